This is an optimization exercise on Yosys and OpenROAD, whose aim is small area, a short achievable clock period and few clock cycles, not a production implementation.
Where RTL was checked, it was by simulation tests only, not by an equivalence proof against the original.
The runs stand in the order in which they began. Some may have run side by side, so a run need not build on the results above it, and the first need not be the original design.
The series may have gaps, and a smaller design here may also do less where the tests do not look.
No functional check of the RTL was part of runs 2 to 15 and 17.

**config.mk**
```make
export PLATFORM = sky130hd
export DESIGN_NAME = copyEngine
export DESIGN_NICKNAME = copyEngine
export VERILOG_FILES = /design/flow/design.v
export SDC_FILE = /design/flow/constraint.sdc
export NUM_CORES = 4
export LEC_CHECK = 0
export CAP_MARGIN = 20
export CORE_MARGIN = 2
export CORE_UTILIZATION = 40
export SLEW_MARGIN = 20
```
**constraint.sdc**
```tcl
create_clock -name core_clock -period 10.0 [get_ports {clk}]
set_input_delay 2.0000 -clock core_clock [delete_from_list [all_inputs] [get_ports {clk}]]
set_output_delay 2.0000 -clock core_clock [all_outputs]
set_load 0.01 [all_outputs]
```
**design.v**
```verilog
module copyEngine  #(
    parameter DATA_WIDTH       = 64,
    parameter ADDR_WIDTH       = 32,
    parameter LEN              = 16,
    parameter FULL_WORD_SIZE   = DATA_WIDTH / 8
) (
    input                             rstn,
    input                             clk,
    input                             src_dw_sel_i, 
    input                             dst_dw_sel_i, 
    input                             copy_i,
    input                             set_i,
    input        [7:0]                setVal_i,
    input                             flush_i,
    input        [LEN-1:0]            len_i,
    input        [ADDR_WIDTH-1:0]     src_i,
    input        [ADDR_WIDTH-1:0]     dst_i,
    output logic                      done_o,
    output logic                      mem_re_r,
    output logic [ADDR_WIDTH-1:0]     mem_rad_r,
    input                             mem_rreq_rdy,
    input        [DATA_WIDTH-1:0]     mem_rdat,
    input                             mem_rdat_rdy,
    output logic [FULL_WORD_SIZE-1:0] mem_bwe_r,
    output logic [ADDR_WIDTH-1:0]     mem_wad_r,
    output logic [DATA_WIDTH-1:0]     mem_wdat_r,
    input                             mem_wreq_rdy,
    output logic                      flush_r,
    output logic [ADDR_WIDTH-1:0]     cmd_adr_r,
    input                             cmd_rdy
);
    localparam int WORD_SIZE = FULL_WORD_SIZE / 2;
    localparam int RD_FIFO_DW = 32;
    localparam int RD_FIFO_AW = 4;
    localparam int BYTE_SHIFT = $clog2(FULL_WORD_SIZE);
    localparam int LOG_BYTE_SHIFT = $clog2(BYTE_SHIFT);
    localparam int ALIGN_BUF_SIZE = 2*RD_FIFO_DW;
    localparam int ALIGN_BUF_SIZE_BYTES = ALIGN_BUF_SIZE / 8;
    localparam int LOG_ALIGN_BUF_SIZE = $clog2(ALIGN_BUF_SIZE);
    localparam int LOG_ALIGN_BUF_SIZE_BYTES = $clog2(ALIGN_BUF_SIZE_BYTES);
    localparam int FULL_WRITE_MASK = {FULL_WORD_SIZE {1'b1}};
    localparam int WRITE_MASK = {WORD_SIZE {1'b1}};
    localparam int WRITE_FIRST=0;
    localparam int WRITE_MIDDLE=1;
    localparam int WRITE_LAST=2;
    localparam int WRITE_SKIP=3;  
    logic [BYTE_SHIFT-1:0]              srcShift, srcShift_r;
    logic [BYTE_SHIFT-1:0]              dstShift, dstShift_r;
    logic [BYTE_SHIFT:0]                readNum;
    logic [BYTE_SHIFT:0]                writeNum;
    logic [LOG_ALIGN_BUF_SIZE_BYTES:0]  readNum_s1;
    logic                               cmdBusy, cmdBusy_r;
    logic                               flush;
    logic [ADDR_WIDTH-1:0]              cmd_adr;
    logic                               rdBusy, rdBusy_r, wrBusy, wrBusy_r;
    logic [LEN-1:0]                     rdCnt, rdCnt_r, wrCnt, wrCnt_r;
    logic [ADDR_WIDTH-1:0]              srcPtr, srcPtr_r, dstPtr, dstPtr_r;
    logic [ALIGN_BUF_SIZE-1:0]          alignBuf_r, alignBuf;
    logic                               memset_run, memset_run_r;
    logic [7:0]                         memset_val, memset_val_r;
    logic                               rstall, wstall;
    logic                               firstRead_req, firstRead_req_r, firstRead_vld, firstRead_vld_r;
    logic                               firstWrite, firstWrite_r;
    logic [1:0]                         writeCase;
    logic [LOG_ALIGN_BUF_SIZE_BYTES:0]  bufNum, bufNum_r;
    logic [FULL_WORD_SIZE-1:0]          mem_bwe, bwe;
    logic [ADDR_WIDTH-1:0]              mem_wad;
    logic [DATA_WIDTH-1:0]              mem_wdat;
    logic                               mem_re;
    logic [ADDR_WIDTH-1:0]              mem_rad;
    logic                               rdfifo_reserve;
    logic                               rdfifo_we;
    logic                               rdfifo_re;
    logic [RD_FIFO_DW-1:0]              rdfifo_wdat;
    logic [RD_FIFO_DW-1:0]              rdfifo_rdat;
    logic                               rdfifo_rrdy;
    logic                               rdfifo_wrdy;
    logic                               almost_full;
    logic                               src_dw_sel, src_dw_sel_r; 
    logic                               dst_dw_sel, dst_dw_sel_r; 
    logic [LOG_BYTE_SHIFT:0]            src_word_size, src_word_size_r;
    logic [LOG_BYTE_SHIFT:0]            dst_word_size, dst_word_size_r;
    assign rdfifo_wdat =  src_dw_sel_r ? {mem_rdat[55:48], mem_rdat[39:32], mem_rdat[23:16], mem_rdat[7:0]} : mem_rdat[31:0];
    reserve_fifo #(
        .DW     (RD_FIFO_DW),
        .AW     (RD_FIFO_AW)
    ) rdfifo (
        .rstn            (rstn),
        .clk             (clk),
        .rd_en           (rdfifo_re),
        .reserve_en      (rdfifo_reserve),
        .dout            (rdfifo_rdat),
        .wr_en           (rdfifo_we),
        .din             (rdfifo_wdat),
        .wrdy            (rdfifo_wrdy),
        .rrdy            (rdfifo_rrdy)
    );
    always @(posedge clk or negedge rstn) begin
        if (~rstn) begin
            alignBuf_r <= 0;
            mem_re_r <= 0;
            mem_rad_r <= 0;
            mem_bwe_r <= 0;
            mem_wad_r <= 0;
            mem_wdat_r <= 0;
            {memset_run_r, memset_val_r, rdCnt_r, wrCnt_r, rdBusy_r, wrBusy_r, alignBuf_r, bufNum_r, srcShift_r, dstShift_r,
            firstWrite_r, firstRead_req_r, firstRead_vld_r, srcPtr_r, dstPtr_r, src_dw_sel_r,
            dst_dw_sel_r} <= 0;
            flush_r <= 0;
            cmd_adr_r <= 0;
            cmdBusy_r <= 0;
        end
        else begin
            alignBuf_r <= alignBuf;
            mem_re_r <= mem_re;
            mem_rad_r <= mem_rad;
            mem_bwe_r <= mem_bwe;
            mem_wad_r <= mem_wad;
            mem_wdat_r <= mem_wdat;
            {memset_run_r, memset_val_r, rdCnt_r, wrCnt_r, rdBusy_r, wrBusy_r, alignBuf_r, bufNum_r, srcShift_r, dstShift_r,  firstWrite_r, firstRead_req_r, firstRead_vld_r, srcPtr_r, dstPtr_r, src_dw_sel_r, dst_dw_sel_r} <=
                {memset_run, memset_val, rdCnt, wrCnt, rdBusy, wrBusy, alignBuf, bufNum, srcShift, dstShift, firstWrite, firstRead_req, firstRead_vld, srcPtr, dstPtr, src_dw_sel, dst_dw_sel};
            flush_r <= flush;
            cmd_adr_r <= cmd_adr;
            cmdBusy_r <= cmdBusy;
        end
    end
    always @(*) begin
        {memset_run, memset_val, rdCnt, wrCnt, rdBusy, wrBusy, alignBuf, bufNum, srcShift, dstShift, firstWrite, firstRead_req, firstRead_vld, srcPtr, dstPtr, src_dw_sel, dst_dw_sel}=
            {memset_run_r, memset_val_r, rdCnt_r, wrCnt_r, rdBusy_r, wrBusy_r, alignBuf_r, bufNum_r, srcShift_r, dstShift_r, firstWrite_r, firstRead_req_r, firstRead_vld_r, srcPtr_r, dstPtr_r, src_dw_sel_r, dst_dw_sel_r} ;
        {writeNum, rdfifo_re, bwe} = 0;
        writeCase = WRITE_SKIP;  
        cmdBusy = cmdBusy_r;
        cmd_adr = cmd_adr_r;
        flush = flush_r;
        if (~rdBusy_r && ~wrBusy_r && ~cmdBusy_r && (mem_bwe_r==0) && (copy_i || set_i || flush_i)) begin  
            srcShift = src_dw_sel_i ? (src_i & 7) : (src_i & 3);
            dstShift = dst_dw_sel_i ? (dst_i & 7) : (dst_i & 3);
            srcPtr = src_i;
            dstPtr = dst_i;
            rdCnt = len_i;
            wrCnt = len_i;
            firstRead_req = 1;
            firstRead_vld = 1;
            firstWrite = 1;
            rdBusy = copy_i;
            wrBusy = (copy_i || set_i);
            memset_run = set_i & ~copy_i;
            memset_val = setVal_i;
            src_dw_sel = src_dw_sel_i;
            dst_dw_sel = dst_dw_sel_i;
            cmdBusy = flush_i;
            cmd_adr = dst_i;
            flush = flush_i;
        end
        if (flush_r && cmd_rdy) begin
            cmdBusy = 0;
            cmd_adr = 0;
            flush = 0;
        end
            if(firstWrite_r==1) begin  
                if (dst_dw_sel_r) begin 
                    writeNum = (((FULL_WORD_SIZE-dstShift_r) / 2) > wrCnt_r) ? (wrCnt_r*2) : (FULL_WORD_SIZE-dstShift_r); 
                    writeCase = ((wrCnt_r <= WORD_SIZE) && ((writeNum/2)==wrCnt_r)) ? WRITE_LAST : WRITE_FIRST;
                end
                else begin
                    writeNum = ((WORD_SIZE-dstShift_r) > wrCnt_r) ? wrCnt_r : (WORD_SIZE-dstShift_r); 
                    writeCase = ((wrCnt_r <= WORD_SIZE) && (writeNum==wrCnt_r)) ? WRITE_LAST : WRITE_FIRST;
                end
                for (int b=0; b<FULL_WORD_SIZE; b++) begin
                    if (b < writeNum) bwe[dstShift_r + b] = 1;
                end
            end
            else if((wrCnt_r<=WORD_SIZE) && wrBusy_r) begin  
                bwe = shift_right_mask(WORD_SIZE-wrCnt_r, dst_dw_sel_r);          
                writeNum = dst_dw_sel_r ? (wrCnt_r*2) : wrCnt_r;
                writeCase = WRITE_LAST;
            end
            else begin
                bwe = dst_dw_sel_r ? {FULL_WORD_SIZE {1'b1}} : {WORD_SIZE {1'b1}};
                writeNum = dst_dw_sel_r ? FULL_WORD_SIZE : WORD_SIZE;
                writeCase = WRITE_MIDDLE;
            end
        rstall = (mem_rreq_rdy && rdBusy_r && rdfifo_wrdy) ? 0 : 1;
        wstall = (mem_wreq_rdy && wrBusy_r && (((bufNum_r>=writeNum && ~dst_dw_sel_r)) || (bufNum_r>=(writeNum/2) && dst_dw_sel_r))) ? 0 : 1;
        readNum = (firstRead_req_r && src_dw_sel_r) ? (FULL_WORD_SIZE - srcShift_r)/2 :
                  (firstRead_req_r && ~src_dw_sel_r) ? (WORD_SIZE - srcShift_r) :
                                                        WORD_SIZE;          
        mem_re = mem_re_r;
        mem_rad = mem_rad_r;
        if (~rstall) begin
            firstRead_req = 0;
            rdCnt = (rdCnt_r >= readNum) ? (rdCnt_r - readNum) : 0;
            rdBusy = (rdCnt==0) ? 0 : 1;
            srcPtr = srcPtr_r + (src_dw_sel_r ? readNum*2 : readNum);
            mem_re = 1;
            mem_rad = src_dw_sel_r ? (srcPtr_r >> BYTE_SHIFT) : (srcPtr_r >> (BYTE_SHIFT-1));
        end
        else if (mem_rreq_rdy) begin
            mem_re = 0;
        end
        rdfifo_reserve = mem_rreq_rdy & mem_re_r;
        rdfifo_we = mem_rdat_rdy; 
            if(~wstall) begin
                if (writeCase==WRITE_LAST) begin
                    bufNum = 0;
                    alignBuf = 0;
                end
                else if (dst_dw_sel) begin
                    bufNum -= (writeNum / 2);                  
                    alignBuf >>= (writeNum*4);          
                end
                else begin
                    bufNum -= writeNum;                  
                    alignBuf >>= (writeNum*8);          
                end
            end
            else begin
                bwe=0; writeCase=WRITE_SKIP; writeNum=0;  
            end
        readNum_s1 = (firstRead_vld_r && src_dw_sel_r) ? (FULL_WORD_SIZE - srcShift_r)/2 :
                    (firstRead_vld_r && ~src_dw_sel_r) ? (WORD_SIZE - srcShift_r) :
                                                         WORD_SIZE;          
        if(rdfifo_rrdy && ((bufNum+readNum_s1)<ALIGN_BUF_SIZE_BYTES) && ~memset_run_r) begin
            rdfifo_re = 1;
            firstRead_vld = 0;
            if(firstRead_vld_r && src_dw_sel_r) begin
                alignBuf |= (rdfifo_rdat >> (srcShift_r*4));
            end
            else if (firstRead_vld_r) begin
                alignBuf |= (rdfifo_rdat >> (srcShift_r*8));
            end
            else begin  
                alignBuf |= (rdfifo_rdat << (bufNum*8));      
            end
            bufNum += readNum_s1;  
        end
        else if ((bufNum<ALIGN_BUF_SIZE_BYTES) && memset_run_r && (writeCase!=WRITE_LAST)) begin
            alignBuf = {ALIGN_BUF_SIZE_BYTES {memset_val_r}};
            bufNum += (((ALIGN_BUF_SIZE_BYTES - bufNum) > wrCnt_r) ? wrCnt_r : (ALIGN_BUF_SIZE_BYTES - bufNum));
        end
        mem_bwe = mem_bwe_r;
        mem_wad = mem_wad_r;
        mem_wdat = mem_wdat_r;
        if (~wstall) begin
            firstWrite = 0;
            if (dst_dw_sel_r) begin
                dstPtr = dstPtr_r + writeNum;
                dstShift = (dstPtr & 7);
                mem_bwe = bwe;
                mem_wad = dstPtr_r >> BYTE_SHIFT;
                wrCnt = wrCnt_r - writeNum/2;
                if (firstWrite_r) begin
                    mem_wdat = shift_left(alignBuf_r[31:0], dstShift_r, dst_dw_sel_r); 
                end
                else begin
                    mem_wdat = {8'b0, alignBuf_r[31:24], 8'b0, alignBuf_r[23:16], 8'b0, alignBuf_r[15:8], 8'b0, alignBuf_r[7:0]};
                end
            end
            else begin
                dstPtr = dstPtr_r + writeNum;
                dstShift = (dstPtr & 3);
                mem_bwe = bwe;
                mem_wad = dstPtr_r >> (BYTE_SHIFT - 1);
                wrCnt = wrCnt_r - writeNum;
                if (firstWrite_r) begin
                    mem_wdat = shift_left(alignBuf_r[31:0], dstShift_r, dst_dw_sel_r); 
                end
                else begin
                    mem_wdat = alignBuf_r[31:0];
                end
            end
            if(writeCase==WRITE_LAST) begin
                wrBusy = 0;
                memset_run = 0;
            end
        end
        else if (mem_wreq_rdy) begin
            mem_bwe = 0;
        end
        done_o = ~rdBusy_r && ~wrBusy_r && (mem_bwe_r==0) && ~cmdBusy_r;
    end
function [DATA_WIDTH-1:0] shift_left;
    input [31:0]           dat;
    input [BYTE_SHIFT-1:0] shift;
    input                  dw_sel;
    if (dw_sel) begin
        shift_left = 0;
        for (int i=0; i<FULL_WORD_SIZE; i++) begin
            if ((i&1)==0) begin
                shift_left[(i + shift)*8 +: 8] = dat[i*8/2 +: 8];
            end
        end
    end
    else begin
        shift_left = (dat << (8*shift)) & ({{32{1'b0}}, {32{1'b1}}});
    end
endfunction
function [FULL_WORD_SIZE-1:0] shift_right_mask;
    input [BYTE_SHIFT-1:0] shift;
    input                  dw_sel;
    shift_right_mask = dw_sel ? (FULL_WRITE_MASK>>(shift*2)) : (WRITE_MASK>>shift);
endfunction
endmodule
module reserve_fifo#(
    parameter DW = 32,
    parameter AW = 1
)(
    input                   rstn,
    input                   clk,
    input                   reserve_en,
    input                   wr_en,
    input        [DW-1:0]   din,
    input                   rd_en,
    output logic [DW-1:0]   dout,
    output logic            wrdy,
    output logic            rrdy
);
    localparam DEPTH = (1 << AW);
    reg [DW-1:0]   mem[DEPTH];
    logic [AW-1:0] wptr, wptr_r;
    logic [AW-1:0] rptr, rptr_r;
    logic [AW:0]   num, num_r, reserveNum, reserveNum_r;
    logic          we;
    logic vrdy;
    always @(posedge clk or negedge rstn) begin
        if (~rstn) begin
            wptr_r <= 0;
            rptr_r <= 0;
            num_r <= 0;
            reserveNum_r<=0;
        end
        else begin
            wptr_r <= wptr;
            rptr_r <= rptr;
            num_r <= num;
            reserveNum_r<=reserveNum;
        end
    end
    always @(*) begin
        wrdy = (reserveNum_r < (DEPTH-1));
        rrdy = (num_r!=0);
        wptr = wptr_r;
        rptr = rptr_r;
        reserveNum = (reserveNum_r + reserve_en - rd_en);
        num        = num_r        + wr_en      - rd_en;
        we = 0;
        if (wr_en) begin
            wptr = wptr_r + 1;
            we = 1;
        end
        if (rd_en) begin
            rptr = rptr_r + 1;
        end
    end
    always @(posedge clk) begin
        if (we) begin
            mem[wptr_r] <= din;
        end
    end
    assign dout = mem[rptr_r];
endmodule
```
**run.sh**
```bash
#!/bin/bash
# synth_recipe.tcl (not shown) runs the flow's synth.tcl, then flattens the netlist and writes it again
# the make line also repeats each setting of config.mk as NAME=value (left out here)
make -C /OpenROAD-flow-scripts/flow DESIGN_CONFIG=/design/flow/config.mk WORK_HOME=/design/flow/orfs CLKGATE_MAP_FILE= SYNTH_SCRIPT=/design/flow/synth_recipe.tcl finish
```
==> metrics.md, run 1 <==
| Metric | Value |
|---|---|
| Run status | `finished clean` |
| Critical path startpoint category | `register` |
| Critical path endpoint category | `register` |
| Worst hold path class | `reg -> reg` |
| WL per Instance | `about 25 um` |
| Crit-path max FO | `38` |
| Placement Rows | `125` |
| Total cell area at the placement stage | `0.05130 mm2` |
| Fin crit period | `a little over 9 ns` |
| Fin cells | `~6,000` |
| Endpoint of the worst hold path | `mem_rad_r[29]` |
| Final routed DRC violation total | `0` |
| Critical Path AT | `9.82 ns` |
| Insertion delay to the later sink of the worst-skew pair | `a little over 0.7 ns` |
| Share of final-layout standard cells stronger than drive strength 1 | `0.09641` |
| Number of ports placed on the die boundary | `about 330` |
| Cell depth of the worst hold path | `2` |
| Buffer cell driving the clock tree root | `clkbuf_16` |
| Chip Height | `346.4 um` |
| CP most frequent cell | `ha_1` |
| Core region area | `0.1162 mm2` |
| Final HPWL from detailed placement | `97.96 mm` |
| Number of global-route vias before repair | `between 30,000 and 40,000` |
| Number of hold buffers added after CTS | `0` |
| Initial core utilization | `0.4035` |
| H-tree depth | `3` |
| Antenna-violating nets left | `0` |
| Area Overhead vs Synth | `16.16%` |
| Most used flip-flop cell after synthesis | `edfxtp_1` |
| Setup repair after global routing missed its margin | `false` |
| Unique cell type count in the Yosys netlist | `about 110` |
| #FFs+latches synth | `between 800 and 900` |
| Post-Syn Area per Cell | `10.96 um2` |
| Required time worst endpoint | `around 11 ns` |
| Ratio of final minimum period to clock period | `0.9267` |
| Setup skew after layout | `between 0.07 and 0.08 ns` |
| Worst R2R Start | `dstPtr_r[1]` |
| CTS tree | `built` |
| Routed vias/inst | `~6` |
| Detailed-router iteration count before antenna repair | `8` |
| Slowest CP cell | `or4b_2` |
| Total length of routed wires | `roughly 150 mm` |
| Fraction of the yosys area taken by sequential cells | `0.5243` |
| R2r endpoint | `bufNum_r[2]` |
| # nets final | `roughly 4,700` |
| Worst-case reg-to-reg path depth | `38` |
| Source of the worst hold timing path | `mem_rad_r[29]` |
| Number of pins exceeding their max-slew limit in the final report | `0` |
| Quantity of I/O buffers inserted on ports | `~310` |
| Fmax achieved | `roughly 0.11 GHz` |
| Die Span X | `around 350 um` |
| Largest net degree at the start of global routing | `approximately 140` |
| First-pass GRT wire length | `approximately 220 mm` |
| Proportion of synthesized flip-flops having asynchronous set or reset | `0.4182` |
| Number of cells produced by synthesis | `about 4,300` |
| Final Hold Fails | `0` |
| Remaining Overflow, GRT | `0` |
| Register-to-register path setup slack | `between 0.7 and 0.8 ns` |
| Register clock-pin slew on the reported worst setup and hold paths | `around 0.06 ns` |
| Cell Area, Synth | `0.04689 mm2` |
| Placer's final routability congestion estimate | `0.9508` |
| CTS Buf Count | `97` |
| Setup Crit Path Kind | `reg -> reg` |
| Via count | `36,340` |
| Worst-margin pin slew | `1.126 ns` |
| Post-Layout Inst Area | `approximately 0.054 mm2` |
| Global Route Usage Sum | `0.2417` |
| Die area | `about 0.12 mm2` |
| Post-synth EDFFs | `between 500 and 600` |
| 1st-iter DRT viols | `between 3,000 and 4,000` |
| Maximum buffer depth of the clock tree | `3` |
| DP Cell Count | `5,859` |
| Total setup violations reported at the end of the flow | `0` |
| Number of sinks driven by the clock tree | `880` |
| Total negative setup slack | `0 ns` |
| Highest cell delay on the worst timing path | `slightly below 0.7 ns` |
| Max-slew headroom at the worst pin | `0.2464` |
| Max Cap Violations | `0` |
| Number of antenna violations at the first check in global routing | `1` |
| Ys Warns | `2` |
cells by family (layout without fill, tap and decap cells):
group | count (synthesis) | count (layout) | share of synthesized area
compound gates | 1210 | 1210 | 0.1752
simple gates | 1187 | 1187 | 0.1126
flops | 880 | 880 | 0.5243
mux | 446 | 446 | 0.1173
buf+inv | 424 | 653 | 0.03722
fa+ha+maj | 92 | 92 | 0.02599
xor+xnor | 39 | 39 | 0.007285
other cells | 1 | 7 | 0.00007998
metrics by stage:
step | utilization | hold WS [ns] | worst slack [ns]
floorplan | - | 0.4464 | 1.083
global placement | 0.4413 | 0.4523 | 0.5861
detailed placement | 0.4415 | 0.4581 | 0.5176
CTS | 0.4685 | 0.4702 | 0.4394
global route | 0.4687 | 0.4964 | 0.03463
finish | 0.4687 | 0.4644 | 0.7330
flip-flops by register name (all words and copies together), names as in the netlist, 3 cells and up:
register,cells
wrCnt_r,16
rdfifo.wptr_r,4
rdCnt_r,16
bufNum_r,4
cmd_adr_r,32
rdfifo.mem,512
mem_bwe_r,8
srcShift_r,3
rdfifo.rptr_r,4
mem_wad_r,30
alignBuf_r,64
mem_rad_r,30
srcPtr_r,32
dstPtr_r,32
mem_wdat_r,64
rdfifo.reserveNum_r,5
memset_val_r,8
rdfifo.num_r,5
timing repair:
action / 4_1_cts / 5_1_grt
endpoints found under the setup margin: 0 / 3
gates resized for setup: 0 / 3
setup buffers: 0 / 0
placed cells by master, fill, tap and decap left out, types with 29 or more instances in the layout:
cell               n
edfxtp_1         512
nand2_1          505
dfrtp_1          364
nor2_1           312
clkdlybuf4s50_1  312
mux2i_1          311
o21ai_0          304
a21oi_1          236
nand3_1          125
a221oi_1         108
clkbuf_16         97
inv_1             81
ha_1              79
mux4_2            77
a22oi_1           75
buf_4             70
mux2_2            58
a222oi_1          44
a211oi_1          44
nor3_1            43
a31oi_1           40
o22ai_1           40
o211ai_1          36
a21o_1            31
xnor2_1           29
synth_stat cells (58+ instances only):
master,count,area share
edfxtp_1,512,0.33
nand2_1,505,0.040
dfrtp_1,368,0.20
nor2_1,313,0.025
mux2i_1,311,0.066
o21ai_0,305,0.033
clkbuf_1,239,0.019
a21oi_1,238,0.025
nand3_1,125,0.013
a221oi_1,108,0.020
inv_1,81,0.0065
ha_1,79,0.021
mux4_2,77,0.037
a22oi_1,75,0.012
mux2_2,58,0.014
critical path, delay by kind of cell (launching register included):
family / cells / cell delay, ns
AO/OA/AOI/OAI: 15 / 3.01
adder cells (fa/ha/maj): 9 / 2.79
AND/OR/NAND/NOR: 9 / 2.09
buffers and inverters: 4 / 0.69
flip-flops: 1 / 0.38
XOR/XNOR: 1 / 0.16
cell type report:
type                            count  area (um2)
Timing Repair Buffer              388        3740
Fill cell                       10650       61740
Clock inverter                     41       452.9
Inverter                           88       342.8
Multi-Input combinational cell   2979       20720
Clock buffer                      136        2694
Sequential cell                   880       24600
Antenna cell                        2       5.005
Tap cell                         1524        1907
worst max path at each step:
stage / startpoint / endpoint / cells after the start / slack [ns]
finish: dstPtr_r[1] / bufNum_r[2] / 38 / 0.73
global route: dstPtr_r[1] / bufNum_r[2] / 39 / 0.03
CTS: dstPtr_r[1] / bufNum_r[2] / 38 / 0.44
detailed placement: dstPtr_r[1] / bufNum_r[2] / 38 / 0.52
global placement: dstPtr_r[1] / bufNum_r[2] / 38 / 0.59
floorplan: dstPtr_r[0] / bufNum_r[2] / 42 / 1.08
metal layers:
metal	vias to the layer above	GRT usage	part of all wire
met3	266	0.03416	0.062
met5	-	0	0
met2	1428	0.3924	0.47
met1	18040	0.3357	0.44
li1	16610	-	-
met4	0	0.07272	0.030
Testbench counts, summed over its fixed seeds: cycles 26,377.
Power of run 1 is not shown: the default activity estimate is doubtful for this run.
==> run 2: changes to the inputs <==
==> design.v (replaced) <==
module copyEngine  #(
    parameter DATA_WIDTH       = 64,
    parameter ADDR_WIDTH       = 32,
    parameter LEN              = 16,
    parameter FULL_WORD_SIZE   = DATA_WIDTH / 8
) (
    input                             rstn,
    input                             clk,
    input                             src_dw_sel_i, 
    input                             dst_dw_sel_i, 
    input                             copy_i,
    input                             set_i,
    input        [7:0]                setVal_i,
    input                             flush_i,
    input        [LEN-1:0]            len_i,
    input        [ADDR_WIDTH-1:0]     src_i,
    input        [ADDR_WIDTH-1:0]     dst_i,
    output logic                      done_o,
    output logic                      mem_re_r,
    output logic [ADDR_WIDTH-1:0]     mem_rad_r,
    input                             mem_rreq_rdy,
    input        [DATA_WIDTH-1:0]     mem_rdat,
    input                             mem_rdat_rdy,
    output logic [FULL_WORD_SIZE-1:0] mem_bwe_r,
    output logic [ADDR_WIDTH-1:0]     mem_wad_r,
    output logic [DATA_WIDTH-1:0]     mem_wdat_r,
    input                             mem_wreq_rdy,
    output logic                      flush_r,
    output logic [ADDR_WIDTH-1:0]     cmd_adr_r,
    input                             cmd_rdy
);
    localparam int K  = 4;                
    localparam int PW = $clog2(K);
    logic              idle_r;            
    logic              copy_r;            
    logic              ddw_r;             
    logic              sdw_r;             
    logic [1:0]        os_r, od_r;        
    logic              rfirst_r, wfirst_r, prime_r;
    logic              rrem_r;            
    logic              wbusy_r;           
    logic [LEN-1:0]    rcnt_r, wcnt_r;    
    logic [29:0]       sadr_r;            
    logic [31:0]       dadr_r;            
    logic [3:0]        wm_r;              
    logic [31:0]       wd_r;              
    logic [23:0]       prev_r;            
    logic [PW:0]       resv_r;            
    logic [PW:0]       cnt_r;             
    logic [PW-1:0]     wp_r, rp_r;
    logic [31:0]       fifo_r [K];
    wire acc      = idle_r & (copy_i | set_i | flush_i);
    wire acc_copy = idle_r & copy_i;
    wire acc_wr   = idle_r & (copy_i | set_i);
    wire acc_fl   = idle_r & flush_i & ~copy_i & ~set_i;
    wire       raccept = mem_re_r & mem_rreq_rdy;
    wire [2:0] rk      = rfirst_r ? (3'd4 - {1'b0, os_r}) : 3'd4;
    wire       rmore   = rcnt_r > {{(LEN-3){1'b0}}, rk};
    wire       wv      = |wm_r;
    wire       waccept = wv & mem_wreq_rdy;
    wire       ofree   = ~wv | mem_wreq_rdy;
    wire       fne     = (cnt_r != 0);
    wire       rdone   = ~rrem_r & (resv_r == 0);
    wire       pneed   = copy_r & prime_r & (os_r > od_r);
    wire       hv      = fne | mem_rdat_rdy;
    wire       dok     = ~copy_r | hv | rdone;
    wire       produce = wbusy_r & ~pneed & dok & ofree;
    wire       ppop    = pneed & hv;
    wire       pop     = ppop | (produce & copy_r & hv);
    wire       byp     = pop & ~fne;
    wire [1:0] lo   = wfirst_r ? od_r : 2'd0;
    wire [2:0] wk   = 3'd4 - {1'b0, lo};
    wire       last = wcnt_r <= {{(LEN-3){1'b0}}, wk};
    wire [1:0] hi   = last ? (lo + wcnt_r[1:0] - 2'd1) : 2'd3;
    logic [3:0] mask;
    always_comb
        for (int i = 0; i < 4; i++) mask[i] = (i >= lo) && (i <= hi);
    wire [31:0] rdin = sdw_r ? {mem_rdat[55:48], mem_rdat[39:32], mem_rdat[23:16], mem_rdat[7:0]}
                             : mem_rdat[31:0];
    wire [31:0] head = fne ? fifo_r[rp_r] : rdin;
    wire [1:0]  t    = os_r - od_r - 2'd1;
    wire [55:0] comb7 = {head, prev_r};
    wire [31:0] aligned = comb7[8*t +: 32];
    wire [PW:0] resv_n = resv_r + raccept - pop;
    always_ff @(posedge clk or negedge rstn) begin
        if (~rstn) begin
            idle_r   <= 1'b1;
            copy_r   <= 1'b0;
            mem_re_r <= 1'b0;
            flush_r  <= 1'b0;
            rrem_r   <= 1'b0;
            wbusy_r  <= 1'b0;
            wm_r     <= 4'd0;
            resv_r   <= '0;
            cnt_r    <= '0;
            wp_r     <= '0;
            rp_r     <= '0;
        end
        else begin
            if (acc) begin
                idle_r   <= 1'b0;
                copy_r   <= copy_i;
                mem_re_r <= copy_i;
                rrem_r   <= copy_i;
                wbusy_r  <= copy_i | set_i;
                flush_r  <= flush_i & ~copy_i & ~set_i;
            end
            else begin
                if (flush_r & cmd_rdy) begin
                    flush_r <= 1'b0;
                    idle_r  <= 1'b1;
                end
                if (waccept & ~wbusy_r)
                    idle_r <= 1'b1;
                if (raccept)
                    rrem_r <= rmore;
                mem_re_r <= (raccept ? rmore : rrem_r) & (resv_n < K);
                if (produce & last)
                    wbusy_r <= 1'b0;
            end
            if (produce)
                wm_r <= mask;
            else if (mem_wreq_rdy)
                wm_r <= 4'd0;
            resv_r <= resv_n;
            cnt_r  <= cnt_r + (mem_rdat_rdy & ~byp) - (pop & fne);
            if (mem_rdat_rdy & ~byp) wp_r <= (wp_r == K-1) ? '0 : wp_r + 1'b1;
            if (pop & fne)    rp_r <= (rp_r == K-1) ? '0 : rp_r + 1'b1;
        end
    end
    always_ff @(posedge clk) begin
        if (acc) begin
            sdw_r    <= src_dw_sel_i;
            ddw_r    <= dst_dw_sel_i;
            os_r     <= src_dw_sel_i ? src_i[2:1] : src_i[1:0];
            od_r     <= dst_dw_sel_i ? dst_i[2:1] : dst_i[1:0];
            rfirst_r <= 1'b1;
            wfirst_r <= 1'b1;
            prime_r  <= 1'b1;
            rcnt_r   <= len_i;
            wcnt_r   <= len_i;
            sadr_r   <= src_dw_sel_i ? {1'b0, src_i[31:3]} : src_i[31:2];
            dadr_r   <= acc_fl ? dst_i : dst_dw_sel_i ? {3'b0, dst_i[31:3]} : {2'b0, dst_i[31:2]};
        end
        else begin
            if (raccept) begin
                rfirst_r <= 1'b0;
                rcnt_r   <= rcnt_r - rk;
                sadr_r   <= sadr_r + 1'b1;
            end
            if (ppop)
                prime_r <= 1'b0;
            if (produce) begin
                wfirst_r <= 1'b0;
                prime_r  <= 1'b0;
                wcnt_r   <= wcnt_r - wk;
            end
            if (waccept)
                dadr_r <= dadr_r + 1'b1;
        end
        if (acc & set_i & ~copy_i)
            wd_r <= {4{setVal_i}};
        else if (produce & copy_r)
            wd_r <= aligned;
        if (pop)
            prev_r <= head[31:8];
        if (mem_rdat_rdy & ~byp)
            fifo_r[wp_r] <= rdin;
    end
    assign done_o    = idle_r;
    assign mem_rad_r = {2'b0, sadr_r};
    assign mem_wad_r = dadr_r;
    assign cmd_adr_r = dadr_r;
    assign mem_bwe_r = ddw_r ? {wm_r[3], wm_r[3], wm_r[2], wm_r[2], wm_r[1], wm_r[1], wm_r[0], wm_r[0]}
                             : {4'b0, wm_r};
    assign mem_wdat_r = ddw_r ? {8'b0, wd_r[31:24], 8'b0, wd_r[23:16], 8'b0, wd_r[15:8], 8'b0, wd_r[7:0]}
                              : {32'b0, wd_r};
endmodule
==> run 2 against run 1 <==
Effect of this change: still clean; area after synthesis decreased by 64%; critical path type is now in -> reg; cell count decreased by 64%; largest cell class unchanged; register-to-register slack improved by 5.4 ns; flip-flop and latch count decreased by 573; worst hold slack improved by 0.0039 ns; critical path depth decreased by 26; clock-buffer cell count decreased by 92; via count decreased by 68%; non-clock buffer count decreased by 70.
==> metrics.md, run 2 <==
| Metric | Value |
|---|---|
| Run status | `finished clean` |
| Worst-margin pin slew | `around 1.1 ns` |
| Quantity of I/O buffers inserted on ports | `roughly 300` |
| Leading cell type in the layout, fill and taps excluded | `clkdlybuf4s50_1` |
| Largest net degree at the start of global routing | `100` |
| Chip Height | `roughly 210 um` |
| Insertion delay to the later sink of the worst-skew pair | `approximately 0.56 ns` |
| Setup repair after global routing missed its margin | `false` |
| Max-slew headroom at the worst pin | `0.2774` |
| Most used standard cells in the synthesized netlist | `edfxtp_1 (284), nand2_1 (128), a21oi_1 (88)` |
| WL per Instance | `20.02 um` |
| Fraction of the yosys area taken by sequential cells | `0.5351` |
| Initial core utilization | `0.4050` |
| CTS Buf Count | `37` |
| Setup bufs post-CTS | `0` |
| Cell chain of the critical path | `clkdlybuf4s50_1 > o21ai_0 > o21bai_1 > o21a_2 > ha_1 > inv_1 > ha_1 > inv_1 > fa_1 > xnor2_1 > xnor2_1 > o21ai_0` |
| Required time worst endpoint | `~10 ns` |
| Placement Rows | `75` |
| Via count | `11,670` |
| Number of antenna violations at the first check in global routing | `4` |
| Final HPWL from detailed placement | `a little over 30 mm` |
| Critical path startpoint category | `input pin` |
| Proportion of synthesized flip-flops having asynchronous set or reset | `0.06515` |
| Fin crit period | `about 4.6 ns` |
| Setup skew after layout | `roughly 0.021 ns` |
| Antenna-violating nets left | `0` |
| Slowest CP cell | `o21a_2` |
| Die area | `around 0.044 mm2` |
| H-tree depth | `2` |
| Cell with the most instances after synthesis | `edfxtp_1` |
| Remaining Overflow, GRT | `0` |
| Unique cell type count in the Yosys netlist | `66` |
| Source of the worst hold timing path | `prime_r` |
| Core region area | `around 0.042 mm2` |
| Placer's final routability congestion estimate | `around 0.8` |
| PostCTS Resize Cnt | `0` |
| Share of final-layout standard cells stronger than drive strength 1 | `0.1266` |
| Top cell type by total area after synthesis | `edfxtp_1` |
| Final Hold Fails | `0` |
| Area Overhead vs Synth | `25.07%` |
| Fmax achieved | `around 0.22 GHz` |
| 1st-iter DRT viols | `735` |
| Total length of routed wires | `~44 mm` |
| Total negative setup slack | `0 ns` |
| Crit-path max FO | `25` |
| # nets final | `~1,800` |
| Crit path buffers/inverters | `3` |
| Max Cap Violations | `0` |
| Highest-count cells in the layout ignoring fill and taps | `clkdlybuf4s50_1 (297), edfxtp_1 (284), nand2_1 (127)` |
| Maximum buffer depth of the clock tree | `3` |
| Die Span X | `~210 um` |
| Register clock-pin slew on the reported worst setup and hold paths | `about 0.060 ns` |
| Dominant cells by area after synthesis | `edfxtp_1 (50%), mux2_2 (4.2%), mux2i_1 (4.0%)` |
| Final routed DRC violation total | `0` |
| Critical Path AT | `roughly 5 ns` |
| Number of cells produced by synthesis | `1,386` |
| Number of hold buffers added after CTS | `0` |
| Post-synth EDFFs | `about 280` |
| First-pass GRT wire length | `roughly 68 mm` |
| Post-Syn Area per Cell | `about 12 um2` |
| Most used flip-flop cell after synthesis | `edfxtp_1` |
| Detailed-router iteration count before antenna repair | `5` |
| Buffer cell driving the clock tree root | `clkbuf_16` |
| Number of global-route vias before repair | `11,540` |
| Routed vias/inst | `about 5.3` |
| Highest cell delay on the worst timing path | `approximately 0.61 ns` |
| Number of ports placed on the die boundary | `334` |
| Ys Warns | `1` |
| Worst hold path class | `reg -> reg` |
| CTS tree | `built` |
| Number of sinks driven by the clock tree | `307` |
| Critical Path Start | `mem_wreq_rdy` |
| Max reg flops | `128` |
| Global Route Usage Sum | `0.1976` |
| Delay-heaviest family, CP | `compound AO/OA/AOI/OAI gates` |
| Cell Area, Synth | `about 0.017 mm2` |
| Critical path endpoint category | `register` |
| Number of pins exceeding their max-slew limit in the final report | `0` |
| #FFs+latches synth | `about 310` |
| Ratio of final minimum period to clock period | `0.4641` |
| Setup Crit Path Kind | `in -> reg` |
| Total setup violations reported at the end of the flow | `0` |
| Worst R2R Start | `os_r[0]` |
| Fraction of post-synthesis cell area in the top cell type by area | `0.5021` |
run 2: metal layers:
| metal | global-route usage | vias up | wire [um] |
|---|---|---|---|
| met2 | 0.3238 | 325 | 21160 |
| met3 | 0.02920 | 58 | 2150 |
| met4 | 0.06725 | 0 | 1018 |
| li1 | - | 5575 | - |
| met1 | 0.2695 | 5713 | 19590 |
| met5 | 0 | - | 0 |
run 2: final cells by class:
type / instances / area (um2)
Fill cell: 3736 / 20700
Sequential cell: 307 / 9091
Multi-Input combinational cell: 928 / 7061
Timing Repair Buffer: 318 / 3126
Clock buffer: 44 / 982.2
Tap cell: 539 / 674.4
Clock inverter: 22 / 181.4
Inverter: 32 / 120.1
Antenna cell: 4 / 10.01
run 2: worst paths after layout:
path / endpoint / slack, ns / cells past startpoint
min in group asynchronous: wp_r[0] / 1.39 / 1
min reg2reg: prime_r / 0.47 / 2
max in group asynchronous: idle_r / 8.25 / 1
max reg2reg: mem_re_r / 6.17 / 15
min: prime_r / 0.47 / 2
max: mem_re_r / 5.36 / 12
run 2: per-stage QoR:
stage	hold WS [ns]	instance area [um2]	instances	utilization	setup WS (ns)
CTS	0.4671	21240	2190	0.5063	5.039
finish	0.4683	21250	2194	0.5065	5.359
global placement	0.4444	20070	2124	0.4785	4.454
floorplan	0.4346	17050	1403	-	5.326
global route	0.4982	21250	2194	0.5065	5.085
detailed placement	0.4605	20080	2124	0.4786	4.463
run 2: worst reg2reg max path, cell delays in order, from the launching register on:
cell and delay, ns:
edfxtp_1 0.44, inv_1 0.12, ha_2 0.27, buf_4 0.31, nand2_1 0.15, o2111a_1 0.24
o21bai_1 0.20, o21a_2 0.61, ha_1 0.35, inv_1 0.05, ha_1 0.12, inv_1 0.05
fa_1 0.37, xnor2_1 0.18, xnor2_1 0.16, o21ai_0 0.11
run 2: kinds of logic (layout without fill, tap and decap cells):
group | count (synthesis) | after routing | share of synthesized area
and+or+nand+nor | 380 | 380 | 0.1148
DFF | 307 | 307 | 0.5351
AOI/OAI and AO/OA | 230 | 230 | 0.08390
muxes | 181 | 181 | 0.1411
buffers and inverters | 168 | 416 | 0.05561
xor gates and xnor gates | 91 | 91 | 0.04692
adders and majority gates | 28 | 28 | 0.02239
other | 1 | 22 | 0.0002208
Power of run 2 is not shown: the default activity estimate is doubtful for this run.
==> run 3: changes to the inputs <==
==> design.v (replaced) <==
module copyEngine  #(
    parameter DATA_WIDTH       = 64,
    parameter ADDR_WIDTH       = 32,
    parameter LEN              = 16,
    parameter FULL_WORD_SIZE   = DATA_WIDTH / 8
) (
    input                             rstn,
    input                             clk,
    input                             src_dw_sel_i, 
    input                             dst_dw_sel_i, 
    input                             copy_i,
    input                             set_i,
    input        [7:0]                setVal_i,
    input                             flush_i,
    input        [LEN-1:0]            len_i,
    input        [ADDR_WIDTH-1:0]     src_i,
    input        [ADDR_WIDTH-1:0]     dst_i,
    output logic                      done_o,
    output logic                      mem_re_r,
    output logic [ADDR_WIDTH-1:0]     mem_rad_r,
    input                             mem_rreq_rdy,
    input        [DATA_WIDTH-1:0]     mem_rdat,
    input                             mem_rdat_rdy,
    output logic [FULL_WORD_SIZE-1:0] mem_bwe_r,
    output logic [ADDR_WIDTH-1:0]     mem_wad_r,
    output logic [DATA_WIDTH-1:0]     mem_wdat_r,
    input                             mem_wreq_rdy,
    output logic                      flush_r,
    output logic [ADDR_WIDTH-1:0]     cmd_adr_r,
    input                             cmd_rdy
);
    localparam int K  = 4;                
    localparam int PW = $clog2(K);
    logic              idle_r;            
    logic              copy_r;            
    logic              sdw_r, ddw_r;      
    logic [2:0]        sl_r, dl_r;        
    logic              rfirst_r, wfirst_r, prime_r;
    logic              rrem_r;            
    logic              wbusy_r;           
    logic [LEN-1:0]    rcnt_r, wcnt_r;    
    logic [29:0]       sadr_r;            
    logic [29:0]       dadr_r;            
    logic [7:0]        bwe_r;
    logic              wv;                
    logic [7:0]        wd_r [6];          
    logic [23:0]       prev_r;            
    logic [PW:0]       resv_r;            
    logic [PW:0]       cnt_r;             
    logic [PW-1:0]     wp_r, rp_r;
    logic [31:0]       fifo_r [K];
    wire [1:0] os = sdw_r ? sl_r[2:1] : sl_r[1:0];
    wire [1:0] od = ddw_r ? dl_r[2:1] : dl_r[1:0];
    wire       raccept = mem_re_r & mem_rreq_rdy;
    wire [2:0] rk      = rfirst_r ? (3'd4 - {1'b0, os}) : 3'd4;
    wire       rmore   = rcnt_r > {{(LEN-3){1'b0}}, rk};
    wire       fne     = (cnt_r != 0);
    wire       rdone   = ~rrem_r & (resv_r == 0);
    wire       pneed   = copy_r & prime_r & (os > od);
    wire       pr_base = wbusy_r & ~pneed;
    wire       dok_reg = ~copy_r | fne | rdone;
    wire       produce = pr_base & (~wv | mem_wreq_rdy) & (dok_reg | mem_rdat_rdy);
    wire       ppop    = pneed & (fne | mem_rdat_rdy);
    wire       hpop    = copy_r & (fne | mem_rdat_rdy);
    wire       pop     = ppop | (produce & hpop);
    wire       byp     = ~fne;            
    wire [1:0] lo   = wfirst_r ? od : 2'd0;
    wire [2:0] wk   = 3'd4 - {1'b0, lo};
    wire       last = wcnt_r <= {{(LEN-3){1'b0}}, wk};
    wire [1:0] hi   = last ? (lo + wcnt_r[1:0] - 2'd1) : 2'd3;
    logic [3:0] mask;
    always_comb
        for (int i = 0; i < 4; i++) mask[i] = (i >= lo) && (i <= hi);
    wire [7:0] bwe_n = ddw_r ? {mask[3], mask[3], mask[2], mask[2], mask[1], mask[1], mask[0], mask[0]}
                             : {4'b0, mask};
    wire [31:0] rdin = sdw_r ? {mem_rdat[55:48], mem_rdat[39:32], mem_rdat[23:16], mem_rdat[7:0]}
                             : mem_rdat[31:0];
    wire [31:0] head = byp ? rdin : fifo_r[rp_r];
    wire [1:0]  t    = os - od - 2'd1;
    wire [55:0] comb7 = {head, prev_r};
    wire [31:0] al = comb7[8*t +: 32];
    always_ff @(posedge clk or negedge rstn) begin
        if (~rstn) begin
            idle_r   <= 1'b1;
            copy_r   <= 1'b0;
            mem_re_r <= 1'b0;
            flush_r  <= 1'b0;
            rrem_r   <= 1'b0;
            wbusy_r  <= 1'b0;
            bwe_r    <= 8'd0;
            wv       <= 1'b0;
            resv_r   <= '0;
            cnt_r    <= '0;
            wp_r     <= '0;
            rp_r     <= '0;
        end
        else begin
            if (idle_r) begin
                idle_r   <= ~(copy_i | set_i | flush_i);
                copy_r   <= copy_i;
                mem_re_r <= copy_i;
                rrem_r   <= copy_i;
                wbusy_r  <= copy_i | set_i;
                flush_r  <= flush_i;
            end
            else begin
                if (flush_r & cmd_rdy) begin
                    flush_r <= 1'b0;
                    idle_r  <= 1'b1;
                end
                if (wv & mem_wreq_rdy & ~wbusy_r)
                    idle_r <= 1'b1;
                if (raccept)
                    rrem_r <= rmore;
                if (raccept)
                    mem_re_r <= rmore & (resv_r + 1 - pop < K);
                else
                    mem_re_r <= rrem_r & (resv_r - pop < K);
                if (produce & last)
                    wbusy_r <= 1'b0;
            end
            if (produce) begin
                bwe_r <= bwe_n;
                wv    <= 1'b1;
            end
            else if (mem_wreq_rdy) begin
                bwe_r <= 8'd0;
                wv    <= 1'b0;
            end
            resv_r <= resv_r + raccept - pop;
            cnt_r  <= cnt_r + (mem_rdat_rdy & ~(pop & byp)) - (pop & ~byp);
            if (mem_rdat_rdy & ~(pop & byp)) wp_r <= wp_r + 1'b1;
            if (pop & ~byp)                  rp_r <= rp_r + 1'b1;
        end
    end
    always_ff @(posedge clk) begin
        if (idle_r) begin
            sdw_r    <= src_dw_sel_i;
            ddw_r    <= dst_dw_sel_i;
            sl_r     <= src_i[2:0];
            dl_r     <= dst_i[2:0];
            rfirst_r <= 1'b1;
            wfirst_r <= 1'b1;
            prime_r  <= 1'b1;
            rcnt_r   <= len_i;
            wcnt_r   <= len_i;
            sadr_r   <= src_dw_sel_i ? {1'b0, src_i[31:3]} : src_i[31:2];
            dadr_r   <= (dst_dw_sel_i & ~flush_i) ? {1'b0, dst_i[31:3]} : dst_i[31:2];
            wd_r[0]  <= setVal_i;
            wd_r[1]  <= dst_dw_sel_i ? 8'd0 : setVal_i;
            wd_r[2]  <= setVal_i;
            wd_r[3]  <= dst_dw_sel_i ? 8'd0 : setVal_i;
            wd_r[4]  <= setVal_i;
            wd_r[5]  <= setVal_i;
        end
        else begin
            if (raccept) begin
                rfirst_r <= 1'b0;
                rcnt_r   <= rcnt_r - rk;
                sadr_r   <= sadr_r + 1'b1;
            end
            if (ppop)
                prime_r <= 1'b0;
            if (produce) begin
                wfirst_r <= 1'b0;
                prime_r  <= 1'b0;
                wcnt_r   <= wcnt_r - wk;
            end
            if (wv & mem_wreq_rdy)
                dadr_r <= dadr_r + 1'b1;
            if (produce & copy_r) begin
                wd_r[0] <= al[7:0];
                wd_r[1] <= ddw_r ? 8'd0 : al[15:8];
                wd_r[2] <= ddw_r ? al[15:8] : al[23:16];
                wd_r[3] <= ddw_r ? 8'd0 : al[31:24];
                wd_r[4] <= al[23:16];
                wd_r[5] <= al[31:24];
            end
        end
        if (pop)
            prev_r <= head[31:8];
        if (mem_rdat_rdy & ~(pop & byp))
            fifo_r[wp_r] <= rdin;
    end
    assign done_o     = idle_r;
    assign mem_rad_r  = {2'b0, sadr_r};
    assign mem_wad_r  = {2'b0, dadr_r};
    assign cmd_adr_r  = {dadr_r, dl_r[1:0]};
    assign mem_bwe_r  = bwe_r;
    assign mem_wdat_r = {8'd0, wd_r[5], 8'd0, wd_r[4], wd_r[3], wd_r[2], wd_r[1], wd_r[0]};
endmodule
==> flow/run.sh (new file) <==
#!/bin/bash
bash standard.sh SETUP_SLACK_MARGIN=7 finish > standard.log 2>&1
==> standard.sh (new file) <==
#!/bin/bash
# synth_recipe.tcl (not shown) runs the flow's synth.tcl, then flattens the netlist and writes it again
# the make line also repeats each setting of config.mk as NAME=value (left out here)
make -C /OpenROAD-flow-scripts/flow DESIGN_CONFIG=/design/flow/config.mk WORK_HOME=/design/flow/orfs CLKGATE_MAP_FILE= SYNTH_SCRIPT=/design/flow/synth_recipe.tcl "${@:-finish}"
removed: run.sh
==> run 3 against run 2 <==
Effect of this change: fmax rose by 38%; critical endpoint is now cnt_r[2]; die area rose by 5.5%; final area rose by 16%; clock-buffer cell count rose by 3; cell count rose by 17%; wire length rose by 29%; register-to-register slack improved by 0.57 ns; area after synthesis rose by 5.6%; sequential share of layout area fell by 3.6 points; critical path type unchanged; critical path depth rose by 1; highest routed layer is now met5; setup slack improved by 1.3 ns; still clean on timing, DRC and antenna.
==> metrics.md, run 3 <==
| Metric | Value |
|---|---|
| Multi-input combinational cell area | `0.008252 mm2` |
| Chip Height | `between 200 and 250 um` |
| Antenna-violating nets left | `0` |
| Placer's final routability congestion estimate | `0.9010` |
| Total length of routed wires | `~57 mm` |
| Storage cell area | `0.009652 mm2` |
| Largest net degree at the start of global routing | `60` |
| Register-to-register path setup slack | `just under 7 ns` |
| Dominant cells by area after synthesis | `edfxtp_1 (50%), mux2i_1 (6.1%), mux4_2 (4.3%)` |
| # nets final | `~2,100` |
| Highest-count cells in the layout ignoring fill and taps | `edfxtp_1 (300), buf_4 (158), nand2_1 (126)` |
| Ratio of final minimum period to clock period | `0.3372` |
| Unique cell type count in the Yosys netlist | `around 70` |
| Most used flip-flop cell after synthesis | `edfxtp_1` |
| Critical Path Start | `mem_wreq_rdy` |
| Cell Area, Synth | `0.01794 mm2` |
| Global Route Usage Sum | `0.2353` |
| H-tree depth | `2` |
| CTS tree | `built` |
| Number of ports placed on the die boundary | `roughly 330` |
| Final HPWL from detailed placement | `around 35 mm` |
| Setup repair after global routing missed its margin | `true` |
| Top cell type by total area after synthesis | `edfxtp_1` |
| Area Overhead vs Synth | `37.16%` |
| 1st-iter DRT viols | `1,236` |
| Capturing element of the worst setup path | `cnt_r[2]` |
| Share of final-layout standard cells stronger than drive strength 1 | `0.3288` |
| R2r endpoint | `cnt_r[2]` |
| Post-place setup slack | `5.467 ns` |
| #FFs+latches synth | `326` |
| Maximum buffer depth of the clock tree | `3` |
| Required time worst endpoint | `10.43 ns` |
| Critical path startpoint category | `input pin` |
| Highest cell delay on the worst timing path | `about 0.34 ns` |
| Placement Rows | `slightly below 80` |
| Post-Syn Area per Cell | `approximately 12 um2` |
| Worst hold path class | `reg -> reg` |
| Final routed DRC violation total | `0` |
| Fmax achieved | `about 0.30 GHz` |
| Number of antenna violations at the first check in global routing | `2` |
| Cell with the most instances after synthesis | `edfxtp_1` |
| Slowest CP cell | `fa_2` |
| Tightest hold margin | `approximately 0.48 ns` |
| Core region area | `roughly 0.044 mm2` |
| Max reg flops | `roughly 130` |
| Run status | `finished clean` |
| Worst-margin pin slew | `about 1.0 ns` |
| Buffer cell driving the clock tree root | `clkbuf_16` |
| CP most frequent cell | `inv_2` |
| Final Hold Fails | `0` |
| Proportion of synthesized flip-flops having asynchronous set or reset | `0.07055` |
| Stages on worst setup path | `13` |
| PnR worst setup slack | `6.628 ns` |
| Die Span X | `~220 um` |
| Routed vias/inst | `5.452` |
| Most used standard cells in the synthesized netlist | `edfxtp_1 (300), nand2_1 (132), mux2i_1 (110)` |
| WL per Instance | `about 22 um` |
| Total setup violations reported at the end of the flow | `0` |
| Max-slew headroom at the worst pin | `0.2966` |
| Fin crit period | `3.372 ns` |
| Post-Layout Inst Area | `around 0.025 mm2` |
| Total cell area at the placement stage | `0.02140 mm2` |
| Leading cell type in the layout, fill and taps excluded | `edfxtp_1` |
| Number of pins exceeding their max-slew limit in the final report | `0` |
| CTS Buf Count | `37` |
| Remaining Overflow, GRT | `0` |
| Worst-case reg-to-reg path depth | `16` |
| Post-synth EDFFs | `300` |
| Critical Path AT | `between 3 and 4 ns` |
| Setup Crit Path Kind | `in -> reg` |
| Critical path endpoint category | `register` |
| Register clock-pin slew on the reported worst setup and hold paths | `0.06 ns` |
| Worst R2R Start | `sdw_r` |
| Number of sinks driven by the clock tree | `between 300 and 400` |
| Fraction of post-synthesis cell area in the top cell type by area | `0.5021` |
| Initial core utilization | `0.4057` |
| First-pass GRT wire length | `around 84 mm` |
| Quantity of I/O buffers inserted on ports | `between 200 and 300` |
| Ys Warns | `2` |
| Number of global-route vias before repair | `between 10,000 and 15,000` |
| Fraction of the yosys area taken by sequential cells | `0.5376` |
| Via count | `approximately 14,000` |
| Insertion delay to the later sink of the worst-skew pair | `between 0.5 and 0.6 ns` |
| Delay-heaviest family, CP | `adder cells` |
| Setup skew after layout | `approximately 0.032 ns` |
| Max Cap Violations | `0` |
| Number of cells produced by synthesis | `about 1,500` |
| Crit-path max FO | `2` |
| Cell chain of the critical path | `buf_8 > nand2b_4 > and3_4 > o21ai_4 > and2_4 > inv_2 > ha_4 > inv_2 > ha_4 > inv_2 > fa_2 > xnor2_2 > xnor2_1` |
| Crit path buffers/inverters | `4` |
| Total negative setup slack | `0 ns` |
| Number of inserted filler cells in the final layout | `3,698` |
| Die area | `around 0.047 mm2` |
| Detailed-router iteration count before antenna repair | `5` |
==> run 3: cell count changes in the layout (fill, tap and decap cells not counted), moves of 19 or more <==
cell / before / now
a211oi_1: 44 / 22
and2_1: 45 / 22
buf_2: 2 / 99
buf_4: 19 / 158
buf_6: 0 / 90
clkdlybuf4s50_1: 297 / 95
dlygate4sd2_1: 0 / 19
mux2_2: 64 / 33
mux2i_1: 68 / 88
nand3_1: 24 / 59
nor2b_1: 27 / 8
==> run 3: layer usage <==
metal / vias up / track usage / wire length, um
met4: 2 / 0.09333 / 2255
li1: 6473 / - / -
met2: 571 / 0.3771 / 26230
met1: 6904 / 0.3067 / 23340
met5: - / 0 / 13
met3: 95 / 0.05877 / 4844
==> run 3: worst min-delay path by stage <==
stage	slack, ns	start	cells past startpoint	endpoint
2_1_floorplan	0.44	rfirst_r	2	rfirst_r
3_3_place_gp	0.46	rfirst_r	2	rfirst_r
3_5_place_dp	0.47	rfirst_r	2	rfirst_r
4_1_cts	0.48	rfirst_r	2	rfirst_r
5_1_grt	0.53	rfirst_r	2	rfirst_r
6_report	0.48	rfirst_r	2	rfirst_r
==> run 3: worst min-delay path, cell delays in order (launching register included) <==
cell and delay, ns:
dfxtp_1 0.33, nand2_1 0.06, nand2_1 0.04
==> run 3: layout make-up <==
cell class | count | area share
clock inverters | 21 | 0.006915
repair inverters | 5 | 0.001576
flip-flops and latches | 326 | 0.3922
repair buffers | 506 | 0.1839
multi-input cells | 1018 | 0.3353
inverters | 60 | 0.01073
diodes | 1 | 0.0001017
well taps | 592 | 0.03010
clock buffers | 47 | 0.03915
==> run 3: cells by family (layout without fill, tap and decap cells) <==
logic type | count (synthesis) | in the layout | share of synthesized area
xor gates and xnor gates | 86 | 86 | 0.04240
buffers and inverters | 191 | 639 | 0.05377
DFF | 326 | 326 | 0.5376
and+or+nand+nor | 427 | 427 | 0.1177
other | 1 | 21 | 0.0002090
AOI/OAI and AO/OA | 263 | 263 | 0.09136
adders and majority gates | 29 | 29 | 0.02190
muxes | 193 | 193 | 0.1350
==> run 3: through the flow <==
step,instances,utilization
2_1_floorplan,1535,-
6_report,2576,0.5565
3_3_place_gp,2306,0.4839
5_1_grt,2576,0.5565
3_5_place_dp,2306,0.4839
4_1_cts,2540,0.5406
==> run 3: repair_timing <==
| action | 4_1_cts | 5_1_grt |
|---|---|---|
| setup buffers | 158 | 31 |
| endpoints found under the hold margin | 0 | 0 |
| cloned | 8 | 4 |
| endpoints found under the setup margin | 592 | 458 |
| hold buffers | 0 | 0 |
| pin swaps | 39 | 43 |
| resized for setup | 855 | 123 |
Power of run 3 is not shown: the default activity estimate is doubtful for this run.
==> run 4: changes to the inputs <==
--- a/design.v
+++ b/design.v
@@ -37,2 +37,4 @@
     logic [2:0]        sl_r, dl_r;        
+    logic              pgt_r;             
+    logic [1:0]        t_r;               
     logic              rfirst_r, wfirst_r, prime_r;
@@ -43,9 +45,8 @@
     logic [29:0]       dadr_r;            
+    logic              wv_r;              
     logic [7:0]        bwe_r;
-    logic              wv;                
     logic [7:0]        wd_r [6];          
     logic [23:0]       prev_r;            
-    logic [PW:0]       resv_r;            
-    logic [PW:0]       cnt_r;             
-    logic [PW-1:0]     wp_r, rp_r;
+    logic [K-1:0]      resv_r;            
+    logic [PW:0]       wp_r, rp_r;        
     logic [31:0]       fifo_r [K];
@@ -56,12 +57,13 @@
     wire       rmore   = rcnt_r > {{(LEN-3){1'b0}}, rk};
-    wire       fne     = (cnt_r != 0);
-    wire       rdone   = ~rrem_r & (resv_r == 0);
-    wire       pneed   = copy_r & prime_r & (os > od);
+    wire       fne     = (wp_r != rp_r);
+    wire       rdone   = ~rrem_r & ~resv_r[0];
+    wire       pneed   = copy_r & prime_r & pgt_r;
     wire       pr_base = wbusy_r & ~pneed;
     wire       dok_reg = ~copy_r | fne | rdone;
-    wire       produce = pr_base & (~wv | mem_wreq_rdy) & (dok_reg | mem_rdat_rdy);
-    wire       ppop    = pneed & (fne | mem_rdat_rdy);
-    wire       hpop    = copy_r & (fne | mem_rdat_rdy);
-    wire       pop     = ppop | (produce & hpop);
-    wire       byp     = ~fne;            
+    wire       hv      = fne | mem_rdat_rdy;
+    wire       produce = pr_base & (~wv_r | mem_wreq_rdy) & (dok_reg | mem_rdat_rdy);
+    wire       ppop    = pneed & hv;
+    wire       pop     = ppop | (produce & copy_r & hv);
+    wire       fpush   = mem_rdat_rdy & (fne | ~pop);
+    wire       fpop    = pop & fne;
     wire [1:0] lo   = wfirst_r ? od : 2'd0;
@@ -77,6 +79,8 @@
                              : mem_rdat[31:0];
-    wire [31:0] head = byp ? rdin : fifo_r[rp_r];
-    wire [1:0]  t    = os - od - 2'd1;
-    wire [55:0] comb7 = {head, prev_r};
-    wire [31:0] al = comb7[8*t +: 32];
+    wire [55:0] cf = {fifo_r[rp_r[PW-1:0]], prev_r};
+    wire [55:0] cr = {rdin, prev_r};
+    wire [31:0] alf = cf[8*t_r +: 32];
+    wire [31:0] alr = cr[8*t_r +: 32];
+    wire [31:0] al  = fne ? alf : alr;
+    wire [31:0] head = fne ? fifo_r[rp_r[PW-1:0]] : rdin;
     always_ff @(posedge clk or negedge rstn) begin
@@ -89,6 +93,5 @@
             wbusy_r  <= 1'b0;
+            wv_r     <= 1'b0;
             bwe_r    <= 8'd0;
-            wv       <= 1'b0;
             resv_r   <= '0;
-            cnt_r    <= '0;
             wp_r     <= '0;
@@ -110,3 +113,3 @@
                 end
-                if (wv & mem_wreq_rdy & ~wbusy_r)
+                if (wv_r & mem_wreq_rdy & ~wbusy_r)
                     idle_r <= 1'b1;
@@ -115,5 +118,5 @@
                 if (raccept)
-                    mem_re_r <= rmore & (resv_r + 1 - pop < K);
+                    mem_re_r <= rmore & (pop ? ~resv_r[K-1] : ~resv_r[K-2]);
                 else
-                    mem_re_r <= rrem_r & (resv_r - pop < K);
+                    mem_re_r <= rrem_r & (pop | ~resv_r[K-1]);
                 if (produce & last)
@@ -123,3 +126,3 @@
                 bwe_r <= bwe_n;
-                wv    <= 1'b1;
+                wv_r  <= 1'b1;
             end
@@ -127,8 +130,10 @@
                 bwe_r <= 8'd0;
-                wv    <= 1'b0;
+                wv_r  <= 1'b0;
             end
-            resv_r <= resv_r + raccept - pop;
-            cnt_r  <= cnt_r + (mem_rdat_rdy & ~(pop & byp)) - (pop & ~byp);
-            if (mem_rdat_rdy & ~(pop & byp)) wp_r <= wp_r + 1'b1;
-            if (pop & ~byp)                  rp_r <= rp_r + 1'b1;
+            if (raccept & ~pop)
+                resv_r <= {resv_r[K-2:0], 1'b1};
+            else if (~raccept & pop)
+                resv_r <= {1'b0, resv_r[K-1:1]};
+            if (fpush) wp_r <= wp_r + 1'b1;
+            if (fpop)  rp_r <= rp_r + 1'b1;
         end
@@ -136,2 +141,4 @@
     always_ff @(posedge clk) begin
+        pgt_r <= os > od;
+        t_r   <= os - od - 2'd1;
         if (idle_r) begin
@@ -168,3 +175,3 @@
             end
-            if (wv & mem_wreq_rdy)
+            if (wv_r & mem_wreq_rdy)
                 dadr_r <= dadr_r + 1'b1;
@@ -181,4 +188,4 @@
             prev_r <= head[31:8];
-        if (mem_rdat_rdy & ~(pop & byp))
-            fifo_r[wp_r] <= rdin;
+        if (fpush)
+            fifo_r[wp_r[PW-1:0]] <= rdin;
     end
==> run.sh (new file) <==
#!/bin/bash
# synth_recipe.tcl (not shown) runs the flow's synth.tcl, then flattens the netlist and writes it again
# the make line also repeats each setting of config.mk as NAME=value (left out here)
make -C /OpenROAD-flow-scripts/flow DESIGN_CONFIG=/design/flow/config.mk WORK_HOME=/design/flow/orfs CLKGATE_MAP_FILE= SYNTH_SCRIPT=/design/flow/synth_recipe.tcl finish
removed: flow/run.sh
removed: standard.sh
==> run 4 against run 3 <==
Effect of this change: via count shrank 10%; register-to-register slack lost 0.31 ns; cell count shrank 10%; clock-buffer cell count grew 2; setup slack lost 0.77 ns; die area shrank 1.6%; worst hold slack lost 0.015 ns; sequential share of layout area grew 4.7 points; critical endpoint is now done_o.
==> metrics.md, run 4 <==
| Metric | Value |
|---|---|
| Most used standard cells in the synthesized netlist | `edfxtp_1 (300), nand2_1 (128), mux2i_1 (69)` |
| PostCTS Resize Cnt | `0` |
| Top cell type by total area after synthesis | `edfxtp_1` |
| Remaining Overflow, GRT | `0` |
| Multi-input combinational cell area | `0.007098 mm2` |
| Final HPWL from detailed placement | `35.00 mm` |
| Quantity of I/O buffers inserted on ports | `about 300` |
| Buffer cell driving the clock tree root | `clkbuf_16` |
| Length of routed wiring on met1 | `roughly 21 mm` |
| Cell with the most instances after synthesis | `edfxtp_1` |
| Max-slew headroom at the worst pin | `0.3353` |
| Initial core utilization | `0.4072` |
| Critical Path AT | `roughly 2.1 ns` |
| H-tree depth | `2` |
| Fraction of the yosys area taken by sequential cells | `0.5497` |
| Highest cell delay on the worst timing path | `0.94 ns` |
| Critical path startpoint category | `register` |
| Die area | `about 0.046 mm2` |
| Antenna-violating nets left | `0` |
| Tightest hold margin | `between 0.4 and 0.5 ns` |
| Setup bufs post-CTS | `0` |
| Fin crit period | `approximately 4.1 ns` |
| Via count | `roughly 13,000` |
| Unique cell type count in the Yosys netlist | `between 60 and 70` |
| Share of final-layout standard cells stronger than drive strength 1 | `0.1127` |
| Cell Area, Synth | `between 0.015 and 0.02 mm2` |
| Leading cell type in the layout, fill and taps excluded | `edfxtp_1` |
| Required time worst endpoint | `about 8 ns` |
| Setup repair after global routing missed its margin | `false` |
| Number of global-route vias before repair | `roughly 12,000` |
| Core region area | `0.04336 mm2` |
| Post-synth EDFFs | `300` |
| Chip Height | `between 200 and 250 um` |
| Crit-path max FO | `48` |
| Critical path endpoint category | `output port` |
| Number of hold buffers added after CTS | `0` |
| Largest net degree at the start of global routing | `78` |
| Proportion of synthesized flip-flops having asynchronous set or reset | `0.06991` |
| Total length of routed wires | `approximately 48 mm` |
| Run status | `finished clean` |
| Detail Route met2 WL | `approximately 23 mm` |
| Number of ports placed on the die boundary | `between 300 and 400` |
| Ratio of final minimum period to clock period | `0.4143` |
| Placer's final routability congestion estimate | `0.8755` |
| Highest-count cells in the layout ignoring fill and taps | `edfxtp_1 (300), clkdlybuf4s50_1 (296), nand2_1 (127)` |
| Ys Warns | `2` |
| # nets final | `approximately 1,900` |
| 1st-iter DRT viols | `854` |
| First-pass GRT wire length | `around 74 mm` |
| Total setup violations reported at the end of the flow | `0` |
| Max Cap Violations | `0` |
| Final Hold Fails | `0` |
| Amount of wire on met3 after detailed routing | `~3.4 mm` |
| Slowest CP cell | `dfstp_4` |
| Setup skew after layout | `around 0.018 ns` |
| Setup Crit Path Kind | `reg -> out` |
| Share of the core filled with cells | `0.5098` |
| Global Route Usage Sum | `0.2076` |
| Max reg flops | `between 100 and 150` |
| Routed vias/inst | `5.450` |
| Worst-margin pin slew | `around 1.0 ns` |
| Post-Syn Area per Cell | `12.22 um2` |
| Register clock-pin slew on the reported worst setup and hold paths | `0.05 ns` |
| Area Overhead vs Synth | `25.19%` |
| Final routed DRC violation total | `0` |
| Number of sinks driven by the clock tree | `roughly 330` |
| Insertion delay to the later sink of the worst-skew pair | `around 0.54 ns` |
| Fmax achieved | `0.2414 GHz` |
| Number of inserted filler cells in the final layout | `~3,800` |
| Worst hold path class | `reg -> reg` |
| WL per Instance | `approximately 21 um` |
| Top Layer Used | `met5` |
| Most used flip-flop cell after synthesis | `edfxtp_1` |
| CTS tree | `built` |
| Cell chain of the critical path | `clkdlybuf4s50_1` |
| Number of pins exceeding their max-slew limit in the final report | `0` |
| Dominant cells by area after synthesis | `edfxtp_1 (51%), mux4_2 (4.7%), mux2i_1 (3.9%)` |
| Storage cell area | `0.009713 mm2` |
| Number of antenna violations at the first check in global routing | `1` |
| Detailed-router iteration count before antenna repair | `5` |
| Number of cells produced by synthesis | `1,445` |
| Fraction of post-synthesis cell area in the top cell type by area | `0.5102` |
| Placement Rows | `between 70 and 80` |
| CTS Buf Count | `39` |
| Total negative setup slack | `0 ns` |
| Die Span X | `about 210 um` |
| #FFs+latches synth | `329` |
| PnR worst setup slack | `slightly below 6 ns` |
| Delay-heaviest family, CP | `flip-flops` |
| Maximum buffer depth of the clock tree | `3` |
| Crit path buffers/inverters | `1` |
| Post-place setup slack | `between 5 and 6 ns` |
[run 4: layout make-up]
type | instances | share of cell area
Sequential cell | 329 | 0.4394
Inverter | 52 | 0.008887
Clock inverter | 21 | 0.006566
Clock buffer | 49 | 0.04868
Antenna cell | 1 | 0.0001132
Timing Repair Buffer | 320 | 0.1421
Tap cell | 585 | 0.03311
Multi-Input combinational cell | 951 | 0.3211
[run 4: kinds of logic after synthesis]
group / after synthesis / synth area share
XOR/XNOR: 81 / 0.04273
other: 1 / 0.0002124
multiplexers: 161 / 0.1265
flip-flops: 329 / 0.5497
AND/OR/NAND/NOR: 377 / 0.1040
adder cells (fa/ha/maj): 23 / 0.01715
AO/OA/AOI/OAI: 289 / 0.1065
buffers and inverters: 184 / 0.05322
[run 4: stage by stage]
step	instance area [um2]	std cells
CTS	22100	2307
global route	22100	2307
floorplan	17730	1464
detailed placement	20880	2237
global placement	20890	2237
finish	22100	2308
[run 4: worst paths after layout]
| path | to | cells after the start | slack [ns] | from |
|---|---|---|---|---|
| min reg2reg | rfirst_r | 2 | 0.47 | rfirst_r |
| max in group asynchronous | rp_r[0] | 1 | 8.11 | rstn |
| max reg2reg | wcnt_r[13] | 11 | 6.43 | ddw_r |
| max | done_o | 1 | 5.86 | idle_r |
| min in group asynchronous | rp_r[2] | 1 | 1.46 | rstn |
| min | rfirst_r | 2 | 0.47 | rfirst_r |
[run 4: per-layer routing]
metal,track usage,vias up
met1,0.2828,6110
met3,0.04525,52
li1,-,5944
met5,0,-
met2,0.3382,471
met4,0.05208,2
Power of run 4 is not shown: the default activity estimate is doubtful for this run.
==> run 5: changes to the inputs <==
==> flow/run.sh (new file) <==
#!/bin/bash
bash standard.sh "BUFFER_PORTS_ARGS=-buffer_cell sky130_fd_sc_hd__buf_2" SETUP_SLACK_MARGIN=7 finish > standard.log 2>&1
==> standard.sh (new file) <==
#!/bin/bash
# synth_recipe.tcl (not shown) runs the flow's synth.tcl, then flattens the netlist and writes it again
# the make line also repeats each setting of config.mk as NAME=value (left out here)
make -C /OpenROAD-flow-scripts/flow DESIGN_CONFIG=/design/flow/config.mk WORK_HOME=/design/flow/orfs CLKGATE_MAP_FILE= SYNTH_SCRIPT=/design/flow/synth_recipe.tcl "${@:-finish}"
removed: run.sh
==> run 5 against run 4 <==
Effect of this change: clock-buffer cell count stayed put; first-iteration DRC count is 28% higher; cell count is 5.2% higher; global-route usage up 0.54 points; area after synthesis unchanged; fmax up 25%; wire length rose by 5.0%; worst hold slack got worse by 0.0012 ns; synthesized cell count unchanged; still clean on timing, DRC and antenna; final area grew 0.71%.
==> metrics.md, run 5 <==
| Metric | Value |
|---|---|
| Required time worst endpoint | `about 8.0 ns` |
| Maximum buffer depth of the clock tree | `3` |
| CTS Buf Count | `40` |
| Fmax achieved | `roughly 0.30 GHz` |
| Critical path startpoint category | `register` |
| Max reg flops | `around 130` |
| Buffer cell driving the clock tree root | `clkbuf_16` |
| Fin crit period | `3.310 ns` |
| Most used flip-flop cell after synthesis | `edfxtp_1` |
| Dominant cells by area after synthesis | `edfxtp_1 (51%), mux4_2 (4.7%), mux2i_1 (3.9%)` |
| Crit path buffers/inverters | `1` |
| Global Route Usage Sum | `0.2130` |
| Max Cap Violations | `0` |
| Total length of routed wires | `just over 50 mm` |
| Most used standard cells in the synthesized netlist | `edfxtp_1 (300), nand2_1 (128), mux2i_1 (69)` |
| Highest-count cells in the layout ignoring fill and taps | `edfxtp_1 (300), buf_2 (272), nand2_1 (124)` |
| Post-synth EDFFs | `300` |
| Delay-heaviest family, CP | `flip-flops` |
| Number of sinks driven by the clock tree | `329` |
| Number of hold buffers added after CTS | `0` |
| Slowest CP cell | `dfstp_4` |
| Number of antenna violations at the first check in global routing | `7` |
| Fraction of post-synthesis cell area in the top cell type by area | `0.5102` |
| Worst hold path class | `reg -> reg` |
| Highest cell delay on the worst timing path | `0.65 ns` |
| #FFs+latches synth | `around 330` |
| H-tree depth | `2` |
| Cell chain of the critical path | `buf_6` |
| Cell Area, Synth | `about 0.018 mm2` |
| CTS tree | `built` |
| Die Span X | `~210 um` |
| Insertion delay to the later sink of the worst-skew pair | `0.57 ns` |
| Share of final-layout standard cells stronger than drive strength 1 | `0.3522` |
| Number of cells produced by synthesis | `about 1,400` |
| Number of global-route vias before repair | `12,590` |
| Fraction of the yosys area taken by sequential cells | `0.5497` |
| Chip Height | `approximately 210 um` |
| Ratio of final minimum period to clock period | `0.3310` |
| Via count | `between 10,000 and 15,000` |
| Final Hold Fails | `0` |
| Critical path endpoint category | `output port` |
| Register clock-pin slew on the reported worst setup and hold paths | `about 0.060 ns` |
| Largest net degree at the start of global routing | `74` |
| Detailed-router iteration count before antenna repair | `5` |
| Crit-path max FO | `2` |
| Quantity of I/O buffers inserted on ports | `about 300` |
| Core region area | `roughly 0.043 mm2` |
| Number of pins exceeding their max-slew limit in the final report | `0` |
| Setup Crit Path Kind | `reg -> out` |
| Run status | `finished clean` |
| Initial core utilization | `0.4072` |
| Proportion of synthesized flip-flops having asynchronous set or reset | `0.06991` |
| Worst-margin pin slew | `0.9752 ns` |
| Remaining Overflow, GRT | `0` |
| Number of ports placed on the die boundary | `between 300 and 400` |
| Max-slew headroom at the worst pin | `0.3499` |
| Total setup violations reported at the end of the flow | `0` |
| Placer's final routability congestion estimate | `approximately 0.88` |
| Routed vias/inst | `approximately 5.5` |
| Final HPWL from detailed placement | `approximately 34 mm` |
| Antenna-violating nets left | `0` |
| Top cell type by total area after synthesis | `edfxtp_1` |
| First-pass GRT wire length | `75.29 mm` |
| Die area | `between 0.04 and 0.05 mm2` |
| Unique cell type count in the Yosys netlist | `64` |
| Area Overhead vs Synth | `26.09%` |
| # nets final | `1,995` |
| Leading cell type in the layout, fill and taps excluded | `edfxtp_1` |
| Setup repair after global routing missed its margin | `true` |
| Ys Warns | `2` |
| Placement Rows | `76` |
| Total negative setup slack | `0 ns` |
| 1st-iter DRT viols | `roughly 1,100` |
| Post-Syn Area per Cell | `12.22 um2` |
| Final routed DRC violation total | `0` |
| Cell with the most instances after synthesis | `edfxtp_1` |
| WL per Instance | `between 20 and 25 um` |
| Setup skew after layout | `0.02153 ns` |
| Critical Path AT | `roughly 1.3 ns` |
[run 5: cell types whose count changed in the layout (fill, tap and decap cells not counted), sizes merged]
cell / change
buf: +401
clkdlybuf4s50: -296
and2: +6
bufinv: +3
diode: +3
clkinv: +2
clkinvlp: -2
bufbuf: +1
inv: +1
nand2b: +1
nand3: +1
[run 5: metrics by stage]
stage | setup WS (ns) | std cells | util | hold WS [ns] | area [um2]
2_1_floorplan | 6.229 | 1464 | - | 0.4395 | 18020
3_3_place_gp | 6.054 | 2230 | 0.4507 | 0.4559 | 19550
3_5_place_dp | 6.040 | 2230 | 0.4507 | 0.4584 | 19550
4_1_cts | 6.664 | 2393 | 0.5038 | 0.4679 | 21840
5_1_grt | 6.664 | 2428 | 0.5133 | 0.5099 | 22260
6_report | 6.690 | 2429 | 0.5134 | 0.4680 | 22260
[run 5: path summary, 6_finish.rpt]
path	from	endpoint	slack, ns	cells after the start
min in group asynchronous	rstn	rp_r[1]	1.42	1
min reg2reg	rfirst_r	rfirst_r	0.47	2
min	rfirst_r	rfirst_r	0.47	2
max	idle_r	done_o	6.69	1
max reg2reg	sdw_r	rcnt_r[13]	7.09	11
max in group asynchronous	rstn	rp_r[0]	8.18	1
[run 5: final cells by class]
cell class	count	area [um2]
diodes	4	10.01
clock buffers	49	1035
clock inverters	24	254.0
fillers	3785	21100
inverters	52	200.2
multi-input cells	959	7551
flip-flops and latches	329	9713
well taps	585	732.0
repair buffers	426	2759
repair inverters	1	7.507
[run 5: cell families after synthesis]
kind of cell	count (synthesis)	synth area share
simple gates	377	0.1040
flops	329	0.5497
compound gates	289	0.1065
buf+inv	184	0.05322
mux	161	0.1265
xor+xnor	81	0.04273
fa+ha+maj	23	0.01715
other cells	1	0.0002124
[run 5: timing repair]
action,in CTS,in global routing
setup buffers,82,30
setup endpoints to repair,498,341
pin swaps,11,9
hold endpoints to repair,0,0
resized for setup,62,43
cloned,8,2
[run 5: routing by layer]
metal / vias up / share of wire / track usage
li1: 6183 / - / -
met5: - / 0.00045 / 0
met3: 91 / 0.069 / 0.04099
met2: 543 / 0.47 / 0.3465
met1: 6509 / 0.42 / 0.2817
met4: 4 / 0.033 / 0.08449
Power of run 5 is not shown: the default activity estimate is doubtful for this run.
==> run 6: changes to the inputs <==
==> flow/run.sh (replaced) <==
#!/bin/bash
bash standard.sh "BUFFER_PORTS_ARGS=-buffer_cell sky130_fd_sc_hd__buf_1" SETUP_SLACK_MARGIN=7 TNS_END_PERCENT=10 finish > standard.log 2>&1
==> run 6 against run 5 <==
Effect of this change: cell count decreased by 3.7%; die area stayed put; area after synthesis unchanged; utilization shrank 3.4 points; worst hold slack got worse by 0.0031 ns; final area decreased by 6.6%; sequential share of layout area is 3.1 points higher; critical endpoint unchanged; clock skew down 0.0022 ns; non-clock buffer count shrank 86; via count fell by 2.9%; synthesized cell count did not move.
==> metrics.md, run 6 <==
| Metric | Value |
|---|---|
| Run status | `finished clean` |
| Cell Area, Synth | `between 0.015 and 0.02 mm2` |
| Number of hold buffers added after CTS | `0` |
| Antenna-violating nets left | `0` |
| Total setup violations reported at the end of the flow | `0` |
| Proportion of synthesized flip-flops having asynchronous set or reset | `0.06991` |
| WL per Instance | `21.36 um` |
| Max reg flops | `approximately 130` |
| R2r endpoint | `mem_re_r` |
| Number of global-route vias before repair | `~12,000` |
| Largest family of logic cells by synthesized area | `multiplexers` |
| Number of sinks driven by the clock tree | `329` |
| Top Layer Used | `met5` |
| Delay-heaviest family, CP | `flip-flops` |
| Die area | `about 0.046 mm2` |
| Detail Route met2 WL | `between 20 and 25 mm` |
| Max-slew headroom at the worst pin | `0.4414` |
| Top cell type by total area after synthesis | `edfxtp_1` |
| Worst-case reg-to-reg path depth | `8` |
| Quantity of I/O buffers inserted on ports | `slightly below 300` |
| Fin crit period | `approximately 3.3 ns` |
| Placement Rows | `76` |
| Amount of wire on met3 after detailed routing | `3.719 mm` |
| CTS Buf Count | `39` |
| Worst-margin pin slew | `about 0.84 ns` |
| Source of the worst hold timing path | `rfirst_r` |
| Final HPWL from detailed placement | `~33 mm` |
| Critical Path AT | `about 1.3 ns` |
| Chip Height | `about 210 um` |
| Slowest CP cell | `dfstp_4` |
| Cell depth of the worst hold path | `2` |
| Dominant cells by area after synthesis | `edfxtp_1 (51%), mux4_2 (4.7%), mux2i_1 (3.9%)` |
| Endpoint of the worst hold path | `rfirst_r` |
| Fraction of post-synthesis cell area in the top cell type by area | `0.5102` |
| Crit path buffers/inverters | `1` |
| Final routed DRC violation total | `0` |
| #FFs+latches synth | `around 330` |
| Max Cap Violations | `0` |
| Cell chain of the critical path | `buf_6` |
| XOR/XNOR share of the synthesized area | `0.04273` |
| Critical path startpoint category | `register` |
| Area Overhead vs Synth | `17.82%` |
| H-tree depth | `2` |
| Number of pins exceeding their max-slew limit in the final report | `0` |
| Stages on worst setup path | `1` |
| Highest-count cells in the layout ignoring fill and taps | `edfxtp_1 (300), buf_1 (296), nand2_1 (125)` |
| Worst R2R Start | `idle_r` |
| Setup skew after layout | `approximately 0.019 ns` |
| # nets final | `about 1,900` |
| Via count | `12,940` |
| Post-synth EDFFs | `300` |
| Routed vias/inst | `5.529` |
| Fmax achieved | `around 0.3 GHz` |
| Simple-gate portion of the synthesized area | `0.1040` |
| Detailed-router iteration count before antenna repair | `5` |
| Unique cell type count in the Yosys netlist | `between 60 and 70` |
| Final Hold Fails | `0` |
| Number of cells produced by synthesis | `between 1,000 and 1,500` |
| Post-Syn Area per Cell | `approximately 12 um2` |
| Fraction of the yosys area taken by sequential cells | `0.5497` |
| Initial core utilization | `0.4072` |
| Core region area | `between 0.04 and 0.05 mm2` |
| Setup repair after global routing missed its margin | `true` |
| Crit-path max FO | `2` |
| Most used standard cells in the synthesized netlist | `edfxtp_1 (300), nand2_1 (128), mux2i_1 (69)` |
| Leading cell type in the layout, fill and taps excluded | `edfxtp_1` |
| Maximum buffer depth of the clock tree | `3` |
| CTS tree | `built` |
| Number of ports placed on the die boundary | `~330` |
| Share of final-layout standard cells stronger than drive strength 1 | `0.1421` |
| Placer's final routability congestion estimate | `roughly 0.86` |
| Highest cell delay on the worst timing path | `roughly 0.65 ns` |
| Die Span X | `about 210 um` |
| Remaining Overflow, GRT | `0` |
| Fraction of synthesized area in multiplexers | `0.1265` |
| Number of inserted filler cells in the final layout | `just under 4,000` |
| Total length of routed wires | `around 50 mm` |
| Ys Warns | `2` |
| Fraction of the mapped netlist area in compound gates | `0.1065` |
| Register-to-register path setup slack | `6.91 ns` |
| Register clock-pin slew on the reported worst setup and hold paths | `~0.06 ns` |
| Global Route Usage Sum | `0.2078` |
| Number of antenna violations at the first check in global routing | `5` |
| Required time worst endpoint | `roughly 8 ns` |
| Most used flip-flop cell after synthesis | `edfxtp_1` |
| Cell with the most instances after synthesis | `edfxtp_1` |
| Synth Area in Adders | `0.01715` |
| Setup Crit Path Kind | `reg -> out` |
| Insertion delay to the later sink of the worst-skew pair | `between 0.5 and 0.6 ns` |
| Ratio of final minimum period to clock period | `0.3329` |
| Buffer cell driving the clock tree root | `clkbuf_16` |
| Worst hold path class | `reg -> reg` |
| Largest net degree at the start of global routing | `slightly below 80` |
| Critical path endpoint category | `output port` |
| First-pass GRT wire length | `about 74 mm` |
| Total negative setup slack | `0 ns` |
| Length of routed wiring on met1 | `21.36 mm` |
| 1st-iter DRT viols | `about 1,100` |
==> run 6: logic make-up (layout without fill, tap and decap cells) <==
| kind of cell | Yosys count | in the layout |
|---|---|---|
| XOR/XNOR | 81 | 81 |
| adder cells (fa/ha/maj) | 23 | 23 |
| AND/OR/NAND/NOR | 377 | 384 |
| AO/OA/AOI/OAI | 289 | 289 |
| flip-flops | 329 | 329 |
| buffers and inverters | 184 | 465 |
| other | 1 | 23 |
| multiplexers | 161 | 161 |
==> run 6: through the flow <==
stage	utilization	hold WS [ns]	instances	setup slack, ns	area, um2
final	0.4797	0.4649	2340	6.671	20800
after global routing	0.4797	0.5164	2340	6.637	20800
after CTS	0.4715	0.4701	2313	6.634	20440
after detailed placement	0.4387	0.4618	2234	5.779	19020
after global placement	0.4387	0.4504	2234	5.802	19020
after floorplan	-	0.4395	1464	6.229	17760
==> run 6: final cells by class <==
class / count / area, um2 / area share
Sequential cell: 329 / 9713 / 0.4669
Multi-Input combinational cell: 958 / 7328 / 0.3523
Timing Repair Buffer: 340 / 1555 / 0.07477
Clock buffer: 46 / 1012 / 0.04866
Tap cell: 585 / 732.0 / 0.03519
Clock inverter: 26 / 245.2 / 0.01179
Inverter: 52 / 200.2 / 0.009624
Timing Repair inverter: 1 / 7.507 / 0.0003609
Antenna cell: 3 / 7.507 / 0.0003609
==> run 6: what timing repair did <==
item	4_1_cts	5_1_grt
resized for setup	22	35
buffers inserted	7	15
endpoints found under the setup margin	554	534
cloned	0	9
pin swaps	1	15
==> run 6: layer usage <==
layer,vias to the layer above,track usage
met5,-,0
met4,4,0.05579
met3,69,0.04468
met2,521,0.3387
met1,6347,0.2820
li1,5997,-
==> run 6: how the worst max path moves through the flow <==
stage / end / from / slack (ns)
2_1_floorplan: wd_r[0][0] / mem_wreq_rdy / 6.23
5_1_grt: done_o / idle_r / 6.64
3_3_place_gp: fifo_r[0][10] / mem_wreq_rdy / 5.80
6_report: done_o / idle_r / 6.67
4_1_cts: done_o / idle_r / 6.63
3_5_place_dp: fifo_r[1][10] / mem_wreq_rdy / 5.78
Power of run 6 is not shown: the default activity estimate is doubtful for this run.
==> run 7: changes to the inputs <==
--- a/design.v
+++ b/design.v
@@ -34,8 +34,11 @@
     logic              idle_r;            
+    logic              busy_r;            
     logic              copy_r;            
     logic              sdw_r, ddw_r;      
-    logic [2:0]        sl_r, dl_r;        
+    logic [1:0]        os_r, od_r;        
+    logic [1:0]        ro_r, wo_r;        
+    logic [1:0]        dl_r;              
     logic              pgt_r;             
     logic [1:0]        t_r;               
-    logic              rfirst_r, wfirst_r, prime_r;
+    logic              prime_r;
     logic              rrem_r;            
@@ -52,7 +55,6 @@
     logic [31:0]       fifo_r [K];
-    wire [1:0] os = sdw_r ? sl_r[2:1] : sl_r[1:0];
-    wire [1:0] od = ddw_r ? dl_r[2:1] : dl_r[1:0];
     wire       raccept = mem_re_r & mem_rreq_rdy;
-    wire [2:0] rk      = rfirst_r ? (3'd4 - {1'b0, os}) : 3'd4;
-    wire       rmore   = rcnt_r > {{(LEN-3){1'b0}}, rk};
+    wire [2:0] rsum    = {1'b0, rcnt_r[1:0]} + {1'b0, ro_r};
+    wire       rmore   = (rcnt_r[LEN-1:3] != 0) | ({1'b0, rcnt_r[2:0]} + {2'b0, ro_r} > 4'd4);
+    wire [LEN-1:0] rcnt_n = {rsum[2] ? rcnt_r[LEN-1:2] : rcnt_r[LEN-1:2] - 1'b1, rsum[1:0]};
     wire       fne     = (wp_r != rp_r);
@@ -68,6 +70,7 @@
     wire       fpop    = pop & fne;
-    wire [1:0] lo   = wfirst_r ? od : 2'd0;
-    wire [2:0] wk   = 3'd4 - {1'b0, lo};
-    wire       last = wcnt_r <= {{(LEN-3){1'b0}}, wk};
-    wire [1:0] hi   = last ? (lo + wcnt_r[1:0] - 2'd1) : 2'd3;
+    wire [1:0] lo   = wo_r;
+    wire [2:0] wsum = {1'b0, wcnt_r[1:0]} + {1'b0, lo};
+    wire       last = (wcnt_r[LEN-1:3] == 0) & ({1'b0, wcnt_r[2:0]} + {2'b0, lo} <= 4'd4);
+    wire [1:0] hi   = last ? (wsum[1:0] - 2'd1) : 2'd3;
+    wire [LEN-1:0] wcnt_n = {wsum[2] ? wcnt_r[LEN-1:2] : wcnt_r[LEN-1:2] - 1'b1, wsum[1:0]};
     logic [3:0] mask;
@@ -88,2 +91,3 @@
             idle_r   <= 1'b1;
+            busy_r   <= 1'b0;
             copy_r   <= 1'b0;
@@ -102,2 +106,3 @@
                 idle_r   <= ~(copy_i | set_i | flush_i);
+                busy_r   <= copy_i | set_i | flush_i;
                 copy_r   <= copy_i;
@@ -112,5 +117,8 @@
                     idle_r  <= 1'b1;
+                    busy_r  <= 1'b0;
                 end
-                if (wv_r & mem_wreq_rdy & ~wbusy_r)
+                if (wv_r & mem_wreq_rdy & ~wbusy_r) begin
                     idle_r <= 1'b1;
+                    busy_r <= 1'b0;
+                end
                 if (raccept)
@@ -141,4 +149,4 @@
     always_ff @(posedge clk) begin
-        pgt_r <= os > od;
-        t_r   <= os - od - 2'd1;
+        pgt_r <= os_r > od_r;
+        t_r   <= os_r - od_r - 2'd1;
         if (idle_r) begin
@@ -146,6 +154,7 @@
             ddw_r    <= dst_dw_sel_i;
-            sl_r     <= src_i[2:0];
-            dl_r     <= dst_i[2:0];
-            rfirst_r <= 1'b1;
-            wfirst_r <= 1'b1;
+            os_r     <= src_dw_sel_i ? src_i[2:1] : src_i[1:0];
+            od_r     <= dst_dw_sel_i ? dst_i[2:1] : dst_i[1:0];
+            ro_r     <= src_dw_sel_i ? src_i[2:1] : src_i[1:0];
+            wo_r     <= dst_dw_sel_i ? dst_i[2:1] : dst_i[1:0];
+            dl_r     <= dst_i[1:0];
             prime_r  <= 1'b1;
@@ -164,4 +173,4 @@
             if (raccept) begin
-                rfirst_r <= 1'b0;
-                rcnt_r   <= rcnt_r - rk;
+                ro_r     <= 2'd0;
+                rcnt_r   <= rcnt_n;
                 sadr_r   <= sadr_r + 1'b1;
@@ -171,5 +180,5 @@
             if (produce) begin
-                wfirst_r <= 1'b0;
+                wo_r     <= 2'd0;
                 prime_r  <= 1'b0;
-                wcnt_r   <= wcnt_r - wk;
+                wcnt_r   <= wcnt_n;
             end
@@ -191,3 +200,3 @@
     end
-    assign done_o     = idle_r;
+    assign done_o     = ~busy_r;
     assign mem_rad_r  = {2'b0, sadr_r};
==> flow/run.sh (replaced) <==
#!/bin/bash
bash standard.sh "BUFFER_PORTS_ARGS=-buffer_cell sky130_fd_sc_hd__buf_1" SETUP_SLACK_MARGIN=7 TNS_END_PERCENT=10 "CTS_ARGS=-sink_clustering_enable -repair_clock_nets -dont_use_dummy_load" finish > standard.log 2>&1
--- a/config.mk
+++ b/config.mk
@@ -9,3 +9,3 @@
 export CORE_MARGIN = 2
-export CORE_UTILIZATION = 40
+export CORE_UTILIZATION = 65
 export SLEW_MARGIN = 20
==> run 7 against run 6 <==
Effect of this change: clock skew rose by 0.016 ns; fmax rose by 5.1%; still clean on timing, DRC and antenna; critical path depth unchanged; via count up 0.18%; flip-flop and latch count rose by 3; utilization rose by 29 points; cell count fell by 13%; first-iteration DRC count up 46%.
==> metrics.md, run 7 <==
| Metric | Value |
|---|---|
| Run status | `finished clean` |
| Final routed DRC violation total | `0` |
| Quantity of I/O buffers inserted on ports | `between 200 and 300` |
| H-tree depth | `2` |
| Area Overhead vs Synth | `16.87%` |
| Number of cells produced by synthesis | `~1,400` |
| Required time worst endpoint | `approximately 8.0 ns` |
| Post-Syn Area per Cell | `approximately 13 um2` |
| Fraction of the yosys area taken by sequential cells | `0.5587` |
| Number of ports placed on the die boundary | `334` |
| Worst hold path class | `reg -> reg` |
| Max reg flops | `around 130` |
| CTS Buf Count | `36` |
| Global Route Usage Sum | `0.3125` |
| Number of inserted filler cells in the final layout | `1,763` |
| WL per Instance | `~23 um` |
| Top cell type by total area after synthesis | `edfxtp_1` |
| Crit path buffers/inverters | `1` |
| Die Span X | `around 170 um` |
| Number of antenna violations at the first check in global routing | `5` |
| Post-synth EDFFs | `between 300 and 400` |
| CTS tree | `built` |
| Total setup violations reported at the end of the flow | `0` |
| Largest net degree at the start of global routing | `70` |
| Number of global-route vias before repair | `11,890` |
| First-pass GRT wire length | `67.70 mm` |
| Proportion of synthesized flip-flops having asynchronous set or reset | `0.07229` |
| Number of sinks driven by the clock tree | `332` |
| Total length of routed wires | `45.94 mm` |
| Antenna-violating nets left | `0` |
| #FFs+latches synth | `~330` |
| Buffer cell driving the clock tree root | `clkbuf_16` |
| Core region area | `about 0.027 mm2` |
| Delay-heaviest family, CP | `flip-flops` |
| Setup Crit Path Kind | `reg -> out` |
| Fin crit period | `roughly 3.2 ns` |
| Initial core utilization | `0.6570` |
| # nets final | `about 1,900` |
| Worst-margin pin slew | `about 1.1 ns` |
| Cell chain of the critical path | `buf_1` |
| Leading cell type in the layout, fill and taps excluded | `edfxtp_1` |
| Unique cell type count in the Yosys netlist | `73` |
| Routed vias/inst | `6.372` |
| Fraction of post-synthesis cell area in the top cell type by area | `0.5199` |
| Cell Area, Synth | `between 0.015 and 0.02 mm2` |
| Cell with the most instances after synthesis | `edfxtp_1` |
| 1st-iter DRT viols | `around 1,600` |
| Critical path endpoint category | `output port` |
| Storage cell area | `0.009819 mm2` |
| Insertion delay to the later sink of the worst-skew pair | `~0.52 ns` |
| Critical Path AT | `between 1 and 1.5 ns` |
| Register clock-pin slew on the reported worst setup and hold paths | `roughly 0.060 ns` |
| Dominant cells by area after synthesis | `edfxtp_1 (52%), mux2i_1 (4.4%), mux4_2 (4.1%)` |
| Maximum buffer depth of the clock tree | `3` |
| Placement Rows | `60` |
| Placer's final routability congestion estimate | `approximately 0.9` |
| Final HPWL from detailed placement | `approximately 30 mm` |
| Most used standard cells in the synthesized netlist | `edfxtp_1 (304), nand2_1 (91), nor2_1 (85)` |
| Detailed-router iteration count before antenna repair | `7` |
| Max Cap Violations | `0` |
| Remaining Overflow, GRT | `0` |
| Number of pins exceeding their max-slew limit in the final report | `0` |
| Most used flip-flop cell after synthesis | `edfxtp_1` |
| Max-slew headroom at the worst pin | `0.2868` |
| Setup repair after global routing missed its margin | `true` |
| Ratio of final minimum period to clock period | `0.3168` |
| Multi-input combinational cell area | `between 0.007 and 0.008 mm2` |
| Highest cell delay on the worst timing path | `between 0.4 and 0.5 ns` |
| Via count | `about 13,000` |
| Share of final-layout standard cells stronger than drive strength 1 | `0.1737` |
| Crit-path max FO | `5` |
| Die area | `0.02835 mm2` |
| Final Hold Fails | `0` |
| Chip Height | `168.4 um` |
| Slowest CP cell | `edfxtp_1` |
| Ys Warns | `2` |
| Critical path startpoint category | `register` |
| Highest-count cells in the layout ignoring fill and taps | `edfxtp_1 (304), buf_1 (284), nand2_1 (90)` |
| Total negative setup slack | `0 ns` |
| Setup skew after layout | `0.03509 ns` |
| Fmax achieved | `~0.32 GHz` |
| Number of hold buffers added after CTS | `0` |
==> run 7: final timing paths <==
path,start,end,slack (ns),depth (start not counted)
max,sadr_r[4],mem_rad_r[4],6.83,1
min,resv_r[1],resv_r[1],0.51,2
max reg2reg,wp_r[1],wd_r[5][7],7.09,5
min reg2reg,resv_r[1],resv_r[1],0.51,2
max in group asynchronous,rstn,idle_r,8.23,2
min in group asynchronous,rstn,bwe_r[3],1.46,2
==> run 7: worst register-to-register path: cells and delay by family, from the launching register on <==
| family | cells | cell delay, ns |
|---|---|---|
| mux | 3 | 0.96 |
| simple gates | 1 | 0.44 |
| xor+xnor | 1 | 0.63 |
| flops | 1 | 0.58 |
==> run 7: logic make-up after synthesis <==
| group | count (synthesis) | synth area share |
|---|---|---|
| xor+xnor | 82 | 0.04453 |
| mux | 171 | 0.1315 |
| buf+inv | 178 | 0.05301 |
| fa+ha+maj | 20 | 0.01511 |
| compound gates | 270 | 0.09976 |
| simple gates | 341 | 0.09712 |
| other cells | 1 | 0.0002136 |
| flops | 332 | 0.5587 |
==> run 7: routing by layer <==
metal  routed length, um  vias up  share of wire  GRT usage
met2               21820      760           0.48     0.4906
met5                   0        -              0          0
li1                    -     5831              -          -
met4                1855        0          0.040     0.1387
met1               17880     6237           0.39     0.4268
met3                4380      133          0.095    0.06535
==> run 7: layout make-up <==
class	instances	area share
Antenna cell	6	0.0007317
Clock buffer	36	0.04390
Inverter	46	0.008963
Multi-Input combinational cell	911	0.3602
Sequential cell	332	0.4785
Tap cell	341	0.02079
Timing Repair Buffer	361	0.08658
Timing Repair inverter	1	0.0003658
==> run 7: per-stage QoR <==
stage	cells	setup WS, ns	util	instance area [um2]	hold slack, ns
floorplan	1414	6.260	-	17680	0.4637
global placement	1937	5.848	0.6961	18600	0.4760
detailed placement	1937	5.812	0.6961	18600	0.5020
CTS	1995	6.806	0.7438	19880	0.5137
global route	2033	6.813	0.7677	20520	0.5524
finish	2034	6.832	0.7678	20520	0.5090
==> run 7: repair_timing <==
item / CTS / global route
pin swaps: 8 / 30
gates resized for setup: 32 / 94
endpoints found under the setup margin: 488 / 431
setup buffers: 15 / 32
cloned: 7 / 1
Power of run 7 is not shown: the default activity estimate is doubtful for this run.
==> run 8: changes to the inputs <==
==> flow/run.sh (replaced) <==
#!/bin/bash
bash standard.sh "BUFFER_PORTS_ARGS=-buffer_cell sky130_fd_sc_hd__buf_1" SETUP_SLACK_MARGIN=7 TNS_END_PERCENT=10 finish > standard.log 2>&1
--- a/config.mk
+++ b/config.mk
@@ -9,3 +9,3 @@
 export CORE_MARGIN = 2
-export CORE_UTILIZATION = 65
+export CORE_UTILIZATION = 40
 export SLEW_MARGIN = 20
==> run 8 against run 7 <==
Effect of this change: flip-flop and latch count is the same; register-to-register slack about the same; area after synthesis unchanged; setup slack lost 0.085 ns; cell count rose by 14%; largest cell class unchanged; worst hold slack improved by 0.0042 ns; still clean on timing, DRC and antenna; critical path depth unchanged; synthesized cell count is the same; clock skew down 0.011 ns; clock-buffer cell count grew 15; sequential share of layout area down 1.1 points; critical path type unchanged; highest routed layer is now met5; non-clock buffer count increased by 5; critical endpoint is now cmd_adr_r[8].
==> metrics.md, run 8 <==
| Metric | Value |
|---|---|
| Initial core utilization | `0.4067` |
| Buffer cell driving the clock tree root | `clkbuf_16` |
| 1st-iter DRT viols | `between 1,000 and 1,500` |
| Delay-heaviest family, CP | `flip-flops` |
| Fin crit period | `approximately 3.3 ns` |
| Post-synth EDFFs | `304` |
| Tightest hold margin | `~0.51 ns` |
| Most used flip-flop cell after synthesis | `edfxtp_1` |
| Number of ports placed on the die boundary | `roughly 330` |
| CTS tree | `built` |
| Number of sinks driven by the clock tree | `332` |
| Leading cell type in the layout, fill and taps excluded | `edfxtp_1` |
| Fraction of post-synthesis cell area in the top cell type by area | `0.5199` |
| Area Overhead vs Synth | `19.57%` |
| Final HPWL from detailed placement | `between 30 and 40 mm` |
| Highest cell delay on the worst timing path | `around 0.48 ns` |
| Post-Layout Inst Area | `around 0.021 mm2` |
| Maximum buffer depth of the clock tree | `3` |
| Cell Area, Synth | `between 0.015 and 0.02 mm2` |
| Top cell type by total area after synthesis | `edfxtp_1` |
| Worst R2R Start | `wp_r[2]` |
| Critical path endpoint category | `output port` |
| Quantity of I/O buffers inserted on ports | `between 200 and 300` |
| Routed vias/inst | `approximately 5.6` |
| Core region area | `around 0.043 mm2` |
| Fraction of the yosys area taken by sequential cells | `0.5587` |
| Die Span X | `213.5 um` |
| Detailed-router iteration count before antenna repair | `5` |
| Number of global-route vias before repair | `11,810` |
| Setup skew after layout | `approximately 0.024 ns` |
| Max Cap Violations | `0` |
| Total negative setup slack | `0 ns` |
| Final Hold Fails | `0` |
| Placer's final routability congestion estimate | `roughly 0.82` |
| Dominant cells by area after synthesis | `edfxtp_1 (52%), mux2i_1 (4.4%), mux4_2 (4.1%)` |
| Share of final-layout standard cells stronger than drive strength 1 | `0.1760` |
| First-pass GRT wire length | `slightly above 70 mm` |
| Die area | `~0.046 mm2` |
| Worst hold path class | `reg -> reg` |
| Number of antenna violations at the first check in global routing | `7` |
| Total setup violations reported at the end of the flow | `0` |
| Chip Height | `213.5 um` |
| Placement Rows | `76` |
| WL per Instance | `~22 um` |
| Fmax achieved | `just over 0.3 GHz` |
| Ratio of final minimum period to clock period | `0.3253` |
| Number of hold buffers added after CTS | `0` |
| Total cell area at the placement stage | `between 0.015 and 0.02 mm2` |
| Via count | `roughly 13,000` |
| Critical Path Start | `dadr_r[6]` |
| #FFs+latches synth | `332` |
| Post-place setup slack | `~5.8 ns` |
| Cell chain of the critical path | `clkbuf_2` |
| Unique cell type count in the Yosys netlist | `73` |
| Max-slew headroom at the worst pin | `0.4158` |
| Crit-path max FO | `5` |
| Run status | `finished clean` |
| Highest-count cells in the layout ignoring fill and taps | `edfxtp_1 (304), buf_1 (283), nand2_1 (90)` |
| Total length of routed wires | `~50 mm` |
| Source of the worst hold timing path | `busy_r` |
| Worst-margin pin slew | `0.8753 ns` |
| Setup repair after global routing missed its margin | `true` |
| Final routed DRC violation total | `0` |
| Antenna-violating nets left | `0` |
| Insertion delay to the later sink of the worst-skew pair | `between 0.5 and 0.6 ns` |
| Critical path startpoint category | `register` |
| Post-Syn Area per Cell | `roughly 13 um2` |
| CTS Buf Count | `37` |
| Remaining Overflow, GRT | `0` |
| Number of cells produced by synthesis | `about 1,400` |
| Critical Path AT | `approximately 1.3 ns` |
| PnR worst setup slack | `slightly below 7 ns` |
| Required time worst endpoint | `8.00 ns` |
| Ys Warns | `2` |
| Crit path buffers/inverters | `1` |
| H-tree depth | `2` |
| Most used standard cells in the synthesized netlist | `edfxtp_1 (304), nand2_1 (91), nor2_1 (85)` |
| Max reg flops | `approximately 130` |
| Register clock-pin slew on the reported worst setup and hold paths | `about 0.060 ns` |
| Slowest CP cell | `edfxtp_1` |
| Setup Crit Path Kind | `reg -> out` |
| Number of pins exceeding their max-slew limit in the final report | `0` |
| Largest net degree at the start of global routing | `73` |
| Global Route Usage Sum | `0.2089` |
| Proportion of synthesized flip-flops having asynchronous set or reset | `0.07229` |
| Cell with the most instances after synthesis | `edfxtp_1` |
| # nets final | `1,881` |
==> run 8: cell counts after synthesis <==
Identical to the previous run, type by type.
==> run 8: metal layers <==
layer / GRT usage / share of wire / vias to the layer above
li1: - / - / 5905
met1: 0.2887 / 0.42 / 6324
met2: 0.3401 / 0.48 / 576
met3: 0.03720 / 0.079 / 72
met4: 0.05723 / 0.023 / 4
met5: 0 / 0.00067 / -
==> run 8: worst register-to-register path, cell delays in order (launching register included) <==
cell and delay [ns]:
dfrtp_1 0.53, xnor2_4 0.60, nand3_4 0.49, mux4_2 0.62, mux2i_1 0.24, o21ai_1 0.14
==> run 8: cell type report <==
class,count,area [um2]
Timing Repair Buffer,366,1752
Clock buffer,51,998.5
Inverter,46,182.7
Timing Repair inverter,1,7.507
Clock inverter,17,215.2
Multi-Input combinational cell,914,7283
Tap cell,585,732.0
Sequential cell,332,9817
Fill cell,3852,22180
Antenna cell,3,7.507
==> run 8: per-stage QoR <==
| step | cells | utilization |
|---|---|---|
| 6_report | 2315 | 0.4863 |
| 5_1_grt | 2315 | 0.4863 |
| 4_1_cts | 2256 | 0.4693 |
| 3_5_place_dp | 2179 | 0.4379 |
| 3_3_place_gp | 2179 | 0.4379 |
| 2_1_floorplan | 1414 | - |
==> run 8: kinds of logic (layout without fill, tap and decap cells) <==
logic type,Yosys count,after routing,share of synthesized area
XOR/XNOR,82,85,0.04453
adder cells (fa/ha/maj),20,20,0.01511
buffers and inverters,178,481,0.05301
AND/OR/NAND/NOR,341,347,0.09712
multiplexers,171,171,0.1315
flip-flops,332,332,0.5587
AO/OA/AOI/OAI,270,271,0.09976
other,1,23,0.0002136
==> run 8: repair_timing <==
item | 4_1_cts | 5_1_grt
setup buffers | 4 | 50
setup endpoints to repair | 470 | 443
gates resized for setup | 14 | 66
cloned | 5 | 6
pin swaps | 5 | 13
==> run 8: final timing paths <==
| kind | end | slack (ns) | depth (start not counted) |
|---|---|---|---|
| max | cmd_adr_r[8] | 6.75 | 1 |
| min | busy_r | 0.51 | 1 |
| max reg2reg | wd_r[3][4] | 7.09 | 5 |
| min reg2reg | busy_r | 0.51 | 1 |
| max in group asynchronous | idle_r | 8.26 | 2 |
| min in group asynchronous | busy_r | 1.45 | 2 |
Power of run 8 is not shown: the default activity estimate is doubtful for this run.
==> run 9: changes to the inputs <==
--- a/design.v
+++ b/design.v
@@ -38,3 +38,3 @@
     logic [1:0]        os_r, od_r;        
-    logic [1:0]        ro_r, wo_r;        
+    logic [1:0]        wo_r;              
     logic [1:0]        dl_r;              
@@ -43,5 +43,5 @@
     logic              prime_r;
-    logic              rrem_r;            
+    logic              dneg_r;            
     logic              wbusy_r;           
-    logic [LEN-1:0]    rcnt_r, wcnt_r;    
+    logic [LEN-1:0]    wcnt_r;            
     logic [29:0]       sadr_r;            
@@ -56,7 +56,10 @@
     wire       raccept = mem_re_r & mem_rreq_rdy;
-    wire [2:0] rsum    = {1'b0, rcnt_r[1:0]} + {1'b0, ro_r};
-    wire       rmore   = (rcnt_r[LEN-1:3] != 0) | ({1'b0, rcnt_r[2:0]} + {2'b0, ro_r} > 4'd4);
-    wire [LEN-1:0] rcnt_n = {rsum[2] ? rcnt_r[LEN-1:2] : rcnt_r[LEN-1:2] - 1'b1, rsum[1:0]};
+    wire       wbig    = wcnt_r[LEN-1:5] != 0;                         
+    wire [3:0] wn      = ({1'b0, wcnt_r[4:0]} + {4'b0, wo_r} + 6'd3) >> 2;
+    wire [3:0] pw      = wn + {3'b0, prime_r & pgt_r} - {3'b0, dneg_r};
+    wire [2:0] nresv   = {2'b0, resv_r[0]} + {2'b0, resv_r[1]} + {2'b0, resv_r[2]} + {2'b0, resv_r[3]};
+    wire       rrem    = copy_r & wbusy_r & (wbig | (pw > {1'b0, nresv}));
+    wire       rmore   = copy_r & wbusy_r & (wbig | (pw > {1'b0, nresv} + 4'd1));
     wire       fne     = (wp_r != rp_r);
-    wire       rdone   = ~rrem_r & ~resv_r[0];
+    wire       rdone   = ~rrem & ~resv_r[0];
     wire       pneed   = copy_r & prime_r & pgt_r;
@@ -88,2 +91,8 @@
     wire [31:0] head = fne ? fifo_r[rp_r[PW-1:0]] : rdin;
+    wire [1:0] os_i = src_dw_sel_i ? src_i[2:1] : src_i[1:0];
+    wire [1:0] od_i = dst_dw_sel_i ? dst_i[2:1] : dst_i[1:0];
+    wire [2:0] ls_i = {1'b0, os_i} + {1'b0, len_i[1:0]};
+    wire [2:0] ld_i = {1'b0, od_i} + {1'b0, len_i[1:0]};
+    wire [1:0] cs_i = (ls_i == 0) ? 2'd0 : (ls_i <= 4) ? 2'd1 : 2'd2;
+    wire [1:0] cd_i = (ld_i == 0) ? 2'd0 : (ld_i <= 4) ? 2'd1 : 2'd2;
     always_ff @(posedge clk or negedge rstn) begin
@@ -95,3 +104,2 @@
             flush_r  <= 1'b0;
-            rrem_r   <= 1'b0;
             wbusy_r  <= 1'b0;
@@ -109,3 +117,2 @@
                 mem_re_r <= copy_i;
-                rrem_r   <= copy_i;
                 wbusy_r  <= copy_i | set_i;
@@ -124,7 +131,5 @@
                 if (raccept)
-                    rrem_r <= rmore;
-                if (raccept)
                     mem_re_r <= rmore & (pop ? ~resv_r[K-1] : ~resv_r[K-2]);
                 else
-                    mem_re_r <= rrem_r & (pop | ~resv_r[K-1]);
+                    mem_re_r <= rrem & (pop | ~resv_r[K-1]);
                 if (produce & last)
@@ -149,3 +154,2 @@
     always_ff @(posedge clk) begin
-        pgt_r <= os_r > od_r;
         t_r   <= os_r - od_r - 2'd1;
@@ -154,9 +158,9 @@
             ddw_r    <= dst_dw_sel_i;
-            os_r     <= src_dw_sel_i ? src_i[2:1] : src_i[1:0];
-            od_r     <= dst_dw_sel_i ? dst_i[2:1] : dst_i[1:0];
-            ro_r     <= src_dw_sel_i ? src_i[2:1] : src_i[1:0];
-            wo_r     <= dst_dw_sel_i ? dst_i[2:1] : dst_i[1:0];
+            os_r     <= os_i;
+            od_r     <= od_i;
+            pgt_r    <= os_i > od_i;
+            dneg_r   <= ({1'b0, cs_i} - {1'b0, os_i > od_i} - {1'b0, cd_i}) == 3'b111;
+            wo_r     <= od_i;
             dl_r     <= dst_i[1:0];
             prime_r  <= 1'b1;
-            rcnt_r   <= len_i;
             wcnt_r   <= len_i;
@@ -173,4 +177,2 @@
             if (raccept) begin
-                ro_r     <= 2'd0;
-                rcnt_r   <= rcnt_n;
                 sadr_r   <= sadr_r + 1'b1;
==> run 9 against run 8 <==
Effect of this change: final area fell by 6.0%; area after synthesis fell by 6.4%; critical path depth rose by 9; sequential share of layout area rose by 0.32 points; critical path type is now in -> reg; register-to-register slack got worse by 1.1 ns; cell count fell by 4.1%; first-iteration DRC count fell by 22%; flip-flop and latch count fell by 18; clock-buffer cell count fell by 4; worst hold slack got worse by 0.039 ns; die area fell by 6.3%.
==> metrics.md, run 9 <==
| Metric | Value |
|---|---|
| Placer's final routability congestion estimate | `between 0.8 and 0.9` |
| Critical path startpoint category | `input pin` |
| Total length of routed wires | `between 40 and 50 mm` |
| Antenna-violating nets left | `0` |
| Number of ports placed on the die boundary | `334` |
| First-pass GRT wire length | `approximately 67 mm` |
| Maximum buffer depth of the clock tree | `3` |
| Number of global-route vias before repair | `around 12,000` |
| Dominant cells by area after synthesis | `edfxtp_1 (53%), mux4_2 (4.4%), nand2_1 (3.4%)` |
| Final HPWL from detailed placement | `around 31 mm` |
| Number of cells produced by synthesis | `~1,400` |
| Number of antenna violations at the first check in global routing | `1` |
| Insertion delay to the later sink of the worst-skew pair | `0.55 ns` |
| Most used standard cells in the synthesized netlist | `edfxtp_1 (288), nand2_1 (147), nor2_1 (99)` |
| Core region area | `0.04065 mm2` |
| CTS tree | `built` |
| Detailed-router iteration count before antenna repair | `5` |
| Number of sinks driven by the clock tree | `around 310` |
| Die area | `around 0.043 mm2` |
| Initial core utilization | `0.4043` |
| Proportion of synthesized flip-flops having asynchronous set or reset | `0.07325` |
| Area Overhead vs Synth | `20.09%` |
| Final routed DRC violation total | `0` |
| Number of inserted filler cells in the final layout | `3,700` |
| Via count | `about 12,000` |
| Setup Crit Path Kind | `in -> reg` |
| Buffer cell driving the clock tree root | `clkbuf_16` |
| Fin crit period | `approximately 4.1 ns` |
| Fraction of the yosys area taken by sequential cells | `0.5650` |
| Post-synth EDFFs | `approximately 290` |
| Ratio of final minimum period to clock period | `0.4094` |
| H-tree depth | `2` |
| Quantity of I/O buffers inserted on ports | `297` |
| Worst-margin pin slew | `between 0.9 and 1 ns` |
| Amount of wire on met3 after detailed routing | `between 2 and 3 mm` |
| Run status | `finished clean` |
| Max-slew headroom at the worst pin | `0.3826` |
| Most used flip-flop cell after synthesis | `edfxtp_1` |
| Crit-path max FO | `6` |
| Worst hold path class | `reg -> reg` |
| 1st-iter DRT viols | `around 900` |
| Remaining Overflow, GRT | `0` |
| Multi-input combinational cell area | `0.006579 mm2` |
| Delay-heaviest family, CP | `adder cells` |
| Number of hold buffers added after CTS | `0` |
| Top Layer Used | `met4` |
| Top cell type by total area after synthesis | `edfxtp_1` |
| Post-Syn Area per Cell | `~12 um2` |
| Critical Path AT | `4.40 ns` |
| Crit path buffers/inverters | `2` |
| Max reg flops | `between 100 and 150` |
| Required time worst endpoint | `10.30 ns` |
| #FFs+latches synth | `approximately 310` |
| Ys Warns | `2` |
| Leading cell type in the layout, fill and taps excluded | `buf_1` |
| Register clock-pin slew on the reported worst setup and hold paths | `0.06 ns` |
| Critical path endpoint category | `register` |
| Max Cap Violations | `0` |
| Highest cell delay on the worst timing path | `0.53 ns` |
| Cell chain of the critical path | `clkbuf_4 > mux2i_1 > fa_1 > nand2b_1 > ha_1 > inv_1 > fa_2 > fa_1 > nand2_1 > nor2_1` |
| # nets final | `about 1,900` |
| Placement Rows | `between 70 and 80` |
| Total negative setup slack | `0 ns` |
| Highest-count cells in the layout ignoring fill and taps | `buf_1 (295), edfxtp_1 (288), nand2_1 (147)` |
| Final Hold Fails | `0` |
| Total setup violations reported at the end of the flow | `0` |
| Fmax achieved | `between 0.2 and 0.25 GHz` |
| Share of final-layout standard cells stronger than drive strength 1 | `0.1382` |
| Largest net degree at the start of global routing | `between 80 and 90` |
| CP most frequent cell | `fa_1` |
| Routed vias/inst | `between 5 and 6` |
| Setup skew after layout | `0.01015 ns` |
| Global Route Usage Sum | `0.2072` |
| Number of pins exceeding their max-slew limit in the final report | `0` |
| Chip Height | `206.7 um` |
| Unique cell type count in the Yosys netlist | `68` |
| Cell Area, Synth | `between 0.015 and 0.02 mm2` |
| Fraction of post-synthesis cell area in the top cell type by area | `0.5263` |
| Die Span X | `roughly 210 um` |
| Setup repair after global routing missed its margin | `true` |
| CTS Buf Count | `37` |
| WL per Instance | `about 20 um` |
| Slowest CP cell | `mux2i_1` |
| Storage cell area | `0.009290 mm2` |
| Length of routed wiring on met1 | `18.62 mm` |
| Detail Route met2 WL | `22.40 mm` |
| Cell with the most instances after synthesis | `edfxtp_1` |
## run 9: layer usage
layer / vias up / GRT usage
met1: 5781 / 0.2620
met3: 68 / 0.03673
li1: 5562 / -
met4: 0 / 0.07497
met5: - / 0
met2: 405 / 0.3570
## run 9: final timing paths
| check | slack (ns) | to | depth (start not counted) | from |
|---|---|---|---|---|
| max | 5.91 | dneg_r | 10 | dst_dw_sel_i |
| max reg2reg | 5.97 | wd_r[2][0] | 15 | wo_r[1] |
| max in group asynchronous | 8.27 | idle_r | 2 | rstn |
| min in group asynchronous | 1.44 | wp_r[2] | 2 | rstn |
| min | 0.47 | prime_r | 1 | prime_r |
| min reg2reg | 0.47 | prime_r | 1 | prime_r |
## run 9: timing repair
| action | CTS | global route |
|---|---|---|
| setup endpoints to repair | 378 | 437 |
| gates resized for setup | 41 | 13 |
| hold endpoints to repair | 0 | 0 |
| buffers inserted | 15 | 8 |
| pin swaps | 12 | 1 |
| cloned | 9 | 0 |
## run 9: kinds of logic after synthesis
kind of cell             Yosys count  share of synthesized area
AND/OR/NAND/NOR                  386                     0.1099
flip-flops                       314                     0.5650
AO/OA/AOI/OAI                    246                    0.09053
buffers and inverters            172                    0.05223
multiplexers                     123                     0.1026
XOR/XNOR                          81                    0.04317
adder cells (fa/ha/maj)           43                    0.03624
other                              1                  0.0002282
## run 9: cell type report
type,count,area share
inverter,57,0.01084
timing repair buffer,350,0.09092
tap,532,0.03373
multi-input combinational,899,0.3334
sequential,314,0.4708
clock inverter,19,0.007799
antenna,1,0.0001268
clock buffer,47,0.05243
## run 9: through the flow
| step | area (um2) | hold slack (ns) | worst slack [ns] | util | cells |
|---|---|---|---|---|---|
| after floorplan | 16580 | 0.4321 | 5.374 | - | 1385 |
| after global placement | 17860 | 0.4506 | 4.869 | 0.4394 | 2119 |
| after detailed placement | 17860 | 0.4655 | 4.849 | 0.4395 | 2119 |
| after CTS | 19610 | 0.4786 | 5.903 | 0.4825 | 2209 |
| after global routing | 19730 | 0.4974 | 5.842 | 0.4854 | 2218 |
| final | 19730 | 0.4745 | 5.906 | 0.4855 | 2219 |
Power of run 9 is not shown: the default activity estimate is doubtful for this run.
==> run 10: changes to the inputs <==
==> flow/run.sh (replaced) <==
#!/bin/bash
bash standard.sh "BUFFER_PORTS_ARGS=-buffer_cell sky130_fd_sc_hd__buf_1" SETUP_SLACK_MARGIN=7 TNS_END_PERCENT=10 "CTS_ARGS=-sink_clustering_enable -repair_clock_nets -dont_use_dummy_load" finish > standard.log 2>&1
--- a/config.mk
+++ b/config.mk
@@ -9,3 +9,3 @@
 export CORE_MARGIN = 2
-export CORE_UTILIZATION = 40
+export CORE_UTILIZATION = 65
 export SLEW_MARGIN = 20
==> run 10 against run 9 <==
Effect of this change: clock-buffer cell count shrank 13; critical path type unchanged; via count increased by 4.3%; fmax shrank 3.3%; still clean.
==> metrics.md, run 10 <==
| Metric | Value |
|---|---|
| Run status | `finished clean` |
| Cell depth of the worst hold path | `1` |
| Delay-heaviest family, CP | `buffers and inverters` |
| Highest-count cells in the layout ignoring fill and taps | `buf_1 (294), edfxtp_1 (288), nand2_1 (146)` |
| Crit path buffers/inverters | `19` |
| Layer with the highest usage | `met2` |
| Most used flip-flop cell after synthesis | `edfxtp_1` |
| Worst hold path class | `reg -> reg` |
| Remaining Overflow, GRT | `0` |
| Share of final-layout standard cells stronger than drive strength 1 | `0.1414` |
| Number of ports placed on the die boundary | `between 300 and 400` |
| R2r endpoint | `wd_r[4][7]` |
| Detailed-router iteration count before antenna repair | `6` |
| Met2 Track Usage GR | `0.5383` |
| Met1 track demand over resource | `0.3962` |
| Total length of routed wires | `42.05 mm` |
| Fraction of post-synthesis cell area in the top cell type by area | `0.5263` |
| Number of inserted filler cells in the final layout | `approximately 1,600` |
| Proportion of synthesized flip-flops having asynchronous set or reset | `0.07325` |
| Dominant cells by area after synthesis | `edfxtp_1 (53%), mux4_2 (4.4%), nand2_1 (3.4%)` |
| Buffer cell driving the clock tree root | `clkbuf_16` |
| Leading cell type in the layout, fill and taps excluded | `buf_1` |
| Post-synth EDFFs | `288` |
| Cell with the most instances after synthesis | `edfxtp_1` |
| Initial core utilization | `0.6564` |
| Placer's final routability congestion estimate | `0.8984` |
| Met3 Use GR | `0.04787` |
| Maximum buffer depth of the clock tree | `3` |
| Unique cell type count in the Yosys netlist | `68` |
| Via count | `between 10,000 and 15,000` |
| Cell chain of the critical path | `buf_8 > buf_12 > mux2i_4 > inv_2 > buf_6 > buf_4 > buf_4 > buf_4 > buf_4 > buf_4 > buf_6 > buf_4 > buf_4 > buf_4 > buf_4 > buf_4 > buf_4 > buf_4 > buf_4 > buf_4` |
| Worst-margin pin slew | `just under 1 ns` |
| Source of the worst hold timing path | `od_r[1]` |
| Critical path endpoint category | `register` |
| CTS tree | `built` |
| Antenna-violating nets left | `0` |
| Top cell type by total area after synthesis | `edfxtp_1` |
| Endpoint of the worst hold path | `t_r[1]` |
| Number of sinks driven by the clock tree | `between 300 and 400` |
| Max Cap Violations | `0` |
| Total setup violations reported at the end of the flow | `0` |
| Max reg flops | `between 100 and 150` |
| Placement Rows | `slightly below 60` |
| Area Overhead vs Synth | `17.97%` |
| Slowest CP cell | `mux2i_4` |
| Global Route Usage Sum | `0.3122` |
| Number of global-route vias before repair | `between 10,000 and 15,000` |
| Cell Area, Synth | `0.01643 mm2` |
| Critical Path AT | `~4.5 ns` |
| Share of the core filled with cells | `0.7743` |
| Ys Warns | `2` |
| Register clock-pin slew on the reported worst setup and hold paths | `approximately 0.060 ns` |
| Final HPWL from detailed placement | `approximately 28 mm` |
| Setup skew after layout | `around 0.036 ns` |
| #FFs+latches synth | `approximately 310` |
| Fmax achieved | `between 0.2 and 0.25 GHz` |
| Insertion delay to the later sink of the worst-skew pair | `just over 0.5 ns` |
| Largest net degree at the start of global routing | `94` |
| First-pass GRT wire length | `between 60 and 70 mm` |
| Fraction of the yosys area taken by sequential cells | `0.5650` |
| Setup Crit Path Kind | `in -> reg` |
| Max-slew headroom at the worst pin | `0.3306` |
| Register-to-register path setup slack | `slightly below 6 ns` |
| 1st-iter DRT viols | `1,264` |
| Routed vias/inst | `6.128` |
| Die Span X | `163 um` |
| Number of antenna violations at the first check in global routing | `6` |
| Most used standard cells in the synthesized netlist | `edfxtp_1 (288), nand2_1 (147), nor2_1 (99)` |
| Worst R2R Start | `wcnt_r[1]` |
| Critical path startpoint category | `input pin` |
| CTS Buf Count | `34` |
| Worst-case reg-to-reg path depth | `15` |
| Number of hold buffers added after CTS | `0` |
| Post-Syn Area per Cell | `between 10 and 15 um2` |
| H-tree depth | `2` |
| Chip Height | `~160 um` |
| Ratio of final minimum period to clock period | `0.4236` |
| Highest cell delay on the worst timing path | `about 0.24 ns` |
| Crit-path max FO | `3` |
| Setup repair after global routing missed its margin | `true` |
| Number of pins exceeding their max-slew limit in the final report | `0` |
| Total negative setup slack | `0 ns` |
| Final routed DRC violation total | `0` |
| Fin crit period | `around 4.2 ns` |
| Final Hold Fails | `0` |
| Die area | `between 0.02 and 0.03 mm2` |
| Quantity of I/O buffers inserted on ports | `around 300` |
| Core region area | `between 0.02 and 0.03 mm2` |
| Required time worst endpoint | `just over 10 ns` |
| # nets final | `about 1,900` |
| Number of cells produced by synthesis | `~1,400` |
| WL per Instance | `20.91 um` |
| CP most frequent cell | `buf_4` |
[run 10: cell count changes in the layout (fill, tap and decap cells not counted), moves of 3 or more]
cell,before,now
buf_12,4,7
buf_4,32,53
clkbuf_1,4,0
clkbuf_16,39,34
clkbuf_8,5,0
clkinv_1,5,0
clkinv_2,6,0
clkinvlp_4,4,0
diode_2,1,5
[run 10: worst max path at each step]
stage,cells after the start,slack [ns],to,from
floorplan,13,5.37,dneg_r,src_dw_sel_i
global placement,13,4.91,dneg_r,src_dw_sel_i
detailed placement,13,4.82,dneg_r,src_dw_sel_i
CTS,13,5.87,dneg_r,src_dw_sel_i
global route,11,5.70,dneg_r,len_i[0]
finish,20,5.76,os_r[0],src_dw_sel_i
[run 10: cell families (layout without fill, tap and decap cells)]
logic type               Yosys count  count (layout)  share of synthesized area
AND/OR/NAND/NOR                  386             386                     0.1099
flip-flops                       314             314                     0.5650
AO/OA/AOI/OAI                    246             246                    0.09053
buffers and inverters            172             463                    0.05223
multiplexers                     123             123                     0.1026
XOR/XNOR                          81              81                    0.04317
adder cells (fa/ha/maj)           43              43                    0.03624
other                              1              25                  0.0002282
[run 10: area by class of cell]
type,instances,area (um2),share of cell area
antenna,5,12.51,0.0006454
clock buffer,34,850.8,0.04389
inverter,57,214.0,0.01104
multi-input combinational,899,6641,0.3426
sequential,314,9290,0.4792
tap,330,412.9,0.02130
timing repair buffer,372,1964,0.1013
[run 10: stage by stage]
stage                     cell area, um2  std cells  hold slack (ns)  setup WS, ns
after floorplan                    16580       1385           0.4321         5.374
after global placement             17580       1914           0.4422         4.910
after detailed placement           17590       1914           0.4433         4.822
final                              19390       2011           0.4548         5.764
after global routing               19380       2009           0.4802         5.700
after CTS                          19190       1996           0.4584         5.869
[run 10: what timing repair did]
action / CTS / global route
gates resized for setup: 43 / 20
buffers inserted: 41 / 8
endpoints found under the setup margin: 421 / 438
pin swaps: 16 / 11
cloned: 7 / 1
[run 10: layer usage]
| metal | up-vias | routed length, um |
|---|---|---|
| met4 | 2 | 1696 |
| met5 | - | 11 |
| met1 | 6013 | 15610 |
| met2 | 612 | 21640 |
| li1 | 5581 | - |
| met3 | 116 | 3098 |
[run 10: worst reg2reg max path, stage by stage (launching register included)]
cell,delay (ns)
edfxtp_1,0.44
inv_2,0.11
ha_4,0.20
or2_4,0.23
fa_2,0.41
xnor2_4,0.19
ha_4,0.30
inv_2,0.03
o311a_1,0.29
or3_4,0.41
a2111oi_4,0.44
o211ai_4,0.15
o21ai_4,0.21
buf_6,0.15
buf_12,0.12
buf_12,0.11
Power of run 10 is not shown: the default activity estimate is doubtful for this run.
==> run 11: changes to the inputs <==
--- a/design.v
+++ b/design.v
@@ -33,2 +33,3 @@
     localparam int PW = $clog2(K);
+    localparam int WH = LEN - 2;
     logic              idle_r;            
@@ -38,10 +39,10 @@
     logic [1:0]        os_r, od_r;        
+    logic [1:0]        ln_r;              
     logic [1:0]        wo_r;              
     logic [1:0]        dl_r;              
-    logic              pgt_r;             
-    logic [1:0]        t_r;               
-    logic              prime_r;
-    logic              dneg_r;            
+    logic              prime_r;           
+    logic              rrem_r;            
     logic              wbusy_r;           
-    logic [LEN-1:0]    wcnt_r;            
+    logic [WH-1:0]     wh_r;              
+    logic [1:0]        wc_r;
     logic [29:0]       sadr_r;            
@@ -55,12 +56,42 @@
     logic [31:0]       fifo_r [K];
+    wire       pgt = os_r > od_r;         
+    wire [1:0] t   = os_r - od_r - 2'd1;  
+    function automatic logic [3:0] wce(input logic [1:0] l, input logic [1:0] o);
+        logic [1:0] c, e;
+        case ({l, o})
+            4'd0: begin c = 2'd0; e = 2'd3; end
+            4'd1: begin c = 2'd1; e = 2'd0; end
+            4'd2: begin c = 2'd1; e = 2'd1; end
+            4'd3: begin c = 2'd1; e = 2'd2; end
+            4'd4: begin c = 2'd1; e = 2'd0; end
+            4'd5: begin c = 2'd1; e = 2'd1; end
+            4'd6: begin c = 2'd1; e = 2'd2; end
+            4'd7: begin c = 2'd1; e = 2'd3; end
+            4'd8: begin c = 2'd1; e = 2'd1; end
+            4'd9: begin c = 2'd1; e = 2'd2; end
+            4'd10: begin c = 2'd1; e = 2'd3; end
+            4'd11: begin c = 2'd2; e = 2'd0; end
+            4'd12: begin c = 2'd1; e = 2'd2; end
+            4'd13: begin c = 2'd1; e = 2'd3; end
+            4'd14: begin c = 2'd2; e = 2'd0; end
+            4'd15: begin c = 2'd2; e = 2'd1; end
+            default: begin c = 2'd0; e = 2'd0; end
+        endcase
+        wce = {c, e};
+    endfunction
+    wire [3:0] wce_r = wce(ln_r, od_r);
+    wire [1:0] we    = wce_r[1:0];        
+    logic      dneg;                      
+    always_comb
+        case ({ln_r, os_r, od_r})
+            6'd1, 6'd2, 6'd3, 6'd9, 6'd13, 6'd14, 6'd20, 6'd24, 6'd25, 6'd28, 6'd29, 6'd30, 6'd35, 6'd36, 6'd39, 6'd40, 6'd41, 6'd43, 6'd50, 6'd51, 6'd52, 6'd54, 6'd55, 6'd62: dneg = 1'b1;
+            default: dneg = 1'b0;
+        endcase
     wire       raccept = mem_re_r & mem_rreq_rdy;
-    wire       wbig    = wcnt_r[LEN-1:5] != 0;                         
-    wire [3:0] wn      = ({1'b0, wcnt_r[4:0]} + {4'b0, wo_r} + 6'd3) >> 2;
-    wire [3:0] pw      = wn + {3'b0, prime_r & pgt_r} - {3'b0, dneg_r};
     wire [2:0] nresv   = {2'b0, resv_r[0]} + {2'b0, resv_r[1]} + {2'b0, resv_r[2]} + {2'b0, resv_r[3]};
-    wire       rrem    = copy_r & wbusy_r & (wbig | (pw > {1'b0, nresv}));
-    wire       rmore   = copy_r & wbusy_r & (wbig | (pw > {1'b0, nresv} + 4'd1));
+    wire [3:0] pw      = {1'b0, wh_r[2:0]} + {2'b0, wc_r} + {3'b0, prime_r & pgt} - {3'b0, dneg};
+    wire       rmore   = copy_r & wbusy_r & ((wh_r[WH-1:3] != 0) | (pw > {1'b0, nresv} + 4'd1));
     wire       fne     = (wp_r != rp_r);
-    wire       rdone   = ~rrem & ~resv_r[0];
-    wire       pneed   = copy_r & prime_r & pgt_r;
+    wire       rdone   = ~rrem_r & ~resv_r[0];
+    wire       pneed   = copy_r & prime_r & pgt;
     wire       pr_base = wbusy_r & ~pneed;
@@ -73,10 +104,9 @@
     wire       fpop    = pop & fne;
-    wire [1:0] lo   = wo_r;
-    wire [2:0] wsum = {1'b0, wcnt_r[1:0]} + {1'b0, lo};
-    wire       last = (wcnt_r[LEN-1:3] == 0) & ({1'b0, wcnt_r[2:0]} + {2'b0, lo} <= 4'd4);
-    wire [1:0] hi   = last ? (wsum[1:0] - 2'd1) : 2'd3;
-    wire [LEN-1:0] wcnt_n = {wsum[2] ? wcnt_r[LEN-1:2] : wcnt_r[LEN-1:2] - 1'b1, wsum[1:0]};
+    wire       wh0  = wh_r == 0;
+    wire       wh1  = wh_r == 1;
+    wire       last = (wh0 & (wc_r == 2'd1)) | (wh1 & (wc_r == 2'd0));
+    wire [1:0] hi   = last ? we : 2'd3;
     logic [3:0] mask;
     always_comb
-        for (int i = 0; i < 4; i++) mask[i] = (i >= lo) && (i <= hi);
+        for (int i = 0; i < 4; i++) mask[i] = (i >= wo_r) && (i <= hi);
     wire [7:0] bwe_n = ddw_r ? {mask[3], mask[3], mask[2], mask[2], mask[1], mask[1], mask[0], mask[0]}
@@ -87,12 +117,9 @@
     wire [55:0] cr = {rdin, prev_r};
-    wire [31:0] alf = cf[8*t_r +: 32];
-    wire [31:0] alr = cr[8*t_r +: 32];
+    wire [31:0] alf = cf[8*t +: 32];
+    wire [31:0] alr = cr[8*t +: 32];
     wire [31:0] al  = fne ? alf : alr;
     wire [31:0] head = fne ? fifo_r[rp_r[PW-1:0]] : rdin;
-    wire [1:0] os_i = src_dw_sel_i ? src_i[2:1] : src_i[1:0];
-    wire [1:0] od_i = dst_dw_sel_i ? dst_i[2:1] : dst_i[1:0];
-    wire [2:0] ls_i = {1'b0, os_i} + {1'b0, len_i[1:0]};
-    wire [2:0] ld_i = {1'b0, od_i} + {1'b0, len_i[1:0]};
-    wire [1:0] cs_i = (ls_i == 0) ? 2'd0 : (ls_i <= 4) ? 2'd1 : 2'd2;
-    wire [1:0] cd_i = (ld_i == 0) ? 2'd0 : (ld_i <= 4) ? 2'd1 : 2'd2;
+    wire [1:0] os_i  = src_dw_sel_i ? src_i[2:1] : src_i[1:0];
+    wire [1:0] od_i  = dst_dw_sel_i ? dst_i[2:1] : dst_i[1:0];
+    wire [3:0] wce_i = wce(len_i[1:0], od_i);
     always_ff @(posedge clk or negedge rstn) begin
@@ -104,2 +131,3 @@
             flush_r  <= 1'b0;
+            rrem_r   <= 1'b0;
             wbusy_r  <= 1'b0;
@@ -117,2 +145,3 @@
                 mem_re_r <= copy_i;
+                rrem_r   <= copy_i;
                 wbusy_r  <= copy_i | set_i;
@@ -121,4 +150,3 @@
             else begin
-                if (flush_r & cmd_rdy) begin
-                    flush_r <= 1'b0;
+                if ((flush_r & cmd_rdy) | (wv_r & mem_wreq_rdy & ~wbusy_r)) begin
                     idle_r  <= 1'b1;
@@ -126,6 +154,6 @@
                 end
-                if (wv_r & mem_wreq_rdy & ~wbusy_r) begin
-                    idle_r <= 1'b1;
-                    busy_r <= 1'b0;
-                end
+                if (flush_r & cmd_rdy)
+                    flush_r <= 1'b0;
+                if (raccept)
+                    rrem_r <= rmore;
                 if (raccept)
@@ -133,3 +161,3 @@
                 else
-                    mem_re_r <= rrem & (pop | ~resv_r[K-1]);
+                    mem_re_r <= rrem_r & (pop | ~resv_r[K-1]);
                 if (produce & last)
@@ -154,3 +182,2 @@
     always_ff @(posedge clk) begin
-        t_r   <= os_r - od_r - 2'd1;
         if (idle_r) begin
@@ -160,8 +187,8 @@
             od_r     <= od_i;
-            pgt_r    <= os_i > od_i;
-            dneg_r   <= ({1'b0, cs_i} - {1'b0, os_i > od_i} - {1'b0, cd_i}) == 3'b111;
             wo_r     <= od_i;
+            ln_r     <= len_i[1:0];
             dl_r     <= dst_i[1:0];
             prime_r  <= 1'b1;
-            wcnt_r   <= len_i;
+            wh_r     <= len_i[LEN-1:2];
+            wc_r     <= wce_i[3:2];
             sadr_r   <= src_dw_sel_i ? {1'b0, src_i[31:3]} : src_i[31:2];
@@ -176,5 +203,4 @@
         else begin
-            if (raccept) begin
-                sadr_r   <= sadr_r + 1'b1;
-            end
+            if (raccept)
+                sadr_r <= sadr_r + 1'b1;
             if (ppop)
@@ -182,5 +208,8 @@
             if (produce) begin
-                wo_r     <= 2'd0;
-                prime_r  <= 1'b0;
-                wcnt_r   <= wcnt_n;
+                wo_r    <= 2'd0;
+                prime_r <= 1'b0;
+                if (wc_r != 0)
+                    wc_r <= wc_r - 1'b1;
+                else
+                    wh_r <= wh_r - 1'b1;
             end
@@ -205,3 +234,3 @@
     assign mem_wad_r  = {2'b0, dadr_r};
-    assign cmd_adr_r  = {dadr_r, dl_r[1:0]};
+    assign cmd_adr_r  = {dadr_r, dl_r};
     assign mem_bwe_r  = bwe_r;
==> run 11 against run 10 <==
Effect of this change: still clean; wire length increased by 6.3%; flip-flop and latch count increased by 2; clock skew decreased by 0.0043 ns; register-to-register slack improved by 0.94 ns; largest cell class unchanged; critical path depth decreased by 9; utilization increased by 0.79 points; clock-buffer cell count unchanged; die area increased by 1.9%; setup slack improved by 0.94 ns; sequential share of layout area decreased by 0.67 points; final area increased by 1.9%.
==> metrics.md, run 11 <==
| Metric | Value |
|---|---|
| Critical Path Start | `dst_dw_sel_i` |
| Antenna-violating nets left | `0` |
| Final HPWL from detailed placement | `between 20 and 30 mm` |
| Dominant cells by area after synthesis | `edfxtp_1 (52%), nand2_1 (5.4%), mux4_2 (4.3%)` |
| Crit-path max FO | `4` |
| Buffer cell driving the clock tree root | `clkbuf_16` |
| 1st-iter DRT viols | `1,329` |
| Number of antenna violations at the first check in global routing | `4` |
| Leading cell type in the layout, fill and taps excluded | `edfxtp_1` |
| Number of pins exceeding their max-slew limit in the final report | `0` |
| Most used standard cells in the synthesized netlist | `edfxtp_1 (288), nand2_1 (239), nor2_1 (86)` |
| Initial core utilization | `0.6633` |
| H-tree depth | `2` |
| Chip Height | `approximately 160 um` |
| Worst R2R Start | `os_r[1]` |
| Required time worst endpoint | `~10 ns` |
| Share of final-layout standard cells stronger than drive strength 1 | `0.1575` |
| Remaining Overflow, GRT | `0` |
| Cell with the most instances after synthesis | `edfxtp_1` |
| Ratio of final minimum period to clock period | `0.3299` |
| Total negative setup slack | `0 ns` |
| Highest-count cells in the layout ignoring fill and taps | `edfxtp_1 (288), buf_1 (279), nand2_1 (236)` |
| CTS tree | `built` |
| Detailed-router iteration count before antenna repair | `7` |
| Number of ports placed on the die boundary | `roughly 330` |
| CTS Buf Count | `34` |
| #FFs+latches synth | `between 300 and 400` |
| Register clock-pin slew on the reported worst setup and hold paths | `~0.060 ns` |
| Maximum buffer depth of the clock tree | `3` |
| Source of the worst hold timing path | `wp_r[2]` |
| Post-Layout Inst Area | `slightly below 0.02 mm2` |
| Critical path startpoint category | `input pin` |
| Quantity of I/O buffers inserted on ports | `roughly 300` |
| Insertion delay to the later sink of the worst-skew pair | `0.51 ns` |
| Number of cells produced by synthesis | `1,434` |
| Share of the core filled with cells | `0.7823` |
| Die Span X | `~160 um` |
| Max reg flops | `between 100 and 150` |
| Unique cell type count in the Yosys netlist | `57` |
| Global Route Usage Sum | `0.3217` |
| Top cell type by total area after synthesis | `edfxtp_1` |
| Worst-margin pin slew | `roughly 0.99 ns` |
| # nets final | `roughly 1,900` |
| First-pass GRT wire length | `~66 mm` |
| Placer's final routability congestion estimate | `0.8773` |
| Number of hold buffers added after CTS | `0` |
| Worst hold path class | `reg -> reg` |
| Ys Warns | `2` |
| Number of sinks driven by the clock tree | `~320` |
| Fin crit period | `between 3 and 4 ns` |
| Critical path endpoint category | `register` |
| Total cell area at the placement stage | `~0.018 mm2` |
| Total length of routed wires | `between 40 and 50 mm` |
| Fraction of post-synthesis cell area in the top cell type by area | `0.5162` |
| Number of global-route vias before repair | `between 10,000 and 15,000` |
| Routed vias/inst | `around 6.2` |
| Final routed DRC violation total | `0` |
| Via count | `about 13,000` |
| WL per Instance | `21.61 um` |
| Largest net degree at the start of global routing | `91` |
| Post-Syn Area per Cell | `~12 um2` |
| Placement Rows | `between 50 and 60` |
| Setup skew after layout | `approximately 0.032 ns` |
| Core region area | `0.02525 mm2` |
| Setup Crit Path Kind | `in -> reg` |
| Area Overhead vs Synth | `17.93%` |
| Max-slew headroom at the worst pin | `0.3394` |
| Final Hold Fails | `0` |
| Fraction of the yosys area taken by sequential cells | `0.5569` |
| Cell Area, Synth | `0.01675 mm2` |
| Number of inserted filler cells in the final layout | `1,608` |
| Critical Path AT | `about 3.7 ns` |
| Total setup violations reported at the end of the flow | `0` |
| Proportion of synthesized flip-flops having asynchronous set or reset | `0.07595` |
| Setup repair after global routing missed its margin | `true` |
| Fmax achieved | `~0.30 GHz` |
| Most used flip-flop cell after synthesis | `edfxtp_1` |
| Post-synth EDFFs | `roughly 290` |
| Die area | `roughly 0.027 mm2` |
| Max Cap Violations | `0` |
| Run status | `finished clean` |
## run 11: changes by cell type in the layout (fill, tap and decap cells not counted), sizes merged, moves of 13 or more
cell and change:
nand2 +92, o22ai -25, o21ai -24, inv -18, o211ai +15, a22oi +14, nor2 -13
## run 11: area by class of cell
cell class,count,area (um2),area share
Sequential cell,316,9335,0.4725
Multi-Input combinational cell,977,7094,0.3591
Timing Repair Buffer,365,1888,0.09557
Clock buffer,34,850.8,0.04307
Tap cell,330,412.9,0.02090
Inverter,40,153.9,0.007790
Antenna cell,5,12.51,0.0006334
Timing Repair inverter,1,7.507,0.0003800
## run 11: through the flow
step / worst slack, ns / hold WS, ns / std cells
floorplan: 6.250 / 0.4478 / 1453
CTS: 6.756 / 0.4913 / 2032
finish: 6.701 / 0.4867 / 2068
detailed placement: 5.599 / 0.4836 / 1971
global route: 6.651 / 0.5140 / 2067
global placement: 5.631 / 0.4791 / 1971
## run 11: path summary, 6_finish.rpt
kind                             to  slack (ns)  cells past startpoint
max in group asynchronous    idle_r        8.21                      2
min in group asynchronous   wp_r[1]        1.48                      2
hold reg to reg             wp_r[2]        0.49                      1
setup reg to reg           mem_re_r        6.84                     13
hold / removal              wp_r[2]        0.49                      1
setup / recovery               dneg        6.70                     11
## run 11: routing by layer
metal,track usage,vias up,routed length (um)
li1,-,5779,-
met1,0.4077,6134,16840
met2,0.5375,689,22190
met3,0.05801,141,3410
met4,0.1589,0,2244
met5,0,-,0
## run 11: critical path: stages
cell	delay (ns)
buf_12	0.11
mux2_4	0.32
and2_4	0.18
a21oi_4	0.17
buf_6	0.14
ha_4	0.13
inv_2	0.03
mux2_4	0.25
o22ai_2	0.14
o211ai_1	0.12
o31ai_1	0.11
## run 11: logic make-up (layout without fill, tap and decap cells)
group	count (synthesis)	after routing	synth area share
AOI/OAI and AO/OA	236	236	0.08821
xor gates and xnor gates	79	79	0.04130
adders and majority gates	32	32	0.02524
buffers and inverters	164	440	0.05086
DFF	316	316	0.5569
muxes	137	137	0.1114
other	1	25	0.0002238
and+or+nand+nor	469	473	0.1259
## run 11: repair_timing
item,in CTS,in global routing
gates resized for setup,62,99
endpoints found under the hold margin,0,0
cloned,7,0
endpoints found under the setup margin,451,391
setup buffers,20,31
pin swaps,19,7
Power of run 11 is not shown: the default activity estimate is doubtful for this run.
==> run 12: changes to the inputs <==
--- a/design.v
+++ b/design.v
@@ -39,3 +39,3 @@
     logic [1:0]        os_r, od_r;        
-    logic [1:0]        ln_r;              
+    logic [1:0]        lm_r;              
     logic [1:0]        wo_r;              
@@ -58,33 +58,6 @@
     wire [1:0] t   = os_r - od_r - 2'd1;  
-    function automatic logic [3:0] wce(input logic [1:0] l, input logic [1:0] o);
-        logic [1:0] c, e;
-        case ({l, o})
-            4'd0: begin c = 2'd0; e = 2'd3; end
-            4'd1: begin c = 2'd1; e = 2'd0; end
-            4'd2: begin c = 2'd1; e = 2'd1; end
-            4'd3: begin c = 2'd1; e = 2'd2; end
-            4'd4: begin c = 2'd1; e = 2'd0; end
-            4'd5: begin c = 2'd1; e = 2'd1; end
-            4'd6: begin c = 2'd1; e = 2'd2; end
-            4'd7: begin c = 2'd1; e = 2'd3; end
-            4'd8: begin c = 2'd1; e = 2'd1; end
-            4'd9: begin c = 2'd1; e = 2'd2; end
-            4'd10: begin c = 2'd1; e = 2'd3; end
-            4'd11: begin c = 2'd2; e = 2'd0; end
-            4'd12: begin c = 2'd1; e = 2'd2; end
-            4'd13: begin c = 2'd1; e = 2'd3; end
-            4'd14: begin c = 2'd2; e = 2'd0; end
-            4'd15: begin c = 2'd2; e = 2'd1; end
-            default: begin c = 2'd0; e = 2'd0; end
-        endcase
-        wce = {c, e};
-    endfunction
-    wire [3:0] wce_r = wce(ln_r, od_r);
-    wire [1:0] we    = wce_r[1:0];        
-    logic      dneg;                      
-    always_comb
-        case ({ln_r, os_r, od_r})
-            6'd1, 6'd2, 6'd3, 6'd9, 6'd13, 6'd14, 6'd20, 6'd24, 6'd25, 6'd28, 6'd29, 6'd30, 6'd35, 6'd36, 6'd39, 6'd40, 6'd41, 6'd43, 6'd50, 6'd51, 6'd52, 6'd54, 6'd55, 6'd62: dneg = 1'b1;
-            default: dneg = 1'b0;
-        endcase
+    wire [2:0] xs   = {1'b0, os_r} + {1'b0, lm_r};
+    wire [2:0] xd   = {1'b0, od_r} + {1'b0, lm_r};
+    wire [1:0] we   = xd[1:0];            
+    wire       dneg = xs[2] ^ xd[2] ^ pgt;
     wire       raccept = mem_re_r & mem_rreq_rdy;
@@ -115,11 +88,12 @@
                              : mem_rdat[31:0];
-    wire [55:0] cf = {fifo_r[rp_r[PW-1:0]], prev_r};
-    wire [55:0] cr = {rdin, prev_r};
-    wire [31:0] alf = cf[8*t +: 32];
-    wire [31:0] alr = cr[8*t +: 32];
-    wire [31:0] al  = fne ? alf : alr;
     wire [31:0] head = fne ? fifo_r[rp_r[PW-1:0]] : rdin;
+    wire [55:0] cf   = {fifo_r[rp_r[PW-1:0]], prev_r};
+    wire [55:0] cr   = {rdin, prev_r};
+    wire [31:0] alf  = cf[8*t +: 32];
+    wire [31:0] alr  = cr[8*t +: 32];
+    wire [31:0] al   = fne ? alf : alr;
     wire [1:0] os_i  = src_dw_sel_i ? src_i[2:1] : src_i[1:0];
     wire [1:0] od_i  = dst_dw_sel_i ? dst_i[2:1] : dst_i[1:0];
-    wire [3:0] wce_i = wce(len_i[1:0], od_i);
+    wire [2:0] ld_i  = {1'b0, od_i} + {1'b0, len_i[1:0]};
+    wire [1:0] wc_i  = (ld_i == 0) ? 2'd0 : (ld_i > 4) ? 2'd2 : 2'd1;
     always_ff @(posedge clk or negedge rstn) begin
@@ -188,3 +162,3 @@
             wo_r     <= od_i;
-            ln_r     <= len_i[1:0];
+            lm_r     <= len_i[1:0] - 2'd1;
             dl_r     <= dst_i[1:0];
@@ -192,3 +166,3 @@
             wh_r     <= len_i[LEN-1:2];
-            wc_r     <= wce_i[3:2];
+            wc_r     <= wc_i;
             sadr_r   <= src_dw_sel_i ? {1'b0, src_i[31:3]} : src_i[31:2];
==> flow/run.sh (replaced) <==
#!/bin/bash
bash standard.sh "BUFFER_PORTS_ARGS=-buffer_cell sky130_fd_sc_hd__buf_1" SETUP_SLACK_MARGIN=7 TNS_END_PERCENT=10 "CTS_ARGS=-sink_clustering_enable -repair_clock_nets -dont_use_dummy_load -buf_list {sky130_fd_sc_hd__clkbuf_4 sky130_fd_sc_hd__clkbuf_8}" finish > standard.log 2>&1
--- a/config.mk
+++ b/config.mk
@@ -7,2 +7,3 @@
 export LEC_CHECK = 0
+export ABC_AREA = 1
 export CAP_MARGIN = 20
==> run 12 against run 11 <==
Effect of this change: still clean on timing, DRC and antenna; via count grew 14%; register-to-register slack worse by 0.43 ns; first-iteration DRC count increased by 33%; critical path depth increased by 11; synthesized cell count grew 30%; wire length rose by 3.7%; worst hold slack is essentially flat; clock skew is 0.027 ns higher; final area fell by 1.9%; fmax down 8.0%.
==> metrics.md, run 12 <==
| Metric | Value |
|---|---|
| Placement Rows | `59` |
| Run status | `finished clean` |
| Critical path endpoint category | `register` |
| Number of pins exceeding their max-slew limit in the final report | `0` |
| Remaining Overflow, GRT | `0` |
| Slowest CP cell | `fa_1` |
| Antenna-violating nets left | `0` |
| Number of sinks driven by the clock tree | `about 310` |
| Highest-count cells in the layout ignoring fill and taps | `nand2_1 (410), buf_1 (294), edfxtp_1 (288)` |
| Cell chain of the critical path | `buf_6 > ha_4 > inv_2 > fa_2 > xnor2_2 > xor2_1 > inv_1 > ha_4 > fa_2 > inv_2 > fa_1 > ha_4 > a21oi_2 > nor2_1 > o21ai_1 > nand3_1 > nand2_1 > inv_1 > nand3_1 > nand2_1 > nand2_1 > nand2_1` |
| Cell with the most instances after synthesis | `nand2_1` |
| Quantity of I/O buffers inserted on ports | `between 200 and 300` |
| Max Cap Violations | `0` |
| Setup skew after layout | `around 0.059 ns` |
| Delay-heaviest family, CP | `adder cells` |
| Max-slew headroom at the worst pin | `0.2895` |
| Most used standard cells in the synthesized netlist | `nand2_1 (417), edfxtp_1 (288), nor2_1 (201)` |
| # nets final | `2,339` |
| #FFs+latches synth | `between 300 and 400` |
| Max reg flops | `128` |
| Crit path buffers/inverters | `5` |
| Proportion of synthesized flip-flops having asynchronous set or reset | `0.07668` |
| Setup repair after global routing missed its margin | `true` |
| Die Span X | `around 170 um` |
| H-tree depth | `2` |
| Placer's final routability congestion estimate | `0.9503` |
| Post-Syn Area per Cell | `~9 um2` |
| Critical Path AT | `4.03 ns` |
| Number of cells produced by synthesis | `1,865` |
| 1st-iter DRT viols | `1,770` |
| CTS tree | `built` |
| Global Route Usage Sum | `0.3263` |
| Number of ports placed on the die boundary | `334` |
| Unique cell type count in the Yosys netlist | `between 50 and 60` |
| Worst hold path class | `reg -> reg` |
| Cell Area, Synth | `around 0.017 mm2` |
| Fraction of post-synthesis cell area in the top cell type by area | `0.5038` |
| Largest net degree at the start of global routing | `68` |
| CTS Buf Count | `49` |
| Ys Warns | `2` |
| Highest cell delay on the worst timing path | `between 0.4 and 0.5 ns` |
| Fraction of the yosys area taken by sequential cells | `0.5401` |
| Share of final-layout standard cells stronger than drive strength 1 | `0.09902` |
| Fin crit period | `around 3.6 ns` |
| Number of inserted filler cells in the final layout | `between 1,500 and 2,000` |
| Required time worst endpoint | `approximately 10 ns` |
| Final HPWL from detailed placement | `30.88 mm` |
| Final Hold Fails | `0` |
| Total length of routed wires | `around 46 mm` |
| Register clock-pin slew on the reported worst setup and hold paths | `approximately 0.06 ns` |
| CP most frequent cell | `nand2_1` |
| Routed vias/inst | `just under 6` |
| Die area | `0.02772 mm2` |
| Insertion delay to the later sink of the worst-skew pair | `between 0.5 and 0.6 ns` |
| Setup Crit Path Kind | `reg -> reg` |
| Initial core utilization | `0.6606` |
| Ratio of final minimum period to clock period | `0.3587` |
| Worst-margin pin slew | `roughly 1.1 ns` |
| Core region area | `0.02598 mm2` |
| Area Overhead vs Synth | `12.91%` |
| Crit-path max FO | `2` |
| Dominant cells by area after synthesis | `edfxtp_1 (50%), nand2_1 (9.1%), o21ai_0 (5.4%)` |
| Final routed DRC violation total | `0` |
| Maximum buffer depth of the clock tree | `3` |
| Total negative setup slack | `0 ns` |
| Via count | `around 15,000` |
| Detailed-router iteration count before antenna repair | `5` |
| Total setup violations reported at the end of the flow | `0` |
| Chip Height | `166.5 um` |
| Most used flip-flop cell after synthesis | `edfxtp_1` |
| Critical path startpoint category | `register` |
| First-pass GRT wire length | `71.99 mm` |
| Number of antenna violations at the first check in global routing | `2` |
| Number of global-route vias before repair | `about 14,000` |
| Top cell type by total area after synthesis | `edfxtp_1` |
| Post-synth EDFFs | `288` |
| Buffer cell driving the clock tree root | `clkbuf_8` |
| WL per Instance | `around 19 um` |
| Leading cell type in the layout, fill and taps excluded | `nand2_1` |
| Fmax achieved | `0.2788 GHz` |
-- run 12: cell count changes after synthesis, sizes merged, moves of 43 or more --
cell	delta
nand2	+207
o21ai	+180
mux2	-43
nor2	+121
mux2i	-54
nand3	+109
inv	+96
-- run 12: area by class of cell --
class	count	area, um2	share of cell area
Antenna cell	4	10.01	0.0005165
Inverter	137	540.5	0.02789
Timing Repair inverter	1	5.005	0.0002582
Timing Repair Buffer	338	1595	0.08231
Tap cell	335	419.2	0.02163
Sequential cell	313	9274	0.4785
Multi-Input combinational cell	1303	6863	0.3541
Clock buffer	49	674.4	0.03480
-- run 12: final timing paths --
check	start	end	slack, ns	depth (start not counted)
min reg2reg	bwe_r[3]	bwe_r[3]	0.49	2
min	bwe_r[3]	bwe_r[3]	0.49	2
max reg2reg	od_r[0]	mem_re_r	6.41	22
max	od_r[0]	mem_re_r	6.41	22
min in group asynchronous	rstn	wp_r[1]	1.40	2
max in group asynchronous	rstn	idle_r	8.27	2
-- run 12: cells by family after synthesis --
| kind of cell | Yosys count | share of synthesized area |
|---|---|---|
| AO/OA/AOI/OAI | 355 | 0.1160 |
| XOR/XNOR | 45 | 0.02427 |
| adder cells (fa/ha/maj) | 33 | 0.02624 |
| buffers and inverters | 273 | 0.07763 |
| flip-flops | 313 | 0.5401 |
| multiplexers | 8 | 0.005248 |
| other | 1 | 0.0002185 |
| AND/OR/NAND/NOR | 837 | 0.2104 |
-- run 12: worst reg2reg max path: cells and delay by family, from the launching register on --
kind	cells	cell delay, ns
AO/OA/AOI/OAI	2	0.24
AND/OR/NAND/NOR	7	0.48
adder cells (fa/ha/maj)	6	1.71
flip-flops	1	0.40
buffers and inverters	5	0.37
XOR/XNOR	2	0.30
-- run 12: metrics by stage --
stage	hold WS, ns	utilization	cell area [um2]	std cells	setup WS [ns]
after global routing	0.5257	0.7456	19370	2477	6.152
after detailed placement	0.4667	0.6998	18180	2396	5.712
after CTS	0.4890	0.7365	19140	2460	6.251
after floorplan	0.4605	-	17330	1884	6.505
after global placement	0.4659	0.6991	18160	2395	5.786
final	0.4864	0.7459	19380	2480	6.413
-- run 12: repair_timing --
item | CTS | global route
endpoints found under the setup margin | 421 | 534
hold buffers | 0 | 0
pin swaps | 16 | 19
gates cloned | 4 | 4
resized for setup | 18 | 24
setup buffers | 11 | 12
-- run 12: per-layer routing --
metal  wire length (um)  track usage  part of all wire
met4               1489       0.1106             0.032
met5                  0            0                 0
met2              22050       0.5372              0.48
met1              18500       0.4441              0.40
met3               4303      0.05608             0.093
Power of run 12 is not shown: the default activity estimate is doubtful for this run.
==> run 13: changes to the inputs <==
--- a/config.mk
+++ b/config.mk
@@ -7,3 +7,2 @@
 export LEC_CHECK = 0
-export ABC_AREA = 1
 export CAP_MARGIN = 20
==> run 13 against run 12 <==
Effect of this change: fmax shrank 8.4%; cell count down 13%; first-iteration DRC count is 18% lower; utilization rose by 1.2 points; register-to-register slack worse by 0.33 ns; critical path type unchanged.
==> metrics.md, run 13 <==
| Metric | Value |
|---|---|
| 1st-iter DRT viols | `roughly 1,400` |
| Die area | `0.02788 mm2` |
| Placement Rows | `59` |
| Chip Height | `~170 um` |
| Fraction of the mapped netlist area in compound gates | `0.1024` |
| First-pass GRT wire length | `slightly above 70 mm` |
| Via count | `13,620` |
| Largest family of logic cells by synthesized area | `simple AND/OR/NAND/NOR gates` |
| Most used standard cells in the synthesized netlist | `edfxtp_1 (288), nand2_1 (248), a21oi_1 (86)` |
| Worst-margin pin slew | `between 1 and 1.5 ns` |
| Number of hold buffers added after CTS | `0` |
| H-tree depth | `2` |
| Max-slew headroom at the worst pin | `0.3247` |
| Placer's final routability congestion estimate | `slightly above 0.9` |
| Fraction of post-synthesis cell area in the top cell type by area | `0.5009` |
| Most used flip-flop cell after synthesis | `edfxtp_1` |
| Cell Area, Synth | `roughly 0.017 mm2` |
| Worst hold path class | `reg -> reg` |
| Met2 Track Usage GR | `0.5568` |
| Initial core utilization | `0.6626` |
| CTS Buf Count | `50` |
| Post-synth EDFFs | `288` |
| Routed vias/inst | `between 6 and 7` |
| Total length of routed wires | `between 40 and 50 mm` |
| Die Span X | `about 170 um` |
| Max Cap Violations | `0` |
| Total cell area at the placement stage | `about 0.018 mm2` |
| Number of antenna violations at the first check in global routing | `3` |
| Share of the core filled with cells | `0.7576` |
| Simple-gate portion of the synthesized area | `0.1302` |
| Critical path endpoint category | `register` |
| Total negative setup slack | `0 ns` |
| Fmax achieved | `0.2552 GHz` |
| Ratio of final minimum period to clock period | `0.3918` |
| Synth Area in Adders | `0.02609` |
| Dominant cells by area after synthesis | `edfxtp_1 (50%), nand2_1 (5.4%), mux2i_1 (4.5%)` |
| Register clock-pin slew on the reported worst setup and hold paths | `about 0.06 ns` |
| Met3 Use GR | `0.06583` |
| Run status | `finished clean` |
| Fraction of synthesized area in multiplexers | `0.1033` |
| Unique cell type count in the Yosys netlist | `between 60 and 70` |
| Worst-case reg-to-reg path depth | `16` |
| Number of pins exceeding their max-slew limit in the final report | `0` |
| Setup skew after layout | `roughly 0.043 ns` |
| Global Route Usage Sum | `0.3360` |
| Largest net degree at the start of global routing | `99` |
| Highest-count cells in the layout ignoring fill and taps | `buf_1 (291), edfxtp_1 (288), nand2_1 (244)` |
| Post-Layout Inst Area | `roughly 0.020 mm2` |
| Antenna-violating nets left | `0` |
| Fraction of the yosys area taken by sequential cells | `0.5369` |
| Number of cells produced by synthesis | `1,550` |
| Final Hold Fails | `0` |
| Cell depth of the worst hold path | `1` |
| Remaining Overflow, GRT | `0` |
| Share of final-layout standard cells stronger than drive strength 1 | `0.1246` |
| # nets final | `roughly 2,000` |
| Cell with the most instances after synthesis | `edfxtp_1` |
| Met1 track demand over resource | `0.4396` |
| Insertion delay to the later sink of the worst-skew pair | `between 0.5 and 0.6 ns` |
| XOR/XNOR share of the synthesized area | `0.04246` |
| Maximum buffer depth of the clock tree | `3` |
| Quantity of I/O buffers inserted on ports | `297` |
| Number of ports placed on the die boundary | `334` |
| #FFs+latches synth | `about 310` |
| Critical Path AT | `approximately 4.4 ns` |
| Number of global-route vias before repair | `approximately 13,000` |
| Layer with the highest usage | `met2` |
| Critical path startpoint category | `register` |
| Proportion of synthesized flip-flops having asynchronous set or reset | `0.07668` |
| Leading cell type in the layout, fill and taps excluded | `buf_1` |
| Required time worst endpoint | `roughly 10 ns` |
| Final HPWL from detailed placement | `31.57 mm` |
| Top cell type by total area after synthesis | `edfxtp_1` |
| Detailed-router iteration count before antenna repair | `5` |
| Setup Crit Path Kind | `reg -> reg` |
| Ys Warns | `2` |
| WL per Instance | `about 22 um` |
| Final routed DRC violation total | `0` |
| Fin crit period | `roughly 4 ns` |
| Buffer cell driving the clock tree root | `clkbuf_8` |
| Setup repair after global routing missed its margin | `true` |
| Crit-path max FO | `2` |
| Number of sinks driven by the clock tree | `roughly 310` |
| Max reg flops | `between 100 and 150` |
| Post-Syn Area per Cell | `approximately 11 um2` |
| Area Overhead vs Synth | `14.34%` |
| Core region area | `between 0.02 and 0.03 mm2` |
| Total setup violations reported at the end of the flow | `0` |
| Number of inserted filler cells in the final layout | `between 1,500 and 2,000` |
| CTS tree | `built` |
## run 13: path summary, 6_finish.rpt
check / from / end / slack (ns)
setup / recovery: lm_r[0] / mem_re_r / 6.08
max in group asynchronous: rstn / idle_r / 8.26
hold / removal: wp_r[2] / wp_r[2] / 0.49
min in group asynchronous: rstn / resv_r[2] / 1.42
setup reg to reg: lm_r[0] / mem_re_r / 6.08
hold reg to reg: wp_r[2] / wp_r[2] / 0.49
## run 13: critical path: stages, from the launching register on
cell and delay, ns:
edfxtp_1 0.37, ha_2 0.17, inv_1 0.05, fa_2 0.35, xor2_2 0.19, xnor2_2 0.14
ha_1 0.30, fa_2 0.37, inv_2 0.07, fa_1 0.43, ha_1 0.33, nor2b_4 0.13
o21a_1 0.17, o21ai_2 0.14, and3_4 0.22, a2111oi_2 0.07, a211o_1 0.28
## run 13: kinds of logic after synthesis
kind of cell	after synthesis
AND/OR/NAND/NOR	497
buffers and inverters	201
flip-flops	313
adder cells (fa/ha/maj)	33
multiplexers	135
AO/OA/AOI/OAI	288
XOR/XNOR	82
other	1
## run 13: area by class of cell
class | count | area, um2 | area share
diodes | 4 | 10.01 | 0.0005070
clock buffers | 50 | 688.2 | 0.03486
inverters | 66 | 255.2 | 0.01293
multi-input cells | 1059 | 7382 | 0.3739
flip-flops and latches | 313 | 9275 | 0.4698
well taps | 335 | 419.2 | 0.02123
repair buffers | 341 | 1708 | 0.08651
repair inverters | 1 | 5.005 | 0.0002535
## run 13: through the flow
step	worst slack (ns)	hold WS, ns	std cells
after global placement	5.628	0.4746	2082
final	6.082	0.4896	2169
after CTS	6.095	0.4938	2159
after global routing	5.942	0.4982	2168
after detailed placement	5.572	0.4827	2082
after floorplan	6.327	0.4592	1569
## run 13: layer usage
layer	vias up	routed length (um)
li1	6130	-
met1	6533	18200
met2	814	23370
met3	146	4748
met4	0	2245
met5	-	0
## run 13: timing repair
action                                  CTS  global route
pin swaps                                16             9
gates cloned                              6             1
setup buffers                            21             5
resized for setup                        24            62
endpoints found under the setup margin  468           445
Power of run 13 is not shown: the default activity estimate is doubtful for this run.
==> run 14: changes to the inputs <==
--- a/design.v
+++ b/design.v
@@ -40,2 +40,4 @@
     logic [1:0]        lm_r;              
+    logic [WH-1:0]     rh_r;              
+    logic [1:0]        rc_r;
     logic [1:0]        wo_r;              
@@ -56,15 +58,12 @@
     logic [31:0]       fifo_r [K];
-    wire       pgt = os_r > od_r;         
+    logic      pgt_r;                     
     wire [1:0] t   = os_r - od_r - 2'd1;  
-    wire [2:0] xs   = {1'b0, os_r} + {1'b0, lm_r};
-    wire [2:0] xd   = {1'b0, od_r} + {1'b0, lm_r};
-    wire [1:0] we   = xd[1:0];            
-    wire       dneg = xs[2] ^ xd[2] ^ pgt;
+    wire [1:0] we   = od_r + lm_r;        
     wire       raccept = mem_re_r & mem_rreq_rdy;
-    wire [2:0] nresv   = {2'b0, resv_r[0]} + {2'b0, resv_r[1]} + {2'b0, resv_r[2]} + {2'b0, resv_r[3]};
-    wire [3:0] pw      = {1'b0, wh_r[2:0]} + {2'b0, wc_r} + {3'b0, prime_r & pgt} - {3'b0, dneg};
-    wire       rmore   = copy_r & wbusy_r & ((wh_r[WH-1:3] != 0) | (pw > {1'b0, nresv} + 4'd1));
+    wire       rh0     = rh_r == 0;
+    wire       rh1     = rh_r == 1;
+    wire       rmore   = ~((rh0 & (rc_r[1] == 1'b0)) | (rh1 & (rc_r == 2'd0)));
     wire       fne     = (wp_r != rp_r);
     wire       rdone   = ~rrem_r & ~resv_r[0];
-    wire       pneed   = copy_r & prime_r & pgt;
+    wire       pneed   = copy_r & prime_r & pgt_r;
     wire       pr_base = wbusy_r & ~pneed;
@@ -75,4 +74,4 @@
     wire       pop     = ppop | (produce & copy_r & hv);
-    wire       fpush   = mem_rdat_rdy & (fne | ~pop);
-    wire       fpop    = pop & fne;
+    wire       fpush   = mem_rdat_rdy;
+    wire       fpop    = pop;
     wire       wh0  = wh_r == 0;
@@ -98,2 +97,4 @@
     wire [1:0] wc_i  = (ld_i == 0) ? 2'd0 : (ld_i > 4) ? 2'd2 : 2'd1;
+    wire [2:0] ls_i  = {1'b0, os_i} + {1'b0, len_i[1:0]};
+    wire [1:0] rc_i  = (ls_i == 0) ? 2'd0 : (ls_i > 4) ? 2'd2 : 2'd1;
     always_ff @(posedge clk or negedge rstn) begin
@@ -156,2 +157,3 @@
     always_ff @(posedge clk) begin
+        pgt_r <= os_r > od_r;             
         if (idle_r) begin
@@ -167,2 +169,4 @@
             wc_r     <= wc_i;
+            rh_r     <= len_i[LEN-1:2];
+            rc_r     <= rc_i;
             sadr_r   <= src_dw_sel_i ? {1'b0, src_i[31:3]} : src_i[31:2];
@@ -177,4 +181,9 @@
         else begin
-            if (raccept)
+            if (raccept) begin
                 sadr_r <= sadr_r + 1'b1;
+                if (rc_r != 0)
+                    rc_r <= rc_r - 1'b1;
+                else
+                    rh_r <= rh_r - 1'b1;
+            end
             if (ppop)
==> run 14 against run 13 <==
Effect of this change: die area up 3.2%; register-to-register slack better by 0.87 ns; non-clock buffer count down 12; worst hold slack worse by 0.015 ns; wire length down 13%; fmax up 18%; critical path type is now in -> reg; utilization down 1.8 points; area after synthesis up 3.3%; synthesized cell count down 10%; setup slack better by 0.61 ns.
==> metrics.md, run 14 <==
| Metric | Value |
|---|---|
| Fin crit period | `~3.3 ns` |
| R2r endpoint | `wd_r[1][0]` |
| Area Overhead vs Synth | `11.82%` |
| Leading cell type in the layout, fill and taps excluded | `edfxtp_1` |
| Critical path startpoint category | `input pin` |
| Length of routed wiring on met1 | `about 18 mm` |
| Chip Height | `roughly 170 um` |
| Number of antenna violations at the first check in global routing | `0` |
| Placer's final routability congestion estimate | `0.8953` |
| Number of sinks driven by the clock tree | `330` |
| Critical Path AT | `around 3.6 ns` |
| Required time worst endpoint | `slightly above 10 ns` |
| Final HPWL from detailed placement | `between 20 and 30 mm` |
| Source of the worst hold timing path | `prime_r` |
| # nets final | `approximately 1,900` |
| Total setup violations reported at the end of the flow | `0` |
| Register-to-register path setup slack | `6.95 ns` |
| Fraction of post-synthesis cell area in the top cell type by area | `0.5120` |
| Number of inserted filler cells in the final layout | `1,851` |
| Endpoint of the worst hold path | `prime_r` |
| Fraction of the yosys area taken by sequential cells | `0.5480` |
| Routed vias/inst | `between 6 and 7` |
| Worst-margin pin slew | `~1 ns` |
| Max Cap Violations | `0` |
| Post-Syn Area per Cell | `12.78 um2` |
| Remaining Overflow, GRT | `0` |
| Largest net degree at the start of global routing | `85` |
| Top cell type by total area after synthesis | `edfxtp_1` |
| Post-synth EDFFs | `between 300 and 400` |
| Number of cells produced by synthesis | `between 1,000 and 1,500` |
| Global Route Usage Sum | `0.2869` |
| Post-Layout Inst Area | `around 0.020 mm2` |
| Number of ports placed on the die boundary | `~330` |
| Amount of wire on met3 after detailed routing | `2.925 mm` |
| Total length of routed wires | `~42 mm` |
| Ratio of final minimum period to clock period | `0.3310` |
| Worst R2R Start | `rp_r[2]` |
| Buffer cell driving the clock tree root | `clkbuf_8` |
| Unique cell type count in the Yosys netlist | `a little over 70` |
| Crit-path max FO | `3` |
| Setup skew after layout | `0.05229 ns` |
| Detail Route met2 WL | `~20 mm` |
| 1st-iter DRT viols | `about 1,400` |
| Cell depth of the worst hold path | `2` |
| Total cell area at the placement stage | `around 0.019 mm2` |
| H-tree depth | `2` |
| Quantity of I/O buffers inserted on ports | `297` |
| Max reg flops | `roughly 130` |
| Max-slew headroom at the worst pin | `0.3431` |
| Via count | `~13,000` |
| Number of global-route vias before repair | `around 12,000` |
| Antenna-violating nets left | `0` |
| Final Hold Fails | `0` |
| Dominant cells by area after synthesis | `edfxtp_1 (51%), mux4_2 (5.8%), mux2i_1 (4.2%)` |
| Final routed DRC violation total | `0` |
| CTS Buf Count | `between 50 and 60` |
| Run status | `finished clean` |
| Share of final-layout standard cells stronger than drive strength 1 | `0.1461` |
| Number of pins exceeding their max-slew limit in the final report | `0` |
| Placement Rows | `60` |
| Most used standard cells in the synthesized netlist | `edfxtp_1 (304), nand2_1 (105), mux2i_1 (74)` |
| CTS tree | `built` |
| First-pass GRT wire length | `63.85 mm` |
| Detailed-router iteration count before antenna repair | `6` |
| Maximum buffer depth of the clock tree | `3` |
| Top Layer Used | `met4` |
| #FFs+latches synth | `330` |
| Worst-case reg-to-reg path depth | `6` |
| Proportion of synthesized flip-flops having asynchronous set or reset | `0.07273` |
| Setup repair after global routing missed its margin | `true` |
| Critical path endpoint category | `register` |
| Most used flip-flop cell after synthesis | `edfxtp_1` |
| WL per Instance | `about 21 um` |
| Initial core utilization | `0.6615` |
| Core region area | `~0.027 mm2` |
| Setup Crit Path Kind | `in -> reg` |
| Cell with the most instances after synthesis | `edfxtp_1` |
| Cell Area, Synth | `around 0.018 mm2` |
| Die area | `around 0.029 mm2` |
| Fmax achieved | `0.3021 GHz` |
| Total negative setup slack | `0 ns` |
| Worst hold path class | `reg -> reg` |
| Highest-count cells in the layout ignoring fill and taps | `edfxtp_1 (304), buf_1 (289), nand2_1 (104)` |
| Ys Warns | `2` |
| Register clock-pin slew on the reported worst setup and hold paths | `around 0.060 ns` |
| Die Span X | `169.6 um` |
| Insertion delay to the later sink of the worst-skew pair | `between 0.5 and 0.6 ns` |
| Tightest hold margin | `between 0.4 and 0.5 ns` |
-- run 14: how the worst max path moves through the flow --
| stage | from | end | slack (ns) | cells after the start |
|---|---|---|---|---|
| global route | src_dw_sel_i | rc_r[0] | 6.64 | 7 |
| finish | src_dw_sel_i | rc_r[0] | 6.69 | 7 |
| global placement | src_dw_sel_i | rc_r[0] | 5.36 | 8 |
| detailed placement | src_dw_sel_i | rc_r[0] | 5.35 | 8 |
| floorplan | src_dw_sel_i | rc_r[0] | 6.04 | 9 |
| CTS | dadr_r[0] | mem_wad_r[0] | 6.73 | 1 |
-- run 14: layout make-up --
type | instances | area [um2] | area share
Tap cell | 341 | 426.7 | 0.02140
Sequential cell | 330 | 9776 | 0.4904
Antenna cell | 1 | 2.502 | 0.0001255
Inverter | 37 | 145.1 | 0.007280
Timing Repair inverter | 1 | 7.507 | 0.0003766
Timing Repair Buffer | 329 | 1461 | 0.07331
Multi-Input combinational cell | 922 | 7415 | 0.3719
Clock buffer | 51 | 701.9 | 0.03521
-- run 14: critical path, cell delays in order --
cell,delay [ns]
clkbuf_16,0.12
buf_4,0.14
mux2i_2,0.32
fa_1,0.47
nand2b_1,0.09
ha_1,0.22
mux2_2,0.25
-- run 14: per-stage QoR --
stage	setup slack, ns	utilization	instances
finish	6.690	0.7397	2012
global route	6.643	0.7396	2011
CTS	6.729	0.7366	2008
detailed placement	5.348	0.7021	1945
global placement	5.357	0.7021	1945
floorplan	6.041	-	1414
-- run 14: logic make-up after synthesis --
kind of cell,synth area share
DFF,0.5480
muxes,0.1533
AOI/OAI and AO/OA,0.08759
other,0.0002103
buffers and inverters,0.04849
and+or+nand+nor,0.1034
adders and majority gates,0.01839
xor gates and xnor gates,0.04056
-- run 14: timing repair --
item | in CTS | in global routing
endpoints found under the hold margin | 0 | 0
pin swaps | 2 | 3
endpoints found under the setup margin | 402 | 358
hold buffers | 0 | 0
buffers inserted | 8 | 2
cloned | 4 | 0
gates resized for setup | 21 | 19
-- run 14: routing by layer --
| metal | vias up | global-route usage |
|---|---|---|
| li1 | 5814 | - |
| met1 | 6159 | 0.4033 |
| met2 | 560 | 0.4632 |
| met3 | 85 | 0.04688 |
| met4 | 0 | 0.09476 |
| met5 | - | 0 |
Power of run 14 is not shown: the default activity estimate is doubtful for this run.
==> run 15: changes to the inputs <==
--- a/config.mk
+++ b/config.mk
@@ -9,3 +9,3 @@
 export CORE_MARGIN = 2
-export CORE_UTILIZATION = 65
+export CORE_UTILIZATION = 75
 export SLEW_MARGIN = 20
==> run 15 against run 14 <==
Effect of this change: cell count rose by 0.35%; area after synthesis did not move; utilization up 12 points; setup slack improved by 0.019 ns; critical endpoint unchanged; fmax rose by 0.58%; clock-buffer cell count is 2 higher; wire length up 8.9%.
==> metrics.md, run 15 <==
| Metric | Value |
|---|---|
| Number of cells produced by synthesis | `1,395` |
| Ys Warns | `2` |
| Number of pins exceeding their max-slew limit in the final report | `0` |
| Fraction of the yosys area taken by sequential cells | `0.5480` |
| #FFs+latches synth | `330` |
| Cell chain of the critical path | `clkbuf_16 > mux2_4 > ha_4 > inv_2 > fa_1 > nand2b_1 > ha_1 > mux2_2` |
| Die Span X | `roughly 160 um` |
| Ratio of final minimum period to clock period | `0.3291` |
| Slowest CP cell | `fa_1` |
| Endpoint of the worst hold path | `bwe_r[1]` |
| XOR/XNOR share of the synthesized area | `0.04056` |
| Total negative setup slack | `0 ns` |
| Simple-gate portion of the synthesized area | `0.1034` |
| Cell Area, Synth | `around 0.018 mm2` |
| Register-to-register path setup slack | `slightly below 7 ns` |
| Final routed DRC violation total | `0` |
| Critical Path Start | `src_dw_sel_i` |
| Register clock-pin slew on the reported worst setup and hold paths | `0.06 ns` |
| Largest family of logic cells by synthesized area | `multiplexers` |
| Max Cap Violations | `0` |
| Buffer cell driving the clock tree root | `clkbuf_8` |
| Insertion delay to the later sink of the worst-skew pair | `0.57 ns` |
| Final Hold Fails | `0` |
| Quantity of I/O buffers inserted on ports | `297` |
| Post-place setup slack | `around 5.3 ns` |
| Source of the worst hold timing path | `bwe_r[1]` |
| Fin crit period | `around 3.3 ns` |
| Initial core utilization | `0.7618` |
| Fmax achieved | `roughly 0.3 GHz` |
| # nets final | `~1,900` |
| CTS tree | `built` |
| Number of antenna violations at the first check in global routing | `3` |
| Placement Rows | `56` |
| Routed vias/inst | `approximately 6.6` |
| Worst R2R Start | `rp_r[0]` |
| Fraction of post-synthesis cell area in the top cell type by area | `0.5120` |
| Detailed-router iteration count before antenna repair | `8` |
| Dominant cells by area after synthesis | `edfxtp_1 (51%), mux4_2 (5.8%), mux2i_1 (4.2%)` |
| Worst-case reg-to-reg path depth | `5` |
| Critical path startpoint category | `input pin` |
| Worst-margin pin slew | `between 1 and 1.5 ns` |
| Core region area | `roughly 0.023 mm2` |
| Setup repair after global routing missed its margin | `true` |
| Fraction of the mapped netlist area in compound gates | `0.08759` |
| H-tree depth | `2` |
| Number of ports placed on the die boundary | `approximately 330` |
| First-pass GRT wire length | `between 60 and 70 mm` |
| Max-slew headroom at the worst pin | `0.2628` |
| Total length of routed wires | `46.18 mm` |
| Share of final-layout standard cells stronger than drive strength 1 | `0.1604` |
| PnR worst setup slack | `6.709 ns` |
| Largest net degree at the start of global routing | `88` |
| Number of sinks driven by the clock tree | `330` |
| Final HPWL from detailed placement | `just over 30 mm` |
| Critical path endpoint category | `register` |
| Via count | `13,360` |
| Required time worst endpoint | `10.32 ns` |
| Most used standard cells in the synthesized netlist | `edfxtp_1 (304), nand2_1 (105), mux2i_1 (74)` |
| Worst hold path class | `reg -> reg` |
| Highest cell delay on the worst timing path | `around 0.4 ns` |
| Delay-heaviest family, CP | `adder cells` |
| Remaining Overflow, GRT | `0` |
| Synth Area in Adders | `0.01839` |
| Number of global-route vias before repair | `roughly 12,000` |
| 1st-iter DRT viols | `approximately 1,600` |
| Cell with the most instances after synthesis | `edfxtp_1` |
| Unique cell type count in the Yosys netlist | `just over 70` |
| Chip Height | `roughly 160 um` |
| Setup Crit Path Kind | `in -> reg` |
| WL per Instance | `around 23 um` |
| Crit path buffers/inverters | `2` |
| Highest-count cells in the layout ignoring fill and taps | `edfxtp_1 (304), buf_1 (284), nand2_1 (104)` |
| Crit-path max FO | `3` |
| Run status | `finished clean` |
| Fraction of synthesized area in multiplexers | `0.1533` |
| Post-synth EDFFs | `a little over 300` |
| Post-Syn Area per Cell | `between 10 and 15 um2` |
| Antenna-violating nets left | `0` |
| R2r endpoint | `wd_r[0][7]` |
| Total setup violations reported at the end of the flow | `0` |
| Stages on worst setup path | `8` |
| Number of hold buffers added after CTS | `0` |
| Global Route Usage Sum | `0.3511` |
| CTS Buf Count | `53` |
| Cell depth of the worst hold path | `1` |
| Placer's final routability congestion estimate | `0.8751` |
| Area Overhead vs Synth | `13.14%` |
| Max reg flops | `around 130` |
| Maximum buffer depth of the clock tree | `3` |
| Most used flip-flop cell after synthesis | `edfxtp_1` |
| Critical Path AT | `3.61 ns` |
| Leading cell type in the layout, fill and taps excluded | `edfxtp_1` |
| Setup skew after layout | `around 0.046 ns` |
| Proportion of synthesized flip-flops having asynchronous set or reset | `0.07273` |
| Die area | `approximately 0.025 mm2` |
| Top cell type by total area after synthesis | `edfxtp_1` |
## run 15: cell counts after synthesis
No cell type changed its count.
## run 15: what timing repair did
| action | CTS | global route |
|---|---|---|
| buffers inserted | 6 | 27 |
| gates cloned | 3 | 2 |
| setup endpoints to repair | 353 | 343 |
| resized for setup | 21 | 39 |
| pin swaps | 2 | 4 |
## run 15: per-stage QoR
stage	std cells	hold WS [ns]	utilization	instance area [um2]
floorplan	1414	0.4426	-	17990
global placement	1923	0.4554	0.8074	18900
detailed placement	1923	0.4743	0.8074	18900
CTS	1985	0.5018	0.8475	19830
global route	2018	0.5286	0.8618	20170
finish	2019	0.5079	0.8620	20170
## run 15: cell type report
cell class	count	area (um2)
inverter	37	143.9
timing repair buffer	352	1687
fill	1146	3231
tap	319	399.1
multi-input combinational	923	7420
antenna	4	10.01
clock buffer	53	729.5
sequential	330	9776
timing repair inverter	1	7.507
## run 15: kinds of logic (layout without fill, tap and decap cells)
logic type,Yosys count,after routing
adder cells (fa/ha/maj),25,25
AND/OR/NAND/NOR,367,368
XOR/XNOR,80,80
buffers and inverters,162,443
AO/OA/AOI/OAI,237,237
other,1,24
multiplexers,193,193
flip-flops,330,330
## run 15: worst max-delay path by stage
stage / slack, ns / end
3_5_place_dp: 5.34 / rc_r[0]
3_3_place_gp: 5.37 / rc_r[0]
6_report: 6.71 / rc_r[0]
4_1_cts: 6.70 / dadr_r[12]
2_1_floorplan: 6.04 / rc_r[0]
5_1_grt: 6.67 / cmd_adr_r[5]
## run 15: routing by layer
layer  vias to the layer above  wire length [um]  track usage
li1                       5872                 -            -
met1                      6440             17140       0.4670
met2                       893             22560       0.5634
met3                       152              4456      0.07692
met4                         0              2026       0.1566
met5                         -                 0            0
Power of run 15 is not shown: the default activity estimate is doubtful for this run.
==> run 16: changes to the inputs <==
--- a/design.v
+++ b/design.v
@@ -39,5 +39,3 @@
     logic [1:0]        os_r, od_r;        
-    logic [1:0]        lm_r;              
-    logic [WH-1:0]     rh_r;              
-    logic [1:0]        rc_r;
+    logic [1:0]        ln_r;              
     logic [1:0]        wo_r;              
@@ -58,12 +56,42 @@
     logic [31:0]       fifo_r [K];
-    logic      pgt_r;                     
+    wire       pgt = os_r > od_r;         
     wire [1:0] t   = os_r - od_r - 2'd1;  
-    wire [1:0] we   = od_r + lm_r;        
+    function automatic logic [3:0] wce(input logic [1:0] l, input logic [1:0] o);
+        logic [1:0] c, e;
+        case ({l, o})
+            4'd0: begin c = 2'd0; e = 2'd3; end
+            4'd1: begin c = 2'd1; e = 2'd0; end
+            4'd2: begin c = 2'd1; e = 2'd1; end
+            4'd3: begin c = 2'd1; e = 2'd2; end
+            4'd4: begin c = 2'd1; e = 2'd0; end
+            4'd5: begin c = 2'd1; e = 2'd1; end
+            4'd6: begin c = 2'd1; e = 2'd2; end
+            4'd7: begin c = 2'd1; e = 2'd3; end
+            4'd8: begin c = 2'd1; e = 2'd1; end
+            4'd9: begin c = 2'd1; e = 2'd2; end
+            4'd10: begin c = 2'd1; e = 2'd3; end
+            4'd11: begin c = 2'd2; e = 2'd0; end
+            4'd12: begin c = 2'd1; e = 2'd2; end
+            4'd13: begin c = 2'd1; e = 2'd3; end
+            4'd14: begin c = 2'd2; e = 2'd0; end
+            4'd15: begin c = 2'd2; e = 2'd1; end
+            default: begin c = 2'd0; e = 2'd0; end
+        endcase
+        wce = {c, e};
+    endfunction
+    wire [3:0] wce_r = wce(ln_r, od_r);
+    wire [1:0] we    = wce_r[1:0];        
+    logic      dneg;                      
+    always_comb
+        case ({ln_r, os_r, od_r})
+            6'd1, 6'd2, 6'd3, 6'd9, 6'd13, 6'd14, 6'd20, 6'd24, 6'd25, 6'd28, 6'd29, 6'd30, 6'd35, 6'd36, 6'd39, 6'd40, 6'd41, 6'd43, 6'd50, 6'd51, 6'd52, 6'd54, 6'd55, 6'd62: dneg = 1'b1;
+            default: dneg = 1'b0;
+        endcase
     wire       raccept = mem_re_r & mem_rreq_rdy;
-    wire       rh0     = rh_r == 0;
-    wire       rh1     = rh_r == 1;
-    wire       rmore   = ~((rh0 & (rc_r[1] == 1'b0)) | (rh1 & (rc_r == 2'd0)));
+    wire [2:0] nresv   = {2'b0, resv_r[0]} + {2'b0, resv_r[1]} + {2'b0, resv_r[2]} + {2'b0, resv_r[3]};
+    wire [3:0] pw      = {1'b0, wh_r[2:0]} + {2'b0, wc_r} + {3'b0, prime_r & pgt} - {3'b0, dneg};
+    wire       rmore   = copy_r & wbusy_r & ((wh_r[WH-1:3] != 0) | (pw > {1'b0, nresv} + 4'd1));
     wire       fne     = (wp_r != rp_r);
     wire       rdone   = ~rrem_r & ~resv_r[0];
-    wire       pneed   = copy_r & prime_r & pgt_r;
+    wire       pneed   = copy_r & prime_r & pgt;
     wire       pr_base = wbusy_r & ~pneed;
@@ -74,4 +102,4 @@
     wire       pop     = ppop | (produce & copy_r & hv);
-    wire       fpush   = mem_rdat_rdy;
-    wire       fpop    = pop;
+    wire       fpush   = mem_rdat_rdy & (fne | ~pop);
+    wire       fpop    = pop & fne;
     wire       wh0  = wh_r == 0;
@@ -88,13 +116,7 @@
     wire [31:0] head = fne ? fifo_r[rp_r[PW-1:0]] : rdin;
-    wire [55:0] cf   = {fifo_r[rp_r[PW-1:0]], prev_r};
-    wire [55:0] cr   = {rdin, prev_r};
-    wire [31:0] alf  = cf[8*t +: 32];
-    wire [31:0] alr  = cr[8*t +: 32];
-    wire [31:0] al   = fne ? alf : alr;
+    wire [55:0] cw   = {head, prev_r};
+    wire [31:0] al   = cw[8*t +: 32];
     wire [1:0] os_i  = src_dw_sel_i ? src_i[2:1] : src_i[1:0];
     wire [1:0] od_i  = dst_dw_sel_i ? dst_i[2:1] : dst_i[1:0];
-    wire [2:0] ld_i  = {1'b0, od_i} + {1'b0, len_i[1:0]};
-    wire [1:0] wc_i  = (ld_i == 0) ? 2'd0 : (ld_i > 4) ? 2'd2 : 2'd1;
-    wire [2:0] ls_i  = {1'b0, os_i} + {1'b0, len_i[1:0]};
-    wire [1:0] rc_i  = (ls_i == 0) ? 2'd0 : (ls_i > 4) ? 2'd2 : 2'd1;
+    wire [3:0] wce_i = wce(len_i[1:0], od_i);
     always_ff @(posedge clk or negedge rstn) begin
@@ -157,3 +179,2 @@
     always_ff @(posedge clk) begin
-        pgt_r <= os_r > od_r;             
         if (idle_r) begin
@@ -164,3 +185,3 @@
             wo_r     <= od_i;
-            lm_r     <= len_i[1:0] - 2'd1;
+            ln_r     <= len_i[1:0];
             dl_r     <= dst_i[1:0];
@@ -168,5 +189,3 @@
             wh_r     <= len_i[LEN-1:2];
-            wc_r     <= wc_i;
-            rh_r     <= len_i[LEN-1:2];
-            rc_r     <= rc_i;
+            wc_r     <= wce_i[3:2];
             sadr_r   <= src_dw_sel_i ? {1'b0, src_i[31:3]} : src_i[31:2];
@@ -181,9 +200,4 @@
         else begin
-            if (raccept) begin
+            if (raccept)
                 sadr_r <= sadr_r + 1'b1;
-                if (rc_r != 0)
-                    rc_r <= rc_r - 1'b1;
-                else
-                    rh_r <= rh_r - 1'b1;
-            end
             if (ppop)
--- a/config.mk
+++ b/config.mk
@@ -9,3 +9,3 @@
 export CORE_MARGIN = 2
-export CORE_UTILIZATION = 75
+export CORE_UTILIZATION = 65
 export SLEW_MARGIN = 20
==> run 16 against run 15 <==
Effect of this change: area after synthesis down 6.0%; non-clock buffer count rose by 2; highest routed layer unchanged; utilization shrank 9.8 points; fmax is 2.2% higher; worst hold slack worse by 0.020 ns; largest cell class unchanged; global-route usage down 4.0 points.
==> metrics.md, run 16 <==
| Metric | Value |
|---|---|
| 1st-iter DRT viols | `~1,200` |
| Max reg flops | `128` |
| # nets final | `just under 2,000` |
| Crit-path max FO | `34` |
| Setup Crit Path Kind | `in -> reg` |
| Ratio of final minimum period to clock period | `0.3220` |
| Post-Syn Area per Cell | `around 12 um2` |
| Number of global-route vias before repair | `around 12,000` |
| Amount of wire on met3 after detailed routing | `3.198 mm` |
| Antenna-violating nets left | `0` |
| PnR worst setup slack | `slightly below 7 ns` |
| Most used flip-flop cell after synthesis | `edfxtp_1` |
| Highest cell delay on the worst timing path | `0.41 ns` |
| Register clock-pin slew on the reported worst setup and hold paths | `about 0.06 ns` |
| Final HPWL from detailed placement | `just under 30 mm` |
| CTS Buf Count | `50` |
| Placement Rows | `58` |
| Number of hold buffers added after CTS | `0` |
| First-pass GRT wire length | `~64 mm` |
| Share of final-layout standard cells stronger than drive strength 1 | `0.1499` |
| Setup skew after layout | `about 0.046 ns` |
| Slowest CP cell | `mux2_2` |
| Remaining Overflow, GRT | `0` |
| Max Cap Violations | `0` |
| Dominant cells by area after synthesis | `edfxtp_1 (52%), nand2_1 (5.4%), mux4_2 (4.3%)` |
| CP most frequent cell | `mux2_2` |
| Length of routed wiring on met1 | `16.51 mm` |
| Buffer cell driving the clock tree root | `clkbuf_8` |
| Fraction of post-synthesis cell area in the top cell type by area | `0.5162` |
| Final Hold Fails | `0` |
| Top Layer Used | `met4` |
| Cell with the most instances after synthesis | `edfxtp_1` |
| Max-slew headroom at the worst pin | `0.3195` |
| Insertion delay to the later sink of the worst-skew pair | `~0.57 ns` |
| Total length of routed wires | `about 44 mm` |
| Required time worst endpoint | `between 10 and 15 ns` |
| Detail Route met2 WL | `21.86 mm` |
| Top cell type by total area after synthesis | `edfxtp_1` |
| Worst-margin pin slew | `approximately 1.0 ns` |
| CTS tree | `built` |
| Fmax achieved | `between 0.3 and 0.4 GHz` |
| Routed vias/inst | `6.049` |
| Leading cell type in the layout, fill and taps excluded | `edfxtp_1` |
| Storage cell area | `slightly above 0.009 mm2` |
| Cell chain of the critical path | `clkbuf_8 > mux2_2 > mux2i_4 > mux2_2 > o22ai_1 > o211ai_1 > o31ai_1` |
| Critical path endpoint category | `register` |
| Quantity of I/O buffers inserted on ports | `a little under 300` |
| Placer's final routability congestion estimate | `0.8822` |
| Total negative setup slack | `0 ns` |
| Number of antenna violations at the first check in global routing | `1` |
| Core region area | `between 0.02 and 0.03 mm2` |
| Maximum buffer depth of the clock tree | `3` |
| Post-place setup slack | `approximately 5.5 ns` |
| #FFs+latches synth | `approximately 320` |
| Die area | `~0.027 mm2` |
| Critical path startpoint category | `input pin` |
| Proportion of synthesized flip-flops having asynchronous set or reset | `0.07595` |
| WL per Instance | `between 20 and 25 um` |
| Worst hold path class | `reg -> reg` |
| Number of inserted filler cells in the final layout | `around 1,700` |
| Global Route Usage Sum | `0.3111` |
| Most used standard cells in the synthesized netlist | `edfxtp_1 (288), nand2_1 (239), nor2_1 (86)` |
| Number of sinks driven by the clock tree | `316` |
| Detailed-router iteration count before antenna repair | `6` |
| Fraction of the yosys area taken by sequential cells | `0.5569` |
| H-tree depth | `2` |
| Total setup violations reported at the end of the flow | `0` |
| Final routed DRC violation total | `0` |
| Critical Path AT | `between 3 and 4 ns` |
| Multi-input combinational cell area | `0.006944 mm2` |
| Via count | `12,500` |
| Unique cell type count in the Yosys netlist | `57` |
| Post-synth EDFFs | `between 200 and 300` |
| Cell Area, Synth | `approximately 0.017 mm2` |
| Area Overhead vs Synth | `15.23%` |
| Setup repair after global routing missed its margin | `true` |
| Die Span X | `around 160 um` |
| Number of ports placed on the die boundary | `approximately 330` |
| Share of the core filled with cells | `0.7644` |
| Number of pins exceeding their max-slew limit in the final report | `0` |
| Initial core utilization | `0.6633` |
| Ys Warns | `2` |
| Largest net degree at the start of global routing | `between 80 and 90` |
| Fin crit period | `3.220 ns` |
| Run status | `finished clean` |
| Highest-count cells in the layout ignoring fill and taps | `edfxtp_1 (288), buf_1 (280), nand2_1 (236)` |
| Number of cells produced by synthesis | `around 1,400` |
| Chip Height | `approximately 160 um` |
run 16: worst max-delay path, delay by kind of cell:
| kind | cells | cell delay, ns |
|---|---|---|
| AO/OA/AOI/OAI | 3 | 0.35 |
| buffers and inverters | 1 | 0.27 |
| multiplexers | 3 | 1.04 |
run 16: logic make-up after synthesis:
family / synth area share
AOI/OAI and AO/OA: 0.08821
buffers and inverters: 0.05086
DFF: 0.5569
and+or+nand+nor: 0.1259
other: 0.0002238
xor gates and xnor gates: 0.04130
adders and majority gates: 0.02524
muxes: 0.1114
run 16: final cells by class:
| type | instances | area share |
|---|---|---|
| Tap cell | 330 | 0.02139 |
| Sequential cell | 316 | 0.4836 |
| Clock buffer | 50 | 0.03565 |
| Inverter | 40 | 0.007973 |
| Antenna cell | 1 | 0.0001296 |
| Timing Repair Buffer | 354 | 0.09113 |
| Timing Repair inverter | 1 | 0.0003889 |
| Multi-Input combinational cell | 974 | 0.3597 |
run 16: path summary, 6_finish.rpt:
kind / start / to / slack, ns / depth (start not counted)
setup / recovery: src_dw_sel_i / dneg / 6.78 / 7
hold / removal: rp_r[2] / rp_r[2] / 0.49 / 1
setup reg to reg: os_r[1] / mem_re_r / 6.83 / 13
hold reg to reg: rp_r[2] / rp_r[2] / 0.49 / 1
max in group asynchronous: rstn / idle_r / 8.27 / 2
min in group asynchronous: rstn / bwe_r[5] / 1.42 / 2
run 16: timing repair:
item	CTS	global route
endpoints found under the setup margin	461	476
gates cloned	4	1
pin swaps	9	15
buffers inserted	27	13
resized for setup	52	49
run 16: metrics by stage:
step / cells / instance area, um2 / hold WS, ns
floorplan: 1453 / 16860 / 0.4478
global placement: 1969 / 17820 / 0.4749
CTS: 2050 / 18970 / 0.4914
detailed placement: 1969 / 17820 / 0.4844
global route: 2066 / 19300 / 0.5074
finish: 2066 / 19300 / 0.4876
run 16: routing by layer:
metal	vias up	track usage
met3	111	0.05650
li1	5757	-
met1	5994	0.3939
met2	636	0.5251
met5	-	0
met4	0	0.1431
Testbench counts for the RTL of run 16, summed over its fixed seeds: cycles 24,235.
Power of run 16 is not shown: the default activity estimate is doubtful for this run.
==> run 17: changes to the inputs <==
--- a/design.v
+++ b/design.v
@@ -39,3 +39,5 @@
     logic [1:0]        os_r, od_r;        
-    logic [1:0]        ln_r;              
+    logic [1:0]        lm_r;              
+    logic [WH-1:0]     rh_r;              
+    logic [1:0]        rc_r;
     logic [1:0]        wo_r;              
@@ -56,42 +58,12 @@
     logic [31:0]       fifo_r [K];
-    wire       pgt = os_r > od_r;         
+    logic      pgt_r;                     
     wire [1:0] t   = os_r - od_r - 2'd1;  
-    function automatic logic [3:0] wce(input logic [1:0] l, input logic [1:0] o);
-        logic [1:0] c, e;
-        case ({l, o})
-            4'd0: begin c = 2'd0; e = 2'd3; end
-            4'd1: begin c = 2'd1; e = 2'd0; end
-            4'd2: begin c = 2'd1; e = 2'd1; end
-            4'd3: begin c = 2'd1; e = 2'd2; end
-            4'd4: begin c = 2'd1; e = 2'd0; end
-            4'd5: begin c = 2'd1; e = 2'd1; end
-            4'd6: begin c = 2'd1; e = 2'd2; end
-            4'd7: begin c = 2'd1; e = 2'd3; end
-            4'd8: begin c = 2'd1; e = 2'd1; end
-            4'd9: begin c = 2'd1; e = 2'd2; end
-            4'd10: begin c = 2'd1; e = 2'd3; end
-            4'd11: begin c = 2'd2; e = 2'd0; end
-            4'd12: begin c = 2'd1; e = 2'd2; end
-            4'd13: begin c = 2'd1; e = 2'd3; end
-            4'd14: begin c = 2'd2; e = 2'd0; end
-            4'd15: begin c = 2'd2; e = 2'd1; end
-            default: begin c = 2'd0; e = 2'd0; end
-        endcase
-        wce = {c, e};
-    endfunction
-    wire [3:0] wce_r = wce(ln_r, od_r);
-    wire [1:0] we    = wce_r[1:0];        
-    logic      dneg;                      
-    always_comb
-        case ({ln_r, os_r, od_r})
-            6'd1, 6'd2, 6'd3, 6'd9, 6'd13, 6'd14, 6'd20, 6'd24, 6'd25, 6'd28, 6'd29, 6'd30, 6'd35, 6'd36, 6'd39, 6'd40, 6'd41, 6'd43, 6'd50, 6'd51, 6'd52, 6'd54, 6'd55, 6'd62: dneg = 1'b1;
-            default: dneg = 1'b0;
-        endcase
+    wire [1:0] we   = od_r + lm_r;        
     wire       raccept = mem_re_r & mem_rreq_rdy;
-    wire [2:0] nresv   = {2'b0, resv_r[0]} + {2'b0, resv_r[1]} + {2'b0, resv_r[2]} + {2'b0, resv_r[3]};
-    wire [3:0] pw      = {1'b0, wh_r[2:0]} + {2'b0, wc_r} + {3'b0, prime_r & pgt} - {3'b0, dneg};
-    wire       rmore   = copy_r & wbusy_r & ((wh_r[WH-1:3] != 0) | (pw > {1'b0, nresv} + 4'd1));
+    wire       rh0     = rh_r == 0;
+    wire       rh1     = rh_r == 1;
+    wire       rmore   = ~((rh0 & (rc_r[1] == 1'b0)) | (rh1 & (rc_r == 2'd0)));
     wire       fne     = (wp_r != rp_r);
     wire       rdone   = ~rrem_r & ~resv_r[0];
-    wire       pneed   = copy_r & prime_r & pgt;
+    wire       pneed   = copy_r & prime_r & pgt_r;
     wire       pr_base = wbusy_r & ~pneed;
@@ -102,7 +74,8 @@
     wire       pop     = ppop | (produce & copy_r & hv);
-    wire       fpush   = mem_rdat_rdy & (fne | ~pop);
-    wire       fpop    = pop & fne;
+    wire       fpush   = mem_rdat_rdy;
+    wire       fpop    = pop;
     wire       wh0  = wh_r == 0;
     wire       wh1  = wh_r == 1;
-    wire       last = (wh0 & (wc_r == 2'd1)) | (wh1 & (wc_r == 2'd0));
+    wire       wh2  = wh_r == 2;
+    wire       last = (wh0 & (wc_r == 2'd2)) | (wh1 & (wc_r == 2'd1)) | (wh2 & (wc_r == 2'd0));
     wire [1:0] hi   = last ? we : 2'd3;
@@ -116,7 +89,31 @@
     wire [31:0] head = fne ? fifo_r[rp_r[PW-1:0]] : rdin;
-    wire [55:0] cw   = {head, prev_r};
-    wire [31:0] al   = cw[8*t +: 32];
+    wire [55:0] cf   = {fifo_r[rp_r[PW-1:0]], prev_r};
+    wire [55:0] cr   = {rdin, prev_r};
+    wire [31:0] alf  = cf[8*t +: 32];
+    wire [31:0] alr  = cr[8*t +: 32];
+    wire [31:0] al   = fne ? alf : alr;
     wire [1:0] os_i  = src_dw_sel_i ? src_i[2:1] : src_i[1:0];
     wire [1:0] od_i  = dst_dw_sel_i ? dst_i[2:1] : dst_i[1:0];
-    wire [3:0] wce_i = wce(len_i[1:0], od_i);
+    wire       wz_i = ~|{od_i, len_i[1:0]};
+    wire       wg_i = od_i[1] & len_i[1] & (od_i[0] | len_i[0]);
+    wire       rz_i = ~|{os_i, len_i[1:0]};
+    wire       rg_i = os_i[1] & len_i[1] & (os_i[0] | len_i[0]);
+    wire [1:0] wc_i = set_i ? {wg_i, ~wz_i & ~wg_i} : {~wz_i, wz_i | wg_i};
+    wire [1:0] rc_i = {rg_i, ~rz_i & ~rg_i};
+    logic       last0_i;                  
+    always_comb
+        case (od_i)
+            2'd0: last0_i = len_i[LEN-1:2] == 0 || len_i == 4;
+            2'd1: last0_i = len_i[LEN-1:2] == 0;
+            2'd2: last0_i = len_i[LEN-1:2] == 0 && len_i[1:0] != 3;
+            default: last0_i = len_i[LEN-1:2] == 0 && len_i[1] == 0;
+        endcase
+    wire [1:0] e0_i  = len_i[1:0] + od_i - 2'd1;
+    wire [1:0] hi0_i = last0_i ? e0_i : 2'd3;
+    logic [3:0] mask0_i;
+    always_comb
+        for (int i = 0; i < 4; i++) mask0_i[i] = (i >= od_i) && (i <= hi0_i);
+    wire [7:0] bwe0_i = dst_dw_sel_i ? {mask0_i[3], mask0_i[3], mask0_i[2], mask0_i[2],
+                                        mask0_i[1], mask0_i[1], mask0_i[0], mask0_i[0]}
+                                     : {4'b0, mask0_i};
     always_ff @(posedge clk or negedge rstn) begin
@@ -143,3 +140,3 @@
                 rrem_r   <= copy_i;
-                wbusy_r  <= copy_i | set_i;
+                wbusy_r  <= copy_i | (set_i & ~last0_i);
                 flush_r  <= flush_i;
@@ -162,3 +159,7 @@
             end
-            if (produce) begin
+            if (idle_r) begin
+                bwe_r <= set_i ? bwe0_i : 8'd0;
+                wv_r  <= set_i;
+            end
+            else if (produce) begin
                 bwe_r <= bwe_n;
@@ -179,2 +180,3 @@
     always_ff @(posedge clk) begin
+        pgt_r <= os_r > od_r;             
         if (idle_r) begin
@@ -184,4 +186,4 @@
             od_r     <= od_i;
-            wo_r     <= od_i;
-            ln_r     <= len_i[1:0];
+            wo_r     <= set_i ? 2'd0 : od_i;
+            lm_r     <= len_i[1:0] - 2'd1;
             dl_r     <= dst_i[1:0];
@@ -189,3 +191,5 @@
             wh_r     <= len_i[LEN-1:2];
-            wc_r     <= wce_i[3:2];
+            wc_r     <= wc_i;
+            rh_r     <= len_i[LEN-1:2];
+            rc_r     <= rc_i;
             sadr_r   <= src_dw_sel_i ? {1'b0, src_i[31:3]} : src_i[31:2];
@@ -200,4 +204,9 @@
         else begin
-            if (raccept)
+            if (raccept) begin
                 sadr_r <= sadr_r + 1'b1;
+                if (rc_r != 0)
+                    rc_r <= rc_r - 1'b1;
+                else
+                    rh_r <= rh_r - 1'b1;
+            end
             if (ppop)
==> run 17 against run 16 <==
Effect of this change: final area grew 4.6%; register-to-register slack gained 0.22 ns; critical path depth shrank 6; via count grew 2.7%; synthesized cell count grew 3.8%; cell count grew 3.2%; sequential share of layout area grew 0.069 points; flip-flop and latch count grew 14; critical path type is now reg -> out; critical endpoint is now mem_wad_r[21]; largest cell class unchanged.
==> metrics.md, run 17 <==
| Metric | Value |
|---|---|
| Run status | `finished clean` |
| Ys Warns | `2` |
| Post-Syn Area per Cell | `around 12 um2` |
| Source of the worst hold timing path | `prime_r` |
| Insertion delay to the later sink of the worst-skew pair | `about 0.58 ns` |
| Worst-margin pin slew | `about 1.1 ns` |
| Fraction of post-synthesis cell area in the top cell type by area | `0.5170` |
| Proportion of synthesized flip-flops having asynchronous set or reset | `0.07273` |
| Post-synth EDFFs | `slightly above 300` |
| Slowest CP cell | `edfxtp_1` |
| Most used standard cells in the synthesized netlist | `edfxtp_1 (304), nand2_1 (164), nor2_1 (97)` |
| Worst hold path class | `reg -> reg` |
| Critical Path AT | `about 1.2 ns` |
| Number of sinks driven by the clock tree | `between 300 and 400` |
| Final HPWL from detailed placement | `between 20 and 30 mm` |
| Leading cell type in the layout, fill and taps excluded | `edfxtp_1` |
| Layer with the highest usage | `met2` |
| Total length of routed wires | `approximately 42 mm` |
| Total setup violations reported at the end of the flow | `0` |
| Cell chain of the critical path | `clkbuf_2` |
| Total negative setup slack | `0 ns` |
| Top cell type by total area after synthesis | `edfxtp_1` |
| Highest cell delay on the worst timing path | `around 0.5 ns` |
| Critical path startpoint category | `register` |
| Largest net degree at the start of global routing | `95` |
| Ratio of final minimum period to clock period | `0.3231` |
| Max-slew headroom at the worst pin | `0.2681` |
| Storage cell area | `a little under 0.01 mm2` |
| Endpoint of the worst hold path | `prime_r` |
| Setup repair after global routing missed its margin | `true` |
| Die area | `between 0.02 and 0.03 mm2` |
| # nets final | `between 1,500 and 2,000` |
| CTS Buf Count | `54` |
| Number of pins exceeding their max-slew limit in the final report | `0` |
| Post-Layout Inst Area | `a little over 0.02 mm2` |
| Antenna-violating nets left | `0` |
| Met1 track demand over resource | `0.3881` |
| Placer's final routability congestion estimate | `0.8744` |
| Cell with the most instances after synthesis | `edfxtp_1` |
| Number of inserted filler cells in the final layout | `about 1,800` |
| Buffer cell driving the clock tree root | `clkbuf_8` |
| Required time worst endpoint | `roughly 8.0 ns` |
| #FFs+latches synth | `330` |
| Final Hold Fails | `0` |
| Chip Height | `around 170 um` |
| Area Overhead vs Synth | `14.32%` |
| Worst R2R Start | `idle_r` |
| Placement Rows | `60` |
| Dominant cells by area after synthesis | `edfxtp_1 (52%), mux4_2 (6.4%), nand2_1 (3.5%)` |
| Cell depth of the worst hold path | `2` |
| Register clock-pin slew on the reported worst setup and hold paths | `about 0.060 ns` |
| DP Cell Count | `between 2,000 and 2,500` |
| Maximum buffer depth of the clock tree | `3` |
| Worst-case reg-to-reg path depth | `5` |
| Max reg flops | `approximately 130` |
| WL per Instance | `just under 20 um` |
| Register-to-register path setup slack | `around 7.1 ns` |
| Fmax achieved | `around 0.31 GHz` |
| Critical path endpoint category | `output port` |
| Fraction of the yosys area taken by sequential cells | `0.5534` |
| Delay-heaviest family, CP | `flip-flops` |
| Final routed DRC violation total | `0` |
| Most used flip-flop cell after synthesis | `edfxtp_1` |
| Core region area | `between 0.02 and 0.03 mm2` |
| Met3 Use GR | `0.05261` |
| Fin crit period | `between 3 and 4 ns` |
| CTS tree | `built` |
| Routed vias/inst | `6.016` |
| Die Span X | `approximately 170 um` |
| First-pass GRT wire length | `roughly 64 mm` |
| Quantity of I/O buffers inserted on ports | `between 200 and 300` |
| Total cell area at the placement stage | `around 0.019 mm2` |
| Multi-input combinational cell area | `between 0.007 and 0.008 mm2` |
| Detailed-router iteration count before antenna repair | `5` |
| Unique cell type count in the Yosys netlist | `59` |
| Via count | `~13,000` |
| Crit-path max FO | `4` |
| R2r endpoint | `bwe_r[1]` |
| Crit path buffers/inverters | `1` |
| Share of final-layout standard cells stronger than drive strength 1 | `0.1559` |
| Fin cells | `about 2,100` |
| Setup skew after layout | `between 0.03 and 0.04 ns` |
| Setup Crit Path Kind | `reg -> out` |
| Remaining Overflow, GRT | `0` |
| H-tree depth | `2` |
| Met2 Track Usage GR | `0.4724` |
| Initial core utilization | `0.6588` |
| Max Cap Violations | `0` |
| Number of ports placed on the die boundary | `around 330` |
| Cell Area, Synth | `between 0.015 and 0.02 mm2` |
| Share of the core filled with cells | `0.7532` |
| 1st-iter DRT viols | `roughly 1,200` |
| Stages on worst setup path | `1` |
| Highest-count cells in the layout ignoring fill and taps | `edfxtp_1 (304), buf_1 (271), nand2_1 (160)` |
| Number of cells produced by synthesis | `about 1,500` |
| Global Route Usage Sum | `0.2847` |
| Number of antenna violations at the first check in global routing | `3` |
| Number of global-route vias before repair | `11,820` |
run 17: cell count changes in the layout (fill, tap and decap cells not counted), sizes merged, moves of 15 or more:
| cell | before | now |
|---|---|---|
| a22oi | 16 | 1 |
| mux4 | 32 | 50 |
| a21oi | 69 | 89 |
| edfxtp | 288 | 304 |
| nor3 | 14 | 40 |
| o211ai | 19 | 1 |
| nand2 | 239 | 164 |
| inv | 39 | 74 |
run 17: final cells by class:
cell class,count,area share
Antenna cell,2,0.0002479
Clock buffer,54,0.03682
Inverter,75,0.01419
Multi-Input combinational cell,972,0.3585
Sequential cell,330,0.4843
Tap cell,341,0.02114
Timing Repair Buffer,359,0.08486
run 17: layer usage:
metal,part of all wire,vias up
met5,0.00026,-
met4,0.029,2
met3,0.074,82
met2,0.49,563
met1,0.41,6180
li1,-,6005
run 17: how the worst max path moves through the flow:
stage / slack (ns) / startpoint / to
floorplan: 6.27 / dst_dw_sel_i / bwe_r[3]
global route: 6.72 / dadr_r[0] / cmd_adr_r[2]
CTS: 6.71 / dadr_r[18] / cmd_adr_r[20]
finish: 6.77 / dadr_r[21] / mem_wad_r[21]
global placement: 5.52 / dst_dw_sel_i / bwe_r[3]
detailed placement: 5.52 / dst_dw_sel_i / bwe_r[3]
run 17: logic make-up (layout without fill, tap and decap cells):
logic type | count (synthesis) | in the layout | share of synthesized area
and+or+nand+nor | 444 | 444 | 0.1178
DFF | 330 | 330 | 0.5534
AOI/OAI and AO/OA | 244 | 244 | 0.08348
buffers and inverters | 205 | 488 | 0.05754
muxes | 154 | 154 | 0.1258
xor gates and xnor gates | 85 | 85 | 0.04408
adders and majority gates | 25 | 25 | 0.01772
other | 1 | 22 | 0.0002124
run 17: what timing repair did:
item | CTS | global route
setup endpoints to repair | 355 | 251
pin swaps | 10 | 7
setup buffers | 13 | 34
hold buffers | 0 | 0
gates resized for setup | 51 | 42
run 17: through the flow:
step | setup slack [ns] | hold WS, ns
after global routing | 6.715 | 0.5473
after floorplan | 6.270 | 0.4504
after detailed placement | 5.519 | 0.5005
after global placement | 5.516 | 0.4593
final | 6.769 | 0.5076
after CTS | 6.713 | 0.5034
Power of run 17 is not shown: the default activity estimate is doubtful for this run.
==> run 18: changes to the inputs <==
--- a/design.v
+++ b/design.v
@@ -40,4 +40,5 @@
     logic [1:0]        lm_r;              
-    logic [WH-1:0]     rh_r;              
-    logic [1:0]        rc_r;
+    logic              rfirst_r;          
+    logic              nr1_r;             
+    logic              dneg_r;            
     logic [1:0]        wo_r;              
@@ -62,5 +63,7 @@
     wire       raccept = mem_re_r & mem_rreq_rdy;
-    wire       rh0     = rh_r == 0;
-    wire       rh1     = rh_r == 1;
-    wire       rmore   = ~((rh0 & (rc_r[1] == 1'b0)) | (rh1 & (rc_r == 2'd0)));
+    wire [3:0] wsm     = {1'b0, wh_r[2:0]} + {2'b0, wc_r};               
+    wire [2:0] nresv   = {2'b0, resv_r[0]} + {2'b0, resv_r[1]} + {2'b0, resv_r[2]} + {2'b0, resv_r[3]};
+    wire       rmore   = rfirst_r ? ~nr1_r
+                       : (wh_r[WH-1:3] != 0) |
+                         ({wsm} + {3'b0, prime_r & pgt_r} > {1'b0, nresv} + 4'd2 + {3'b0, dneg_r});
     wire       fne     = (wp_r != rp_r);
@@ -98,6 +101,11 @@
     wire       wg_i = od_i[1] & len_i[1] & (od_i[0] | len_i[0]);
-    wire       rz_i = ~|{os_i, len_i[1:0]};
-    wire       rg_i = os_i[1] & len_i[1] & (os_i[0] | len_i[0]);
     wire [1:0] wc_i = set_i ? {wg_i, ~wz_i & ~wg_i} : {~wz_i, wz_i | wg_i};
-    wire [1:0] rc_i = {rg_i, ~rz_i & ~rg_i};
+    logic       nr1_i;
+    always_comb
+        case (os_i)
+            2'd0: nr1_i = len_i[LEN-1:2] == 0 || len_i == 4;
+            2'd1: nr1_i = len_i[LEN-1:2] == 0;
+            2'd2: nr1_i = len_i[LEN-1:2] == 0 && len_i[1:0] != 3;
+            default: nr1_i = len_i[LEN-1:2] == 0 && len_i[1] == 0;
+        endcase
     logic       last0_i;                  
@@ -180,3 +188,4 @@
     always_ff @(posedge clk) begin
-        pgt_r <= os_r > od_r;             
+        pgt_r  <= os_r > od_r;
+        dneg_r <= (({1'b0, os_r} + {1'b0, lm_r}) > 3'd3) ^ (({1'b0, od_r} + {1'b0, lm_r}) > 3'd3) ^ (os_r > od_r);
         if (idle_r) begin
@@ -192,4 +201,4 @@
             wc_r     <= wc_i;
-            rh_r     <= len_i[LEN-1:2];
-            rc_r     <= rc_i;
+            rfirst_r <= 1'b1;
+            nr1_r    <= nr1_i;
             sadr_r   <= src_dw_sel_i ? {1'b0, src_i[31:3]} : src_i[31:2];
@@ -206,6 +215,3 @@
                 sadr_r <= sadr_r + 1'b1;
-                if (rc_r != 0)
-                    rc_r <= rc_r - 1'b1;
-                else
-                    rh_r <= rh_r - 1'b1;
+                rfirst_r <= 1'b0;
             end
==> flow/run.sh (replaced) <==
#!/bin/bash
bash standard.sh "BUFFER_PORTS_ARGS=-buffer_cell sky130_fd_sc_hd__buf_1" SETUP_SLACK_MARGIN=7 TNS_END_PERCENT=10 "CTS_ARGS=-sink_clustering_enable -repair_clock_nets -dont_use_dummy_load" finish > standard.log 2>&1
==> run 18 against run 17 <==
Effect of this change: worst hold slack worse by 0.024 ns; first-iteration DRC count up 15%; area after synthesis down 3.6%; critical path depth unchanged; utilization down 0.64 points; sequential share of layout area about the same; cell count down 4.0%; clock skew about the same; via count down 3.5%; critical endpoint is now mem_rad_r[11].
==> metrics.md, run 18 <==
| Metric | Value |
|---|---|
| Run status | `finished clean` |
| #FFs+latches synth | `between 300 and 400` |
| Max reg flops | `between 100 and 150` |
| Largest family of logic cells by synthesized area | `multiplexers` |
| Number of global-route vias before repair | `roughly 12,000` |
| Antenna-violating nets left | `0` |
| Fraction of the yosys area taken by sequential cells | `0.5500` |
| Met1 track demand over resource | `0.4046` |
| Chip Height | `165.8 um` |
| Number of inserted filler cells in the final layout | `around 1,800` |
| Buffer cell driving the clock tree root | `clkbuf_16` |
| Crit-path max FO | `7` |
| Number of ports placed on the die boundary | `334` |
| Met2 Track Usage GR | `0.4649` |
| Placement Rows | `between 50 and 60` |
| Share of final-layout standard cells stronger than drive strength 1 | `0.1192` |
| Post-place setup slack | `about 5.8 ns` |
| Total negative setup slack | `0 ns` |
| Simple-gate portion of the synthesized area | `0.1159` |
| Core region area | `around 0.026 mm2` |
| Final routed DRC violation total | `0` |
| Number of cells produced by synthesis | `1,454` |
| Via count | `about 12,000` |
| WL per Instance | `between 20 and 25 um` |
| Post-synth EDFFs | `~290` |
| Placer's final routability congestion estimate | `0.8706` |
| 1st-iter DRT viols | `1,328` |
| Die area | `approximately 0.027 mm2` |
| H-tree depth | `2` |
| Critical path endpoint category | `output port` |
| Ratio of final minimum period to clock period | `0.3162` |
| Final Hold Fails | `0` |
| Ys Warns | `2` |
| Initial core utilization | `0.6569` |
| Remaining Overflow, GRT | `0` |
| Routed vias/inst | `approximately 6` |
| Final HPWL from detailed placement | `27.79 mm` |
| Setup Crit Path Kind | `reg -> out` |
| Fin crit period | `between 3 and 4 ns` |
| Maximum buffer depth of the clock tree | `3` |
| Required time worst endpoint | `around 8.0 ns` |
| Most used flip-flop cell after synthesis | `edfxtp_1` |
| Fraction of post-synthesis cell area in the top cell type by area | `0.5099` |
| Fraction of synthesized area in multiplexers | `0.1193` |
| Crit path buffers/inverters | `1` |
| XOR/XNOR share of the synthesized area | `0.04109` |
| Most used standard cells in the synthesized netlist | `edfxtp_1 (289), nand2_1 (167), nor2_1 (113)` |
| Highest cell delay on the worst timing path | `roughly 0.5 ns` |
| Area Overhead vs Synth | `13.68%` |
| Worst hold path class | `reg -> reg` |
| Die Span X | `165.8 um` |
| Register clock-pin slew on the reported worst setup and hold paths | `around 0.06 ns` |
| Max Cap Violations | `0` |
| Quantity of I/O buffers inserted on ports | `~300` |
| Critical Path AT | `1.16 ns` |
| Worst-margin pin slew | `a little under 0.9 ns` |
| First-pass GRT wire length | `about 63 mm` |
| Cell chain of the critical path | `buf_1` |
| Unique cell type count in the Yosys netlist | `71` |
| Slowest CP cell | `edfxtp_1` |
| Total length of routed wires | `approximately 41 mm` |
| DP Cell Count | `around 2,000` |
| Highest-count cells in the layout ignoring fill and taps | `edfxtp_1 (289), buf_1 (286), nand2_1 (163)` |
| Global Route Usage Sum | `0.2899` |
| Critical path startpoint category | `register` |
| Layer with the highest usage | `met2` |
| Cell Area, Synth | `0.01702 mm2` |
| PnR worst setup slack | `between 6 and 7 ns` |
| Detailed-router iteration count before antenna repair | `5` |
| Number of sinks driven by the clock tree | `317` |
| Fmax achieved | `around 0.32 GHz` |
| CTS Buf Count | `35` |
| Fin cells | `slightly above 2,000` |
| Met3 Use GR | `0.05124` |
| Total setup violations reported at the end of the flow | `0` |
| Setup skew after layout | `0.03818 ns` |
| Synth Area in Adders | `0.02646` |
| Post-Syn Area per Cell | `roughly 12 um2` |
| Delay-heaviest family, CP | `flip-flops` |
| Number of pins exceeding their max-slew limit in the final report | `0` |
| Proportion of synthesized flip-flops having asynchronous set or reset | `0.07571` |
| Top cell type by total area after synthesis | `edfxtp_1` |
| Insertion delay to the later sink of the worst-skew pair | `roughly 0.52 ns` |
| # nets final | `between 1,500 and 2,000` |
| Number of antenna violations at the first check in global routing | `1` |
| Fraction of the mapped netlist area in compound gates | `0.09174` |
| Leading cell type in the layout, fill and taps excluded | `edfxtp_1` |
| Number of hold buffers added after CTS | `0` |
| Largest net degree at the start of global routing | `91` |
| Dominant cells by area after synthesis | `edfxtp_1 (51%), mux4_2 (4.6%), mux2i_1 (4.2%)` |
| Max-slew headroom at the worst pin | `0.4089` |
| CTS tree | `built` |
| Setup repair after global routing missed its margin | `true` |
| Cell with the most instances after synthesis | `edfxtp_1` |
==> run 18: kinds of logic (layout without fill, tap and decap cells) <==
group	Yosys count	count (layout)
AND/OR/NAND/NOR	432	435
flip-flops	317	317
AO/OA/AOI/OAI	261	261
buffers and inverters	179	414
multiplexers	152	152
XOR/XNOR	79	79
adder cells (fa/ha/maj)	33	33
other	1	21
==> run 18: final cells by class <==
class / count / area, um2 / area share
Sequential cell: 317 / 9365 / 0.4840
Multi-Input combinational cell: 980 / 7057 / 0.3647
Timing Repair Buffer: 328 / 1434 / 0.07411
Clock buffer: 35 / 875.8 / 0.04527
Tap cell: 335 / 419.2 / 0.02166
Inverter: 51 / 195.2 / 0.01009
Antenna cell: 1 / 2.502 / 0.0001293
==> run 18: tightest hold or removal path, cell delays in order, from the launching register on <==
cell and delay (ns):
dfxtp_1 0.32, nand2_1 0.05, o21ai_0 0.06
==> run 18: path summary, 6_finish.rpt <==
path / from / to / slack [ns] / depth (start not counted)
max in group asynchronous: rstn / idle_r / 8.20 / 2
min: prime_r / prime_r / 0.48 / 2
max reg2reg: rp_r[1] / wd_r[5][5] / 7.02 / 8
min reg2reg: prime_r / prime_r / 0.48 / 2
max: sadr_r[11] / mem_rad_r[11] / 6.84 / 1
min in group asynchronous: rstn / mem_re_r / 1.49 / 2
==> run 18: metal layers <==
layer,routed length (um),vias up,part of all wire
li1,-,5772,-
met1,16990,5993,0.41
met2,19620,534,0.48
met3,2983,85,0.073
met4,1456,0,0.035
met5,0,-,0
==> run 18: timing repair <==
action	CTS	global route
cloned	3	0
buffers inserted	9	7
endpoints found under the setup margin	482	308
pin swaps	3	10
gates resized for setup	35	27
==> run 18: stage by stage <==
step | area, um2 | util | hold WS (ns)
final | 19350 | 0.7467 | 0.4833
after global routing | 19350 | 0.7467 | 0.5242
after detailed placement | 18060 | 0.6971 | 0.4744
after floorplan | 17180 | - | 0.4360
after CTS | 19170 | 0.7400 | 0.4864
after global placement | 18060 | 0.6971 | 0.4530
Testbench counts for the RTL of run 18, summed over its fixed seeds: cycles 24,052.
Power of run 18 is not shown: the default activity estimate is doubtful for this run.
==> run 19: changes to the inputs <==
==> flow/run.sh (replaced) <==
#!/bin/bash
bash standard.sh "BUFFER_PORTS_ARGS=-buffer_cell sky130_fd_sc_hd__buf_1" SETUP_SLACK_MARGIN=7 TNS_END_PERCENT=10 "CTS_ARGS=-sink_clustering_enable -repair_clock_nets -dont_use_dummy_load -buf_list {sky130_fd_sc_hd__clkbuf_4 sky130_fd_sc_hd__clkbuf_8}" finish > standard.log 2>&1
==> run 19 against run 18 <==
Effect of this change: wire length fell by 2.4%; final area fell by 1.2%; synthesized cell count did not move; cell count rose by 1.2%; via count fell by 1.2%; highest routed layer unchanged.
==> metrics.md, run 19 <==
| Metric | Value |
|---|---|
| #FFs+latches synth | `~320` |
| Ys Warns | `2` |
| Most used flip-flop cell after synthesis | `edfxtp_1` |
| Highest-count cells in the layout ignoring fill and taps | `edfxtp_1 (289), buf_1 (277), nand2_1 (163)` |
| PnR worst setup slack | `6.802 ns` |
| Highest cell delay on the worst timing path | `0.49 ns` |
| Cell chain of the critical path | `buf_1` |
| Max-slew headroom at the worst pin | `0.4130` |
| Setup Crit Path Kind | `reg -> out` |
| Chip Height | `around 170 um` |
| Total setup violations reported at the end of the flow | `0` |
| Number of cells produced by synthesis | `between 1,000 and 1,500` |
| Largest family of logic cells by synthesized area | `multiplexers` |
| Remaining Overflow, GRT | `0` |
| Area Overhead vs Synth | `12.27%` |
| Number of global-route vias before repair | `11,480` |
| Slowest CP cell | `edfxtp_1` |
| Post-Syn Area per Cell | `around 12 um2` |
| Critical path endpoint category | `output port` |
| Ratio of final minimum period to clock period | `0.3198` |
| Delay-heaviest family, CP | `flip-flops` |
| 1st-iter DRT viols | `~1,200` |
| Largest net degree at the start of global routing | `91` |
| Register clock-pin slew on the reported worst setup and hold paths | `0.06 ns` |
| # nets final | `~1,900` |
| Worst-margin pin slew | `0.8805 ns` |
| Final Hold Fails | `0` |
| Number of ports placed on the die boundary | `between 300 and 400` |
| Fmax achieved | `0.3127 GHz` |
| Stages on worst setup path | `1` |
| Fin crit period | `approximately 3.2 ns` |
| Critical Path Start | `dadr_r[23]` |
| Number of sinks driven by the clock tree | `317` |
| Routed vias/inst | `between 5 and 6` |
| Source of the worst hold timing path | `rfirst_r` |
| Number of inserted filler cells in the final layout | `between 1,500 and 2,000` |
| WL per Instance | `~19 um` |
| Die Span X | `about 170 um` |
| Share of final-layout standard cells stronger than drive strength 1 | `0.1349` |
| Worst hold path class | `reg -> reg` |
| Fraction of synthesized area in multiplexers | `0.1193` |
| Placement Rows | `59` |
| Synth Area in Adders | `0.02646` |
| Worst-case reg-to-reg path depth | `8` |
| Critical Path AT | `1.20 ns` |
| Required time worst endpoint | `roughly 8 ns` |
| Most used standard cells in the synthesized netlist | `edfxtp_1 (289), nand2_1 (167), nor2_1 (113)` |
| Total negative setup slack | `0 ns` |
| Total length of routed wires | `roughly 40 mm` |
| Detailed-router iteration count before antenna repair | `9` |
| Proportion of synthesized flip-flops having asynchronous set or reset | `0.07571` |
| Cell Area, Synth | `0.01702 mm2` |
| Number of hold buffers added after CTS | `0` |
| Post-synth EDFFs | `~290` |
| Via count | `approximately 12,000` |
| Cell with the most instances after synthesis | `edfxtp_1` |
| Maximum buffer depth of the clock tree | `3` |
| CTS tree | `built` |
| CTS Buf Count | `51` |
| Number of antenna violations at the first check in global routing | `1` |
| Setup skew after layout | `approximately 0.063 ns` |
| Fraction of post-synthesis cell area in the top cell type by area | `0.5099` |
| Crit-path max FO | `5` |
| Insertion delay to the later sink of the worst-skew pair | `about 0.59 ns` |
| Max Cap Violations | `0` |
| Critical path startpoint category | `register` |
| Die area | `0.02749 mm2` |
| H-tree depth | `2` |
| Fraction of the mapped netlist area in compound gates | `0.09174` |
| Global Route Usage Sum | `0.2817` |
| Unique cell type count in the Yosys netlist | `71` |
| XOR/XNOR share of the synthesized area | `0.04109` |
| Antenna-violating nets left | `0` |
| Run status | `finished clean` |
| Fraction of the yosys area taken by sequential cells | `0.5500` |
| Post-place setup slack | `between 5 and 6 ns` |
| Initial core utilization | `0.6569` |
| Quantity of I/O buffers inserted on ports | `about 300` |
| First-pass GRT wire length | `between 60 and 70 mm` |
| Top cell type by total area after synthesis | `edfxtp_1` |
| Final HPWL from detailed placement | `roughly 28 mm` |
| Worst R2R Start | `rp_r[1]` |
| Leading cell type in the layout, fill and taps excluded | `edfxtp_1` |
| Placer's final routability congestion estimate | `0.8706` |
| Final routed DRC violation total | `0` |
| Buffer cell driving the clock tree root | `clkbuf_8` |
| Setup repair after global routing missed its margin | `true` |
| Number of pins exceeding their max-slew limit in the final report | `0` |
| Tightest hold margin | `0.4822 ns` |
| Crit path buffers/inverters | `1` |
| Simple-gate portion of the synthesized area | `0.1159` |
| Max reg flops | `around 130` |
| Cell depth of the worst hold path | `2` |
| Core region area | `about 0.026 mm2` |
| Dominant cells by area after synthesis | `edfxtp_1 (51%), mux4_2 (4.6%), mux2i_1 (4.2%)` |
## run 19: worst paths after layout
path / slack, ns / to
min reg2reg: 0.48 / rfirst_r
max in group asynchronous: 8.24 / idle_r
min: 0.48 / rfirst_r
min in group asynchronous: 1.44 / mem_re_r
max reg2reg: 7.03 / wd_r[5][5]
max: 6.80 / cmd_adr_r[25]
## run 19: metal layers
metal	up-vias	part of all wire	global-route usage
met3	81	0.064	0.04600
met4	0	0.029	0.09149
met1	5877	0.43	0.3967
met2	475	0.48	0.4553
li1	5806	-	-
met5	-	0	0
## run 19: what timing repair did
item                                   in CTS  in global routing
setup buffers                               6                 20
endpoints found under the hold margin       0                  0
setup endpoints to repair                 456                269
resized for setup                          27                 18
cloned                                      1                  0
pin swaps                                   2                  1
## run 19: logic make-up (layout without fill, tap and decap cells)
| kind of cell | after synthesis | count (layout) |
|---|---|---|
| mux | 152 | 152 |
| buf+inv | 179 | 440 |
| simple gates | 432 | 433 |
| xor+xnor | 79 | 79 |
| other cells | 1 | 21 |
| compound gates | 261 | 261 |
| flops | 317 | 317 |
| fa+ha+maj | 33 | 33 |
## run 19: area by class of cell
class	instances	area (um2)	area share
multi-input combinational	978	6935	0.3630
tap	335	419.2	0.02194
clock buffer	51	701.9	0.03673
inverter	51	195.2	0.01021
timing repair buffer	338	1489	0.07792
sequential	317	9365	0.4901
antenna	1	2.502	0.0001310
## run 19: per-stage QoR
stage,util,cell area (um2),std cells
floorplan,-,17180,1473
global placement,0.6971,18060,1992
detailed placement,0.6971,18060,1992
CTS,0.7300,18920,2050
global route,0.7375,19110,2071
finish,0.7375,19110,2071
Power of run 19 is not shown: the default activity estimate is doubtful for this run.
==> run 20: changes to the inputs <==
==> flow/run.sh (replaced) <==
#!/bin/bash
bash standard.sh "BUFFER_PORTS_ARGS=-buffer_cell sky130_fd_sc_hd__buf_1" SETUP_SLACK_MARGIN=7 TNS_END_PERCENT=10 "CTS_ARGS=-sink_clustering_enable -repair_clock_nets -dont_use_dummy_load -buf_list {sky130_fd_sc_hd__clkbuf_8} -sink_clustering_size 20 -sink_clustering_max_diameter 60" finish > standard.log 2>&1
==> run 20 against run 19 <==
Effect of this change: still clean on timing, DRC and antenna; flip-flop and latch count unchanged; first-iteration DRC count up 1.1%; global-route usage down 0.40 points; register-to-register slack worse by 0.11 ns; die area unchanged; area after synthesis unchanged; highest routed layer unchanged.
==> metrics.md, run 20 <==
| Metric | Value |
|---|---|
| Register clock-pin slew on the reported worst setup and hold paths | `0.11 ns` |
| Most used flip-flop cell after synthesis | `edfxtp_1` |
| Max Cap Violations | `0` |
| Worst-margin pin slew | `between 0.8 and 0.9 ns` |
| Fin crit period | `between 3 and 4 ns` |
| Leading cell type in the layout, fill and taps excluded | `edfxtp_1` |
| Number of hold buffers added after CTS | `0` |
| # nets final | `roughly 1,900` |
| Run status | `finished clean` |
| R2r endpoint | `dadr_r[15]` |
| Number of cells produced by synthesis | `1,454` |
| Initial core utilization | `0.6569` |
| Final routed DRC violation total | `0` |
| Max reg flops | `roughly 130` |
| Number of inserted filler cells in the final layout | `around 1,900` |
| Maximum buffer depth of the clock tree | `3` |
| Insertion delay to the later sink of the worst-skew pair | `approximately 0.6 ns` |
| First-pass GRT wire length | `~61 mm` |
| Cell Area, Synth | `roughly 0.017 mm2` |
| Cell depth of the worst hold path | `2` |
| Worst-case reg-to-reg path depth | `4` |
| Unique cell type count in the Yosys netlist | `a little over 70` |
| Cell chain of the critical path | `buf_1` |
| Endpoint of the worst hold path | `rfirst_r` |
| Slowest CP cell | `edfxtp_1` |
| Crit-path max FO | `3` |
| Proportion of synthesized flip-flops having asynchronous set or reset | `0.07571` |
| Multi-input combinational cell area | `between 0.006 and 0.007 mm2` |
| PnR worst setup slack | `just under 7 ns` |
| Remaining Overflow, GRT | `0` |
| Crit path buffers/inverters | `1` |
| Dominant cells by area after synthesis | `edfxtp_1 (51%), mux4_2 (4.6%), mux2i_1 (4.2%)` |
| Core region area | `~0.026 mm2` |
| Placer's final routability congestion estimate | `0.8706` |
| Via count | `roughly 12,000` |
| Post-place setup slack | `slightly below 6 ns` |
| Area Overhead vs Synth | `11.01%` |
| Number of sinks driven by the clock tree | `roughly 320` |
| Total cell area at the placement stage | `around 0.018 mm2` |
| Chip Height | `between 150 and 200 um` |
| #FFs+latches synth | `between 300 and 400` |
| Placement Rows | `59` |
| Post-Syn Area per Cell | `approximately 12 um2` |
| Setup Crit Path Kind | `reg -> out` |
| Total setup violations reported at the end of the flow | `0` |
| Setup repair after global routing missed its margin | `true` |
| Storage cell area | `between 0.009 and 0.01 mm2` |
| Fraction of post-synthesis cell area in the top cell type by area | `0.5099` |
| Die Span X | `between 150 and 200 um` |
| Delay-heaviest family, CP | `flip-flops` |
| Final Hold Fails | `0` |
| Fmax achieved | `approximately 0.31 GHz` |
| Setup skew after layout | `0.04939 ns` |
| Critical Path AT | `~1.3 ns` |
| Total length of routed wires | `between 30 and 40 mm` |
| Post-Layout Inst Area | `roughly 0.019 mm2` |
| Buffer cell driving the clock tree root | `clkbuf_8` |
| Number of global-route vias before repair | `between 10,000 and 15,000` |
| Antenna-violating nets left | `0` |
| Highest cell delay on the worst timing path | `~0.51 ns` |
| Final HPWL from detailed placement | `roughly 28 mm` |
| Total negative setup slack | `0 ns` |
| Share of the core filled with cells | `0.7292` |
| Worst hold path class | `reg -> reg` |
| Most used standard cells in the synthesized netlist | `edfxtp_1 (289), nand2_1 (167), nor2_1 (113)` |
| Critical path startpoint category | `register` |
| Critical path endpoint category | `output port` |
| Share of final-layout standard cells stronger than drive strength 1 | `0.1364` |
| Cell with the most instances after synthesis | `edfxtp_1` |
| Quantity of I/O buffers inserted on ports | `between 200 and 300` |
| 1st-iter DRT viols | `roughly 1,200` |
| Highest-count cells in the layout ignoring fill and taps | `edfxtp_1 (289), buf_1 (269), nand2_1 (163)` |
| Number of ports placed on the die boundary | `~330` |
| Max-slew headroom at the worst pin | `0.4080` |
| Global Route Usage Sum | `0.2777` |
| Detailed-router iteration count before antenna repair | `8` |
| CTS Buf Count | `28` |
| Source of the worst hold timing path | `rfirst_r` |
| Routed vias/inst | `between 5 and 6` |
| Largest net degree at the start of global routing | `roughly 90` |
| Ratio of final minimum period to clock period | `0.3257` |
| Fraction of the yosys area taken by sequential cells | `0.5500` |
| Ys Warns | `2` |
| Top cell type by total area after synthesis | `edfxtp_1` |
| Worst R2R Start | `idle_r` |
| Die area | `0.02749 mm2` |
| Post-synth EDFFs | `289` |
| Number of antenna violations at the first check in global routing | `2` |
| Required time worst endpoint | `~8 ns` |
| Register-to-register path setup slack | `just under 7 ns` |
| CTS tree | `built` |
| WL per Instance | `between 15 and 20 um` |
| H-tree depth | `1` |
| Number of pins exceeding their max-slew limit in the final report | `0` |
## run 20: cell counts after synthesis
No cell type changed its count.
## run 20: repair_timing
action | CTS | global route
endpoints found under the setup margin | 415 | 434
gates cloned | 1 | 0
resized for setup | 22 | 24
pin swaps | 1 | 0
setup buffers | 3 | 41
## run 20: cell type report
type / instances / area share
inverter: 51 / 0.01020
antenna: 2 / 0.0002649
multi-input combinational: 978 / 0.3659
clock buffer: 28 / 0.02040
tap: 335 / 0.02218
sequential: 317 / 0.4957
timing repair buffer: 356 / 0.08536
## run 20: metrics by stage
step | cells | hold WS (ns)
3_5_place_dp | 1992 | 0.4744
3_3_place_gp | 1992 | 0.4530
5_1_grt | 2067 | 0.5226
2_1_floorplan | 1473 | 0.4360
4_1_cts | 2024 | 0.4942
6_report | 2067 | 0.4881
## run 20: worst max path at each step
stage | start | to | slack [ns] | cells after the start
6_report | dadr_r[22] | cmd_adr_r[24] | 6.74 | 1
3_3_place_gp | dst_dw_sel_i | bwe_r[2] | 5.83 | 9
4_1_cts | dadr_r[20] | mem_wad_r[20] | 6.71 | 1
2_1_floorplan | dst_dw_sel_i | bwe_r[2] | 6.53 | 10
5_1_grt | dadr_r[20] | mem_wad_r[20] | 6.71 | 1
3_5_place_dp | dst_dw_sel_i | bwe_r[2] | 5.80 | 9
## run 20: logic make-up (layout without fill, tap and decap cells)
family,after synthesis,count (layout),synth area share
xor gates and xnor gates,79,79,0.04109
AOI/OAI and AO/OA,261,261,0.09175
buffers and inverters,179,435,0.05536
muxes,152,152,0.1193
DFF,317,317,0.5500
adders and majority gates,33,33,0.02647
and+or+nand+nor,432,433,0.1159
other,1,22,0.0002203
## run 20: layer usage
layer  global-route usage  part of all wire  wire length (um)  vias to the layer above
met4              0.07826             0.030              1194                        0
met5                    0                 0                 0                        -
met3              0.03837             0.063              2529                       80
met1               0.4007              0.43             17270                     5903
met2               0.4494              0.47             18980                      493
li1                     -                 -                 -                     5800
Power of run 20 is not shown: the default activity estimate is doubtful for this run.
==> run 21: changes to the inputs <==
==> flow/run.sh (replaced) <==
#!/bin/bash
bash standard.sh "BUFFER_PORTS_ARGS=-buffer_cell sky130_fd_sc_hd__buf_1" SETUP_SLACK_MARGIN=7 TNS_END_PERCENT=10 "CTS_ARGS=-sink_clustering_enable -repair_clock_nets -dont_use_dummy_load -buf_list {sky130_fd_sc_hd__clkbuf_8 sky130_fd_sc_hd__clkbuf_16} -sink_clustering_size 24 -sink_clustering_max_diameter 80" finish > standard.log 2>&1
--- a/config.mk
+++ b/config.mk
@@ -7,2 +7,3 @@
 export LEC_CHECK = 0
+export ABC_CLOCK_PERIOD_IN_PS = 3000
 export CAP_MARGIN = 20
==> run 21 against run 20 <==
Effect of this change: sequential share of layout area grew 0.12 points; cell count shrank 2.0%; clock skew is essentially flat; setup slack gained 0.092 ns; utilization shrank 0.18 points; wire length is essentially flat; critical endpoint is now mem_rad_r[1]; largest cell class unchanged; highest routed layer unchanged.
==> metrics.md, run 21 <==
| Metric | Value |
|---|---|
| Run status | `finished clean` |
| R2r endpoint | `wd_r[5][1]` |
| Ratio of final minimum period to clock period | `0.3165` |
| Final Hold Fails | `0` |
| Met3 Use GR | `0.03456` |
| Insertion delay to the later sink of the worst-skew pair | `slightly above 0.5 ns` |
| Remaining Overflow, GRT | `0` |
| Fraction of the yosys area taken by sequential cells | `0.5500` |
| Number of global-route vias before repair | `11,270` |
| Area Overhead vs Synth | `10.74%` |
| Number of cells produced by synthesis | `1,454` |
| Final routed DRC violation total | `0` |
| # nets final | `1,886` |
| Critical path startpoint category | `register` |
| Worst-margin pin slew | `0.8811 ns` |
| Max-slew headroom at the worst pin | `0.4126` |
| WL per Instance | `just under 20 um` |
| Highest-count cells in the layout ignoring fill and taps | `edfxtp_1 (289), buf_1 (286), nand2_1 (163)` |
| Die Span X | `roughly 170 um` |
| Met2 Track Usage GR | `0.4590` |
| Max reg flops | `between 100 and 150` |
| Chip Height | `between 150 and 200 um` |
| Total negative setup slack | `0 ns` |
| Leading cell type in the layout, fill and taps excluded | `edfxtp_1` |
| Source of the worst hold timing path | `prime_r` |
| Storage cell area | `between 0.009 and 0.01 mm2` |
| H-tree depth | `1` |
| Proportion of synthesized flip-flops having asynchronous set or reset | `0.07571` |
| Total length of routed wires | `around 40 mm` |
| CTS Buf Count | `17` |
| Number of ports placed on the die boundary | `around 330` |
| Number of inserted filler cells in the final layout | `1,874` |
| Initial core utilization | `0.6569` |
| Max Cap Violations | `0` |
| Crit path buffers/inverters | `1` |
| Register clock-pin slew on the reported worst setup and hold paths | `0.10 ns` |
| Largest net degree at the start of global routing | `slightly above 90` |
| Number of pins exceeding their max-slew limit in the final report | `0` |
| Placer's final routability congestion estimate | `0.8706` |
| #FFs+latches synth | `between 300 and 400` |
| Required time worst endpoint | `about 8 ns` |
| Maximum buffer depth of the clock tree | `3` |
| Cell Area, Synth | `~0.017 mm2` |
| Delay-heaviest family, CP | `flip-flops` |
| Cell with the most instances after synthesis | `edfxtp_1` |
| Most used standard cells in the synthesized netlist | `edfxtp_1 (289), nand2_1 (167), nor2_1 (113)` |
| Total setup violations reported at the end of the flow | `0` |
| Crit-path max FO | `3` |
| Setup repair after global routing missed its margin | `true` |
| Met1 track demand over resource | `0.4041` |
| Post-synth EDFFs | `slightly below 300` |
| Critical Path AT | `between 1 and 1.5 ns` |
| Cell chain of the critical path | `buf_1` |
| Detailed-router iteration count before antenna repair | `6` |
| CTS tree | `built` |
| Worst R2R Start | `rp_r[1]` |
| Worst-case reg-to-reg path depth | `8` |
| Endpoint of the worst hold path | `prime_r` |
| Routed vias/inst | `5.999` |
| Number of hold buffers added after CTS | `0` |
| Core region area | `between 0.02 and 0.03 mm2` |
| Layer with the highest usage | `met2` |
| Number of antenna violations at the first check in global routing | `2` |
| Share of final-layout standard cells stronger than drive strength 1 | `0.1072` |
| Global Route Usage Sum | `0.2796` |
| Slowest CP cell | `edfxtp_1` |
| Final HPWL from detailed placement | `27.79 mm` |
| Worst hold path class | `reg -> reg` |
| Post-Syn Area per Cell | `approximately 12 um2` |
| Setup Crit Path Kind | `reg -> out` |
| First-pass GRT wire length | `roughly 62 mm` |
| Dominant cells by area after synthesis | `edfxtp_1 (51%), mux4_2 (4.6%), mux2i_1 (4.2%)` |
| Unique cell type count in the Yosys netlist | `71` |
| Fin crit period | `approximately 3.2 ns` |
| Most used flip-flop cell after synthesis | `edfxtp_1` |
| Ys Warns | `2` |
| Die area | `about 0.027 mm2` |
| Critical path endpoint category | `output port` |
| Number of sinks driven by the clock tree | `around 320` |
| Placement Rows | `59` |
| Fmax achieved | `0.3159 GHz` |
| Top cell type by total area after synthesis | `edfxtp_1` |
| Highest cell delay on the worst timing path | `around 0.48 ns` |
| Fraction of post-synthesis cell area in the top cell type by area | `0.5099` |
| Cell depth of the worst hold path | `2` |
| Buffer cell driving the clock tree root | `clkbuf_16` |
| Antenna-violating nets left | `0` |
| Setup skew after layout | `between 0.04 and 0.05 ns` |
| Via count | `between 10,000 and 15,000` |
| 1st-iter DRT viols | `between 1,000 and 1,500` |
| Quantity of I/O buffers inserted on ports | `between 200 and 300` |
| Register-to-register path setup slack | `a little under 7 ns` |
| Multi-input combinational cell area | `between 0.007 and 0.008 mm2` |
==> run 21: area by class of cell <==
cell class | count | share of cell area
Clock buffer | 17 | 0.02257
Tap cell | 335 | 0.02224
Multi-Input combinational cell | 978 | 0.3727
Inverter | 51 | 0.01036
Antenna cell | 3 | 0.0003983
Sequential cell | 317 | 0.4969
Timing Repair Buffer | 325 | 0.07488
==> run 21: worst max path at each step <==
stage / startpoint / slack [ns] / cells past startpoint / to
CTS: dadr_r[20] / 6.82 / 1 / mem_wad_r[20]
global route: dadr_r[7] / 6.78 / 1 / cmd_adr_r[9]
finish: sadr_r[1] / 6.83 / 1 / mem_rad_r[1]
floorplan: dst_dw_sel_i / 6.53 / 10 / bwe_r[2]
detailed placement: dst_dw_sel_i / 5.80 / 9 / bwe_r[2]
global placement: dst_dw_sel_i / 5.83 / 9 / bwe_r[2]
==> run 21: metrics by stage <==
step,hold slack [ns],setup slack (ns),instance area [um2],std cells,utilization
after floorplan,0.4360,6.528,17180,1473,-
after global placement,0.4530,5.828,18060,1992,0.6971
after detailed placement,0.4744,5.800,18060,1992,0.6971
after CTS,0.4908,6.819,18670,2016,0.7205
after global routing,0.5293,6.783,18850,2025,0.7273
final,0.4852,6.835,18850,2026,0.7274
==> run 21: repair_timing <==
action,CTS,global route
resized for setup,34,27
cloned,1,0
setup buffers,6,7
endpoints found under the setup margin,516,311
pin swaps,3,10
==> run 21: layer usage <==
layer,up-vias,part of all wire
li1,5728,-
met2,484,0.49
met5,-,0
met1,5887,0.43
met4,0,0.023
met3,54,0.064
==> run 21: cell families after synthesis <==
kind of cell / Yosys count / synth area share
buffers and inverters: 179 / 0.05536
AOI/OAI and AO/OA: 261 / 0.09175
xor gates and xnor gates: 79 / 0.04109
other: 1 / 0.0002203
DFF: 317 / 0.5500
muxes: 152 / 0.1193
adders and majority gates: 33 / 0.02647
and+or+nand+nor: 432 / 0.1159
Power of run 21 is not shown: the default activity estimate is doubtful for this run.
==> run 22: changes to the inputs <==
==> flow/run.sh (replaced) <==
#!/bin/bash
bash standard.sh "BUFFER_PORTS_ARGS=-buffer_cell sky130_fd_sc_hd__buf_1" SETUP_SLACK_MARGIN=7.3 TNS_END_PERCENT=10 "CTS_ARGS=-sink_clustering_enable -repair_clock_nets -dont_use_dummy_load -buf_list {sky130_fd_sc_hd__clkbuf_8 sky130_fd_sc_hd__clkbuf_16} -sink_clustering_size 24 -sink_clustering_max_diameter 80" finish > standard.log 2>&1
--- a/config.mk
+++ b/config.mk
@@ -7,3 +7,2 @@
 export LEC_CHECK = 0
-export ABC_CLOCK_PERIOD_IN_PS = 3000
 export CAP_MARGIN = 20
==> run 22 against run 21 <==
Effect of this change: flip-flop and latch count unchanged; clock skew is 0.0055 ns lower; clock-buffer cell count did not move; utilization grew 3.8 points; still clean on timing, DRC and antenna; global-route usage rose by 0.92 points; critical path depth stayed put; register-to-register slack improved by 0.12 ns; setup slack worse by 0.0043 ns; via count increased by 3.4%; synthesized cell count is the same; wire length rose by 4.2%; critical path type unchanged; die area did not move.
==> metrics.md, run 22 <==
| Metric | Value |
|---|---|
| Setup repair after global routing missed its margin | `true` |
| Area Overhead vs Synth | `16.52%` |
| Crit-path max FO | `5` |
| Maximum buffer depth of the clock tree | `3` |
| Total length of routed wires | `about 42 mm` |
| Insertion delay to the later sink of the worst-skew pair | `0.52 ns` |
| Via count | `12,560` |
| Antenna-violating nets left | `0` |
| # nets final | `1,956` |
| Placement Rows | `59` |
| Number of cells produced by synthesis | `~1,500` |
| Total setup violations reported at the end of the flow | `0` |
| Critical Path AT | `around 1.2 ns` |
| Highest cell delay on the worst timing path | `0.51 ns` |
| Share of final-layout standard cells stronger than drive strength 1 | `0.1792` |
| Run status | `finished clean` |
| Required time worst endpoint | `around 8.0 ns` |
| Post-synth EDFFs | `289` |
| Most used standard cells in the synthesized netlist | `edfxtp_1 (289), nand2_1 (167), nor2_1 (113)` |
| Total cell area at the placement stage | `approximately 0.018 mm2` |
| Final routed DRC violation total | `0` |
| Fraction of post-synthesis cell area in the top cell type by area | `0.5099` |
| Critical path startpoint category | `register` |
| Leading cell type in the layout, fill and taps excluded | `edfxtp_1` |
| H-tree depth | `1` |
| Largest net degree at the start of global routing | `73` |
| Setup skew after layout | `roughly 0.044 ns` |
| Cell Area, Synth | `~0.017 mm2` |
| Delay-heaviest family, CP | `flip-flops` |
| Max reg flops | `between 100 and 150` |
| CTS Buf Count | `17` |
| Ratio of final minimum period to clock period | `0.3169` |
| WL per Instance | `19.88 um` |
| CTS tree | `built` |
| Fmax achieved | `around 0.32 GHz` |
| Worst hold path class | `reg -> reg` |
| Max Cap Violations | `0` |
| Routed vias/inst | `about 6.0` |
| Buffer cell driving the clock tree root | `clkbuf_16` |
| Fraction of the yosys area taken by sequential cells | `0.5500` |
| Unique cell type count in the Yosys netlist | `71` |
| Number of pins exceeding their max-slew limit in the final report | `0` |
| Global Route Usage Sum | `0.2889` |
| Fin crit period | `around 3.2 ns` |
| Number of inserted filler cells in the final layout | `~1,700` |
| Number of sinks driven by the clock tree | `around 320` |
| Top cell type by total area after synthesis | `edfxtp_1` |
| Chip Height | `about 170 um` |
| Highest-count cells in the layout ignoring fill and taps | `edfxtp_1 (289), buf_1 (260), nand2_1 (162)` |
| #FFs+latches synth | `~320` |
| Final Hold Fails | `0` |
| Detailed-router iteration count before antenna repair | `5` |
| Core region area | `roughly 0.026 mm2` |
| Number of ports placed on the die boundary | `roughly 330` |
| Max-slew headroom at the worst pin | `0.3477` |
| Remaining Overflow, GRT | `0` |
| Final HPWL from detailed placement | `about 28 mm` |
| Quantity of I/O buffers inserted on ports | `around 300` |
| Crit path buffers/inverters | `1` |
| Post-Layout Inst Area | `~0.020 mm2` |
| First-pass GRT wire length | `63.61 mm` |
| Number of antenna violations at the first check in global routing | `2` |
| Initial core utilization | `0.6569` |
| Setup Crit Path Kind | `reg -> out` |
| Total negative setup slack | `0 ns` |
| Proportion of synthesized flip-flops having asynchronous set or reset | `0.07571` |
| Cell chain of the critical path | `buf_1` |
| Critical path endpoint category | `output port` |
| Post-Syn Area per Cell | `about 12 um2` |
| Die Span X | `165.8 um` |
| Register clock-pin slew on the reported worst setup and hold paths | `about 0.1 ns` |
| Die area | `0.02749 mm2` |
| Dominant cells by area after synthesis | `edfxtp_1 (51%), mux4_2 (4.6%), mux2i_1 (4.2%)` |
| Tightest hold margin | `0.4927 ns` |
| Ys Warns | `2` |
| Slowest CP cell | `edfxtp_1` |
| 1st-iter DRT viols | `approximately 1,300` |
| Placer's final routability congestion estimate | `approximately 0.87` |
| Cell with the most instances after synthesis | `edfxtp_1` |
| Most used flip-flop cell after synthesis | `edfxtp_1` |
| Worst-margin pin slew | `0.9784 ns` |
| Number of global-route vias before repair | `around 12,000` |
-- run 22: stage by stage --
step	utilization	std cells	setup WS [ns]
after floorplan	-	1473	6.528
after global placement	0.6971	1992	5.828
after detailed placement	0.6971	1992	5.800
after CTS	0.7400	2042	6.819
after global routing	0.7653	2095	6.815
final	0.7654	2096	6.831
-- run 22: worst paths after layout --
check	startpoint	end	slack (ns)	depth (start not counted)
setup / recovery	dadr_r[23]	cmd_adr_r[25]	6.83	1
hold reg to reg	prime_r	prime_r	0.49	2
hold / removal	prime_r	prime_r	0.49	2
min in group asynchronous	rstn	mem_re_r	1.47	2
max in group asynchronous	rstn	idle_r	8.24	2
setup reg to reg	idle_r	wh_r[2]	7.07	3
-- run 22: worst register-to-register path: cells and delay by family (launching register included) --
family                 cells  cell delay (ns)
buffers and inverters      2             1.45
flip-flops                 1             0.65
AND/OR/NAND/NOR            1             0.47
-- run 22: kinds of logic (layout without fill, tap and decap cells) --
| group | Yosys count | in the layout | synth area share |
|---|---|---|---|
| AND/OR/NAND/NOR | 432 | 440 | 0.1159 |
| flip-flops | 317 | 317 | 0.5500 |
| AO/OA/AOI/OAI | 261 | 261 | 0.09175 |
| buffers and inverters | 179 | 456 | 0.05536 |
| multiplexers | 152 | 152 | 0.1193 |
| XOR/XNOR | 79 | 79 | 0.04109 |
| adder cells (fa/ha/maj) | 33 | 33 | 0.02647 |
| other | 1 | 23 | 0.0002203 |
-- run 22: repair_timing --
action                     CTS  global route
resized for setup           87            81
setup endpoints to repair  583           534
gates cloned                 7             1
pin swaps                   25             9
hold buffers                 0             0
setup buffers               26            50
-- run 22: area by class of cell --
cell class | count | area, um2 | area share
antenna | 3 | 7.507 | 0.0003785
multi-input combinational | 985 | 7416 | 0.3739
timing repair buffer | 388 | 1997 | 0.1007
sequential | 317 | 9368 | 0.4724
tap | 335 | 419.2 | 0.02114
inverter | 51 | 198.9 | 0.01003
clock buffer | 17 | 425.4 | 0.02145
-- run 22: routing by layer --
layer | vias to the layer above | wire length (um) | track usage
li1 | 5873 | - | -
met1 | 6150 | 17760 | 0.4145
met2 | 471 | 20460 | 0.4719
met3 | 67 | 2256 | 0.03599
met4 | 0 | 1192 | 0.08355
met5 | - | 0 | 0
Power of run 22 is not shown: the default activity estimate is doubtful for this run.
==> run 23: changes to the inputs <==
==> flow/run.sh (replaced) <==
#!/bin/bash
bash standard.sh "BUFFER_PORTS_ARGS=-buffer_cell sky130_fd_sc_hd__buf_1" SETUP_SLACK_MARGIN=7 TNS_END_PERCENT=30 "CTS_ARGS=-sink_clustering_enable -repair_clock_nets -dont_use_dummy_load -buf_list {sky130_fd_sc_hd__clkbuf_8 sky130_fd_sc_hd__clkbuf_16} -sink_clustering_size 24 -sink_clustering_max_diameter 80" finish > standard.log 2>&1
==> run 23 against run 22 <==
Effect of this change: still clean on timing, DRC and antenna; via count down 0.89%; synthesized cell count unchanged; final area down 1.7%; critical endpoint unchanged; largest cell class unchanged.
==> metrics.md, run 23 <==
| Metric | Value |
|---|---|
| Via count | `12,450` |
| Crit-path max FO | `4` |
| Most used standard cells in the synthesized netlist | `edfxtp_1 (289), nand2_1 (167), nor2_1 (113)` |
| Total setup violations reported at the end of the flow | `0` |
| Final HPWL from detailed placement | `27.88 mm` |
| Number of global-route vias before repair | `between 10,000 and 15,000` |
| Required time worst endpoint | `around 8.0 ns` |
| Number of cells produced by synthesis | `1,454` |
| XOR/XNOR share of the synthesized area | `0.04109` |
| Setup repair after global routing missed its margin | `true` |
| Buffer cell driving the clock tree root | `clkbuf_16` |
| Maximum buffer depth of the clock tree | `3` |
| H-tree depth | `1` |
| Setup skew after layout | `about 0.055 ns` |
| Routed vias/inst | `a little under 6` |
| Total negative setup slack | `0 ns` |
| Number of antenna violations at the first check in global routing | `0` |
| #FFs+latches synth | `roughly 320` |
| Setup Crit Path Kind | `reg -> out` |
| Fraction of post-synthesis cell area in the top cell type by area | `0.5099` |
| Crit path buffers/inverters | `1` |
| Simple-gate portion of the synthesized area | `0.1159` |
| Area Overhead vs Synth | `14.50%` |
| Synth Area in Adders | `0.02646` |
| Ys Warns | `2` |
| Delay-heaviest family, CP | `flip-flops` |
| Unique cell type count in the Yosys netlist | `just over 70` |
| Largest net degree at the start of global routing | `between 60 and 70` |
| Quantity of I/O buffers inserted on ports | `~300` |
| Global Route Usage Sum | `0.2837` |
| Total length of routed wires | `approximately 40 mm` |
| Critical Path Start | `dadr_r[23]` |
| Post-synth EDFFs | `between 200 and 300` |
| Post-Syn Area per Cell | `roughly 12 um2` |
| First-pass GRT wire length | `between 60 and 70 mm` |
| Largest family of logic cells by synthesized area | `multiplexers` |
| WL per Instance | `between 15 and 20 um` |
| Fin crit period | `~3.2 ns` |
| CTS Buf Count | `18` |
| Share of final-layout standard cells stronger than drive strength 1 | `0.1717` |
| Fraction of the yosys area taken by sequential cells | `0.5500` |
| Max-slew headroom at the worst pin | `0.4033` |
| PnR worst setup slack | `slightly below 7 ns` |
| Cell chain of the critical path | `clkbuf_2` |
| Number of pins exceeding their max-slew limit in the final report | `0` |
| Share of the core filled with cells | `0.7521` |
| CTS tree | `built` |
| Critical Path AT | `about 1.2 ns` |
| Critical path startpoint category | `register` |
| Antenna-violating nets left | `0` |
| Die Span X | `about 170 um` |
| Worst-margin pin slew | `around 0.90 ns` |
| Slowest CP cell | `edfxtp_1` |
| Highest cell delay on the worst timing path | `between 0.4 and 0.5 ns` |
| Top cell type by total area after synthesis | `edfxtp_1` |
| Ratio of final minimum period to clock period | `0.3158` |
| Detailed-router iteration count before antenna repair | `5` |
| Proportion of synthesized flip-flops having asynchronous set or reset | `0.07571` |
| Chip Height | `165.8 um` |
| Max reg flops | `~130` |
| Die area | `around 0.027 mm2` |
| 1st-iter DRT viols | `about 1,400` |
| Remaining Overflow, GRT | `0` |
| Dominant cells by area after synthesis | `edfxtp_1 (51%), mux4_2 (4.6%), mux2i_1 (4.2%)` |
| Worst hold path class | `reg -> reg` |
| Insertion delay to the later sink of the worst-skew pair | `0.53 ns` |
| Number of ports placed on the die boundary | `roughly 330` |
| Fraction of the mapped netlist area in compound gates | `0.09174` |
| Critical path endpoint category | `output port` |
| Final routed DRC violation total | `0` |
| Highest-count cells in the layout ignoring fill and taps | `edfxtp_1 (289), buf_1 (242), nand2_1 (163)` |
| # nets final | `slightly below 2,000` |
| Number of sinks driven by the clock tree | `317` |
| Final Hold Fails | `0` |
| Max Cap Violations | `0` |
| Register clock-pin slew on the reported worst setup and hold paths | `approximately 0.090 ns` |
| Fmax achieved | `between 0.3 and 0.4 GHz` |
| Fraction of synthesized area in multiplexers | `0.1193` |
| Source of the worst hold timing path | `wp_r[2]` |
| Worst R2R Start | `rp_r[1]` |
| Initial core utilization | `0.6569` |
| Cell Area, Synth | `between 0.015 and 0.02 mm2` |
| Placer's final routability congestion estimate | `0.8808` |
| Core region area | `0.02591 mm2` |
| Run status | `finished clean` |
| Placement Rows | `59` |
| Leading cell type in the layout, fill and taps excluded | `edfxtp_1` |
| Number of diodes | `0` |
| Most used flip-flop cell after synthesis | `edfxtp_1` |
| Number of hold buffers added after CTS | `0` |
| Cell with the most instances after synthesis | `edfxtp_1` |
| Post-place setup slack | `about 5.7 ns` |
run 23: cell count changes in the layout (fill, tap and decap cells not counted), moves of 4 or more:
cell / previous run / this run
buf_6: 6 / 16
mux2_2: 29 / 37
nand2_8: 9 / 1
nor2_1: 108 / 113
buf_8: 5 / 1
clkbuf_2: 22 / 38
mux2_4: 12 / 4
buf_1: 260 / 242
mux2i_1: 61 / 67
mux2i_4: 6 / 1
a21oi_1: 94 / 99
run 23: worst paths after layout:
path	end	slack [ns]	cells past startpoint
setup / recovery	cmd_adr_r[25]	6.84	1
hold / removal	wp_r[2]	0.50	1
setup reg to reg	wd_r[2][3]	7.07	9
hold reg to reg	wp_r[2]	0.50	1
max in group asynchronous	idle_r	8.24	2
min in group asynchronous	bwe_r[0]	1.46	2
run 23: what timing repair did:
item | 4_1_cts | 5_1_grt
buffers inserted | 13 | 64
pin swaps | 5 | 8
gates cloned | 1 | 0
endpoints found under the setup margin | 485 | 277
gates resized for setup | 52 | 75
run 23: through the flow:
step | cell area, um2 | std cells | hold WS (ns)
after floorplan | 17200 | 1473 | 0.4360
after global placement | 18060 | 1991 | 0.4529
after detailed placement | 18080 | 1992 | 0.4793
after CTS | 18820 | 2024 | 0.4936
after global routing | 19490 | 2088 | 0.5180
final | 19490 | 2088 | 0.4996
run 23: cell type report:
cell class / count / area [um2]
Inverter: 51 / 200.2
Timing Repair Buffer: 389 / 2012
Clock buffer: 18 / 450.4
Fill cell: 1807 / 6424
Multi-Input combinational cell: 978 / 7038
Sequential cell: 317 / 9368
Tap cell: 335 / 419.2
run 23: cells by family after synthesis:
| logic type | count (synthesis) |
|---|---|
| simple gates | 432 |
| flops | 317 |
| compound gates | 261 |
| buf+inv | 179 |
| mux | 152 |
| xor+xnor | 79 |
| fa+ha+maj | 33 |
| other cells | 1 |
run 23: layer usage:
metal	wire [um]	vias to the layer above	track usage	share of wire
li1	-	5844	-	-
met1	17650	6000	0.4127	0.43
met2	19440	516	0.4615	0.47
met3	2502	89	0.03480	0.061
met4	1336	0	0.07448	0.033
met5	0	-	0	0
Power of run 23 is not shown: the default activity estimate is doubtful for this run.
==> run 24: changes to the inputs <==
==> flow/run.sh (replaced) <==
#!/bin/bash
bash standard.sh "BUFFER_PORTS_ARGS=-buffer_cell sky130_fd_sc_hd__buf_1" SETUP_SLACK_MARGIN=6.6 TNS_END_PERCENT=10 "CTS_ARGS=-sink_clustering_enable -repair_clock_nets -dont_use_dummy_load -buf_list {sky130_fd_sc_hd__clkbuf_8 sky130_fd_sc_hd__clkbuf_16} -sink_clustering_size 24 -sink_clustering_max_diameter 80" finish > standard.log 2>&1
==> run 24 against run 23 <==
Effect of this change: critical endpoint is now wd_r[3][6]; flip-flop and latch count stayed put; cell count down 3.5%; setup slack got worse by 0.20 ns; clock skew is 0.015 ns lower; wire length down 4.8%; first-iteration DRC count shrank 18%; worst hold slack got worse by 0.015 ns; still clean on timing, DRC and antenna; synthesized cell count is the same.
==> metrics.md, run 24 <==
| Metric | Value |
|---|---|
| Cell with the most instances after synthesis | `edfxtp_1` |
| Register-to-register path setup slack | `between 6 and 7 ns` |
| Dominant cells by area after synthesis | `edfxtp_1 (51%), mux4_2 (4.6%), mux2i_1 (4.2%)` |
| Max Cap Violations | `0` |
| Fraction of the yosys area taken by sequential cells | `0.5500` |
| Worst hold path class | `reg -> reg` |
| Max reg flops | `between 100 and 150` |
| Worst-case reg-to-reg path depth | `5` |
| Die area | `about 0.027 mm2` |
| Total setup violations reported at the end of the flow | `0` |
| Chip Height | `165.8 um` |
| Crit-path max FO | `48` |
| Antenna-violating nets left | `0` |
| Final Hold Fails | `0` |
| Placement Rows | `59` |
| Buffer cell driving the clock tree root | `clkbuf_16` |
| # nets final | `roughly 1,900` |
| Number of antenna violations at the first check in global routing | `2` |
| Via count | `between 10,000 and 15,000` |
| Cell Area, Synth | `around 0.017 mm2` |
| Detailed-router iteration count before antenna repair | `6` |
| Endpoint of the worst hold path | `rfirst_r` |
| Highest-count cells in the layout ignoring fill and taps | `buf_1 (293), edfxtp_1 (289), nand2_1 (165)` |
| Total negative setup slack | `0 ns` |
| Number of ports placed on the die boundary | `~330` |
| R2r endpoint | `wd_r[1][6]` |
| Critical path endpoint category | `register` |
| Max-slew headroom at the worst pin | `0.3790` |
| Register clock-pin slew on the reported worst setup and hold paths | `approximately 0.090 ns` |
| Routed vias/inst | `5.939` |
| PnR worst setup slack | `6.643 ns` |
| Ratio of final minimum period to clock period | `0.3357` |
| Setup Crit Path Kind | `in -> reg` |
| Final HPWL from detailed placement | `27.52 mm` |
| Post-place setup slack | `about 5.7 ns` |
| CTS Buf Count | `17` |
| Total length of routed wires | `38.96 mm` |
| Most used standard cells in the synthesized netlist | `edfxtp_1 (289), nand2_1 (167), nor2_1 (113)` |
| Leading cell type in the layout, fill and taps excluded | `buf_1` |
| Proportion of synthesized flip-flops having asynchronous set or reset | `0.07571` |
| Share of the core filled with cells | `0.7153` |
| Remaining Overflow, GRT | `0` |
| 1st-iter DRT viols | `between 1,000 and 1,500` |
| WL per Instance | `slightly below 20 um` |
| Number of pins exceeding their max-slew limit in the final report | `0` |
| Total cell area at the placement stage | `roughly 0.018 mm2` |
| Final routed DRC violation total | `0` |
| Number of inserted filler cells in the final layout | `1,887` |
| Run status | `finished clean` |
| Setup bufs post-CTS | `0` |
| Die Span X | `around 170 um` |
| Initial core utilization | `0.6569` |
| Maximum buffer depth of the clock tree | `3` |
| #FFs+latches synth | `317` |
| Fraction of post-synthesis cell area in the top cell type by area | `0.5099` |
| Required time worst endpoint | `a little over 10 ns` |
| Worst R2R Start | `idle_r` |
| Quantity of I/O buffers inserted on ports | `~300` |
| Number of global-route vias before repair | `11,170` |
| Post-Layout Inst Area | `about 0.019 mm2` |
| CTS tree | `built` |
| Core region area | `between 0.02 and 0.03 mm2` |
| Setup repair after global routing missed its margin | `true` |
| H-tree depth | `1` |
| Worst-margin pin slew | `a little over 0.9 ns` |
| Critical path startpoint category | `input pin` |
| Global Route Usage Sum | `0.2785` |
| Number of sinks driven by the clock tree | `around 320` |
| Unique cell type count in the Yosys netlist | `a little over 70` |
| Share of final-layout standard cells stronger than drive strength 1 | `0.08706` |
| Area Overhead vs Synth | `8.903%` |
| Cell depth of the worst hold path | `2` |
| Post-synth EDFFs | `289` |
| Source of the worst hold timing path | `rfirst_r` |
| Setup skew after layout | `about 0.04 ns` |
| Placer's final routability congestion estimate | `0.8643` |
| Critical Path AT | `between 3 and 4 ns` |
| Fmax achieved | `approximately 0.30 GHz` |
| Critical Path Start | `mem_wreq_rdy` |
| Insertion delay to the later sink of the worst-skew pair | `0.51 ns` |
| Most used flip-flop cell after synthesis | `edfxtp_1` |
| Post-Syn Area per Cell | `roughly 12 um2` |
| First-pass GRT wire length | `around 61 mm` |
| Fin crit period | `between 3 and 4 ns` |
| Ys Warns | `2` |
| Number of cells produced by synthesis | `about 1,500` |
| Largest net degree at the start of global routing | `103` |
| Top cell type by total area after synthesis | `edfxtp_1` |
-- run 24: cell families after synthesis --
group	count (synthesis)	share of synthesized area
simple gates	432	0.1159
flops	317	0.5500
fa+ha+maj	33	0.02647
compound gates	261	0.09175
buf+inv	179	0.05536
other cells	1	0.0002203
mux	152	0.1193
xor+xnor	79	0.04109
-- run 24: worst max path at each step --
stage	end	slack, ns	cells after the start
2_1_floorplan	bwe_r[2]	6.45	10
3_3_place_gp	bwe_r[2]	5.83	9
3_5_place_dp	bwe_r[2]	5.73	9
4_1_cts	wd_r[0][3]	6.52	6
5_1_grt	wd_r[1][2]	6.53	5
6_report	wd_r[3][6]	6.64	6
-- run 24: per-stage QoR --
stage	hold WS (ns)	std cells
5_1_grt	0.5161	2014
3_3_place_gp	0.4537	1995
6_report	0.4847	2015
3_5_place_dp	0.4617	1995
4_1_cts	0.4766	2012
2_1_floorplan	0.4360	1473
-- run 24: critical path: stages --
cell,delay (ns)
buf_1,0.23
nand2b_1,0.22
and3_1,0.22
o21a_2,0.29
nand2_1,0.19
nand2_8,0.33
-- run 24: repair_timing --
action,4_1_cts,5_1_grt
pin swaps,0,0
endpoints found under the setup margin,100,90
cloned,0,0
hold buffers,0,0
gates resized for setup,5,8
-- run 24: metal layers --
metal	GRT usage	wire [um]
met2	0.4467	18640
met3	0.03408	2387
met1	0.4063	16850
met4	0.08355	1083
met5	0	0
-- run 24: area by class of cell --
type                       count  area, um2  area share
inverter                      51      191.4     0.01033
antenna                        3      7.507   0.0004050
tap                          335      419.2     0.02261
clock buffer                  17      425.4     0.02295
sequential                   317       9365      0.5053
multi-input combinational    977       6847      0.3694
timing repair buffer         315       1280     0.06906
Power of run 24 is not shown: the default activity estimate is doubtful for this run.
==> run 25: changes to the inputs <==
==> flow/run.sh (replaced) <==
#!/bin/bash
bash standard.sh "BUFFER_PORTS_ARGS=-buffer_cell sky130_fd_sc_hd__buf_1" SETUP_SLACK_MARGIN=6.8 TNS_END_PERCENT=10 "CTS_ARGS=-sink_clustering_enable -repair_clock_nets -dont_use_dummy_load -buf_list {sky130_fd_sc_hd__clkbuf_8 sky130_fd_sc_hd__clkbuf_16} -sink_clustering_size 24 -sink_clustering_max_diameter 80" finish > standard.log 2>&1
==> run 25 against run 24 <==
Effect of this change: critical path depth down 5; clock-buffer cell count is the same; final area rose by 0.26%; register-to-register slack improved by 0.13 ns; clock skew is 0.0073 ns higher; global-route usage about the same; critical endpoint is now mem_wad_r[20]; wire length rose by 0.98%; critical path type is now reg -> out; die area is the same.
==> metrics.md, run 25 <==
| Metric | Value |
|---|---|
| Run status | `finished clean` |
| Initial core utilization | `0.6569` |
| Proportion of synthesized flip-flops having asynchronous set or reset | `0.07571` |
| Endpoint of the worst hold path | `rfirst_r` |
| Cell depth of the worst hold path | `2` |
| Antenna-violating nets left | `0` |
| Placer's final routability congestion estimate | `just under 0.9` |
| Total negative setup slack | `0 ns` |
| Number of pins exceeding their max-slew limit in the final report | `0` |
| Ratio of final minimum period to clock period | `0.3208` |
| Area Overhead vs Synth | `9.182%` |
| Die Span X | `approximately 170 um` |
| Detailed-router iteration count before antenna repair | `8` |
| Unique cell type count in the Yosys netlist | `between 70 and 80` |
| Crit path buffers/inverters | `1` |
| Global Route Usage Sum | `0.2781` |
| Register clock-pin slew on the reported worst setup and hold paths | `around 0.09 ns` |
| Fraction of the yosys area taken by sequential cells | `0.5500` |
| Register-to-register path setup slack | `about 7 ns` |
| Remaining Overflow, GRT | `0` |
| Placement Rows | `59` |
| Required time worst endpoint | `approximately 8.0 ns` |
| CTS Buf Count | `17` |
| Source of the worst hold timing path | `rfirst_r` |
| Delay-heaviest family, CP | `flip-flops` |
| Final routed DRC violation total | `0` |
| # nets final | `approximately 1,900` |
| Ys Warns | `2` |
| WL per Instance | `between 15 and 20 um` |
| Crit-path max FO | `6` |
| Setup Crit Path Kind | `reg -> out` |
| Fraction of post-synthesis cell area in the top cell type by area | `0.5099` |
| #FFs+latches synth | `around 320` |
| 1st-iter DRT viols | `between 1,000 and 1,500` |
| Number of antenna violations at the first check in global routing | `2` |
| Cell Area, Synth | `0.01702 mm2` |
| Number of cells produced by synthesis | `roughly 1,500` |
| Most used standard cells in the synthesized netlist | `edfxtp_1 (289), nand2_1 (167), nor2_1 (113)` |
| Dominant cells by area after synthesis | `edfxtp_1 (51%), mux4_2 (4.6%), mux2i_1 (4.2%)` |
| Critical path endpoint category | `output port` |
| Cell with the most instances after synthesis | `edfxtp_1` |
| Via count | `12,090` |
| Maximum buffer depth of the clock tree | `3` |
| Insertion delay to the later sink of the worst-skew pair | `between 0.5 and 0.6 ns` |
| Final Hold Fails | `0` |
| Fmax achieved | `roughly 0.31 GHz` |
| Setup skew after layout | `0.04738 ns` |
| Fin crit period | `approximately 3.2 ns` |
| Worst hold path class | `reg -> reg` |
| Setup repair after global routing missed its margin | `true` |
| Critical path startpoint category | `register` |
| Chip Height | `between 150 and 200 um` |
| R2r endpoint | `wd_r[2][7]` |
| Worst R2R Start | `rp_r[1]` |
| Number of ports placed on the die boundary | `between 300 and 400` |
| Buffer cell driving the clock tree root | `clkbuf_16` |
| CTS tree | `built` |
| Worst-case reg-to-reg path depth | `8` |
| Highest cell delay on the worst timing path | `0.53 ns` |
| Total length of routed wires | `approximately 39 mm` |
| Top cell type by total area after synthesis | `edfxtp_1` |
| Largest net degree at the start of global routing | `91` |
| Max Cap Violations | `0` |
| Total setup violations reported at the end of the flow | `0` |
| Max reg flops | `~130` |
| Slowest CP cell | `edfxtp_1` |
| Cell chain of the critical path | `buf_1` |
| Final HPWL from detailed placement | `~28 mm` |
| Post-Syn Area per Cell | `11.71 um2` |
| Quantity of I/O buffers inserted on ports | `about 300` |
| Number of global-route vias before repair | `between 10,000 and 15,000` |
| Die area | `0.02749 mm2` |
| H-tree depth | `1` |
| Leading cell type in the layout, fill and taps excluded | `buf_1` |
| Post-synth EDFFs | `289` |
| Worst-margin pin slew | `between 0.8 and 0.9 ns` |
| Routed vias/inst | `roughly 6` |
| Highest-count cells in the layout ignoring fill and taps | `buf_1 (293), edfxtp_1 (289), nand2_1 (163)` |
| Max-slew headroom at the worst pin | `0.4001` |
| Most used flip-flop cell after synthesis | `edfxtp_1` |
| First-pass GRT wire length | `about 61 mm` |
| Critical Path AT | `1.21 ns` |
| Number of sinks driven by the clock tree | `317` |
| Share of final-layout standard cells stronger than drive strength 1 | `0.09248` |
| Core region area | `between 0.02 and 0.03 mm2` |
-- run 25: cell counts after synthesis --
Identical to the previous run, type by type.
-- run 25: layer usage --
metal,share of wire,global-route usage,vias up
li1,-,-,5693
met1,0.43,0.4024,5885
met2,0.49,0.4561,456
met3,0.061,0.03456,55
met4,0.025,0.06957,0
met5,0,0,-
-- run 25: worst register-to-register path: stages (launching register included) --
cell and delay, ns:
dfrtp_1 0.36, buf_6 0.34, xor2_1 0.27, or3_4 0.36
buf_6 0.37, mux2_2 0.45, a311oi_1 0.42, or3b_1 0.18
o211ai_1 0.09
-- run 25: worst max path at each step --
stage | startpoint | to | slack, ns | depth (start not counted)
final | dadr_r[20] | mem_wad_r[20] | 6.79 | 1
after global routing | dst_i[1] | bwe_r[2] | 6.68 | 10
after CTS | mem_wreq_rdy | wd_r[0][6] | 6.56 | 6
after detailed placement | dst_dw_sel_i | bwe_r[2] | 5.80 | 9
after global placement | dst_dw_sel_i | bwe_r[2] | 5.83 | 9
after floorplan | dst_dw_sel_i | bwe_r[2] | 6.53 | 10
-- run 25: timing repair --
item,CTS,global route
hold buffers,0,0
pin swaps,1,1
setup buffers,1,0
gates cloned,0,1
endpoints found under the setup margin,116,199
gates resized for setup,10,8
-- run 25: layout make-up --
type / instances / area [um2]
antenna: 3 / 7.507
clock buffer: 17 / 425.4
fill: 1913 / 7328
inverter: 51 / 193.9
multi-input combinational: 978 / 6919
sequential: 317 / 9365
tap: 335 / 419.2
timing repair buffer: 313 / 1252
-- run 25: cell families (layout without fill, tap and decap cells) --
group           count (synthesis)  after routing  synth area share
fa+ha+maj                      33             33           0.02647
compound gates                261            261           0.09175
simple gates                  432            433            0.1159
buf+inv                       179            381           0.05536
mux                           152            152            0.1193
xor+xnor                       79             79           0.04109
other cells                     1             23         0.0002203
flops                         317            317            0.5500
-- run 25: stage by stage --
step | worst slack (ns) | hold slack, ns | utilization | instances | cell area (um2)
6_report | 6.792 | 0.4869 | 0.7172 | 2014 | 18580
3_5_place_dp | 5.800 | 0.4744 | 0.6971 | 1992 | 18060
3_3_place_gp | 5.828 | 0.4530 | 0.6971 | 1992 | 18060
5_1_grt | 6.678 | 0.5293 | 0.7171 | 2013 | 18580
2_1_floorplan | 6.528 | 0.4360 | - | 1473 | 17180
4_1_cts | 6.565 | 0.4908 | 0.7150 | 2010 | 18530
Power of run 25 is not shown: the default activity estimate is doubtful for this run.
==> run 26: changes to the inputs <==
==> flow/run.sh (replaced) <==
#!/bin/bash
bash standard.sh "BUFFER_PORTS_ARGS=-buffer_cell sky130_fd_sc_hd__buf_1" SETUP_SLACK_MARGIN=7 TNS_END_PERCENT=10 "CTS_ARGS=-sink_clustering_enable -repair_clock_nets -dont_use_dummy_load -buf_list {sky130_fd_sc_hd__clkbuf_8 sky130_fd_sc_hd__clkbuf_16} -sink_clustering_size 24 -sink_clustering_max_diameter 80" finish > standard.log 2>&1
==> run 26 against run 25 <==
Effect of this change: area after synthesis is the same; utilization rose by 1.0 points; register-to-register slack improved by 0.07 ns; still clean on timing, DRC and antenna; die area stayed put; critical path depth stayed put; non-clock buffer count up 12; worst hold slack worse by 0.0017 ns; wire length increased by 1.6%; fmax is 1.4% higher; clock-buffer cell count unchanged.
==> metrics.md, run 26 <==
| Metric | Value |
|---|---|
| DP Cell Count | `roughly 2,000` |
| Leading cell type in the layout, fill and taps excluded | `edfxtp_1` |
| Max-slew headroom at the worst pin | `0.4126` |
| Cell Area, Synth | `~0.017 mm2` |
| Most used standard cells in the synthesized netlist | `edfxtp_1 (289), nand2_1 (167), nor2_1 (113)` |
| Proportion of synthesized flip-flops having asynchronous set or reset | `0.07571` |
| Most used flip-flop cell after synthesis | `edfxtp_1` |
| Core region area | `0.02591 mm2` |
| Die area | `approximately 0.027 mm2` |
| #FFs+latches synth | `approximately 320` |
| Final HPWL from detailed placement | `27.79 mm` |
| Global Route Usage Sum | `0.2796` |
| Stages on worst setup path | `1` |
| Length of routed wiring on met1 | `17.03 mm` |
| Delay-heaviest family, CP | `flip-flops` |
| Largest net degree at the start of global routing | `around 90` |
| Critical path endpoint category | `output port` |
| Number of sinks driven by the clock tree | `317` |
| Fraction of post-synthesis cell area in the top cell type by area | `0.5099` |
| Source of the worst hold timing path | `prime_r` |
| Critical path startpoint category | `register` |
| Detailed-router iteration count before antenna repair | `6` |
| Setup Crit Path Kind | `reg -> out` |
| Number of global-route vias before repair | `11,270` |
| Critical Path AT | `roughly 1.2 ns` |
| Fin crit period | `between 3 and 4 ns` |
| Cell depth of the worst hold path | `2` |
| Area Overhead vs Synth | `10.74%` |
| Routed vias/inst | `approximately 6` |
| Total length of routed wires | `39.98 mm` |
| Register clock-pin slew on the reported worst setup and hold paths | `around 0.10 ns` |
| Dominant cells by area after synthesis | `edfxtp_1 (51%), mux4_2 (4.6%), mux2i_1 (4.2%)` |
| Quantity of I/O buffers inserted on ports | `just under 300` |
| Cell with the most instances after synthesis | `edfxtp_1` |
| 1st-iter DRT viols | `around 1,300` |
| H-tree depth | `1` |
| Max Cap Violations | `0` |
| Ys Warns | `2` |
| Remaining Overflow, GRT | `0` |
| Critical Path Start | `sadr_r[1]` |
| Post-place setup slack | `5.800 ns` |
| Fraction of the yosys area taken by sequential cells | `0.5500` |
| Post-Syn Area per Cell | `11.71 um2` |
| Unique cell type count in the Yosys netlist | `71` |
| Placement Rows | `approximately 60` |
| PnR worst setup slack | `around 7 ns` |
| Chip Height | `~170 um` |
| Die Span X | `165.8 um` |
| Run status | `finished clean` |
| Top cell type by total area after synthesis | `edfxtp_1` |
| Detail Route met2 WL | `19.46 mm` |
| Highest-count cells in the layout ignoring fill and taps | `edfxtp_1 (289), buf_1 (286), nand2_1 (163)` |
| CTS tree | `built` |
| Number of cells produced by synthesis | `roughly 1,500` |
| Top Layer Used | `met4` |
| Max reg flops | `about 130` |
| Worst-margin pin slew | `roughly 0.88 ns` |
| Ratio of final minimum period to clock period | `0.3165` |
| WL per Instance | `just under 20 um` |
| Post-synth EDFFs | `between 200 and 300` |
| Amount of wire on met3 after detailed routing | `roughly 2.6 mm` |
| Worst hold path class | `reg -> reg` |
| Number of ports placed on the die boundary | `~330` |
| Antenna-violating nets left | `0` |
| CTS Buf Count | `17` |
| Final routed DRC violation total | `0` |
| Worst R2R Start | `rp_r[1]` |
| Share of final-layout standard cells stronger than drive strength 1 | `0.1072` |
| Worst-case reg-to-reg path depth | `8` |
| Highest cell delay on the worst timing path | `around 0.48 ns` |
| Placer's final routability congestion estimate | `0.8706` |
| Setup skew after layout | `0.04936 ns` |
| Insertion delay to the later sink of the worst-skew pair | `0.51 ns` |
| # nets final | `1,886` |
| Fin cells | `roughly 2,000` |
| Number of pins exceeding their max-slew limit in the final report | `0` |
| Number of antenna violations at the first check in global routing | `2` |
| Total negative setup slack | `0 ns` |
| Crit path buffers/inverters | `1` |
| Final Hold Fails | `0` |
| Setup repair after global routing missed its margin | `true` |
| First-pass GRT wire length | `between 60 and 70 mm` |
| Via count | `between 10,000 and 15,000` |
| Buffer cell driving the clock tree root | `clkbuf_16` |
| Crit-path max FO | `3` |
| Maximum buffer depth of the clock tree | `3` |
| Cell chain of the critical path | `buf_1` |
| Total setup violations reported at the end of the flow | `0` |
| Fmax achieved | `approximately 0.32 GHz` |
| Initial core utilization | `0.6569` |
| Required time worst endpoint | `8.00 ns` |
| Slowest CP cell | `edfxtp_1` |
==> run 26: cell counts after synthesis <==
Identical to the previous run, type by type.
==> run 26: path summary, 6_finish.rpt <==
path,end,slack (ns)
min in group asynchronous,mem_re_r,1.47
worst max register to register,wd_r[5][1],6.95
worst min-delay path,prime_r,0.49
worst max-delay path,mem_rad_r[1],6.83
worst min register to register,prime_r,0.49
max in group asynchronous,idle_r,8.23
==> run 26: per-layer routing <==
metal  global-route usage  vias up
met5                    0        -
met4              0.07032        0
met3              0.03456       54
met2               0.4590      484
met1               0.4041     5887
li1                     -     5728
==> run 26: cell type report <==
| type | count | area, um2 |
|---|---|---|
| multi-input cells | 978 | 7024 |
| diodes | 3 | 7.507 |
| repair buffers | 325 | 1411 |
| well taps | 335 | 419.2 |
| inverters | 51 | 195.2 |
| clock buffers | 17 | 425.4 |
| flip-flops and latches | 317 | 9365 |
| fillers | 1874 | 7063 |
==> run 26: logic make-up after synthesis <==
family | after synthesis | synth area share
muxes | 152 | 0.1193
adders and majority gates | 33 | 0.02647
buffers and inverters | 179 | 0.05536
DFF | 317 | 0.5500
xor gates and xnor gates | 79 | 0.04109
AOI/OAI and AO/OA | 261 | 0.09175
and+or+nand+nor | 432 | 0.1159
other | 1 | 0.0002203
==> run 26: per-stage QoR <==
| step | cell area [um2] | hold slack, ns | util |
|---|---|---|---|
| final | 18850 | 0.4852 | 0.7274 |
| after global routing | 18850 | 0.5293 | 0.7273 |
| after CTS | 18670 | 0.4908 | 0.7205 |
| after detailed placement | 18060 | 0.4744 | 0.6971 |
| after global placement | 18060 | 0.4530 | 0.6971 |
| after floorplan | 17180 | 0.4360 | - |
==> run 26: repair_timing <==
item	4_1_cts	5_1_grt
endpoints found under the hold margin	0	0
hold buffers	0	0
setup buffers	6	7
pin swaps	3	10
setup endpoints to repair	516	311
gates resized for setup	34	27
cloned	1	0
Power of run 26 is not shown: the default activity estimate is doubtful for this run.
==> run 27: changes to the inputs <==
--- a/config.mk
+++ b/config.mk
@@ -9,3 +9,3 @@
 export CORE_MARGIN = 2
-export CORE_UTILIZATION = 65
+export CORE_UTILIZATION = 70
 export SLEW_MARGIN = 20
==> run 27 against run 26 <==
Effect of this change: still clean; area after synthesis did not move; sequential share of layout area is 0.53 points lower; critical path depth stayed put; worst hold slack improved by 0.0041 ns; critical path type unchanged.
==> metrics.md, run 27 <==
| Metric | Value |
|---|---|
| Routed vias/inst | `roughly 6` |
| 1st-iter DRT viols | `~1,500` |
| Crit path buffers/inverters | `1` |
| DP Cell Count | `about 2,000` |
| Required time worst endpoint | `8.00 ns` |
| Total length of routed wires | `approximately 40 mm` |
| Number of ports placed on the die boundary | `between 300 and 400` |
| Max reg flops | `128` |
| Ratio of final minimum period to clock period | `0.3164` |
| Max-slew headroom at the worst pin | `0.3848` |
| Critical Path AT | `~1.2 ns` |
| Critical path endpoint category | `output port` |
| Detailed-router iteration count before antenna repair | `5` |
| Top cell type by total area after synthesis | `edfxtp_1` |
| Fmax achieved | `~0.32 GHz` |
| Worst hold path class | `reg -> reg` |
| Post-Syn Area per Cell | `~12 um2` |
| Stages on worst setup path | `1` |
| Cell chain of the critical path | `buf_1` |
| Number of inserted filler cells in the final layout | `approximately 1,500` |
| Ys Warns | `2` |
| Number of cells produced by synthesis | `1,454` |
| Leading cell type in the layout, fill and taps excluded | `edfxtp_1` |
| Global Route Usage Sum | `0.3066` |
| First-pass GRT wire length | `~62 mm` |
| Share of final-layout standard cells stronger than drive strength 1 | `0.1349` |
| Number of pins exceeding their max-slew limit in the final report | `0` |
| Worst-case reg-to-reg path depth | `6` |
| Delay-heaviest family, CP | `flip-flops` |
| Total setup violations reported at the end of the flow | `0` |
| Worst-margin pin slew | `0.9228 ns` |
| Number of sinks driven by the clock tree | `317` |
| Total negative setup slack | `0 ns` |
| Chip Height | `roughly 160 um` |
| H-tree depth | `1` |
| Placer's final routability congestion estimate | `~0.9` |
| Initial core utilization | `0.7061` |
| Cell with the most instances after synthesis | `edfxtp_1` |
| Die area | `0.02558 mm2` |
| Highest cell delay on the worst timing path | `0.51 ns` |
| Cell depth of the worst hold path | `2` |
| Fraction of the yosys area taken by sequential cells | `0.5500` |
| # nets final | `approximately 1,900` |
| Critical path startpoint category | `register` |
| CTS Buf Count | `17` |
| Largest net degree at the start of global routing | `96` |
| Buffer cell driving the clock tree root | `clkbuf_16` |
| Setup skew after layout | `0.03701 ns` |
| Fin cells | `2,043` |
| Core region area | `roughly 0.024 mm2` |
| Final Hold Fails | `0` |
| Insertion delay to the later sink of the worst-skew pair | `0.52 ns` |
| Dominant cells by area after synthesis | `edfxtp_1 (51%), mux4_2 (4.6%), mux2i_1 (4.2%)` |
| Cell Area, Synth | `roughly 0.017 mm2` |
| Max Cap Violations | `0` |
| Antenna-violating nets left | `0` |
| Setup repair after global routing missed its margin | `true` |
| Via count | `12,410` |
| Fraction of post-synthesis cell area in the top cell type by area | `0.5099` |
| Maximum buffer depth of the clock tree | `3` |
| Remaining Overflow, GRT | `0` |
| Proportion of synthesized flip-flops having asynchronous set or reset | `0.07571` |
| CTS tree | `built` |
| Final routed DRC violation total | `0` |
| Unique cell type count in the Yosys netlist | `71` |
| Slowest CP cell | `edfxtp_1` |
| Number of global-route vias before repair | `roughly 11,000` |
| Register clock-pin slew on the reported worst setup and hold paths | `0.08 ns` |
| Setup Crit Path Kind | `reg -> out` |
| Highest-count cells in the layout ignoring fill and taps | `edfxtp_1 (289), buf_1 (268), nand2_1 (162)` |
| #FFs+latches synth | `approximately 320` |
| Placement Rows | `57` |
| Fin crit period | `around 3.2 ns` |
| Post-synth EDFFs | `289` |
| Die Span X | `approximately 160 um` |
| Run status | `finished clean` |
| WL per Instance | `slightly below 20 um` |
| Number of antenna violations at the first check in global routing | `3` |
| Crit-path max FO | `4` |
| Quantity of I/O buffers inserted on ports | `~300` |
| Area Overhead vs Synth | `11.92%` |
| Final HPWL from detailed placement | `between 20 and 30 mm` |
| Most used standard cells in the synthesized netlist | `edfxtp_1 (289), nand2_1 (167), nor2_1 (113)` |
| Most used flip-flop cell after synthesis | `edfxtp_1` |
==> run 27: changes by cell type in the layout (fill, tap and decap cells not counted), sizes merged <==
cell | before | now
clkbuf | 18 | 38
buf | 324 | 329
diode | 3 | 6
==> run 27: logic make-up (layout without fill, tap and decap cells) <==
group,Yosys count,in the layout,share of synthesized area
AND/OR/NAND/NOR,432,433,0.1159
adder cells (fa/ha/maj),33,33,0.02647
XOR/XNOR,79,79,0.04109
flip-flops,317,317,0.5500
AO/OA/AOI/OAI,261,261,0.09175
other,1,26,0.0002203
multiplexers,152,152,0.1193
buffers and inverters,179,418,0.05536
==> run 27: timing repair <==
item,CTS,global route
setup endpoints to repair,459,308
hold buffers,0,0
cloned,1,0
pin swaps,2,8
gates resized for setup,31,48
setup buffers,17,23
==> run 27: layout make-up <==
cell class / count / area, um2 / share of cell area
Tap cell: 324 / 405.4 / 0.02128
Multi-Input combinational cell: 978 / 7037 / 0.3694
Inverter: 51 / 195.2 / 0.01025
Antenna cell: 6 / 15.01 / 0.0007882
Clock buffer: 17 / 425.4 / 0.02233
Timing Repair Buffer: 350 / 1607 / 0.08434
Sequential cell: 317 / 9365 / 0.4916
==> run 27: worst min-delay path, stage by stage (launching register included) <==
cell and delay [ns]:
dfxtp_1 0.34, nand2_1 0.07, nand2_1 0.05
==> run 27: path summary, 6_finish.rpt <==
path                       slack [ns]       from           end
setup / recovery                 6.84  sadr_r[0]  mem_rad_r[0]
hold / removal                   0.49   rfirst_r      rfirst_r
setup reg to reg                 6.98     idle_r    wd_r[2][3]
hold reg to reg                  0.49   rfirst_r      rfirst_r
max in group asynchronous        8.21       rstn        idle_r
min in group asynchronous        1.49       rstn      bwe_r[0]
==> run 27: metal layers <==
metal | part of all wire | track usage
met2 | 0.49 | 0.5094
met5 | 0 | 0
met4 | 0.029 | 0.09378
met1 | 0.40 | 0.4274
met3 | 0.076 | 0.04364
==> run 27: metrics by stage <==
step / instance area [um2] / setup WS (ns) / hold WS, ns / utilization
detailed placement: 18040 / 5.753 / 0.4762 / 0.7485
floorplan: 17180 / 6.528 / 0.4360 / -
global placement: 18030 / 5.782 / 0.4531 / 0.7482
CTS: 18710 / 6.829 / 0.4908 / 0.7763
finish: 19050 / 6.836 / 0.4893 / 0.7903
global route: 19040 / 6.811 / 0.5034 / 0.7899
Power of run 27 is not shown: the default activity estimate is doubtful for this run.
==> run 28: changes to the inputs <==
==> flow/run.sh (replaced) <==
#!/bin/bash
bash standard.sh "BUFFER_PORTS_ARGS=-buffer_cell sky130_fd_sc_hd__buf_1" SETUP_SLACK_MARGIN=7 TNS_END_PERCENT=10 "CTS_ARGS=-sink_clustering_enable -repair_clock_nets -dont_use_dummy_load -buf_list {sky130_fd_sc_hd__clkbuf_16} -sink_clustering_size 30 -sink_clustering_max_diameter 100" finish > standard.log 2>&1
--- a/config.mk
+++ b/config.mk
@@ -9,3 +9,3 @@
 export CORE_MARGIN = 2
-export CORE_UTILIZATION = 70
+export CORE_UTILIZATION = 65
 export SLEW_MARGIN = 20
==> run 28 against run 27 <==
Effect of this change: sequential share of layout area grew 0.48 points; cell count is essentially flat; still clean on timing, DRC and antenna; worst hold slack is essentially flat; setup slack lost 0.033 ns; clock-buffer cell count shrank 2; global-route usage shrank 3.0 points; flip-flop and latch count is the same; area after synthesis is the same; utilization shrank 6.2 points; synthesized cell count is the same; critical path depth is the same; critical path type unchanged; clock skew grew 0.023 ns.
==> metrics.md, run 28 <==
| Metric | Value |
|---|---|
| Placement Rows | `a little under 60` |
| Delay-heaviest family, CP | `flip-flops` |
| #FFs+latches synth | `between 300 and 400` |
| Cell depth of the worst hold path | `2` |
| CTS Buf Count | `15` |
| Fraction of synthesized area in multiplexers | `0.1193` |
| Remaining Overflow, GRT | `0` |
| Unique cell type count in the Yosys netlist | `approximately 70` |
| Required time worst endpoint | `around 8.0 ns` |
| Final routed DRC violation total | `0` |
| CTS tree | `built` |
| Ratio of final minimum period to clock period | `0.3197` |
| Most used flip-flop cell after synthesis | `edfxtp_1` |
| # nets final | `1,901` |
| Top cell type by total area after synthesis | `edfxtp_1` |
| Max-slew headroom at the worst pin | `0.4144` |
| Final HPWL from detailed placement | `27.79 mm` |
| Final Hold Fails | `0` |
| Total negative setup slack | `0 ns` |
| Most used standard cells in the synthesized netlist | `edfxtp_1 (289), nand2_1 (167), nor2_1 (113)` |
| Number of global-route vias before repair | `around 11,000` |
| Die Span X | `165.8 um` |
| Routed vias/inst | `5.948` |
| Post-Layout Inst Area | `between 0.015 and 0.02 mm2` |
| Cell Area, Synth | `0.01702 mm2` |
| Dominant cells by area after synthesis | `edfxtp_1 (51%), mux4_2 (4.6%), mux2i_1 (4.2%)` |
| 1st-iter DRT viols | `1,184` |
| Highest-count cells in the layout ignoring fill and taps | `edfxtp_1 (289), buf_1 (275), nand2_1 (163)` |
| Buffer cell driving the clock tree root | `clkbuf_16` |
| Critical path startpoint category | `register` |
| Core region area | `approximately 0.026 mm2` |
| Largest family of logic cells by synthesized area | `multiplexers` |
| Initial core utilization | `0.6569` |
| Number of pins exceeding their max-slew limit in the final report | `0` |
| Leading cell type in the layout, fill and taps excluded | `edfxtp_1` |
| Number of antenna violations at the first check in global routing | `2` |
| Crit path buffers/inverters | `1` |
| Placer's final routability congestion estimate | `0.8706` |
| Met1 track demand over resource | `0.3946` |
| Critical Path AT | `between 1 and 1.5 ns` |
| Global Route Usage Sum | `0.2766` |
| Antenna-violating nets left | `0` |
| Crit-path max FO | `3` |
| WL per Instance | `slightly below 20 um` |
| First-pass GRT wire length | `60.87 mm` |
| Layer with the highest usage | `met2` |
| Total cell area at the placement stage | `around 0.018 mm2` |
| Fraction of post-synthesis cell area in the top cell type by area | `0.5099` |
| Met3 Use GR | `0.03742` |
| Number of sinks driven by the clock tree | `about 320` |
| Total setup violations reported at the end of the flow | `0` |
| XOR/XNOR share of the synthesized area | `0.04109` |
| Slowest CP cell | `edfxtp_1` |
| Ys Warns | `2` |
| H-tree depth | `1` |
| Total length of routed wires | `between 30 and 40 mm` |
| Fin crit period | `between 3 and 4 ns` |
| Cell chain of the critical path | `buf_1` |
| Run status | `finished clean` |
| Fraction of the mapped netlist area in compound gates | `0.09174` |
| Endpoint of the worst hold path | `prime_r` |
| Number of cells produced by synthesis | `about 1,500` |
| Worst-case reg-to-reg path depth | `8` |
| Quantity of I/O buffers inserted on ports | `between 200 and 300` |
| Fmax achieved | `approximately 0.31 GHz` |
| Insertion delay to the later sink of the worst-skew pair | `between 0.5 and 0.6 ns` |
| Register-to-register path setup slack | `approximately 7.0 ns` |
| Source of the worst hold timing path | `prime_r` |
| Fraction of the yosys area taken by sequential cells | `0.5500` |
| R2r endpoint | `wd_r[5][5]` |
| Highest cell delay on the worst timing path | `around 0.51 ns` |
| Largest net degree at the start of global routing | `91` |
| Via count | `approximately 12,000` |
| Cell with the most instances after synthesis | `edfxtp_1` |
| Maximum buffer depth of the clock tree | `3` |
| Met2 Track Usage GR | `0.4452` |
| Number of ports placed on the die boundary | `around 330` |
| Simple-gate portion of the synthesized area | `0.1159` |
| Die area | `0.02749 mm2` |
| Area Overhead vs Synth | `10.86%` |
| Critical path endpoint category | `output port` |
| Register clock-pin slew on the reported worst setup and hold paths | `between 0.1 and 0.15 ns` |
| Chip Height | `around 170 um` |
| Synth Area in Adders | `0.02646` |
| Setup skew after layout | `about 0.06 ns` |
| Setup Crit Path Kind | `reg -> out` |
| Max reg flops | `about 130` |
| Detailed-router iteration count before antenna repair | `5` |
| Max Cap Violations | `0` |
| Share of final-layout standard cells stronger than drive strength 1 | `0.1227` |
| Stages on worst setup path | `1` |
| Worst R2R Start | `rp_r[1]` |
| Post-Syn Area per Cell | `11.71 um2` |
| Proportion of synthesized flip-flops having asynchronous set or reset | `0.07571` |
| Setup repair after global routing missed its margin | `true` |
| Worst hold path class | `reg -> reg` |
| Post-synth EDFFs | `between 200 and 300` |
| Worst-margin pin slew | `slightly below 0.9 ns` |
run 28: changes by cell type in the layout (fill, tap and decap cells not counted), sizes merged:
| cell | delta |
|---|---|
| diode | -3 |
| clkbuf | -7 |
| buf | -3 |
run 28: worst max-delay path by stage:
| stage | slack, ns | end | start |
|---|---|---|---|
| floorplan | 6.53 | bwe_r[2] | dst_dw_sel_i |
| global placement | 5.83 | bwe_r[2] | dst_dw_sel_i |
| detailed placement | 5.80 | bwe_r[2] | dst_dw_sel_i |
| CTS | 6.78 | mem_wad_r[20] | dadr_r[20] |
| global route | 6.78 | mem_wad_r[20] | dadr_r[20] |
| finish | 6.80 | mem_wad_r[20] | dadr_r[20] |
run 28: cell families after synthesis:
family / count (synthesis)
and+or+nand+nor: 432
DFF: 317
AOI/OAI and AO/OA: 261
buffers and inverters: 179
muxes: 152
xor gates and xnor gates: 79
adders and majority gates: 33
other: 1
run 28: area by class of cell:
class	instances	area, um2
Clock buffer	15	375.4
Tap cell	335	419.2
Multi-Input combinational cell	978	6983
Antenna cell	3	7.507
Timing Repair Buffer	342	1521
Inverter	51	195.2
Sequential cell	317	9368
Fill cell	1869	7042
run 28: repair_timing:
item	CTS	global route
gates resized for setup	30	23
pin swaps	3	5
setup buffers	5	25
setup endpoints to repair	466	315
hold buffers	0	0
cloned	1	0
run 28: stage by stage:
step | utilization | setup slack, ns | hold WS (ns) | instances
detailed placement | 0.6971 | 5.800 | 0.4744 | 1992
floorplan | - | 6.528 | 0.4360 | 1473
CTS | 0.7178 | 6.780 | 0.4924 | 2013
global route | 0.7281 | 6.776 | 0.5217 | 2040
global placement | 0.6971 | 5.828 | 0.4530 | 1992
finish | 0.7282 | 6.803 | 0.4889 | 2041
run 28: routing by layer:
layer | share of wire | up-vias
met3 | 0.064 | 78
met5 | 0 | -
met2 | 0.47 | 476
met4 | 0.034 | 0
met1 | 0.43 | 5836
li1 | - | 5750
Power of run 28 is not shown: the default activity estimate is doubtful for this run.
==> run 29: changes to the inputs <==
==> flow/run.sh (replaced) <==
#!/bin/bash
bash standard.sh "BUFFER_PORTS_ARGS=-buffer_cell sky130_fd_sc_hd__buf_1" SETUP_SLACK_MARGIN=7 TNS_END_PERCENT=10 "CTS_ARGS=-sink_clustering_enable -repair_clock_nets -dont_use_dummy_load -buf_list {sky130_fd_sc_hd__clkbuf_8 sky130_fd_sc_hd__clkbuf_16} -sink_clustering_size 16 -sink_clustering_max_diameter 60" finish > standard.log 2>&1
==> run 29 against run 28 <==
Effect of this change: via count grew 0.67%; flip-flop and latch count is the same; wire length grew 1.5%; largest cell class unchanged; area after synthesis is the same; clock skew shrank 0.035 ns; highest routed layer unchanged; final area grew 1.3%; critical path type unchanged; critical path depth is the same; worst hold slack lost 0.0058 ns; first-iteration DRC count grew 11%; cell count grew 0.44%.
==> metrics.md, run 29 <==
| Metric | Value |
|---|---|
| Run status | `finished clean` |
| Number of inserted filler cells in the final layout | `1,863` |
| Critical Path AT | `roughly 1.2 ns` |
| Number of ports placed on the die boundary | `between 300 and 400` |
| Final routed DRC violation total | `0` |
| Ys Warns | `2` |
| Total length of routed wires | `40.34 mm` |
| Placement Rows | `just under 60` |
| Routed vias/inst | `a little under 6` |
| WL per Instance | `roughly 20 um` |
| Critical path endpoint category | `output port` |
| Total negative setup slack | `0 ns` |
| Proportion of synthesized flip-flops having asynchronous set or reset | `0.07571` |
| Number of antenna violations at the first check in global routing | `2` |
| Number of cells produced by synthesis | `around 1,500` |
| Placer's final routability congestion estimate | `0.8706` |
| CTS Buf Count | `29` |
| #FFs+latches synth | `317` |
| Final Hold Fails | `0` |
| Max reg flops | `approximately 130` |
| Cell Area, Synth | `around 0.017 mm2` |
| Total setup violations reported at the end of the flow | `0` |
| Max-slew headroom at the worst pin | `0.4162` |
| Number of pins exceeding their max-slew limit in the final report | `0` |
| Final HPWL from detailed placement | `around 28 mm` |
| Maximum buffer depth of the clock tree | `3` |
| Remaining Overflow, GRT | `0` |
| Largest net degree at the start of global routing | `91` |
| Most used standard cells in the synthesized netlist | `edfxtp_1 (289), nand2_1 (167), nor2_1 (113)` |
| Core region area | `~0.026 mm2` |
| Crit path buffers/inverters | `1` |
| CTS tree | `built` |
| Quantity of I/O buffers inserted on ports | `about 300` |
| Share of final-layout standard cells stronger than drive strength 1 | `0.1220` |
| Setup repair after global routing missed its margin | `true` |
| Number of global-route vias before repair | `~11,000` |
| Ratio of final minimum period to clock period | `0.3212` |
| Fraction of the yosys area taken by sequential cells | `0.5500` |
| Post-synth EDFFs | `289` |
| Tightest hold margin | `~0.48 ns` |
| Register clock-pin slew on the reported worst setup and hold paths | `0.06 ns` |
| Insertion delay to the later sink of the worst-skew pair | `0.55 ns` |
| Max Cap Violations | `0` |
| Die Span X | `approximately 170 um` |
| Antenna-violating nets left | `0` |
| Global Route Usage Sum | `0.2826` |
| Area Overhead vs Synth | `12.30%` |
| Crit-path max FO | `3` |
| Initial core utilization | `0.6569` |
| Unique cell type count in the Yosys netlist | `71` |
| Number of sinks driven by the clock tree | `317` |
| Cell with the most instances after synthesis | `edfxtp_1` |
| Cell chain of the critical path | `buf_1` |
| Detailed-router iteration count before antenna repair | `8` |
| Delay-heaviest family, CP | `flip-flops` |
| Chip Height | `approximately 170 um` |
| Setup Crit Path Kind | `reg -> out` |
| Buffer cell driving the clock tree root | `clkbuf_16` |
| Leading cell type in the layout, fill and taps excluded | `edfxtp_1` |
| Most used flip-flop cell after synthesis | `edfxtp_1` |
| H-tree depth | `1` |
| Fmax achieved | `approximately 0.31 GHz` |
| Fin crit period | `3.212 ns` |
| Highest cell delay on the worst timing path | `around 0.50 ns` |
| Highest-count cells in the layout ignoring fill and taps | `edfxtp_1 (289), buf_1 (279), nand2_1 (163)` |
| Slowest CP cell | `edfxtp_1` |
| Die area | `~0.027 mm2` |
| Setup skew after layout | `roughly 0.025 ns` |
| # nets final | `roughly 1,900` |
| Worst hold path class | `reg -> reg` |
| Via count | `~12,000` |
| 1st-iter DRT viols | `between 1,000 and 1,500` |
| First-pass GRT wire length | `roughly 62 mm` |
| Top cell type by total area after synthesis | `edfxtp_1` |
| Post-Syn Area per Cell | `~12 um2` |
| Worst-margin pin slew | `between 0.8 and 0.9 ns` |
| Required time worst endpoint | `around 8 ns` |
| Critical path startpoint category | `register` |
| Dominant cells by area after synthesis | `edfxtp_1 (51%), mux4_2 (4.6%), mux2i_1 (4.2%)` |
| Fraction of post-synthesis cell area in the top cell type by area | `0.5099` |
==> run 29: metrics by stage <==
stage	std cells	instance area (um2)	util	worst slack (ns)
after floorplan	1473	17180	-	6.528
after global placement	1992	18060	0.6971	5.828
after detailed placement	1992	18060	0.6971	5.800
after CTS	2026	18920	0.7301	6.766
after global routing	2050	19110	0.7377	6.766
final	2050	19110	0.7377	6.788
==> run 29: cells by family (layout without fill, tap and decap cells) <==
kind of cell / Yosys count / in the layout / synth area share
buffers and inverters: 179 / 418 / 0.05536
AOI/OAI and AO/OA: 261 / 261 / 0.09175
and+or+nand+nor: 432 / 433 / 0.1159
other: 1 / 22 / 0.0002203
muxes: 152 / 152 / 0.1193
adders and majority gates: 33 / 33 / 0.02647
xor gates and xnor gates: 79 / 79 / 0.04109
DFF: 317 / 317 / 0.5500
==> run 29: timing repair <==
action,in CTS,in global routing
hold buffers,0,0
pin swaps,2,1
setup endpoints to repair,489,311
cloned,1,0
buffers inserted,4,22
gates resized for setup,24,11
==> run 29: path summary, 6_finish.rpt <==
kind	slack (ns)	start	cells past startpoint	end
max in group asynchronous	8.26	rstn	2	idle_r
min reg2reg	0.48	rfirst_r	2	rfirst_r
min in group asynchronous	1.43	rstn	2	mem_re_r
max reg2reg	7.04	rp_r[1]	8	wd_r[5][7]
max	6.79	dadr_r[22]	1	mem_wad_r[22]
min	0.48	rfirst_r	2	rfirst_r
==> run 29: worst min-delay path, cell delays in order, from the launching register on <==
cell and delay, ns:
dfxtp_1 0.33, nand2_1 0.06, nand2_1 0.05
==> run 29: cell type report <==
cell class,count,area (um2),area share
Antenna cell,2,5.005,0.0002618
Inverter,51,192.7,0.01008
Tap cell,335,419.2,0.02193
Clock buffer,29,725.7,0.03797
Sequential cell,317,9365,0.4900
Timing Repair Buffer,338,1474,0.07711
Multi-Input combinational cell,978,6932,0.3627
==> run 29: layer usage <==
layer,track usage,share of wire,wire length (um),up-vias
met5,0,0,0,-
met1,0.4065,0.43,17520,5898
met3,0.03789,0.059,2386,64
met4,0.07372,0.027,1090,0
met2,0.4624,0.48,19340,489
li1,-,-,-,5770
Power of run 29 is not shown: the default activity estimate is doubtful for this run.
==> run 30: changes to the inputs <==
==> flow/run.sh (replaced) <==
#!/bin/bash
bash standard.sh "BUFFER_PORTS_ARGS=-buffer_cell sky130_fd_sc_hd__buf_1" SETUP_SLACK_MARGIN=7 TNS_END_PERCENT=5 "CTS_ARGS=-sink_clustering_enable -repair_clock_nets -dont_use_dummy_load -buf_list {sky130_fd_sc_hd__clkbuf_8 sky130_fd_sc_hd__clkbuf_16} -sink_clustering_size 24 -sink_clustering_max_diameter 80" finish > standard.log 2>&1
==> run 30 against run 29 <==
Effect of this change: still clean; first-iteration DRC count stayed put; synthesized cell count stayed put; non-clock buffer count is 13 lower; flip-flop and latch count stayed put; worst hold slack better by 0.0021 ns; largest cell class unchanged.
==> metrics.md, run 30 <==
| Metric | Value |
|---|---|
| Run status | `finished clean` |
| Slowest CP cell | `edfxtp_1` |
| Total length of routed wires | `roughly 40 mm` |
| Fraction of the yosys area taken by sequential cells | `0.5500` |
| First-pass GRT wire length | `about 62 mm` |
| Number of antenna violations at the first check in global routing | `2` |
| Setup skew after layout | `slightly below 0.05 ns` |
| Required time worst endpoint | `approximately 8.0 ns` |
| Max reg flops | `128` |
| Share of final-layout standard cells stronger than drive strength 1 | `0.1072` |
| Leading cell type in the layout, fill and taps excluded | `edfxtp_1` |
| Critical Path AT | `roughly 1.2 ns` |
| Critical path startpoint category | `register` |
| Chip Height | `165.8 um` |
| Number of inserted filler cells in the final layout | `about 1,900` |
| Remaining Overflow, GRT | `0` |
| Largest net degree at the start of global routing | `91` |
| CTS tree | `built` |
| Cell chain of the critical path | `buf_1` |
| Ratio of final minimum period to clock period | `0.3165` |
| Register clock-pin slew on the reported worst setup and hold paths | `roughly 0.10 ns` |
| Fmax achieved | `between 0.3 and 0.4 GHz` |
| Number of pins exceeding their max-slew limit in the final report | `0` |
| Synth Area in Adders | `0.02646` |
| Fraction of the mapped netlist area in compound gates | `0.09174` |
| Max Cap Violations | `0` |
| Fin crit period | `3.165 ns` |
| Routed vias/inst | `~6` |
| Highest-count cells in the layout ignoring fill and taps | `edfxtp_1 (289), buf_1 (286), nand2_1 (163)` |
| Cell with the most instances after synthesis | `edfxtp_1` |
| Via count | `between 10,000 and 15,000` |
| Dominant cells by area after synthesis | `edfxtp_1 (51%), mux4_2 (4.6%), mux2i_1 (4.2%)` |
| Worst hold path class | `reg -> reg` |
| Number of sinks driven by the clock tree | `around 320` |
| Antenna-violating nets left | `0` |
| Insertion delay to the later sink of the worst-skew pair | `approximately 0.51 ns` |
| Highest cell delay on the worst timing path | `0.48 ns` |
| Number of hold buffers added after CTS | `0` |
| Detailed-router iteration count before antenna repair | `6` |
| WL per Instance | `between 15 and 20 um` |
| Cell Area, Synth | `between 0.015 and 0.02 mm2` |
| Proportion of synthesized flip-flops having asynchronous set or reset | `0.07571` |
| Area Overhead vs Synth | `10.74%` |
| Total negative setup slack | `0 ns` |
| Ys Warns | `2` |
| Die area | `0.02749 mm2` |
| Number of global-route vias before repair | `roughly 11,000` |
| Die Span X | `~170 um` |
| Final routed DRC violation total | `0` |
| Post-Syn Area per Cell | `11.71 um2` |
| Core region area | `0.02591 mm2` |
| Max-slew headroom at the worst pin | `0.4126` |
| #FFs+latches synth | `317` |
| Largest family of logic cells by synthesized area | `multiplexers` |
| Final HPWL from detailed placement | `around 28 mm` |
| Final Hold Fails | `0` |
| Crit-path max FO | `3` |
| Total setup violations reported at the end of the flow | `0` |
| Fraction of synthesized area in multiplexers | `0.1193` |
| Global Route Usage Sum | `0.2796` |
| Worst-margin pin slew | `about 0.88 ns` |
| Placer's final routability congestion estimate | `a little under 0.9` |
| Critical path endpoint category | `output port` |
| Post-synth EDFFs | `about 290` |
| Unique cell type count in the Yosys netlist | `71` |
| Quantity of I/O buffers inserted on ports | `between 200 and 300` |
| Placement Rows | `between 50 and 60` |
| H-tree depth | `1` |
| Most used standard cells in the synthesized netlist | `edfxtp_1 (289), nand2_1 (167), nor2_1 (113)` |
| 1st-iter DRT viols | `1,319` |
| Crit path buffers/inverters | `1` |
| Delay-heaviest family, CP | `flip-flops` |
| Top cell type by total area after synthesis | `edfxtp_1` |
| Storage cell area | `0.009365 mm2` |
| Maximum buffer depth of the clock tree | `3` |
| Initial core utilization | `0.6569` |
| Simple-gate portion of the synthesized area | `0.1159` |
| Post-place setup slack | `slightly below 6 ns` |
| CTS Buf Count | `17` |
| # nets final | `~1,900` |
| PnR worst setup slack | `roughly 7 ns` |
| Most used flip-flop cell after synthesis | `edfxtp_1` |
| XOR/XNOR share of the synthesized area | `0.04109` |
| Number of cells produced by synthesis | `approximately 1,500` |
| Buffer cell driving the clock tree root | `clkbuf_16` |
| Setup repair after global routing missed its margin | `true` |
| Multi-input combinational cell area | `0.007024 mm2` |
| Setup Crit Path Kind | `reg -> out` |
| Fraction of post-synthesis cell area in the top cell type by area | `0.5099` |
| Number of ports placed on the die boundary | `334` |
-- run 30: routing by layer --
| metal | track usage | vias up | share of wire |
|---|---|---|---|
| met1 | 0.4041 | 5887 | 0.43 |
| met4 | 0.07032 | 0 | 0.023 |
| li1 | - | 5728 | - |
| met5 | 0 | - | 0 |
| met2 | 0.4590 | 484 | 0.49 |
| met3 | 0.03456 | 54 | 0.064 |
-- run 30: path summary, 6_finish.rpt --
path                            startpoint            to  slack, ns  cells past startpoint
min in group asynchronous             rstn      mem_re_r       1.47                      2
max in group asynchronous             rstn        idle_r       8.23                      2
worst max register to register     rp_r[1]    wd_r[5][1]       6.95                      8
worst max-delay path             sadr_r[1]  mem_rad_r[1]       6.83                      1
worst min register to register     prime_r       prime_r       0.49                      2
worst min-delay path               prime_r       prime_r       0.49                      2
-- run 30: metrics by stage --
stage	std cells	utilization	hold WS [ns]	area [um2]
2_1_floorplan	1473	-	0.4360	17180
3_3_place_gp	1992	0.6971	0.4530	18060
3_5_place_dp	1992	0.6971	0.4744	18060
4_1_cts	2016	0.7205	0.4908	18670
5_1_grt	2025	0.7273	0.5293	18850
6_report	2026	0.7274	0.4852	18850
-- run 30: what timing repair did --
item,4_1_cts,5_1_grt
setup buffers,6,7
pin swaps,3,10
resized for setup,34,27
endpoints found under the hold margin,0,0
cloned,1,0
endpoints found under the setup margin,516,311
-- run 30: layout make-up --
class / instances / share of cell area
Antenna cell: 3 / 0.0003983
Clock buffer: 17 / 0.02257
Inverter: 51 / 0.01036
Multi-Input combinational cell: 978 / 0.3727
Sequential cell: 317 / 0.4969
Tap cell: 335 / 0.02224
Timing Repair Buffer: 325 / 0.07488
-- run 30: cell families (layout without fill, tap and decap cells) --
logic type,after synthesis,after routing
multiplexers,152,152
adder cells (fa/ha/maj),33,33
buffers and inverters,179,393
XOR/XNOR,79,79
flip-flops,317,317
AO/OA/AOI/OAI,261,261
AND/OR/NAND/NOR,432,433
other,1,23
Power of run 30 is not shown: the default activity estimate is doubtful for this run.
==> run 31: changes to the inputs <==
==> flow/run.sh (replaced) <==
#!/bin/bash
bash standard.sh "BUFFER_PORTS_ARGS=-buffer_cell sky130_fd_sc_hd__buf_1" SETUP_SLACK_MARGIN=7 TNS_END_PERCENT=0 "CTS_ARGS=-sink_clustering_enable -repair_clock_nets -dont_use_dummy_load -buf_list {sky130_fd_sc_hd__clkbuf_8 sky130_fd_sc_hd__clkbuf_16} -sink_clustering_size 24 -sink_clustering_max_diameter 80" finish > standard.log 2>&1
==> run 31 against run 30 <==
Effect of this change: sequential share of layout area grew 0.45 points; via count increased by 0.22%; wire length down 0.18%; critical path type unchanged; global-route usage is 0.23 points higher; clock skew shrank 0.019 ns.
==> metrics.md, run 31 <==
| Metric | Value |
|---|---|
| Crit path buffers/inverters | `1` |
| First-pass GRT wire length | `approximately 62 mm` |
| Final routed DRC violation total | `0` |
| Highest-count cells in the layout ignoring fill and taps | `edfxtp_1 (289), buf_1 (289), nand2_1 (163)` |
| Global Route Usage Sum | `0.2819` |
| Share of final-layout standard cells stronger than drive strength 1 | `0.09691` |
| Delay-heaviest family, CP | `flip-flops` |
| Insertion delay to the later sink of the worst-skew pair | `0.52 ns` |
| Fraction of post-synthesis cell area in the top cell type by area | `0.5099` |
| Fraction of the yosys area taken by sequential cells | `0.5500` |
| Worst hold path class | `reg -> reg` |
| Cell Area, Synth | `0.01702 mm2` |
| Max reg flops | `approximately 130` |
| Final Hold Fails | `0` |
| Routed vias/inst | `between 6 and 7` |
| Number of antenna violations at the first check in global routing | `0` |
| Area Overhead vs Synth | `9.755%` |
| Most used standard cells in the synthesized netlist | `edfxtp_1 (289), nand2_1 (167), nor2_1 (113)` |
| Critical path endpoint category | `output port` |
| Number of pins exceeding their max-slew limit in the final report | `0` |
| Die Span X | `around 170 um` |
| Remaining Overflow, GRT | `0` |
| Total negative setup slack | `0 ns` |
| Die area | `roughly 0.027 mm2` |
| Largest net degree at the start of global routing | `about 100` |
| Highest cell delay on the worst timing path | `0.53 ns` |
| Proportion of synthesized flip-flops having asynchronous set or reset | `0.07571` |
| Placer's final routability congestion estimate | `approximately 0.84` |
| Final HPWL from detailed placement | `27.48 mm` |
| Met2 Track Usage GR | `0.4629` |
| Crit-path max FO | `6` |
| CTS tree | `built` |
| Critical Path AT | `1.22 ns` |
| Setup skew after layout | `0.03014 ns` |
| Number of sinks driven by the clock tree | `317` |
| Fin crit period | `3.224 ns` |
| Via count | `around 12,000` |
| Ratio of final minimum period to clock period | `0.3224` |
| Met1 track demand over resource | `0.4022` |
| Core region area | `roughly 0.026 mm2` |
| Setup Crit Path Kind | `reg -> out` |
| Ys Warns | `2` |
| Run status | `finished clean` |
| Critical path startpoint category | `register` |
| Layer with the highest usage | `met2` |
| Cell with the most instances after synthesis | `edfxtp_1` |
| #FFs+latches synth | `about 320` |
| Number of cells produced by synthesis | `around 1,500` |
| WL per Instance | `19.79 um` |
| Total setup violations reported at the end of the flow | `0` |
| Total length of routed wires | `roughly 40 mm` |
| Dominant cells by area after synthesis | `edfxtp_1 (51%), mux4_2 (4.6%), mux2i_1 (4.2%)` |
| Post-Syn Area per Cell | `around 12 um2` |
| Placement Rows | `59` |
| Antenna-violating nets left | `0` |
| Cell chain of the critical path | `clkbuf_2` |
| Number of global-route vias before repair | `11,310` |
| Maximum buffer depth of the clock tree | `3` |
| Chip Height | `roughly 170 um` |
| Number of ports placed on the die boundary | `~330` |
| Slowest CP cell | `edfxtp_1` |
| Worst-margin pin slew | `between 0.9 and 1 ns` |
| Met3 Use GR | `0.03384` |
| Unique cell type count in the Yosys netlist | `71` |
| CTS Buf Count | `18` |
| Most used flip-flop cell after synthesis | `edfxtp_1` |
| Post-synth EDFFs | `289` |
| Top cell type by total area after synthesis | `edfxtp_1` |
| Register clock-pin slew on the reported worst setup and hold paths | `0.09 ns` |
| Detailed-router iteration count before antenna repair | `5` |
| Fmax achieved | `roughly 0.31 GHz` |
| 1st-iter DRT viols | `1,181` |
| Buffer cell driving the clock tree root | `clkbuf_16` |
| Setup repair after global routing missed its margin | `true` |
| # nets final | `around 1,900` |
| Max-slew headroom at the worst pin | `0.3802` |
| Quantity of I/O buffers inserted on ports | `roughly 300` |
| H-tree depth | `1` |
| Initial core utilization | `0.6569` |
| Max Cap Violations | `0` |
| Share of the core filled with cells | `0.7209` |
| Number of diodes | `0` |
| Required time worst endpoint | `roughly 8.0 ns` |
[run 31: cell counts after synthesis]
Identical to the previous run, type by type.
[run 31: logic make-up after synthesis]
family | share of synthesized area
AND/OR/NAND/NOR | 0.1159
flip-flops | 0.5500
AO/OA/AOI/OAI | 0.09175
buffers and inverters | 0.05536
multiplexers | 0.1193
XOR/XNOR | 0.04109
adder cells (fa/ha/maj) | 0.02647
other | 0.0002203
[run 31: final timing paths]
path,start,to,slack [ns],cells past startpoint
setup / recovery,dadr_r[20],mem_wad_r[20],6.78,1
hold / removal,rfirst_r,rfirst_r,0.48,2
setup reg to reg,idle_r,sadr_r[14],6.94,5
hold reg to reg,rfirst_r,rfirst_r,0.48,2
max in group asynchronous,rstn,idle_r,8.23,2
min in group asynchronous,rstn,bwe_r[2],1.47,2
[run 31: timing repair]
action,4_1_cts,5_1_grt
setup buffers,0,5
pin swaps,0,2
hold buffers,0,0
endpoints found under the setup margin,542,508
resized for setup,16,14
gates cloned,1,2
[run 31: per-stage QoR]
stage | hold WS (ns) | setup WS (ns) | instances | cell area [um2]
6_report | 0.4775 | 6.776 | 2017 | 18680
4_1_cts | 0.4770 | 6.726 | 2010 | 18570
3_5_place_dp | 0.4618 | 5.676 | 1991 | 18050
3_3_place_gp | 0.4526 | 5.799 | 1991 | 18050
2_1_floorplan | 0.4360 | 6.528 | 1473 | 17150
5_1_grt | 0.4955 | 6.742 | 2017 | 18680
[run 31: cell type report]
cell class	instances	area [um2]
Multi-Input combinational cell	980	6939
Clock buffer	18	450.4
Fill cell	1932	7231
Tap cell	335	419.2
Inverter	51	193.9
Timing Repair Buffer	316	1313
Sequential cell	317	9365
[run 31: routing by layer]
layer | share of wire | up-vias
li1 | - | 5715
met1 | 0.42 | 5904
met2 | 0.48 | 502
met3 | 0.065 | 59
met4 | 0.029 | 0
met5 | 0 | -
Power of run 31 is not shown: the default activity estimate is doubtful for this run.

[static timing again, ports no longer ideal]
The flow's constraints put no driver on any port. The routed layouts listed below were extracted and timed again, unchanged, in two steps.
Step 1 sets driving cells, clkbuf_16 on the clock port and buf_2 on the other inputs (assumed; they add their load-dependent delay and slew).
Step 2 moves the port delays by t, midway between the first and last clock arrival at a register: inputs arrive t later, outputs are due t later. That takes back most of the time a late clock gives input paths.
Slacks: no drivers / after step 1 / after step 2; pairs: no drivers / after step 1.
run	t (ns)	setup WS [ns]	latest minus earliest clock arrival (ns)	worst data-port slew with drivers (ns)
run 1	0.750	0.733 / 0.733 / 0.733	0.072 / 0.071	0.12
run 2	0.606	5.359 / 5.345 / 4.739	0.022 / 0.022	0.09
run 3	0.620	6.628 / 6.597 / 6.023	0.032 / 0.032	0.11
run 4	0.585	5.857 / 5.806 / 5.407	0.018 / 0.019	0.10
run 5	0.615	6.690 / 6.635 / 6.447	0.022 / 0.023	0.09
run 6	0.615	6.671 / 6.619 / 6.164	0.021 / 0.022	0.11
run 7	0.555	6.832 / 6.781 / 6.320	0.037 / 0.037	0.10
run 8	0.595	6.747 / 6.687 / 6.227	0.026 / 0.026	0.12
run 9	0.593	5.906 / 5.907 / 5.315	0.011 / 0.011	0.09
run 10	0.549	5.764 / 5.768 / 5.219	0.040 / 0.040	0.11
run 11	0.538	6.701 / 6.700 / 6.161	0.033 / 0.033	0.11
run 12	0.595	6.413 / 6.413 / 6.016	0.060 / 0.059	0.12
run 13	0.611	6.082 / 6.082 / 6.020	0.044 / 0.043	0.11
run 14	0.596	6.690 / 6.592 / 5.996	0.056 / 0.056	0.14
run 15	0.597	6.709 / 6.625 / 6.027	0.048 / 0.049	0.14
run 16	0.595	6.780 / 6.739 / 6.194	0.046 / 0.047	0.08
run 17	0.601	6.769 / 6.724 / 6.262	0.044 / 0.043	0.09
run 18	0.547	6.838 / 6.789 / 6.382	0.039 / 0.039	0.11
run 19	0.601	6.802 / 6.756 / 6.309	0.068 / 0.069	0.11
run 20	0.617	6.743 / 6.697 / 6.265	0.052 / 0.051	0.10
run 21	0.543	6.835 / 6.782 / 6.382	0.049 / 0.049	0.10
run 22	0.546	6.831 / 6.779 / 6.423	0.044 / 0.044	0.10
run 23	0.556	6.842 / 6.791 / 6.401	0.055 / 0.054	0.09
run 24	0.542	6.643 / 6.660 / 6.118	0.045 / 0.046	0.08
run 25	0.545	6.792 / 6.739 / 6.278	0.048 / 0.047	0.10
run 26	0.543	6.835 / 6.782 / 6.382	0.049 / 0.049	0.10
run 27	0.544	6.836 / 6.788 / 6.381	0.041 / 0.042	0.09
run 28	0.531	6.803 / 6.757 / 6.358	0.069 / 0.068	0.11
run 29	0.585	6.788 / 6.742 / 6.322	0.026 / 0.025	0.10
run 30	0.543	6.835 / 6.782 / 6.382	0.049 / 0.049	0.10
run 31	0.547	6.776 / 6.726 / 6.271	0.038 / 0.038	0.08
After both steps setup and hold are still met in every run listed. The setup slack of run 14, which loses most, moves by -0.098 ns with the drivers and by -0.694 ns with both steps.
